This design comes from an exercise in tuning for small area on the open sky130 flow, not from production work.
Where RTL was checked, it was by simulation tests only, not by an equivalence proof against the original.
The runs stand in the order in which they began. Some may have run side by side, so a run need not build on the results above it, and the first need not be the original design.
Some runs may be left out. An edit can pass the tests and still lose a function that they never use.
Function not checked in runs 2 to 6 and 14 to 17: the RTL went through the layout flow alone.
Power is estimated from default activity; no workload was simulated.

==> flow/design.v <==
module stack( 
  input wire clk,
  input wire [4:0] ra,
  output wire [16-1:0] rd,
  input wire we,
  input wire [4:0] wa,
  input wire [16-1:0] wd);
  reg [16-1:0] store[0:7];
  always @(posedge clk)
    if (we)
      store[wa[2:0]] <= wd;
  assign rd = store[ra[2:0]];
endmodule
module j1(
  input wire clk,
  input wire resetq,
  output wire io_rd,
  output wire io_wr,
  output wire [15:0] mem_addr,
  output wire mem_wr,
  output wire [16-1:0] dout,
  input  wire [16-1:0] mem_din,
  input  wire [16-1:0] io_din,
  output wire [12:0] code_addr,
  input  wire [15:0] insn);
  reg [4:0] dsp, dspN;       
  reg [16-1:0] st0;      
  reg [16-1:0] st0N;
  reg dstkW;                 
  reg [12:0] pc, pcN;      
  reg [4:0] rsp, rspN;
  reg rstkW;           
  wire [16-1:0] rstkD;    
  reg reboot;
  wire [12:0] pc_plus_1 = pc + 1;
  assign mem_addr = st0[15:0];
  assign code_addr = {pcN};
  wire [16-1:0] st1, rst0;
  stack dstack(.clk(clk), .ra(dsp), .rd(st1), .we(dstkW), .wa(dspN), .wd(st0));
  stack rstack(.clk(clk), .ra(rsp), .rd(rst0), .we(rstkW), .wa(rspN), .wd(rstkD));
  always @*
  begin
    casez ({insn[15:8]})
      8'b1??_?????: st0N = { {(16 - 15){1'b0}}, insn[14:0] };     
      8'b000_?????: st0N = st0;                      
      8'b010_?????: st0N = st0;                      
      8'b001_?????: st0N = st1;                      
      8'b011_?0000: st0N = st0;                      
      8'b011_?0001: st0N = st1;
      8'b011_?0010: st0N = st0 + st1;
      8'b011_?0011: st0N = st0 & st1;
      8'b011_?0100: st0N = st0 | st1;
      8'b011_?0101: st0N = st0 ^ st1;
      8'b011_?0110: st0N = ~st0;
      8'b011_?0111: st0N = {16{(st1 == st0)}};
      8'b011_?1000: st0N = {16{($signed(st1) < $signed(st0))}};
      8'b011_?1001: st0N = st1 >> st0[4:0];
      8'b011_?1010: st0N = st1 << st0[4:0];
      8'b011_?1011: st0N = rst0;
      8'b011_?1100: st0N = mem_din;
      8'b011_?1101: st0N = io_din;
      8'b011_?1110: st0N = {{(16 - 10){1'b0}}, rsp, dsp};
      8'b011_?1111: st0N = {16{(st1 < st0)}};
      default: st0N = st0;
    endcase
  end
  wire func_T_N =   (insn[6:4] == 1);
  wire func_T_R =   (insn[6:4] == 2);
  wire func_write = (insn[6:4] == 3);
  wire func_iow =   (insn[6:4] == 4);
  wire func_ior =   (insn[6:4] == 5);
  wire is_alu = (insn[15:13] == 3'b011);
  assign mem_wr = !reboot & is_alu & func_write;
  assign dout = st1;
  assign io_wr = !reboot & is_alu & func_iow;
  assign io_rd = !reboot & is_alu & func_ior;
  assign rstkD = (insn[13] == 1'b0) ? {{(16 - 14){1'b0}}, pc_plus_1, 1'b0} : st0;
  reg [4:0] dspI, rspI;
  always @*
  begin
    casez ({insn[15:13]})
    3'b1??:   {dstkW, dspI} = {1'b1,      5'b00001};
    3'b001:   {dstkW, dspI} = {1'b0,      5'b11111};
    3'b011:   {dstkW, dspI} = {func_T_N,  {insn[1], insn[1], insn[1], insn[1:0]}};
    default:  {dstkW, dspI} = {1'b0,      5'b00000};
    endcase
    dspN = dsp + dspI;
    casez ({insn[15:13]})
    3'b010:   {rstkW, rspI} = {1'b1,      5'b00001};
    3'b011:   {rstkW, rspI} = {func_T_R,  {insn[3], insn[3], insn[3], insn[3:2]}};
    default:  {rstkW, rspI} = {1'b0,      5'b00000};
    endcase
    rspN = rsp + rspI;
    casez ({reboot, insn[15:13], insn[7], |st0})
    6'b1_???_?_?:   pcN = 0;
    6'b0_000_?_?,
    6'b0_010_?_?,
    6'b0_001_?_0:   pcN = insn[12:0];
    6'b0_011_1_?:   pcN = rst0[13:1];
    default:        pcN = pc_plus_1;
    endcase
  end
  always @(negedge resetq or posedge clk)
  begin
    if (!resetq) begin
      reboot <= 1'b1;
      { pc, dsp, st0, rsp } <= 0;
    end else begin
      reboot <= 0;
      { pc, dsp, st0, rsp } <= { pcN, dspN, st0N, rspN };
    end
  end
endmodule
==> flow/run.sh <==
#!/bin/bash
# synth_recipe.tcl (not shown) runs the flow's synth.tcl, then flattens the netlist and writes it again
# the make line also repeats each setting of config.mk as NAME=value (left out here)
make -C /OpenROAD-flow-scripts/flow DESIGN_CONFIG=/design/flow/config.mk WORK_HOME=/design/flow/orfs CLKGATE_MAP_FILE= SYNTH_SCRIPT=/design/flow/synth_recipe.tcl finish
==> flow/config.mk <==
export PLATFORM = sky130hd
export DESIGN_NAME = j1
export DESIGN_NICKNAME = j1
export VERILOG_FILES = /design/flow/design.v
export SDC_FILE = /design/flow/constraint.sdc
export NUM_CORES = 4
export LEC_CHECK = 0
export CAP_MARGIN = 20
export CORE_MARGIN = 2
export CORE_UTILIZATION = 40
export SLEW_MARGIN = 20
==> flow/constraint.sdc <==
create_clock -name core_clock -period 4.5 [get_ports {clk}]
set_input_delay 0.9000 -clock core_clock [delete_from_list [all_inputs] [get_ports {clk}]]
set_output_delay 0.9000 -clock core_clock [all_outputs]
set_load 0.01 [all_outputs]
==> metrics.md, run 1 <==
| Metric | Value |
|---|---|
| YS warnings | `2` |
| Startpoint type of the worst setup path | `flop` |
| Die footprint | `0.0413 mm2` |
| Endpoints failing setup | `0` |
| Final HPWL DP | `40600 um` |
| Vias in the first global route | `11900` |
| Initial core utilization | `40.8%` |
| Synthesized flop and latch total | `296` |
| Vias per cell | `6.14` |
| CTS Buffer Depth | `3` |
| Share of cells above drive strength 1 | `24.2%` |
| Post-synth EDFFs | `256` |
| Avg Inst Size Synth | `13.3 um2` |
| Drt first pass iters | `8` |
| Commonest non-fill, non-tap cell in the layout | `edfxtp_1` |
| Antenna violations before repair | `1` |
| Synth Area in Adders | `5.03%` |
| Cells after Synth | `1197` |
| Max-slew violations | `0` |
| CTS Root Cell | `clkbuf_16` |
| Largest net degree at the start of global routing | `41` |
| Hold Crit Class | `input pin to asynchronous set/reset pin` |
| Final Util | `50.3%` |
| Number of hold buffers added after CTS | `0` |
| Slowest stage cell, crit path | `clkdlybuf4s50_1` |
| Worst path max stage delay | `600 ps` |
| CTS tree | `yes` |
| Critical Path RT | `3600 ps` |
| DRC | `0` |
| Relative slew slack | `40.3%` |
| CTS sink count | `296` |
| Simple-Gate Fraction of Synth Area | `8.32%` |
| Final Critical Period | `4300 ps` |
| Least-Margin Pin Slew | `890 ps` |
| Synth top area share | `48.4%` |
| Yosys cell types | `82` |
| IO Count | `98` |
| Diodes inserted | `0` |
| Worst Skew | `46.7 ps` |
| Worst vdd ir | `0.000319 V` |
| CP Cell Sequence | `nor4_4 -> nand2_1 -> nor4_1 -> nand3_1 -> a21oi_4 -> buf_4 -> a22oi_1 -> o22ai_1 -> clkdlybuf4s50_1` |
| Commonest cells after routing, fill and taps aside | `edfxtp_1, buf_4, clkdlybuf4s50_1, nor2_1, mux4_2` |
| DRT antenna net count | `0` |
| # port buffers | `97` |
| Placer Congestion | `0.954` |
| Syn Std Cell Area | `0.0159 mm2` |
| Post-synth top area cell | `edfxtp_1` |
| DP Area | `0.0185 mm2` |
| Leakage | `7.09 nW` |
| Setup tns final | `0 ps` |
| GRT overflow | `0` |
| Minimum hold slack | `413 ps` |
| Via count | `12000` |
| Cell area power density | `698 mW/mm2` |
| Final period util | `95.6%` |
| Syn Nets | `1309` |
| Final wirelength | `55100 um` |
| Status | `complete, no violations` |
| RSZ-0062 raised after global routing | `no` |
| Post-synthesis compound-gate area fraction | `11.9%` |
| FMAX | `233 MHz` |
| Clk pin slew, worst setup/hold paths | `70 ps` |
| Die Wd | `203 um` |
| Layout area overhead | `23.3%` |
| Largest family of logic cells by synthesized area | `multiplexers` |
| Post-CTS setup buffer count | `0` |
| Worst-Skew Late Latency | `590 ps` |
| Post-synth ARST share | `13.5%` |
| Seq/Total Area, Yosys | `54.7%` |
| WL/cell | `28.2 um` |
| Critical Path End Type | `output port` |
| Mux share of post-synthesis cell area | `15.3%` |
| Fin nets | `1523` |
| CP Max Fanout | `14` |
| Primary FF master, synth | `edfxtp_1` |
| First-pass GRT wire length | `80400 um` |
| Critical Path AT | `3400 ps` |
| CTS buffer count | `31` |
| Main area contributors after synthesis | `edfxtp_1, mux4_2, dfrtp_1` |
| Setup Crit Path Kind | `flop to output port` |
| Hold Violations, Final | `0` |
| FP Rows | `72` |
| Tot GR Track Use | `26.6%` |
| Core box area | `0.0389 mm2` |
| H-tree levels | `1` |
| Max cap viols | `0` |
| Final Cell Area | `0.0196 mm2` |
| XOR/XNOR Fraction of Synth Area | `1.54%` |
| Die Ht | `203 um` |
| Starting DRC count in detailed routing | `1409` |
## kinds of logic (layout without fill, tap and decap cells)
group           count (synthesis)  in the layout
buf+inv                       124            363
compound gates                276            276
xor+xnor                       28             28
flops                         296            296
simple gates                  271            271
other cells                     1              1
fa+ha+maj                      62             62
mux                           139            139
## worst paths after layout
kind | from | slack (ps) | endpoint | cells after the start
worst min-delay path | resetq | 410 | rsp[0] | 2
worst min register to register | rsp[4] | 610 | rsp[4] | 2
min in group core_clock | rsp[4] | 610 | rsp[4] | 2
max in group asynchronous | resetq | 3600 | dsp[1] | 2
worst max-delay path | st0[2] | 200 | code_addr[4] | 9
worst max register to register | dsp[1] | 260 | st0[0] | 17
## layer usage
| layer | wire (um) | share of wire, % | GRT usage (%) |
|---|---|---|---|
| met4 | 2400 | 4.4 | 9.80 |
| met2 | 25600 | 46 | 42.4 |
| met5 | 12 | 0.022 | 0 |
| met1 | 22400 | 41 | 36.1 |
| met3 | 4720 | 8.6 | 5.59 |
## through the flow
stage / worst slack, ps / power (mW) / cells
3_5_place_dp: -7.67 / 11.0 / 1896
6_report: 200 / 13.7 / 1954
3_3_place_gp: 66.1 / 11.0 / 1896
2_1_floorplan: 352 / 7.83 / 1197
4_1_cts: 62.8 / 13.6 / 1954
5_1_grt: 8.73 / 14.3 / 1954
## cell usage after synthesis (all sizes together) (6+ instances only)
cell     count
xnor2       19
nor4        12
buf         23
dfrtp       39
o221ai       8
a2111oi      9
o211ai      11
a211oi      11
a22oi       26
nand2b      13
mux2i       55
nand3       26
a221o        6
a31oi       13
a21o         8
mux2         7
ha          59
nor3        32
nor2b        8
o21ai       47
and2         6
nor2        79
inv         45
mux4        77
nand4        8
a21oi       50
edfxtp     256
a221oi      14
o22ai       33
nand2       59
xor2         9
clkbuf      53
## critical path: cells and delay by family, from the launching register on
family,cells,cell delay [ps]
flops,1,490
compound gates,3,590
buf+inv,2,850
simple gates,4,890
## flip-flops by register name, indices dropped and copies added, names as in the netlist
signal,count
st0,16
reboot,1
rstack.store,128
dstack.store,128
rsp,5
pc,13
dsp,5
## timing repair
item | in CTS | in global routing
endpoints found under the hold margin | 0 | 0
setup endpoints to repair | 13 | 14
resized for setup | 3 | 14
## where the power goes
part | leakage [nW] | internal, mW | total (mW) | switching (mW)
combinational | 3.78 | 3.13 | 7.26 | 4.13
sequential | 2.81 | 3.54 | 3.84 | 0.304
clock | 0.500 | 1.49 | 2.56 | 1.07
## layout make-up
type / count / area, um2
clock buffers: 33 / 783
clock inverters: 25 / 231
fillers: 3400 / 19300
inverters: 48 / 180
multi-input cells: 777 / 6820
flip-flops and latches: 296 / 8700
well taps: 518 / 648
repair buffers: 257 / 2220
==> run 2, diff against run 1 <==
==> flow/design.v (replaced) <==
module stack(
  input wire clk,
  input wire [2:0] ra,
  output wire [15:0] rd,
  input wire we,
  input wire [2:0] wa,
  input wire [15:0] wd);
  reg [15:0] store[0:7];
  always @(posedge clk)
    if (we)
      store[wa] <= wd;
  assign rd = store[ra];
endmodule
module j1(
  input wire clk,
  input wire resetq,
  output wire io_rd,
  output wire io_wr,
  output wire [15:0] mem_addr,
  output wire mem_wr,
  output wire [15:0] dout,
  input  wire [15:0] mem_din,
  input  wire [15:0] io_din,
  output wire [12:0] code_addr,
  input  wire [15:0] insn);
  reg [4:0] dsp, rsp;
  reg [15:0] st0;
  reg [12:0] pc;
  reg reboot;
  wire [15:0] st1, rst0;
  wire is_lit  = insn[15];
  wire is_jmp  = (insn[15:13] == 3'b000);
  wire is_cjmp = (insn[15:13] == 3'b001);
  wire is_call = (insn[15:13] == 3'b010);
  wire is_alu  = (insn[15:13] == 3'b011);
  wire [3:0] op = insn[11:8];
  wire [2:0] fn = insn[6:4];
  wire [15:0] T = st0;
  wire [15:0] N = st1;
  wire sub = op[3];
  wire [15:0] b = T ^ {16{sub}};
  wire [16:0] c;
  assign c[0] = sub;
  wire [15:0] add = N ^ b ^ c[15:0];
  assign c[16:1] = (N & b) | (c[15:0] & (N ^ b));
  wire ltu = ~c[16];
  wire lts = (N[15] ^ T[15]) ? N[15] : ltu;
  wire [15:0] x = T ^ N;
  wire eq = ~|x;
  wire left = ~op[0];
  wire [15:0] nrev, srev;
  wire [15:0] shin = left ? nrev : N;
  wire [15:0] shr = T[4] ? 16'd0 : (shin >> T[3:0]);
  genvar i;
  generate
    for (i = 0; i < 16; i = i + 1) begin : g_rev
      assign nrev[i] = N[15 - i];
      assign srev[i] = shr[15 - i];
    end
  endgenerate
  wire [15:0] sh = left ? srev : shr;
  reg [15:0] st0N;
  always @* begin
    if (is_lit)
      st0N = {1'b0, insn[14:0]};
    else if (is_cjmp)
      st0N = N;
    else if (!is_alu)
      st0N = T;
    else case (op)
      4'd0:  st0N = T;
      4'd1:  st0N = N;
      4'd2:  st0N = add;
      4'd3:  st0N = T & N;
      4'd4:  st0N = T | N;
      4'd5:  st0N = x;
      4'd6:  st0N = ~T;
      4'd7:  st0N = {16{eq}};
      4'd8:  st0N = {16{lts}};
      4'd9:  st0N = sh;
      4'd10: st0N = sh;
      4'd11: st0N = rst0;
      4'd12: st0N = mem_din;
      4'd13: st0N = io_din;
      4'd14: st0N = {6'b0, rsp, dsp};
      default: st0N = {16{ltu}};
    endcase
  end
  wire dstkW = is_lit | (is_alu & (fn == 3'd1));
  reg [4:0] dspI;
  always @* begin
    if (is_lit)       dspI = 5'b00001;
    else if (is_cjmp) dspI = 5'b11111;
    else if (is_alu)  dspI = {{3{insn[1]}}, insn[1:0]};
    else              dspI = 5'b00000;
  end
  wire [4:0] dc = {(dsp[3:0] & dspI[3:0]) | (dc[3:0] & (dsp[3:0] ^ dspI[3:0])), 1'b0};
  wire [4:0] dspN = dsp ^ dspI ^ dc;
  wire rstkW = is_call | (is_alu & (fn == 3'd2));
  wire [4:0] rspI = is_call ? 5'b00001 : is_alu ? {{3{insn[3]}}, insn[3:2]} : 5'b00000;
  wire [4:0] rc = {(rsp[3:0] & rspI[3:0]) | (rc[3:0] & (rsp[3:0] ^ rspI[3:0])), 1'b0};
  wire [4:0] rspN = rsp ^ rspI ^ rc;
  wire [12:0] pcc = {pcc[11:0] & pc[11:0], 1'b1};
  wire [12:0] pc_plus_1 = pc ^ pcc;
  wire [15:0] rstkD = insn[13] ? st0 : {2'b00, pc_plus_1, 1'b0};
  stack dstack(.clk(clk), .ra(dsp[2:0]), .rd(st1), .we(dstkW), .wa(dspN[2:0]), .wd(st0));
  stack rstack(.clk(clk), .ra(rsp[2:0]), .rd(rst0), .we(rstkW), .wa(rspN[2:0]), .wd(rstkD));
  reg [12:0] pcN;
  always @* begin
    if (reboot)
      pcN = 13'd0;
    else if (is_jmp | is_call | (is_cjmp & ~|st0))
      pcN = insn[12:0];
    else if (is_alu & insn[7])
      pcN = rst0[13:1];
    else
      pcN = pc_plus_1;
  end
  assign code_addr = pcN;
  assign mem_addr = st0;
  assign dout = st1;
  assign mem_wr = !reboot & is_alu & (fn == 3'd3);
  assign io_wr  = !reboot & is_alu & (fn == 3'd4);
  assign io_rd  = !reboot & is_alu & (fn == 3'd5);
  always @(negedge resetq or posedge clk)
  begin
    if (!resetq) begin
      reboot <= 1'b1;
      { pc, dsp, st0, rsp } <= 0;
    end else begin
      reboot <= 0;
      { pc, dsp, st0, rsp } <= { pcN, dspN, st0N, rspN };
    end
  end
endmodule
==> metrics.md, run 2 <==
| Metric | Value |
|---|---|
| Status | `failed layout checks (was complete, no violations)` |
| Layout Check Fails | `negative setup slack` |
| CTS tree | `yes (unchanged)` |
| Fin nets | `1428 (was 1523)` |
| Max cap viols | `0 (unchanged)` |
| IO Count | `98 (unchanged)` |
| Commonest non-fill, non-tap cell in the layout | `edfxtp_1 (unchanged)` |
| WL/cell | `28.8 um (was 28.2 um)` |
| Vias per cell | `6.06 (was 6.14)` |
| Tot GR Track Use | `26.5% (was 26.6%)` |
| Critical Path AT | `8060 ps (was 3400 ps)` |
| Largest net degree at the start of global routing | `41 (unchanged)` |
| Die Ht | `202 um (was 203 um)` |
| Met2 routed WL | `24900 um (was 25600 um)` |
| Endpoints failing setup | `17 (was 0)` |
| Worst reg2reg path depth | `26 (was 17)` |
| DRC | `0 (unchanged)` |
| CTS sink count | `296 (unchanged)` |
| Setup tns final | `-47320 ps (was 0 ps)` |
| Share of cells above drive strength 1 | `30.3% (was 24.2%)` |
| FP Rows | `72 (unchanged)` |
| Post-synth top area cell | `edfxtp_1 (unchanged)` |
| Hold Violations, Final | `0 (unchanged)` |
| Starting DRC count in detailed routing | `1210 (was 1409)` |
| Post-synth EDFFs | `256 (unchanged)` |
| RSZ-0062 raised after global routing | `yes (was no)` |
| Worst-Skew Late Latency | `540 ps (was 590 ps)` |
| M1 wire length | `22300 um (was 22400 um)` |
| Worst vdd ir | `0.000444 V (was 0.000319 V)` |
| First-pass GRT wire length | `77800 um (was 80400 um)` |
| Setup Crit Path Kind | `flop to flop (was flop to output port)` |
| Count leader, synth | `edfxtp_1 (unchanged)` |
| Diodes inserted | `0 (unchanged)` |
| # port buffers | `97 (unchanged)` |
| Seq/Total Area, Yosys | `55.6% (was 54.7%)` |
| CP Max Fanout | `6 (was 14)` |
| Layout area overhead | `26.8% (was 23.3%)` |
| Placer Congestion | `1.02 (was 0.954)` |
| Synth top cells by count | `edfxtp_1, nor2_1, mux4_2, nand2_1, clkbuf_1 (was edfxtp_1, nor2_1, mux4_2, ha_1, nand2_1)` |
| Avg Inst Size Synth | `14.3 um2 (was 13.3 um2)` |
| H-tree levels | `2 (was 1)` |
| Final HPWL DP | `38400 um (was 40600 um)` |
| Startpoint type of the worst setup path | `flop (unchanged)` |
| Final Cell Area | `0.0198 mm2 (was 0.0196 mm2)` |
| Initial core utilization | `40.4% (was 40.8%)` |
| Relative slew slack | `27.7% (was 40.3%)` |
| Yosys cell types | `82 (unchanged)` |
| Main area contributors after synthesis | `edfxtp_1, mux4_2, dfrtp_1 (unchanged)` |
| Worst path setup slack after routing | `-3160 ps (was 200 ps)` |
| Final period util | `170% (was 95.6%)` |
| Vias in the first global route | `11300 (was 11900)` |
| Final Critical Period | `7660 ps (was 4300 ps)` |
| Top Metal Used | `met4 (was met5)` |
| Synthesized flop and latch total | `296 (unchanged)` |
| YS warnings | `2 (unchanged)` |
| Drt first pass iters | `5 (was 8)` |
| CTS Root Cell | `clkbuf_16 (unchanged)` |
| Post-synth ARST share | `13.5% (unchanged)` |
| DRT antenna net count | `0 (unchanged)` |
| Die footprint | `0.0407 mm2 (was 0.0413 mm2)` |
| Commonest cells after routing, fill and taps aside | `edfxtp_1, buf_4, mux4_2, clkdlybuf4s50_1, nor2_1 (was edfxtp_1, buf_4, clkdlybuf4s50_1, nor2_1, mux4_2)` |
| Syn Std Cell Area | `0.0156 mm2 (was 0.0159 mm2)` |
| Worst Skew | `19.6 ps (was 46.7 ps)` |
| GRT overflow | `0 (unchanged)` |
| Routed length on met3 | `3990 um (was 4720 um)` |
| Least-Margin Pin Slew | `1070 ps (was 890 ps)` |
| Leakage | `7.12 nW (was 7.09 nW)` |
| Cell area power density | `740 mW/mm2 (was 698 mW/mm2)` |
| Primary FF master, synth | `edfxtp_1 (unchanged)` |
| Final wirelength | `53500 um (was 55100 um)` |
| Critical Path RT | `4900 ps (was 3600 ps)` |
| CTS Buffer Depth | `3 (unchanged)` |
| DP Area | `0.0183 mm2 (was 0.0185 mm2)` |
| Syn Nets | `1208 (was 1309)` |
| Clk pin slew, worst setup/hold paths | `70 ps (about the same)` |
| Core box area | `0.0386 mm2 (was 0.0389 mm2)` |
| FMAX | `131 MHz (was 233 MHz)` |
| Synth top area share | `49.2% (was 48.4%)` |
| Max-slew violations | `0 (unchanged)` |
| Critical Path End Type | `flop (was output port)` |
| Hold Crit Class | `input pin to asynchronous set/reset pin (unchanged)` |
| CTS buffer count | `34 (was 31)` |
| Die Wd | `202 um (was 203 um)` |
| Cells after Synth | `1092 (was 1197)` |
| Via count | `11300 (was 12000)` |
| Antenna violations before repair | `1 (unchanged)` |
run 2: cell count changes in the layout (fill, tap and decap cells not counted), moves of 13 or more:
| cell | previous run | this run |
|---|---|---|
| ha_1 | 59 | 34 |
| o22ai_1 | 30 | 7 |
| o21ai_0 | 38 | 18 |
| mux2i_1 | 46 | 27 |
| buf_4 | 156 | 139 |
| mux2_2 | 5 | 20 |
| buf_12 | 4 | 18 |
| fa_2 | 0 | 14 |
| nor3_1 | 21 | 7 |
| xnor2_1 | 19 | 5 |
| clkdlybuf4s50_1 | 95 | 82 |
| inv_1 | 33 | 46 |
run 2: cells by family (layout without fill, tap and decap cells):
kind of cell / after synthesis / count (layout) / synth area share, %
flip-flops: 296 / 296 / 55.6
other: 1 / 1 / 0.0240
XOR/XNOR: 22 / 22 / 1.23
AND/OR/NAND/NOR: 231 / 231 / 7.30
multiplexers: 146 / 146 / 16.6
buffers and inverters: 126 / 372 / 3.54
adder cells (fa/ha/maj): 66 / 66 / 6.29
AO/OA/AOI/OAI: 204 / 204 / 9.43
run 2: what timing repair did:
item	in CTS	in global routing
hold buffers	0	0
gates cloned	2	0
setup endpoints to repair	28	25
gates resized for setup	55	13
endpoints found under the hold margin	0	0
pin swaps	16	8
buffers inserted	12	1
run 2: final timing paths:
check                           slack, ps  startpoint      end
worst min-delay path                  480      resetq  st0[12]
worst max register to register      -3160      dsp[1]  st0[15]
min in group core_clock               610      rsp[3]   rsp[3]
worst min register to register        610      rsp[3]   rsp[3]
worst max-delay path                -3160      dsp[1]  st0[15]
max in group asynchronous            3540      resetq   rsp[0]
run 2: final cells by class:
| cell class | instances | area (um2) |
|---|---|---|
| fill | 3298 | 18800 |
| timing repair buffer | 258 | 2430 |
| clock inverter | 18 | 230 |
| clock buffer | 44 | 930 |
| sequential | 296 | 8690 |
| inverter | 52 | 200 |
| tap | 518 | 648 |
| multi-input combinational | 670 | 6690 |
run 2: where the power goes:
group | internal, mW | leakage [nW] | total, mW | switching [mW]
Clock | 1.71 | 0.553 | 2.85 | 1.14
Combinational | 3.35 | 3.73 | 7.85 | 4.50
Sequential | 3.68 | 2.84 | 3.97 | 0.289
Total | 8.74 | 7.12 | 14.7 | 5.93
run 2: worst max-delay path, cell delays in order, from the launching register on:
cell       delay, ps
dfrtp_2          470
mux4_2           580
mux2i_4          190
inv_2             70
fa_2             390
fa_2             340
fa_2             390
fa_2             360
fa_2             350
fa_2             370
fa_2             410
fa_2             390
fa_2             360
fa_2             350
fa_2             360
fa_2             370
fa_2             350
fa_2             340
inv_2             60
fa_1             150
inv_1             40
a22oi_1          120
o21ai_1           80
nor4_1           240
o211a_1          200
a2bb2oi_2        130
o31ai_1           70
run 2: stage by stage:
stage / setup WS, ps / hold WS, ps / utilization (%) / total power [mW] / std cells
floorplan: -3260 / 509 / - / 8.11 / 1092
global placement: -3200 / 591 / 47.4 / 11.7 / 1779
detailed placement: -3260 / 592 / 47.4 / 11.6 / 1779
CTS: -3140 / 475 / 51.1 / 14.6 / 1855
global route: -3360 / 502 / 51.3 / 15.3 / 1856
finish: -3160 / 479 / 51.3 / 14.7 / 1856
run 2: metal layers:
metal | up-vias | GRT usage [%]
met5 | - | 0
met3 | 120 | 4.39
met2 | 587 | 41.7
met1 | 5798 | 36.7
li1 | 4750 | -
met4 | 0 | 10.7
==> run 3, diff against run 2 <==
--- a/flow/design.v
+++ b/flow/design.v
@@ -37,16 +37,16 @@
   wire [2:0] fn = insn[6:4];
   wire [15:0] T = st0;
   wire [15:0] N = st1;
-  wire sub = op[3];
+  wire sub = op[0] | op[3];
   wire [15:0] b = T ^ {16{sub}};
+  wire [15:0] p = N ^ b;
   wire [16:0] c;
   assign c[0] = sub;
-  wire [15:0] add = N ^ b ^ c[15:0];
-  assign c[16:1] = (N & b) | (c[15:0] & (N ^ b));
+  assign c[16:1] = (N & b) | (c[15:0] & p);
+  wire [15:0] add = p ^ c[15:0];
   wire ltu = ~c[16];
   wire lts = (N[15] ^ T[15]) ? N[15] : ltu;
-  wire [15:0] x = T ^ N;
-  wire eq = ~|x;
+  wire eq = &p;
   wire left = ~op[0];
   wire [15:0] nrev, srev;
   wire [15:0] shin = left ? nrev : N;
@@ -58,34 +58,47 @@
       assign srev[i] = shr[15 - i];
     end
   endgenerate
-  wire [15:0] sh = left ? srev : shr;
-  reg [15:0] st0N;
+  reg [3:0] k;
   always @* begin
     if (is_lit)
-      st0N = {1'b0, insn[14:0]};
+      k = 4'b0000;
     else if (is_cjmp)
-      st0N = N;
+      k = 4'b1010;
     else if (!is_alu)
-      st0N = T;
+      k = 4'b1100;
     else case (op)
-      4'd0:  st0N = T;
-      4'd1:  st0N = N;
-      4'd2:  st0N = add;
-      4'd3:  st0N = T & N;
-      4'd4:  st0N = T | N;
-      4'd5:  st0N = x;
-      4'd6:  st0N = ~T;
-      4'd7:  st0N = {16{eq}};
-      4'd8:  st0N = {16{lts}};
-      4'd9:  st0N = sh;
-      4'd10: st0N = sh;
-      4'd11: st0N = rst0;
-      4'd12: st0N = mem_din;
-      4'd13: st0N = io_din;
-      4'd14: st0N = {6'b0, rsp, dsp};
-      default: st0N = {16{ltu}};
+      4'd0: k = 4'b1100;
+      4'd1: k = 4'b1010;
+      4'd3: k = 4'b1000;
+      4'd4: k = 4'b1110;
+      4'd5: k = 4'b0110;
+      4'd6: k = 4'b0011;
+      default: k = 4'b0000;
     endcase
   end
+  wire [15:0] lu;
+  generate
+    for (i = 0; i < 16; i = i + 1) begin : g_lu
+      assign lu[i] = k[{T[i], N[i]}];
+    end
+  endgenerate
+  wire sel_flag = is_alu & ((op == 4'd7) ? eq : (op == 4'd8) ? lts : (op == 4'd15) ? ltu : 1'b0);
+  wire sel_add = is_alu & (op == 4'd2);
+  wire sel_shr = is_alu & (op == 4'd9);
+  wire sel_shl = is_alu & (op == 4'd10);
+  wire sel_r   = is_alu & (op == 4'd11);
+  wire sel_mem = is_alu & (op == 4'd12);
+  wire sel_io  = is_alu & (op == 4'd13);
+  wire sel_dep = is_alu & (op == 4'd14);
+  wire [15:0] st0N = lu | {16{sel_flag}}
+                   | ({16{sel_add}} & add)
+                   | ({16{sel_shr}} & shr)
+                   | ({16{sel_shl}} & srev)
+                   | ({16{sel_r}}   & rst0)
+                   | ({16{sel_mem}} & mem_din)
+                   | ({16{sel_io}}  & io_din)
+                   | ({16{sel_dep}} & {6'b0, rsp, dsp})
+                   | ({16{is_lit}}  & {1'b0, insn[14:0]});
   wire dstkW = is_lit | (is_alu & (fn == 3'd1));
   reg [4:0] dspI;
   always @* begin
==> metrics.md, run 3 <==
| Metric | Value |
|---|---|
| Status | `failed layout checks (unchanged)` |
| Layout Check Fails | `negative setup slack (unchanged)` |
| Starting DRC count in detailed routing | `846 (was 1210)` |
| Largest net degree at the start of global routing | `41 (unchanged)` |
| Die Wd | `196 um (was 202 um)` |
| Final HPWL DP | `32700 um (was 38400 um)` |
| IO Count | `98 (unchanged)` |
| Reg-to-reg endpoint | `st0[15] (unchanged)` |
| DRT antenna net count | `0 (unchanged)` |
| Critical Path End Type | `flop (unchanged)` |
| WL/cell | `27.8 um (was 28.8 um)` |
| Placed cells | `1572 (was 1779)` |
| Diodes inserted | `0 (unchanged)` |
| Cell Count, Final, Fillers Out | `1634 (was 1856)` |
| CP Max Fanout | `9 (was 6)` |
| Worst Skew | `31.6 ps (was 19.6 ps)` |
| FMAX | `126 MHz (was 131 MHz)` |
| Leakage | `6.65 nW (was 7.12 nW)` |
| Share of cells above drive strength 1 | `29.8% (was 30.3%)` |
| DRC | `0 (unchanged)` |
| Avg Inst Size Synth | `15.8 um2 (was 14.3 um2)` |
| Final period util | `176% (was 170%)` |
| Met1 usage | `32.5% (was 36.7%)` |
| YS warnings | `2 (unchanged)` |
| Startpoint type of the worst setup path | `flop (unchanged)` |
| Post-synth EDFFs | `256 (unchanged)` |
| Critical Path RT | `4990 ps (was 4900 ps)` |
| Number of hold buffers added after CTS | `0 (unchanged)` |
| # port buffers | `97 (unchanged)` |
| Die footprint | `0.0385 mm2 (was 0.0407 mm2)` |
| Die Ht | `196 um (was 202 um)` |
| Least-Margin Pin Slew | `970 ps (was 1070 ps)` |
| Clk pin slew, worst setup/hold paths | `70 ps (about the same)` |
| Worst-Skew Late Latency | `590 ps (was 540 ps)` |
| CTS sink count | `296 (unchanged)` |
| Worst path setup slack after routing | `-3440 ps (was -3160 ps)` |
| Max cap viols | `0 (unchanged)` |
| Slowest stage cell, crit path | `mux4_2 (unchanged)` |
| CTS tree | `yes (unchanged)` |
| Via count | `9499 (was 11300)` |
| Count leader, synth | `edfxtp_1 (unchanged)` |
| Yosys cell types | `66 (was 82)` |
| Layout area overhead | `24.9% (was 26.8%)` |
| Vias per cell | `5.81 (was 6.06)` |
| M3 GR Usage | `5.14% (was 4.39%)` |
| Initial core utilization | `40.5% (was 40.4%)` |
| Synth top area share | `52.0% (was 49.2%)` |
| Primary FF master, synth | `edfxtp_1 (unchanged)` |
| Final wirelength | `45400 um (was 53500 um)` |
| Worst path max stage delay | `470 ps (was 580 ps)` |
| CP startpoint | `dsp[0] (was dsp[1])` |
| Tot GR Track Use | `24.0% (was 26.5%)` |
| Vias in the first global route | `9757 (was 11300)` |
| Commonest non-fill, non-tap cell in the layout | `edfxtp_1 (unchanged)` |
| Placer Congestion | `0.957 (was 1.02)` |
| Worst reg2reg path depth | `30 (was 26)` |
| Setup Crit Path Kind | `flop to flop (unchanged)` |
| CTS buffer count | `31 (was 34)` |
| Hold Violations, Final | `0 (unchanged)` |
| Synth top cells by count | `edfxtp_1, mux4_2, nor2_1, mux2i_1, dfrtp_1 (was edfxtp_1, nor2_1, mux4_2, nand2_1, clkbuf_1)` |
| First-pass GRT wire length | `66600 um (was 77800 um)` |
| H-tree levels | `1 (was 2)` |
| Worst vdd ir | `0.000351 V (was 0.000444 V)` |
| Reg2reg setup slack | `-3440 ps (was -3160 ps)` |
| Max-slew violations | `0 (unchanged)` |
| Main area contributors after synthesis | `edfxtp_1, mux4_2, dfrtp_1 (unchanged)` |
| RSZ-0062 raised after global routing | `yes (unchanged)` |
| DP Worst Slack | `-3850 ps (was -3260 ps)` |
| Worst reg2reg path startpoint | `dsp[0] (was dsp[1])` |
| Power Total | `13.7 mW (was 14.7 mW)` |
| FP Rows | `70 (was 72)` |
| Final Critical Period | `7940 ps (was 7660 ps)` |
| Syn Nets | `1033 (was 1208)` |
| Endpoints failing setup | `16 (was 17)` |
| Cell area power density | `743 mW/mm2 (was 740 mW/mm2)` |
| Syn Std Cell Area | `0.0148 mm2 (was 0.0156 mm2)` |
| Cells after Synth | `934 (was 1092)` |
| Synthesized flop and latch total | `296 (unchanged)` |
| GRT overflow | `0 (unchanged)` |
| Hold Crit Class | `input pin to asynchronous set/reset pin (unchanged)` |
| Relative slew slack | `34.7% (was 27.7%)` |
| CP dominant cell by count | `fa_2 (unchanged)` |
| Commonest cells after routing, fill and taps aside | `edfxtp_1, buf_4, clkdlybuf4s50_1, mux4_2, nor2_1 (was edfxtp_1, buf_4, mux4_2, clkdlybuf4s50_1, nor2_1)` |
| Drt first pass iters | `8 (was 5)` |
| Post-synth ARST share | `13.5% (unchanged)` |
| CTS Root Cell | `clkbuf_16 (unchanged)` |
| CTS Buffer Depth | `3 (unchanged)` |
| Post-synth top area cell | `edfxtp_1 (unchanged)` |
| Fin nets | `1240 (was 1428)` |
| Minimum hold slack | `302 ps (was 479 ps)` |
| GR Util met2 | `38.6% (was 41.7%)` |
| Seq/Total Area, Yosys | `58.7% (was 55.6%)` |
| Antenna violations before repair | `0 (was 1)` |
| Critical Path AT | `8430 ps (was 8060 ps)` |
| Core box area | `0.0365 mm2 (was 0.0386 mm2)` |
| GR peak layer | `met2 (unchanged)` |
## run 3: changes by cell type after synthesis, moves of 17 or more
cell      previous run  this run
nand2_1             58        26
clkbuf_1            53        29
mux4_1               2        20
ha_1                45        28
inv_1               48        31
## run 3: repair_timing
item / 4_1_cts / 5_1_grt
resized for setup: 42 / 6
buffers inserted: 2 / 1
setup endpoints to repair: 22 / 20
pin swaps: 9 / 7
## run 3: how the worst max path moves through the flow
stage,slack [ps],endpoint
floorplan,-3790,st0[9]
global placement,-3820,st0[14]
detailed placement,-3850,st0[14]
CTS,-3430,st0[14]
global route,-3750,st0[14]
finish,-3440,st0[15]
## run 3: through the flow
step | cell area [um2] | setup TNS [ps] | util (%)
6_report | 18500 | -54300 | 50.6
5_1_grt | 18500 | -59050 | 50.6
4_1_cts | 18400 | -54200 | 50.4
3_5_place_dp | 17200 | -61060 | 47.1
3_3_place_gp | 17200 | -60460 | 47.1
2_1_floorplan | 14900 | -59910 | -
## run 3: cell families (layout without fill, tap and decap cells)
| kind of cell | Yosys count | in the layout | synth area share (%) |
|---|---|---|---|
| adders and majority gates | 50 | 50 | 5.28 |
| buffers and inverters | 98 | 330 | 2.99 |
| and+or+nand+nor | 182 | 182 | 6.05 |
| xor gates and xnor gates | 22 | 22 | 1.30 |
| other | 1 | 1 | 0.0253 |
| DFF | 296 | 296 | 58.7 |
| AOI/OAI and AO/OA | 126 | 126 | 6.06 |
| muxes | 159 | 159 | 19.6 |
## run 3: report_power, final
part	total [mW]	internal [mW]	switching [mW]
Combinational	7.06	3.13	3.93
Clock	2.65	1.57	1.08
Sequential	4.03	3.74	0.299
Total	13.7	8.44	5.31
## run 3: metal layers
layer	vias up	wire, um
li1	4141	-
met1	4821	19000
met2	441	21400
met3	96	3450
met4	0	1660
met5	-	0
## run 3: area by class of cell
class	count	area (um2)
well taps	468	586
fillers	3074	18000
repair buffers	234	2060
inverters	38	143
clock inverters	19	224
flip-flops and latches	296	8690
clock buffers	39	846
multi-input cells	540	5930
## run 3: worst max-delay path, delay by kind of cell (launching register included)
kind | cells | cell delay (ps)
flops | 1 | 430
compound gates | 3 | 400
simple gates | 2 | 320
buf+inv | 7 | 650
fa+ha+maj | 16 | 5390
mux | 2 | 650
==> run 4, diff against run 3 <==
--- a/flow/design.v
+++ b/flow/design.v
@@ -35,14 +35,45 @@
   wire is_alu  = (insn[15:13] == 3'b011);
   wire [3:0] op = insn[11:8];
   wire [2:0] fn = insn[6:4];
+  genvar i;
   wire [15:0] T = st0;
   wire [15:0] N = st1;
   wire sub = op[0] | op[3];
   wire [15:0] b = T ^ {16{sub}};
   wire [15:0] p = N ^ b;
-  wire [16:0] c;
-  assign c[0] = sub;
-  assign c[16:1] = (N & b) | (c[15:0] & p);
+  wire [15:0] g0 = {N[15:1] & b[15:1], (N[0] & b[0]) | (p[0] & sub)};
+  wire [15:0] g1, g2, g3, g4, p1, p2, p3, p4;
+  generate
+    for (i = 0; i < 16; i = i + 1) begin : g_pfx
+      if (i & 1) begin : l1
+        assign g1[i] = g0[i] | (p[i] & g0[i - 1]);
+        assign p1[i] = p[i] & p[i - 1];
+      end else begin : l1n
+        assign g1[i] = g0[i];
+        assign p1[i] = p[i];
+      end
+      if (i & 2) begin : l2
+        assign g2[i] = g1[i] | (p1[i] & g1[(i & ~1) - 1]);
+        assign p2[i] = p1[i] & p1[(i & ~1) - 1];
+      end else begin : l2n
+        assign g2[i] = g1[i];
+        assign p2[i] = p1[i];
+      end
+      if (i & 4) begin : l3
+        assign g3[i] = g2[i] | (p2[i] & g2[(i & ~3) - 1]);
+        assign p3[i] = p2[i] & p2[(i & ~3) - 1];
+      end else begin : l3n
+        assign g3[i] = g2[i];
+        assign p3[i] = p2[i];
+      end
+      if (i & 8) begin : l4
+        assign g4[i] = g3[i] | (p3[i] & g3[7]);
+      end else begin : l4n
+        assign g4[i] = g3[i];
+      end
+    end
+  endgenerate
+  wire [16:0] c = {g4, sub};
   wire [15:0] add = p ^ c[15:0];
   wire ltu = ~c[16];
   wire lts = (N[15] ^ T[15]) ? N[15] : ltu;
@@ -51,7 +82,6 @@
   wire [15:0] nrev, srev;
   wire [15:0] shin = left ? nrev : N;
   wire [15:0] shr = T[4] ? 16'd0 : (shin >> T[3:0]);
-  genvar i;
   generate
     for (i = 0; i < 16; i = i + 1) begin : g_rev
       assign nrev[i] = N[15 - i];
==> metrics.md, run 4 <==
| Metric | Value |
|---|---|
| Tot GR Track Use | `25.5% (was 24.0%)` |
| Main area contributors after synthesis | `edfxtp_1, mux4_2, dfrtp_1 (unchanged)` |
| Count leader, synth | `edfxtp_1 (unchanged)` |
| Syn Std Cell Area | `0.0151 mm2 (was 0.0148 mm2)` |
| Seq/Total Area, Yosys | `57.6% (was 58.7%)` |
| Mux share of post-synthesis cell area | `15.8% (was 19.6%)` |
| Placer Congestion | `0.966 (was 0.957)` |
| Largest net degree at the start of global routing | `28 (was 41)` |
| Endpoints failing setup | `0 (was 16)` |
| CTS buffer count | `35 (was 31)` |
| YS warnings | `2 (unchanged)` |
| Worst reg2reg path startpoint | `dsp[2] (was dsp[0])` |
| Status | `complete, no violations (was failed layout checks)` |
| Vias in the first global route | `10900 (was 9757)` |
| Initial core utilization | `40.4% (was 40.5%)` |
| Drt first pass iters | `6 (was 8)` |
| Max cap viols | `0 (unchanged)` |
| Max-slew violations | `0 (unchanged)` |
| DRC | `0 (unchanged)` |
| FP Rows | `71 (was 70)` |
| Comb pwr share | `52.4% (was 51.4%)` |
| Cell Count, Final, Fillers Out | `1822 (was 1634)` |
| Synth top cells by count | `edfxtp_1, nor2_1, mux4_2, o21ai_0, mux2_1 (was edfxtp_1, mux4_2, nor2_1, mux2i_1, dfrtp_1)` |
| Final period util | `97.7% (was 176%)` |
| Cell area power density | `768 mW/mm2 (was 743 mW/mm2)` |
| Relative slew slack | `24.9% (was 34.7%)` |
| Antenna violations before repair | `2 (was 0)` |
| Leakage | `6.68 nW (was 6.65 nW)` |
| Final Util | `50.3% (was 50.6%)` |
| Switching pwr | `5.83 mW (was 5.31 mW)` |
| Share of cells above drive strength 1 | `25.2% (was 29.8%)` |
| Vias per cell | `6.00 (was 5.81)` |
| IO Count | `98 (unchanged)` |
| Critical Path AT | `3500 ps (was 8430 ps)` |
| Commonest cells after routing, fill and taps aside | `edfxtp_1, buf_4, clkdlybuf4s50_1, nor2_1, mux4_2 (was edfxtp_1, buf_4, clkdlybuf4s50_1, mux4_2, nor2_1)` |
| Startpoint type of the worst setup path | `flop (unchanged)` |
| Cells after Synth | `1074 (was 934)` |
| RSZ-0062 raised after global routing | `yes (unchanged)` |
| H-tree levels | `2 (was 1)` |
| Syn Nets | `1162 (was 1033)` |
| Final wirelength | `49100 um (was 45400 um)` |
| WL/cell | `26.9 um (was 27.8 um)` |
| Layout area overhead | `24.6% (was 24.9%)` |
| Hold Crit Class | `input pin to asynchronous set/reset pin (unchanged)` |
| Critical Path End Type | `output port (was flop)` |
| Fin nets | `1372 (was 1240)` |
| Simple-Gate Fraction of Synth Area | `7.59% (was 6.05%)` |
| Final Critical Period | `4400 ps (was 7940 ps)` |
| Worst reg2reg path depth | `15 (was 30)` |
| Post-synth ARST share | `13.5% (unchanged)` |
| CP Max Fanout | `2 (was 9)` |
| Worst Skew | `16.1 ps (was 31.6 ps)` |
| Largest family of logic cells by synthesized area | `multiplexers (unchanged)` |
| Starting DRC count in detailed routing | `1195 (was 846)` |
| Final HPWL DP | `36100 um (was 32700 um)` |
| FMAX | `227 MHz (was 126 MHz)` |
| Post-synth top area cell | `edfxtp_1 (unchanged)` |
| Reg-to-reg endpoint | `st0[14] (was st0[15])` |
| Worst-Skew Late Latency | `530 ps (was 590 ps)` |
| Reg2reg setup slack | `340 ps (was -3440 ps)` |
| Via count | `10900 (was 9499)` |
| Critical Path RT | `3600 ps (was 4990 ps)` |
| Die Wd | `198 um (was 196 um)` |
| Worst vdd ir | `0.000412 V (was 0.000351 V)` |
| Core box area | `0.0374 mm2 (was 0.0365 mm2)` |
| Primary FF master, synth | `edfxtp_1 (unchanged)` |
| Int Pwr | `8.61 mW (was 8.44 mW)` |
| DRT antenna net count | `0 (unchanged)` |
| Post-synthesis compound-gate area fraction | `10.8% (was 6.05%)` |
| Die footprint | `0.0393 mm2 (was 0.0385 mm2)` |
| Sequential power share | `28.3% (was 29.4%)` |
| CTS Root Cell | `clkbuf_16 (unchanged)` |
| Commonest non-fill, non-tap cell in the layout | `edfxtp_1 (unchanged)` |
| Post-synth EDFFs | `256 (unchanged)` |
| Switch share | `40.4% (was 38.6%)` |
| Placed cells | `1750 (was 1572)` |
| First-pass GRT wire length | `72200 um (was 66600 um)` |
| Clock power share | `19.3% (about the same)` |
| Synth top area share | `50.9% (was 52.0%)` |
| CTS tree | `yes (unchanged)` |
| Synthesized flop and latch total | `296 (unchanged)` |
| CTS Buffer Depth | `3 (unchanged)` |
| Hold Violations, Final | `0 (unchanged)` |
| Yosys cell types | `76 (was 66)` |
| GRT overflow | `0 (unchanged)` |
| Clk pin slew, worst setup/hold paths | `60 ps (was 70 ps)` |
| Synth Area in Adders | `3.65% (was 5.28%)` |
| Die Ht | `198 um (was 196 um)` |
| Setup Crit Path Kind | `flop to output port (was flop to flop)` |
| CTS sink count | `296 (unchanged)` |
| Least-Margin Pin Slew | `1120 ps (was 970 ps)` |
| XOR/XNOR Fraction of Synth Area | `1.68% (was 1.30%)` |
| # port buffers | `97 (unchanged)` |
| Fill count | `3199 (was 3074)` |
| Avg Inst Size Synth | `14.1 um2 (was 15.8 um2)` |
## run 4: cell count changes in the layout (fill, tap and decap cells not counted), moves of 11 or more
cell	before	now
mux2_1	0	45
mux4_2	74	58
nand2_1	26	43
o22ai_1	3	30
o21ai_0	14	50
fa_2	13	0
mux2i_1	41	19
mux2_2	17	30
nor2_1	66	77
mux4_1	20	0
## run 4: worst max path at each step
stage          depth (start not counted)  slack, ps     start                 end
5_1_grt                               17        -60     pc[0]       code_addr[12]
6_report                              17        100     pc[0]       code_addr[12]
3_5_place_dp                          17        -90     pc[0]       code_addr[12]
4_1_cts                               17        -30     pc[0]       code_addr[12]
3_3_place_gp                          17        -60     pc[0]       code_addr[12]
2_1_floorplan                         10         50  insn[13]  rstack.store[2][0]
## run 4: repair_timing
action,4_1_cts,5_1_grt
hold buffers,0,0
setup endpoints to repair,6,7
gates resized for setup,20,19
endpoints found under the hold margin,0,0
pin swaps,8,7
buffers inserted,8,0
## run 4: area by class of cell
| type | instances | area (um2) | share of cell area [%] |
|---|---|---|---|
| Antenna cell | 1 | 2.50 | 0.0133 |
| Clock buffer | 43 | 948 | 5.04 |
| Clock inverter | 20 | 180 | 0.958 |
| Inverter | 32 | 120 | 0.639 |
| Multi-Input combinational cell | 684 | 6170 | 32.8 |
| Sequential cell | 296 | 8690 | 46.2 |
| Tap cell | 511 | 639 | 3.40 |
| Timing Repair Buffer | 235 | 2050 | 10.9 |
## run 4: kinds of logic after synthesis
group                    count (synthesis)
XOR/XNOR                                29
adder cells (fa/ha/maj)                 38
other                                    1
multiplexers                           155
AND/OR/NAND/NOR                        231
AO/OA/AOI/OAI                          230
flip-flops                             296
buffers and inverters                   94
## run 4: power groups by stage
stage	clock, mW	combinational [mW]	sequential (mW)
finish	2.79	7.57	4.08
global route	2.94	8.08	4.13
CTS	2.83	7.50	4.08
detailed placement	0	7.45	4.13
global placement	0	7.42	4.12
floorplan	0	4.14	4.07
## run 4: routing by layer
metal / wire, um / vias up / track usage [%]
met3: 3640 / 107 / 3.92
met1: 20400 / 5578 / 34.5
met4: 1530 / 0 / 7.80
met2: 23600 / 524 / 42.4
li1: - / 4715 / -
met5: 0 / - / 0
## run 4: worst max-delay path, cell delays in order, from the launching register on
cell and delay (ps):
dfrtp_1 390, ha_2 200, ha_4 170, ha_4 160, ha_4 150, ha_4 150
ha_4 150, ha_4 160, ha_4 160, ha_4 160, ha_4 150, ha_4 160
xor2_2 180, nor2_2 60, a211oi_2 200, a21oi_1 70, nor2_1 150, buf_2 160
## run 4: metrics by stage
| stage | setup WS, ps | hold slack [ps] | power, mW | area, um2 | setup TNS [ps] |
|---|---|---|---|---|---|
| 4_1_cts | -31.5 | 292 | 14.4 | 18700 | -49.6 |
| 6_report | 102 | 294 | 14.4 | 18800 | 0 |
| 5_1_grt | -58.6 | 314 | 15.1 | 18800 | -58.6 |
| 3_3_place_gp | -59.9 | 572 | 11.5 | 17500 | -59.9 |
| 3_5_place_dp | -85.7 | 578 | 11.6 | 17500 | -85.7 |
| 2_1_floorplan | 52.3 | 509 | 8.21 | 15100 | 0 |
==> run 5, diff against run 4 <==
--- a/flow/config.mk
+++ b/flow/config.mk
@@ -8,4 +8,7 @@
 export CAP_MARGIN = 20
 export CORE_MARGIN = 2
 export CORE_UTILIZATION = 40
+export CTS_BUF_LIST = sky130_fd_sc_hd__clkbuf_16
+export CTS_CLUSTER_DIAMETER = 100
+export CTS_CLUSTER_SIZE = 24
 export SLEW_MARGIN = 20
==> metrics.md, run 5 <==
| Metric | Value |
|---|---|
| WL/cell | `27.3 um (was 26.9 um)` |
| Syn Std Cell Area | `0.0151 mm2 (unchanged)` |
| Cell Count, Final, Fillers Out | `1785 (was 1822)` |
| Least-Margin Pin Slew | `1110 ps (was 1120 ps)` |
| Post-synth EDFFs | `256 (unchanged)` |
| CP dominant cell by count | `ha_4 (unchanged)` |
| Placed cells | `1750 (unchanged)` |
| Starting DRC count in detailed routing | `1163 (was 1195)` |
| Reg2reg setup slack | `330 ps (was 340 ps)` |
| Worst vdd ir | `0.000467 V (was 0.000412 V)` |
| Power Total | `13.3 mW (was 14.4 mW)` |
| CTS buffer count | `17 (was 35)` |
| Leakage | `6.38 nW (was 6.68 nW)` |
| Commonest cells after routing, fill and taps aside | `edfxtp_1, buf_4, clkdlybuf4s50_1, nor2_1, mux4_2 (unchanged)` |
| Post-synth ARST share | `13.5% (unchanged)` |
| Yosys cell types | `76 (unchanged)` |
| Initial core utilization | `40.4% (unchanged)` |
| Max cap viols | `0 (unchanged)` |
| Synth top cells by count | `edfxtp_1, nor2_1, mux4_2, o21ai_0, mux2_1 (unchanged)` |
| Hold Crit Class | `input pin to asynchronous set/reset pin (unchanged)` |
| Number of hold buffers added after CTS | `0 (unchanged)` |
| Slowest stage cell, crit path | `dfrtp_1 (unchanged)` |
| First-pass GRT wire length | `71400 um (was 72200 um)` |
| Tot GR Track Use | `25.2% (was 25.5%)` |
| Synth top area share | `50.9% (unchanged)` |
| Endpoints failing setup | `0 (unchanged)` |
| Relative slew slack | `25.5% (was 24.9%)` |
| Cells after Synth | `1074 (unchanged)` |
| Clk pin slew, worst setup/hold paths | `110 ps (was 60 ps)` |
| Core box area | `0.0374 mm2 (unchanged)` |
| FMAX | `225 MHz (was 227 MHz)` |
| Worst Skew | `27.8 ps (was 16.1 ps)` |
| Die Wd | `198 um (unchanged)` |
| CP startpoint | `pc[0] (unchanged)` |
| RSZ-0062 raised after global routing | `yes (unchanged)` |
| Max-slew violations | `0 (unchanged)` |
| Die footprint | `0.0393 mm2 (unchanged)` |
| Hold Violations, Final | `0 (unchanged)` |
| YS warnings | `2 (unchanged)` |
| CTS tree | `yes (unchanged)` |
| Commonest non-fill, non-tap cell in the layout | `edfxtp_1 (unchanged)` |
| DRC | `0 (unchanged)` |
| CP Max Fanout | `2 (unchanged)` |
| Share of cells above drive strength 1 | `23.7% (was 25.2%)` |
| Worst path max stage delay | `410 ps (was 390 ps)` |
| Vias per cell | `6.00 (about the same)` |
| CP Cell Sequence | `ha_2 -> ha_4 -> ha_4 -> ha_4 -> ha_4 -> ha_4 -> ha_4 -> ha_4 -> ha_4 -> ha_4 -> ha_4 -> xor2_2 -> nor2_2 -> a211oi_2 -> a21oi_1 -> nor2_1 -> buf_2 (unchanged)` |
| Avg Inst Size Synth | `14.1 um2 (unchanged)` |
| DRT antenna net count | `0 (unchanged)` |
| GRT overflow | `0 (unchanged)` |
| DP Worst Slack | `-85.7 ps (unchanged)` |
| Largest net degree at the start of global routing | `28 (unchanged)` |
| Cell area power density | `732 mW/mm2 (was 768 mW/mm2)` |
| Critical Path RT | `3600 ps (about the same)` |
| Status | `complete, no violations (unchanged)` |
| Critical Path End Type | `output port (unchanged)` |
| Antenna violations before repair | `0 (was 2)` |
| H-tree levels | `1 (was 2)` |
| Die Ht | `198 um (unchanged)` |
| CTS Root Cell | `clkbuf_16 (unchanged)` |
| CTS Buffer Depth | `3 (unchanged)` |
| Synthesized flop and latch total | `296 (unchanged)` |
| Count leader, synth | `edfxtp_1 (unchanged)` |
| Final Critical Period | `4440 ps (was 4400 ps)` |
| Startpoint type of the worst setup path | `flop (unchanged)` |
| Final HPWL DP | `36100 um (unchanged)` |
| Worst-Skew Late Latency | `530 ps (about the same)` |
| Layout area overhead | `20.4% (was 24.6%)` |
| Setup Crit Path Kind | `flop to output port (unchanged)` |
| Final period util | `98.7% (was 97.7%)` |
| Via count | `10700 (was 10900)` |
| Worst path setup slack after routing | `59.1 ps (was 102 ps)` |
| Primary FF master, synth | `edfxtp_1 (unchanged)` |
| Worst reg2reg path startpoint | `dsp[2] (unchanged)` |
| Critical Path AT | `3540 ps (was 3500 ps)` |
| Placer Congestion | `0.966 (unchanged)` |
| CTS sink count | `296 (unchanged)` |
| Final wirelength | `48700 um (was 49100 um)` |
| Fin nets | `1354 (was 1372)` |
| Vias in the first global route | `10700 (was 10900)` |
| Syn Nets | `1162 (unchanged)` |
| Main area contributors after synthesis | `edfxtp_1, mux4_2, dfrtp_1 (unchanged)` |
| FP Rows | `71 (unchanged)` |
| Setup tns final | `0 ps (unchanged)` |
| Drt first pass iters | `5 (was 6)` |
| Seq/Total Area, Yosys | `57.6% (unchanged)` |
| # port buffers | `97 (unchanged)` |
| IO Count | `98 (unchanged)` |
| Post-synth top area cell | `edfxtp_1 (unchanged)` |
## run 5: cell types whose count changed in the layout (fill, tap and decap cells not counted), moves of 3 or more
cell / before / now
clkbuf_16: 37 / 17
clkbuf_1: 6 / 0
clkinv_4: 3 / 0
clkinv_2: 5 / 0
clkinv_1: 8 / 1
bufinv_16: 3 / 0
inv_1: 23 / 27
## run 5: final timing paths
path,end,depth (start not counted)
max in group asynchronous,dsp[2],2
hold / removal,pc[7],1
min in group core_clock,rsp[3],1
setup / recovery,code_addr[12],17
hold reg to reg,rsp[3],1
setup reg to reg,st0[14],15
## run 5: area by class of cell
type	count	area [um2]
diodes	1	2.50
clock buffers	17	425
clock inverters	9	66.3
fillers	3271	19200
inverters	32	120
multi-input cells	684	6170
flip-flops and latches	296	8690
well taps	511	639
repair buffers	235	2050
## run 5: what timing repair did
action,4_1_cts,5_1_grt
endpoints found under the setup margin,6,7
gates resized for setup,21,18
pin swaps,8,8
endpoints found under the hold margin,0,0
setup buffers,8,0
## run 5: metal layers
| metal | vias up | global-route usage (%) | share of wire, % |
|---|---|---|---|
| met5 | - | 0 | 0 |
| met4 | 0 | 7.18 | 3.0 |
| met3 | 90 | 3.90 | 7.2 |
| met2 | 456 | 42.0 | 48 |
| met1 | 5497 | 34.1 | 42 |
| li1 | 4661 | - | - |
## run 5: power breakdown
part / switching (mW) / internal [mW]
logic: 4.40 / 3.18
clock network: 0.931 / 0.709
registers: 0.327 / 3.75
total: 5.65 / 7.64
## run 5: cell families (layout without fill, tap and decap cells)
kind of cell	after synthesis	count (layout)	share of synthesized area, %
xor+xnor	29	29	1.68
fa+ha+maj	38	38	3.65
flops	296	296	57.6
mux	155	155	15.8
buf+inv	94	293	2.83
simple gates	231	231	7.59
other cells	1	2	0.0248
compound gates	230	230	10.8
## run 5: worst max-delay path: cells and delay by family (launching register included)
| family | cells | cell delay, ps |
|---|---|---|
| flip-flops | 1 | 410 |
| AND/OR/NAND/NOR | 2 | 210 |
| adder cells (fa/ha/maj) | 11 | 1770 |
| buffers and inverters | 1 | 160 |
| XOR/XNOR | 1 | 190 |
| AO/OA/AOI/OAI | 2 | 260 |
## run 5: stage by stage
stage	util [%]	hold WS, ps	instance area (um2)
2_1_floorplan	-	509	15100
3_3_place_gp	46.7	572	17500
3_5_place_dp	46.7	578	17500
4_1_cts	48.2	277	18000
5_1_grt	48.6	295	18200
6_report	48.6	280	18200
==> run 6, diff against run 5 <==
==> flow/flow/run.sh (new file) <==
#!/bin/bash
# The standard layout (standard.sh) with: the smallest buffer on each port,
# timing-driven placement that does not keep its trial buffering, and a
# clock tree of clkbuf_16 leaf buffers without dummy loads.
set -euo pipefail
export BUFFER_PORTS_ARGS="-buffer_cell sky130_fd_sc_hd__buf_1"
export GPL_KEEP_OVERFLOW=0
export CTS_ARGS="-sink_clustering_enable -repair_clock_nets -buf_list sky130_fd_sc_hd__clkbuf_16 -sink_clustering_size 24 -sink_clustering_max_diameter 100 -dont_use_dummy_load"
bash standard.sh > standard.log 2>&1
==> flow/standard.sh (new file) <==
#!/bin/bash
# synth_recipe.tcl (not shown) runs the flow's synth.tcl, then flattens the netlist and writes it again
# the make line also repeats each setting of config.mk as NAME=value (left out here)
make -C /OpenROAD-flow-scripts/flow DESIGN_CONFIG=/design/flow/config.mk WORK_HOME=/design/flow/orfs CLKGATE_MAP_FILE= SYNTH_SCRIPT=/design/flow/synth_recipe.tcl "${@:-finish}"
--- a/flow/config.mk
+++ b/flow/config.mk
@@ -8,7 +8,4 @@
 export CAP_MARGIN = 20
 export CORE_MARGIN = 2
 export CORE_UTILIZATION = 40
-export CTS_BUF_LIST = sky130_fd_sc_hd__clkbuf_16
-export CTS_CLUSTER_DIAMETER = 100
-export CTS_CLUSTER_SIZE = 24
 export SLEW_MARGIN = 20
removed: flow/run.sh
==> metrics.md, run 6 <==
| Metric | Value |
|---|---|
| Relative slew slack | `27.9% (was 25.5%)` |
| Least-Margin Pin Slew | `1080 ps (was 1110 ps)` |
| Tot GR Track Use | `23.7% (was 25.2%)` |
| Cells after Synth | `1074 (unchanged)` |
| GRT overflow | `0 (unchanged)` |
| Hold Crit Class | `input pin to asynchronous set/reset pin (unchanged)` |
| Critical Path End Type | `output port (unchanged)` |
| Leakage | `5.55 nW (was 6.38 nW)` |
| Vias per cell | `6.15 (was 6.00)` |
| Diodes inserted | `0 (was 1)` |
| Max cap viols | `0 (unchanged)` |
| Reg-to-reg endpoint | `st0[9] (was st0[14])` |
| H-tree levels | `1 (unchanged)` |
| CTS Buffer Depth | `3 (unchanged)` |
| Post-synth top area cell | `edfxtp_1 (unchanged)` |
| Worst vdd ir | `0.000322 V (was 0.000467 V)` |
| Clock power share | `12.7% (was 12.3%)` |
| Placer Congestion | `0.940 (was 0.966)` |
| Sequential power share | `37.8% (was 30.6%)` |
| Switching pwr | `5.31 mW (was 5.65 mW)` |
| Comb pwr share | `49.5% (was 57.0%)` |
| Setup Crit Path Kind | `flop to output port (unchanged)` |
| Hold Violations, Final | `0 (unchanged)` |
| Synthesized flop and latch total | `296 (unchanged)` |
| Critical Path AT | `3490 ps (was 3540 ps)` |
| Antenna violations before repair | `1 (was 0)` |
| Syn Nets | `1162 (unchanged)` |
| Primary FF master, synth | `edfxtp_1 (unchanged)` |
| Syn Std Cell Area | `0.0151 mm2 (unchanged)` |
| Worst Skew | `50.1 ps (was 27.8 ps)` |
| Vias in the first global route | `10200 (was 10700)` |
| CTS Root Cell | `clkbuf_16 (unchanged)` |
| IO Count | `98 (unchanged)` |
| Switch share | `44.1% (was 42.5%)` |
| Synth top cells by count | `edfxtp_1, nor2_1, mux4_2, o21ai_0, mux2_1 (unchanged)` |
| Int Pwr | `6.72 mW (was 7.64 mW)` |
| Layout area overhead | `11.4% (was 20.4%)` |
| Die Wd | `198 um (unchanged)` |
| Initial core utilization | `40.4% (unchanged)` |
| Minimum hold slack | `356 ps (was 280 ps)` |
| Final Cell Area | `0.0168 mm2 (was 0.0182 mm2)` |
| Endpoints failing setup | `0 (unchanged)` |
| Seq/Total Area, Yosys | `57.6% (unchanged)` |
| Startpoint type of the worst setup path | `flop (unchanged)` |
| Fin nets | `1242 (was 1354)` |
| # port buffers | `97 (unchanged)` |
| DP Area | `0.0162 mm2 (was 0.0175 mm2)` |
| Final HPWL DP | `32800 um (was 36100 um)` |
| Final period util | `97.5% (was 98.7%)` |
| DRT antenna net count | `0 (unchanged)` |
| WL/cell | `27.6 um (was 27.3 um)` |
| Core box area | `0.0374 mm2 (unchanged)` |
| DRC | `0 (unchanged)` |
| Worst-Skew Late Latency | `540 ps (was 530 ps)` |
| Die footprint | `0.0393 mm2 (unchanged)` |
| Worst reg2reg path startpoint | `dsp[2] (unchanged)` |
| Max-slew violations | `0 (unchanged)` |
| Via count | `10200 (was 10700)` |
| FMAX | `228 MHz (was 225 MHz)` |
| Reg2reg setup slack | `240 ps (was 330 ps)` |
| Power Total | `12.0 mW (was 13.3 mW)` |
| Count leader, synth | `edfxtp_1 (unchanged)` |
| Final wirelength | `46000 um (was 48700 um)` |
| Worst reg2reg path depth | `15 (unchanged)` |
| CTS sink count | `296 (unchanged)` |
| Post-synth EDFFs | `256 (unchanged)` |
| Main area contributors after synthesis | `edfxtp_1, mux4_2, dfrtp_1 (unchanged)` |
| Synth top area share | `50.9% (unchanged)` |
| Die Ht | `198 um (unchanged)` |
| CTS tree | `yes (unchanged)` |
| Drt first pass iters | `7 (was 5)` |
| Final Critical Period | `4390 ps (was 4440 ps)` |
| Share of cells above drive strength 1 | `18.8% (was 23.7%)` |
| Critical Path RT | `3600 ps (about the same)` |
| Number of hold buffers added after CTS | `0 (unchanged)` |
| Cell area power density | `715 mW/mm2 (was 732 mW/mm2)` |
| YS warnings | `2 (unchanged)` |
| Status | `complete, no violations (unchanged)` |
| CTS buffer count | `17 (unchanged)` |
| Starting DRC count in detailed routing | `1063 (was 1163)` |
| Clk pin slew, worst setup/hold paths | `100 ps (was 110 ps)` |
| CP Max Fanout | `2 (unchanged)` |
| Yosys cell types | `76 (unchanged)` |
| Avg Inst Size Synth | `14.1 um2 (unchanged)` |
| First-pass GRT wire length | `67900 um (was 71400 um)` |
| Commonest non-fill, non-tap cell in the layout | `edfxtp_1 (unchanged)` |
| Largest net degree at the start of global routing | `48 (was 28)` |
| Commonest cells after routing, fill and taps aside | `edfxtp_1, buf_1, nor2_1, mux4_2, o21ai_0 (was edfxtp_1, buf_4, clkdlybuf4s50_1, nor2_1, mux4_2)` |
| Final Util | `45.0% (was 48.6%)` |
| Post-synth ARST share | `13.5% (unchanged)` |
| FP Rows | `71 (unchanged)` |
==> run 6: worst max-delay path, cell delays in order, from the launching register on <==
cell	delay [ps]
dfrtp_1	390
ha_2	190
ha_2	180
ha_4	160
ha_4	160
ha_4	150
ha_4	150
ha_4	160
ha_4	150
ha_4	150
ha_4	150
ha_4	150
xor2_1	160
nor2_1	60
a211oi_1	210
a21oi_1	70
nor2_1	140
buf_2	150
==> run 6: per-stage QoR <==
stage	instances	setup WS (ps)	TNS (ps)
floorplan	1074	52.3	0
global placement	1620	-2140	-349700
detailed placement	1642	-829	-11230
CTS	1660	0.688	0
global route	1663	-23.0	-23.0
finish	1663	114	0
==> run 6: cell type report <==
| cell class | instances | area [um2] |
|---|---|---|
| fillers | 3387 | 20600 |
| flip-flops and latches | 296 | 8700 |
| multi-input cells | 684 | 6270 |
| repair buffers | 123 | 654 |
| well taps | 511 | 639 |
| clock buffers | 17 | 425 |
| inverters | 32 | 120 |
==> run 6: power by group through the flow <==
stage	sequential, mW	combinational [mW]	clock (mW)
floorplan	4.07	4.14	0
global placement	4.71	5.53	0
detailed placement	4.62	5.78	0
CTS	4.56	5.84	1.56
global route	4.60	6.44	1.63
finish	4.54	5.96	1.53
==> run 6: layer usage <==
metal | global-route usage, % | part of all wire (%)
met5 | 0 | 0.033
met2 | 39.1 | 48
met4 | 7.80 | 3.5
met3 | 4.12 | 8.5
met1 | 31.8 | 40
==> run 6: what timing repair did <==
action | CTS | global route
resized for setup | 21 | 19
buffers inserted | 1 | 3
pin swaps | 6 | 4
endpoints found under the setup margin | 28 | 22
==> run 6: cell families (layout without fill, tap and decap cells) <==
group / Yosys count / count (layout) / share of synthesized area, %
AO/OA/AOI/OAI: 230 / 230 / 10.8
XOR/XNOR: 29 / 29 / 1.68
adder cells (fa/ha/maj): 38 / 38 / 3.65
buffers and inverters: 94 / 172 / 2.83
flip-flops: 296 / 296 / 57.6
multiplexers: 155 / 155 / 15.8
other: 1 / 1 / 0.0248
AND/OR/NAND/NOR: 231 / 231 / 7.59
==> run 6: worst max path at each step <==
stage	startpoint	end	slack, ps	depth (start not counted)
after floorplan	insn[13]	rstack.store[2][0]	50	10
after global placement	insn[13]	rstack.store[3][10]	-2140	7
after detailed placement	insn[11]	st0[9]	-830	13
after CTS	pc[0]	code_addr[12]	0.7	17
after global routing	pc[0]	code_addr[11]	-20	16
final	pc[0]	code_addr[12]	110	17
==> run 7, diff against run 6 <==
--- a/flow/design.v
+++ b/flow/design.v
@@ -1,15 +1,14 @@
-module stack(
-  input wire clk,
-  input wire [2:0] ra,
-  output wire [15:0] rd,
-  input wire we,
-  input wire [2:0] wa,
-  input wire [15:0] wd);
-  reg [15:0] store[0:7];
-  always @(posedge clk)
-    if (we)
-      store[wa] <= wd;
-  assign rd = store[ra];
+module stack_rd(
+  input wire [127:0] d,
+  input wire [7:0] sel,
+  output wire [15:0] q);
+  genvar i;
+  generate
+    for (i = 0; i < 16; i = i + 1) begin : g_bit
+      assign q[i] = |({d[112 + i], d[96 + i], d[80 + i], d[64 + i],
+                       d[48 + i], d[32 + i], d[16 + i], d[i]} & sel);
+    end
+  endgenerate
 endmodule
 module j1(
   input wire clk,
@@ -39,10 +38,10 @@
   wire [15:0] T = st0;
   wire [15:0] N = st1;
   wire sub = op[0] | op[3];
-  wire [15:0] b = T ^ {16{sub}};
-  wire [15:0] p = N ^ b;
-  wire [15:0] g0 = {N[15:1] & b[15:1], (N[0] & b[0]) | (p[0] & sub)};
-  wire [15:0] g1, g2, g3, g4, p1, p2, p3, p4;
+  wire [15:0] a = N ^ {16{sub}};
+  wire [15:0] p = a ^ T;
+  wire [15:0] g0 = a & T;
+  wire [15:0] g1, g2, g3, g4, p1, p2, p3;
   generate
     for (i = 0; i < 16; i = i + 1) begin : g_pfx
       if (i & 1) begin : l1
@@ -73,15 +72,17 @@
       end
     end
   endgenerate
-  wire [16:0] c = {g4, sub};
-  wire [15:0] add = p ^ c[15:0];
-  wire ltu = ~c[16];
+  wire [15:0] add = p ^ {g4[14:0], 1'b0};
+  wire ltu = g4[15];
   wire lts = (N[15] ^ T[15]) ? N[15] : ltu;
   wire eq = &p;
   wire left = ~op[0];
   wire [15:0] nrev, srev;
   wire [15:0] shin = left ? nrev : N;
-  wire [15:0] shr = T[4] ? 16'd0 : (shin >> T[3:0]);
+  wire [15:0] s1 = T[3] ? {8'b0, shin[15:8]} : shin;
+  wire [15:0] s2 = T[2] ? {4'b0, s1[15:4]} : s1;
+  wire [15:0] s3 = T[1] ? {2'b0, s2[15:2]} : s2;
+  wire [15:0] shr = T[0] ? {1'b0, s3[15:1]} : s3;
   generate
     for (i = 0; i < 16; i = i + 1) begin : g_rev
       assign nrev[i] = N[15 - i];
@@ -114,8 +115,8 @@
   endgenerate
   wire sel_flag = is_alu & ((op == 4'd7) ? eq : (op == 4'd8) ? lts : (op == 4'd15) ? ltu : 1'b0);
   wire sel_add = is_alu & (op == 4'd2);
-  wire sel_shr = is_alu & (op == 4'd9);
-  wire sel_shl = is_alu & (op == 4'd10);
+  wire sel_shr = is_alu & (op == 4'd9) & ~T[4];
+  wire sel_shl = is_alu & (op == 4'd10) & ~T[4];
   wire sel_r   = is_alu & (op == 4'd11);
   wire sel_mem = is_alu & (op == 4'd12);
   wire sel_io  = is_alu & (op == 4'd13);
@@ -146,8 +147,20 @@
   wire [12:0] pcc = {pcc[11:0] & pc[11:0], 1'b1};
   wire [12:0] pc_plus_1 = pc ^ pcc;
   wire [15:0] rstkD = insn[13] ? st0 : {2'b00, pc_plus_1, 1'b0};
-  stack dstack(.clk(clk), .ra(dsp[2:0]), .rd(st1), .we(dstkW), .wa(dspN[2:0]), .wd(st0));
-  stack rstack(.clk(clk), .ra(rsp[2:0]), .rd(rst0), .we(rstkW), .wa(rspN[2:0]), .wd(rstkD));
+  reg [15:0] dstk [0:7];
+  reg [15:0] rstk [0:7];
+  always @(posedge clk) begin
+    if (dstkW)
+      dstk[dspN[2:0]] <= st0;
+    if (rstkW)
+      rstk[rspN[2:0]] <= rstkD;
+  end
+  wire [7:0] dsel = 8'd1 << dsp[2:0];
+  wire [7:0] rsel = 8'd1 << rsp[2:0];
+  stack_rd dread(.d({dstk[7], dstk[6], dstk[5], dstk[4], dstk[3], dstk[2], dstk[1], dstk[0]}),
+                 .sel(dsel), .q(st1));
+  stack_rd rread(.d({rstk[7], rstk[6], rstk[5], rstk[4], rstk[3], rstk[2], rstk[1], rstk[0]}),
+                 .sel(rsel), .q(rst0));
   reg [12:0] pcN;
   always @* begin
     if (reboot)
--- a/flow/config.mk
+++ b/flow/config.mk
@@ -9,3 +9,4 @@
 export CORE_MARGIN = 2
 export CORE_UTILIZATION = 40
 export SLEW_MARGIN = 20
+export SYNTH_HIERARCHICAL = 1
==> metrics.md, run 7 <==
| Metric | Value |
|---|---|
| Status | `complete, no violations (unchanged)` |
| Share of cells above drive strength 1 | `17.8% (was 18.8%)` |
| DRC | `0 (unchanged)` |
| Cell Count, Final, Fillers Out | `1629 (was 1663)` |
| DRT antenna net count | `0 (unchanged)` |
| FP Rows | `69 (was 71)` |
| YS warnings | `7 (was 2)` |
| Sequential power share | `36.2% (was 37.8%)` |
| Hold Crit Class | `input pin to asynchronous set/reset pin (unchanged)` |
| Switch share | `44.0% (was 44.1%)` |
| Commonest non-fill, non-tap cell in the layout | `edfxtp_1 (unchanged)` |
| Minimum hold slack | `302 ps (was 356 ps)` |
| Synthesized flop and latch total | `296 (unchanged)` |
| Fin nets | `1257 (was 1242)` |
| Count leader, synth | `edfxtp_1 (unchanged)` |
| Core box area | `0.0357 mm2 (was 0.0374 mm2)` |
| Register area | `0.00870 mm2 (about the same)` |
| Vias in the first global route | `9983 (was 10200)` |
| Die footprint | `0.0381 mm2 (was 0.0393 mm2)` |
| Via count | `10400 (was 10200)` |
| GRT overflow | `0 (unchanged)` |
| Initial core utilization | `40.9% (was 40.4%)` |
| Critical Path RT | `3600 ps (about the same)` |
| Leakage | `5.53 nW (was 5.55 nW)` |
| RSZ-0062 raised after global routing | `yes` |
| Placed cells | `1583 (was 1642)` |
| Tot GR Track Use | `24.1% (was 23.7%)` |
| Least-Margin Pin Slew | `924 ps (was 1080 ps)` |
| Post-synth top area cell | `edfxtp_1 (unchanged)` |
| Placer Congestion | `0.944 (was 0.940)` |
| Critical Path AT | `3530 ps (was 3490 ps)` |
| Comb pwr share | `52.0% (was 49.5%)` |
| Clk pin slew, worst setup/hold paths | `100 ps (about the same)` |
| Synth top cells by count | `edfxtp_1, a22oi_1, nor2_1, nand2_1, nand4_1 (was edfxtp_1, nor2_1, mux4_2, o21ai_0, mux2_1)` |
| Syn Std Cell Area | `0.0146 mm2 (was 0.0151 mm2)` |
| Switching pwr | `5.49 mW (was 5.31 mW)` |
| Commonest cells after routing, fill and taps aside | `edfxtp_1, a22oi_1, buf_1, nand2_1 (was edfxtp_1, buf_1, nor2_1, mux4_2, o21ai_0)` |
| Final wirelength | `46600 um (was 46000 um)` |
| Cells after Synth | `1063 (was 1074)` |
| Main area contributors after synthesis | `edfxtp_1, a22oi_1, dfrtp_1 (was edfxtp_1, mux4_2, dfrtp_1)` |
| Worst-Skew Late Latency | `510 ps (was 540 ps)` |
| Synth top area share | `52.6% (was 50.9%)` |
| Top Family by Delay on Critical Path | `adder cells (unchanged)` |
| Avg Inst Size Synth | `13.7 um2 (was 14.1 um2)` |
| CP dominant cell by count | `ha_4 (unchanged)` |
| CP Max Fanout | `2 (unchanged)` |
| Fill count | `3201 (was 3387)` |
| Die Ht | `195 um (was 198 um)` |
| WL/cell | `28.6 um (was 27.6 um)` |
| CTS sink count | `296 (unchanged)` |
| Primary FF master, synth | `edfxtp_1 (unchanged)` |
| CP Cell Sequence | `ha_2 -> ha_1 -> ha_2 -> ha_4 -> ha_4 -> ha_4 -> ha_4 -> ha_4 -> ha_4 -> ha_4 -> ha_4 -> nand2_2 -> a311oi_2 -> buf_2 (was ha_2 -> ha_2 -> ha_4 -> ha_4 -> ha_4 -> ha_4 -> ha_4 -> ha_4 -> ha_4 -> ha_4 -> ha_4 -> xor2_1 -> nor2_1 -> a211oi_1 -> a21oi_1 -> nor2_1 -> buf_2)` |
| # port buffers | `97 (unchanged)` |
| Antenna violations before repair | `2 (was 1)` |
| Vias per cell | `6.38 (was 6.15)` |
| Final period util | `98.4% (was 97.5%)` |
| Largest net degree at the start of global routing | `40 (was 48)` |
| Final HPWL DP | `33200 um (was 32800 um)` |
| Yosys cell types | `69 (was 76)` |
| Syn Nets | `1152 (was 1162)` |
| Worst vdd ir | `0.000322 V (about the same)` |
| IO Count | `98 (unchanged)` |
| Max cap viols | `0 (unchanged)` |
| Critical Path End Type | `output port (unchanged)` |
| Worst path buffer plus inverter count | `1 (unchanged)` |
| Slowest stage cell, crit path | `dfrtp_1 (unchanged)` |
| H-tree levels | `1 (unchanged)` |
| Final Critical Period | `4430 ps (was 4390 ps)` |
| Seq/Total Area, Yosys | `59.5% (was 57.6%)` |
| Setup Crit Path Kind | `flop to output port (unchanged)` |
| Worst path max stage delay | `400 ps (was 390 ps)` |
| CTS tree | `yes (unchanged)` |
| Cell area power density | `761 mW/mm2 (was 715 mW/mm2)` |
| Hold Violations, Final | `0 (unchanged)` |
| Startpoint type of the worst setup path | `flop (unchanged)` |
| Layout area overhead | `12.4% (was 11.4%)` |
| CTS Root Cell | `clkbuf_16 (unchanged)` |
| Starting DRC count in detailed routing | `1016 (was 1063)` |
| Endpoints failing setup | `0 (unchanged)` |
| Int Pwr | `7.00 mW (was 6.72 mW)` |
| Clock power share | `11.8% (was 12.7%)` |
| Area of the multi-input gates | `0.00559 mm2 (was 0.00627 mm2)` |
| Post-synth ARST share | `13.5% (unchanged)` |
| Relative slew slack | `38.4% (was 27.9%)` |
| Worst Skew | `24.2 ps (was 50.1 ps)` |
| CTS buffer count | `16 (was 17)` |
| CTS Buffer Depth | `3 (unchanged)` |
| Post-synth EDFFs | `256 (unchanged)` |
| Max-slew violations | `0 (unchanged)` |
| FMAX | `226 MHz (was 228 MHz)` |
| First-pass GRT wire length | `67900 um (about the same)` |
| Drt first pass iters | `5 (was 7)` |
| Die Wd | `195 um (was 198 um)` |
## run 7: per-stage QoR
stage	utilization, %	cell area [um2]	TNS [ps]	worst slack (ps)	power (mW)
4_1_cts	45.3	16200	0	6.49	12.2
5_1_grt	45.9	16400	-174	-150	13.1
6_report	45.9	16400	0	73.2	12.5
3_3_place_gp	41.9	15000	-343950	-2360	10.2
2_1_floorplan	-	14600	0	0.870	8.34
3_5_place_dp	43.7	15600	-10200	-300	10.5
## run 7: path summary, 6_finish.rpt
path	slack [ps]	from	end	cells past startpoint
setup / recovery	70	pc[0]	code_addr[11]	14
hold / removal	300	resetq	pc[2]	1
setup reg to reg	100	dsp[1]	st0[9]	18
hold reg to reg	600	dsp[3]	dsp[3]	1
max in group asynchronous	3660	resetq	st0[10]	2
min in group core_clock	600	dsp[3]	dsp[3]	1
## run 7: kinds of logic after synthesis
logic type | Yosys count | share of synthesized area (%)
adders and majority gates | 39 | 3.85
DFF | 296 | 59.5
buffers and inverters | 100 | 4.53
muxes | 74 | 7.73
other | 1 | 0.0257
AOI/OAI and AO/OA | 264 | 13.5
and+or+nand+nor | 258 | 9.05
xor gates and xnor gates | 31 | 1.86
## run 7: metal layers
layer / track usage (%) / up-vias / part of all wire, %
met1: 31.7 / 5329 / 40
met2: 39.4 / 503 / 48
li1: - / 4446 / -
met3: 3.90 / 115 / 7.5
met5: 0 / - / 0
met4: 10.7 / 0 / 5.1
## run 7: power by group through the flow
stage | logic (mW) | clock network [mW] | registers (mW)
floorplan | 4.20 | 0 | 4.14
global placement | 5.67 | 0 | 4.54
detailed placement | 5.98 | 0 | 4.54
CTS | 6.22 | 1.50 | 4.50
global route | 6.92 | 1.59 | 4.58
finish | 6.49 | 1.48 | 4.52
## run 7: what timing repair did
action / 4_1_cts / 5_1_grt
pin swaps: 9 / 10
resized for setup: 26 / 13
hold buffers: 0 / 0
endpoints found under the setup margin: 19 / 24
setup buffers: 11 / 17
## run 7: layout make-up
cell class / instances / area share [%]
inverters: 18 / 0.412
repair buffers: 169 / 6.59
clock buffers: 16 / 2.44
multi-input cells: 667 / 34.0
flip-flops and latches: 296 / 53.0
diodes: 2 / 0.0305
well taps: 461 / 3.51
## run 7: worst register-to-register path, stage by stage (launching register included)
cell	delay [ps]
dfrtp_2	500
inv_1	260
nor3_4	80
buf_6	150
a22oi_1	280
nand4_1	460
xnor2_1	410
ha_1	300
nand3_1	110
a21oi_1	110
nor2_1	160
inv_1	70
fa_1	400
xor2_1	170
a22oi_1	150
nand2_1	80
a221oi_1	210
nand3_1	110
a211o_1	270
## run 7: modules after synthesis (local to each module, per instance)
module | flip-flops and latches | area [um2] | cells inside | times used
stack_rd | 0 | 758 | 96 | 2
j1 | 296 | 13100 | 871 | 1
==> run 8, diff against run 7 <==
==> flow/run.sh (new file) <==
#!/bin/bash
# synth_recipe.tcl (not shown) runs the flow's synth.tcl, then flattens the netlist and writes it again
# the make line also repeats each setting of config.mk as NAME=value (left out here)
make -C /OpenROAD-flow-scripts/flow DESIGN_CONFIG=/design/flow/config.mk WORK_HOME=/design/flow/orfs CLKGATE_MAP_FILE= SYNTH_SCRIPT=/design/flow/synth_recipe.tcl finish
--- a/flow/config.mk
+++ b/flow/config.mk
@@ -8,5 +8,8 @@
 export CAP_MARGIN = 20
 export CORE_MARGIN = 2
 export CORE_UTILIZATION = 40
+export CTS_BUF_LIST = sky130_fd_sc_hd__clkbuf_16
+export CTS_CLUSTER_DIAMETER = 100
+export CTS_CLUSTER_SIZE = 24
 export SLEW_MARGIN = 20
 export SYNTH_HIERARCHICAL = 1
removed: flow/flow/run.sh
removed: flow/standard.sh
==> metrics.md, run 8 <==
| Metric | Value |
|---|---|
| Worst-Skew Late Latency | `510 ps (about the same)` |
| Post-synth EDFFs | `256 (unchanged)` |
| Drt first pass iters | `5 (unchanged)` |
| YS warnings | `7 (unchanged)` |
| Seq/Total Area, Yosys | `59.5% (unchanged)` |
| Leakage | `5.96 nW (was 5.53 nW)` |
| # port buffers | `97 (unchanged)` |
| WL/cell | `27.3 um (was 28.6 um)` |
| FP Rows | `69 (unchanged)` |
| Count leader, synth | `edfxtp_1 (unchanged)` |
| Max cap viols | `0 (unchanged)` |
| Initial core utilization | `40.9% (unchanged)` |
| Worst vdd ir | `0.000366 V (was 0.000322 V)` |
| Worst reg2reg path startpoint | `dsp[1] (unchanged)` |
| GR peak layer | `met2 (unchanged)` |
| Fin nets | `1288 (was 1257)` |
| Synth top cells by count | `edfxtp_1, a22oi_1, nor2_1, nand2_1, nand4_1 (unchanged)` |
| Hold Crit Class | `input pin to asynchronous set/reset pin (unchanged)` |
| Tot GR Track Use | `23.7% (was 24.1%)` |
| IO Count | `98 (unchanged)` |
| Synth top area share | `52.6% (unchanged)` |
| Final Util | `47.7% (was 45.9%)` |
| Endpoints failing setup | `0 (unchanged)` |
| FMAX | `226 MHz (about the same)` |
| Yosys cell types | `69 (unchanged)` |
| Die footprint | `0.0381 mm2 (unchanged)` |
| Vias per cell | `6.17 (was 6.38)` |
| DP Area | `0.0164 mm2 (was 0.0156 mm2)` |
| Critical Path AT | `3520 ps (was 3530 ps)` |
| Via count | `10300 (was 10400)` |
| Starting DRC count in detailed routing | `1098 (was 1016)` |
| Relative slew slack | `34.0% (was 38.4%)` |
| Cells after Synth | `1063 (unchanged)` |
| Diodes inserted | `0 (was 2)` |
| Largest net degree at the start of global routing | `41 (was 40)` |
| Commonest cells after routing, fill and taps aside | `edfxtp_1, a22oi_1, buf_4, clkdlybuf4s50_1, nor2_1 (was edfxtp_1, a22oi_1, buf_1, nand2_1)` |
| Commonest non-fill, non-tap cell in the layout | `edfxtp_1 (unchanged)` |
| Worst Skew | `25.3 ps (was 24.2 ps)` |
| Main area contributors after synthesis | `edfxtp_1, a22oi_1, dfrtp_1 (unchanged)` |
| First-pass GRT wire length | `66900 um (was 67900 um)` |
| Antenna violations before repair | `0 (was 2)` |
| CP Max Fanout | `2 (unchanged)` |
| Post-synth top area cell | `edfxtp_1 (unchanged)` |
| M3 GR Usage | `3.01% (was 3.90%)` |
| Least-Margin Pin Slew | `991 ps (was 924 ps)` |
| Primary FF master, synth | `edfxtp_1 (unchanged)` |
| Core box area | `0.0357 mm2 (unchanged)` |
| Reg2reg setup slack | `330 ps (was 100 ps)` |
| Final wirelength | `45600 um (was 46600 um)` |
| Avg Inst Size Synth | `13.7 um2 (unchanged)` |
| Worst reg2reg path depth | `18 (unchanged)` |
| Final Critical Period | `4420 ps (was 4430 ps)` |
| Met1 usage | `32.6% (was 31.7%)` |
| Clk pin slew, worst setup/hold paths | `100 ps (about the same)` |
| GR Util met2 | `38.5% (was 39.4%)` |
| CTS buffer count | `16 (unchanged)` |
| Critical Path RT | `3600 ps (about the same)` |
| Status | `complete, no violations (unchanged)` |
| Share of cells above drive strength 1 | `17.5% (was 17.8%)` |
| Placer Congestion | `0.928 (was 0.944)` |
| Vias in the first global route | `10000 (was 9983)` |
| Cell area power density | `760 mW/mm2 (was 761 mW/mm2)` |
| Setup Crit Path Kind | `flop to output port (unchanged)` |
| Layout area overhead | `16.7% (was 12.4%)` |
| CTS sink count | `296 (unchanged)` |
| Reg-to-reg endpoint | `st0[9] (unchanged)` |
| Critical Path End Type | `output port (unchanged)` |
| Final Cell Area | `0.0171 mm2 (was 0.0164 mm2)` |
| GRT overflow | `0 (unchanged)` |
| Die Ht | `195 um (unchanged)` |
| CTS tree | `yes (unchanged)` |
| Die Wd | `195 um (unchanged)` |
| CTS Buffer Depth | `3 (unchanged)` |
| H-tree levels | `1 (unchanged)` |
| RSZ-0062 raised after global routing | `no (was yes)` |
| CTS Root Cell | `clkbuf_16 (unchanged)` |
| Final period util | `98.2% (was 98.4%)` |
| DRC | `0 (unchanged)` |
| Startpoint type of the worst setup path | `flop (unchanged)` |
| Syn Std Cell Area | `0.0146 mm2 (unchanged)` |
| DP Worst Slack | `-224 ps (was -300 ps)` |
| Syn Nets | `1152 (unchanged)` |
| Worst path setup slack after routing | `79.4 ps (was 73.2 ps)` |
| Final HPWL DP | `32400 um (was 33200 um)` |
| Post-synth ARST share | `13.5% (unchanged)` |
| Max-slew violations | `0 (unchanged)` |
| Hold Violations, Final | `0 (unchanged)` |
| DRT antenna net count | `0 (unchanged)` |
| Minimum hold slack | `538 ps (was 302 ps)` |
| Synthesized flop and latch total | `296 (unchanged)` |
-- run 8: Yosys stat by module, one instance, submodules excluded --
| module | area [um2] | cells |
|---|---|---|
| j1 | 13100 | 871 |
| stack_rd | 758 | 96 |
-- run 8: worst max-delay path by stage --
| stage | from | end | slack [ps] | depth (start not counted) |
|---|---|---|---|---|
| final | pc[0] | code_addr[12] | 80 | 16 |
| after global routing | pc[1] | code_addr[12] | 7 | 16 |
| after global placement | pc[0] | code_addr[12] | -150 | 16 |
| after floorplan | insn[8] | st0[9] | 0.9 | 20 |
| after CTS | pc[0] | code_addr[12] | 0.5 | 16 |
| after detailed placement | pc[0] | code_addr[12] | -220 | 16 |
-- run 8: cell families after synthesis --
| group | count (synthesis) | synth area share [%] |
|---|---|---|
| adder cells (fa/ha/maj) | 39 | 3.85 |
| other | 1 | 0.0257 |
| flip-flops | 296 | 59.5 |
| XOR/XNOR | 31 | 1.86 |
| multiplexers | 74 | 7.73 |
| AO/OA/AOI/OAI | 264 | 13.5 |
| buffers and inverters | 100 | 4.53 |
| AND/OR/NAND/NOR | 258 | 9.05 |
-- run 8: what timing repair did --
| action | CTS | global route |
|---|---|---|
| setup buffers | 0 | 1 |
| setup endpoints to repair | 5 | 12 |
| pin swaps | 2 | 1 |
| hold buffers | 0 | 0 |
| resized for setup | 28 | 11 |
-- run 8: final cells by class --
type                       count  area, um2
multi-input combinational    667       5480
clock buffer                  17        425
timing repair buffer         200       1760
sequential                   296       8690
clock inverter                11       53.8
fill                        3195      18700
tap                          461        577
inverter                      18       67.6
-- run 8: power breakdown --
group	total, mW	internal (mW)	switching [mW]
Clock	1.57	0.699	0.874
Combinational	7.38	2.88	4.51
Sequential	4.01	3.77	0.239
Total	13.0	7.34	5.62
-- run 8: stage by stage --
stage / total power, mW / setup TNS [ps] / cells
detailed placement: 11.3 / -224 / 1641
finish: 13.0 / 0 / 1670
global route: 13.6 / 0 / 1670
CTS: 12.9 / 0 / 1669
floorplan: 8.34 / 0 / 1063
global placement: 11.2 / -148 / 1640
-- run 8: routing by layer --
metal | part of all wire [%] | wire, um | vias up
met5 | 0 | 0 | -
li1 | - | - | 4517
met1 | 42 | 19300 | 5253
met3 | 6.7 | 3070 | 86
met4 | 4.1 | 1850 | 0
met2 | 47 | 21400 | 449
-- run 8: critical path, stage by stage (launching register included) --
cell and delay, ps:
dfrtp_1 400, ha_2 180, ha_2 170, ha_2 160
ha_1 180, ha_2 180, ha_4 170, ha_4 160
ha_4 160, ha_4 160, ha_4 160, ha_4 160
xor2_2 160, mux2i_1 130, mux2i_1 170, nor2b_4 210
buf_6 120
==> run 9, diff against run 8 <==
==> flow/flow/run.sh (new file) <==
#!/bin/bash
# The standard layout (standard.sh) with these changes:
# - synthesis is the standard one except that ABC maps the logic with the
#   area-oriented script flow/area.abc (registers are untouched by ABC);
# - the smallest buffer on each port;
# - timing-driven placement that does not keep its trial buffering;
# - a clock tree of clkbuf_16 leaf buffers without dummy loads.
set -euo pipefail
W=$PWD
sed 's|^source \$::env(SCRIPTS_DIR)/synth_preamble.tcl$|&\nset abc_args [list -script '"$W"'/flow/area.abc {*}[lrange $abc_args 2 end]]|' \
  "$FLOW_HOME/scripts/synth.tcl" > my_synth_body.tcl
grep -q "flow/area.abc" my_synth_body.tcl
sed 's|^source \$::env(SCRIPTS_DIR)/synth.tcl$|source '"$W"'/my_synth_body.tcl|' synth_recipe.tcl > my_synth.tcl
grep -q "my_synth_body.tcl" my_synth.tcl
sed 's|SYNTH_SCRIPT=[^ ]*|SYNTH_SCRIPT='"$W"'/my_synth.tcl|' standard.sh > my_standard.sh
grep -q "SYNTH_SCRIPT=$W/my_synth.tcl" my_standard.sh
export BUFFER_PORTS_ARGS="-buffer_cell sky130_fd_sc_hd__buf_1"
export GPL_KEEP_OVERFLOW=0
export CTS_ARGS="-sink_clustering_enable -repair_clock_nets -buf_list sky130_fd_sc_hd__clkbuf_16 -sink_clustering_size 24 -sink_clustering_max_diameter 100 -dont_use_dummy_load"
bash my_standard.sh > standard.log 2>&1
==> flow/flow/area.abc (new file) <==
strash
dch
map -a
topo
dnsize -c
==> flow/standard.sh (new file) <==
#!/bin/bash
# synth_recipe.tcl (not shown) runs the flow's synth.tcl, then flattens the netlist and writes it again
# the make line also repeats each setting of config.mk as NAME=value (left out here)
make -C /OpenROAD-flow-scripts/flow DESIGN_CONFIG=/design/flow/config.mk WORK_HOME=/design/flow/orfs CLKGATE_MAP_FILE= SYNTH_SCRIPT=/design/flow/synth_recipe.tcl "${@:-finish}"
--- a/flow/config.mk
+++ b/flow/config.mk
@@ -8,8 +8,5 @@
 export CAP_MARGIN = 20
 export CORE_MARGIN = 2
 export CORE_UTILIZATION = 40
-export CTS_BUF_LIST = sky130_fd_sc_hd__clkbuf_16
-export CTS_CLUSTER_DIAMETER = 100
-export CTS_CLUSTER_SIZE = 24
 export SLEW_MARGIN = 20
 export SYNTH_HIERARCHICAL = 1
removed: flow/run.sh
==> metrics.md, run 9 <==
| Metric | Value |
|---|---|
| Worst-Skew Late Latency | `530 ps (was 510 ps)` |
| Synth top area share | `56.0% (was 52.6%)` |
| Slowest stage cell, crit path | `dfrtp_1 (unchanged)` |
| Top Family by Delay on Critical Path | `adder cells (unchanged)` |
| Commonest non-fill, non-tap cell in the layout | `edfxtp_1 (unchanged)` |
| First-pass GRT wire length | `68800 um (was 66900 um)` |
| Critical Path End Type | `output port (unchanged)` |
| Syn Nets | `1250 (was 1152)` |
| Fill count | `3041 (was 3195)` |
| Vias in the first global route | `10600 (was 10000)` |
| Commonest cells after routing, fill and taps aside | `edfxtp_1, a22oi_1, nand2_1 (was edfxtp_1, a22oi_1, buf_4, clkdlybuf4s50_1, nor2_1)` |
| Cells after Synth | `1161 (was 1063)` |
| Final period util | `98.6% (was 98.2%)` |
| Fin nets | `1456 (was 1288)` |
| Area of the multi-input gates | `0.00505 mm2 (was 0.00548 mm2)` |
| Die Wd | `189 um (was 195 um)` |
| FP Rows | `67 (was 69)` |
| Hold Violations, Final | `0 (unchanged)` |
| Relative slew slack | `26.9% (was 34.0%)` |
| Layout area overhead | `19.3% (was 16.7%)` |
| Setup Crit Path Kind | `flop to output port (unchanged)` |
| Antenna violations before repair | `0 (unchanged)` |
| CTS sink count | `296 (unchanged)` |
| Clk pin slew, worst setup/hold paths | `110 ps (was 100 ps)` |
| Register area | `0.00869 mm2 (about the same)` |
| Primary FF master, synth | `edfxtp_1 (unchanged)` |
| Status | `complete, no violations (unchanged)` |
| Vias per cell | `6.12 (was 6.17)` |
| Synth top cells by count | `edfxtp_1, a22oi_1, nand2_1, clkinv_1, o21ai_0 (was edfxtp_1, a22oi_1, nor2_1, nand2_1, nand4_1)` |
| Final HPWL DP | `32700 um (was 32400 um)` |
| Main area contributors after synthesis | `edfxtp_1, a22oi_1, dfrtp_1 (unchanged)` |
| Critical Path AT | `3540 ps (was 3520 ps)` |
| Post-synth EDFFs | `256 (unchanged)` |
| IO Count | `98 (unchanged)` |
| # port buffers | `97 (unchanged)` |
| H-tree levels | `1 (unchanged)` |
| Number of hold buffers added after CTS | `0 (unchanged)` |
| Startpoint type of the worst setup path | `flop (unchanged)` |
| CP dominant cell by count | `ha_2 (was ha_4)` |
| Max cap viols | `0 (unchanged)` |
| Via count | `11100 (was 10300)` |
| Synthesized flop and latch total | `296 (unchanged)` |
| Initial core utilization | `40.7% (was 40.9%)` |
| Share of cells above drive strength 1 | `13.2% (was 17.5%)` |
| Final Cell Area | `0.0164 mm2 (was 0.0171 mm2)` |
| Yosys cell types | `35 (was 69)` |
| Cell area power density | `744 mW/mm2 (was 760 mW/mm2)` |
| Post-synth top area cell | `edfxtp_1 (unchanged)` |
| Seq/Total Area, Yosys | `63.3% (was 59.5%)` |
| Count leader, synth | `edfxtp_1 (unchanged)` |
| CP Max Fanout | `2 (unchanged)` |
| DRT antenna net count | `0 (unchanged)` |
| Die footprint | `0.0358 mm2 (was 0.0381 mm2)` |
| CTS buffer count | `16 (unchanged)` |
| Leakage | `5.35 nW (was 5.96 nW)` |
| Starting DRC count in detailed routing | `1199 (was 1098)` |
| RSZ-0062 raised after global routing | `yes (was no)` |
| Critical Path RT | `3600 ps (about the same)` |
| DP Area | `0.0153 mm2 (was 0.0164 mm2)` |
| Worst path buffer plus inverter count | `1 (unchanged)` |
| Hold Crit Class | `input pin to asynchronous set/reset pin (unchanged)` |
| CP Cell Sequence | `ha_2 -> ha_2 -> ha_2 -> ha_2 -> ha_2 -> ha_1 -> ha_2 -> ha_2 -> ha_2 -> ha_2 -> ha_4 -> xnor2_2 -> a21oi_1 -> a31oi_1 -> a21oi_2 -> buf_2 (was ha_2 -> ha_2 -> ha_2 -> ha_1 -> ha_2 -> ha_4 -> ha_4 -> ha_4 -> ha_4 -> ha_4 -> ha_4 -> xor2_2 -> mux2i_1 -> mux2i_1 -> nor2b_4 -> buf_6)` |
| FMAX | `225 MHz (was 226 MHz)` |
| Post-synth ARST share | `13.5% (unchanged)` |
| YS warnings | `7 (unchanged)` |
| GRT overflow | `0 (unchanged)` |
| DP Worst Slack | `-2410 ps (was -224 ps)` |
| Drt first pass iters | `6 (was 5)` |
| Reg2reg setup slack | `280 ps (was 330 ps)` |
| Die Ht | `189 um (was 195 um)` |
| CTS Buffer Depth | `3 (unchanged)` |
| Least-Margin Pin Slew | `1090 ps (was 991 ps)` |
| Largest net degree at the start of global routing | `30 (was 41)` |
| Core box area | `0.0337 mm2 (was 0.0357 mm2)` |
| Final Critical Period | `4440 ps (was 4420 ps)` |
| Final wirelength | `46600 um (was 45600 um)` |
| Placer Congestion | `0.963 (was 0.928)` |
| Syn Std Cell Area | `0.0137 mm2 (was 0.0146 mm2)` |
| Max-slew violations | `0 (unchanged)` |
| Tot GR Track Use | `25.9% (was 23.7%)` |
| CTS Root Cell | `clkbuf_16 (unchanged)` |
| Endpoints failing setup | `0 (unchanged)` |
| Avg Inst Size Synth | `11.8 um2 (was 13.7 um2)` |
| CTS tree | `yes (unchanged)` |
| Worst vdd ir | `0.000333 V (was 0.000366 V)` |
| DRC | `0 (unchanged)` |
| Worst Skew | `47.8 ps (was 25.3 ps)` |
| Worst path max stage delay | `400 ps (about the same)` |
| WL/cell | `25.7 um (was 27.3 um)` |
| Final Util | `48.6% (was 47.7%)` |
| Diodes inserted | `0 (unchanged)` |
| Worst path setup slack after routing | `61.2 ps (was 79.4 ps)` |
run 9: cell count changes after synthesis, sizes merged, moves of 25 or more:
cell    delta
mux4      -27
nand2     +76
buf       -54
clkbuf    -28
a21oi     +42
mux2      -25
o21ai     +85
clkinv    +97
run 9: power by group:
part	switching (mW)	total [mW]	internal [mW]
Clock	0.829	1.47	0.640
Combinational	4.15	6.36	2.21
Sequential	0.604	4.36	3.76
run 9: stage by stage:
step	std cells	TNS, ps	hold slack [ps]	power (mW)
finish	1813	0	373	12.2
global route	1813	-41.4	418	12.9
CTS	1789	0	389	11.7
detailed placement	1741	-523820	564	10.0
global placement	1706	-642210	567	9.67
floorplan	1161	-4420	544	7.63
run 9: per-module statistics from Yosys (local to each module, per instance):
module | copies in the design | cell area, um2 | flip-flops and latches
stack_rd | 2 | 581 | 0
j1 | 1 | 12600 | 296
run 9: logic make-up (layout without fill, tap and decap cells):
logic type	Yosys count	in the layout	synth area share, %
AO/OA/AOI/OAI	376	376	17.7
AND/OR/NAND/NOR	325	326	10.5
XOR/XNOR	24	24	1.53
adder cells (fa/ha/maj)	39	39	4.10
other	1	1	0.0273
multiplexers	2	2	0.146
flip-flops	296	296	63.3
buffers and inverters	98	301	2.68
run 9: worst paths after layout:
path,end,depth (start not counted),from
min reg2reg,dsp[3],1,dsp[3]
min,pc[5],1,resetq
max,code_addr[12],16,pc[0]
max in group asynchronous,reboot,2,resetq
min in group core_clock,dsp[3],1,dsp[3]
max reg2reg,st0[15],17,dsp[0]
run 9: metal layers:
metal	vias up	part of all wire, %	GRT usage [%]	routed length [um]
met2	604	47	42.0	21800
met3	121	8.5	3.08	3950
li1	4918	-	-	-
met4	0	5.5	12.4	2570
met5	-	0	0	0
met1	5453	39	35.0	18300
run 9: repair_timing:
item | CTS | global route
endpoints found under the setup margin | 296 | 86
endpoints found under the hold margin | 0 | 0
gates cloned | 1 | 0
gates resized for setup | 24 | 22
buffers inserted | 31 | 24
pin swaps | 16 | 7
run 9: cell type report:
class / instances / area share [%]
multi-input cells: 768 / 30.9
flip-flops and latches: 296 / 53.1
repair buffers: 187 / 7.89
clock buffers: 16 / 2.44
inverters: 98 / 2.31
well taps: 448 / 3.42
==> run 10, diff against run 9 <==
==> flow/flow/area.abc (replaced) <==
strash
&get -n
&st
&syn2
&dch
&nf
&st
&syn2
&dch
&nf
&put
topo
dnsize -c
==> metrics.md, run 10 <==
| Metric | Value |
|---|---|
| Status | `complete, no violations (unchanged)` |
| Seq/Total Area, Yosys | `63.8% (was 63.3%)` |
| Hold Crit Class | `input pin to asynchronous set/reset pin (unchanged)` |
| Worst vdd ir | `0.000346 V (was 0.000333 V)` |
| Drt first pass iters | `5 (was 6)` |
| FP Rows | `67 (unchanged)` |
| Final Util | `47.9% (was 48.6%)` |
| Final Critical Period | `4370 ps (was 4440 ps)` |
| Post-synth EDFFs | `256 (unchanged)` |
| Leakage | `5.30 nW (was 5.35 nW)` |
| Least-Margin Pin Slew | `960 ps (was 1090 ps)` |
| Fill count | `3037 (was 3041)` |
| # port buffers | `97 (unchanged)` |
| Number of hold buffers added after CTS | `0 (unchanged)` |
| Cells after Synth | `1000 (was 1161)` |
| Int Pwr | `6.72 mW (was 6.61 mW)` |
| Worst Skew | `43.3 ps (was 47.8 ps)` |
| GRT overflow | `0 (unchanged)` |
| First-pass GRT wire length | `64200 um (was 68800 um)` |
| Layout area overhead | `18.0% (was 19.3%)` |
| CP dominant cell by count | `nor2b_1 (was ha_2)` |
| Switching pwr | `5.27 mW (was 5.58 mW)` |
| CTS tree | `yes (unchanged)` |
| DP Area | `0.0151 mm2 (was 0.0153 mm2)` |
| Synthesized flop and latch total | `296 (unchanged)` |
| Final period util | `97.2% (was 98.6%)` |
| Endpoints failing setup | `0 (unchanged)` |
| Critical Path AT | `3470 ps (was 3540 ps)` |
| Tot GR Track Use | `24.4% (was 25.9%)` |
| Yosys cell types | `53 (was 35)` |
| Vias in the first global route | `9848 (was 10600)` |
| Setup tns final | `0 ps (unchanged)` |
| Largest net degree at the start of global routing | `44 (was 30)` |
| Die footprint | `0.0355 mm2 (was 0.0358 mm2)` |
| DRT antenna net count | `0 (unchanged)` |
| YS warnings | `7 (unchanged)` |
| Final Cell Area | `0.0161 mm2 (was 0.0164 mm2)` |
| Synth top cells by count | `edfxtp_1, a22oi_1, nand2_1, nor2_1 (was edfxtp_1, a22oi_1, nand2_1, clkinv_1, o21ai_0)` |
| Clk pin slew, worst setup/hold paths | `100 ps (was 110 ps)` |
| Avg Inst Size Synth | `13.6 um2 (was 11.8 um2)` |
| Clock power share | `12.7% (was 12.0%)` |
| CTS Root Cell | `clkbuf_16 (unchanged)` |
| Syn Nets | `1089 (was 1250)` |
| IO Count | `98 (unchanged)` |
| Comb pwr share | `50.2% (was 52.2%)` |
| CP Cell Sequence | `buf_2 -> nor2b_1 -> nor2b_1 -> nand4_1 -> o22a_2 -> a311oi_1 -> buf_1 (was ha_2 -> ha_2 -> ha_2 -> ha_2 -> ha_2 -> ha_1 -> ha_2 -> ha_2 -> ha_2 -> ha_2 -> ha_4 -> xnor2_2 -> a21oi_1 -> a31oi_1 -> a21oi_2 -> buf_2)` |
| CTS buffer count | `17 (was 16)` |
| Placer Congestion | `0.918 (was 0.963)` |
| Syn Std Cell Area | `0.0136 mm2 (was 0.0137 mm2)` |
| Count leader, synth | `edfxtp_1 (unchanged)` |
| Setup Crit Path Kind | `input pin to output port (was flop to output port)` |
| CTS Buffer Depth | `3 (unchanged)` |
| Placed cells | `1582 (was 1741)` |
| H-tree levels | `1 (unchanged)` |
| Synth top area share | `56.4% (was 56.0%)` |
| Hold Violations, Final | `0 (unchanged)` |
| Worst-Skew Late Latency | `520 ps (was 530 ps)` |
| Max-slew violations | `0 (unchanged)` |
| Starting DRC count in detailed routing | `1285 (was 1199)` |
| Final HPWL DP | `31100 um (was 32700 um)` |
| Worst path max stage delay | `610 ps (was 400 ps)` |
| Antenna violations before repair | `2 (was 0)` |
| Critical Path RT | `3600 ps (about the same)` |
| Relative slew slack | `36.0% (was 26.9%)` |
| Critical Path End Type | `output port (unchanged)` |
| Die Ht | `189 um (about the same)` |
| Sequential power share | `37.2% (was 35.8%)` |
| Power Total | `12.0 mW (was 12.2 mW)` |
| Post-synth ARST share | `13.5% (unchanged)` |
| Startpoint type of the worst setup path | `input pin (was flop)` |
| WL/cell | `26.8 um (was 25.7 um)` |
| Die Wd | `189 um (about the same)` |
| Cell area power density | `746 mW/mm2 (was 744 mW/mm2)` |
| Vias per cell | `6.24 (was 6.12)` |
| Slowest stage cell, crit path | `a311oi_1 (was dfrtp_1)` |
| FMAX | `229 MHz (was 225 MHz)` |
| Max cap viols | `0 (unchanged)` |
| Switch share | `44.0% (was 45.8%)` |
| Via count | `10300 (was 11100)` |
| CTS sink count | `296 (unchanged)` |
| Main area contributors after synthesis | `edfxtp_1, a22oi_1, dfrtp_1 (unchanged)` |
| Post-synth top area cell | `edfxtp_1 (unchanged)` |
| RSZ-0062 raised after global routing | `yes (unchanged)` |
| Core box area | `0.0335 mm2 (was 0.0337 mm2)` |
| Initial core utilization | `40.6% (was 40.7%)` |
| Final wirelength | `44300 um (was 46600 um)` |
| Primary FF master, synth | `edfxtp_1 (unchanged)` |
| Cell Count, Final, Fillers Out | `1653 (was 1813)` |
| Commonest cells after routing, fill and taps aside | `edfxtp_1, a22oi_1, buf_1, nand2_1, buf_4 (was edfxtp_1, a22oi_1, nand2_1)` |
| Fin nets | `1295 (was 1456)` |
| CP Max Fanout | `27 (was 2)` |
| Commonest non-fill, non-tap cell in the layout | `edfxtp_1 (unchanged)` |
| DRC | `0 (unchanged)` |
| Share of cells above drive strength 1 | `15.4% (was 13.2%)` |
[run 10: cell types whose count changed after synthesis, sizes merged, moves of 12 or more]
| cell | change |
|---|---|
| o21ai | -65 |
| mux4 | +12 |
| a21oi | -27 |
| mux2 | +15 |
| nand4 | -15 |
| nand2 | -57 |
| clkinv | -82 |
[run 10: critical path: cells and delay by family]
kind            cells  cell delay, ps
compound gates      2            1020
simple gates        3             850
buf+inv             2             690
[run 10: timing repair]
action,4_1_cts,5_1_grt
gates resized for setup,13,24
buffers inserted,18,34
pin swaps,8,9
endpoints found under the setup margin,27,72
gates cloned,0,1
[run 10: final timing paths]
path                          start           end  slack [ps]  cells past startpoint
setup / recovery           insn[13]  code_addr[2]         130                      7
hold / removal               resetq        dsp[0]         290                      1
setup reg to reg             dsp[0]        st0[1]         220                     14
hold reg to reg              rsp[3]        rsp[3]         590                      1
max in group asynchronous    resetq        st0[0]        3670                      2
min in group core_clock      rsp[3]        rsp[3]         590                      1
[run 10: cell families (layout without fill, tap and decap cells)]
logic type,count (synthesis),count (layout),synth area share (%)
other,1,2,0.0275
AOI/OAI and AO/OA,301,301,15.7
and+or+nand+nor,282,283,10.1
buffers and inverters,16,219,0.441
adders and majority gates,39,39,4.13
DFF,296,296,63.8
muxes,37,37,3.96
xor gates and xnor gates,28,28,1.80
[run 10: final cells by class]
class                           count  area [um2]  area share (%)
Timing Repair Buffer              186        1170            7.29
Clock buffer                       17         425            2.65
Multi-Input combinational cell    689        5150            32.1
Antenna cell                        1        2.50          0.0156
Sequential cell                   296        8700            54.1
Tap cell                          448         561            3.49
Inverter                           16        61.3           0.382
[run 10: power groups by stage]
stage	sequential, mW	clock [mW]	combinational [mW]
3_5_place_dp	4.49	0	5.36
3_3_place_gp	4.47	0	5.13
6_report	4.45	1.52	6.01
2_1_floorplan	4.24	0	3.39
4_1_cts	4.44	1.54	5.55
5_1_grt	4.52	1.62	6.44
[run 10: layer usage]
layer,GRT usage [%],up-vias,share of wire [%]
met5,0,-,0.027
met4,11.2,2,5.0
met3,3.71,116,7.3
met2,40.2,499,48
met1,31.9,5194,39
li1,-,4511,-
[run 10: per-module statistics from Yosys, one instance, submodules excluded]
module / cell area, um2 / flops+latches
j1: 12500 / 296
stack_rd: 581 / 0
[run 10: per-stage QoR]
stage,worst slack (ps),hold WS (ps)
after floorplan,9.35,545
after detailed placement,-1010,570
after global placement,-2500,565
after global routing,-54.1,308
after CTS,12.2,285
final,125,291
==> run 11, diff against run 10 <==
--- a/flow/config.mk
+++ b/flow/config.mk
@@ -5,8 +5,8 @@
 export SDC_FILE = /design/flow/constraint.sdc
 export NUM_CORES = 4
 export LEC_CHECK = 0
-export CAP_MARGIN = 20
+export CAP_MARGIN = 0
 export CORE_MARGIN = 2
 export CORE_UTILIZATION = 40
-export SLEW_MARGIN = 20
+export SLEW_MARGIN = 0
 export SYNTH_HIERARCHICAL = 1
==> metrics.md, run 11 <==
| Metric | Value |
|---|---|
| Setup Crit Path Kind | `flop to output port (was input pin to output port)` |
| Core box area | `0.0335 mm2 (unchanged)` |
| Vias in the first global route | `9652 (was 9848)` |
| Leakage | `5.30 nW (about the same)` |
| Initial core utilization | `40.6% (unchanged)` |
| Fin nets | `1289 (was 1295)` |
| Share of cells above drive strength 1 | `15.4% (about the same)` |
| Worst path buffer plus inverter count | `1 (was 2)` |
| Post-synth top area cell | `edfxtp_1 (unchanged)` |
| FMAX | `229 MHz (about the same)` |
| Synthesized flop and latch total | `296 (unchanged)` |
| Worst-Skew Late Latency | `520 ps (about the same)` |
| H-tree levels | `1 (unchanged)` |
| Met1 usage | `33.2% (was 31.9%)` |
| DP Worst Slack | `-1500 ps (was -1010 ps)` |
| Worst vdd ir | `0.000397 V (was 0.000346 V)` |
| Drt first pass iters | `5 (unchanged)` |
| Cell Count, Final, Fillers Out | `1648 (was 1653)` |
| Cells after Synth | `1000 (unchanged)` |
| Syn Std Cell Area | `0.0136 mm2 (unchanged)` |
| Reg2reg setup slack | `220 ps (about the same)` |
| Commonest cells after routing, fill and taps aside | `edfxtp_1, a22oi_1, buf_1, nand2_1, buf_4 (unchanged)` |
| Placer Congestion | `0.918 (unchanged)` |
| Yosys cell types | `53 (unchanged)` |
| Hold Violations, Final | `0 (unchanged)` |
| Primary FF master, synth | `edfxtp_1 (unchanged)` |
| XOR/XNOR Fraction of Synth Area | `1.80% (unchanged)` |
| FP Rows | `67 (unchanged)` |
| Top Family by Delay on Critical Path | `adder cells (was compound AO/OA/AOI/OAI gates)` |
| Largest family of logic cells by synthesized area | `compound AO/OA/AOI/OAI gates (unchanged)` |
| CTS buffer count | `17 (unchanged)` |
| Max-slew violations | `0 (unchanged)` |
| Number of hold buffers added after CTS | `0 (unchanged)` |
| Seq/Total Area, Yosys | `63.8% (unchanged)` |
| Reg-to-reg endpoint | `st0[4] (was st0[1])` |
| Largest net degree at the start of global routing | `44 (unchanged)` |
| Synth Area in Adders | `4.13% (unchanged)` |
| Critical Path RT | `3600 ps (about the same)` |
| Final period util | `97.2% (about the same)` |
| Syn Nets | `1089 (unchanged)` |
| DP Area | `0.0151 mm2 (about the same)` |
| Commonest non-fill, non-tap cell in the layout | `edfxtp_1 (unchanged)` |
| Main area contributors after synthesis | `edfxtp_1, a22oi_1, dfrtp_1 (unchanged)` |
| WL/cell | `27.2 um (was 26.8 um)` |
| Minimum hold slack | `297 ps (was 291 ps)` |
| Max cap viols | `0 (unchanged)` |
| First-pass GRT wire length | `64400 um (was 64200 um)` |
| Synth top area share | `56.4% (unchanged)` |
| Placed cells | `1571 (was 1582)` |
| Simple-Gate Fraction of Synth Area | `10.1% (unchanged)` |
| Cell area power density | `752 mW/mm2 (was 746 mW/mm2)` |
| Endpoints failing setup | `0 (unchanged)` |
| Die Wd | `189 um (unchanged)` |
| Post-synth EDFFs | `256 (unchanged)` |
| Antenna violations before repair | `1 (was 2)` |
| Least-Margin Pin Slew | `1010 ps (was 960 ps)` |
| Count leader, synth | `edfxtp_1 (unchanged)` |
| Worst path setup slack after routing | `127 ps (was 125 ps)` |
| Layout area overhead | `18.7% (was 18.0%)` |
| GRT overflow | `0 (unchanged)` |
| CP dominant cell by count | `ha_2 (was nor2b_1)` |
| Vias per cell | `6.32 (was 6.24)` |
| Starting DRC count in detailed routing | `1369 (was 1285)` |
| YS warnings | `7 (unchanged)` |
| CTS tree | `yes (unchanged)` |
| Area of the multi-input gates | `0.00522 mm2 (was 0.00515 mm2)` |
| Die footprint | `0.0355 mm2 (unchanged)` |
| Critical Path AT | `3470 ps (about the same)` |
| Hold Crit Class | `input pin to asynchronous set/reset pin (unchanged)` |
| DRC | `0 (unchanged)` |
| CP Max Fanout | `2 (was 27)` |
| Startpoint type of the worst setup path | `flop (was input pin)` |
| Via count | `10400 (was 10300)` |
| Worst reg2reg path startpoint | `dsp[2] (was dsp[0])` |
| Register area | `0.00870 mm2 (about the same)` |
| Fill count | `3035 (was 3037)` |
| Post-synth ARST share | `13.5% (unchanged)` |
| Post-synthesis compound-gate area fraction | `15.7% (unchanged)` |
| Relative slew slack | `32.2% (was 36.0%)` |
| CTS Buffer Depth | `3 (unchanged)` |
| Worst path max stage delay | `390 ps (was 610 ps)` |
| M3 GR Usage | `3.41% (was 3.71%)` |
| GR Util met2 | `39.8% (was 40.2%)` |
| Mux share of post-synthesis cell area | `3.96% (unchanged)` |
| Die Ht | `189 um (unchanged)` |
| Worst reg2reg path depth | `14 (unchanged)` |
| Final Cell Area | `0.0162 mm2 (was 0.0161 mm2)` |
| CTS sink count | `296 (unchanged)` |
| # port buffers | `97 (unchanged)` |
| Critical Path End Type | `output port (unchanged)` |
| Status | `complete, no violations (unchanged)` |
| Synth top cells by count | `edfxtp_1, a22oi_1, nand2_1, nor2_1 (unchanged)` |
| DRT antenna net count | `0 (unchanged)` |
| IO Count | `98 (unchanged)` |
| CTS Root Cell | `clkbuf_16 (unchanged)` |
| Avg Inst Size Synth | `13.6 um2 (unchanged)` |
| Slowest stage cell, crit path | `dfrtp_1 (was a311oi_1)` |
| GR peak layer | `met2 (unchanged)` |
| Final wirelength | `44900 um (was 44300 um)` |
| CP Cell Sequence | `ha_2 -> ha_1 -> ha_2 -> ha_2 -> ha_2 -> ha_2 -> ha_1 -> ha_2 -> ha_4 -> ha_4 -> ha_4 -> xnor2_2 -> nor2_1 -> a21oi_2 -> a211oi_2 -> buf_2 (was buf_2 -> nor2b_1 -> nor2b_1 -> nand4_1 -> o22a_2 -> a311oi_1 -> buf_1)` |
| Clk pin slew, worst setup/hold paths | `100 ps (about the same)` |
| Worst Skew | `46.2 ps (was 43.3 ps)` |
| Final HPWL DP | `30500 um (was 31100 um)` |
| Tot GR Track Use | `24.6% (was 24.4%)` |
| Final Critical Period | `4370 ps (about the same)` |
## run 11: cell types whose count changed in the layout (fill, tap and decap cells not counted), moves of 2 or more
cell             previous run  this run
buf_6                      17         7
buf_8                       6        13
buf_4                      63        58
a311oi_1                   10         6
a311oi_2                    1         5
buf_2                       7         3
xnor2_1                    22        19
xnor2_2                     0         3
buf_16                      0         2
clkdlybuf4s15_2             0         2
ha_2                        8         6
## run 11: cell families after synthesis
kind of cell,count (synthesis)
AND/OR/NAND/NOR,282
AO/OA/AOI/OAI,301
multiplexers,37
buffers and inverters,16
other,1
flip-flops,296
XOR/XNOR,28
adder cells (fa/ha/maj),39
## run 11: layout make-up
class | instances | share of cell area (%)
Sequential cell | 296 | 53.8
Multi-Input combinational cell | 689 | 32.3
Timing Repair Buffer | 180 | 7.39
Tap cell | 448 | 3.47
Clock buffer | 17 | 2.63
Inverter | 16 | 0.379
Antenna cell | 2 | 0.0310
## run 11: per-layer routing
layer  up-vias  part of all wire [%]
met4         2                   4.8
met3       104                   8.1
li1       4496                     -
met1      5264                    39
met2       557                    48
met5         -                 0.027
## run 11: worst max-delay path by stage
stage	startpoint	end	depth (start not counted)
after floorplan	dsp[1]	st0[12]	17
after global placement	insn[13]	rstk[2][12]	9
after detailed placement	insn[8]	st0[12]	15
after CTS	pc[0]	code_addr[12]	16
after global routing	pc[0]	code_addr[12]	16
final	pc[0]	code_addr[12]	16
## run 11: modules after synthesis (local to each module, per instance)
module,cells inside,area [um2]
j1,840,12500
stack_rd,80,581
## run 11: where the power goes
part           switching [mW]  internal [mW]
clock                   0.847          0.678
combinational            3.81           2.37
sequential              0.674           3.77
total                    5.33           6.82
## run 11: stage by stage
stage	setup TNS, ps	util (%)	power [mW]
floorplan	0	-	7.64
global placement	-400210	43.6	9.60
detailed placement	-180080	45.0	9.83
CTS	0	47.1	11.5
global route	-16.3	48.2	12.8
finish	0	48.2	12.2
## run 11: repair_timing
action                     CTS  global route
setup endpoints to repair  164            93
setup buffers               22            35
gates cloned                 0             1
resized for setup           33            24
pin swaps                    6            17
## run 11: worst register-to-register path, cell delays in order, from the launching register on
cell and delay (ps):
dfrtp_2 560, nor3b_4 240, buf_4 190, buf_4 170, a22oi_1 220, nand4_1 440, xnor2_1 310, ha_1 360
nand3_1 120, or3_1 320, nor4_1 330, nor4b_1 530, o21ai_4 140, buf_4 180, o2111ai_1 70
==> run 12, diff against run 11 <==
--- a/flow/design.v
+++ b/flow/design.v
@@ -1,3 +1,16 @@
+module aoi222(
+  input wire a1, input wire a2,
+  input wire b1, input wire b2,
+  input wire c1, input wire c2,
+  output wire y);
+  assign y = ~((a1 & a2) | (b1 & b2) | (c1 & c2));
+endmodule
+module aoi22(
+  input wire a1, input wire a2,
+  input wire b1, input wire b2,
+  output wire y);
+  assign y = ~((a1 & a2) | (b1 & b2));
+endmodule
 module stack_rd(
   input wire [127:0] d,
   input wire [7:0] sel,
@@ -5,8 +18,11 @@
   genvar i;
   generate
     for (i = 0; i < 16; i = i + 1) begin : g_bit
-      assign q[i] = |({d[112 + i], d[96 + i], d[80 + i], d[64 + i],
-                       d[48 + i], d[32 + i], d[16 + i], d[i]} & sel);
+      wire y0, y1, y2;
+      aoi222 u0(.a1(d[i]), .a2(sel[0]), .b1(d[16 + i]), .b2(sel[1]), .c1(d[32 + i]), .c2(sel[2]), .y(y0));
+      aoi222 u1(.a1(d[48 + i]), .a2(sel[3]), .b1(d[64 + i]), .b2(sel[4]), .c1(d[80 + i]), .c2(sel[5]), .y(y1));
+      aoi22 u2(.a1(d[96 + i]), .a2(sel[6]), .b1(d[112 + i]), .b2(sel[7]), .y(y2));
+      assign q[i] = ~(y0 & y1 & y2);
     end
   endgenerate
 endmodule
@@ -144,7 +160,13 @@
   wire [4:0] rspI = is_call ? 5'b00001 : is_alu ? {{3{insn[3]}}, insn[3:2]} : 5'b00000;
   wire [4:0] rc = {(rsp[3:0] & rspI[3:0]) | (rc[3:0] & (rsp[3:0] ^ rspI[3:0])), 1'b0};
   wire [4:0] rspN = rsp ^ rspI ^ rc;
-  wire [12:0] pcc = {pcc[11:0] & pc[11:0], 1'b1};
+  wire [12:0] pcc;
+  generate
+    assign pcc[0] = 1'b1;
+    for (i = 1; i < 13; i = i + 1) begin : g_inc
+      assign pcc[i] = &pc[i - 1:0];
+    end
+  endgenerate
   wire [12:0] pc_plus_1 = pc ^ pcc;
   wire [15:0] rstkD = insn[13] ? st0 : {2'b00, pc_plus_1, 1'b0};
   reg [15:0] dstk [0:7];
--- a/flow/flow/run.sh
+++ b/flow/flow/run.sh
@@ -16,5 +16,5 @@
 grep -q "SYNTH_SCRIPT=$W/my_synth.tcl" my_standard.sh
 export BUFFER_PORTS_ARGS="-buffer_cell sky130_fd_sc_hd__buf_1"
 export GPL_KEEP_OVERFLOW=0
-export CTS_ARGS="-sink_clustering_enable -repair_clock_nets -buf_list sky130_fd_sc_hd__clkbuf_16 -sink_clustering_size 24 -sink_clustering_max_diameter 100 -dont_use_dummy_load"
+export CTS_ARGS="-sink_clustering_enable -repair_clock_nets -buf_list sky130_fd_sc_hd__clkbuf_16 -sink_clustering_size 26 -sink_clustering_max_diameter 110 -dont_use_dummy_load"
 bash my_standard.sh > standard.log 2>&1
--- a/flow/config.mk
+++ b/flow/config.mk
@@ -5,8 +5,8 @@
 export SDC_FILE = /design/flow/constraint.sdc
 export NUM_CORES = 4
 export LEC_CHECK = 0
-export CAP_MARGIN = 0
+export CAP_MARGIN = 20
 export CORE_MARGIN = 2
 export CORE_UTILIZATION = 40
-export SLEW_MARGIN = 0
+export SLEW_MARGIN = 20
 export SYNTH_HIERARCHICAL = 1
==> metrics.md, run 12 <==
| Metric | Value |
|---|---|
| Status | `complete, no violations (unchanged)` |
| Syn Nets | `1064 (was 1089)` |
| Max-slew violations | `0 (unchanged)` |
| Post-synth ARST share | `13.5% (unchanged)` |
| Via count | `10300 (was 10400)` |
| H-tree levels | `1 (unchanged)` |
| Critical Path End Type | `flop (was output port)` |
| Layout area overhead | `16.0% (was 18.7%)` |
| CTS tree | `yes (unchanged)` |
| Die footprint | `0.0351 mm2 (was 0.0355 mm2)` |
| Main area contributors after synthesis | `edfxtp_1, dfrtp_1, a222oi_1 (was edfxtp_1, a22oi_1, dfrtp_1)` |
| Count leader, synth | `edfxtp_1 (unchanged)` |
| IO Count | `98 (unchanged)` |
| Minimum hold slack | `304 ps (was 297 ps)` |
| Least-Margin Pin Slew | `1050 ps (was 1010 ps)` |
| Relative slew slack | `29.8% (was 32.2%)` |
| Core box area | `0.0333 mm2 (was 0.0335 mm2)` |
| Final Cell Area | `0.0156 mm2 (was 0.0162 mm2)` |
| Yosys cell types | `55 (was 53)` |
| Startpoint type of the worst setup path | `flop (unchanged)` |
| Critical Path AT | `4750 ps (was 3470 ps)` |
| WL/cell | `28.0 um (was 27.2 um)` |
| Setup Crit Path Kind | `flop to flop (was flop to output port)` |
| Placer Congestion | `0.946 (was 0.918)` |
| Synth top cells by count | `edfxtp_1, nor2_1, a222oi_1, nand2_1, nand3_1 (was edfxtp_1, a22oi_1, nand2_1, nor2_1)` |
| Critical Path RT | `4880 ps (was 3600 ps)` |
| Syn Std Cell Area | `0.0134 mm2 (was 0.0136 mm2)` |
| Post-synth EDFFs | `256 (unchanged)` |
| Hold Crit Class | `input pin to asynchronous set/reset pin (unchanged)` |
| FMAX | `229 MHz (about the same)` |
| Drt first pass iters | `10 (was 5)` |
| Max cap viols | `0 (unchanged)` |
| CTS sink count | `296 (unchanged)` |
| Synthesized flop and latch total | `296 (unchanged)` |
| Avg Inst Size Synth | `13.7 um2 (was 13.6 um2)` |
| Post-synth top area cell | `edfxtp_1 (unchanged)` |
| Worst-Skew Late Latency | `510 ps (was 520 ps)` |
| DRT antenna net count | `0 (unchanged)` |
| Worst Skew | `54.6 ps (was 46.2 ps)` |
| Largest net degree at the start of global routing | `40 (was 44)` |
| Commonest non-fill, non-tap cell in the layout | `edfxtp_1 (unchanged)` |
| FP Rows | `67 (unchanged)` |
| Seq/Total Area, Yosys | `64.7% (was 63.8%)` |
| Starting DRC count in detailed routing | `1588 (was 1369)` |
| Endpoints failing setup | `0 (unchanged)` |
| Final wirelength | `44700 um (was 44900 um)` |
| Die Wd | `187 um (was 189 um)` |
| Hold Violations, Final | `0 (unchanged)` |
| Leakage | `5.14 nW (was 5.30 nW)` |
| Die Ht | `187 um (was 189 um)` |
| Final HPWL DP | `31600 um (was 30500 um)` |
| Worst vdd ir | `0.000362 V (was 0.000397 V)` |
| Fin nets | `1235 (was 1289)` |
| CTS Root Cell | `clkbuf_16 (unchanged)` |
| Primary FF master, synth | `edfxtp_1 (unchanged)` |
| GRT overflow | `0 (unchanged)` |
| Antenna violations before repair | `1 (unchanged)` |
| Commonest cells after routing, fill and taps aside | `edfxtp_1, buf_1, a222oi_1, nand2_1, nor2_1 (was edfxtp_1, a22oi_1, buf_1, nand2_1, buf_4)` |
| Diodes inserted | `0 (was 2)` |
| Vias in the first global route | `9813 (was 9652)` |
| Worst reg2reg path depth | `18 (was 14)` |
| Vias per cell | `6.41 (was 6.32)` |
| Final period util | `97.1% (was 97.2%)` |
| First-pass GRT wire length | `65500 um (was 64400 um)` |
| Clk pin slew, worst setup/hold paths | `110 ps (was 100 ps)` |
| Final Util | `46.8% (was 48.2%)` |
| Share of cells above drive strength 1 | `12.9% (was 15.4%)` |
| Cells after Synth | `982 (was 1000)` |
| DP Area | `0.0148 mm2 (was 0.0151 mm2)` |
| Initial core utilization | `40.4% (was 40.6%)` |
| Cell area power density | `767 mW/mm2 (was 752 mW/mm2)` |
| # port buffers | `97 (unchanged)` |
| Synth top area share | `57.2% (was 56.4%)` |
| CTS buffer count | `16 (was 17)` |
| DRC | `0 (unchanged)` |
| Final Critical Period | `4370 ps (about the same)` |
| CTS Buffer Depth | `3 (unchanged)` |
| CP Max Fanout | `4 (was 2)` |
| YS warnings | `7 (unchanged)` |
| Tot GR Track Use | `25.2% (was 24.6%)` |
## run 12: cells by family (layout without fill, tap and decap cells)
| logic type | after synthesis | after routing | share of synthesized area [%] |
|---|---|---|---|
| flops | 296 | 296 | 64.7 |
| simple gates | 285 | 285 | 9.89 |
| compound gates | 279 | 279 | 15.5 |
| xor+xnor | 34 | 34 | 2.22 |
| mux | 34 | 34 | 3.55 |
| fa+ha+maj | 32 | 32 | 3.54 |
| buf+inv | 21 | 190 | 0.587 |
| other cells | 1 | 1 | 0.0279 |
## run 12: final cells by class
type / count / area [um2]
Clock buffer: 16 / 400
Fill cell: 2938 / 17700
Inverter: 21 / 80.1
Multi-Input combinational cell: 665 / 4970
Sequential cell: 296 / 8700
Tap cell: 448 / 561
Timing Repair Buffer: 153 / 883
## run 12: critical path: stages (launching register included)
cell and delay (ps):
dfrtp_2 410, buf_4 140, buf_4 140, nor3b_4 60
a222oi_1 410, nand3_2 260, xnor2_1 200, ha_1 230
fa_2 390, a21o_1 200, a21oi_2 170, o21ai_2 110
a221o_1 400, fa_1 420, xor2_1 170, a22oi_1 160
nand4_1 110, a21oi_1 150, o211ai_1 110
## run 12: power by group
part           total (mW)  internal (mW)  switching, mW
Clock                1.46          0.639          0.823
Combinational        5.95           2.10           3.85
Sequential           4.55           3.78          0.768
## run 12: modules after synthesis (local to each module, per instance)
module / flops+latches / times used / cells
aoi222: 0 / 64 / 1
j1: 296 / 1 / 854
aoi22: 0 / 32 / 1
stack_rd: 0 / 2 / 16
## run 12: timing repair
| action | 4_1_cts | 5_1_grt |
|---|---|---|
| resized for setup | 24 | 19 |
| buffers inserted | 16 | 11 |
| hold buffers | 0 | 0 |
| endpoints found under the hold margin | 0 | 0 |
| setup endpoints to repair | 38 | 110 |
| pin swaps | 4 | 7 |
## run 12: path summary, 6_finish.rpt
kind                       slack (ps)      to   start
hold reg to reg                   610  dsp[3]  dsp[3]
min in group core_clock           610  dsp[3]  dsp[3]
setup reg to reg                  130  st0[9]  dsp[1]
setup / recovery                  130  st0[9]  dsp[1]
max in group asynchronous        3640  reboot  resetq
hold / removal                    300  dsp[0]  resetq
## run 12: routing by layer
| metal | wire length [um] | up-vias | track usage (%) |
|---|---|---|---|
| met2 | 20300 | 630 | 39.3 |
| met4 | 1970 | 0 | 9.19 |
| met5 | 0 | - | 0 |
| li1 | - | 4400 | - |
| met1 | 18000 | 5116 | 35.4 |
| met3 | 4480 | 106 | 4.56 |
## run 12: stage by stage
step	total power, mW	setup TNS [ps]	std cells	setup slack, ps
2_1_floorplan	7.61	0	982	5.24
3_3_place_gp	9.85	-336030	1527	-2110
3_5_place_dp	10.0	-71420	1556	-988
4_1_cts	11.6	0	1588	8.37
5_1_grt	12.5	-108	1599	-57.5
6_report	12.0	0	1599	132
==> run 13, diff against run 12 <==
--- a/flow/config.mk
+++ b/flow/config.mk
@@ -8,5 +8,6 @@
 export CAP_MARGIN = 20
 export CORE_MARGIN = 2
 export CORE_UTILIZATION = 40
+export GPL_TIMING_DRIVEN = 0
 export SLEW_MARGIN = 20
 export SYNTH_HIERARCHICAL = 1
==> metrics.md, run 13 <==
| Metric | Value |
|---|---|
| Status | `complete, no violations (unchanged)` |
| Post-synthesis compound-gate area fraction | `15.5% (unchanged)` |
| CTS buffer count | `15 (was 16)` |
| CTS sink count | `296 (unchanged)` |
| DP Worst Slack | `-1420 ps (was -988 ps)` |
| Synth Area in Adders | `3.54% (unchanged)` |
| Comb pwr share | `51.7% (was 49.7%)` |
| Post-synth top area cell | `edfxtp_1 (unchanged)` |
| Die Ht | `187 um (unchanged)` |
| Final wirelength | `43800 um (was 44700 um)` |
| Worst reg2reg path depth | `17 (was 18)` |
| FP Rows | `67 (unchanged)` |
| Starting DRC count in detailed routing | `1513 (was 1588)` |
| Drt first pass iters | `9 (was 10)` |
| Clock power share | `11.6% (was 12.2%)` |
| Setup tns final | `0 ps (unchanged)` |
| Share of cells above drive strength 1 | `15.7% (was 12.9%)` |
| Switch share | `44.4% (was 45.5%)` |
| Synth top cells by count | `edfxtp_1, nor2_1, a222oi_1, nand2_1, nand3_1 (unchanged)` |
| GR Util met2 | `38.6% (was 39.3%)` |
| Avg Inst Size Synth | `13.7 um2 (unchanged)` |
| Final period util | `97.9% (was 97.1%)` |
| Diodes inserted | `0 (unchanged)` |
| Setup Crit Path Kind | `flop to flop (unchanged)` |
| Final Util | `47.6% (was 46.8%)` |
| Switching pwr | `5.37 mW (was 5.44 mW)` |
| Post-synth ARST share | `13.5% (unchanged)` |
| YS warnings | `7 (unchanged)` |
| WL/cell | `27.0 um (was 28.0 um)` |
| Worst Skew | `69.8 ps (was 54.6 ps)` |
| Relative slew slack | `34.7% (was 29.8%)` |
| Fin nets | `1259 (was 1235)` |
| Cells after Synth | `982 (unchanged)` |
| Critical Path AT | `4840 ps (was 4750 ps)` |
| Least-Margin Pin Slew | `975 ps (was 1050 ps)` |
| XOR/XNOR Fraction of Synth Area | `2.22% (unchanged)` |
| Vias in the first global route | `9817 (was 9813)` |
| Mux share of post-synthesis cell area | `3.55% (unchanged)` |
| First-pass GRT wire length | `63600 um (was 65500 um)` |
| Final HPWL DP | `29900 um (was 31600 um)` |
| Count leader, synth | `edfxtp_1 (unchanged)` |
| Syn Nets | `1064 (unchanged)` |
| Primary FF master, synth | `edfxtp_1 (unchanged)` |
| Int Pwr | `6.72 mW (was 6.52 mW)` |
| CTS Buffer Depth | `3 (unchanged)` |
| Core box area | `0.0333 mm2 (unchanged)` |
| Seq/Total Area, Yosys | `64.7% (unchanged)` |
| FMAX | `227 MHz (was 229 MHz)` |
| Placer Congestion | `0.898 (was 0.946)` |
| GR peak layer | `met2 (unchanged)` |
| Largest family of logic cells by synthesized area | `compound AO/OA/AOI/OAI gates (unchanged)` |
| IO Count | `98 (unchanged)` |
| Die footprint | `0.0351 mm2 (unchanged)` |
| Tot GR Track Use | `24.5% (was 25.2%)` |
| Synth top area share | `57.2% (unchanged)` |
| Number of hold buffers added after CTS | `0 (unchanged)` |
| Max-slew violations | `0 (unchanged)` |
| H-tree levels | `1 (unchanged)` |
| CP Max Fanout | `10 (was 4)` |
| Leakage | `5.28 nW (was 5.14 nW)` |
| Simple-Gate Fraction of Synth Area | `9.89% (unchanged)` |
| Largest net degree at the start of global routing | `40 (unchanged)` |
| Cell area power density | `763 mW/mm2 (was 767 mW/mm2)` |
| GRT overflow | `0 (unchanged)` |
| Synthesized flop and latch total | `296 (unchanged)` |
| Sequential power share | `36.8% (was 38.0%)` |
| Hold Crit Class | `input pin to asynchronous set/reset pin (unchanged)` |
| Die Wd | `187 um (unchanged)` |
| Layout area overhead | `18.0% (was 16.0%)` |
| Main area contributors after synthesis | `edfxtp_1, dfrtp_1, a222oi_1 (unchanged)` |
| Commonest non-fill, non-tap cell in the layout | `edfxtp_1 (unchanged)` |
| Worst path setup slack after routing | `93.1 ps (was 132 ps)` |
| Critical Path RT | `4930 ps (was 4880 ps)` |
| Worst-Skew Late Latency | `530 ps (was 510 ps)` |
| DRC | `0 (unchanged)` |
| Final Critical Period | `4410 ps (was 4370 ps)` |
| CTS tree | `yes (unchanged)` |
| Antenna violations before repair | `0 (was 1)` |
| Critical Path End Type | `flop (unchanged)` |
| Fill count | `2988 (was 2938)` |
| Initial core utilization | `40.4% (unchanged)` |
| Commonest cells after routing, fill and taps aside | `edfxtp_1, buf_1, a222oi_1, nand2_1, buf_4 (was edfxtp_1, buf_1, a222oi_1, nand2_1, nor2_1)` |
| Endpoints failing setup | `0 (unchanged)` |
| M3 GR Usage | `6.30% (was 4.56%)` |
| Post-synth EDFFs | `256 (unchanged)` |
| Yosys cell types | `55 (unchanged)` |
| CTS Root Cell | `clkbuf_16 (unchanged)` |
| Startpoint type of the worst setup path | `flop (unchanged)` |
| DRT antenna net count | `0 (unchanged)` |
| Syn Std Cell Area | `0.0134 mm2 (unchanged)` |
| Worst vdd ir | `0.000322 V (was 0.000362 V)` |
| Max cap viols | `0 (unchanged)` |
| Clk pin slew, worst setup/hold paths | `120 ps (was 110 ps)` |
| Via count | `10300 (about the same)` |
| # port buffers | `97 (unchanged)` |
| Vias per cell | `6.35 (was 6.41)` |
| Met1 usage | `33.0% (was 35.4%)` |
| Hold Violations, Final | `0 (unchanged)` |
[run 13: cell counts after synthesis]
Identical to the previous run, type by type.
[run 13: modules after synthesis, one instance, submodules excluded]
module	area, um2	flip-flops and latches
aoi222	10.0	0
j1	12400	296
aoi22	7.51	0
stack_rd	80.1	0
[run 13: layer usage]
layer  vias to the layer above  part of all wire, %  wire, um
met5                         -                    0         0
met1                      5134                   39     17200
met2                       634                   46     20000
li1                       4432                    -         -
met3                       100                   11      5000
met4                         0                  3.7      1610
[run 13: layout make-up]
type / count / area [um2] / area share, %
clock buffer: 15 / 375 / 2.37
inverter: 21 / 80.1 / 0.505
multi-input combinational: 665 / 5040 / 31.8
sequential: 296 / 8700 / 54.9
tap: 448 / 561 / 3.54
timing repair buffer: 178 / 1090 / 6.90
[run 13: power groups by stage]
| stage | sequential (mW) | combinational, mW | clock, mW |
|---|---|---|---|
| 2_1_floorplan | 4.24 | 3.38 | 0 |
| 3_3_place_gp | 4.48 | 5.16 | 0 |
| 3_5_place_dp | 4.52 | 5.40 | 0 |
| 4_1_cts | 4.42 | 5.80 | 1.42 |
| 5_1_grt | 4.50 | 6.70 | 1.50 |
| 6_report | 4.44 | 6.25 | 1.40 |
[run 13: critical path: stages, from the launching register on]
cell	delay, ps
dfrtp_4	470
buf_6	140
buf_4	120
nor3b_4	40
buf_4	160
buf_4	190
a222oi_1	490
nand3_2	260
xnor2_1	210
ha_1	350
a21oi_1	170
o21ai_2	120
a221o_1	400
fa_1	500
a222oi_1	340
nand2_1	100
a211oi_2	150
nand2_1	70
[run 13: worst paths after layout]
path,startpoint,endpoint,slack (ps)
worst min-delay path,resetq,st0[2],320
min in group core_clock,rsp[4],rsp[4],640
max in group asynchronous,resetq,reboot,3520
worst min register to register,rsp[4],rsp[4],640
worst max register to register,dsp[2],st0[8],90
worst max-delay path,dsp[2],st0[8],90
[run 13: logic make-up (layout without fill, tap and decap cells)]
kind of cell    Yosys count  count (layout)
simple gates            285             285
mux                      34              34
buf+inv                  21             214
flops                   296             296
compound gates          279             279
xor+xnor                 34              34
other cells               1               1
fa+ha+maj                32              32
[run 13: through the flow]
| step | power [mW] | hold WS (ps) | area [um2] | cells |
|---|---|---|---|---|
| floorplan | 7.61 | 544 | 13500 | 982 |
| global placement | 9.64 | 581 | 14400 | 1527 |
| detailed placement | 9.92 | 616 | 14900 | 1559 |
| CTS | 11.6 | 322 | 15600 | 1606 |
| global route | 12.7 | 334 | 15900 | 1623 |
| finish | 12.1 | 324 | 15900 | 1623 |
[run 13: repair_timing]
item / CTS / global route
hold endpoints to repair: 0 / 0
gates resized for setup: 33 / 20
endpoints found under the setup margin: 29 / 108
setup buffers: 32 / 17
pin swaps: 11 / 16
==> run 14, diff against run 13 <==
--- a/flow/design.v
+++ b/flow/design.v
@@ -25,6 +25,21 @@
       assign q[i] = ~(y0 & y1 & y2);
     end
   endgenerate
+endmodule
+module mux4m(
+  input wire [3:0] d,
+  input wire s1, input wire s0,
+  output wire y);
+  assign y = s1 ? (s0 ? d[3] : d[2]) : (s0 ? d[1] : d[0]);
+endmodule
+module nand4m(input wire a, input wire b, input wire c, input wire d, output wire y);
+  assign y = ~(a & b & c & d);
+endmodule
+module nand3m(input wire a, input wire b, input wire c, output wire y);
+  assign y = ~(a & b & c);
+endmodule
+module nand2m(input wire a, input wire b, output wire y);
+  assign y = ~(a & b);
 endmodule
 module j1(
   input wire clk,
@@ -123,12 +138,6 @@
       default: k = 4'b0000;
     endcase
   end
-  wire [15:0] lu;
-  generate
-    for (i = 0; i < 16; i = i + 1) begin : g_lu
-      assign lu[i] = k[{T[i], N[i]}];
-    end
-  endgenerate
   wire sel_flag = is_alu & ((op == 4'd7) ? eq : (op == 4'd8) ? lts : (op == 4'd15) ? ltu : 1'b0);
   wire sel_add = is_alu & (op == 4'd2);
   wire sel_shr = is_alu & (op == 4'd9) & ~T[4];
@@ -137,15 +146,26 @@
   wire sel_mem = is_alu & (op == 4'd12);
   wire sel_io  = is_alu & (op == 4'd13);
   wire sel_dep = is_alu & (op == 4'd14);
-  wire [15:0] st0N = lu | {16{sel_flag}}
-                   | ({16{sel_add}} & add)
-                   | ({16{sel_shr}} & shr)
-                   | ({16{sel_shl}} & srev)
-                   | ({16{sel_r}}   & rst0)
-                   | ({16{sel_mem}} & mem_din)
-                   | ({16{sel_io}}  & io_din)
-                   | ({16{sel_dep}} & {6'b0, rsp, dsp})
-                   | ({16{is_lit}}  & {1'b0, insn[14:0]});
+  wire [3:0] kn = ~(k | {4{sel_flag}});
+  wire [15:0] st0N;
+  generate
+    for (i = 0; i < 16; i = i + 1) begin : g_out
+      wire lun, y0, y1, y2;
+      mux4m u_lu(.d(kn), .s1(T[i]), .s0(N[i]), .y(lun));
+      aoi222 u_a(.a1(sel_add), .a2(add[i]), .b1(sel_shr), .b2(shr[i]), .c1(sel_shl), .c2(srev[i]), .y(y0));
+      aoi222 u_b(.a1(sel_r), .a2(rst0[i]), .b1(sel_mem), .b2(mem_din[i]), .c1(sel_io), .c2(io_din[i]), .y(y1));
+      if (i < 10) begin : g_dl
+        aoi22 u_c(.a1(sel_dep), .a2(dep[i]), .b1(is_lit), .b2(insn[i]), .y(y2));
+        nand4m u_o(.a(lun), .b(y0), .c(y1), .d(y2), .y(st0N[i]));
+      end else if (i < 15) begin : g_l
+        nand2m u_c(.a(is_lit), .b(insn[i]), .y(y2));
+        nand4m u_o(.a(lun), .b(y0), .c(y1), .d(y2), .y(st0N[i]));
+      end else begin : g_n
+        nand3m u_o(.a(lun), .b(y0), .c(y1), .y(st0N[i]));
+      end
+    end
+  endgenerate
+  wire [9:0] dep = {rsp, dsp};
   wire dstkW = is_lit | (is_alu & (fn == 3'd1));
   reg [4:0] dspI;
   always @* begin
@@ -183,17 +203,19 @@
                  .sel(dsel), .q(st1));
   stack_rd rread(.d({rstk[7], rstk[6], rstk[5], rstk[4], rstk[3], rstk[2], rstk[1], rstk[0]}),
                  .sel(rsel), .q(rst0));
-  reg [12:0] pcN;
-  always @* begin
-    if (reboot)
-      pcN = 13'd0;
-    else if (is_jmp | is_call | (is_cjmp & ~|st0))
-      pcN = insn[12:0];
-    else if (is_alu & insn[7])
-      pcN = rst0[13:1];
-    else
-      pcN = pc_plus_1;
-  end
+  wire take = is_jmp | is_call | (is_cjmp & ~|st0);
+  wire ret = is_alu & insn[7];
+  wire sel_jmp = ~reboot & take;
+  wire sel_ret = ~reboot & ret;
+  wire sel_inc = ~reboot & ~take & ~ret;
+  wire [12:0] pcN;
+  generate
+    for (i = 0; i < 13; i = i + 1) begin : g_pc
+      wire pcn_n;
+      aoi222 u_pc(.a1(sel_jmp), .a2(insn[i]), .b1(sel_ret), .b2(rst0[i + 1]), .c1(sel_inc), .c2(pc_plus_1[i]), .y(pcn_n));
+      assign pcN[i] = ~pcn_n;
+    end
+  endgenerate
   assign code_addr = pcN;
   assign mem_addr = st0;
   assign dout = st1;
--- a/flow/config.mk
+++ b/flow/config.mk
@@ -8,6 +8,5 @@
 export CAP_MARGIN = 20
 export CORE_MARGIN = 2
 export CORE_UTILIZATION = 40
-export GPL_TIMING_DRIVEN = 0
 export SLEW_MARGIN = 20
 export SYNTH_HIERARCHICAL = 1
==> metrics.md, run 14 <==
| Metric | Value |
|---|---|
| Final Critical Period | `4340 ps (was 4410 ps)` |
| Placed cells | `1464 (was 1559)` |
| Vias per cell | `6.29 (was 6.35)` |
| Leakage | `5.28 nW (about the same)` |
| Clk pin slew, worst setup/hold paths | `120 ps (about the same)` |
| Clock power share | `12.0% (was 11.6%)` |
| Post-synth EDFFs | `256 (unchanged)` |
| Vias in the first global route | `9237 (was 9817)` |
| Drt first pass iters | `8 (was 9)` |
| Count leader, synth | `edfxtp_1 (unchanged)` |
| CTS Buffer Depth | `3 (unchanged)` |
| FMAX | `230 MHz (was 227 MHz)` |
| Share of cells above drive strength 1 | `17.4% (was 15.7%)` |
| Worst vdd ir | `0.000324 V (was 0.000322 V)` |
| Primary FF master, synth | `edfxtp_1 (unchanged)` |
| Fill count | `2771 (was 2988)` |
| Top Family by Delay on Critical Path | `buffers and inverters (was compound AO/OA/AOI/OAI gates)` |
| Relative slew slack | `29.7% (was 34.7%)` |
| CTS sink count | `296 (unchanged)` |
| Core box area | `0.0326 mm2 (was 0.0333 mm2)` |
| Max-slew violations | `0 (unchanged)` |
| Status | `complete, no violations (unchanged)` |
| # port buffers | `97 (unchanged)` |
| Syn Nets | `970 (was 1064)` |
| Slowest stage cell, crit path | `a2111oi_2 (was fa_1)` |
| Cell area power density | `752 mW/mm2 (was 763 mW/mm2)` |
| Avg Inst Size Synth | `14.9 um2 (was 13.7 um2)` |
| WL/cell | `26.9 um (was 27.0 um)` |
| Max cap viols | `0 (unchanged)` |
| Starting DRC count in detailed routing | `1400 (was 1513)` |
| GRT overflow | `0 (unchanged)` |
| Synth top area share | `57.9% (was 57.2%)` |
| IO Count | `98 (unchanged)` |
| Worst path buffer plus inverter count | `4 (unchanged)` |
| Critical Path AT | `3440 ps (was 4840 ps)` |
| CTS buffer count | `15 (unchanged)` |
| M3 GR Usage | `3.03% (was 6.30%)` |
| Synth top cells by count | `edfxtp_1, a222oi_1, nor2_1, clkinv_1, a22oi_1 (was edfxtp_1, nor2_1, a222oi_1, nand2_1, nand3_1)` |
| CTS tree | `yes (unchanged)` |
| Main area contributors after synthesis | `edfxtp_1, a222oi_1, dfrtp_1 (was edfxtp_1, dfrtp_1, a222oi_1)` |
| Final wirelength | `41100 um (was 43800 um)` |
| GR Util met2 | `39.0% (was 38.6%)` |
| DP Area | `0.0147 mm2 (was 0.0149 mm2)` |
| Final period util | `96.5% (was 97.9%)` |
| CTS Root Cell | `clkbuf_16 (unchanged)` |
| Worst Skew | `45.6 ps (was 69.8 ps)` |
| First-pass GRT wire length | `59600 um (was 63600 um)` |
| Syn Std Cell Area | `0.0133 mm2 (was 0.0134 mm2)` |
| YS warnings | `7 (unchanged)` |
| Die Wd | `186 um (was 187 um)` |
| Sequential power share | `37.1% (was 36.8%)` |
| Final Cell Area | `0.0158 mm2 (was 0.0159 mm2)` |
| GR peak layer | `met2 (unchanged)` |
| DRC | `0 (unchanged)` |
| Final HPWL DP | `28600 um (was 29900 um)` |
| Via count | `9600 (was 10300)` |
| FP Rows | `66 (was 67)` |
| Minimum hold slack | `318 ps (was 324 ps)` |
| Hold Crit Class | `input pin to asynchronous set/reset pin (unchanged)` |
| Die Ht | `186 um (was 187 um)` |
| Diodes inserted | `0 (unchanged)` |
| Initial core utilization | `40.7% (was 40.4%)` |
| Cell Count, Final, Fillers Out | `1526 (was 1623)` |
| H-tree levels | `1 (unchanged)` |
| DRT antenna net count | `0 (unchanged)` |
| Post-synth ARST share | `13.5% (unchanged)` |
| Comb pwr share | `50.9% (was 51.7%)` |
| Switch share | `43.1% (was 44.4%)` |
| Setup Crit Path Kind | `input pin to output port (was flop to flop)` |
| Endpoints failing setup | `0 (unchanged)` |
| Critical Path End Type | `output port (was flop)` |
| Met1 usage | `32.3% (was 33.0%)` |
| Cells after Synth | `888 (was 982)` |
| Synthesized flop and latch total | `296 (unchanged)` |
| Placer Congestion | `0.892 (was 0.898)` |
| Die footprint | `0.0346 mm2 (was 0.0351 mm2)` |
| CP Cell Sequence | `clkdlybuf4s15_2 -> nor2b_1 -> and2_0 -> a2111oi_2 -> buf_2 -> a222oi_1 -> clkinv_1 -> buf_1 (was buf_6 -> buf_4 -> nor3b_4 -> buf_4 -> buf_4 -> a222oi_1 -> nand3_2 -> xnor2_1 -> ha_1 -> a21oi_1 -> o21ai_2 -> a221o_1 -> fa_1 -> a222oi_1 -> nand2_1 -> a211oi_2 -> nand2_1)` |
| Yosys cell types | `48 (was 55)` |
| Fin nets | `1168 (was 1259)` |
| Layout area overhead | `19.0% (was 18.0%)` |
| Seq/Total Area, Yosys | `65.5% (was 64.7%)` |
| Post-synth top area cell | `edfxtp_1 (unchanged)` |
| Int Pwr | `6.75 mW (was 6.72 mW)` |
| Least-Margin Pin Slew | `1050 ps (was 975 ps)` |
| Worst-Skew Late Latency | `520 ps (was 530 ps)` |
| Number of hold buffers added after CTS | `0 (unchanged)` |
| Antenna violations before repair | `1 (was 0)` |
| Largest net degree at the start of global routing | `41 (was 40)` |
| Worst path max stage delay | `710 ps (was 500 ps)` |
| CP Max Fanout | `21 (was 10)` |
| Tot GR Track Use | `23.7% (was 24.5%)` |
| Commonest cells after routing, fill and taps aside | `edfxtp_1, a222oi_1, buf_1, buf_4 (was edfxtp_1, buf_1, a222oi_1, nand2_1, buf_4)` |
| Startpoint type of the worst setup path | `input pin (was flop)` |
| Critical Path RT | `3600 ps (was 4930 ps)` |
| Hold Violations, Final | `0 (unchanged)` |
| Switching pwr | `5.11 mW (was 5.37 mW)` |
| Commonest non-fill, non-tap cell in the layout | `edfxtp_1 (unchanged)` |
run 14: cell count changes in the layout (fill, tap and decap cells not counted), sizes merged, moves of 6 or more:
cell | before | now
clkinv | 21 | 43
nand2 | 74 | 38
mux2 | 9 | 15
mux4 | 10 | 16
a222oi | 77 | 109
o21ai | 48 | 19
a21oi | 47 | 24
o211ai | 6 | 0
nor3 | 23 | 14
nand3 | 50 | 35
nor2 | 79 | 45
nand4 | 7 | 19
run 14: worst register-to-register path: stages, from the launching register on:
cell and delay, ps:
dfrtp_2 440, clkbuf_2 160, and3_4 270, a222oi_1 350
nand3_2 210, xnor2_1 200, ha_1 170, clkinv_1 90
fa_2 400, o21ai_4 200, a221oi_4 110, o21ai_2 220
a211oi_1 100, o21a_1 240, o31ai_1 180, a21oi_4 120
buf_4 190, mux4_2 470, nand4_1 100
run 14: area by class of cell:
class                      instances  area (um2)  area share (%)
multi-input combinational        549        4800            30.4
clock buffer                      15         375            2.38
inverter                          43         163            1.03
timing repair buffer             181        1200            7.58
sequential                       296        8690            55.1
tap                              442         553            3.50
run 14: path summary, 6_finish.rpt:
check                           depth (start not counted)  startpoint             to  slack (ps)
worst max-delay path                                    8    insn[15]  code_addr[11]         160
worst min-delay path                                    1      resetq         pc[11]         320
worst max register to register                         18      dsp[2]         st0[8]         190
worst min register to register                          1      dsp[3]         dsp[3]         600
max in group asynchronous                               2      resetq         st0[0]        3650
min in group core_clock                                 1      dsp[3]         dsp[3]         600
run 14: cell families (layout without fill, tap and decap cells):
kind of cell    after synthesis  in the layout  share of synthesized area [%]
other cells                   1              1                         0.0283
flops                       296            296                           65.5
buf+inv                      43            239                           1.22
xor+xnor                     39             39                           2.57
compound gates              231            231                           14.4
mux                          46             46                           5.12
simple gates                200            200                           7.55
fa+ha+maj                    32             32                           3.58
run 14: Yosys stat by module (local to each module, per instance):
| module | times used | cell area (um2) | flip-flops and latches | cells |
|---|---|---|---|---|
| j1 | 1 | 11200 | 296 | 668 |
| mux4m | 16 | 22.5 | 0 | 1 |
| nand4m | 15 | 6.26 | 0 | 1 |
| nand3m | 1 | 5.00 | 0 | 1 |
| aoi22 | 42 | 7.51 | 0 | 1 |
| stack_rd | 2 | 80.1 | 0 | 16 |
| nand2m | 5 | 3.75 | 0 | 1 |
| aoi222 | 109 | 10.0 | 0 | 1 |
run 14: power by group through the flow:
| stage | registers [mW] | logic [mW] | clock network, mW |
|---|---|---|---|
| detailed placement | 4.47 | 5.29 | 0 |
| global route | 4.47 | 6.53 | 1.52 |
| floorplan | 4.23 | 3.47 | 0 |
| finish | 4.40 | 6.04 | 1.43 |
| global placement | 4.45 | 5.04 | 0 |
| CTS | 4.40 | 5.55 | 1.45 |
run 14: repair_timing:
| action | CTS | global route |
|---|---|---|
| gates resized for setup | 25 | 18 |
| setup endpoints to repair | 29 | 23 |
| pin swaps | 6 | 10 |
| buffers inserted | 24 | 23 |
| hold endpoints to repair | 0 | 0 |
run 14: metal layers:
metal | vias to the layer above | wire length, um
met5 | - | 11
met4 | 2 | 1500
met3 | 94 | 3030
met2 | 477 | 19800
met1 | 4856 | 16800
li1 | 4171 | -
run 14: stage by stage:
stage / power (mW) / setup TNS [ps] / setup WS [ps] / utilization [%]
4_1_cts: 11.4 / 0 / 3.94 / 47.5
3_5_place_dp: 9.76 / -35330 / -1460 / 45.2
2_1_floorplan: 7.70 / 0 / 3.03 / -
5_1_grt: 12.5 / -436 / -68.3 / 48.4
6_report: 11.9 / 0 / 159 / 48.4
3_3_place_gp: 9.49 / -367880 / -2610 / 43.7
==> run 15, diff against run 14 <==
--- a/flow/flow/run.sh
+++ b/flow/flow/run.sh
@@ -16,5 +16,6 @@
 grep -q "SYNTH_SCRIPT=$W/my_synth.tcl" my_standard.sh
 export BUFFER_PORTS_ARGS="-buffer_cell sky130_fd_sc_hd__buf_1"
 export GPL_KEEP_OVERFLOW=0
+export RECOVER_POWER=100
 export CTS_ARGS="-sink_clustering_enable -repair_clock_nets -buf_list sky130_fd_sc_hd__clkbuf_16 -sink_clustering_size 26 -sink_clustering_max_diameter 110 -dont_use_dummy_load"
 bash my_standard.sh > standard.log 2>&1
--- a/flow/config.mk
+++ b/flow/config.mk
@@ -8,5 +8,6 @@
 export CAP_MARGIN = 20
 export CORE_MARGIN = 2
 export CORE_UTILIZATION = 40
+export SETUP_SLACK_MARGIN = 0.1
 export SLEW_MARGIN = 20
 export SYNTH_HIERARCHICAL = 1
==> metrics.md, run 15 <==
| Metric | Value |
|---|---|
| Worst-Skew Late Latency | `510 ps (was 520 ps)` |
| Final period util | `96.5% (about the same)` |
| Post-synth top area cell | `edfxtp_1 (unchanged)` |
| CTS buffer count | `15 (unchanged)` |
| Primary FF master, synth | `edfxtp_1 (unchanged)` |
| Worst reg2reg path depth | `18 (unchanged)` |
| CP startpoint | `dsp[1] (was insn[15])` |
| Via count | `9740 (was 9600)` |
| Leakage | `5.39 nW (was 5.28 nW)` |
| DP Worst Slack | `-1220 ps (was -1460 ps)` |
| CP Max Fanout | `11 (was 21)` |
| Hold_sp | `rsp[3]` |
| Reg-to-reg endpoint | `st0[5] (was st0[8])` |
| Cell area power density | `772 mW/mm2 (was 752 mW/mm2)` |
| Syn Std Cell Area | `0.0133 mm2 (unchanged)` |
| Worst vdd ir | `0.000334 V (was 0.000324 V)` |
| Final wirelength | `42200 um (was 41100 um)` |
| Synth top cells by count | `edfxtp_1, a222oi_1, nor2_1, clkinv_1, a22oi_1 (unchanged)` |
| # port buffers | `97 (unchanged)` |
| Number of hold buffers added after CTS | `0 (unchanged)` |
| Die Ht | `186 um (unchanged)` |
| Commonest cells after routing, fill and taps aside | `edfxtp_1, a222oi_1, buf_1, buf_4, a22oi_1 (was edfxtp_1, a222oi_1, buf_1, buf_4)` |
| Synthesized flop and latch total | `296 (unchanged)` |
| Crit path to | `st0[5] (was code_addr[11])` |
| Syn Nets | `970 (unchanged)` |
| Placed cells | `1465 (was 1464)` |
| Avg Inst Size Synth | `14.9 um2 (unchanged)` |
| Core box area | `0.0326 mm2 (unchanged)` |
| Startpoint type of the worst setup path | `flop (was input pin)` |
| Die footprint | `0.0346 mm2 (unchanged)` |
| Final Util | `48.9% (was 48.4%)` |
| Cell Count, Final, Fillers Out | `1552 (was 1526)` |
| Hold Violations, Final | `0 (unchanged)` |
| Layout area overhead | `20.1% (was 19.0%)` |
| DP Area | `0.0148 mm2 (was 0.0147 mm2)` |
| Seq/Total Area, Yosys | `65.5% (unchanged)` |
| Fin nets | `1193 (was 1168)` |
| GRT overflow | `0 (unchanged)` |
| Commonest non-fill, non-tap cell in the layout | `edfxtp_1 (unchanged)` |
| Antenna violations before repair | `0 (was 1)` |
| CTS sink count | `296 (unchanged)` |
| Die Wd | `186 um (unchanged)` |
| Status | `complete, no violations (unchanged)` |
| RSZ-0062 raised after global routing | `yes` |
| FMAX | `230 MHz (about the same)` |
| Critical Path End Type | `flop (was output port)` |
| Cells after Synth | `888 (unchanged)` |
| Vias per cell | `6.28 (was 6.29)` |
| Main area contributors after synthesis | `edfxtp_1, a222oi_1, dfrtp_1 (unchanged)` |
| Max cap viols | `0 (unchanged)` |
| Critical Path AT | `4760 ps (was 3440 ps)` |
| FP Rows | `66 (unchanged)` |
| Post-synth EDFFs | `256 (unchanged)` |
| Final HPWL DP | `28800 um (was 28600 um)` |
| Minimum hold slack | `595 ps (was 318 ps)` |
| YS warnings | `7 (unchanged)` |
| Post-synth ARST share | `13.5% (unchanged)` |
| Worst reg2reg path startpoint | `dsp[1] (was dsp[2])` |
| Count leader, synth | `edfxtp_1 (unchanged)` |
| Starting DRC count in detailed routing | `1455 (was 1400)` |
| Power Total | `12.3 mW (was 11.9 mW)` |
| Least-Margin Pin Slew | `1300 ps (was 1050 ps)` |
| First-pass GRT wire length | `60700 um (was 59600 um)` |
| Setup Crit Path Kind | `flop to flop (was input pin to output port)` |
| Worst path setup slack after routing | `158 ps (was 159 ps)` |
| Placer Congestion | `0.855 (was 0.892)` |
| Max-slew violations | `0 (unchanged)` |
| Share of cells above drive strength 1 | `19.1% (was 17.4%)` |
| Hold Path Stages | `1` |
| Drt first pass iters | `9 (was 8)` |
| Relative slew slack | `13.7% (was 29.7%)` |
| Largest net degree at the start of global routing | `41 (unchanged)` |
| Yosys cell types | `48 (unchanged)` |
| DRT antenna net count | `0 (unchanged)` |
| CTS Root Cell | `clkbuf_16 (unchanged)` |
| DRC | `0 (unchanged)` |
| Clk pin slew, worst setup/hold paths | `100 ps (was 120 ps)` |
| CTS tree | `yes (unchanged)` |
| Hold Crit Class | `flop to flop (was input pin to asynchronous set/reset pin)` |
| Final Critical Period | `4340 ps (about the same)` |
| Endpoints failing setup | `0 (unchanged)` |
| H-tree levels | `1 (unchanged)` |
| Initial core utilization | `40.7% (unchanged)` |
| Final Cell Area | `0.0159 mm2 (was 0.0158 mm2)` |
| Critical Path RT | `4920 ps (was 3600 ps)` |
| Tot GR Track Use | `24.0% (was 23.7%)` |
| Worst Skew | `25.7 ps (was 45.6 ps)` |
| Setup tns final | `0 ps (unchanged)` |
| Vias in the first global route | `9493 (was 9237)` |
| Reg2reg setup slack | `160 ps (was 190 ps)` |
| WL/cell | `27.2 um (was 26.9 um)` |
| CTS Buffer Depth | `3 (unchanged)` |
| Synth top area share | `57.9% (unchanged)` |
| IO Count | `98 (unchanged)` |
run 15: how the worst min path moves through the flow:
| stage | to |
|---|---|
| detailed placement | dsp[3] |
| finish | rsp[3] |
| floorplan | st0[4] |
| global placement | st0[4] |
| global route | rsp[3] |
| CTS | pc[2] |
run 15: power by group:
group,switching (mW),total [mW],internal (mW)
Combinational,3.83,6.45,2.62
Sequential,0.645,4.43,3.78
Clock,0.823,1.43,0.603
run 15: worst max-delay path, stage by stage, from the launching register on:
cell and delay (ps):
dfrtp_2 500, nand2_2 90, nor2_2 80, buf_6 160
a222oi_1 410, nand3_1 310, xnor2_2 270, inv_2 70
fa_2 390, o21ai_4 210, a221oi_4 90, o21ai_2 220
a211oi_2 100, o21a_2 230, nor2_4 280, a41oi_4 70
buf_6 200, mux4_2 460, nand4_1 100
run 15: logic make-up (layout without fill, tap and decap cells):
group | count (synthesis) | in the layout | share of synthesized area, %
other | 1 | 2 | 0.0283
AO/OA/AOI/OAI | 231 | 232 | 14.4
buffers and inverters | 43 | 262 | 1.22
flip-flops | 296 | 296 | 65.5
adder cells (fa/ha/maj) | 32 | 32 | 3.58
XOR/XNOR | 39 | 39 | 2.57
AND/OR/NAND/NOR | 200 | 201 | 7.55
multiplexers | 46 | 46 | 5.12
run 15: repair_timing:
item	CTS	global route
resized for setup	36	39
pin swaps	16	33
endpoints found under the setup margin	36	29
cloned	1	1
setup buffers	40	29
run 15: final cells by class:
class,count,area (um2)
multi-input cells,551,4880
fillers,2842,16700
clock buffers,15,375
inverters,43,164
diodes,1,2.50
flip-flops and latches,296,8690
well taps,442,553
repair buffers,204,1270
run 15: per-module statistics from Yosys, one instance, submodules excluded:
module    flops+latches  cell area, um2
j1                  296           11200
aoi22                 0            7.51
nand2m                0            3.75
nand3m                0            5.00
nand4m                0            6.26
mux4m                 0            22.5
stack_rd              0            80.1
aoi222                0            10.0
run 15: per-layer routing:
metal  vias to the layer above  routed length [um]  share of wire, %  global-route usage (%)
li1                       4231                   -                 -                       -
met1                      4902               16900                40                    31.8
met2                       536               20600                49                    39.8
met3                        71                3620               8.6                    4.58
met4                         0                1190               2.8                    7.75
met5                         -                   0                 0                       0
==> run 16, diff against run 15 <==
--- a/flow/flow/run.sh
+++ b/flow/flow/run.sh
@@ -16,6 +16,5 @@
 grep -q "SYNTH_SCRIPT=$W/my_synth.tcl" my_standard.sh
 export BUFFER_PORTS_ARGS="-buffer_cell sky130_fd_sc_hd__buf_1"
 export GPL_KEEP_OVERFLOW=0
-export RECOVER_POWER=100
-export CTS_ARGS="-sink_clustering_enable -repair_clock_nets -buf_list sky130_fd_sc_hd__clkbuf_16 -sink_clustering_size 26 -sink_clustering_max_diameter 110 -dont_use_dummy_load"
+export CTS_ARGS="-sink_clustering_enable -repair_clock_nets -buf_list sky130_fd_sc_hd__clkbuf_8 -sink_clustering_size 14 -sink_clustering_max_diameter 80 -dont_use_dummy_load"
 bash my_standard.sh > standard.log 2>&1
--- a/flow/config.mk
+++ b/flow/config.mk
@@ -8,6 +8,5 @@
 export CAP_MARGIN = 20
 export CORE_MARGIN = 2
 export CORE_UTILIZATION = 40
-export SETUP_SLACK_MARGIN = 0.1
 export SLEW_MARGIN = 20
 export SYNTH_HIERARCHICAL = 1
==> metrics.md, run 16 <==
| Metric | Value |
|---|---|
| Status | `complete, no violations (unchanged)` |
| FMAX | `229 MHz (was 230 MHz)` |
| Critical Path RT | `5000 ps (was 4920 ps)` |
| # port buffers | `97 (unchanged)` |
| FP Rows | `66 (unchanged)` |
| Antenna violations before repair | `1 (was 0)` |
| Core box area | `0.0326 mm2 (unchanged)` |
| WL/cell | `26.9 um (was 27.2 um)` |
| First-pass GRT wire length | `59900 um (was 60700 um)` |
| Critical Path AT | `4860 ps (was 4760 ps)` |
| Setup tns final | `0 ps (unchanged)` |
| Clk pin slew, worst setup/hold paths | `120 ps (was 100 ps)` |
| Avg Inst Size Synth | `14.9 um2 (unchanged)` |
| CTS tree | `yes (unchanged)` |
| CTS Root Cell | `clkbuf_8 (was clkbuf_16)` |
| CP startpoint | `dsp[0] (was dsp[1])` |
| Post-synth top area cell | `edfxtp_1 (unchanged)` |
| CTS Buffer Depth | `3 (unchanged)` |
| Cell Count, Final, Fillers Out | `1534 (was 1552)` |
| Starting DRC count in detailed routing | `1451 (was 1455)` |
| Worst-Skew Late Latency | `610 ps (was 510 ps)` |
| Syn Std Cell Area | `0.0133 mm2 (unchanged)` |
| Post-synth ARST share | `13.5% (unchanged)` |
| DRT antenna net count | `0 (unchanged)` |
| Layout area overhead | `18.3% (was 20.1%)` |
| Commonest non-fill, non-tap cell in the layout | `edfxtp_1 (unchanged)` |
| Worst vdd ir | `0.000288 V (was 0.000334 V)` |
| Diodes inserted | `0 (was 1)` |
| Via count | `9617 (was 9740)` |
| Synth top cells by count | `edfxtp_1, a222oi_1, nor2_1, clkinv_1, a22oi_1 (unchanged)` |
| Hold Violations, Final | `0 (unchanged)` |
| Count leader, synth | `edfxtp_1 (unchanged)` |
| Hold Crit Class | `input pin to asynchronous set/reset pin (was flop to flop)` |
| Drt first pass iters | `7 (was 9)` |
| Worst Skew | `68.7 ps (was 25.7 ps)` |
| Post-synth EDFFs | `256 (unchanged)` |
| CTS buffer count | `25 (was 15)` |
| Initial core utilization | `40.7% (unchanged)` |
| Die Wd | `186 um (unchanged)` |
| Leakage | `5.24 nW (was 5.39 nW)` |
| Cell area power density | `751 mW/mm2 (was 772 mW/mm2)` |
| Vias per cell | `6.27 (was 6.28)` |
| DRC | `0 (unchanged)` |
| Synth top area share | `57.9% (unchanged)` |
| Area of the multi-input gates | `0.00479 mm2 (was 0.00488 mm2)` |
| Placer Congestion | `0.892 (was 0.855)` |
| Fill count | `2796 (was 2842)` |
| Critical Path End Type | `flop (unchanged)` |
| Max cap viols | `0 (unchanged)` |
| H-tree levels | `1 (unchanged)` |
| GRT overflow | `0 (unchanged)` |
| Yosys cell types | `48 (unchanged)` |
| Syn Nets | `970 (unchanged)` |
| Endpoints failing setup | `0 (unchanged)` |
| CTS sink count | `296 (unchanged)` |
| Worst path max stage delay | `460 ps (was 500 ps)` |
| Largest net degree at the start of global routing | `41 (unchanged)` |
| Seq/Total Area, Yosys | `65.5% (unchanged)` |
| Least-Margin Pin Slew | `979 ps (was 1300 ps)` |
| Die footprint | `0.0346 mm2 (unchanged)` |
| Final HPWL DP | `28600 um (was 28800 um)` |
| Register area | `0.00869 mm2 (unchanged)` |
| Share of cells above drive strength 1 | `17.9% (was 19.1%)` |
| Cells after Synth | `888 (unchanged)` |
| Final wirelength | `41200 um (was 42200 um)` |
| Worst reg2reg path depth | `19 (was 18)` |
| Tot GR Track Use | `23.7% (was 24.0%)` |
| Main area contributors after synthesis | `edfxtp_1, a222oi_1, dfrtp_1 (unchanged)` |
| Synthesized flop and latch total | `296 (unchanged)` |
| CP Max Fanout | `16 (was 11)` |
| Vias in the first global route | `9393 (was 9493)` |
| CP dominant cell by count | `buf_12 (was buf_6)` |
| Fin nets | `1176 (was 1193)` |
| Die Ht | `186 um (unchanged)` |
| YS warnings | `7 (unchanged)` |
| Primary FF master, synth | `edfxtp_1 (unchanged)` |
| Final Critical Period | `4360 ps (was 4340 ps)` |
| Slowest stage cell, crit path | `dfrtp_2 (unchanged)` |
| IO Count | `98 (unchanged)` |
| Max-slew violations | `0 (unchanged)` |
| CP Cell Sequence | `buf_2 -> nor3b_4 -> buf_12 -> a222oi_1 -> nand3_2 -> xnor2_1 -> ha_1 -> clkinv_1 -> fa_2 -> o21ai_4 -> a221oi_4 -> o21ai_2 -> a211oi_1 -> o21a_1 -> nor2_4 -> a41oi_4 -> buf_12 -> mux4_2 -> nand4_1 (was nand2_2 -> nor2_2 -> buf_6 -> a222oi_1 -> nand3_1 -> xnor2_2 -> inv_2 -> fa_2 -> o21ai_4 -> a221oi_4 -> o21ai_2 -> a211oi_2 -> o21a_2 -> nor2_4 -> a41oi_4 -> buf_6 -> mux4_2 -> nand4_1)` |
| Final period util | `96.8% (was 96.5%)` |
| Startpoint type of the worst setup path | `flop (unchanged)` |
| Placed cells | `1464 (was 1465)` |
| Commonest cells after routing, fill and taps aside | `edfxtp_1, a222oi_1, buf_1, buf_4 (was edfxtp_1, a222oi_1, buf_1, buf_4, a22oi_1)` |
| Relative slew slack | `34.7% (was 13.7%)` |
| Setup Crit Path Kind | `flop to flop (unchanged)` |
| Worst reg2reg path startpoint | `dsp[0] (was dsp[1])` |
[run 16: logic make-up after synthesis]
group	after synthesis	synth area share, %
AOI/OAI and AO/OA	231	14.4
xor gates and xnor gates	39	2.57
adders and majority gates	32	3.58
buffers and inverters	43	1.22
DFF	296	65.5
muxes	46	5.12
other	1	0.0283
and+or+nand+nor	200	7.55
[run 16: layout make-up]
class                           instances  share of cell area (%)
Clock buffer                           25                    2.19
Timing Repair Buffer                  179                    7.29
Tap cell                              442                    3.52
Inverter                               43                    1.04
Multi-Input combinational cell        549                    30.5
Sequential cell                       296                    55.4
[run 16: worst max-delay path: cells and delay by family (launching register included)]
family | cells | cell delay, ps
AND/OR/NAND/NOR | 4 | 680
XOR/XNOR | 1 | 210
flip-flops | 1 | 460
multiplexers | 1 | 460
adder cells (fa/ha/maj) | 2 | 570
buffers and inverters | 4 | 630
AO/OA/AOI/OAI | 7 | 1270
[run 16: metal layers]
layer	GRT usage, %	up-vias	wire (um)
met1	32.3	4821	16500
met2	38.4	511	19700
met3	3.74	102	3480
met4	9.32	2	1530
met5	0	-	13
li1	-	4181	-
[run 16: per-stage QoR]
stage / instance area, um2 / setup WS [ps] / hold WS, ps / util [%] / total power, mW
after floorplan: 13300 / 3.03 / 527 / - / 7.70
after global placement: 14200 / -2610 / 570 / 43.7 / 9.49
after detailed placement: 14700 / -1460 / 571 / 45.2 / 9.76
after CTS: 15500 / 3.13 / 212 / 47.4 / 11.3
after global routing: 15700 / -182 / 240 / 48.1 / 12.5
final: 15700 / 143 / 225 / 48.1 / 11.8
[run 16: report_power, final]
part	switching [mW]	internal, mW
clock network	0.844	0.496
registers	0.618	3.78
logic	3.67	2.38
total	5.13	6.66
[run 16: path summary, 6_finish.rpt]
check	to	slack, ps
worst max register to register	st0[8]	140
min in group core_clock	st0[12]	590
max in group asynchronous	st0[0]	3680
worst max-delay path	st0[8]	140
worst min register to register	dsp[3]	600
worst min-delay path	pc[2]	220
[run 16: per-module statistics from Yosys, one instance, submodules excluded]
module	cells inside	copies in the design	cell area (um2)	flops+latches
aoi22	1	42	7.51	0
aoi222	1	109	10.0	0
j1	668	1	11200	296
mux4m	1	16	22.5	0
nand2m	1	5	3.75	0
nand3m	1	1	5.00	0
nand4m	1	15	6.26	0
stack_rd	16	2	80.1	0
[run 16: repair_timing]
action	CTS	global route
gates resized for setup	25	16
buffers inserted	26	19
hold buffers	0	0
pin swaps	5	14
setup endpoints to repair	29	16
==> run 17, diff against run 16 <==
--- a/flow/flow/run.sh
+++ b/flow/flow/run.sh
@@ -16,5 +16,6 @@
 grep -q "SYNTH_SCRIPT=$W/my_synth.tcl" my_standard.sh
 export BUFFER_PORTS_ARGS="-buffer_cell sky130_fd_sc_hd__buf_1"
 export GPL_KEEP_OVERFLOW=0
+export RECOVER_POWER=100
 export CTS_ARGS="-sink_clustering_enable -repair_clock_nets -buf_list sky130_fd_sc_hd__clkbuf_8 -sink_clustering_size 14 -sink_clustering_max_diameter 80 -dont_use_dummy_load"
 bash my_standard.sh > standard.log 2>&1
==> metrics.md, run 17 <==
| Metric | Value |
|---|---|
| First-pass GRT wire length | `59900 um (unchanged)` |
| Critical Path RT | `3600 ps (was 5000 ps)` |
| CTS sink count | `296 (unchanged)` |
| Worst-Skew Late Latency | `610 ps (about the same)` |
| Share of cells above drive strength 1 | `17.5% (was 17.9%)` |
| Worst path setup slack after routing | `153 ps (was 143 ps)` |
| Primary FF master, synth | `edfxtp_1 (unchanged)` |
| Via count | `9678 (was 9617)` |
| GRT overflow | `0 (unchanged)` |
| Minimum hold slack | `427 ps (was 225 ps)` |
| Startpoint type of the worst setup path | `input pin (was flop)` |
| Die footprint | `0.0346 mm2 (unchanged)` |
| Worst Skew | `69.9 ps (was 68.7 ps)` |
| Max cap viols | `1 (was 0)` |
| Syn Nets | `970 (unchanged)` |
| Final wirelength | `41400 um (was 41200 um)` |
| Commonest non-fill, non-tap cell in the layout | `edfxtp_1 (unchanged)` |
| Die Ht | `186 um (unchanged)` |
| YS warnings | `7 (unchanged)` |
| Switching pwr | `5.14 mW (was 5.13 mW)` |
| Final Critical Period | `4350 ps (was 4360 ps)` |
| Power Total | `11.8 mW (about the same)` |
| Diodes inserted | `0 (unchanged)` |
| DRT antenna net count | `0 (unchanged)` |
| Final HPWL DP | `28600 um (unchanged)` |
| Endpoints failing setup | `0 (unchanged)` |
| Initial core utilization | `40.7% (unchanged)` |
| Avg Inst Size Synth | `14.9 um2 (unchanged)` |
| Max-slew violations | `25 (was 0)` |
| CTS buffer count | `25 (unchanged)` |
| Cell area power density | `753 mW/mm2 (was 751 mW/mm2)` |
| Clock power share | `11.4% (about the same)` |
| Number of hold buffers added after CTS | `0 (unchanged)` |
| Relative slew slack | `-3.20% (was 34.7%)` |
| Sequential power share | `37.3% (about the same)` |
| Layout Check Fails | `max-capacitance violations, max-slew violations` |
| IO Count | `98 (unchanged)` |
| FMAX | `230 MHz (was 229 MHz)` |
| Final period util | `96.6% (was 96.8%)` |
| Cells after Synth | `888 (unchanged)` |
| Post-synth EDFFs | `256 (unchanged)` |
| Area of the multi-input gates | `0.00478 mm2 (was 0.00479 mm2)` |
| Placer Congestion | `0.892 (unchanged)` |
| CTS Buffer Depth | `3 (unchanged)` |
| Commonest cells after routing, fill and taps aside | `edfxtp_1, a222oi_1, buf_1, buf_4 (unchanged)` |
| CTS tree | `yes (unchanged)` |
| Tot GR Track Use | `23.7% (unchanged)` |
| # port buffers | `97 (unchanged)` |
| DP Worst Slack | `-1460 ps (unchanged)` |
| Critical Path AT | `3450 ps (was 4860 ps)` |
| Die Wd | `186 um (unchanged)` |
| Core box area | `0.0326 mm2 (unchanged)` |
| Least-Margin Pin Slew | `1550 ps (was 979 ps)` |
| Yosys cell types | `48 (unchanged)` |
| Vias in the first global route | `9393 (unchanged)` |
| Post-synth top area cell | `edfxtp_1 (unchanged)` |
| CTS Root Cell | `clkbuf_8 (unchanged)` |
| Main area contributors after synthesis | `edfxtp_1, a222oi_1, dfrtp_1 (unchanged)` |
| Layout area overhead | `18.1% (was 18.3%)` |
| Worst vdd ir | `0.000289 V (was 0.000288 V)` |
| Critical Path End Type | `output port (was flop)` |
| CP Max Fanout | `21 (was 16)` |
| Fin nets | `1176 (unchanged)` |
| Cell Count, Final, Fillers Out | `1534 (unchanged)` |
| Syn Std Cell Area | `0.0133 mm2 (unchanged)` |
| Int Pwr | `6.66 mW (about the same)` |
| Seq/Total Area, Yosys | `65.5% (unchanged)` |
| H-tree levels | `1 (unchanged)` |
| Hold Crit Class | `input pin to asynchronous set/reset pin (unchanged)` |
| Drt first pass iters | `8 (was 7)` |
| Vias per cell | `6.31 (was 6.27)` |
| Status | `failed layout checks (was complete, no violations)` |
| Switch share | `43.6% (was 43.5%)` |
| Hold Violations, Final | `0 (unchanged)` |
| Fill count | `2798 (was 2796)` |
| Largest net degree at the start of global routing | `41 (unchanged)` |
| Setup Crit Path Kind | `input pin to output port (was flop to flop)` |
| Leakage | `5.23 nW (was 5.24 nW)` |
| Synthesized flop and latch total | `296 (unchanged)` |
| Clk pin slew, worst setup/hold paths | `120 ps (about the same)` |
| Starting DRC count in detailed routing | `1429 (was 1451)` |
| DRC | `0 (unchanged)` |
| Antenna violations before repair | `1 (unchanged)` |
| Comb pwr share | `51.3% (about the same)` |
| Count leader, synth | `edfxtp_1 (unchanged)` |
| Post-synth ARST share | `13.5% (unchanged)` |
| Synth top cells by count | `edfxtp_1, a222oi_1, nor2_1, clkinv_1, a22oi_1 (unchanged)` |
| Placed cells | `1464 (unchanged)` |
| FP Rows | `66 (unchanged)` |
| Register area | `0.00869 mm2 (unchanged)` |
| Synth top area share | `57.9% (unchanged)` |
| WL/cell | `27.0 um (was 26.9 um)` |
[run 17: cell counts after synthesis]
No cell type changed its count.
[run 17: logic make-up (layout without fill, tap and decap cells)]
kind of cell	count (synthesis)	in the layout	share of synthesized area [%]
xor gates and xnor gates	39	39	2.57
adders and majority gates	32	32	3.58
muxes	46	46	5.12
other	1	1	0.0283
buffers and inverters	43	247	1.22
DFF	296	296	65.5
AOI/OAI and AO/OA	231	231	14.4
and+or+nand+nor	200	200	7.55
[run 17: Yosys stat by module (local to each module, per instance)]
module	cells	area, um2
j1	668	11200
stack_rd	16	80.1
mux4m	1	22.5
aoi222	1	10.0
aoi22	1	7.51
nand4m	1	6.26
nand3m	1	5.00
nand2m	1	3.75
[run 17: worst paths after layout]
| kind | cells after the start | slack (ps) | startpoint | endpoint |
|---|---|---|---|---|
| setup / recovery | 8 | 150 | insn[15] | code_addr[11] |
| hold / removal | 1 | 430 | resetq | pc[2] |
| setup reg to reg | 18 | 160 | dsp[2] | st0[0] |
| hold reg to reg | 1 | 600 | dsp[3] | dsp[3] |
| max in group asynchronous | 2 | 1940 | resetq | st0[0] |
| min in group core_clock | 3 | 590 | mem_din[12] | st0[12] |
[run 17: layout make-up]
| class | instances | area share (%) |
|---|---|---|
| clock buffers | 25 | 2.20 |
| inverters | 43 | 1.04 |
| multi-input cells | 549 | 30.5 |
| flip-flops and latches | 296 | 55.5 |
| well taps | 442 | 3.53 |
| repair buffers | 179 | 7.18 |
[run 17: critical path, stage by stage]
cell	delay [ps]
clkdlybuf4s15_2	490
nor2b_1	190
and2_0	400
a2111oi_2	730
buf_2	310
a222oi_1	120
clkinv_1	130
buf_1	170
[run 17: power groups by stage]
stage	clock network [mW]	logic, mW	registers, mW
2_1_floorplan	0	3.47	4.23
5_1_grt	1.45	6.55	4.47
3_5_place_dp	0	5.29	4.47
3_3_place_gp	0	5.04	4.45
4_1_cts	1.37	5.55	4.40
6_report	1.34	6.05	4.40
[run 17: metrics by stage]
step                      TNS [ps]  area (um2)  util, %
after floorplan                  0       13300        -
after global placement     -367880       14200     43.7
after detailed placement    -35330       14700     45.2
after CTS                        0       15500     47.4
after global routing         -1920       15700     48.0
final                            0       15700     48.0
[run 17: routing by layer]
metal	up-vias	part of all wire [%]	global-route usage, %
li1	4177	-	-
met1	4890	40	32.3
met2	502	48	38.4
met3	107	8.3	3.74
met4	2	3.8	9.32
met5	-	0.031	0
[run 17: repair_timing]
action | in CTS | in global routing
buffers inserted | 26 | 19
endpoints found under the setup margin | 29 | 16
gates resized for setup | 25 | 16
pin swaps | 5 | 14
==> run 18, diff against run 17 <==
==> flow/design.v: back to that of run 12 <==
--- a/flow/flow/run.sh
+++ b/flow/flow/run.sh
@@ -16,6 +16,5 @@
 grep -q "SYNTH_SCRIPT=$W/my_synth.tcl" my_standard.sh
 export BUFFER_PORTS_ARGS="-buffer_cell sky130_fd_sc_hd__buf_1"
 export GPL_KEEP_OVERFLOW=0
-export RECOVER_POWER=100
 export CTS_ARGS="-sink_clustering_enable -repair_clock_nets -buf_list sky130_fd_sc_hd__clkbuf_8 -sink_clustering_size 14 -sink_clustering_max_diameter 80 -dont_use_dummy_load"
 bash my_standard.sh > standard.log 2>&1
==> metrics.md, run 18 <==
| Metric | Value |
|---|---|
| Layout area overhead | `16.4% (was 18.1%)` |
| Share of cells above drive strength 1 | `14.2% (was 17.5%)` |
| Final Critical Period | `4420 ps (was 4350 ps)` |
| Via count | `10300 (was 9678)` |
| Leakage | `5.17 nW (was 5.23 nW)` |
| Synthesized flop and latch total | `296 (unchanged)` |
| CTS Buffer Depth | `3 (unchanged)` |
| Die Wd | `187 um (was 186 um)` |
| Final period util | `98.2% (was 96.6%)` |
| First-pass GRT wire length | `65600 um (was 59900 um)` |
| Hold Violations, Final | `0 (unchanged)` |
| Clock power share | `11.3% (was 11.4%)` |
| Core box area | `0.0333 mm2 (was 0.0326 mm2)` |
| IO Count | `98 (unchanged)` |
| Switching pwr | `5.51 mW (was 5.14 mW)` |
| Main area contributors after synthesis | `edfxtp_1, dfrtp_1, a222oi_1 (was edfxtp_1, a222oi_1, dfrtp_1)` |
| Commonest cells after routing, fill and taps aside | `edfxtp_1, buf_1, a222oi_1, nand2_1, nor2_1 (was edfxtp_1, a222oi_1, buf_1, buf_4)` |
| CTS sink count | `296 (unchanged)` |
| CP Max Fanout | `6 (was 21)` |
| Post-synth EDFFs | `256 (unchanged)` |
| Relative slew slack | `26.7% (was -3.20%)` |
| Startpoint type of the worst setup path | `flop (was input pin)` |
| Antenna violations before repair | `1 (unchanged)` |
| Least-Margin Pin Slew | `1100 ps (was 1550 ps)` |
| # port buffers | `97 (unchanged)` |
| Seq/Total Area, Yosys | `64.7% (was 65.5%)` |
| FP Rows | `67 (was 66)` |
| DRC | `0 (unchanged)` |
| Avg Inst Size Synth | `13.7 um2 (was 14.9 um2)` |
| Vias in the first global route | `9785 (was 9393)` |
| Power Total | `12.0 mW (was 11.8 mW)` |
| Worst reg2reg path startpoint | `dsp[0] (was dsp[2])` |
| Critical Path RT | `4960 ps (was 3600 ps)` |
| Reg-to-reg endpoint | `st0[9] (was st0[0])` |
| Initial core utilization | `40.4% (was 40.7%)` |
| Drt first pass iters | `10 (was 8)` |
| Post-synth top area cell | `edfxtp_1 (unchanged)` |
| Tot GR Track Use | `25.3% (was 23.7%)` |
| YS warnings | `7 (unchanged)` |
| Diodes inserted | `0 (unchanged)` |
| CTS buffer count | `26 (was 25)` |
| Cells after Synth | `982 (was 888)` |
| Placer Congestion | `0.946 (was 0.892)` |
| H-tree levels | `1 (unchanged)` |
| Syn Std Cell Area | `0.0134 mm2 (was 0.0133 mm2)` |
| Worst vdd ir | `0.000306 V (was 0.000289 V)` |
| Commonest non-fill, non-tap cell in the layout | `edfxtp_1 (unchanged)` |
| Die Ht | `187 um (was 186 um)` |
| Final wirelength | `45200 um (was 41400 um)` |
| Int Pwr | `6.47 mW (was 6.66 mW)` |
| Yosys cell types | `55 (was 48)` |
| Max cap viols | `0 (was 1)` |
| Post-synth ARST share | `13.5% (unchanged)` |
| Clk pin slew, worst setup/hold paths | `110 ps (was 120 ps)` |
| Fin nets | `1250 (was 1176)` |
| Count leader, synth | `edfxtp_1 (unchanged)` |
| DP Worst Slack | `-988 ps (was -1460 ps)` |
| Worst reg2reg path depth | `17 (was 18)` |
| Switch share | `46.0% (was 43.6%)` |
| Reg2reg setup slack | `80 ps (was 160 ps)` |
| DRT antenna net count | `0 (unchanged)` |
| Critical Path AT | `4880 ps (was 3450 ps)` |
| Worst-Skew Late Latency | `590 ps (was 610 ps)` |
| Critical Path End Type | `flop (was output port)` |
| Cell Count, Final, Fillers Out | `1614 (was 1534)` |
| Status | `complete, no violations (was failed layout checks)` |
| CTS tree | `yes (unchanged)` |
| Syn Nets | `1064 (was 970)` |
| Placed cells | `1556 (was 1464)` |
| Primary FF master, synth | `edfxtp_1 (unchanged)` |
| Synth top cells by count | `edfxtp_1, nor2_1, a222oi_1, nand2_1, nand3_1 (was edfxtp_1, a222oi_1, nor2_1, clkinv_1, a22oi_1)` |
| Starting DRC count in detailed routing | `1587 (was 1429)` |
| Comb pwr share | `50.7% (was 51.3%)` |
| GRT overflow | `0 (unchanged)` |
| Worst Skew | `44.6 ps (was 69.9 ps)` |
| Setup Crit Path Kind | `flop to flop (was input pin to output port)` |
| Hold Crit Class | `input pin to asynchronous set/reset pin (unchanged)` |
| Endpoints failing setup | `0 (unchanged)` |
| CTS Root Cell | `clkbuf_8 (unchanged)` |
| WL/cell | `28.0 um (was 27.0 um)` |
| Synth top area share | `57.2% (was 57.9%)` |
| Max-slew violations | `0 (was 25)` |
| Minimum hold slack | `247 ps (was 427 ps)` |
| Worst path setup slack after routing | `79.3 ps (was 153 ps)` |
| Largest net degree at the start of global routing | `40 (was 41)` |
| Vias per cell | `6.40 (was 6.31)` |
| Sequential power share | `37.9% (was 37.3%)` |
| FMAX | `226 MHz (was 230 MHz)` |
| Final HPWL DP | `31600 um (was 28600 um)` |
| Die footprint | `0.0351 mm2 (was 0.0346 mm2)` |
| Cell area power density | `767 mW/mm2 (was 753 mW/mm2)` |
-- run 18: cell types whose count changed after synthesis, moves of 6 or more --
cell	before	now
mux4_2	16	10
nor2_1	45	79
o21ai_0	19	48
o211ai_1	0	6
clkinv_1	43	21
nor3_1	14	23
nand4_1	19	7
nand2_1	38	74
a222oi_1	109	77
nand3_1	35	50
mux2_1	15	9
a21oi_1	24	47
-- run 18: layout make-up --
class,instances,area [um2]
clock buffer,26,358
fill,2941,17600
inverter,21,81.3
multi-input combinational,665,4970
sequential,296,8700
tap,448,561
timing repair buffer,158,962
-- run 18: timing repair --
action                                  in CTS  in global routing
endpoints found under the setup margin      29                101
pin swaps                                    4                  9
hold buffers                                 0                  0
gates resized for setup                     22                 26
hold endpoints to repair                     0                  0
setup buffers                               15                 17
-- run 18: critical path: stages (launching register included) --
cell	delay [ps]
dfrtp_2	440
buf_6	170
nor3_4	60
a222oi_1	530
nand3_2	270
xnor2_1	200
ha_1	230
fa_2	390
a21o_1	200
a21oi_2	170
o21ai_2	110
a221o_1	400
fa_1	420
xor2_1	170
a22oi_1	170
nand4_1	110
a21oi_1	150
o211ai_1	110
-- run 18: logic make-up after synthesis --
family	count (synthesis)	share of synthesized area [%]
muxes	34	3.55
and+or+nand+nor	285	9.89
DFF	296	64.7
xor gates and xnor gates	34	2.22
AOI/OAI and AO/OA	279	15.5
adders and majority gates	32	3.54
buffers and inverters	21	0.587
other	1	0.0279
-- run 18: per-module statistics from Yosys, one instance, submodules excluded --
module / cells / cell area (um2) / times used / flip-flops and latches
j1: 854 / 12400 / 1 / 296
stack_rd: 16 / 80.1 / 2 / 0
aoi222: 1 / 10.0 / 64 / 0
aoi22: 1 / 7.51 / 32 / 0
-- run 18: metal layers --
metal / vias up / GRT usage, % / wire, um
li1: 4425 / - / -
met1: 5113 / 35.1 / 17900
met3: 119 / 5.63 / 4930
met5: - / 0 / 0
met4: 0 / 9.13 / 2070
met2: 679 / 39.4 / 20400
-- run 18: worst max path at each step --
| stage | start | endpoint | slack [ps] | cells after the start |
|---|---|---|---|---|
| 2_1_floorplan | dsp[1] | st0[8] | 5 | 16 |
| 3_3_place_gp | insn[13] | rstk[2][11] | -2110 | 8 |
| 3_5_place_dp | dsp[2] | st0[13] | -990 | 17 |
| 4_1_cts | st0[3] | code_addr[4] | -30 | 7 |
| 5_1_grt | dsp[0] | st0[9] | -30 | 17 |
| 6_report | dsp[0] | st0[9] | 80 | 17 |
-- run 18: power groups by stage --
stage	combinational (mW)	sequential, mW	clock [mW]
floorplan	3.38	4.24	0
global placement	5.27	4.58	0
detailed placement	5.44	4.59	0
CTS	5.61	4.54	1.38
global route	6.45	4.59	1.48
finish	6.08	4.55	1.36
-- run 18: stage by stage --
stage	utilization (%)	TNS, ps	cell area, um2
floorplan	-	0	13500
global route	47.0	-57.5	15600
global placement	43.3	-336030	14400
detailed placement	44.5	-71420	14800
CTS	46.2	-56.1	15400
finish	47.0	0	15600
==> run 19, diff against run 18 <==
--- a/flow/design.v
+++ b/flow/design.v
@@ -25,6 +25,28 @@
       assign q[i] = ~(y0 & y1 & y2);
     end
   endgenerate
+endmodule
+module mux4m(
+  input wire [3:0] d,
+  input wire s1, input wire s0,
+  output wire y);
+  assign y = s1 ? (s0 ? d[3] : d[2]) : (s0 ? d[1] : d[0]);
+endmodule
+module nand4m(input wire a, input wire b, input wire c, input wire d, output wire y);
+  assign y = ~(a & b & c & d);
+endmodule
+module aoi221(
+  input wire a1, input wire a2,
+  input wire b1, input wire b2,
+  input wire c,
+  output wire y);
+  assign y = ~((a1 & a2) | (b1 & b2) | c);
+endmodule
+module aoi21(
+  input wire a1, input wire a2,
+  input wire b,
+  output wire y);
+  assign y = ~((a1 & a2) | b);
 endmodule
 module j1(
   input wire clk,
@@ -123,12 +145,6 @@
       default: k = 4'b0000;
     endcase
   end
-  wire [15:0] lu;
-  generate
-    for (i = 0; i < 16; i = i + 1) begin : g_lu
-      assign lu[i] = k[{T[i], N[i]}];
-    end
-  endgenerate
   wire sel_flag = is_alu & ((op == 4'd7) ? eq : (op == 4'd8) ? lts : (op == 4'd15) ? ltu : 1'b0);
   wire sel_add = is_alu & (op == 4'd2);
   wire sel_shr = is_alu & (op == 4'd9) & ~T[4];
@@ -137,15 +153,25 @@
   wire sel_mem = is_alu & (op == 4'd12);
   wire sel_io  = is_alu & (op == 4'd13);
   wire sel_dep = is_alu & (op == 4'd14);
-  wire [15:0] st0N = lu | {16{sel_flag}}
-                   | ({16{sel_add}} & add)
-                   | ({16{sel_shr}} & shr)
-                   | ({16{sel_shl}} & srev)
-                   | ({16{sel_r}}   & rst0)
-                   | ({16{sel_mem}} & mem_din)
-                   | ({16{sel_io}}  & io_din)
-                   | ({16{sel_dep}} & {6'b0, rsp, dsp})
-                   | ({16{is_lit}}  & {1'b0, insn[14:0]});
+  wire [3:0] kn = ~k;
+  wire [15:0] st0N;
+  generate
+    for (i = 0; i < 16; i = i + 1) begin : g_out
+      wire lun, y0, y1, y2;
+      mux4m u_lu(.d(kn), .s1(T[i]), .s0(N[i]), .y(lun));
+      aoi222 u_a(.a1(sel_add), .a2(add[i]), .b1(sel_shr), .b2(shr[i]), .c1(sel_shl), .c2(srev[i]), .y(y0));
+      aoi222 u_b(.a1(sel_r), .a2(rst0[i]), .b1(sel_mem), .b2(mem_din[i]), .c1(sel_io), .c2(io_din[i]), .y(y1));
+      if (i < 10) begin : g_dl
+        aoi221 u_c(.a1(sel_dep), .a2(dep[i]), .b1(is_lit), .b2(insn[i]), .c(sel_flag), .y(y2));
+      end else if (i < 15) begin : g_l
+        aoi21 u_c(.a1(is_lit), .a2(insn[i]), .b(sel_flag), .y(y2));
+      end else begin : g_n
+        assign y2 = ~sel_flag;
+      end
+      nand4m u_o(.a(lun), .b(y0), .c(y1), .d(y2), .y(st0N[i]));
+    end
+  endgenerate
+  wire [9:0] dep = {rsp, dsp};
   wire dstkW = is_lit | (is_alu & (fn == 3'd1));
   reg [4:0] dspI;
   always @* begin
@@ -183,17 +209,19 @@
                  .sel(dsel), .q(st1));
   stack_rd rread(.d({rstk[7], rstk[6], rstk[5], rstk[4], rstk[3], rstk[2], rstk[1], rstk[0]}),
                  .sel(rsel), .q(rst0));
-  reg [12:0] pcN;
-  always @* begin
-    if (reboot)
-      pcN = 13'd0;
-    else if (is_jmp | is_call | (is_cjmp & ~|st0))
-      pcN = insn[12:0];
-    else if (is_alu & insn[7])
-      pcN = rst0[13:1];
-    else
-      pcN = pc_plus_1;
-  end
+  wire take = is_jmp | is_call | (is_cjmp & ~|st0);
+  wire ret = is_alu & insn[7];
+  wire sel_jmp = ~reboot & take;
+  wire sel_ret = ~reboot & ret;
+  wire sel_inc = ~reboot & ~take & ~ret;
+  wire [12:0] pcN;
+  generate
+    for (i = 0; i < 13; i = i + 1) begin : g_pc
+      wire pcn_n;
+      aoi222 u_pc(.a1(sel_jmp), .a2(insn[i]), .b1(sel_ret), .b2(rst0[i + 1]), .c1(sel_inc), .c2(pc_plus_1[i]), .y(pcn_n));
+      assign pcN[i] = ~pcn_n;
+    end
+  endgenerate
   assign code_addr = pcN;
   assign mem_addr = st0;
   assign dout = st1;
--- a/flow/flow/run.sh
+++ b/flow/flow/run.sh
@@ -16,5 +16,5 @@
 grep -q "SYNTH_SCRIPT=$W/my_synth.tcl" my_standard.sh
 export BUFFER_PORTS_ARGS="-buffer_cell sky130_fd_sc_hd__buf_1"
 export GPL_KEEP_OVERFLOW=0
-export CTS_ARGS="-sink_clustering_enable -repair_clock_nets -buf_list sky130_fd_sc_hd__clkbuf_8 -sink_clustering_size 14 -sink_clustering_max_diameter 80 -dont_use_dummy_load"
+export CTS_ARGS="-sink_clustering_enable -repair_clock_nets -buf_list sky130_fd_sc_hd__clkbuf_16 -sink_clustering_size 26 -sink_clustering_max_diameter 110 -dont_use_dummy_load"
 bash my_standard.sh > standard.log 2>&1
==> metrics.md, run 19 <==
| Metric | Value |
|---|---|
| Antenna violations before repair | `1 (unchanged)` |
| Post-synth ARST share | `13.5% (unchanged)` |
| Max-slew violations | `0 (unchanged)` |
| Core box area | `0.0326 mm2 (was 0.0333 mm2)` |
| # port buffers | `97 (unchanged)` |
| Vias per cell | `6.39 (was 6.40)` |
| CTS tree | `yes (unchanged)` |
| Die Ht | `186 um (was 187 um)` |
| Top Family by Delay on Critical Path | `simple AND/OR/NAND/NOR gates (was compound AO/OA/AOI/OAI gates)` |
| Cells after Synth | `892 (was 982)` |
| WL/cell | `27.3 um (was 28.0 um)` |
| Worst reg2reg path startpoint | `dsp[0] (unchanged)` |
| Synthesized flop and latch total | `296 (unchanged)` |
| CTS Root Cell | `clkbuf_16 (was clkbuf_8)` |
| Mux share of post-synthesis cell area | `4.96% (was 3.55%)` |
| Hold Violations, Final | `0 (unchanged)` |
| Worst Skew | `25.9 ps (was 44.6 ps)` |
| Syn Nets | `974 (was 1064)` |
| CP Max Fanout | `22 (was 6)` |
| Comb pwr share | `49.4% (was 50.7%)` |
| First-pass GRT wire length | `60700 um (was 65600 um)` |
| Endpoints failing setup | `0 (unchanged)` |
| Power Total | `11.5 mW (was 12.0 mW)` |
| Synth top cells by count | `edfxtp_1, a222oi_1, nor2_1, clkinv_1, dfrtp_1 (was edfxtp_1, nor2_1, a222oi_1, nand2_1, nand3_1)` |
| Clock power share | `12.3% (was 11.3%)` |
| Largest net degree at the start of global routing | `34 (was 40)` |
| CTS buffer count | `15 (was 26)` |
| Critical Path RT | `3600 ps (was 4960 ps)` |
| Die Wd | `186 um (was 187 um)` |
| Synth top area share | `57.9% (was 57.2%)` |
| Reg-to-reg endpoint | `st0[0] (was st0[9])` |
| Post-synthesis compound-gate area fraction | `14.7% (was 15.5%)` |
| FMAX | `231 MHz (was 226 MHz)` |
| Worst reg2reg path depth | `17 (unchanged)` |
| Cell area power density | `748 mW/mm2 (was 767 mW/mm2)` |
| Setup tns final | `0 ps (unchanged)` |
| Seq/Total Area, Yosys | `65.4% (was 64.7%)` |
| H-tree levels | `1 (unchanged)` |
| Syn Std Cell Area | `0.0133 mm2 (was 0.0134 mm2)` |
| Relative slew slack | `34.8% (was 26.7%)` |
| Tot GR Track Use | `24.0% (was 25.3%)` |
| Fin nets | `1141 (was 1250)` |
| Primary FF master, synth | `edfxtp_1 (unchanged)` |
| Minimum hold slack | `375 ps (was 247 ps)` |
| DRC | `0 (unchanged)` |
| CTS sink count | `296 (unchanged)` |
| Critical Path AT | `3440 ps (was 4880 ps)` |
| Avg Inst Size Synth | `14.9 um2 (was 13.7 um2)` |
| Placed cells | `1466 (was 1556)` |
| Drt first pass iters | `10 (unchanged)` |
| CTS Buffer Depth | `3 (unchanged)` |
| FP Rows | `66 (was 67)` |
| Worst vdd ir | `0.000334 V (was 0.000306 V)` |
| Worst path buffer plus inverter count | `3 (was 1)` |
| Placer Congestion | `0.934 (was 0.946)` |
| Switch share | `43.9% (was 46.0%)` |
| Critical Path End Type | `output port (was flop)` |
| Yosys cell types | `49 (was 55)` |
| Max cap viols | `0 (unchanged)` |
| Final Util | `47.2% (was 47.0%)` |
| Vias in the first global route | `9456 (was 9785)` |
| Final Critical Period | `4340 ps (was 4420 ps)` |
| Switching pwr | `5.06 mW (was 5.51 mW)` |
| Commonest non-fill, non-tap cell in the layout | `edfxtp_1 (unchanged)` |
| Slowest stage cell, crit path | `and2_0 (was a222oi_1)` |
| Clk pin slew, worst setup/hold paths | `100 ps (was 110 ps)` |
| Layout area overhead | `15.9% (was 16.4%)` |
| Worst path max stage delay | `660 ps (was 530 ps)` |
| Startpoint type of the worst setup path | `input pin (was flop)` |
| Setup Crit Path Kind | `input pin to output port (was flop to flop)` |
| Post-synth top area cell | `edfxtp_1 (unchanged)` |
| Commonest cells after routing, fill and taps aside | `edfxtp_1, a222oi_1, buf_1, clkinv_1 (was edfxtp_1, buf_1, a222oi_1, nand2_1, nor2_1)` |
| GRT overflow | `0 (unchanged)` |
| Worst-Skew Late Latency | `500 ps (was 590 ps)` |
| Main area contributors after synthesis | `edfxtp_1, a222oi_1, dfrtp_1 (was edfxtp_1, dfrtp_1, a222oi_1)` |
| CP Cell Sequence | `clkdlybuf4s15_2 -> nor2b_1 -> nand2_1 -> nor2_1 -> and2_0 -> a222oi_1 -> clkinv_1 -> buf_1 (was buf_6 -> nor3_4 -> a222oi_1 -> nand3_2 -> xnor2_1 -> ha_1 -> fa_2 -> a21o_1 -> a21oi_2 -> o21ai_2 -> a221o_1 -> fa_1 -> xor2_1 -> a22oi_1 -> nand4_1 -> a21oi_1 -> o211ai_1)` |
| DRT antenna net count | `0 (unchanged)` |
| Hold Crit Class | `input pin to asynchronous set/reset pin (unchanged)` |
| Final HPWL DP | `29100 um (was 31600 um)` |
| Largest family of logic cells by synthesized area | `compound AO/OA/AOI/OAI gates (unchanged)` |
| Least-Margin Pin Slew | `979 ps (was 1100 ps)` |
| Reg2reg setup slack | `170 ps (was 80 ps)` |
| Initial core utilization | `40.7% (was 40.4%)` |
| YS warnings | `7 (unchanged)` |
| Share of cells above drive strength 1 | `14.1% (was 14.2%)` |
| Synth Area in Adders | `3.58% (was 3.54%)` |
| Via count | `9582 (was 10300)` |
| Status | `complete, no violations (unchanged)` |
| Leakage | `5.05 nW (was 5.17 nW)` |
| Cell Count, Final, Fillers Out | `1500 (was 1614)` |
| Post-synth EDFFs | `256 (unchanged)` |
| Starting DRC count in detailed routing | `1424 (was 1587)` |
| Sequential power share | `38.3% (was 37.9%)` |
| Final wirelength | `41000 um (was 45200 um)` |
| Die footprint | `0.0347 mm2 (was 0.0351 mm2)` |
| XOR/XNOR Fraction of Synth Area | `2.57% (was 2.22%)` |
| Fill count | `2823 (was 2941)` |
| Final period util | `96.4% (was 98.2%)` |
| Int Pwr | `6.46 mW (was 6.47 mW)` |
| Simple-Gate Fraction of Synth Area | `7.56% (was 9.89%)` |
| Count leader, synth | `edfxtp_1 (unchanged)` |
| IO Count | `98 (unchanged)` |
run 19: layer usage:
metal | part of all wire (%) | wire length [um] | track usage (%) | up-vias
li1 | - | - | - | 4132
met5 | 0 | 0 | 0 | -
met2 | 49 | 20200 | 41.0 | 503
met4 | 3.6 | 1470 | 8.19 | 0
met3 | 7.3 | 2980 | 3.23 | 76
met1 | 40 | 16400 | 31.6 | 4871
run 19: final cells by class:
type | instances | area, um2 | share of cell area [%]
antenna | 1 | 2.50 | 0.0162
clock buffer | 15 | 375 | 2.44
inverter | 42 | 159 | 1.03
multi-input combinational | 554 | 4730 | 30.7
sequential | 296 | 8700 | 56.5
tap | 442 | 553 | 3.59
timing repair buffer | 150 | 885 | 5.74
run 19: how the worst max path moves through the flow:
stage                        start           end  depth (start not counted)
after floorplan             st0[0]  code_addr[0]                          6
after global placement    insn[15]  code_addr[8]                          9
after detailed placement   insn[8]       st0[13]                         16
after CTS                   dsp[1]       st0[14]                         18
after global routing        dsp[2]       st0[14]                         17
final                     insn[15]  code_addr[2]                          8
run 19: modules after synthesis, one instance, submodules excluded, a selection:
module	flip-flops and latches	area, um2	cells inside
aoi221	0	8.76	1
aoi21	0	5.00	1
aoi22	0	7.51	1
aoi222	0	10.0	1
mux4m	0	22.5	1
stack_rd	0	80.1	16
run 19: power by group through the flow:
stage	Combinational [mW]	Sequential, mW	Clock, mW
final	5.69	4.42	1.41
after floorplan	3.42	4.22	0
after CTS	5.50	4.42	1.45
after global routing	6.16	4.49	1.53
after global placement	5.11	4.44	0
after detailed placement	5.34	4.45	0
run 19: through the flow:
| step | setup WS [ps] | area (um2) |
|---|---|---|
| 6_report | 163 | 15400 |
| 5_1_grt | -23.9 | 15400 |
| 4_1_cts | 11.5 | 15300 |
| 3_5_place_dp | -1210 | 14700 |
| 3_3_place_gp | -2230 | 14200 |
| 2_1_floorplan | 76.7 | 13300 |
run 19: repair_timing:
action	CTS	global route
buffers inserted	13	5
pin swaps	4	3
hold buffers	0	0
gates resized for setup	31	9
endpoints found under the setup margin	35	26
endpoints found under the hold margin	0	0
run 19: cell families (layout without fill, tap and decap cells):
| kind of cell | count (synthesis) | count (layout) |
|---|---|---|
| AO/OA/AOI/OAI | 240 | 240 |
| XOR/XNOR | 39 | 39 |
| multiplexers | 44 | 44 |
| flip-flops | 296 | 296 |
| adder cells (fa/ha/maj) | 32 | 32 |
| AND/OR/NAND/NOR | 198 | 198 |
| other | 1 | 2 |
| buffers and inverters | 42 | 207 |
==> run 20, diff against run 19 <==
--- a/flow/flow/run.sh
+++ b/flow/flow/run.sh
@@ -16,5 +16,5 @@
 grep -q "SYNTH_SCRIPT=$W/my_synth.tcl" my_standard.sh
 export BUFFER_PORTS_ARGS="-buffer_cell sky130_fd_sc_hd__buf_1"
 export GPL_KEEP_OVERFLOW=0
-export CTS_ARGS="-sink_clustering_enable -repair_clock_nets -buf_list sky130_fd_sc_hd__clkbuf_16 -sink_clustering_size 26 -sink_clustering_max_diameter 110 -dont_use_dummy_load"
+export CTS_ARGS="-sink_clustering_enable -repair_clock_nets -buf_list sky130_fd_sc_hd__clkbuf_8 -sink_clustering_size 14 -sink_clustering_max_diameter 80 -dont_use_dummy_load"
 bash my_standard.sh > standard.log 2>&1
==> metrics.md, run 20 <==
| Metric | Value |
|---|---|
| Critical Path AT | `3440 ps (about the same)` |
| Starting DRC count in detailed routing | `1268 (was 1424)` |
| CP startpoint | `insn[15] (unchanged)` |
| Worst vdd ir | `0.000286 V (was 0.000334 V)` |
| Reg2reg setup slack | `210 ps (was 170 ps)` |
| Syn Std Cell Area | `0.0133 mm2 (unchanged)` |
| Post-synth ARST share | `13.5% (unchanged)` |
| YS warnings | `7 (unchanged)` |
| DRC | `0 (unchanged)` |
| Commonest cells after routing, fill and taps aside | `edfxtp_1, a222oi_1, buf_1, clkinv_1 (unchanged)` |
| Commonest non-fill, non-tap cell in the layout | `edfxtp_1 (unchanged)` |
| CTS Buffer Depth | `3 (unchanged)` |
| Via count | `9549 (was 9582)` |
| Die footprint | `0.0347 mm2 (unchanged)` |
| Die Wd | `186 um (unchanged)` |
| Vias in the first global route | `9540 (was 9456)` |
| Worst reg2reg path startpoint | `dsp[0] (unchanged)` |
| CTS Root Cell | `clkbuf_8 (was clkbuf_16)` |
| Antenna violations before repair | `1 (unchanged)` |
| Placer Congestion | `0.934 (unchanged)` |
| Startpoint type of the worst setup path | `input pin (unchanged)` |
| Primary FF master, synth | `edfxtp_1 (unchanged)` |
| Critical Path End Type | `output port (unchanged)` |
| M3 GR Usage | `3.52% (was 3.23%)` |
| CTS sink count | `296 (unchanged)` |
| Die Ht | `186 um (unchanged)` |
| CP Max Fanout | `22 (unchanged)` |
| Yosys cell types | `49 (unchanged)` |
| Worst Skew | `56.1 ps (was 25.9 ps)` |
| Max cap viols | `0 (unchanged)` |
| GRT overflow | `0 (unchanged)` |
| Clock power share | `11.6% (was 12.3%)` |
| Met1 usage | `31.6% (about the same)` |
| Comb pwr share | `49.6% (was 49.4%)` |
| Register area | `0.00870 mm2 (unchanged)` |
| FMAX | `231 MHz (about the same)` |
| Avg Inst Size Synth | `14.9 um2 (unchanged)` |
| Core box area | `0.0326 mm2 (unchanged)` |
| Seq/Total Area, Yosys | `65.4% (unchanged)` |
| Setup Crit Path Kind | `input pin to output port (unchanged)` |
| Cells after Synth | `892 (unchanged)` |
| Area of the multi-input gates | `0.00473 mm2 (about the same)` |
| Clk pin slew, worst setup/hold paths | `100 ps (about the same)` |
| Critical Path RT | `3600 ps (about the same)` |
| CTS buffer count | `25 (was 15)` |
| Synthesized flop and latch total | `296 (unchanged)` |
| Share of cells above drive strength 1 | `14.9% (was 14.1%)` |
| GR Util met2 | `41.0% (about the same)` |
| Worst reg2reg path depth | `17 (unchanged)` |
| Sequential power share | `38.8% (was 38.3%)` |
| Hold Violations, Final | `0 (unchanged)` |
| Final wirelength | `41100 um (was 41000 um)` |
| Crit path to | `code_addr[0] (was code_addr[2])` |
| Largest net degree at the start of global routing | `34 (unchanged)` |
| Int Pwr | `6.33 mW (was 6.46 mW)` |
| Post-synth EDFFs | `256 (unchanged)` |
| Switching pwr | `5.06 mW (about the same)` |
| Reg-to-reg endpoint | `st0[0] (unchanged)` |
| First-pass GRT wire length | `61100 um (was 60700 um)` |
| CTS tree | `yes (unchanged)` |
| Number of hold buffers added after CTS | `0 (unchanged)` |
| Synth top cells by count | `edfxtp_1, a222oi_1, nor2_1, clkinv_1, dfrtp_1 (unchanged)` |
| DRT antenna net count | `0 (unchanged)` |
| WL/cell | `27.2 um (was 27.3 um)` |
| Leakage | `5.04 nW (was 5.05 nW)` |
| Hold Crit Class | `input pin to asynchronous set/reset pin (unchanged)` |
| Endpoints failing setup | `0 (unchanged)` |
| Worst-Skew Late Latency | `570 ps (was 500 ps)` |
| Setup tns final | `0 ps (unchanged)` |
| FP Rows | `66 (unchanged)` |
| Final period util | `96.4% (about the same)` |
| Vias per cell | `6.32 (was 6.39)` |
| Main area contributors after synthesis | `edfxtp_1, a222oi_1, dfrtp_1 (unchanged)` |
| # port buffers | `97 (unchanged)` |
| IO Count | `98 (unchanged)` |
| Layout area overhead | `15.6% (was 15.9%)` |
| Status | `complete, no violations (unchanged)` |
| Least-Margin Pin Slew | `970 ps (was 979 ps)` |
| Fill count | `2845 (was 2823)` |
| DP Area | `0.0147 mm2 (unchanged)` |
| Switch share | `44.4% (was 43.9%)` |
| Max-slew violations | `0 (unchanged)` |
| Final Cell Area | `0.0154 mm2 (about the same)` |
| Fin nets | `1150 (was 1141)` |
| Initial core utilization | `40.7% (unchanged)` |
| Post-synth top area cell | `edfxtp_1 (unchanged)` |
| H-tree levels | `1 (unchanged)` |
| Count leader, synth | `edfxtp_1 (unchanged)` |
| Synth top area share | `57.9% (unchanged)` |
| Tot GR Track Use | `24.1% (was 24.0%)` |
| GR peak layer | `met2 (unchanged)` |
| Cell area power density | `742 mW/mm2 (was 748 mW/mm2)` |
| Final Critical Period | `4340 ps (about the same)` |
| Syn Nets | `974 (unchanged)` |
| Drt first pass iters | `10 (unchanged)` |
| Relative slew slack | `35.3% (was 34.8%)` |
| Final HPWL DP | `29100 um (unchanged)` |
run 20: cell counts after synthesis:
Identical to the previous run, type by type.
run 20: layer usage:
layer	part of all wire (%)	vias to the layer above	wire, um
li1	-	4147	-
met1	39	4816	16100
met2	49	493	20000
met3	8.0	93	3300
met4	4.1	0	1680
met5	0	-	0
run 20: power by group through the flow:
stage,registers [mW],logic [mW],clock network [mW]
2_1_floorplan,4.22,3.42,0
6_report,4.42,5.64,1.32
5_1_grt,4.50,6.13,1.45
3_5_place_dp,4.45,5.34,0
3_3_place_gp,4.44,5.11,0
4_1_cts,4.42,5.50,1.35
run 20: per-module statistics from Yosys, one instance, submodules excluded:
module	times used	area [um2]	cells inside
j1	1	11200	672
stack_rd	2	80.1	16
mux4m	16	22.5	1
aoi222	109	10.0	1
aoi221	10	8.76	1
aoi22	32	7.51	1
nand4m	16	6.26	1
aoi21	5	5.00	1
run 20: timing repair:
| item | 4_1_cts | 5_1_grt |
|---|---|---|
| buffers inserted | 13 | 3 |
| gates resized for setup | 29 | 10 |
| pin swaps | 4 | 3 |
| setup endpoints to repair | 29 | 29 |
| cloned | 0 | 0 |
run 20: cell type report:
cell class | count | area share, %
inverter | 42 | 1.06
clock buffer | 25 | 2.24
antenna | 2 | 0.0326
tap | 442 | 3.60
multi-input combinational | 554 | 30.8
sequential | 296 | 56.6
timing repair buffer | 149 | 5.64
run 20: cell families (layout without fill, tap and decap cells):
kind of cell	after synthesis	after routing	share of synthesized area, %
multiplexers	44	44	4.96
buffers and inverters	42	216	1.19
flip-flops	296	296	65.4
other	1	3	0.0282
AND/OR/NAND/NOR	198	198	7.56
AO/OA/AOI/OAI	240	240	14.7
adder cells (fa/ha/maj)	32	32	3.58
XOR/XNOR	39	39	2.57
run 20: worst max-delay path: stages:
cell	delay (ps)
clkdlybuf4s15_2	400
nor2b_1	330
nand2_1	330
nor2_1	300
and2_0	690
a222oi_1	180
clkinv_1	140
buf_1	160
run 20: worst min-delay path by stage:
stage | end | slack [ps] | cells after the start
after floorplan | st0[4] | 530 | 2
after CTS | rsp[4] | 300 | 1
final | rsp[4] | 310 | 1
after global routing | rsp[4] | 310 | 1
after detailed placement | st0[4] | 590 | 2
after global placement | st0[4] | 570 | 2
run 20: metrics by stage:
| stage | std cells | util (%) | hold slack (ps) | setup WS, ps | power (mW) |
|---|---|---|---|---|---|
| 4_1_cts | 1504 | 46.9 | 300 | 9.39 | 11.3 |
| 6_report | 1510 | 47.1 | 311 | 164 | 11.4 |
| 2_1_floorplan | 892 | - | 528 | 76.7 | 7.64 |
| 5_1_grt | 1508 | 47.1 | 314 | -18.5 | 12.1 |
| 3_3_place_gp | 1431 | 43.6 | 570 | -2230 | 9.55 |
| 3_5_place_dp | 1466 | 45.1 | 586 | -1210 | 9.79 |
==> run 21, diff against run 20 <==
--- a/flow/design.v
+++ b/flow/design.v
@@ -1,3 +1,19 @@
+module nor2m(input wire a, input wire b, output wire y);
+  assign y = ~(a | b);
+endmodule
+module sel16(
+  input wire en,
+  input wire [2:0] a,
+  output wire [15:0] y);
+  wire [3:0] lo_n = ~({4{en}} & (4'd1 << a[1:0]));
+  wire [1:0] hi_n = ~(2'd1 << a[2]);
+  genvar k;
+  generate
+    for (k = 0; k < 16; k = k + 1) begin : g_k
+      nor2m u(.a(lo_n[k % 4]), .b(hi_n[(k / 4) % 2]), .y(y[k]));
+    end
+  endgenerate
+endmodule
 module aoi222(
   input wire a1, input wire a2,
   input wire b1, input wire b2,
@@ -13,11 +29,13 @@
 endmodule
 module stack_rd(
   input wire [127:0] d,
-  input wire [7:0] sel,
+  input wire [7:0] sel_lo,
+  input wire [7:0] sel_hi,
   output wire [15:0] q);
   genvar i;
   generate
     for (i = 0; i < 16; i = i + 1) begin : g_bit
+      wire [7:0] sel = i < 8 ? sel_lo : sel_hi;
       wire y0, y1, y2;
       aoi222 u0(.a1(d[i]), .a2(sel[0]), .b1(d[16 + i]), .b2(sel[1]), .c1(d[32 + i]), .c2(sel[2]), .y(y0));
       aoi222 u1(.a1(d[48 + i]), .a2(sel[3]), .b1(d[64 + i]), .b2(sel[4]), .c1(d[80 + i]), .c2(sel[5]), .y(y1));
@@ -197,18 +215,29 @@
   wire [15:0] rstkD = insn[13] ? st0 : {2'b00, pc_plus_1, 1'b0};
   reg [15:0] dstk [0:7];
   reg [15:0] rstk [0:7];
-  always @(posedge clk) begin
-    if (dstkW)
-      dstk[dspN[2:0]] <= st0;
-    if (rstkW)
-      rstk[rspN[2:0]] <= rstkD;
-  end
+  wire [15:0] dwe, rwe;
   wire [7:0] dsel = 8'd1 << dsp[2:0];
   wire [7:0] rsel = 8'd1 << rsp[2:0];
+  sel16 u_dwe(.en(dstkW), .a(dspN[2:0]), .y(dwe));
+  sel16 u_rwe(.en(rstkW), .a(rspN[2:0]), .y(rwe));
+  generate
+    for (i = 0; i < 8; i = i + 1) begin : g_st
+      always @(posedge clk) begin
+        if (dwe[i])
+          dstk[i][7:0] <= st0[7:0];
+        if (dwe[8 + i])
+          dstk[i][15:8] <= st0[15:8];
+        if (rwe[i])
+          rstk[i][7:0] <= rstkD[7:0];
+        if (rwe[8 + i])
+          rstk[i][15:8] <= rstkD[15:8];
+      end
+    end
+  endgenerate
   stack_rd dread(.d({dstk[7], dstk[6], dstk[5], dstk[4], dstk[3], dstk[2], dstk[1], dstk[0]}),
-                 .sel(dsel), .q(st1));
+                 .sel_lo(dsel), .sel_hi(dsel), .q(st1));
   stack_rd rread(.d({rstk[7], rstk[6], rstk[5], rstk[4], rstk[3], rstk[2], rstk[1], rstk[0]}),
-                 .sel(rsel), .q(rst0));
+                 .sel_lo(rsel), .sel_hi(rsel), .q(rst0));
   wire take = is_jmp | is_call | (is_cjmp & ~|st0);
   wire ret = is_alu & insn[7];
   wire sel_jmp = ~reboot & take;
==> metrics.md, run 21 <==
| Metric | Value |
|---|---|
| Status | `complete, no violations (unchanged)` |
| Reg-to-reg endpoint | `st0[9] (was st0[0])` |
| Cells after Synth | `924 (was 892)` |
| Clk pin slew, worst setup/hold paths | `100 ps (about the same)` |
| DRT antenna net count | `0 (unchanged)` |
| Vias per cell | `6.43 (was 6.32)` |
| CTS tree | `yes (unchanged)` |
| Starting DRC count in detailed routing | `1632 (was 1268)` |
| Drt first pass iters | `10 (unchanged)` |
| Main area contributors after synthesis | `edfxtp_1, a222oi_1, dfrtp_1 (unchanged)` |
| Die Ht | `187 um (was 186 um)` |
| Placed cells | `1486 (was 1466)` |
| Yosys cell types | `46 (was 49)` |
| DP Worst Slack | `-727 ps (was -1210 ps)` |
| Vias in the first global route | `9502 (was 9540)` |
| GRT overflow | `0 (unchanged)` |
| Power Total | `11.4 mW (about the same)` |
| Tot GR Track Use | `23.3% (was 24.1%)` |
| Initial core utilization | `40.2% (was 40.7%)` |
| First-pass GRT wire length | `60900 um (was 61100 um)` |
| # port buffers | `97 (unchanged)` |
| Final HPWL DP | `29100 um (about the same)` |
| CTS Root Cell | `clkbuf_8 (unchanged)` |
| Worst reg2reg path startpoint | `dsp[1] (was dsp[0])` |
| Final Critical Period | `4340 ps (about the same)` |
| Critical Path AT | `4760 ps (was 3440 ps)` |
| CTS sink count | `296 (unchanged)` |
| Final period util | `96.4% (about the same)` |
| Syn Std Cell Area | `0.0134 mm2 (was 0.0133 mm2)` |
| CP Cell Sequence | `and3_4 -> a222oi_1 -> nand3_2 -> xnor2_1 -> ha_1 -> clkinv_1 -> fa_1 -> clkinv_1 -> a21o_1 -> a21oi_2 -> o21a_1 -> o21ai_2 -> clkinv_1 -> fa_1 -> xnor2_1 -> a222oi_1 -> nand4_1 (was clkdlybuf4s15_2 -> nor2b_1 -> nand2_1 -> nor2_1 -> and2_0 -> a222oi_1 -> clkinv_1 -> buf_1)` |
| FP Rows | `67 (was 66)` |
| Syn Nets | `1006 (was 974)` |
| Commonest cells after routing, fill and taps aside | `edfxtp_1, a222oi_1, buf_1, nor2_1, clkinv_1 (was edfxtp_1, a222oi_1, buf_1, clkinv_1)` |
| Final wirelength | `41700 um (was 41100 um)` |
| Count leader, synth | `edfxtp_1 (unchanged)` |
| Final Util | `45.6% (was 47.1%)` |
| Largest net degree at the start of global routing | `41 (was 34)` |
| Least-Margin Pin Slew | `982 ps (was 970 ps)` |
| CP startpoint | `dsp[1] (was insn[15])` |
| CP Max Fanout | `16 (was 22)` |
| CTS buffer count | `25 (unchanged)` |
| Synthesized flop and latch total | `296 (unchanged)` |
| WL/cell | `27.3 um (was 27.2 um)` |
| Worst path max stage delay | `540 ps (was 690 ps)` |
| Critical Path End Type | `flop (was output port)` |
| Post-synth EDFFs | `256 (unchanged)` |
| Synth top area share | `57.4% (was 57.9%)` |
| Cell area power density | `748 mW/mm2 (was 742 mW/mm2)` |
| Setup tns final | `0 ps (unchanged)` |
| Post-synth ARST share | `13.5% (unchanged)` |
| Primary FF master, synth | `edfxtp_1 (unchanged)` |
| RSZ-0062 raised after global routing | `yes` |
| Startpoint type of the worst setup path | `flop (was input pin)` |
| Worst-Skew Late Latency | `590 ps (was 570 ps)` |
| Max-slew violations | `0 (unchanged)` |
| CP dominant cell by count | `clkinv_1` |
| DRC | `0 (unchanged)` |
| Diodes inserted | `0 (was 2)` |
| Leakage | `4.95 nW (was 5.04 nW)` |
| Synth top cells by count | `edfxtp_1, a222oi_1, nor2_1, clkinv_1, nand3_1 (was edfxtp_1, a222oi_1, nor2_1, clkinv_1, dfrtp_1)` |
| Worst path buffer plus inverter count | `3 (unchanged)` |
| Relative slew slack | `34.3% (was 35.3%)` |
| Worst reg2reg path depth | `17 (unchanged)` |
| Fill count | `2992 (was 2845)` |
| Hold Crit Class | `input pin to asynchronous set/reset pin (unchanged)` |
| Critical Path RT | `4920 ps (was 3600 ps)` |
| Avg Inst Size Synth | `14.5 um2 (was 14.9 um2)` |
| IO Count | `98 (unchanged)` |
| Hold Violations, Final | `0 (unchanged)` |
| Endpoints failing setup | `0 (unchanged)` |
| YS warnings | `9 (was 7)` |
| Worst path setup slack after routing | `160 ps (was 164 ps)` |
| H-tree levels | `1 (unchanged)` |
| Die footprint | `0.0350 mm2 (was 0.0347 mm2)` |
| Setup Crit Path Kind | `flop to flop (was input pin to output port)` |
| Layout area overhead | `13.4% (was 15.6%)` |
| Fin nets | `1164 (was 1150)` |
| Core box area | `0.0333 mm2 (was 0.0326 mm2)` |
| Top Family by Delay on Critical Path | `compound AO/OA/AOI/OAI gates (was simple AND/OR/NAND/NOR gates)` |
| Post-synth top area cell | `edfxtp_1 (unchanged)` |
| Via count | `9823 (was 9549)` |
| Reg2reg setup slack | `160 ps (was 210 ps)` |
| Worst Skew | `44.8 ps (was 56.1 ps)` |
| Commonest non-fill, non-tap cell in the layout | `edfxtp_1 (unchanged)` |
| Placer Congestion | `0.899 (was 0.934)` |
| Die Wd | `187 um (was 186 um)` |
| Antenna violations before repair | `0 (was 1)` |
| Slowest stage cell, crit path | `dfrtp_2 (was and2_0)` |
| Seq/Total Area, Yosys | `64.9% (was 65.4%)` |
| Cell Count, Final, Fillers Out | `1528 (was 1510)` |
| Share of cells above drive strength 1 | `11.2% (was 14.9%)` |
| Number of hold buffers added after CTS | `0 (unchanged)` |
| CTS Buffer Depth | `3 (unchanged)` |
| FMAX | `230 MHz (was 231 MHz)` |
| Max cap viols | `0 (unchanged)` |
| Worst vdd ir | `0.000328 V (was 0.000286 V)` |
[run 21: cell count changes after synthesis, moves of 5 or more]
| cell | previous run | this run |
|---|---|---|
| nand3_1 | 35 | 42 |
| nand2b_1 | 11 | 5 |
| nor2_1 | 47 | 69 |
| clkinv_1 | 42 | 47 |
| a21oi_1 | 34 | 39 |
[run 21: area by class of cell]
class	count	area [um2]	share of cell area, %
sequential	296	8700	57.3
multi-input combinational	581	4730	31.1
timing repair buffer	131	677	4.46
tap	448	561	3.69
inverter	47	181	1.19
clock buffer	25	344	2.27
[run 21: worst max-delay path by stage]
| stage | to | slack (ps) | cells after the start |
|---|---|---|---|
| 2_1_floorplan | st0[0] | 8 | 19 |
| 3_3_place_gp | code_addr[6] | -2670 | 9 |
| 3_5_place_dp | st0[4] | -730 | 18 |
| 4_1_cts | st0[9] | 20 | 17 |
| 5_1_grt | st0[11] | -90 | 18 |
| 6_report | st0[9] | 160 | 17 |
[run 21: what timing repair did]
action | CTS | global route
cloned | 0 | 0
pin swaps | 4 | 2
gates resized for setup | 26 | 9
setup buffers | 11 | 6
setup endpoints to repair | 89 | 27
[run 21: report_power, final]
group          switching, mW  leakage [nW]  internal [mW]
clock                  0.810         0.180          0.496
sequential             0.692          2.83           3.79
combinational           3.59          1.94           1.98
total                   5.09          4.95           6.27
[run 21: Yosys stat by module, one instance, submodules excluded, a selection]
module	times used	flops+latches	cells
nor2m	32	0	1
mux4m	16	0	1
j1	1	296	662
aoi21	5	0	1
aoi222	109	0	1
stack_rd	2	0	16
sel16	2	0	5
nand4m	16	0	1
aoi22	32	0	1
[run 21: cell families after synthesis]
group           Yosys count  synth area share [%]
xor+xnor                 39                  2.55
simple gates            225                  8.29
mux                      42                  4.77
buf+inv                  47                  1.32
flops                   296                  64.9
fa+ha+maj                32                  3.55
other cells               1                0.0280
compound gates          242                  14.6
[run 21: per-layer routing]
| metal | vias to the layer above | part of all wire (%) | track usage, % |
|---|---|---|---|
| met3 | 123 | 7.6 | 3.90 |
| met1 | 4938 | 39 | 30.0 |
| met5 | - | 0 | 0 |
| li1 | 4203 | - | - |
| met4 | 0 | 4.5 | 9.43 |
| met2 | 559 | 49 | 39.2 |
[run 21: metrics by stage]
stage | hold slack [ps] | area, um2
finish | 227 | 15200
detailed placement | 567 | 14600
global route | 234 | 15200
global placement | 566 | 14300
CTS | 202 | 15100
floorplan | 528 | 13400
==> run 22, diff against run 21 <==
--- a/flow/design.v
+++ b/flow/design.v
@@ -6,6 +6,18 @@
   input wire [2:0] a,
   output wire [15:0] y);
   wire [3:0] lo_n = ~({4{en}} & (4'd1 << a[1:0]));
+  wire [1:0] hi_n = ~(2'd1 << a[2]);
+  genvar k;
+  generate
+    for (k = 0; k < 16; k = k + 1) begin : g_k
+      nor2m u(.a(lo_n[k % 4]), .b(hi_n[(k / 4) % 2]), .y(y[k]));
+    end
+  endgenerate
+endmodule
+module rsel16(
+  input wire [2:0] a,
+  output wire [15:0] y);
+  wire [3:0] lo_n = ~(4'd1 << a[1:0]);
   wire [1:0] hi_n = ~(2'd1 << a[2]);
   genvar k;
   generate
@@ -215,11 +227,11 @@
   wire [15:0] rstkD = insn[13] ? st0 : {2'b00, pc_plus_1, 1'b0};
   reg [15:0] dstk [0:7];
   reg [15:0] rstk [0:7];
-  wire [15:0] dwe, rwe;
-  wire [7:0] dsel = 8'd1 << dsp[2:0];
-  wire [7:0] rsel = 8'd1 << rsp[2:0];
+  wire [15:0] dwe, rwe, dsel, rsel;
   sel16 u_dwe(.en(dstkW), .a(dspN[2:0]), .y(dwe));
   sel16 u_rwe(.en(rstkW), .a(rspN[2:0]), .y(rwe));
+  rsel16 u_dsel(.a(dsp[2:0]), .y(dsel));
+  rsel16 u_rsel(.a(rsp[2:0]), .y(rsel));
   generate
     for (i = 0; i < 8; i = i + 1) begin : g_st
       always @(posedge clk) begin
@@ -235,9 +247,9 @@
     end
   endgenerate
   stack_rd dread(.d({dstk[7], dstk[6], dstk[5], dstk[4], dstk[3], dstk[2], dstk[1], dstk[0]}),
-                 .sel_lo(dsel), .sel_hi(dsel), .q(st1));
+                 .sel_lo(dsel[7:0]), .sel_hi(dsel[15:8]), .q(st1));
   stack_rd rread(.d({rstk[7], rstk[6], rstk[5], rstk[4], rstk[3], rstk[2], rstk[1], rstk[0]}),
-                 .sel_lo(rsel), .sel_hi(rsel), .q(rst0));
+                 .sel_lo(rsel[7:0]), .sel_hi(rsel[15:8]), .q(rst0));
   wire take = is_jmp | is_call | (is_cjmp & ~|st0);
   wire ret = is_alu & insn[7];
   wire sel_jmp = ~reboot & take;
--- a/flow/config.mk
+++ b/flow/config.mk
@@ -8,5 +8,6 @@
 export CAP_MARGIN = 20
 export CORE_MARGIN = 2
 export CORE_UTILIZATION = 40
+export SETUP_SLACK_MARGIN = 0.05
 export SLEW_MARGIN = 20
 export SYNTH_HIERARCHICAL = 1
==> metrics.md, run 22 <==
| Metric | Value |
|---|---|
| Critical Path End Type | `flop (unchanged)` |
| XOR/XNOR Fraction of Synth Area | `2.35% (was 2.55%)` |
| Switch share | `44.2% (was 44.8%)` |
| Final wirelength | `38500 um (was 41700 um)` |
| Crit path to | `st0[3] (was st0[9])` |
| FMAX | `231 MHz (was 230 MHz)` |
| Die Wd | `187 um (about the same)` |
| Relative slew slack | `36.2% (was 34.3%)` |
| Placer Congestion | `0.890 (was 0.899)` |
| Die Ht | `187 um (about the same)` |
| Max-slew violations | `0 (unchanged)` |
| Core box area | `0.0333 mm2 (unchanged)` |
| Final Util | `45.6% (about the same)` |
| Worst path setup slack after routing | `178 ps (was 160 ps)` |
| CP Max Fanout | `8 (was 16)` |
| CP Cell Sequence | `nand2_4 -> nor2_1 -> a222oi_1 -> nand3_1 -> xnor2_1 -> ha_1 -> a21o_1 -> a21oi_1 -> nor2b_1 -> o311a_1 -> o31a_4 -> a221oi_2 -> nand4_1 (was and3_4 -> a222oi_1 -> nand3_2 -> xnor2_1 -> ha_1 -> clkinv_1 -> fa_1 -> clkinv_1 -> a21o_1 -> a21oi_2 -> o21a_1 -> o21ai_2 -> clkinv_1 -> fa_1 -> xnor2_1 -> a222oi_1 -> nand4_1)` |
| Critical Path AT | `4710 ps (was 4760 ps)` |
| Final period util | `96.0% (was 96.4%)` |
| Status | `complete, no violations (unchanged)` |
| Clock power share | `11.7% (was 11.5%)` |
| Fin nets | `1161 (was 1164)` |
| Antenna violations before repair | `0 (unchanged)` |
| FP Rows | `67 (unchanged)` |
| Synth Area in Adders | `3.54% (was 3.55%)` |
| Synth top cells by count | `edfxtp_1, a222oi_1, nor2_1, clkinv_1 (was edfxtp_1, a222oi_1, nor2_1, clkinv_1, nand3_1)` |
| Switching pwr | `5.02 mW (was 5.09 mW)` |
| Critical Path RT | `4890 ps (was 4920 ps)` |
| Diodes inserted | `0 (unchanged)` |
| Reg-to-reg endpoint | `st0[3] (was st0[9])` |
| YS warnings | `9 (unchanged)` |
| Avg Inst Size Synth | `14.5 um2 (about the same)` |
| Count leader, synth | `edfxtp_1 (unchanged)` |
| Final Critical Period | `4320 ps (was 4340 ps)` |
| DRC | `0 (unchanged)` |
| Share of cells above drive strength 1 | `12.9% (was 11.2%)` |
| Leakage | `5.01 nW (was 4.95 nW)` |
| Register area | `0.00870 mm2 (about the same)` |
| Comb pwr share | `49.2% (was 49.1%)` |
| CTS Root Cell | `clkbuf_8 (unchanged)` |
| # port buffers | `97 (unchanged)` |
| Synth top area share | `57.3% (was 57.4%)` |
| Die footprint | `0.0350 mm2 (about the same)` |
| Final HPWL DP | `27700 um (was 29100 um)` |
| Primary FF master, synth | `edfxtp_1 (unchanged)` |
| Fill count | `3017 (was 2992)` |
| WL/cell | `25.2 um (was 27.3 um)` |
| Clk pin slew, worst setup/hold paths | `100 ps (about the same)` |
| Syn Nets | `1009 (was 1006)` |
| Post-synth ARST share | `13.5% (unchanged)` |
| Sequential power share | `39.1% (was 39.4%)` |
| Worst path buffer plus inverter count | `0 (was 3)` |
| CTS buffer count | `26 (was 25)` |
| CTS tree | `yes (unchanged)` |
| Via count | `9546 (was 9823)` |
| Least-Margin Pin Slew | `958 ps (was 982 ps)` |
| Syn Std Cell Area | `0.0134 mm2 (about the same)` |
| Int Pwr | `6.33 mW (was 6.27 mW)` |
| Synthesized flop and latch total | `296 (unchanged)` |
| Worst reg2reg path depth | `13 (was 17)` |
| Slowest stage cell, crit path | `nand3_1 (was dfrtp_2)` |
| Tot GR Track Use | `21.5% (was 23.3%)` |
| Mux share of post-synthesis cell area | `5.14% (was 4.77%)` |
| Seq/Total Area, Yosys | `64.8% (was 64.9%)` |
| IO Count | `98 (unchanged)` |
| CTS sink count | `296 (unchanged)` |
| Cells after Synth | `927 (was 924)` |
| DP Worst Slack | `-834 ps (was -727 ps)` |
| Worst path max stage delay | `690 ps (was 540 ps)` |
| Worst path depth | `13 (was 17)` |
| Setup Crit Path Kind | `flop to flop (unchanged)` |
| Minimum hold slack | `160 ps (was 227 ps)` |
| Reg2reg setup slack | `180 ps (was 160 ps)` |
| Vias in the first global route | `9140 (was 9502)` |
| Largest family of logic cells by synthesized area | `compound AO/OA/AOI/OAI gates (unchanged)` |
| Cell area power density | `747 mW/mm2 (was 748 mW/mm2)` |
| Post-synth top area cell | `edfxtp_1 (unchanged)` |
| H-tree levels | `1 (unchanged)` |
| Vias per cell | `6.26 (was 6.43)` |
| Post-synth EDFFs | `256 (unchanged)` |
| Commonest non-fill, non-tap cell in the layout | `edfxtp_1 (unchanged)` |
| Commonest cells after routing, fill and taps aside | `edfxtp_1, a222oi_1, buf_1, nor2_1, clkinv_1 (unchanged)` |
| Top Family by Delay on Critical Path | `compound AO/OA/AOI/OAI gates (unchanged)` |
| Hold Crit Class | `input pin to asynchronous set/reset pin (unchanged)` |
| Area of the multi-input gates | `0.00483 mm2 (was 0.00473 mm2)` |
| Max cap viols | `0 (unchanged)` |
| First-pass GRT wire length | `57200 um (was 60900 um)` |
| Initial core utilization | `40.3% (was 40.2%)` |
| Hold Violations, Final | `0 (unchanged)` |
| Worst-Skew Late Latency | `620 ps (was 590 ps)` |
| DRT antenna net count | `0 (unchanged)` |
| Main area contributors after synthesis | `edfxtp_1, a222oi_1, dfrtp_1 (unchanged)` |
| Post-synthesis compound-gate area fraction | `14.5% (was 14.6%)` |
| Largest net degree at the start of global routing | `37 (was 41)` |
| CTS Buffer Depth | `3 (unchanged)` |
| GRT overflow | `0 (unchanged)` |
| Simple-Gate Fraction of Synth Area | `8.42% (was 8.29%)` |
| Layout area overhead | `13.2% (was 13.4%)` |
| Yosys cell types | `49 (was 46)` |
| Worst vdd ir | `0.000317 V (was 0.000328 V)` |
| RSZ-0062 raised after global routing | `no (was yes)` |
| Power Total | `11.3 mW (was 11.4 mW)` |
| Worst reg2reg path startpoint | `dsp[1] (unchanged)` |
| Worst Skew | `122 ps (was 44.8 ps)` |
| Endpoints failing setup | `0 (unchanged)` |
| Number of hold buffers added after CTS | `0 (unchanged)` |
| Starting DRC count in detailed routing | `1434 (was 1632)` |
| Startpoint type of the worst setup path | `flop (unchanged)` |
| Drt first pass iters | `10 (unchanged)` |
| CP startpoint | `dsp[1] (unchanged)` |
[run 22: cell count changes in the layout (fill, tap and decap cells not counted), moves of 4 or more]
cell / delta
o21ai_0: -8
nor2_4: +4
a21oi_1: -6
nor2_2: +17
buf_6: -5
o22ai_1: +4
nand3_1: -10
nor3b_4: -4
nand3_2: +7
a221oi_2: +5
nand2_1: -8
[run 22: worst min-delay path by stage]
stage	from	to	slack, ps	cells past startpoint
finish	resetq	st0[14]	160	1
global route	resetq	st0[14]	170	1
CTS	resetq	st0[14]	140	1
detailed placement	dsp[4]	st0[4]	570	2
global placement	dsp[4]	st0[4]	560	2
floorplan	dsp[4]	st0[4]	530	2
[run 22: layout make-up]
type / instances / share of cell area, %
sequential: 296 / 57.3
clock buffer: 26 / 2.36
inverter: 46 / 1.17
timing repair buffer: 123 / 3.73
multi-input combinational: 586 / 31.8
tap: 448 / 3.69
[run 22: through the flow]
stage | area [um2] | std cells | setup TNS, ps
2_1_floorplan | 13400 | 927 | 0
3_3_place_gp | 14400 | 1472 | -177180
3_5_place_dp | 14400 | 1478 | -55580
4_1_cts | 15000 | 1508 | 0
5_1_grt | 15200 | 1525 | 0
6_report | 15200 | 1525 | 0
[run 22: repair_timing]
| action | in CTS | in global routing |
|---|---|---|
| setup endpoints to repair | 29 | 105 |
| resized for setup | 38 | 31 |
| gates cloned | 0 | 1 |
| buffers inserted | 4 | 16 |
| pin swaps | 8 | 12 |
[run 22: logic make-up after synthesis]
group,after synthesis
xor+xnor,36
simple gates,234
mux,47
fa+ha+maj,32
buf+inv,46
compound gates,235
other cells,1
flops,296
[run 22: layer usage]
| layer | track usage, % | part of all wire (%) | up-vias |
|---|---|---|---|
| met1 | 30.1 | 42 | 4782 |
| met4 | 8.55 | 4.5 | 0 |
| met5 | 0 | 0 | - |
| met2 | 33.5 | 45 | 486 |
| li1 | - | - | 4196 |
| met3 | 3.81 | 8.1 | 82 |
[run 22: Yosys stat by module, one instance, submodules excluded, excerpt]
module,copies in the design,flops+latches,cell area [um2],cells
rsel16,2,0,26.3,5
nor2m,64,0,3.75,1
aoi221,10,0,8.76,1
aoi222,109,0,10.0,1
j1,1,296,11000,623
nand4m,16,0,6.26,1
mux4m,16,0,22.5,1
[run 22: power groups by stage]
stage,clock [mW],combinational [mW],sequential (mW)
5_1_grt,1.45,6.06,4.50
3_5_place_dp,0,5.11,4.48
6_report,1.33,5.58,4.44
3_3_place_gp,0,5.09,4.45
2_1_floorplan,0,3.50,4.20
4_1_cts,1.36,5.30,4.42
==> run 23, diff against run 22 <==
--- a/flow/config.mk
+++ b/flow/config.mk
@@ -8,6 +8,5 @@
 export CAP_MARGIN = 20
 export CORE_MARGIN = 2
 export CORE_UTILIZATION = 40
-export SETUP_SLACK_MARGIN = 0.05
 export SLEW_MARGIN = 20
 export SYNTH_HIERARCHICAL = 1
==> metrics.md, run 23 <==
| Metric | Value |
|---|---|
| Status | `complete, no violations (unchanged)` |
| Post-synth top area cell | `edfxtp_1 (unchanged)` |
| Critical Path AT | `3450 ps (was 4710 ps)` |
| Cell area power density | `744 mW/mm2 (was 747 mW/mm2)` |
| Seq/Total Area, Yosys | `64.8% (unchanged)` |
| Antenna violations before repair | `0 (unchanged)` |
| CTS Root Cell | `clkbuf_8 (unchanged)` |
| Largest net degree at the start of global routing | `37 (unchanged)` |
| Max cap viols | `0 (unchanged)` |
| Die footprint | `0.0350 mm2 (unchanged)` |
| Starting DRC count in detailed routing | `1213 (was 1434)` |
| FMAX | `230 MHz (was 231 MHz)` |
| Power Total | `11.2 mW (was 11.3 mW)` |
| Core box area | `0.0333 mm2 (unchanged)` |
| Primary FF master, synth | `edfxtp_1 (unchanged)` |
| Synth Area in Adders | `3.54% (unchanged)` |
| XOR/XNOR Fraction of Synth Area | `2.35% (unchanged)` |
| Cells after Synth | `927 (unchanged)` |
| Post-synth EDFFs | `256 (unchanged)` |
| Worst-Skew Late Latency | `600 ps (was 620 ps)` |
| Slowest stage cell, crit path | `dfrtp_2 (was nand3_1)` |
| CP Cell Sequence | `or3_1 -> nor4_2 -> a2111oi_4 -> buf_2 -> a222oi_1 -> clkinv_1 -> buf_1 (was nand2_4 -> nor2_1 -> a222oi_1 -> nand3_1 -> xnor2_1 -> ha_1 -> a21o_1 -> a21oi_1 -> nor2b_1 -> o311a_1 -> o31a_4 -> a221oi_2 -> nand4_1)` |
| Max-slew violations | `0 (unchanged)` |
| CP Max Fanout | `31 (was 8)` |
| CTS sink count | `296 (unchanged)` |
| Layout area overhead | `12.2% (was 13.2%)` |
| Synthesized flop and latch total | `296 (unchanged)` |
| Fill count | `3029 (was 3017)` |
| Die Ht | `187 um (unchanged)` |
| Post-synth ARST share | `13.5% (unchanged)` |
| Clk pin slew, worst setup/hold paths | `100 ps (about the same)` |
| Syn Nets | `1009 (unchanged)` |
| Largest family of logic cells by synthesized area | `compound AO/OA/AOI/OAI gates (unchanged)` |
| Tot GR Track Use | `21.8% (was 21.5%)` |
| GRT overflow | `0 (unchanged)` |
| DRC | `0 (unchanged)` |
| CTS Buffer Depth | `3 (unchanged)` |
| Relative slew slack | `27.7% (was 36.2%)` |
| Commonest non-fill, non-tap cell in the layout | `edfxtp_1 (unchanged)` |
| Final period util | `96.7% (was 96.0%)` |
| Vias in the first global route | `9256 (was 9140)` |
| Share of cells above drive strength 1 | `10.8% (was 12.9%)` |
| Critical Path RT | `3600 ps (was 4890 ps)` |
| DRT antenna net count | `0 (unchanged)` |
| Avg Inst Size Synth | `14.5 um2 (unchanged)` |
| Synth top cells by count | `edfxtp_1, a222oi_1, nor2_1, clkinv_1 (unchanged)` |
| Fin nets | `1150 (was 1161)` |
| Die Wd | `187 um (unchanged)` |
| H-tree levels | `1 (unchanged)` |
| Worst Skew | `76.3 ps (was 122 ps)` |
| Worst vdd ir | `0.000312 V (was 0.000317 V)` |
| CTS buffer count | `25 (was 26)` |
| Placer Congestion | `0.937 (was 0.890)` |
| Via count | `9478 (was 9546)` |
| Critical Path End Type | `output port (was flop)` |
| CTS tree | `yes (unchanged)` |
| Vias per cell | `6.26 (about the same)` |
| Hold Violations, Final | `0 (unchanged)` |
| Hold Crit Class | `input pin to asynchronous set/reset pin (unchanged)` |
| Setup tns final | `0 ps (unchanged)` |
| Syn Std Cell Area | `0.0134 mm2 (unchanged)` |
| Least-Margin Pin Slew | `1080 ps (was 958 ps)` |
| Setup Crit Path Kind | `flop to output port (was flop to flop)` |
| IO Count | `98 (unchanged)` |
| Final wirelength | `39100 um (was 38500 um)` |
| Main area contributors after synthesis | `edfxtp_1, a222oi_1, dfrtp_1 (unchanged)` |
| Minimum hold slack | `208 ps (was 160 ps)` |
| Final Critical Period | `4350 ps (was 4320 ps)` |
| WL/cell | `25.9 um (was 25.2 um)` |
| Endpoints failing setup | `0 (unchanged)` |
| Diodes inserted | `0 (unchanged)` |
| RSZ-0062 raised after global routing | `yes (was no)` |
| Simple-Gate Fraction of Synth Area | `8.42% (unchanged)` |
| Startpoint type of the worst setup path | `flop (unchanged)` |
| YS warnings | `9 (unchanged)` |
| # port buffers | `97 (unchanged)` |
| FP Rows | `67 (unchanged)` |
| Yosys cell types | `49 (unchanged)` |
| Final HPWL DP | `28200 um (was 27700 um)` |
| Initial core utilization | `40.3% (unchanged)` |
| Count leader, synth | `edfxtp_1 (unchanged)` |
| Mux share of post-synthesis cell area | `5.14% (unchanged)` |
| Commonest cells after routing, fill and taps aside | `edfxtp_1, a222oi_1, buf_1, nor2_1, clkinv_1 (unchanged)` |
| Worst path max stage delay | `650 ps (was 690 ps)` |
| Leakage | `4.93 nW (was 5.01 nW)` |
| Synth top area share | `57.3% (unchanged)` |
| First-pass GRT wire length | `58100 um (was 57200 um)` |
| Drt first pass iters | `9 (was 10)` |
| Post-synthesis compound-gate area fraction | `14.5% (unchanged)` |
run 23: cell counts after synthesis:
Identical to the previous run, type by type.
run 23: critical path, delay by kind of cell (launching register included):
family	cells	cell delay, ps
AND/OR/NAND/NOR	2	1070
AO/OA/AOI/OAI	2	490
buffers and inverters	3	620
flip-flops	1	650
run 23: final cells by class:
class / count / area, um2 / share of cell area (%)
inverter: 46 / 174 / 1.16
tap: 448 / 561 / 3.72
timing repair buffer: 113 / 503 / 3.34
sequential: 296 / 8700 / 57.8
clock buffer: 25 / 344 / 2.29
multi-input combinational: 586 / 4780 / 31.7
run 23: repair_timing:
item                       CTS  global route
resized for setup           39            13
pin swaps                    5            13
cloned                       0             1
hold buffers                 0             0
setup endpoints to repair   29            44
setup buffers                7             4
run 23: worst paths after layout:
check / slack (ps) / endpoint / from / cells past startpoint
worst max-delay path: 150 / code_addr[1] / st0[3] / 7
worst max register to register: 210 / st0[0] / dsp[1] / 14
worst min register to register: 590 / rsp[3] / rsp[3] / 1
min in group core_clock: 580 / st0[12] / mem_din[12] / 3
max in group asynchronous: 3710 / st0[0] / resetq / 2
worst min-delay path: 210 / st0[10] / resetq / 1
run 23: modules after synthesis (local to each module, per instance), a selection:
module | flip-flops and latches | cell area (um2)
aoi21 | 0 | 5.00
aoi221 | 0 | 8.76
stack_rd | 0 | 80.1
sel16 | 0 | 32.5
j1 | 296 | 11000
nand4m | 0 | 6.26
run 23: where the power goes:
group / total (mW) / leakage [nW] / internal [mW] / switching [mW]
Clock: 1.33 / 0.180 / 0.496 / 0.832
Sequential: 4.40 / 2.83 / 3.78 / 0.621
Combinational: 5.47 / 1.92 / 1.98 / 3.49
Total: 11.2 / 4.93 / 6.25 / 4.95
run 23: cell families (layout without fill, tap and decap cells):
kind of cell / after synthesis / count (layout)
xor gates and xnor gates: 36 / 36
AOI/OAI and AO/OA: 235 / 236
adders and majority gates: 32 / 32
buffers and inverters: 46 / 184
and+or+nand+nor: 234 / 234
other: 1 / 1
muxes: 47 / 47
DFF: 296 / 296
run 23: metrics by stage:
step / instance area [um2] / setup WS, ps / util [%] / cells
after floorplan: 13400 / 26.3 / - / 927
after global placement: 14400 / -2430 / 43.1 / 1472
after detailed placement: 14400 / -941 / 43.4 / 1477
after CTS: 15000 / 27.1 / 45.0 / 1509
after global routing: 15100 / -34.7 / 45.2 / 1514
final: 15100 / 149 / 45.2 / 1514
run 23: metal layers:
layer	GRT usage [%]	up-vias	part of all wire, %
met2	36.5	404	49
met4	6.53	0	3.2
met3	3.68	83	7.2
li1	-	4184	-
met5	0	-	0
met1	29.4	4807	41
==> run 24, diff against run 23 <==
--- a/flow/design.v
+++ b/flow/design.v
@@ -6,18 +6,6 @@
   input wire [2:0] a,
   output wire [15:0] y);
   wire [3:0] lo_n = ~({4{en}} & (4'd1 << a[1:0]));
-  wire [1:0] hi_n = ~(2'd1 << a[2]);
-  genvar k;
-  generate
-    for (k = 0; k < 16; k = k + 1) begin : g_k
-      nor2m u(.a(lo_n[k % 4]), .b(hi_n[(k / 4) % 2]), .y(y[k]));
-    end
-  endgenerate
-endmodule
-module rsel16(
-  input wire [2:0] a,
-  output wire [15:0] y);
-  wire [3:0] lo_n = ~(4'd1 << a[1:0]);
   wire [1:0] hi_n = ~(2'd1 << a[2]);
   genvar k;
   generate
@@ -227,11 +215,11 @@
   wire [15:0] rstkD = insn[13] ? st0 : {2'b00, pc_plus_1, 1'b0};
   reg [15:0] dstk [0:7];
   reg [15:0] rstk [0:7];
-  wire [15:0] dwe, rwe, dsel, rsel;
+  wire [15:0] dwe, rwe;
+  wire [7:0] dsel = 8'd1 << dsp[2:0];
+  wire [7:0] rsel = 8'd1 << rsp[2:0];
   sel16 u_dwe(.en(dstkW), .a(dspN[2:0]), .y(dwe));
   sel16 u_rwe(.en(rstkW), .a(rspN[2:0]), .y(rwe));
-  rsel16 u_dsel(.a(dsp[2:0]), .y(dsel));
-  rsel16 u_rsel(.a(rsp[2:0]), .y(rsel));
   generate
     for (i = 0; i < 8; i = i + 1) begin : g_st
       always @(posedge clk) begin
@@ -247,9 +235,9 @@
     end
   endgenerate
   stack_rd dread(.d({dstk[7], dstk[6], dstk[5], dstk[4], dstk[3], dstk[2], dstk[1], dstk[0]}),
-                 .sel_lo(dsel[7:0]), .sel_hi(dsel[15:8]), .q(st1));
+                 .sel_lo(dsel), .sel_hi(dsel), .q(st1));
   stack_rd rread(.d({rstk[7], rstk[6], rstk[5], rstk[4], rstk[3], rstk[2], rstk[1], rstk[0]}),
-                 .sel_lo(rsel[7:0]), .sel_hi(rsel[15:8]), .q(rst0));
+                 .sel_lo(rsel), .sel_hi(rsel), .q(rst0));
   wire take = is_jmp | is_call | (is_cjmp & ~|st0);
   wire ret = is_alu & insn[7];
   wire sel_jmp = ~reboot & take;
--- a/flow/flow/run.sh
+++ b/flow/flow/run.sh
@@ -4,7 +4,8 @@
 #   area-oriented script flow/area.abc (registers are untouched by ABC);
 # - the smallest buffer on each port;
 # - timing-driven placement that does not keep its trial buffering;
-# - a clock tree of clkbuf_16 leaf buffers without dummy loads.
+# - a clock tree of clkbuf_8 buffers, at most 14 sinks per leaf buffer,
+#   without dummy loads.
 set -euo pipefail
 W=$PWD
 sed 's|^source \$::env(SCRIPTS_DIR)/synth_preamble.tcl$|&\nset abc_args [list -script '"$W"'/flow/area.abc {*}[lrange $abc_args 2 end]]|' \
==> metrics.md, run 24 <==
| Metric | Value |
|---|---|
| Post-synth EDFFs | `256 (unchanged)` |
| YS warnings | `9 (unchanged)` |
| Starting DRC count in detailed routing | `1632 (was 1213)` |
| Diodes inserted | `0 (unchanged)` |
| DP Worst Slack | `-727 ps (was -941 ps)` |
| CP Max Fanout | `16 (was 31)` |
| CP dominant cell by count | `clkinv_1` |
| Post-synth top area cell | `edfxtp_1 (unchanged)` |
| Vias in the first global route | `9502 (was 9256)` |
| Commonest non-fill, non-tap cell in the layout | `edfxtp_1 (unchanged)` |
| Worst vdd ir | `0.000328 V (was 0.000312 V)` |
| Final period util | `96.4% (was 96.7%)` |
| Final HPWL DP | `29100 um (was 28200 um)` |
| CTS sink count | `296 (unchanged)` |
| CTS tree | `yes (unchanged)` |
| Yosys cell types | `46 (was 49)` |
| Final Util | `45.6% (was 45.2%)` |
| # port buffers | `97 (unchanged)` |
| Final wirelength | `41700 um (was 39100 um)` |
| Relative slew slack | `34.3% (was 27.7%)` |
| Commonest cells after routing, fill and taps aside | `edfxtp_1, a222oi_1, buf_1, nor2_1, clkinv_1 (unchanged)` |
| Final Cell Area | `0.0152 mm2 (was 0.0151 mm2)` |
| Initial core utilization | `40.2% (was 40.3%)` |
| Critical Path AT | `4760 ps (was 3450 ps)` |
| Share of cells above drive strength 1 | `11.2% (was 10.8%)` |
| Minimum hold slack | `227 ps (was 208 ps)` |
| Seq/Total Area, Yosys | `64.9% (was 64.8%)` |
| DRT antenna net count | `0 (unchanged)` |
| RSZ-0062 raised after global routing | `yes (unchanged)` |
| Least-Margin Pin Slew | `982 ps (was 1080 ps)` |
| Core box area | `0.0333 mm2 (unchanged)` |
| Crit path to | `st0[9] (was code_addr[1])` |
| CP startpoint | `dsp[1] (was st0[3])` |
| Max cap viols | `0 (unchanged)` |
| DRC | `0 (unchanged)` |
| DP Area | `0.0146 mm2 (was 0.0144 mm2)` |
| Largest net degree at the start of global routing | `41 (was 37)` |
| FMAX | `230 MHz (about the same)` |
| Setup Crit Path Kind | `flop to flop (was flop to output port)` |
| Placer Congestion | `0.899 (was 0.937)` |
| Hold Crit Class | `input pin to asynchronous set/reset pin (unchanged)` |
| Endpoints failing setup | `0 (unchanged)` |
| Fin nets | `1164 (was 1150)` |
| Reg2reg setup slack | `160 ps (was 210 ps)` |
| Slowest stage cell, crit path | `dfrtp_2 (unchanged)` |
| Die footprint | `0.0350 mm2 (about the same)` |
| Startpoint type of the worst setup path | `flop (unchanged)` |
| Worst reg2reg path startpoint | `dsp[1] (unchanged)` |
| Worst path max stage delay | `540 ps (was 650 ps)` |
| Status | `complete, no violations (unchanged)` |
| Synthesized flop and latch total | `296 (unchanged)` |
| Final Critical Period | `4340 ps (was 4350 ps)` |
| Vias per cell | `6.43 (was 6.26)` |
| Leakage | `4.95 nW (was 4.93 nW)` |
| H-tree levels | `1 (unchanged)` |
| FP Rows | `67 (unchanged)` |
| WL/cell | `27.3 um (was 25.9 um)` |
| Worst path setup slack after routing | `160 ps (was 149 ps)` |
| CP Cell Sequence | `and3_4 -> a222oi_1 -> nand3_2 -> xnor2_1 -> ha_1 -> clkinv_1 -> fa_1 -> clkinv_1 -> a21o_1 -> a21oi_2 -> o21a_1 -> o21ai_2 -> clkinv_1 -> fa_1 -> xnor2_1 -> a222oi_1 -> nand4_1 (was or3_1 -> nor4_2 -> a2111oi_4 -> buf_2 -> a222oi_1 -> clkinv_1 -> buf_1)` |
| Fill count | `2992 (was 3029)` |
| Synth top cells by count | `edfxtp_1, a222oi_1, nor2_1, clkinv_1, nand3_1 (was edfxtp_1, a222oi_1, nor2_1, clkinv_1)` |
| Critical Path RT | `4920 ps (was 3600 ps)` |
| Worst-Skew Late Latency | `590 ps (was 600 ps)` |
| Worst reg2reg path depth | `17 (was 14)` |
| Via count | `9823 (was 9478)` |
| Layout area overhead | `13.4% (was 12.2%)` |
| GRT overflow | `0 (unchanged)` |
| Count leader, synth | `edfxtp_1 (unchanged)` |
| CTS Root Cell | `clkbuf_8 (unchanged)` |
| Cells after Synth | `924 (was 927)` |
| Clk pin slew, worst setup/hold paths | `100 ps (about the same)` |
| Cell area power density | `748 mW/mm2 (was 744 mW/mm2)` |
| Syn Std Cell Area | `0.0134 mm2 (about the same)` |
| Die Wd | `187 um (about the same)` |
| Primary FF master, synth | `edfxtp_1 (unchanged)` |
| Worst Skew | `44.8 ps (was 76.3 ps)` |
| Worst path buffer plus inverter count | `3 (unchanged)` |
| Worst path depth | `17 (was 7)` |
| Die Ht | `187 um (about the same)` |
| Tot GR Track Use | `23.3% (was 21.8%)` |
| CTS Buffer Depth | `3 (unchanged)` |
| Main area contributors after synthesis | `edfxtp_1, a222oi_1, dfrtp_1 (unchanged)` |
| IO Count | `98 (unchanged)` |
| Avg Inst Size Synth | `14.5 um2 (about the same)` |
| Synth top area share | `57.4% (was 57.3%)` |
| CTS buffer count | `25 (unchanged)` |
| Syn Nets | `1006 (was 1009)` |
| Antenna violations before repair | `0 (unchanged)` |
| Register area | `0.00870 mm2 (about the same)` |
| Area of the multi-input gates | `0.00473 mm2 (was 0.00478 mm2)` |
| Post-synth ARST share | `13.5% (unchanged)` |
| Max-slew violations | `0 (unchanged)` |
| Hold Violations, Final | `0 (unchanged)` |
| Critical Path End Type | `flop (was output port)` |
| Drt first pass iters | `10 (was 9)` |
| Reg-to-reg endpoint | `st0[9] (was st0[0])` |
| Top Family by Delay on Critical Path | `compound AO/OA/AOI/OAI gates (was simple AND/OR/NAND/NOR gates)` |
| First-pass GRT wire length | `60900 um (was 58100 um)` |
run 24: repair_timing:
| action | CTS | global route |
|---|---|---|
| endpoints found under the setup margin | 89 | 27 |
| setup buffers | 11 | 6 |
| pin swaps | 4 | 2 |
| hold buffers | 0 | 0 |
| resized for setup | 26 | 9 |
run 24: per-module statistics from Yosys (local to each module, per instance), a selection:
module | cell area [um2] | cells inside | copies in the design | flip-flops and latches
aoi21 | 5.00 | 1 | 5 | 0
aoi22 | 7.51 | 1 | 32 | 0
aoi221 | 8.76 | 1 | 10 | 0
aoi222 | 10.0 | 1 | 109 | 0
j1 | 11100 | 662 | 1 | 296
mux4m | 22.5 | 1 | 16 | 0
nor2m | 3.75 | 1 | 32 | 0
sel16 | 32.5 | 5 | 2 | 0
stack_rd | 80.1 | 16 | 2 | 0
run 24: metrics by stage:
step / cells / TNS, ps / power (mW)
after floorplan: 924 / 0 / 7.70
after global placement: 1469 / -223480 / 9.63
final: 1528 / 0 / 11.4
after global routing: 1528 / -428 / 12.0
after detailed placement: 1486 / -111050 / 9.75
after CTS: 1522 / 0 / 11.2
run 24: worst reg2reg max path, cell delays in order, from the launching register on:
cell      delay (ps)
dfrtp_2          540
and3_4           270
a222oi_1         410
nand3_2          230
xnor2_1          250
ha_1             180
clkinv_1          80
fa_1             390
clkinv_1          90
a21o_1           130
a21oi_2           80
o21a_1           240
o21ai_2          200
clkinv_1         150
fa_1             420
xnor2_1          140
a222oi_1         300
nand4_1          120
run 24: logic make-up after synthesis:
kind of cell	count (synthesis)	share of synthesized area, %
XOR/XNOR	39	2.55
adder cells (fa/ha/maj)	32	3.55
other	1	0.0280
AO/OA/AOI/OAI	242	14.6
flip-flops	296	64.9
multiplexers	42	4.77
buffers and inverters	47	1.32
AND/OR/NAND/NOR	225	8.29
run 24: report_power, final:
group,internal (mW),leakage [nW],total (mW),switching (mW)
Sequential,3.79,2.83,4.48,0.692
Clock,0.496,0.180,1.31,0.810
Combinational,1.98,1.94,5.57,3.59
Total,6.27,4.95,11.4,5.09
run 24: layout make-up:
type                    instances  share of cell area [%]
clock buffers                  25                    2.27
inverters                      47                    1.19
repair buffers                131                    4.46
multi-input cells             581                    31.1
well taps                     448                    3.69
flip-flops and latches        296                    57.3
run 24: worst min-delay path by stage:
| stage | start | endpoint | slack, ps | cells after the start |
|---|---|---|---|---|
| after floorplan | dsp[4] | st0[4] | 530 | 2 |
| after global placement | dsp[4] | st0[4] | 570 | 2 |
| after detailed placement | dsp[4] | st0[4] | 570 | 2 |
| after CTS | resetq | pc[10] | 200 | 1 |
| after global routing | resetq | pc[10] | 230 | 1 |
| final | resetq | pc[10] | 230 | 1 |
run 24: metal layers:
metal	vias up	wire, um	GRT usage [%]
li1	4203	-	-
met1	4938	16400	30.0
met3	123	3170	3.90
met5	-	0	0
met4	0	1860	9.43
met2	559	20300	39.2
==> run 25, diff against run 24 <==
--- a/flow/design.v
+++ b/flow/design.v
@@ -6,6 +6,18 @@
   input wire [2:0] a,
   output wire [15:0] y);
   wire [3:0] lo_n = ~({4{en}} & (4'd1 << a[1:0]));
+  wire [1:0] hi_n = ~(2'd1 << a[2]);
+  genvar k;
+  generate
+    for (k = 0; k < 16; k = k + 1) begin : g_k
+      nor2m u(.a(lo_n[k % 4]), .b(hi_n[(k / 4) % 2]), .y(y[k]));
+    end
+  endgenerate
+endmodule
+module rsel16(
+  input wire [2:0] a,
+  output wire [15:0] y);
+  wire [3:0] lo_n = ~(4'd1 << a[1:0]);
   wire [1:0] hi_n = ~(2'd1 << a[2]);
   genvar k;
   generate
@@ -215,11 +227,11 @@
   wire [15:0] rstkD = insn[13] ? st0 : {2'b00, pc_plus_1, 1'b0};
   reg [15:0] dstk [0:7];
   reg [15:0] rstk [0:7];
-  wire [15:0] dwe, rwe;
-  wire [7:0] dsel = 8'd1 << dsp[2:0];
-  wire [7:0] rsel = 8'd1 << rsp[2:0];
+  wire [15:0] dwe, rwe, dsel, rsel;
   sel16 u_dwe(.en(dstkW), .a(dspN[2:0]), .y(dwe));
   sel16 u_rwe(.en(rstkW), .a(rspN[2:0]), .y(rwe));
+  rsel16 u_dsel(.a(dsp[2:0]), .y(dsel));
+  rsel16 u_rsel(.a(rsp[2:0]), .y(rsel));
   generate
     for (i = 0; i < 8; i = i + 1) begin : g_st
       always @(posedge clk) begin
@@ -235,9 +247,9 @@
     end
   endgenerate
   stack_rd dread(.d({dstk[7], dstk[6], dstk[5], dstk[4], dstk[3], dstk[2], dstk[1], dstk[0]}),
-                 .sel_lo(dsel), .sel_hi(dsel), .q(st1));
+                 .sel_lo(dsel[7:0]), .sel_hi(dsel[15:8]), .q(st1));
   stack_rd rread(.d({rstk[7], rstk[6], rstk[5], rstk[4], rstk[3], rstk[2], rstk[1], rstk[0]}),
-                 .sel_lo(rsel), .sel_hi(rsel), .q(rst0));
+                 .sel_lo(rsel[7:0]), .sel_hi(rsel[15:8]), .q(rst0));
   wire take = is_jmp | is_call | (is_cjmp & ~|st0);
   wire ret = is_alu & insn[7];
   wire sel_jmp = ~reboot & take;
==> metrics.md, run 25 <==
| Metric | Value |
|---|---|
| DRT antenna net count | `0 (unchanged)` |
| Critical Path AT | `3450 ps (was 4760 ps)` |
| Main area contributors after synthesis | `edfxtp_1, a222oi_1, dfrtp_1 (unchanged)` |
| Cell Count, Final, Fillers Out | `1514 (was 1528)` |
| Slowest stage cell, crit path | `dfrtp_2 (unchanged)` |
| Hold Crit Class | `input pin to asynchronous set/reset pin (unchanged)` |
| Final Util | `45.2% (was 45.6%)` |
| CTS sink count | `296 (unchanged)` |
| Post-synth EDFFs | `256 (unchanged)` |
| Mux share of post-synthesis cell area | `5.14% (was 4.77%)` |
| Least-Margin Pin Slew | `1080 ps (was 982 ps)` |
| Setup Crit Path Kind | `flop to output port (was flop to flop)` |
| Largest net degree at the start of global routing | `37 (was 41)` |
| CTS Buffer Depth | `3 (unchanged)` |
| Top Family by Delay on Critical Path | `simple AND/OR/NAND/NOR gates (was compound AO/OA/AOI/OAI gates)` |
| CP Cell Sequence | `or3_1 -> nor4_2 -> a2111oi_4 -> buf_2 -> a222oi_1 -> clkinv_1 -> buf_1 (was and3_4 -> a222oi_1 -> nand3_2 -> xnor2_1 -> ha_1 -> clkinv_1 -> fa_1 -> clkinv_1 -> a21o_1 -> a21oi_2 -> o21a_1 -> o21ai_2 -> clkinv_1 -> fa_1 -> xnor2_1 -> a222oi_1 -> nand4_1)` |
| Fill count | `3029 (was 2992)` |
| Critical Path RT | `3600 ps (was 4920 ps)` |
| Syn Std Cell Area | `0.0134 mm2 (about the same)` |
| Fin nets | `1150 (was 1164)` |
| CTS buffer count | `25 (unchanged)` |
| Core box area | `0.0333 mm2 (unchanged)` |
| CP Max Fanout | `31 (was 16)` |
| Drt first pass iters | `9 (was 10)` |
| Synth top area share | `57.3% (was 57.4%)` |
| Worst path buffer plus inverter count | `3 (unchanged)` |
| Die Wd | `187 um (about the same)` |
| Critical Path End Type | `output port (was flop)` |
| Final HPWL DP | `28200 um (was 29100 um)` |
| WL/cell | `25.9 um (was 27.3 um)` |
| Share of cells above drive strength 1 | `10.8% (was 11.2%)` |
| Initial core utilization | `40.3% (was 40.2%)` |
| IO Count | `98 (unchanged)` |
| GRT overflow | `0 (unchanged)` |
| RSZ-0062 raised after global routing | `yes (unchanged)` |
| Endpoints failing setup | `0 (unchanged)` |
| Simple-Gate Fraction of Synth Area | `8.42% (was 8.29%)` |
| Synth Area in Adders | `3.54% (was 3.55%)` |
| Relative slew slack | `27.7% (was 34.3%)` |
| First-pass GRT wire length | `58100 um (was 60900 um)` |
| Commonest cells after routing, fill and taps aside | `edfxtp_1, a222oi_1, buf_1, nor2_1, clkinv_1 (unchanged)` |
| Synthesized flop and latch total | `296 (unchanged)` |
| # port buffers | `97 (unchanged)` |
| Diodes inserted | `0 (unchanged)` |
| Max cap viols | `0 (unchanged)` |
| Final Critical Period | `4350 ps (was 4340 ps)` |
| H-tree levels | `1 (unchanged)` |
| Max-slew violations | `0 (unchanged)` |
| CTS Root Cell | `clkbuf_8 (unchanged)` |
| Worst Skew | `76.3 ps (was 44.8 ps)` |
| Leakage | `4.93 nW (was 4.95 nW)` |
| Cells after Synth | `927 (was 924)` |
| Placed cells | `1477 (was 1486)` |
| Primary FF master, synth | `edfxtp_1 (unchanged)` |
| Layout area overhead | `12.2% (was 13.4%)` |
| Status | `complete, no violations (unchanged)` |
| FP Rows | `67 (unchanged)` |
| Worst-Skew Late Latency | `600 ps (was 590 ps)` |
| YS warnings | `9 (unchanged)` |
| Post-synth top area cell | `edfxtp_1 (unchanged)` |
| Post-synth ARST share | `13.5% (unchanged)` |
| Syn Nets | `1009 (was 1006)` |
| Yosys cell types | `49 (was 46)` |
| XOR/XNOR Fraction of Synth Area | `2.35% (was 2.55%)` |
| DRC | `0 (unchanged)` |
| Vias in the first global route | `9256 (was 9502)` |
| Placer Congestion | `0.937 (was 0.899)` |
| Via count | `9478 (was 9823)` |
| CTS tree | `yes (unchanged)` |
| Worst path max stage delay | `650 ps (was 540 ps)` |
| Hold Violations, Final | `0 (unchanged)` |
| Number of hold buffers added after CTS | `0 (unchanged)` |
| Synth top cells by count | `edfxtp_1, a222oi_1, nor2_1, clkinv_1 (was edfxtp_1, a222oi_1, nor2_1, clkinv_1, nand3_1)` |
| Post-synthesis compound-gate area fraction | `14.5% (was 14.6%)` |
| Vias per cell | `6.26 (was 6.43)` |
| Starting DRC count in detailed routing | `1213 (was 1632)` |
| Largest family of logic cells by synthesized area | `compound AO/OA/AOI/OAI gates (unchanged)` |
| Die footprint | `0.0350 mm2 (about the same)` |
| Commonest non-fill, non-tap cell in the layout | `edfxtp_1 (unchanged)` |
| Tot GR Track Use | `21.8% (was 23.3%)` |
| Avg Inst Size Synth | `14.5 um2 (about the same)` |
| Die Ht | `187 um (about the same)` |
| Seq/Total Area, Yosys | `64.8% (was 64.9%)` |
| Startpoint type of the worst setup path | `flop (unchanged)` |
| Count leader, synth | `edfxtp_1 (unchanged)` |
| Antenna violations before repair | `0 (unchanged)` |
| Worst vdd ir | `0.000312 V (was 0.000328 V)` |
| Cell area power density | `744 mW/mm2 (was 748 mW/mm2)` |
| Final wirelength | `39100 um (was 41700 um)` |
| FMAX | `230 MHz (about the same)` |
| Final period util | `96.7% (was 96.4%)` |
| Clk pin slew, worst setup/hold paths | `100 ps (about the same)` |
-- run 25: changes by cell type after synthesis, moves of 3 or more --
cell and change:
or2_0 +4, nand3_1 -3, a21oi_1 -7, o21ai_0 -9, o22ai_1 +4, mux2i_1 +4, nand2b_1 +3, nor3b_1 -8
nand2_1 -7, nor3_1 -6, nor2_1 +24
-- run 25: metrics by stage --
stage / hold WS, ps / TNS, ps / worst slack (ps) / instance area (um2) / total power [mW]
floorplan: 528 / 0 / 26.3 / 13400 / 7.70
global placement: 554 / -192310 / -2430 / 14400 / 9.51
detailed placement: 567 / -83580 / -941 / 14400 / 9.56
CTS: 187 / 0 / 27.1 / 15000 / 11.1
global route: 198 / -430 / -34.7 / 15100 / 11.9
finish: 208 / 0 / 149 / 15100 / 11.2
-- run 25: kinds of logic (layout without fill, tap and decap cells) --
group,count (synthesis),after routing
other,1,1
buffers and inverters,46,184
XOR/XNOR,36,36
multiplexers,47,47
flip-flops,296,296
AO/OA/AOI/OAI,235,236
AND/OR/NAND/NOR,234,234
adder cells (fa/ha/maj),32,32
-- run 25: worst paths after layout --
check                           slack, ps  depth (start not counted)         from           end
worst min-delay path                  210                          1       resetq       st0[10]
worst max-delay path                  150                          7       st0[3]  code_addr[1]
worst max register to register        210                         14       dsp[1]        st0[0]
min in group core_clock               580                          3  mem_din[12]       st0[12]
worst min register to register        590                          1       rsp[3]        rsp[3]
max in group asynchronous            3710                          2       resetq        st0[0]
-- run 25: layout make-up --
class / instances / area, um2 / area share (%)
sequential: 296 / 8700 / 57.8
multi-input combinational: 586 / 4780 / 31.7
tap: 448 / 561 / 3.72
timing repair buffer: 113 / 503 / 3.34
clock buffer: 25 / 344 / 2.29
inverter: 46 / 174 / 1.16
-- run 25: what timing repair did --
| action | in CTS | in global routing |
|---|---|---|
| gates resized for setup | 39 | 13 |
| buffers inserted | 7 | 4 |
| setup endpoints to repair | 29 | 44 |
| pin swaps | 5 | 13 |
| cloned | 0 | 1 |
-- run 25: power breakdown --
| group | switching, mW | internal [mW] |
|---|---|---|
| Combinational | 3.49 | 1.98 |
| Clock | 0.832 | 0.496 |
| Sequential | 0.621 | 3.78 |
| Total | 4.95 | 6.25 |
-- run 25: Yosys stat by module, one instance, submodules excluded --
module / area (um2) / cells inside / flops+latches / times used
mux4m: 22.5 / 1 / 0 / 16
aoi222: 10.0 / 1 / 0 / 109
j1: 11000 / 623 / 296 / 1
aoi221: 8.76 / 1 / 0 / 10
nand4m: 6.26 / 1 / 0 / 16
rsel16: 26.3 / 5 / 0 / 2
aoi21: 5.00 / 1 / 0 / 5
nor2m: 3.75 / 1 / 0 / 64
sel16: 32.5 / 5 / 0 / 2
stack_rd: 80.1 / 16 / 0 / 2
aoi22: 7.51 / 1 / 0 / 32
-- run 25: layer usage --
metal	GRT usage [%]	share of wire [%]	vias to the layer above
met1	29.4	41	4807
met4	6.53	3.2	0
met2	36.5	49	404
met5	0	0	-
met3	3.68	7.2	83
li1	-	-	4184
==> run 26, diff against run 25 <==
--- a/flow/flow/run.sh
+++ b/flow/flow/run.sh
@@ -4,8 +4,7 @@
 #   area-oriented script flow/area.abc (registers are untouched by ABC);
 # - the smallest buffer on each port;
 # - timing-driven placement that does not keep its trial buffering;
-# - a clock tree of clkbuf_8 buffers, at most 14 sinks per leaf buffer,
-#   without dummy loads.
+# - a clock tree of clkbuf_16 leaf buffers without dummy loads.
 set -euo pipefail
 W=$PWD
 sed 's|^source \$::env(SCRIPTS_DIR)/synth_preamble.tcl$|&\nset abc_args [list -script '"$W"'/flow/area.abc {*}[lrange $abc_args 2 end]]|' \
@@ -17,5 +16,5 @@
 grep -q "SYNTH_SCRIPT=$W/my_synth.tcl" my_standard.sh
 export BUFFER_PORTS_ARGS="-buffer_cell sky130_fd_sc_hd__buf_1"
 export GPL_KEEP_OVERFLOW=0
-export CTS_ARGS="-sink_clustering_enable -repair_clock_nets -buf_list sky130_fd_sc_hd__clkbuf_8 -sink_clustering_size 14 -sink_clustering_max_diameter 80 -dont_use_dummy_load"
+export CTS_ARGS="-sink_clustering_enable -repair_clock_nets -buf_list sky130_fd_sc_hd__clkbuf_16 -sink_clustering_size 26 -sink_clustering_max_diameter 110 -dont_use_dummy_load"
 bash my_standard.sh > standard.log 2>&1
==> metrics.md, run 26 <==
| Metric | Value |
|---|---|
| Die Ht | `187 um (unchanged)` |
| Max-slew violations | `0 (unchanged)` |
| Primary FF master, synth | `edfxtp_1 (unchanged)` |
| Share of cells above drive strength 1 | `10.8% (about the same)` |
| CTS Root Cell | `clkbuf_16 (was clkbuf_8)` |
| Least-Margin Pin Slew | `1040 ps (was 1080 ps)` |
| Yosys cell types | `49 (unchanged)` |
| Layout area overhead | `13.1% (was 12.2%)` |
| Critical Path End Type | `flop (was output port)` |
| Commonest cells after routing, fill and taps aside | `edfxtp_1, a222oi_1, buf_1, nor2_1, clkinv_1 (unchanged)` |
| Worst vdd ir | `0.000313 V (was 0.000312 V)` |
| Max cap viols | `0 (unchanged)` |
| Area of the multi-input gates | `0.00482 mm2 (was 0.00478 mm2)` |
| Comb pwr share | `48.6% (was 48.9%)` |
| Int Pwr | `6.39 mW (was 6.25 mW)` |
| Commonest non-fill, non-tap cell in the layout | `edfxtp_1 (unchanged)` |
| Final period util | `97.2% (was 96.7%)` |
| Post-synth ARST share | `13.5% (unchanged)` |
| WL/cell | `25.9 um (about the same)` |
| YS warnings | `9 (unchanged)` |
| # port buffers | `97 (unchanged)` |
| Clk pin slew, worst setup/hold paths | `100 ps (about the same)` |
| Register area | `0.00870 mm2 (about the same)` |
| Cell area power density | `748 mW/mm2 (was 744 mW/mm2)` |
| Met2 routed WL | `19300 um (was 19100 um)` |
| Main area contributors after synthesis | `edfxtp_1, a222oi_1, dfrtp_1 (unchanged)` |
| Startpoint type of the worst setup path | `input pin (was flop)` |
| Sequential power share | `38.9% (was 39.3%)` |
| Synth top cells by count | `edfxtp_1, a222oi_1, nor2_1, clkinv_1 (unchanged)` |
| Initial core utilization | `40.3% (unchanged)` |
| Endpoints failing setup | `0 (unchanged)` |
| CP Max Fanout | `10 (was 31)` |
| First-pass GRT wire length | `57600 um (was 58100 um)` |
| Vias per cell | `6.22 (was 6.26)` |
| Switching pwr | `4.96 mW (was 4.95 mW)` |
| Syn Std Cell Area | `0.0134 mm2 (unchanged)` |
| IO Count | `98 (unchanged)` |
| CTS sink count | `296 (unchanged)` |
| FP Rows | `67 (unchanged)` |
| Final Critical Period | `4380 ps (was 4350 ps)` |
| DP Worst Slack | `-941 ps (unchanged)` |
| Final HPWL DP | `28200 um (unchanged)` |
| Power Total | `11.4 mW (was 11.2 mW)` |
| Placer Congestion | `0.937 (unchanged)` |
| Fin nets | `1146 (was 1150)` |
| Seq/Total Area, Yosys | `64.8% (unchanged)` |
| Clock power share | `12.5% (was 11.9%)` |
| FMAX | `229 MHz (was 230 MHz)` |
| Setup Crit Path Kind | `input pin to flop (was flop to output port)` |
| Status | `complete, no violations (unchanged)` |
| Routed length on met3 | `2640 um (was 2830 um)` |
| CTS buffer count | `15 (was 25)` |
| Cells after Synth | `927 (unchanged)` |
| Syn Nets | `1009 (unchanged)` |
| Minimum hold slack | `296 ps (was 208 ps)` |
| Drt first pass iters | `9 (unchanged)` |
| Worst Skew | `35.2 ps (was 76.3 ps)` |
| DRT antenna net count | `0 (unchanged)` |
| CTS tree | `yes (unchanged)` |
| Final wirelength | `39100 um (about the same)` |
| RSZ-0062 raised after global routing | `yes (unchanged)` |
| CTS Buffer Depth | `3 (unchanged)` |
| H-tree levels | `1 (unchanged)` |
| Tot GR Track Use | `21.6% (was 21.8%)` |
| Antenna violations before repair | `0 (unchanged)` |
| Synthesized flop and latch total | `296 (unchanged)` |
| Critical Path RT | `4630 ps (was 3600 ps)` |
| Largest net degree at the start of global routing | `37 (unchanged)` |
| Worst-Skew Late Latency | `510 ps (was 600 ps)` |
| Worst path setup slack after routing | `124 ps (was 149 ps)` |
| Hold Violations, Final | `0 (unchanged)` |
| Avg Inst Size Synth | `14.5 um2 (unchanged)` |
| Count leader, synth | `edfxtp_1 (unchanged)` |
| Post-synth EDFFs | `256 (unchanged)` |
| Fill count | `3009 (was 3029)` |
| Post-synth top area cell | `edfxtp_1 (unchanged)` |
| Via count | `9386 (was 9478)` |
| Hold Crit Class | `input pin to asynchronous set/reset pin (unchanged)` |
| Starting DRC count in detailed routing | `1127 (was 1213)` |
| Diodes inserted | `0 (unchanged)` |
| Vias in the first global route | `9157 (was 9256)` |
| Core box area | `0.0333 mm2 (unchanged)` |
| DRC | `0 (unchanged)` |
| M1 wire length | `16000 um (about the same)` |
| Synth top area share | `57.3% (unchanged)` |
| Relative slew slack | `30.1% (was 27.7%)` |
| Switch share | `43.7% (was 44.2%)` |
| Critical Path AT | `4500 ps (was 3450 ps)` |
| Number of hold buffers added after CTS | `0 (unchanged)` |
| Top Metal Used | `met4 (unchanged)` |
| Leakage | `4.98 nW (was 4.93 nW)` |
| GRT overflow | `0 (unchanged)` |
| Die footprint | `0.0350 mm2 (unchanged)` |
| Die Wd | `187 um (unchanged)` |
## run 26: cell counts after synthesis
Identical to the previous run, type by type.
## run 26: kinds of logic (layout without fill, tap and decap cells)
| family | after synthesis | count (layout) | synth area share [%] |
|---|---|---|---|
| fa+ha+maj | 32 | 32 | 3.54 |
| buf+inv | 46 | 180 | 1.29 |
| mux | 47 | 47 | 5.14 |
| simple gates | 234 | 234 | 8.42 |
| xor+xnor | 36 | 36 | 2.35 |
| compound gates | 235 | 236 | 14.5 |
| flops | 296 | 296 | 64.8 |
| other cells | 1 | 1 | 0.0279 |
## run 26: path summary, 6_finish.rpt
path                                    end      from  slack (ps)  depth (start not counted)
worst min register to register       rsp[3]    rsp[3]         590                          1
worst min-delay path                 pc[11]    resetq         300                          1
min in group core_clock              rsp[3]    rsp[3]         590                          1
worst max-delay path            dstk[5][15]  insn[14]         120                         10
max in group asynchronous            reboot    resetq        3650                          2
worst max register to register      st0[13]    dsp[0]         200                         17
## run 26: power by group through the flow
stage / clock (mW) / combinational, mW / sequential [mW]
detailed placement: 0 / 5.10 / 4.46
CTS: 1.45 / 5.25 / 4.41
finish: 1.42 / 5.52 / 4.41
global placement: 0 / 5.06 / 4.44
global route: 1.54 / 5.98 / 4.48
floorplan: 0 / 3.50 / 4.20
## run 26: layout make-up
class / instances / share of cell area [%]
Clock buffer: 15 / 2.47
Inverter: 46 / 1.15
Multi-Input combinational cell: 586 / 31.8
Sequential cell: 296 / 57.3
Tap cell: 448 / 3.69
Timing Repair Buffer: 119 / 3.64
## run 26: per-stage QoR
stage               utilization [%]  area, um2  instances  TNS [ps]
global placement               43.1      14400       1472   -192310
floorplan                         -      13400        927         0
global route                   45.6      15200       1510     -1380
finish                         45.6      15200       1510         0
CTS                            44.9      15000       1495     -1.53
detailed placement             43.4      14400       1477    -83580
## run 26: layer usage
layer,track usage [%],vias to the layer above
li1,-,4171
met1,29.1,4762
met2,36.5,381
met3,3.41,72
met4,5.92,0
met5,0,-
## run 26: worst max-delay path, stage by stage
cell and delay [ps]:
buf_1 350, clkinv_1 170, o21ai_0 550, clkinv_1 290, fa_1 430, clkinv_1 70
fa_1 410, clkinv_1 210, clkinv_1 280, nor2_1 830
## run 26: per-module statistics from Yosys (local to each module, per instance)
module    cell area (um2)  copies in the design  flip-flops and latches  cells
aoi22                7.51                    32                       0      1
aoi221               8.76                    10                       0      1
rsel16               26.3                     2                       0      5
aoi222               10.0                   109                       0      1
j1                  11000                     1                     296    623
sel16                32.5                     2                       0      5
aoi21                5.00                     5                       0      1
nor2m                3.75                    64                       0      1
stack_rd             80.1                     2                       0     16
mux4m                22.5                    16                       0      1
nand4m               6.26                    16                       0      1
## run 26: repair_timing
item / CTS / global route
gates cloned: 0 / 1
gates resized for setup: 35 / 27
pin swaps: 5 / 11
buffers inserted: 3 / 14
setup endpoints to repair: 29 / 129
==> run 27, diff against run 26 <==
--- a/flow/flow/run.sh
+++ b/flow/flow/run.sh
@@ -4,7 +4,8 @@
 #   area-oriented script flow/area.abc (registers are untouched by ABC);
 # - the smallest buffer on each port;
 # - timing-driven placement that does not keep its trial buffering;
-# - a clock tree of clkbuf_16 leaf buffers without dummy loads.
+# - a clock tree of clkbuf_8 buffers, at most 14 sinks per leaf buffer,
+#   without dummy loads.
 set -euo pipefail
 W=$PWD
 sed 's|^source \$::env(SCRIPTS_DIR)/synth_preamble.tcl$|&\nset abc_args [list -script '"$W"'/flow/area.abc {*}[lrange $abc_args 2 end]]|' \
@@ -15,6 +16,5 @@
 sed 's|SYNTH_SCRIPT=[^ ]*|SYNTH_SCRIPT='"$W"'/my_synth.tcl|' standard.sh > my_standard.sh
 grep -q "SYNTH_SCRIPT=$W/my_synth.tcl" my_standard.sh
 export BUFFER_PORTS_ARGS="-buffer_cell sky130_fd_sc_hd__buf_1"
-export GPL_KEEP_OVERFLOW=0
-export CTS_ARGS="-sink_clustering_enable -repair_clock_nets -buf_list sky130_fd_sc_hd__clkbuf_16 -sink_clustering_size 26 -sink_clustering_max_diameter 110 -dont_use_dummy_load"
+export CTS_ARGS="-sink_clustering_enable -repair_clock_nets -buf_list sky130_fd_sc_hd__clkbuf_8 -sink_clustering_size 14 -sink_clustering_max_diameter 80 -dont_use_dummy_load"
 bash my_standard.sh > standard.log 2>&1
==> metrics.md, run 27 <==
| Metric | Value |
|---|---|
| Status | `complete, no violations (unchanged)` |
| H-tree levels | `1 (unchanged)` |
| Syn Std Cell Area | `0.0134 mm2 (unchanged)` |
| Tot GR Track Use | `22.0% (was 21.6%)` |
| Max cap viols | `0 (unchanged)` |
| DP Area | `0.0152 mm2 (was 0.0144 mm2)` |
| Avg Inst Size Synth | `14.5 um2 (unchanged)` |
| Fin nets | `1239 (was 1146)` |
| Area of the multi-input gates | `0.00463 mm2 (was 0.00482 mm2)` |
| Register area | `0.00869 mm2 (was 0.00870 mm2)` |
| YS warnings | `9 (unchanged)` |
| Top Metal Used | `met4 (unchanged)` |
| Die footprint | `0.0350 mm2 (unchanged)` |
| WL/cell | `24.2 um (was 25.9 um)` |
| Worst reg2reg path depth | `19 (was 17)` |
| Least-Margin Pin Slew | `905 ps (was 1040 ps)` |
| Worst Skew | `76.3 ps (was 35.2 ps)` |
| Fill count | `3038 (was 3009)` |
| CTS Root Cell | `clkbuf_8 (was clkbuf_16)` |
| Cells after Synth | `927 (unchanged)` |
| Syn Nets | `1009 (unchanged)` |
| Final wirelength | `38900 um (was 39100 um)` |
| Yosys cell types | `49 (unchanged)` |
| Clk pin slew, worst setup/hold paths | `100 ps (about the same)` |
| Worst reg2reg path startpoint | `dsp[0] (unchanged)` |
| Via count | `9661 (was 9386)` |
| Final Critical Period | `4290 ps (was 4380 ps)` |
| Critical Path AT | `4680 ps (was 4500 ps)` |
| Layout area overhead | `16.1% (was 13.1%)` |
| Startpoint type of the worst setup path | `flop (was input pin)` |
| Setup Crit Path Kind | `flop to flop (was input pin to flop)` |
| Drt first pass iters | `8 (was 9)` |
| Vias in the first global route | `9528 (was 9157)` |
| Synth top area share | `57.3% (unchanged)` |
| Hold Crit Class | `input pin to asynchronous set/reset pin (unchanged)` |
| Routed length on met3 | `2410 um (was 2640 um)` |
| Post-synth ARST share | `13.5% (unchanged)` |
| Antenna violations before repair | `0 (unchanged)` |
| Die Wd | `187 um (unchanged)` |
| CTS tree | `yes (unchanged)` |
| Commonest cells after routing, fill and taps aside | `edfxtp_1, a222oi_1, buf_4, buf_1, nor2_1 (was edfxtp_1, a222oi_1, buf_1, nor2_1, clkinv_1)` |
| M1 wire length | `16300 um (was 16000 um)` |
| Initial core utilization | `40.3% (unchanged)` |
| Critical Path RT | `4890 ps (was 4630 ps)` |
| Commonest non-fill, non-tap cell in the layout | `edfxtp_1 (unchanged)` |
| Count leader, synth | `edfxtp_1 (unchanged)` |
| CTS Buffer Depth | `3 (unchanged)` |
| Vias per cell | `6.02 (was 6.22)` |
| Worst vdd ir | `0.000347 V (was 0.000313 V)` |
| Synthesized flop and latch total | `296 (unchanged)` |
| Post-synth EDFFs | `256 (unchanged)` |
| Endpoints failing setup | `0 (unchanged)` |
| First-pass GRT wire length | `59200 um (was 57600 um)` |
| Synth top cells by count | `edfxtp_1, a222oi_1, nor2_1, clkinv_1 (unchanged)` |
| Max-slew violations | `0 (unchanged)` |
| Die Ht | `187 um (unchanged)` |
| Largest net degree at the start of global routing | `41 (was 37)` |
| Starting DRC count in detailed routing | `1314 (was 1127)` |
| CP startpoint | `dsp[0] (was insn[14])` |
| GRT overflow | `0 (unchanged)` |
| Core box area | `0.0333 mm2 (unchanged)` |
| DRC | `0 (unchanged)` |
| CTS sink count | `296 (unchanged)` |
| FMAX | `233 MHz (was 229 MHz)` |
| Main area contributors after synthesis | `edfxtp_1, a222oi_1, dfrtp_1 (unchanged)` |
| Met2 routed WL | `19200 um (was 19300 um)` |
| Leakage | `5.35 nW (was 4.98 nW)` |
| CP Max Fanout | `11 (was 10)` |
| # port buffers | `97 (unchanged)` |
| Primary FF master, synth | `edfxtp_1 (unchanged)` |
| Critical Path End Type | `flop (unchanged)` |
| Worst-Skew Late Latency | `610 ps (was 510 ps)` |
| IO Count | `98 (unchanged)` |
| Seq/Total Area, Yosys | `64.8% (unchanged)` |
| Post-synth top area cell | `edfxtp_1 (unchanged)` |
| Minimum hold slack | `366 ps (was 296 ps)` |
| Final HPWL DP | `29500 um (was 28200 um)` |
| Cell area power density | `753 mW/mm2 (was 748 mW/mm2)` |
| Final period util | `95.4% (was 97.2%)` |
| Placer Congestion | `0.954 (was 0.937)` |
| DRT antenna net count | `0 (unchanged)` |
| FP Rows | `67 (unchanged)` |
| Share of cells above drive strength 1 | `14.4% (was 10.8%)` |
| Hold Violations, Final | `0 (unchanged)` |
| Relative slew slack | `39.1% (was 30.1%)` |
| CTS buffer count | `25 (was 15)` |
| Final Cell Area | `0.0156 mm2 (was 0.0152 mm2)` |
==> run 27: changes by cell type in the layout (fill, tap and decap cells not counted), sizes merged <==
cell / change
clkdlybuf4s15: -1
clkinv: +2
o31a: -1
diode: +1
inv: -2
clkbuf: +11
buf: +84
==> run 27: final timing paths <==
path / slack [ps] / end
worst min-delay path: 370 / pc[12]
min in group core_clock: 570 / st0[15]
worst max-delay path: 210 / st0[9]
worst max register to register: 210 / st0[9]
worst min register to register: 590 / rsp[3]
max in group asynchronous: 3620 / dsp[0]
==> run 27: modules after synthesis (local to each module, per instance), excerpt <==
module / cells inside / flops+latches
stack_rd: 16 / 0
j1: 623 / 296
aoi222: 1 / 0
aoi221: 1 / 0
mux4m: 1 / 0
nor2m: 1 / 0
==> run 27: cells by family after synthesis <==
group | share of synthesized area, %
flip-flops | 64.8
buffers and inverters | 1.29
adder cells (fa/ha/maj) | 3.54
multiplexers | 5.14
other | 0.0279
AND/OR/NAND/NOR | 8.42
AO/OA/AOI/OAI | 14.5
XOR/XNOR | 2.35
==> run 27: layer usage <==
layer | track usage, % | vias to the layer above
met3 | 2.81 | 74
li1 | - | 4354
met4 | 5.62 | 0
met5 | 0 | -
met1 | 30.1 | 4865
met2 | 37.5 | 368
==> run 27: repair_timing <==
| action | in CTS | in global routing |
|---|---|---|
| buffers inserted | 0 | 3 |
| hold endpoints to repair | 0 | 0 |
| gates cloned | 0 | 0 |
| setup endpoints to repair | 15 | 15 |
| gates resized for setup | 5 | 9 |
| hold buffers | 0 | 0 |
| pin swaps | 0 | 8 |
==> run 27: area by class of cell <==
type	count	share of cell area, %
Multi-Input combinational cell	585	29.7
Sequential cell	296	55.8
Antenna cell	1	0.0161
Clock buffer	25	2.21
Tap cell	448	3.60
Timing Repair Buffer	203	7.53
Inverter	46	1.11
==> run 27: critical path, stage by stage, from the launching register on <==
cell,delay [ps]
dfrtp_2,450
nand2_1,100
nor2_1,100
buf_4,170
a222oi_1,430
nand3_1,240
xnor2_2,200
clkinv_1,60
fa_1,150
clkinv_1,90
a21o_1,180
a21oi_2,160
o21a_1,180
o21ai_2,110
a221oi_2,320
nor2_1,100
o311a_1,370
o31a_4,360
a221oi_1,250
nand4_1,130
==> run 27: power breakdown <==
| group | switching (mW) | leakage (nW) | total [mW] | internal [mW] |
|---|---|---|---|---|
| Combinational | 3.90 | 2.33 | 6.31 | 2.41 |
| Clock | 0.847 | 0.180 | 1.34 | 0.496 |
| Sequential | 0.314 | 2.83 | 4.08 | 3.77 |
==> run 27: stage by stage <==
step | util, % | total power, mW | instances | TNS (ps) | worst slack (ps)
4_1_cts | 46.6 | 11.6 | 1600 | 0 | 114
5_1_grt | 46.8 | 12.5 | 1603 | -75.8 | -38.7
2_1_floorplan | - | 7.70 | 927 | 0 | 26.3
3_3_place_gp | 45.5 | 10.2 | 1575 | 0 | 38.2
6_report | 46.8 | 11.7 | 1604 | 0 | 209
3_5_place_dp | 45.5 | 10.3 | 1575 | -1090 | -99.6
==> run 28, diff against run 27 <==
--- a/flow/flow/run.sh
+++ b/flow/flow/run.sh
@@ -16,5 +16,6 @@
 sed 's|SYNTH_SCRIPT=[^ ]*|SYNTH_SCRIPT='"$W"'/my_synth.tcl|' standard.sh > my_standard.sh
 grep -q "SYNTH_SCRIPT=$W/my_synth.tcl" my_standard.sh
 export BUFFER_PORTS_ARGS="-buffer_cell sky130_fd_sc_hd__buf_1"
-export CTS_ARGS="-sink_clustering_enable -repair_clock_nets -buf_list sky130_fd_sc_hd__clkbuf_8 -sink_clustering_size 14 -sink_clustering_max_diameter 80 -dont_use_dummy_load"
+export GPL_KEEP_OVERFLOW=0
+export CTS_ARGS="-sink_clustering_enable -repair_clock_nets -buf_list sky130_fd_sc_hd__clkbuf_8 -sink_clustering_size 17 -sink_clustering_max_diameter 90 -dont_use_dummy_load"
 bash my_standard.sh > standard.log 2>&1
==> metrics.md, run 28 <==
| Metric | Value |
|---|---|
| CTS sink count | `296 (unchanged)` |
| Primary FF master, synth | `edfxtp_1 (unchanged)` |
| Startpoint type of the worst setup path | `flop (unchanged)` |
| Top Metal Used | `met4 (unchanged)` |
| Worst path depth | `16 (was 19)` |
| Tot GR Track Use | `21.7% (was 22.0%)` |
| Leakage | `4.92 nW (was 5.35 nW)` |
| DRT antenna net count | `0 (unchanged)` |
| Crit path to | `st0[6] (was st0[9])` |
| Sequential power share | `39.6% (was 34.8%)` |
| Synthesized flop and latch total | `296 (unchanged)` |
| Initial core utilization | `40.3% (unchanged)` |
| Switching pwr | `4.93 mW (was 5.06 mW)` |
| Hold Violations, Final | `0 (unchanged)` |
| Number of hold buffers added after CTS | `0 (unchanged)` |
| Critical Path AT | `4810 ps (was 4680 ps)` |
| Endpoints failing setup | `0 (unchanged)` |
| Reg-to-reg endpoint | `st0[6] (was st0[9])` |
| Max cap viols | `0 (unchanged)` |
| CP Max Fanout | `8 (was 11)` |
| Status | `complete, no violations (unchanged)` |
| Synth top cells by count | `edfxtp_1, a222oi_1, nor2_1, clkinv_1 (unchanged)` |
| # port buffers | `97 (unchanged)` |
| CTS Root Cell | `clkbuf_8 (unchanged)` |
| Switch share | `44.4% (was 43.1%)` |
| DRC | `0 (unchanged)` |
| Worst Skew | `56.3 ps (was 76.3 ps)` |
| IO Count | `98 (unchanged)` |
| Count leader, synth | `edfxtp_1 (unchanged)` |
| Yosys cell types | `49 (unchanged)` |
| CTS Buffer Depth | `3 (unchanged)` |
| GRT overflow | `0 (unchanged)` |
| Vias per cell | `6.26 (was 6.02)` |
| Clk pin slew, worst setup/hold paths | `120 ps (was 100 ps)` |
| Diodes inserted | `0 (was 1)` |
| Post-synth top area cell | `edfxtp_1 (unchanged)` |
| Critical Path RT | `4920 ps (was 4890 ps)` |
| Reg2reg setup slack | `110 ps (was 210 ps)` |
| Worst path setup slack after routing | `113 ps (was 209 ps)` |
| Cells after Synth | `927 (unchanged)` |
| Share of cells above drive strength 1 | `11.1% (was 14.4%)` |
| Comb pwr share | `49.4% (was 53.8%)` |
| Critical Path End Type | `flop (unchanged)` |
| Commonest cells after routing, fill and taps aside | `edfxtp_1, a222oi_1, buf_1, nor2_1, clkinv_1 (was edfxtp_1, a222oi_1, buf_4, buf_1, nor2_1)` |
| Avg Inst Size Synth | `14.5 um2 (unchanged)` |
| FMAX | `228 MHz (was 233 MHz)` |
| Worst-Skew Late Latency | `570 ps (was 610 ps)` |
| Slowest stage cell, crit path | `a222oi_1 (was dfrtp_2)` |
| Setup Crit Path Kind | `flop to flop (unchanged)` |
| YS warnings | `9 (unchanged)` |
| Fill count | `3027 (was 3038)` |
| Least-Margin Pin Slew | `1050 ps (was 905 ps)` |
| Final wirelength | `39100 um (was 38900 um)` |
| Final period util | `97.5% (was 95.4%)` |
| Vias in the first global route | `9196 (was 9528)` |
| Synth top area share | `57.3% (unchanged)` |
| Main area contributors after synthesis | `edfxtp_1, a222oi_1, dfrtp_1 (unchanged)` |
| Drt first pass iters | `8 (unchanged)` |
| Layout area overhead | `12.0% (was 16.1%)` |
| Worst path max stage delay | `480 ps (was 450 ps)` |
| CP startpoint | `dsp[1] (was dsp[0])` |
| Power Total | `11.1 mW (was 11.7 mW)` |
| Final HPWL DP | `28200 um (was 29500 um)` |
| Worst vdd ir | `0.000316 V (was 0.000347 V)` |
| CTS tree | `yes (unchanged)` |
| WL/cell | `25.9 um (was 24.2 um)` |
| Largest net degree at the start of global routing | `37 (was 41)` |
| DP Worst Slack | `-941 ps (was -99.6 ps)` |
| Syn Nets | `1009 (unchanged)` |
| Fin nets | `1147 (was 1239)` |
| First-pass GRT wire length | `57700 um (was 59200 um)` |
| CP Cell Sequence | `or2_4 -> nor2_2 -> a222oi_1 -> nand3_2 -> xnor2_2 -> ha_1 -> a21o_1 -> a21oi_2 -> o21a_1 -> o21ai_2 -> a221oi_2 -> nor2_1 -> o311a_1 -> o31a_2 -> a221oi_1 -> nand4_1 (was nand2_1 -> nor2_1 -> buf_4 -> a222oi_1 -> nand3_1 -> xnor2_2 -> clkinv_1 -> fa_1 -> clkinv_1 -> a21o_1 -> a21oi_2 -> o21a_1 -> o21ai_2 -> a221oi_2 -> nor2_1 -> o311a_1 -> o31a_4 -> a221oi_1 -> nand4_1)` |
| Seq/Total Area, Yosys | `64.8% (unchanged)` |
| Die footprint | `0.0350 mm2 (unchanged)` |
| Final Critical Period | `4390 ps (was 4290 ps)` |
| Commonest non-fill, non-tap cell in the layout | `edfxtp_1 (unchanged)` |
| Die Wd | `187 um (unchanged)` |
| Cell area power density | `739 mW/mm2 (was 753 mW/mm2)` |
| Via count | `9464 (was 9661)` |
| Top Family by Delay on Critical Path | `compound AO/OA/AOI/OAI gates (unchanged)` |
| Clock power share | `11.0% (was 11.4%)` |
| Relative slew slack | `29.7% (was 39.1%)` |
| Syn Std Cell Area | `0.0134 mm2 (unchanged)` |
| Worst path buffer plus inverter count | `0 (was 3)` |
| CTS buffer count | `21 (was 25)` |
| Routed length on met3 | `2760 um (was 2410 um)` |
| Placer Congestion | `0.937 (was 0.954)` |
| Worst reg2reg path depth | `16 (was 19)` |
| FP Rows | `67 (unchanged)` |
| Max-slew violations | `0 (unchanged)` |
| Hold Crit Class | `input pin to asynchronous set/reset pin (unchanged)` |
| M1 wire length | `15800 um (was 16300 um)` |
| Int Pwr | `6.18 mW (was 6.68 mW)` |
| H-tree levels | `1 (unchanged)` |
| Die Ht | `187 um (unchanged)` |
| Core box area | `0.0333 mm2 (unchanged)` |
| Antenna violations before repair | `0 (unchanged)` |
| Met2 routed WL | `19100 um (was 19200 um)` |
| Starting DRC count in detailed routing | `1150 (was 1314)` |
| Worst reg2reg path startpoint | `dsp[1] (was dsp[0])` |
| Post-synth ARST share | `13.5% (unchanged)` |
| Post-synth EDFFs | `256 (unchanged)` |
[run 28: cell counts after synthesis]
No cell type changed its count.
[run 28: cell type report]
| cell class | count | area (um2) | share of cell area, % |
|---|---|---|---|
| Multi-Input combinational cell | 586 | 4800 | 31.9 |
| Sequential cell | 296 | 8700 | 57.9 |
| Clock buffer | 21 | 289 | 1.92 |
| Timing Repair Buffer | 114 | 510 | 3.40 |
| Inverter | 46 | 175 | 1.17 |
| Tap cell | 448 | 561 | 3.73 |
[run 28: repair_timing]
action                     CTS  global route
gates resized for setup     30            32
gates cloned                 0             1
pin swaps                    6            12
buffers inserted             3             9
setup endpoints to repair   29            83
hold endpoints to repair     0             0
[run 28: kinds of logic (layout without fill, tap and decap cells)]
kind of cell	after synthesis	after routing	synth area share, %
flops	296	296	64.8
compound gates	235	236	14.5
mux	47	47	5.14
other cells	1	1	0.0279
fa+ha+maj	32	32	3.54
simple gates	234	234	8.42
buf+inv	46	181	1.29
xor+xnor	36	36	2.35
[run 28: power by group through the flow]
stage	clock, mW	sequential (mW)	combinational, mW
floorplan	0	4.20	3.50
global placement	0	4.44	5.06
detailed placement	0	4.46	5.10
CTS	1.25	4.41	5.25
global route	1.34	4.48	5.95
finish	1.22	4.41	5.49
[run 28: per-layer routing]
metal  global-route usage [%]  vias to the layer above
li1                         -                     4168
met1                     29.3                     4792
met2                     36.3                      423
met3                     3.25                       81
met4                     6.81                        0
met5                        0                        -
[run 28: Yosys stat by module (local to each module, per instance)]
| module | flops+latches | copies in the design | cells | cell area, um2 |
|---|---|---|---|---|
| nor2m | 0 | 64 | 1 | 3.75 |
| rsel16 | 0 | 2 | 5 | 26.3 |
| aoi22 | 0 | 32 | 1 | 7.51 |
| mux4m | 0 | 16 | 1 | 22.5 |
| aoi222 | 0 | 109 | 1 | 10.0 |
| sel16 | 0 | 2 | 5 | 32.5 |
| stack_rd | 0 | 2 | 16 | 80.1 |
| nand4m | 0 | 16 | 1 | 6.26 |
| aoi221 | 0 | 10 | 1 | 8.76 |
| j1 | 296 | 1 | 623 | 11000 |
| aoi21 | 0 | 5 | 1 | 5.00 |
[run 28: metrics by stage]
step | hold WS (ps) | cell area (um2) | setup TNS (ps) | std cells | util, %
after floorplan | 528 | 13400 | 0 | 927 | -
after global placement | 554 | 14400 | -192310 | 1472 | 43.1
after detailed placement | 567 | 14400 | -83580 | 1477 | 43.4
after CTS | 215 | 14900 | -42.0 | 1501 | 44.6
after global routing | 222 | 15000 | -248 | 1511 | 45.2
final | 221 | 15000 | 0 | 1511 | 45.2
[run 28: worst min path at each step]
stage,from,to,slack (ps),cells past startpoint
6_report,resetq,pc[11],220,1
5_1_grt,resetq,pc[11],220,1
4_1_cts,resetq,pc[11],210,1
3_5_place_dp,rsp[3],rsp[3],570,1
3_3_place_gp,dsp[4],st0[4],550,2
2_1_floorplan,dsp[4],st0[4],530,2

## static timing again, ports no longer ideal
How much do the figures lean on ideal ports? The routed layouts below were timed once more, with nothing changed but the port constraints.
Step 1: set_driving_cell puts a clkbuf_16 on clk and a buf_2 on each other input, an assumption about the parent block.
Step 2, shift: input delay + t, output delay - t, t = (earliest + latest rising clock arrival at the registers) / 2. This alone moves slack from input paths to output paths.
Slacks: ideal ports / drivers / drivers and shift; pairs: ideal ports / drivers.
| run | t (ns) | setup WS [ns] | worst setup path after step 2 | worst register clock-pin slew, ns |
|---|---|---|---|---|
| run 1 | 0.619 | 0.200 / 0.148 / 0.202 | input to output | 0.07 / 0.07 |
| run 2 | 0.588 | -3.160 / -3.160 / -3.160 | register to register | 0.07 / 0.07 |
| run 3 | 0.624 | -3.441 / -3.441 / -3.834 | input to register | 0.07 / 0.07 |
| run 4 | 0.565 | 0.102 / 0.054 / 0.130 | input to register | 0.06 / 0.06 |
| run 5 | 0.566 | 0.059 / 0.009 / 0.092 | input to output | 0.11 / 0.11 |
| run 6 | 0.569 | 0.114 / 0.063 / -0.228 | input to register | 0.10 / 0.10 |
| run 7 | 0.555 | 0.073 / 0.020 / -0.244 | input to register | 0.10 / 0.10 |
| run 8 | 0.553 | 0.079 / 0.028 / 0.122 | input to register | 0.10 / 0.10 |
| run 9 | 0.549 | 0.061 / 0.014 / -0.326 | input to register | 0.11 / 0.11 |
| run 10 | 0.549 | 0.125 / 0.079 / -0.304 | input to register | 0.10 / 0.10 |
| run 11 | 0.546 | 0.127 / 0.076 / -0.306 | input to register | 0.10 / 0.10 |
| run 12 | 0.534 | 0.132 / 0.117 / -0.201 | input to register | 0.11 / 0.11 |
| run 13 | 0.549 | 0.093 / 0.093 / -0.304 | input to register | 0.12 / 0.12 |
| run 14 | 0.547 | 0.159 / 0.117 / -0.212 | input to register | 0.12 / 0.12 |
| run 15 | 0.548 | 0.158 / 0.158 / -0.331 | input to register | 0.11 / 0.11 |
| run 16 | 0.621 | 0.143 / 0.107 / -0.375 | input to register | 0.12 / 0.12 |
| run 17 | 0.623 | 0.153 / 0.110 / -0.372 | input to register | 0.12 / 0.12 |
| run 18 | 0.613 | 0.079 / 0.046 / -0.232 | input to register | 0.11 / 0.11 |
| run 19 | 0.536 | 0.163 / 0.125 / -0.228 | input to register | 0.10 / 0.10 |
| run 20 | 0.594 | 0.164 / 0.122 / -0.391 | input to register | 0.10 / 0.10 |
| run 21 | 0.613 | 0.160 / 0.160 / -0.437 | input to register | 0.10 / 0.10 |
| run 22 | 0.608 | 0.178 / 0.178 / -0.173 | input to register | 0.10 / 0.10 |
| run 23 | 0.612 | 0.149 / 0.101 / -0.425 | input to register | 0.10 / 0.10 |
| run 24 | 0.613 | 0.160 / 0.160 / -0.437 | input to register | 0.10 / 0.10 |
| run 25 | 0.612 | 0.149 / 0.101 / -0.425 | input to register | 0.10 / 0.10 |
| run 26 | 0.537 | 0.124 / 0.079 / -0.387 | input to register | 0.11 / 0.11 |
| run 27 | 0.615 | 0.209 / 0.209 / 0.209 | register to register | 0.10 / 0.10 |
| run 28 | 0.591 | 0.113 / 0.106 / -0.370 | input to register | 0.12 / 0.12 |
